From an optimization exercise on the open Yosys and OpenROAD flow, aimed at small area, a short achievable clock period and few clock cycles; shortcuts taken in it are not production practice. The RTL was checked by simulation tests, not by an equivalence proof against the original design. Order is by start time. A run may have started before the one above it ended, and the first run may already hold edits. Not every run is shown, and edits may drop behaviour that the tests do not exercise. The clock port is modelled as an ideal driver; clocking choices that lean on that would not hold on a real chip. No activity file was given, so power comes from the tool's default toggle rates.

`flow/config.mk`:
```
export PLATFORM = sky130hd
export DESIGN_NAME = macci
export DESIGN_NICKNAME = macci
export VERILOG_FILES = /design/flow/design.v
export SDC_FILE = /design/flow/constraint.sdc
export NUM_CORES = 4
export LEC_CHECK = 0
export CAP_MARGIN = 20
export CORE_MARGIN = 2
export CORE_UTILIZATION = 40
export SLEW_MARGIN = 20
```
`flow/constraint.sdc`:
```
create_clock -name core_clock -period 11.0 [get_ports {clk}]
set_input_delay 2.2000 -clock core_clock [delete_from_list [all_inputs] [get_ports {clk}]]
set_output_delay 2.2000 -clock core_clock [all_outputs]
set_load 0.01 [all_outputs]
```
`flow/design.v`:
```
module macci(input  wire  clk,
             input  wire  clk_en,
             input  wire  reset,
             input  wire  [7:0]  n,
             input  wire  start,
             output reg   done,
             input  wire  [31:0] dataa,
             input  wire  [31:0] datab,
             output reg   [31:0] result);
  reg signed [31:0] acc;
  always @(posedge clk or posedge reset)
  begin
    if (reset) 
    begin
      acc <= 32'h0; 
      done <= 1'b0;
    end
    else begin
    done <= 1'b0;
    if (clk_en & start & (n == 8'd1))
        begin
            acc  <= acc + (dataa * datab);
            done <= 1'b1;
        end
    else if (clk_en & start & (n == 8'd2))
        begin
            result <= acc[31:0];
            acc <= 32'h0; 
            done <= 1'b1;
        end
    else if (clk_en & start & (n == 8'd3))
        begin
            acc  <= dataa * datab;
            done <= 1'b1;
        end
    end
end
endmodule
```
`flow/run.sh`:
```
#!/bin/bash
# synth_recipe.tcl (not shown) runs the flow's synth.tcl, then flattens the netlist and writes it again
# the make line also repeats each setting of config.mk as NAME=value (left out here)
make -C /OpenROAD-flow-scripts/flow DESIGN_CONFIG=/design/flow/config.mk WORK_HOME=/design/flow/orfs CLKGATE_MAP_FILE= SYNTH_SCRIPT=/design/flow/synth_recipe.tcl finish
```
==> metrics.md, run 1 <==
| Metric | Value |
|---|---|
| Outcome | `no timing/DRC/antenna violations` |
| Clock transition at the registers of the reported paths | `0.06 ns` |
| RSZ-0062 raised after global routing | `false` |
| Mapped Area | `19,700 um2` |
| Via-per-instance ratio | `5.03` |
| Slew Limit Fails | `0` |
| Count of final setup violators | `0` |
| Die Y | `226 um` |
| Synth Area in Compound Gates | `6.84%` |
| Final ANT Viol Nets | `0` |
| Largest net degree at the start of global routing | `34` |
| Tightest Hold Check Type | `reg -> reg` |
| Minimum clock period | `10.51 ns` |
| Share of the synthesized area in the top cell type | `41.6%` |
| Synth area leader | `fa_1` |
| Layout area overhead | `12.6%` |
| Post-CTS Setup Inserts | `0` |
| Clock Sinks | `65` |
| Worst skew pair latency | `0.33 ns` |
| Mux contribution to synthesized area | `0.204%` |
| Initial antenna violation count | `3` |
| CTS Buffer Depth | `2` |
| Critical-path maximum fanout | `12` |
| 1st-pass router iterations | `5` |
| Synthesized net count | `2,783` |
| Clk_skew | `0.00646 ns` |
| Proportion of layout cells with a drive suffix above 1 | `5.26%` |
| Library cells used by synthesis | `71` |
| Startpoint types | `input port` |
| Critical Path RT | `11.22 ns` |
| Routed WL | `55,400 um` |
| Slew HR | `24.8%` |
| CP Class | `in -> reg` |
| Slowest cell delay on critical path | `0.59 ns` |
| Global Route Usage Sum | `22.8%` |
| Post-Synth Adder-Cell Area | `51.6%` |
| Worst slew pin tran | `1.12 ns` |
| Number of synthesized flops with an enable pin | `32` |
| Via count | `14,600` |
| Port buffer count | `108` |
| Synthesis Warnings | `1` |
| GR Overflow Total | `0` |
| Post_cts resized | `0` |
| Top cells by area, synth | `fa_1 42%, ha_1 9.9%, and2_1 8.8%` |
| Largest family of logic cells by synthesized area | `adder cells` |
| Number of max-cap violations | `0` |
| Synth Area in XOR/XNOR | `5.16%` |
| Arrival time worst endpoint | `10.73 ns` |
| Htree depth | `3` |
| Final WS setup | `0.490 ns` |
| Prevailing post-synth register cell | `dfrtp_1` |
| Die X-Extent | `226 um` |
| Final hold violation count | `0` |
| Seq/Total Area, Yosys | `9.08%` |
| Pre-CTS WS | `0.110 ns` |
| Number of global-route vias before repair | `16,100` |
| I/O pin count | `109` |
| First-pass GRT wire length | `89,300 um` |
| RePlAce Congestion | `0.883` |
| Post-CTS Hold Buffers | `0` |
| Setup TNS | `0 ns` |
| CP most frequent cell | `fa_1` |
| Post-synthesis simple-gate area fraction | `17.4%` |
| Post-synthesis async set-or-reset flop share | `50.8%` |
| Slowest-stage cell, CP | `clkdlybuf4s50_1` |
| Post-synthesis register bit count | `65` |
| CTS tree | `done` |
| Core area | `48,700 um2` |
| Crit. End Element | `flop` |
| Fill cell count | `4,713` |
| Number of diodes | `0` |
| Final worst path period share | `95.5%` |
| DP HPWL | `47,400 um` |
| Row cnt | `81` |
| Initial Util | `40.3%` |
| Root buffer selected by CTS | `clkbuf_16` |
| Final-stage net count | `2,880` |
| Starting DRT DRC Count | `772` |
| Fmax | `95.1 MHz` |
| Synth Instances | `2,142` |
| Die Footprint | `51,000 um2` |
| Synthesized area per cell | `9.18 um2` |
| Routed len/inst | `19.1 um` |
| CTS Buf Count | `9` |
| # DRC | `0` |
-- cell usage after synthesis, types with 5 or more instances --
cell type,instances
nor2b_1,7
nand2_1,305
fa_1,409
nand2b_1,11
o211ai_1,5
o21a_1,5
inv_1,413
xnor2_1,84
and2_1,278
and3_1,5
edfxtp_1,32
a211oi_1,5
a21o_1,21
nand3_1,5
nand4_1,5
dfrtp_1,33
o21ai_1,6
a21oi_1,65
o21ai_0,41
clkbuf_1,91
nor2_1,36
o21bai_1,8
nor3_1,10
ha_1,156
a22oi_1,8
xor2_1,30
-- metal layers --
metal / up-vias / global-route usage [%] / share of wire [%] / routed length, um
met2: 359 / 41.4 / 52 / 29100
met4: 6 / 7.90 / 3.9 / 2180
met1: 7505 / 27.8 / 39 / 21700
met3: 119 / 2.89 / 4.4 / 2410
li1: 6643 / - / - / -
met5: - / 0 / 0.072 / 40
-- cells in the final DEF (no fill, tap or decap), drive strengths merged, types with 6 or more instances in the layout --
cell / Yosys / layout
nand2: 306 / 306
nor2: 37 / 37
a21oi: 67 / 67
nor2b: 8 / 8
inv: 413 / 413
xnor2: 85 / 85
o211ai: 6 / 6
o21bai: 8 / 8
a211oi: 7 / 7
o21ai: 49 / 49
nand2b: 11 / 11
buf: 5 / 74
clkdlybuf4s50: 0 / 108
nor3: 11 / 11
edfxtp: 32 / 32
xor2: 30 / 30
a22oi: 8 / 8
clkbuf: 91 / 10
fa: 409 / 409
a21o: 22 / 22
ha: 156 / 156
and2: 279 / 279
dfrtp: 33 / 33
-- kinds of logic after synthesis --
kind of cell | count (synthesis)
buffers and inverters | 509
AO/OA/AOI/OAI | 203
flip-flops | 65
XOR/XNOR | 115
AND/OR/NAND/NOR | 681
adder cells (fa/ha/maj) | 565
multiplexers | 4
-- registers in the layout, summed over array words and instances, names as in the netlist --
register and cells:
result 32, acc 32, done 1
-- worst max-delay path: cells and delay by family --
kind / cells / cell delay [ns]
simple gates: 8 / 1.13
fa+ha+maj: 10 / 4.64
compound gates: 6 / 1.39
buf+inv: 4 / 0.99
xor+xnor: 2 / 0.36
-- worst paths after layout --
| check | startpoint | to | slack, ns | cells past startpoint |
|---|---|---|---|---|
| setup / recovery | datab[2] | acc[31] | 0.49 | 30 |
| hold / removal | acc[8] | result[8] | 0.49 | 0 |
| setup reg to reg | acc[0] | acc[28] | 7.51 | 13 |
| hold reg to reg | acc[8] | result[8] | 0.49 | 0 |
| max in group asynchronous | reset | done | 8.34 | 3 |
| min in group asynchronous | reset | acc[6] | 2.33 | 3 |
-- final cells by class --
class	instances	area (um2)	area share, %
clock inverter	6	82.6	0.373
tap	664	831	3.75
clock buffer	10	229	1.03
sequential	65	1790	8.07
timing repair buffer	182	1690	7.62
multi-input combinational	1568	16000	72.2
inverter	413	1550	7.00
-- through the flow --
step	hold slack [ns]	cells	utilization [%]	area, um2
6_report	0.487	2908	45.4	22100
5_1_grt	0.501	2908	45.4	22100
4_1_cts	0.489	2908	45.4	22100
3_5_place_dp	0.476	2892	44.8	21800
3_3_place_gp	0.472	2892	44.8	21800
2_1_floorplan	0.448	2142	-	19700
Testbench counts, summed over its fixed seeds: cycles 4,883.
Power of run 1 is not shown: default switching activity piles up to over one toggle a cycle in this logic, so the estimate is an artifact.
==> run 2, diff against run 1 <==
==> flow/design.v (replaced) <==
module macci(input  wire  clk,
             input  wire  clk_en,
             input  wire  reset,
             input  wire  [7:0]  n,
             input  wire  start,
             output reg   done,
             input  wire  [31:0] dataa,
             input  wire  [31:0] datab,
             output wire  [31:0] result);
  wire go = start & clk_en;
  reg  [31:0] ar;
  reg  [31:0] br;
  reg         clr0, clr1, rdp;
  reg  [31:0] ps, pc;
  reg  [31:0] acc;
  wire pp0_0, pp0_1, pp0_2, pp0_3, pp0_4, pp0_5, pp0_6, pp0_7, pp0_8, pp0_9, pp0_10, pp0_11, pp0_12, pp0_13, pp0_14, pp0_15, pp0_16, pp0_17, pp0_18, pp0_19, pp0_20, pp0_21, pp0_22, pp0_23, pp0_24, pp0_25, pp0_26, pp0_27, pp0_28, pp0_29, pp0_30, pp0_31, pp1_0, pp1_1, pp1_2, pp1_3, pp1_4, pp1_5, pp1_6, pp1_7, pp1_8, pp1_9, pp1_10, pp1_11, pp1_12, pp1_13, pp1_14, pp1_15, pp1_16, pp1_17, pp1_18, pp1_19, pp1_20, pp1_21, pp1_22, pp1_23, pp1_24, pp1_25, pp1_26, pp1_27, pp1_28, pp1_29, pp2_0, pp2_1, pp2_2, pp2_3, pp2_4, pp2_5, pp2_6, pp2_7, pp2_8, pp2_9, pp2_10, pp2_11, pp2_12, pp2_13, pp2_14, pp2_15, pp2_16, pp2_17, pp2_18, pp2_19, pp2_20, pp2_21, pp2_22, pp2_23, pp2_24, pp2_25, pp2_26, pp2_27, pp3_0, pp3_1, pp3_2, pp3_3, pp3_4, pp3_5, pp3_6, pp3_7, pp3_8, pp3_9, pp3_10, pp3_11, pp3_12, pp3_13, pp3_14, pp3_15, pp3_16, pp3_17, pp3_18, pp3_19, pp3_20, pp3_21, pp3_22, pp3_23, pp3_24, pp3_25, pp4_0, pp4_1, pp4_2, pp4_3, pp4_4, pp4_5, pp4_6, pp4_7, pp4_8, pp4_9, pp4_10, pp4_11, pp4_12, pp4_13, pp4_14, pp4_15, pp4_16, pp4_17, pp4_18, pp4_19, pp4_20, pp4_21, pp4_22, pp4_23, pp5_0, pp5_1, pp5_2, pp5_3, pp5_4, pp5_5, pp5_6, pp5_7, pp5_8, pp5_9, pp5_10, pp5_11, pp5_12, pp5_13, pp5_14, pp5_15, pp5_16, pp5_17, pp5_18, pp5_19, pp5_20, pp5_21, pp6_0, pp6_1, pp6_2, pp6_3, pp6_4, pp6_5, pp6_6, pp6_7, pp6_8, pp6_9, pp6_10, pp6_11, pp6_12, pp6_13, pp6_14, pp6_15, pp6_16, pp6_17, pp6_18, pp6_19, pp7_0, pp7_1, pp7_2, pp7_3, pp7_4, pp7_5, pp7_6, pp7_7, pp7_8, pp7_9, pp7_10, pp7_11, pp7_12, pp7_13, pp7_14, pp7_15, pp7_16, pp7_17, pp8_0, pp8_1, pp8_2, pp8_3, pp8_4, pp8_5, pp8_6, pp8_7, pp8_8, pp8_9, pp8_10, pp8_11, pp8_12, pp8_13, pp8_14, pp8_15, pp9_0, pp9_1, pp9_2, pp9_3, pp9_4, pp9_5, pp9_6, pp9_7, pp9_8, pp9_9, pp9_10, pp9_11, pp9_12, pp9_13, pp10_0, pp10_1, pp10_2, pp10_3, pp10_4, pp10_5, pp10_6, pp10_7, pp10_8, pp10_9, pp10_10, pp10_11, pp11_0, pp11_1, pp11_2, pp11_3, pp11_4, pp11_5, pp11_6, pp11_7, pp11_8, pp11_9, pp12_0, pp12_1, pp12_2, pp12_3, pp12_4, pp12_5, pp12_6, pp12_7, pp13_0, pp13_1, pp13_2, pp13_3, pp13_4, pp13_5, pp14_0, pp14_1, pp14_2, pp14_3, pp15_0, pp15_1, hs0, hc0, hs1, hc1, fs2, fc2, hs3, hc3, fs4, fc4, hs5, hc5, fs6, fc6, fs7, fc7, hs8, hc8, fs9, fc9, fs10, fc10, hs11, hc11, fs12, fc12, fs13, fc13, fs14, fc14, hs15, hc15, fs16, fs17, fs18, hs19, hs20, hc20, hs21, hc21, fs22, fc22, hs23, hc23, fs24, fc24, hs25, hc25, fs26, fc26, fs27, fc27, hs28, hc28, fs29, fc29, fs30, fc30, hs31, hc31, fs32, fc32, fs33, fc33, fs34, fc34, hs35, hc35, fs36, fc36, fs37, fc37, fs38, fc38, hs39, hc39, fs40, fc40, fs41, fc41, fs42, fc42, fs43, fc43, fs44, fc44, fs45, fc45, fs46, fc46, fs47, fc47, fs48, fc48, fs49, fc49, fs50, fc50, fs51, fc51, fs52, fc52, fs53, fc53, fs54, fc54, fs55, fc55, fs56, fc56, fs57, fc57, fs58, fc58, fs59, fc59, fs60, fc60, fs61, fc61, fs62, fc62, fs63, fc63, fs64, fc64, fs65, fc65, fs66, fc66, fs67, fc67, fs68, fs69, fs70, fs71, hs72, hc72, hs73, hc73, fs74, fc74, hs75, hc75, fs76, fc76, hs77, hc77, fs78, fc78, fs79, fc79, hs80, hc80, fs81, fc81, fs82, fc82, hs83, hc83, fs84, fc84, fs85, fc85, fs86, fc86, fs87, fc87, fs88, fc88, fs89, fc89, fs90, fc90, fs91, fc91, fs92, fc92, fs93, fc93, fs94, fc94, fs95, fc95, fs96, fc96, fs97, fc97, fs98, fc98, fs99, fc99, fs100, fc100, fs101, fc101, fs102, fc102, fs103, fc103, fs104, fc104, fs105, fc105, fs106, fc106, fs107, fc107, fs108, fc108, fs109, fc109, fs110, fc110, fs111, fc111, fs112, fc112, fs113, fc113, fs114, fc114, fs115, fc115, fs116, fc116, fs117, fc117, fs118, fc118, fs119, fc119, fs120, fc120, fs121, fc121, fs122, fc122, fs123, fc123, fs124, fc124, fs125, fc125, fs126, fc126, fs127, fc127, fs128, fc128, fs129, fs130, fs131, hs132, hc132, hs133, hc133, fs134, fc134, hs135, hc135, fs136, fc136, hs137, hc137, fs138, fc138, fs139, fc139, fs140, fc140, fs141, fc141, fs142, fc142, fs143, fc143, fs144, fc144, fs145, fc145, fs146, fc146, fs147, fc147, fs148, fc148, fs149, fc149, fs150, fc150, fs151, fc151, fs152, fc152, fs153, fc153, fs154, fc154, fs155, fc155, fs156, fc156, fs157, fc157, fs158, fc158, fs159, fc159, fs160, fc160, fs161, fc161, fs162, fc162, fs163, fc163, fs164, fc164, fs165, fc165, fs166, fc166, fs167, fc167, fs168, fc168, fs169, fc169, fs170, fc170, fs171, fc171, fs172, fc172, fs173, fc173, fs174, fc174, fs175, fc175, fs176, fc176, fs177, fc177, fs178, fc178, fs179, fc179, fs180, fs181, hs182, hc182, hs183, hc183, fs184, fc184, fs185, fc185, fs186, fc186, fs187, fc187, fs188, fc188, fs189, fc189, fs190, fc190, fs191, fc191, fs192, fc192, fs193, fc193, fs194, fc194, fs195, fc195, fs196, fc196, fs197, fc197, fs198, fc198, fs199, fc199, fs200, fc200, fs201, fc201, fs202, fc202, fs203, fc203, fs204, fc204, fs205, fc205, fs206, fc206, fs207, fc207, fs208, fc208, fs209, hs210, hc210, hs211, hc211, fs212, fc212, fs213, fc213, fs214, fc214, fs215, fc215, fs216, fc216, fs217, fc217, fs218, fc218, fs219, fc219, fs220, fc220, fs221, fc221, fs222, fc222, fs223, fc223, fs224, fc224, fs225, fc225, fs226, fc226, fs227, fc227, fs228, fc228, fs229, fc229, fs230, fc230, fs231, fc231, fs232, fc232, fs233, fc233, fs234, fc234, fs235, fc235, fs236, fc236, fs237, fc237, fs238, fc238, fs239;
  wire neg0 = br[1];
  wire one0 = br[0] ^ 1'b0;
  wire two0 = (br[1] & ~br[0] & ~1'b0) | (~br[1] & br[0] & 1'b0);
  assign pp0_0 = ((one0 & ar[0]) | (two0 & 1'b0)) ^ neg0;
  assign pp0_1 = ((one0 & ar[1]) | (two0 & ar[0])) ^ neg0;
  assign pp0_2 = ((one0 & ar[2]) | (two0 & ar[1])) ^ neg0;
  assign pp0_3 = ((one0 & ar[3]) | (two0 & ar[2])) ^ neg0;
  assign pp0_4 = ((one0 & ar[4]) | (two0 & ar[3])) ^ neg0;
  assign pp0_5 = ((one0 & ar[5]) | (two0 & ar[4])) ^ neg0;
  assign pp0_6 = ((one0 & ar[6]) | (two0 & ar[5])) ^ neg0;
  assign pp0_7 = ((one0 & ar[7]) | (two0 & ar[6])) ^ neg0;
  assign pp0_8 = ((one0 & ar[8]) | (two0 & ar[7])) ^ neg0;
  assign pp0_9 = ((one0 & ar[9]) | (two0 & ar[8])) ^ neg0;
  assign pp0_10 = ((one0 & ar[10]) | (two0 & ar[9])) ^ neg0;
  assign pp0_11 = ((one0 & ar[11]) | (two0 & ar[10])) ^ neg0;
  assign pp0_12 = ((one0 & ar[12]) | (two0 & ar[11])) ^ neg0;
  assign pp0_13 = ((one0 & ar[13]) | (two0 & ar[12])) ^ neg0;
  assign pp0_14 = ((one0 & ar[14]) | (two0 & ar[13])) ^ neg0;
  assign pp0_15 = ((one0 & ar[15]) | (two0 & ar[14])) ^ neg0;
  assign pp0_16 = ((one0 & ar[16]) | (two0 & ar[15])) ^ neg0;
  assign pp0_17 = ((one0 & ar[17]) | (two0 & ar[16])) ^ neg0;
  assign pp0_18 = ((one0 & ar[18]) | (two0 & ar[17])) ^ neg0;
  assign pp0_19 = ((one0 & ar[19]) | (two0 & ar[18])) ^ neg0;
  assign pp0_20 = ((one0 & ar[20]) | (two0 & ar[19])) ^ neg0;
  assign pp0_21 = ((one0 & ar[21]) | (two0 & ar[20])) ^ neg0;
  assign pp0_22 = ((one0 & ar[22]) | (two0 & ar[21])) ^ neg0;
  assign pp0_23 = ((one0 & ar[23]) | (two0 & ar[22])) ^ neg0;
  assign pp0_24 = ((one0 & ar[24]) | (two0 & ar[23])) ^ neg0;
  assign pp0_25 = ((one0 & ar[25]) | (two0 & ar[24])) ^ neg0;
  assign pp0_26 = ((one0 & ar[26]) | (two0 & ar[25])) ^ neg0;
  assign pp0_27 = ((one0 & ar[27]) | (two0 & ar[26])) ^ neg0;
  assign pp0_28 = ((one0 & ar[28]) | (two0 & ar[27])) ^ neg0;
  assign pp0_29 = ((one0 & ar[29]) | (two0 & ar[28])) ^ neg0;
  assign pp0_30 = ((one0 & ar[30]) | (two0 & ar[29])) ^ neg0;
  assign pp0_31 = ((one0 & ar[31]) | (two0 & ar[30])) ^ neg0;
  wire neg1 = br[3];
  wire one1 = br[2] ^ br[1];
  wire two1 = (br[3] & ~br[2] & ~br[1]) | (~br[3] & br[2] & br[1]);
  assign pp1_0 = ((one1 & ar[0]) | (two1 & 1'b0)) ^ neg1;
  assign pp1_1 = ((one1 & ar[1]) | (two1 & ar[0])) ^ neg1;
  assign pp1_2 = ((one1 & ar[2]) | (two1 & ar[1])) ^ neg1;
  assign pp1_3 = ((one1 & ar[3]) | (two1 & ar[2])) ^ neg1;
  assign pp1_4 = ((one1 & ar[4]) | (two1 & ar[3])) ^ neg1;
  assign pp1_5 = ((one1 & ar[5]) | (two1 & ar[4])) ^ neg1;
  assign pp1_6 = ((one1 & ar[6]) | (two1 & ar[5])) ^ neg1;
  assign pp1_7 = ((one1 & ar[7]) | (two1 & ar[6])) ^ neg1;
  assign pp1_8 = ((one1 & ar[8]) | (two1 & ar[7])) ^ neg1;
  assign pp1_9 = ((one1 & ar[9]) | (two1 & ar[8])) ^ neg1;
  assign pp1_10 = ((one1 & ar[10]) | (two1 & ar[9])) ^ neg1;
  assign pp1_11 = ((one1 & ar[11]) | (two1 & ar[10])) ^ neg1;
  assign pp1_12 = ((one1 & ar[12]) | (two1 & ar[11])) ^ neg1;
  assign pp1_13 = ((one1 & ar[13]) | (two1 & ar[12])) ^ neg1;
  assign pp1_14 = ((one1 & ar[14]) | (two1 & ar[13])) ^ neg1;
  assign pp1_15 = ((one1 & ar[15]) | (two1 & ar[14])) ^ neg1;
  assign pp1_16 = ((one1 & ar[16]) | (two1 & ar[15])) ^ neg1;
  assign pp1_17 = ((one1 & ar[17]) | (two1 & ar[16])) ^ neg1;
  assign pp1_18 = ((one1 & ar[18]) | (two1 & ar[17])) ^ neg1;
  assign pp1_19 = ((one1 & ar[19]) | (two1 & ar[18])) ^ neg1;
  assign pp1_20 = ((one1 & ar[20]) | (two1 & ar[19])) ^ neg1;
  assign pp1_21 = ((one1 & ar[21]) | (two1 & ar[20])) ^ neg1;
  assign pp1_22 = ((one1 & ar[22]) | (two1 & ar[21])) ^ neg1;
  assign pp1_23 = ((one1 & ar[23]) | (two1 & ar[22])) ^ neg1;
  assign pp1_24 = ((one1 & ar[24]) | (two1 & ar[23])) ^ neg1;
  assign pp1_25 = ((one1 & ar[25]) | (two1 & ar[24])) ^ neg1;
  assign pp1_26 = ((one1 & ar[26]) | (two1 & ar[25])) ^ neg1;
  assign pp1_27 = ((one1 & ar[27]) | (two1 & ar[26])) ^ neg1;
  assign pp1_28 = ((one1 & ar[28]) | (two1 & ar[27])) ^ neg1;
  assign pp1_29 = ((one1 & ar[29]) | (two1 & ar[28])) ^ neg1;
  wire neg2 = br[5];
  wire one2 = br[4] ^ br[3];
  wire two2 = (br[5] & ~br[4] & ~br[3]) | (~br[5] & br[4] & br[3]);
  assign pp2_0 = ((one2 & ar[0]) | (two2 & 1'b0)) ^ neg2;
  assign pp2_1 = ((one2 & ar[1]) | (two2 & ar[0])) ^ neg2;
  assign pp2_2 = ((one2 & ar[2]) | (two2 & ar[1])) ^ neg2;
  assign pp2_3 = ((one2 & ar[3]) | (two2 & ar[2])) ^ neg2;
  assign pp2_4 = ((one2 & ar[4]) | (two2 & ar[3])) ^ neg2;
  assign pp2_5 = ((one2 & ar[5]) | (two2 & ar[4])) ^ neg2;
  assign pp2_6 = ((one2 & ar[6]) | (two2 & ar[5])) ^ neg2;
  assign pp2_7 = ((one2 & ar[7]) | (two2 & ar[6])) ^ neg2;
  assign pp2_8 = ((one2 & ar[8]) | (two2 & ar[7])) ^ neg2;
  assign pp2_9 = ((one2 & ar[9]) | (two2 & ar[8])) ^ neg2;
  assign pp2_10 = ((one2 & ar[10]) | (two2 & ar[9])) ^ neg2;
  assign pp2_11 = ((one2 & ar[11]) | (two2 & ar[10])) ^ neg2;
  assign pp2_12 = ((one2 & ar[12]) | (two2 & ar[11])) ^ neg2;
  assign pp2_13 = ((one2 & ar[13]) | (two2 & ar[12])) ^ neg2;
  assign pp2_14 = ((one2 & ar[14]) | (two2 & ar[13])) ^ neg2;
  assign pp2_15 = ((one2 & ar[15]) | (two2 & ar[14])) ^ neg2;
  assign pp2_16 = ((one2 & ar[16]) | (two2 & ar[15])) ^ neg2;
  assign pp2_17 = ((one2 & ar[17]) | (two2 & ar[16])) ^ neg2;
  assign pp2_18 = ((one2 & ar[18]) | (two2 & ar[17])) ^ neg2;
  assign pp2_19 = ((one2 & ar[19]) | (two2 & ar[18])) ^ neg2;
  assign pp2_20 = ((one2 & ar[20]) | (two2 & ar[19])) ^ neg2;
  assign pp2_21 = ((one2 & ar[21]) | (two2 & ar[20])) ^ neg2;
  assign pp2_22 = ((one2 & ar[22]) | (two2 & ar[21])) ^ neg2;
  assign pp2_23 = ((one2 & ar[23]) | (two2 & ar[22])) ^ neg2;
  assign pp2_24 = ((one2 & ar[24]) | (two2 & ar[23])) ^ neg2;
  assign pp2_25 = ((one2 & ar[25]) | (two2 & ar[24])) ^ neg2;
  assign pp2_26 = ((one2 & ar[26]) | (two2 & ar[25])) ^ neg2;
  assign pp2_27 = ((one2 & ar[27]) | (two2 & ar[26])) ^ neg2;
  wire neg3 = br[7];
  wire one3 = br[6] ^ br[5];
  wire two3 = (br[7] & ~br[6] & ~br[5]) | (~br[7] & br[6] & br[5]);
  assign pp3_0 = ((one3 & ar[0]) | (two3 & 1'b0)) ^ neg3;
  assign pp3_1 = ((one3 & ar[1]) | (two3 & ar[0])) ^ neg3;
  assign pp3_2 = ((one3 & ar[2]) | (two3 & ar[1])) ^ neg3;
  assign pp3_3 = ((one3 & ar[3]) | (two3 & ar[2])) ^ neg3;
  assign pp3_4 = ((one3 & ar[4]) | (two3 & ar[3])) ^ neg3;
  assign pp3_5 = ((one3 & ar[5]) | (two3 & ar[4])) ^ neg3;
  assign pp3_6 = ((one3 & ar[6]) | (two3 & ar[5])) ^ neg3;
  assign pp3_7 = ((one3 & ar[7]) | (two3 & ar[6])) ^ neg3;
  assign pp3_8 = ((one3 & ar[8]) | (two3 & ar[7])) ^ neg3;
  assign pp3_9 = ((one3 & ar[9]) | (two3 & ar[8])) ^ neg3;
  assign pp3_10 = ((one3 & ar[10]) | (two3 & ar[9])) ^ neg3;
  assign pp3_11 = ((one3 & ar[11]) | (two3 & ar[10])) ^ neg3;
  assign pp3_12 = ((one3 & ar[12]) | (two3 & ar[11])) ^ neg3;
  assign pp3_13 = ((one3 & ar[13]) | (two3 & ar[12])) ^ neg3;
  assign pp3_14 = ((one3 & ar[14]) | (two3 & ar[13])) ^ neg3;
  assign pp3_15 = ((one3 & ar[15]) | (two3 & ar[14])) ^ neg3;
  assign pp3_16 = ((one3 & ar[16]) | (two3 & ar[15])) ^ neg3;
  assign pp3_17 = ((one3 & ar[17]) | (two3 & ar[16])) ^ neg3;
  assign pp3_18 = ((one3 & ar[18]) | (two3 & ar[17])) ^ neg3;
  assign pp3_19 = ((one3 & ar[19]) | (two3 & ar[18])) ^ neg3;
  assign pp3_20 = ((one3 & ar[20]) | (two3 & ar[19])) ^ neg3;
  assign pp3_21 = ((one3 & ar[21]) | (two3 & ar[20])) ^ neg3;
  assign pp3_22 = ((one3 & ar[22]) | (two3 & ar[21])) ^ neg3;
  assign pp3_23 = ((one3 & ar[23]) | (two3 & ar[22])) ^ neg3;
  assign pp3_24 = ((one3 & ar[24]) | (two3 & ar[23])) ^ neg3;
  assign pp3_25 = ((one3 & ar[25]) | (two3 & ar[24])) ^ neg3;
  wire neg4 = br[9];
  wire one4 = br[8] ^ br[7];
  wire two4 = (br[9] & ~br[8] & ~br[7]) | (~br[9] & br[8] & br[7]);
  assign pp4_0 = ((one4 & ar[0]) | (two4 & 1'b0)) ^ neg4;
  assign pp4_1 = ((one4 & ar[1]) | (two4 & ar[0])) ^ neg4;
  assign pp4_2 = ((one4 & ar[2]) | (two4 & ar[1])) ^ neg4;
  assign pp4_3 = ((one4 & ar[3]) | (two4 & ar[2])) ^ neg4;
  assign pp4_4 = ((one4 & ar[4]) | (two4 & ar[3])) ^ neg4;
  assign pp4_5 = ((one4 & ar[5]) | (two4 & ar[4])) ^ neg4;
  assign pp4_6 = ((one4 & ar[6]) | (two4 & ar[5])) ^ neg4;
  assign pp4_7 = ((one4 & ar[7]) | (two4 & ar[6])) ^ neg4;
  assign pp4_8 = ((one4 & ar[8]) | (two4 & ar[7])) ^ neg4;
  assign pp4_9 = ((one4 & ar[9]) | (two4 & ar[8])) ^ neg4;
  assign pp4_10 = ((one4 & ar[10]) | (two4 & ar[9])) ^ neg4;
  assign pp4_11 = ((one4 & ar[11]) | (two4 & ar[10])) ^ neg4;
  assign pp4_12 = ((one4 & ar[12]) | (two4 & ar[11])) ^ neg4;
  assign pp4_13 = ((one4 & ar[13]) | (two4 & ar[12])) ^ neg4;
  assign pp4_14 = ((one4 & ar[14]) | (two4 & ar[13])) ^ neg4;
  assign pp4_15 = ((one4 & ar[15]) | (two4 & ar[14])) ^ neg4;
  assign pp4_16 = ((one4 & ar[16]) | (two4 & ar[15])) ^ neg4;
  assign pp4_17 = ((one4 & ar[17]) | (two4 & ar[16])) ^ neg4;
  assign pp4_18 = ((one4 & ar[18]) | (two4 & ar[17])) ^ neg4;
  assign pp4_19 = ((one4 & ar[19]) | (two4 & ar[18])) ^ neg4;
  assign pp4_20 = ((one4 & ar[20]) | (two4 & ar[19])) ^ neg4;
  assign pp4_21 = ((one4 & ar[21]) | (two4 & ar[20])) ^ neg4;
  assign pp4_22 = ((one4 & ar[22]) | (two4 & ar[21])) ^ neg4;
  assign pp4_23 = ((one4 & ar[23]) | (two4 & ar[22])) ^ neg4;
  wire neg5 = br[11];
  wire one5 = br[10] ^ br[9];
  wire two5 = (br[11] & ~br[10] & ~br[9]) | (~br[11] & br[10] & br[9]);
  assign pp5_0 = ((one5 & ar[0]) | (two5 & 1'b0)) ^ neg5;
  assign pp5_1 = ((one5 & ar[1]) | (two5 & ar[0])) ^ neg5;
  assign pp5_2 = ((one5 & ar[2]) | (two5 & ar[1])) ^ neg5;
  assign pp5_3 = ((one5 & ar[3]) | (two5 & ar[2])) ^ neg5;
  assign pp5_4 = ((one5 & ar[4]) | (two5 & ar[3])) ^ neg5;
  assign pp5_5 = ((one5 & ar[5]) | (two5 & ar[4])) ^ neg5;
  assign pp5_6 = ((one5 & ar[6]) | (two5 & ar[5])) ^ neg5;
  assign pp5_7 = ((one5 & ar[7]) | (two5 & ar[6])) ^ neg5;
  assign pp5_8 = ((one5 & ar[8]) | (two5 & ar[7])) ^ neg5;
  assign pp5_9 = ((one5 & ar[9]) | (two5 & ar[8])) ^ neg5;
  assign pp5_10 = ((one5 & ar[10]) | (two5 & ar[9])) ^ neg5;
  assign pp5_11 = ((one5 & ar[11]) | (two5 & ar[10])) ^ neg5;
  assign pp5_12 = ((one5 & ar[12]) | (two5 & ar[11])) ^ neg5;
  assign pp5_13 = ((one5 & ar[13]) | (two5 & ar[12])) ^ neg5;
  assign pp5_14 = ((one5 & ar[14]) | (two5 & ar[13])) ^ neg5;
  assign pp5_15 = ((one5 & ar[15]) | (two5 & ar[14])) ^ neg5;
  assign pp5_16 = ((one5 & ar[16]) | (two5 & ar[15])) ^ neg5;
  assign pp5_17 = ((one5 & ar[17]) | (two5 & ar[16])) ^ neg5;
  assign pp5_18 = ((one5 & ar[18]) | (two5 & ar[17])) ^ neg5;
  assign pp5_19 = ((one5 & ar[19]) | (two5 & ar[18])) ^ neg5;
  assign pp5_20 = ((one5 & ar[20]) | (two5 & ar[19])) ^ neg5;
  assign pp5_21 = ((one5 & ar[21]) | (two5 & ar[20])) ^ neg5;
  wire neg6 = br[13];
  wire one6 = br[12] ^ br[11];
  wire two6 = (br[13] & ~br[12] & ~br[11]) | (~br[13] & br[12] & br[11]);
  assign pp6_0 = ((one6 & ar[0]) | (two6 & 1'b0)) ^ neg6;
  assign pp6_1 = ((one6 & ar[1]) | (two6 & ar[0])) ^ neg6;
  assign pp6_2 = ((one6 & ar[2]) | (two6 & ar[1])) ^ neg6;
  assign pp6_3 = ((one6 & ar[3]) | (two6 & ar[2])) ^ neg6;
  assign pp6_4 = ((one6 & ar[4]) | (two6 & ar[3])) ^ neg6;
  assign pp6_5 = ((one6 & ar[5]) | (two6 & ar[4])) ^ neg6;
  assign pp6_6 = ((one6 & ar[6]) | (two6 & ar[5])) ^ neg6;
  assign pp6_7 = ((one6 & ar[7]) | (two6 & ar[6])) ^ neg6;
  assign pp6_8 = ((one6 & ar[8]) | (two6 & ar[7])) ^ neg6;
  assign pp6_9 = ((one6 & ar[9]) | (two6 & ar[8])) ^ neg6;
  assign pp6_10 = ((one6 & ar[10]) | (two6 & ar[9])) ^ neg6;
  assign pp6_11 = ((one6 & ar[11]) | (two6 & ar[10])) ^ neg6;
  assign pp6_12 = ((one6 & ar[12]) | (two6 & ar[11])) ^ neg6;
  assign pp6_13 = ((one6 & ar[13]) | (two6 & ar[12])) ^ neg6;
  assign pp6_14 = ((one6 & ar[14]) | (two6 & ar[13])) ^ neg6;
  assign pp6_15 = ((one6 & ar[15]) | (two6 & ar[14])) ^ neg6;
  assign pp6_16 = ((one6 & ar[16]) | (two6 & ar[15])) ^ neg6;
  assign pp6_17 = ((one6 & ar[17]) | (two6 & ar[16])) ^ neg6;
  assign pp6_18 = ((one6 & ar[18]) | (two6 & ar[17])) ^ neg6;
  assign pp6_19 = ((one6 & ar[19]) | (two6 & ar[18])) ^ neg6;
  wire neg7 = br[15];
  wire one7 = br[14] ^ br[13];
  wire two7 = (br[15] & ~br[14] & ~br[13]) | (~br[15] & br[14] & br[13]);
  assign pp7_0 = ((one7 & ar[0]) | (two7 & 1'b0)) ^ neg7;
  assign pp7_1 = ((one7 & ar[1]) | (two7 & ar[0])) ^ neg7;
  assign pp7_2 = ((one7 & ar[2]) | (two7 & ar[1])) ^ neg7;
  assign pp7_3 = ((one7 & ar[3]) | (two7 & ar[2])) ^ neg7;
  assign pp7_4 = ((one7 & ar[4]) | (two7 & ar[3])) ^ neg7;
  assign pp7_5 = ((one7 & ar[5]) | (two7 & ar[4])) ^ neg7;
  assign pp7_6 = ((one7 & ar[6]) | (two7 & ar[5])) ^ neg7;
  assign pp7_7 = ((one7 & ar[7]) | (two7 & ar[6])) ^ neg7;
  assign pp7_8 = ((one7 & ar[8]) | (two7 & ar[7])) ^ neg7;
  assign pp7_9 = ((one7 & ar[9]) | (two7 & ar[8])) ^ neg7;
  assign pp7_10 = ((one7 & ar[10]) | (two7 & ar[9])) ^ neg7;
  assign pp7_11 = ((one7 & ar[11]) | (two7 & ar[10])) ^ neg7;
  assign pp7_12 = ((one7 & ar[12]) | (two7 & ar[11])) ^ neg7;
  assign pp7_13 = ((one7 & ar[13]) | (two7 & ar[12])) ^ neg7;
  assign pp7_14 = ((one7 & ar[14]) | (two7 & ar[13])) ^ neg7;
  assign pp7_15 = ((one7 & ar[15]) | (two7 & ar[14])) ^ neg7;
  assign pp7_16 = ((one7 & ar[16]) | (two7 & ar[15])) ^ neg7;
  assign pp7_17 = ((one7 & ar[17]) | (two7 & ar[16])) ^ neg7;
  wire neg8 = br[17];
  wire one8 = br[16] ^ br[15];
  wire two8 = (br[17] & ~br[16] & ~br[15]) | (~br[17] & br[16] & br[15]);
  assign pp8_0 = ((one8 & ar[0]) | (two8 & 1'b0)) ^ neg8;
  assign pp8_1 = ((one8 & ar[1]) | (two8 & ar[0])) ^ neg8;
  assign pp8_2 = ((one8 & ar[2]) | (two8 & ar[1])) ^ neg8;
  assign pp8_3 = ((one8 & ar[3]) | (two8 & ar[2])) ^ neg8;
  assign pp8_4 = ((one8 & ar[4]) | (two8 & ar[3])) ^ neg8;
  assign pp8_5 = ((one8 & ar[5]) | (two8 & ar[4])) ^ neg8;
  assign pp8_6 = ((one8 & ar[6]) | (two8 & ar[5])) ^ neg8;
  assign pp8_7 = ((one8 & ar[7]) | (two8 & ar[6])) ^ neg8;
  assign pp8_8 = ((one8 & ar[8]) | (two8 & ar[7])) ^ neg8;
  assign pp8_9 = ((one8 & ar[9]) | (two8 & ar[8])) ^ neg8;
  assign pp8_10 = ((one8 & ar[10]) | (two8 & ar[9])) ^ neg8;
  assign pp8_11 = ((one8 & ar[11]) | (two8 & ar[10])) ^ neg8;
  assign pp8_12 = ((one8 & ar[12]) | (two8 & ar[11])) ^ neg8;
  assign pp8_13 = ((one8 & ar[13]) | (two8 & ar[12])) ^ neg8;
  assign pp8_14 = ((one8 & ar[14]) | (two8 & ar[13])) ^ neg8;
  assign pp8_15 = ((one8 & ar[15]) | (two8 & ar[14])) ^ neg8;
  wire neg9 = br[19];
  wire one9 = br[18] ^ br[17];
  wire two9 = (br[19] & ~br[18] & ~br[17]) | (~br[19] & br[18] & br[17]);
  assign pp9_0 = ((one9 & ar[0]) | (two9 & 1'b0)) ^ neg9;
  assign pp9_1 = ((one9 & ar[1]) | (two9 & ar[0])) ^ neg9;
  assign pp9_2 = ((one9 & ar[2]) | (two9 & ar[1])) ^ neg9;
  assign pp9_3 = ((one9 & ar[3]) | (two9 & ar[2])) ^ neg9;
  assign pp9_4 = ((one9 & ar[4]) | (two9 & ar[3])) ^ neg9;
  assign pp9_5 = ((one9 & ar[5]) | (two9 & ar[4])) ^ neg9;
  assign pp9_6 = ((one9 & ar[6]) | (two9 & ar[5])) ^ neg9;
  assign pp9_7 = ((one9 & ar[7]) | (two9 & ar[6])) ^ neg9;
  assign pp9_8 = ((one9 & ar[8]) | (two9 & ar[7])) ^ neg9;
  assign pp9_9 = ((one9 & ar[9]) | (two9 & ar[8])) ^ neg9;
  assign pp9_10 = ((one9 & ar[10]) | (two9 & ar[9])) ^ neg9;
  assign pp9_11 = ((one9 & ar[11]) | (two9 & ar[10])) ^ neg9;
  assign pp9_12 = ((one9 & ar[12]) | (two9 & ar[11])) ^ neg9;
  assign pp9_13 = ((one9 & ar[13]) | (two9 & ar[12])) ^ neg9;
  wire neg10 = br[21];
  wire one10 = br[20] ^ br[19];
  wire two10 = (br[21] & ~br[20] & ~br[19]) | (~br[21] & br[20] & br[19]);
  assign pp10_0 = ((one10 & ar[0]) | (two10 & 1'b0)) ^ neg10;
  assign pp10_1 = ((one10 & ar[1]) | (two10 & ar[0])) ^ neg10;
  assign pp10_2 = ((one10 & ar[2]) | (two10 & ar[1])) ^ neg10;
  assign pp10_3 = ((one10 & ar[3]) | (two10 & ar[2])) ^ neg10;
  assign pp10_4 = ((one10 & ar[4]) | (two10 & ar[3])) ^ neg10;
  assign pp10_5 = ((one10 & ar[5]) | (two10 & ar[4])) ^ neg10;
  assign pp10_6 = ((one10 & ar[6]) | (two10 & ar[5])) ^ neg10;
  assign pp10_7 = ((one10 & ar[7]) | (two10 & ar[6])) ^ neg10;
  assign pp10_8 = ((one10 & ar[8]) | (two10 & ar[7])) ^ neg10;
  assign pp10_9 = ((one10 & ar[9]) | (two10 & ar[8])) ^ neg10;
  assign pp10_10 = ((one10 & ar[10]) | (two10 & ar[9])) ^ neg10;
  assign pp10_11 = ((one10 & ar[11]) | (two10 & ar[10])) ^ neg10;
  wire neg11 = br[23];
  wire one11 = br[22] ^ br[21];
  wire two11 = (br[23] & ~br[22] & ~br[21]) | (~br[23] & br[22] & br[21]);
  assign pp11_0 = ((one11 & ar[0]) | (two11 & 1'b0)) ^ neg11;
  assign pp11_1 = ((one11 & ar[1]) | (two11 & ar[0])) ^ neg11;
  assign pp11_2 = ((one11 & ar[2]) | (two11 & ar[1])) ^ neg11;
  assign pp11_3 = ((one11 & ar[3]) | (two11 & ar[2])) ^ neg11;
  assign pp11_4 = ((one11 & ar[4]) | (two11 & ar[3])) ^ neg11;
  assign pp11_5 = ((one11 & ar[5]) | (two11 & ar[4])) ^ neg11;
  assign pp11_6 = ((one11 & ar[6]) | (two11 & ar[5])) ^ neg11;
  assign pp11_7 = ((one11 & ar[7]) | (two11 & ar[6])) ^ neg11;
  assign pp11_8 = ((one11 & ar[8]) | (two11 & ar[7])) ^ neg11;
  assign pp11_9 = ((one11 & ar[9]) | (two11 & ar[8])) ^ neg11;
  wire neg12 = br[25];
  wire one12 = br[24] ^ br[23];
  wire two12 = (br[25] & ~br[24] & ~br[23]) | (~br[25] & br[24] & br[23]);
  assign pp12_0 = ((one12 & ar[0]) | (two12 & 1'b0)) ^ neg12;
  assign pp12_1 = ((one12 & ar[1]) | (two12 & ar[0])) ^ neg12;
  assign pp12_2 = ((one12 & ar[2]) | (two12 & ar[1])) ^ neg12;
  assign pp12_3 = ((one12 & ar[3]) | (two12 & ar[2])) ^ neg12;
  assign pp12_4 = ((one12 & ar[4]) | (two12 & ar[3])) ^ neg12;
  assign pp12_5 = ((one12 & ar[5]) | (two12 & ar[4])) ^ neg12;
  assign pp12_6 = ((one12 & ar[6]) | (two12 & ar[5])) ^ neg12;
  assign pp12_7 = ((one12 & ar[7]) | (two12 & ar[6])) ^ neg12;
  wire neg13 = br[27];
  wire one13 = br[26] ^ br[25];
  wire two13 = (br[27] & ~br[26] & ~br[25]) | (~br[27] & br[26] & br[25]);
  assign pp13_0 = ((one13 & ar[0]) | (two13 & 1'b0)) ^ neg13;
  assign pp13_1 = ((one13 & ar[1]) | (two13 & ar[0])) ^ neg13;
  assign pp13_2 = ((one13 & ar[2]) | (two13 & ar[1])) ^ neg13;
  assign pp13_3 = ((one13 & ar[3]) | (two13 & ar[2])) ^ neg13;
  assign pp13_4 = ((one13 & ar[4]) | (two13 & ar[3])) ^ neg13;
  assign pp13_5 = ((one13 & ar[5]) | (two13 & ar[4])) ^ neg13;
  wire neg14 = br[29];
  wire one14 = br[28] ^ br[27];
  wire two14 = (br[29] & ~br[28] & ~br[27]) | (~br[29] & br[28] & br[27]);
  assign pp14_0 = ((one14 & ar[0]) | (two14 & 1'b0)) ^ neg14;
  assign pp14_1 = ((one14 & ar[1]) | (two14 & ar[0])) ^ neg14;
  assign pp14_2 = ((one14 & ar[2]) | (two14 & ar[1])) ^ neg14;
  assign pp14_3 = ((one14 & ar[3]) | (two14 & ar[2])) ^ neg14;
  wire neg15 = br[31];
  wire one15 = br[30] ^ br[29];
  wire two15 = (br[31] & ~br[30] & ~br[29]) | (~br[31] & br[30] & br[29]);
  assign pp15_0 = ((one15 & ar[0]) | (two15 & 1'b0)) ^ neg15;
  assign pp15_1 = ((one15 & ar[1]) | (two15 & ar[0])) ^ neg15;
  assign hs0 = neg12 ^ pp0_24;
  assign hc0 = neg12 & pp0_24;
  assign hs1 = pp0_25 ^ pp1_23;
  assign hc1 = pp0_25 & pp1_23;
  assign fs2 = neg13 ^ pp0_26 ^ pp1_24;
  assign fc2 = (neg13 & pp0_26) | (neg13 & pp1_24) | (pp0_26 & pp1_24);
  assign hs3 = pp2_22 ^ pp3_20;
  assign hc3 = pp2_22 & pp3_20;
  assign fs4 = pp0_27 ^ pp1_25 ^ pp2_23;
  assign fc4 = (pp0_27 & pp1_25) | (pp0_27 & pp2_23) | (pp1_25 & pp2_23);
  assign hs5 = pp3_21 ^ pp4_19;
  assign hc5 = pp3_21 & pp4_19;
  assign fs6 = neg14 ^ pp0_28 ^ pp1_26;
  assign fc6 = (neg14 & pp0_28) | (neg14 & pp1_26) | (pp0_28 & pp1_26);
  assign fs7 = pp2_24 ^ pp3_22 ^ pp4_20;
  assign fc7 = (pp2_24 & pp3_22) | (pp2_24 & pp4_20) | (pp3_22 & pp4_20);
  assign hs8 = pp5_18 ^ pp6_16;
  assign hc8 = pp5_18 & pp6_16;
  assign fs9 = pp0_29 ^ pp1_27 ^ pp2_25;
  assign fc9 = (pp0_29 & pp1_27) | (pp0_29 & pp2_25) | (pp1_27 & pp2_25);
  assign fs10 = pp3_23 ^ pp4_21 ^ pp5_19;
  assign fc10 = (pp3_23 & pp4_21) | (pp3_23 & pp5_19) | (pp4_21 & pp5_19);
  assign hs11 = pp6_17 ^ pp7_15;
  assign hc11 = pp6_17 & pp7_15;
  assign fs12 = neg15 ^ pp0_30 ^ pp1_28;
  assign fc12 = (neg15 & pp0_30) | (neg15 & pp1_28) | (pp0_30 & pp1_28);
  assign fs13 = pp2_26 ^ pp3_24 ^ pp4_22;
  assign fc13 = (pp2_26 & pp3_24) | (pp2_26 & pp4_22) | (pp3_24 & pp4_22);
  assign fs14 = pp5_20 ^ pp6_18 ^ pp7_16;
  assign fc14 = (pp5_20 & pp6_18) | (pp5_20 & pp7_16) | (pp6_18 & pp7_16);
  assign hs15 = pp8_14 ^ pp9_12;
  assign hc15 = pp8_14 & pp9_12;
  assign fs16 = pp0_31 ^ pp1_29 ^ pp2_27;
  assign fs17 = pp3_25 ^ pp4_23 ^ pp5_21;
  assign fs18 = pp6_19 ^ pp7_17 ^ pp8_15;
  assign hs19 = pp9_13 ^ pp10_11;
  assign hs20 = neg8 ^ pp0_16;
  assign hc20 = neg8 & pp0_16;
  assign hs21 = pp0_17 ^ pp1_15;
  assign hc21 = pp0_17 & pp1_15;
  assign fs22 = neg9 ^ pp0_18 ^ pp1_16;
  assign fc22 = (neg9 & pp0_18) | (neg9 & pp1_16) | (pp0_18 & pp1_16);
  assign hs23 = pp2_14 ^ pp3_12;
  assign hc23 = pp2_14 & pp3_12;
  assign fs24 = pp0_19 ^ pp1_17 ^ pp2_15;
  assign fc24 = (pp0_19 & pp1_17) | (pp0_19 & pp2_15) | (pp1_17 & pp2_15);
  assign hs25 = pp3_13 ^ pp4_11;
  assign hc25 = pp3_13 & pp4_11;
  assign fs26 = neg10 ^ pp0_20 ^ pp1_18;
  assign fc26 = (neg10 & pp0_20) | (neg10 & pp1_18) | (pp0_20 & pp1_18);
  assign fs27 = pp2_16 ^ pp3_14 ^ pp4_12;
  assign fc27 = (pp2_16 & pp3_14) | (pp2_16 & pp4_12) | (pp3_14 & pp4_12);
  assign hs28 = pp5_10 ^ pp6_8;
  assign hc28 = pp5_10 & pp6_8;
  assign fs29 = pp0_21 ^ pp1_19 ^ pp2_17;
  assign fc29 = (pp0_21 & pp1_19) | (pp0_21 & pp2_17) | (pp1_19 & pp2_17);
  assign fs30 = pp3_15 ^ pp4_13 ^ pp5_11;
  assign fc30 = (pp3_15 & pp4_13) | (pp3_15 & pp5_11) | (pp4_13 & pp5_11);
  assign hs31 = pp6_9 ^ pp7_7;
  assign hc31 = pp6_9 & pp7_7;
  assign fs32 = neg11 ^ pp0_22 ^ pp1_20;
  assign fc32 = (neg11 & pp0_22) | (neg11 & pp1_20) | (pp0_22 & pp1_20);
  assign fs33 = pp2_18 ^ pp3_16 ^ pp4_14;
  assign fc33 = (pp2_18 & pp3_16) | (pp2_18 & pp4_14) | (pp3_16 & pp4_14);
  assign fs34 = pp5_12 ^ pp6_10 ^ pp7_8;
  assign fc34 = (pp5_12 & pp6_10) | (pp5_12 & pp7_8) | (pp6_10 & pp7_8);
  assign hs35 = pp8_6 ^ pp9_4;
  assign hc35 = pp8_6 & pp9_4;
  assign fs36 = pp0_23 ^ pp1_21 ^ pp2_19;
  assign fc36 = (pp0_23 & pp1_21) | (pp0_23 & pp2_19) | (pp1_21 & pp2_19);
  assign fs37 = pp3_17 ^ pp4_15 ^ pp5_13;
  assign fc37 = (pp3_17 & pp4_15) | (pp3_17 & pp5_13) | (pp4_15 & pp5_13);
  assign fs38 = pp6_11 ^ pp7_9 ^ pp8_7;
  assign fc38 = (pp6_11 & pp7_9) | (pp6_11 & pp8_7) | (pp7_9 & pp8_7);
  assign hs39 = pp9_5 ^ pp10_3;
  assign hc39 = pp9_5 & pp10_3;
  assign fs40 = pp1_22 ^ pp2_20 ^ pp3_18;
  assign fc40 = (pp1_22 & pp2_20) | (pp1_22 & pp3_18) | (pp2_20 & pp3_18);
  assign fs41 = pp4_16 ^ pp5_14 ^ pp6_12;
  assign fc41 = (pp4_16 & pp5_14) | (pp4_16 & pp6_12) | (pp5_14 & pp6_12);
  assign fs42 = pp7_10 ^ pp8_8 ^ pp9_6;
  assign fc42 = (pp7_10 & pp8_8) | (pp7_10 & pp9_6) | (pp8_8 & pp9_6);
  assign fs43 = pp10_4 ^ pp11_2 ^ pp12_0;
  assign fc43 = (pp10_4 & pp11_2) | (pp10_4 & pp12_0) | (pp11_2 & pp12_0);
  assign fs44 = pp2_21 ^ pp3_19 ^ pp4_17;
  assign fc44 = (pp2_21 & pp3_19) | (pp2_21 & pp4_17) | (pp3_19 & pp4_17);
  assign fs45 = pp5_15 ^ pp6_13 ^ pp7_11;
  assign fc45 = (pp5_15 & pp6_13) | (pp5_15 & pp7_11) | (pp6_13 & pp7_11);
  assign fs46 = pp8_9 ^ pp9_7 ^ pp10_5;
  assign fc46 = (pp8_9 & pp9_7) | (pp8_9 & pp10_5) | (pp9_7 & pp10_5);
  assign fs47 = pp11_3 ^ pp12_1 ^ hc0;
  assign fc47 = (pp11_3 & pp12_1) | (pp11_3 & hc0) | (pp12_1 & hc0);
  assign fs48 = pp4_18 ^ pp5_16 ^ pp6_14;
  assign fc48 = (pp4_18 & pp5_16) | (pp4_18 & pp6_14) | (pp5_16 & pp6_14);
  assign fs49 = pp7_12 ^ pp8_10 ^ pp9_8;
  assign fc49 = (pp7_12 & pp8_10) | (pp7_12 & pp9_8) | (pp8_10 & pp9_8);
  assign fs50 = pp10_6 ^ pp11_4 ^ pp12_2;
  assign fc50 = (pp10_6 & pp11_4) | (pp10_6 & pp12_2) | (pp11_4 & pp12_2);
  assign fs51 = pp13_0 ^ hc1 ^ hs3;
  assign fc51 = (pp13_0 & hc1) | (pp13_0 & hs3) | (hc1 & hs3);
  assign fs52 = pp5_17 ^ pp6_15 ^ pp7_13;
  assign fc52 = (pp5_17 & pp6_15) | (pp5_17 & pp7_13) | (pp6_15 & pp7_13);
  assign fs53 = pp8_11 ^ pp9_9 ^ pp10_7;
  assign fc53 = (pp8_11 & pp9_9) | (pp8_11 & pp10_7) | (pp9_9 & pp10_7);
  assign fs54 = pp11_5 ^ pp12_3 ^ pp13_1;
  assign fc54 = (pp11_5 & pp12_3) | (pp11_5 & pp13_1) | (pp12_3 & pp13_1);
  assign fs55 = hc3 ^ hs5 ^ fc2;
  assign fc55 = (hc3 & hs5) | (hc3 & fc2) | (hs5 & fc2);
  assign fs56 = pp7_14 ^ pp8_12 ^ pp9_10;
  assign fc56 = (pp7_14 & pp8_12) | (pp7_14 & pp9_10) | (pp8_12 & pp9_10);
  assign fs57 = pp10_8 ^ pp11_6 ^ pp12_4;
  assign fc57 = (pp10_8 & pp11_6) | (pp10_8 & pp12_4) | (pp11_6 & pp12_4);
  assign fs58 = pp13_2 ^ pp14_0 ^ hc5;
  assign fc58 = (pp13_2 & pp14_0) | (pp13_2 & hc5) | (pp14_0 & hc5);
  assign fs59 = hs8 ^ fc4 ^ fs6;
  assign fc59 = (hs8 & fc4) | (hs8 & fs6) | (fc4 & fs6);
  assign fs60 = pp8_13 ^ pp9_11 ^ pp10_9;
  assign fc60 = (pp8_13 & pp9_11) | (pp8_13 & pp10_9) | (pp9_11 & pp10_9);
  assign fs61 = pp11_7 ^ pp12_5 ^ pp13_3;
  assign fc61 = (pp11_7 & pp12_5) | (pp11_7 & pp13_3) | (pp12_5 & pp13_3);
  assign fs62 = pp14_1 ^ hc8 ^ hs11;
  assign fc62 = (pp14_1 & hc8) | (pp14_1 & hs11) | (hc8 & hs11);
  assign fs63 = fc6 ^ fc7 ^ fs9;
  assign fc63 = (fc6 & fc7) | (fc6 & fs9) | (fc7 & fs9);
  assign fs64 = pp10_10 ^ pp11_8 ^ pp12_6;
  assign fc64 = (pp10_10 & pp11_8) | (pp10_10 & pp12_6) | (pp11_8 & pp12_6);
  assign fs65 = pp13_4 ^ pp14_2 ^ pp15_0;
  assign fc65 = (pp13_4 & pp14_2) | (pp13_4 & pp15_0) | (pp14_2 & pp15_0);
  assign fs66 = hc11 ^ hs15 ^ fc9;
  assign fc66 = (hc11 & hs15) | (hc11 & fc9) | (hs15 & fc9);
  assign fs67 = fc10 ^ fs12 ^ fs13;
  assign fc67 = (fc10 & fs12) | (fc10 & fs13) | (fs12 & fs13);
  assign fs68 = pp11_9 ^ pp12_7 ^ pp13_5;
  assign fs69 = pp14_3 ^ pp15_1 ^ hc15;
  assign fs70 = hs19 ^ fc12 ^ fc13;
  assign fs71 = fc14 ^ fs16 ^ fs17;
  assign hs72 = neg5 ^ pp0_10;
  assign hc72 = neg5 & pp0_10;
  assign hs73 = pp0_11 ^ pp1_9;
  assign hc73 = pp0_11 & pp1_9;
  assign fs74 = neg6 ^ pp0_12 ^ pp1_10;
  assign fc74 = (neg6 & pp0_12) | (neg6 & pp1_10) | (pp0_12 & pp1_10);
  assign hs75 = pp2_8 ^ pp3_6;
  assign hc75 = pp2_8 & pp3_6;
  assign fs76 = pp0_13 ^ pp1_11 ^ pp2_9;
  assign fc76 = (pp0_13 & pp1_11) | (pp0_13 & pp2_9) | (pp1_11 & pp2_9);
  assign hs77 = pp3_7 ^ pp4_5;
  assign hc77 = pp3_7 & pp4_5;
  assign fs78 = neg7 ^ pp0_14 ^ pp1_12;
  assign fc78 = (neg7 & pp0_14) | (neg7 & pp1_12) | (pp0_14 & pp1_12);
  assign fs79 = pp2_10 ^ pp3_8 ^ pp4_6;
  assign fc79 = (pp2_10 & pp3_8) | (pp2_10 & pp4_6) | (pp3_8 & pp4_6);
  assign hs80 = pp5_4 ^ pp6_2;
  assign hc80 = pp5_4 & pp6_2;
  assign fs81 = pp0_15 ^ pp1_13 ^ pp2_11;
  assign fc81 = (pp0_15 & pp1_13) | (pp0_15 & pp2_11) | (pp1_13 & pp2_11);
  assign fs82 = pp3_9 ^ pp4_7 ^ pp5_5;
  assign fc82 = (pp3_9 & pp4_7) | (pp3_9 & pp5_5) | (pp4_7 & pp5_5);
  assign hs83 = pp6_3 ^ pp7_1;
  assign hc83 = pp6_3 & pp7_1;
  assign fs84 = pp1_14 ^ pp2_12 ^ pp3_10;
  assign fc84 = (pp1_14 & pp2_12) | (pp1_14 & pp3_10) | (pp2_12 & pp3_10);
  assign fs85 = pp4_8 ^ pp5_6 ^ pp6_4;
  assign fc85 = (pp4_8 & pp5_6) | (pp4_8 & pp6_4) | (pp5_6 & pp6_4);
  assign fs86 = pp7_2 ^ pp8_0 ^ hs20;
  assign fc86 = (pp7_2 & pp8_0) | (pp7_2 & hs20) | (pp8_0 & hs20);
  assign fs87 = pp2_13 ^ pp3_11 ^ pp4_9;
  assign fc87 = (pp2_13 & pp3_11) | (pp2_13 & pp4_9) | (pp3_11 & pp4_9);
  assign fs88 = pp5_7 ^ pp6_5 ^ pp7_3;
  assign fc88 = (pp5_7 & pp6_5) | (pp5_7 & pp7_3) | (pp6_5 & pp7_3);
  assign fs89 = pp8_1 ^ hc20 ^ hs21;
  assign fc89 = (pp8_1 & hc20) | (pp8_1 & hs21) | (hc20 & hs21);
  assign fs90 = pp4_10 ^ pp5_8 ^ pp6_6;
  assign fc90 = (pp4_10 & pp5_8) | (pp4_10 & pp6_6) | (pp5_8 & pp6_6);
  assign fs91 = pp7_4 ^ pp8_2 ^ pp9_0;
  assign fc91 = (pp7_4 & pp8_2) | (pp7_4 & pp9_0) | (pp8_2 & pp9_0);
  assign fs92 = hc21 ^ hs23 ^ fs22;
  assign fc92 = (hc21 & hs23) | (hc21 & fs22) | (hs23 & fs22);
  assign fs93 = pp5_9 ^ pp6_7 ^ pp7_5;
  assign fc93 = (pp5_9 & pp6_7) | (pp5_9 & pp7_5) | (pp6_7 & pp7_5);
  assign fs94 = pp8_3 ^ pp9_1 ^ hc23;
  assign fc94 = (pp8_3 & pp9_1) | (pp8_3 & hc23) | (pp9_1 & hc23);
  assign fs95 = hs25 ^ fc22 ^ fs24;
  assign fc95 = (hs25 & fc22) | (hs25 & fs24) | (fc22 & fs24);
  assign fs96 = pp7_6 ^ pp8_4 ^ pp9_2;
  assign fc96 = (pp7_6 & pp8_4) | (pp7_6 & pp9_2) | (pp8_4 & pp9_2);
  assign fs97 = pp10_0 ^ hc25 ^ hs28;
  assign fc97 = (pp10_0 & hc25) | (pp10_0 & hs28) | (hc25 & hs28);
  assign fs98 = fc24 ^ fs26 ^ fs27;
  assign fc98 = (fc24 & fs26) | (fc24 & fs27) | (fs26 & fs27);
  assign fs99 = pp8_5 ^ pp9_3 ^ pp10_1;
  assign fc99 = (pp8_5 & pp9_3) | (pp8_5 & pp10_1) | (pp9_3 & pp10_1);
  assign fs100 = hc28 ^ hs31 ^ fc26;
  assign fc100 = (hc28 & hs31) | (hc28 & fc26) | (hs31 & fc26);
  assign fs101 = fc27 ^ fs29 ^ fs30;
  assign fc101 = (fc27 & fs29) | (fc27 & fs30) | (fs29 & fs30);
  assign fs102 = pp10_2 ^ pp11_0 ^ hc31;
  assign fc102 = (pp10_2 & pp11_0) | (pp10_2 & hc31) | (pp11_0 & hc31);
  assign fs103 = hs35 ^ fc29 ^ fc30;
  assign fc103 = (hs35 & fc29) | (hs35 & fc30) | (fc29 & fc30);
  assign fs104 = fs32 ^ fs33 ^ fs34;
  assign fc104 = (fs32 & fs33) | (fs32 & fs34) | (fs33 & fs34);
  assign fs105 = pp11_1 ^ hc35 ^ hs39;
  assign fc105 = (pp11_1 & hc35) | (pp11_1 & hs39) | (hc35 & hs39);
  assign fs106 = fc32 ^ fc33 ^ fc34;
  assign fc106 = (fc32 & fc33) | (fc32 & fc34) | (fc33 & fc34);
  assign fs107 = fs36 ^ fs37 ^ fs38;
  assign fc107 = (fs36 & fs37) | (fs36 & fs38) | (fs37 & fs38);
  assign fs108 = hc39 ^ hs0 ^ fc36;
  assign fc108 = (hc39 & hs0) | (hc39 & fc36) | (hs0 & fc36);
  assign fs109 = fc37 ^ fc38 ^ fs40;
  assign fc109 = (fc37 & fc38) | (fc37 & fs40) | (fc38 & fs40);
  assign fs110 = fs41 ^ fs42 ^ fs43;
  assign fc110 = (fs41 & fs42) | (fs41 & fs43) | (fs42 & fs43);
  assign fs111 = hs1 ^ fc40 ^ fc41;
  assign fc111 = (hs1 & fc40) | (hs1 & fc41) | (fc40 & fc41);
  assign fs112 = fc42 ^ fc43 ^ fs44;
  assign fc112 = (fc42 & fc43) | (fc42 & fs44) | (fc43 & fs44);
  assign fs113 = fs45 ^ fs46 ^ fs47;
  assign fc113 = (fs45 & fs46) | (fs45 & fs47) | (fs46 & fs47);
  assign fs114 = fc44 ^ fc45 ^ fc46;
  assign fc114 = (fc44 & fc45) | (fc44 & fc46) | (fc45 & fc46);
  assign fs115 = fs48 ^ fs49 ^ fs50;
  assign fc115 = (fs48 & fs49) | (fs48 & fs50) | (fs49 & fs50);
  assign fs116 = fs2 ^ fc47 ^ fs51;
  assign fc116 = (fs2 & fc47) | (fs2 & fs51) | (fc47 & fs51);
  assign fs117 = fc48 ^ fc49 ^ fc50;
  assign fc117 = (fc48 & fc49) | (fc48 & fc50) | (fc49 & fc50);
  assign fs118 = fs52 ^ fs53 ^ fs54;
  assign fc118 = (fs52 & fs53) | (fs52 & fs54) | (fs53 & fs54);
  assign fs119 = fs4 ^ fc51 ^ fs55;
  assign fc119 = (fs4 & fc51) | (fs4 & fs55) | (fc51 & fs55);
  assign fs120 = fc52 ^ fc53 ^ fc54;
  assign fc120 = (fc52 & fc53) | (fc52 & fc54) | (fc53 & fc54);
  assign fs121 = fs56 ^ fs57 ^ fs7;
  assign fc121 = (fs56 & fs57) | (fs56 & fs7) | (fs57 & fs7);
  assign fs122 = fs58 ^ fc55 ^ fs59;
  assign fc122 = (fs58 & fc55) | (fs58 & fs59) | (fc55 & fs59);
  assign fs123 = fc56 ^ fc57 ^ fs60;
  assign fc123 = (fc56 & fc57) | (fc56 & fs60) | (fc57 & fs60);
  assign fs124 = fs61 ^ fs10 ^ fc58;
  assign fc124 = (fs61 & fs10) | (fs61 & fc58) | (fs10 & fc58);
  assign fs125 = fs62 ^ fc59 ^ fs63;
  assign fc125 = (fs62 & fc59) | (fs62 & fs63) | (fc59 & fs63);
  assign fs126 = fc60 ^ fc61 ^ fs64;
  assign fc126 = (fc60 & fc61) | (fc60 & fs64) | (fc61 & fs64);
  assign fs127 = fs65 ^ fs14 ^ fc62;
  assign fc127 = (fs65 & fs14) | (fs65 & fc62) | (fs14 & fc62);
  assign fs128 = fc63 ^ fs66 ^ fs67;
  assign fc128 = (fc63 & fs66) | (fc63 & fs67) | (fs66 & fs67);
  assign fs129 = fc64 ^ fc65 ^ fs68;
  assign fs130 = fs18 ^ fs69 ^ fc66;
  assign fs131 = fc67 ^ fs70 ^ fs71;
  assign hs132 = neg3 ^ pp0_6;
  assign hc132 = neg3 & pp0_6;
  assign hs133 = pp0_7 ^ pp1_5;
  assign hc133 = pp0_7 & pp1_5;
  assign fs134 = neg4 ^ pp0_8 ^ pp1_6;
  assign fc134 = (neg4 & pp0_8) | (neg4 & pp1_6) | (pp0_8 & pp1_6);
  assign hs135 = pp2_4 ^ pp3_2;
  assign hc135 = pp2_4 & pp3_2;
  assign fs136 = pp0_9 ^ pp1_7 ^ pp2_5;
  assign fc136 = (pp0_9 & pp1_7) | (pp0_9 & pp2_5) | (pp1_7 & pp2_5);
  assign hs137 = pp3_3 ^ pp4_1;
  assign hc137 = pp3_3 & pp4_1;
  assign fs138 = pp1_8 ^ pp2_6 ^ pp3_4;
  assign fc138 = (pp1_8 & pp2_6) | (pp1_8 & pp3_4) | (pp2_6 & pp3_4);
  assign fs139 = pp4_2 ^ pp5_0 ^ hs72;
  assign fc139 = (pp4_2 & pp5_0) | (pp4_2 & hs72) | (pp5_0 & hs72);
  assign fs140 = pp2_7 ^ pp3_5 ^ pp4_3;
  assign fc140 = (pp2_7 & pp3_5) | (pp2_7 & pp4_3) | (pp3_5 & pp4_3);
  assign fs141 = pp5_1 ^ hc72 ^ hs73;
  assign fc141 = (pp5_1 & hc72) | (pp5_1 & hs73) | (hc72 & hs73);
  assign fs142 = pp4_4 ^ pp5_2 ^ pp6_0;
  assign fc142 = (pp4_4 & pp5_2) | (pp4_4 & pp6_0) | (pp5_2 & pp6_0);
  assign fs143 = hc73 ^ hs75 ^ fs74;
  assign fc143 = (hc73 & hs75) | (hc73 & fs74) | (hs75 & fs74);
  assign fs144 = pp5_3 ^ pp6_1 ^ hc75;
  assign fc144 = (pp5_3 & pp6_1) | (pp5_3 & hc75) | (pp6_1 & hc75);
  assign fs145 = hs77 ^ fc74 ^ fs76;
  assign fc145 = (hs77 & fc74) | (hs77 & fs76) | (fc74 & fs76);
  assign fs146 = pp7_0 ^ hc77 ^ hs80;
  assign fc146 = (pp7_0 & hc77) | (pp7_0 & hs80) | (hc77 & hs80);
  assign fs147 = fc76 ^ fs78 ^ fs79;
  assign fc147 = (fc76 & fs78) | (fc76 & fs79) | (fs78 & fs79);
  assign fs148 = hc80 ^ hs83 ^ fc78;
  assign fc148 = (hc80 & hs83) | (hc80 & fc78) | (hs83 & fc78);
  assign fs149 = fc79 ^ fs81 ^ fs82;
  assign fc149 = (fc79 & fs81) | (fc79 & fs82) | (fs81 & fs82);
  assign fs150 = hc83 ^ fc81 ^ fc82;
  assign fc150 = (hc83 & fc81) | (hc83 & fc82) | (fc81 & fc82);
  assign fs151 = fs84 ^ fs85 ^ fs86;
  assign fc151 = (fs84 & fs85) | (fs84 & fs86) | (fs85 & fs86);
  assign fs152 = fc84 ^ fc85 ^ fs87;
  assign fc152 = (fc84 & fc85) | (fc84 & fs87) | (fc85 & fs87);
  assign fs153 = fs88 ^ fc86 ^ fs89;
  assign fc153 = (fs88 & fc86) | (fs88 & fs89) | (fc86 & fs89);
  assign fs154 = fc87 ^ fc88 ^ fs90;
  assign fc154 = (fc87 & fc88) | (fc87 & fs90) | (fc88 & fs90);
  assign fs155 = fs91 ^ fc89 ^ fs92;
  assign fc155 = (fs91 & fc89) | (fs91 & fs92) | (fc89 & fs92);
  assign fs156 = fc90 ^ fc91 ^ fs93;
  assign fc156 = (fc90 & fc91) | (fc90 & fs93) | (fc91 & fs93);
  assign fs157 = fs94 ^ fc92 ^ fs95;
  assign fc157 = (fs94 & fc92) | (fs94 & fs95) | (fc92 & fs95);
  assign fs158 = fc93 ^ fs96 ^ fc94;
  assign fc158 = (fc93 & fs96) | (fc93 & fc94) | (fs96 & fc94);
  assign fs159 = fs97 ^ fc95 ^ fs98;
  assign fc159 = (fs97 & fc95) | (fs97 & fs98) | (fc95 & fs98);
  assign fs160 = fc96 ^ fs99 ^ fc97;
  assign fc160 = (fc96 & fs99) | (fc96 & fc97) | (fs99 & fc97);
  assign fs161 = fc98 ^ fs100 ^ fs101;
  assign fc161 = (fc98 & fs100) | (fc98 & fs101) | (fs100 & fs101);
  assign fs162 = fc99 ^ fs102 ^ fc100;
  assign fc162 = (fc99 & fs102) | (fc99 & fc100) | (fs102 & fc100);
  assign fs163 = fc101 ^ fs103 ^ fs104;
  assign fc163 = (fc101 & fs103) | (fc101 & fs104) | (fs103 & fs104);
  assign fs164 = fc102 ^ fc103 ^ fs105;
  assign fc164 = (fc102 & fc103) | (fc102 & fs105) | (fc103 & fs105);
  assign fs165 = fc104 ^ fs106 ^ fs107;
  assign fc165 = (fc104 & fs106) | (fc104 & fs107) | (fs106 & fs107);
  assign fs166 = fc105 ^ fc106 ^ fc107;
  assign fc166 = (fc105 & fc106) | (fc105 & fc107) | (fc106 & fc107);
  assign fs167 = fs108 ^ fs109 ^ fs110;
  assign fc167 = (fs108 & fs109) | (fs108 & fs110) | (fs109 & fs110);
  assign fs168 = fc108 ^ fc109 ^ fc110;
  assign fc168 = (fc108 & fc109) | (fc108 & fc110) | (fc109 & fc110);
  assign fs169 = fs111 ^ fs112 ^ fs113;
  assign fc169 = (fs111 & fs112) | (fs111 & fs113) | (fs112 & fs113);
  assign fs170 = fc111 ^ fc112 ^ fs114;
  assign fc170 = (fc111 & fc112) | (fc111 & fs114) | (fc112 & fs114);
  assign fs171 = fs115 ^ fc113 ^ fs116;
  assign fc171 = (fs115 & fc113) | (fs115 & fs116) | (fc113 & fs116);
  assign fs172 = fc114 ^ fc115 ^ fs117;
  assign fc172 = (fc114 & fc115) | (fc114 & fs117) | (fc115 & fs117);
  assign fs173 = fs118 ^ fc116 ^ fs119;
  assign fc173 = (fs118 & fc116) | (fs118 & fs119) | (fc116 & fs119);
  assign fs174 = fc117 ^ fc118 ^ fs120;
  assign fc174 = (fc117 & fc118) | (fc117 & fs120) | (fc118 & fs120);
  assign fs175 = fs121 ^ fc119 ^ fs122;
  assign fc175 = (fs121 & fc119) | (fs121 & fs122) | (fc119 & fs122);
  assign fs176 = fc120 ^ fc121 ^ fs123;
  assign fc176 = (fc120 & fc121) | (fc120 & fs123) | (fc121 & fs123);
  assign fs177 = fs124 ^ fc122 ^ fs125;
  assign fc177 = (fs124 & fc122) | (fs124 & fs125) | (fc122 & fs125);
  assign fs178 = fc123 ^ fs126 ^ fc124;
  assign fc178 = (fc123 & fs126) | (fc123 & fc124) | (fs126 & fc124);
  assign fs179 = fs127 ^ fc125 ^ fs128;
  assign fc179 = (fs127 & fc125) | (fs127 & fs128) | (fc125 & fs128);
  assign fs180 = fc126 ^ fs129 ^ fc127;
  assign fs181 = fs130 ^ fc128 ^ fs131;
  assign hs182 = neg2 ^ pp0_4;
  assign hc182 = neg2 & pp0_4;
  assign hs183 = pp0_5 ^ pp1_3;
  assign hc183 = pp0_5 & pp1_3;
  assign fs184 = pp1_4 ^ pp2_2 ^ pp3_0;
  assign fc184 = (pp1_4 & pp2_2) | (pp1_4 & pp3_0) | (pp2_2 & pp3_0);
  assign fs185 = pp2_3 ^ pp3_1 ^ hc132;
  assign fc185 = (pp2_3 & pp3_1) | (pp2_3 & hc132) | (pp3_1 & hc132);
  assign fs186 = pp4_0 ^ hc133 ^ hs135;
  assign fc186 = (pp4_0 & hc133) | (pp4_0 & hs135) | (hc133 & hs135);
  assign fs187 = hc135 ^ hs137 ^ fc134;
  assign fc187 = (hc135 & hs137) | (hc135 & fc134) | (hs137 & fc134);
  assign fs188 = hc137 ^ fc136 ^ fs138;
  assign fc188 = (hc137 & fc136) | (hc137 & fs138) | (fc136 & fs138);
  assign fs189 = fc138 ^ fs140 ^ fc139;
  assign fc189 = (fc138 & fs140) | (fc138 & fc139) | (fs140 & fc139);
  assign fs190 = fc140 ^ fs142 ^ fc141;
  assign fc190 = (fc140 & fs142) | (fc140 & fc141) | (fs142 & fc141);
  assign fs191 = fc142 ^ fs144 ^ fc143;
  assign fc191 = (fc142 & fs144) | (fc142 & fc143) | (fs144 & fc143);
  assign fs192 = fc144 ^ fs146 ^ fc145;
  assign fc192 = (fc144 & fs146) | (fc144 & fc145) | (fs146 & fc145);
  assign fs193 = fc146 ^ fc147 ^ fs148;
  assign fc193 = (fc146 & fc147) | (fc146 & fs148) | (fc147 & fs148);
  assign fs194 = fc148 ^ fc149 ^ fs150;
  assign fc194 = (fc148 & fc149) | (fc148 & fs150) | (fc149 & fs150);
  assign fs195 = fc150 ^ fs152 ^ fc151;
  assign fc195 = (fc150 & fs152) | (fc150 & fc151) | (fs152 & fc151);
  assign fs196 = fc152 ^ fs154 ^ fc153;
  assign fc196 = (fc152 & fs154) | (fc152 & fc153) | (fs154 & fc153);
  assign fs197 = fc154 ^ fs156 ^ fc155;
  assign fc197 = (fc154 & fs156) | (fc154 & fc155) | (fs156 & fc155);
  assign fs198 = fc156 ^ fs158 ^ fc157;
  assign fc198 = (fc156 & fs158) | (fc156 & fc157) | (fs158 & fc157);
  assign fs199 = fc158 ^ fs160 ^ fc159;
  assign fc199 = (fc158 & fs160) | (fc158 & fc159) | (fs160 & fc159);
  assign fs200 = fc160 ^ fs162 ^ fc161;
  assign fc200 = (fc160 & fs162) | (fc160 & fc161) | (fs162 & fc161);
  assign fs201 = fc162 ^ fs164 ^ fc163;
  assign fc201 = (fc162 & fs164) | (fc162 & fc163) | (fs164 & fc163);
  assign fs202 = fc164 ^ fc165 ^ fs166;
  assign fc202 = (fc164 & fc165) | (fc164 & fs166) | (fc165 & fs166);
  assign fs203 = fc166 ^ fc167 ^ fs168;
  assign fc203 = (fc166 & fc167) | (fc166 & fs168) | (fc167 & fs168);
  assign fs204 = fc168 ^ fs170 ^ fc169;
  assign fc204 = (fc168 & fs170) | (fc168 & fc169) | (fs170 & fc169);
  assign fs205 = fc170 ^ fs172 ^ fc171;
  assign fc205 = (fc170 & fs172) | (fc170 & fc171) | (fs172 & fc171);
  assign fs206 = fc172 ^ fs174 ^ fc173;
  assign fc206 = (fc172 & fs174) | (fc172 & fc173) | (fs174 & fc173);
  assign fs207 = fc174 ^ fs176 ^ fc175;
  assign fc207 = (fc174 & fs176) | (fc174 & fc175) | (fs176 & fc175);
  assign fs208 = fc176 ^ fs178 ^ fc177;
  assign fc208 = (fc176 & fs178) | (fc176 & fc177) | (fs178 & fc177);
  assign fs209 = fc178 ^ fs180 ^ fc179;
  assign hs210 = neg1 ^ pp0_2;
  assign hc210 = neg1 & pp0_2;
  assign hs211 = pp0_3 ^ pp1_1;
  assign hc211 = pp0_3 & pp1_1;
  assign fs212 = pp1_2 ^ pp2_0 ^ hs182;
  assign fc212 = (pp1_2 & pp2_0) | (pp1_2 & hs182) | (pp2_0 & hs182);
  assign fs213 = pp2_1 ^ hc182 ^ hs183;
  assign fc213 = (pp2_1 & hc182) | (pp2_1 & hs183) | (hc182 & hs183);
  assign fs214 = hc183 ^ hs132 ^ fs184;
  assign fc214 = (hc183 & hs132) | (hc183 & fs184) | (hs132 & fs184);
  assign fs215 = hs133 ^ fc184 ^ fs185;
  assign fc215 = (hs133 & fc184) | (hs133 & fs185) | (fc184 & fs185);
  assign fs216 = fs134 ^ fc185 ^ fs186;
  assign fc216 = (fs134 & fc185) | (fs134 & fs186) | (fc185 & fs186);
  assign fs217 = fs136 ^ fc186 ^ fs187;
  assign fc217 = (fs136 & fc186) | (fs136 & fs187) | (fc186 & fs187);
  assign fs218 = fc187 ^ fs139 ^ fs188;
  assign fc218 = (fc187 & fs139) | (fc187 & fs188) | (fs139 & fs188);
  assign fs219 = fs141 ^ fc188 ^ fs189;
  assign fc219 = (fs141 & fc188) | (fs141 & fs189) | (fc188 & fs189);
  assign fs220 = fs143 ^ fc189 ^ fs190;
  assign fc220 = (fs143 & fc189) | (fs143 & fs190) | (fc189 & fs190);
  assign fs221 = fs145 ^ fc190 ^ fs191;
  assign fc221 = (fs145 & fc190) | (fs145 & fs191) | (fc190 & fs191);
  assign fs222 = fs147 ^ fc191 ^ fs192;
  assign fc222 = (fs147 & fc191) | (fs147 & fs192) | (fc191 & fs192);
  assign fs223 = fs149 ^ fc192 ^ fs193;
  assign fc223 = (fs149 & fc192) | (fs149 & fs193) | (fc192 & fs193);
  assign fs224 = fc193 ^ fs151 ^ fs194;
  assign fc224 = (fc193 & fs151) | (fc193 & fs194) | (fs151 & fs194);
  assign fs225 = fc194 ^ fs153 ^ fs195;
  assign fc225 = (fc194 & fs153) | (fc194 & fs195) | (fs153 & fs195);
  assign fs226 = fs155 ^ fc195 ^ fs196;
  assign fc226 = (fs155 & fc195) | (fs155 & fs196) | (fc195 & fs196);
  assign fs227 = fs157 ^ fc196 ^ fs197;
  assign fc227 = (fs157 & fc196) | (fs157 & fs197) | (fc196 & fs197);
  assign fs228 = fs159 ^ fc197 ^ fs198;
  assign fc228 = (fs159 & fc197) | (fs159 & fs198) | (fc197 & fs198);
  assign fs229 = fs161 ^ fc198 ^ fs199;
  assign fc229 = (fs161 & fc198) | (fs161 & fs199) | (fc198 & fs199);
  assign fs230 = fs163 ^ fc199 ^ fs200;
  assign fc230 = (fs163 & fc199) | (fs163 & fs200) | (fc199 & fs200);
  assign fs231 = fs165 ^ fc200 ^ fs201;
  assign fc231 = (fs165 & fc200) | (fs165 & fs201) | (fc200 & fs201);
  assign fs232 = fs167 ^ fc201 ^ fs202;
  assign fc232 = (fs167 & fc201) | (fs167 & fs202) | (fc201 & fs202);
  assign fs233 = fs169 ^ fc202 ^ fs203;
  assign fc233 = (fs169 & fc202) | (fs169 & fs203) | (fc202 & fs203);
  assign fs234 = fc203 ^ fs171 ^ fs204;
  assign fc234 = (fc203 & fs171) | (fc203 & fs204) | (fs171 & fs204);
  assign fs235 = fs173 ^ fc204 ^ fs205;
  assign fc235 = (fs173 & fc204) | (fs173 & fs205) | (fc204 & fs205);
  assign fs236 = fs175 ^ fc205 ^ fs206;
  assign fc236 = (fs175 & fc205) | (fs175 & fs206) | (fc205 & fs206);
  assign fs237 = fs177 ^ fc206 ^ fs207;
  assign fc237 = (fs177 & fc206) | (fs177 & fs207) | (fc206 & fs207);
  assign fs238 = fs179 ^ fc207 ^ fs208;
  assign fc238 = (fs179 & fc207) | (fs179 & fs208) | (fc207 & fs208);
  assign fs239 = fs181 ^ fc208 ^ fs209;
  wire [31:0] s_nx = {fc238, fc237, fc236, fc235, fc234, fc233, fc232, fc231, fc230, fc229, fc228, fc227, fc226, fc225, fc224, fc223, fc222, fc221, fc220, fc219, fc218, fc217, fc216, fc215, fc214, fc213, fc212, hc211, hc210, hs210, pp0_1, neg0};
  wire [31:0] c_nx = {fs239, fs238, fs237, fs236, fs235, fs234, fs233, fs232, fs231, fs230, fs229, fs228, fs227, fs226, fs225, fs224, fs223, fs222, fs221, fs220, fs219, fs218, fs217, fs216, fs215, fs214, fs213, fs212, hs211, pp1_0, 1'b0, pp0_0};
  always @(posedge clk)
    br <= datab;
  always @(posedge clk or posedge reset)
  begin
    if (reset) begin
      ar   <= 32'h0;
      clr0 <= 1'b0;
      clr1 <= 1'b0;
      rdp  <= 1'b0;
      done <= 1'b0;
      ps   <= 32'h0;
      pc   <= 32'h0;
      acc  <= 32'h0;
    end else begin
      ar   <= (go & n[0]) ? dataa : 32'h0;
      clr0 <= go & n[1];
      clr1 <= clr0;
      rdp  <= go & n[1] & ~n[0];
      done <= (go & ~(n[1] & ~n[0])) | rdp;
      ps   <= s_nx;
      pc   <= c_nx;
      acc  <= (clr1 ? 32'h0 : acc) + ps + pc;
    end
  end
  assign result = acc;
endmodule
==> metrics.md, run 2 <==
| Metric | Value |
|---|---|
| Synthesized net count | `3,076` |
| CP Class | `reg -> reg` |
| Worst skew pair latency | `0.49 ns` |
| Final ANT Viol Nets | `0` |
| Row cnt | `84` |
| 1st-pass router iterations | `5` |
| Setup TNS | `0 ns` |
| Post-synthesis async set-or-reset flop share | `80.4%` |
| Initial antenna violation count | `0` |
| Final-stage net count | `2,952` |
| Largest net degree at the start of global routing | `84` |
| Most frequent cells in the layout | `311 x a21oi_1, 259 x nor2_1, 230 x inv_1` |
| CTS Buffer Depth | `2` |
| CTS Buf Count | `17` |
| Synth area leader | `fa_1` |
| Hold_ws | `0.349 ns` |
| Clk_skew | `0.0117 ns` |
| Pre-CTS WS | `5.44 ns` |
| Register-to-register setup slack | `5.42 ns` |
| Final WS setup | `5.42 ns` |
| Via-per-instance ratio | `6.00` |
| Htree depth | `4` |
| GR Overflow Total | `0` |
| Number of synthesized flops with an enable pin | `0` |
| Synth Instances | `2,713` |
| Final hold violation count | `0` |
| Top cells by area, synth | `fa_1 21%, dfrtp_1 15%, a21oi_1 7.3%` |
| Max rail drop VDD | `0.136 mV` |
| Share of the synthesized area in the top cell type | `21.2%` |
| Critical-path maximum fanout | `76` |
| Starting DRT DRC Count | `2,272` |
| Worst path cell trace | `buf_4, and2_1, a211oi_1, o22ai_1, fa_1, fa_1, fa_1, inv_1, fa_1, inv_1, fa_1, xnor2_1, xnor2_1, xnor2_1, xnor2_1, xnor2_1, xnor2_1, xnor2_1` |
| CP most frequent cell | `xnor2_1` |
| # DRC | `0` |
| Global Route Usage Sum | `25.1%` |
| Number of global-route vias before repair | `18,700` |
| Startpoint types | `flop` |
| Port buffer count | `102` |
| Library cells used by synthesis | `60` |
| Slowest cell delay on critical path | `0.74 ns` |
| I/O pin count | `109` |
| Routed len/inst | `20.9 um` |
| Initial Util | `40.5%` |
| Layout area overhead | `8.84%` |
| Slew HR | `26.3%` |
| Final worst path period share | `50.7%` |
| Clock transition at the registers of the reported paths | `0.07 ns` |
| Die Y | `235 um` |
| Slew Limit Fails | `0` |
| Critical Path RT | `11.38 ns` |
| Lkg Pwr | `9.27 nW` |
| CTS tree | `done` |
| DP HPWL | `49,100 um` |
| Count of final setup violators | `0` |
| Slowest-stage cell, CP | `and2_1` |
| Mapped Area | `21,400 um2` |
| Proportion of layout cells with a drive suffix above 1 | `4.46%` |
| Post-CTS Hold Buffers | `0` |
| Number of max-cap violations | `0` |
| Worst slew pin tran | `1.10 ns` |
| Core area | `52,800 um2` |
| Most frequent cell after synthesis | `a21oi_1` |
| Prevailing post-synth register cell | `dfrtp_1` |
| Synthesis Warnings | `1` |
| Commonest non-fill, non-tap cell in the layout | `a21oi_1` |
| Commonest cells in the netlist | `311 x a21oi_1, 260 x nor2_1, 237 x clkbuf_1, 231 x inv_1, 227 x fa_1` |
| First-pass GRT wire length | `109,000 um` |
| Outcome | `no timing/DRC/antenna violations` |
| Die Footprint | `55,300 um2` |
| Minimum clock period | `5.58 ns` |
| Synthesized area per cell | `7.89 um2` |
| Post-synthesis register bit count | `163` |
| Routed WL | `68,800 um` |
| Root buffer selected by CTS | `clkbuf_16` |
| Crit. End Element | `flop` |
| RSZ-0062 raised after global routing | `false` |
| Via count | `19,800` |
| Power Dens Cells | `243 nW/um2` |
| RePlAce Congestion | `0.899` |
| Post-CTS Setup Inserts | `0` |
| Post_cts resized | `0` |
| Clock Sinks | `163` |
| Fmax | `179 MHz` |
| Tightest Hold Check Type | `reg -> reg` |
| Arrival time worst endpoint | `5.96 ns` |
| Seq/Total Area, Yosys | `18.3%` |
| Die X-Extent | `235 um` |
[run 2: cell count changes after synthesis, moves of 103 or more]
cell / delta
inv_1: -182
fa_1: -182
and2_1: -223
clkbuf_1: +146
nor2_1: +224
a21oi_1: +246
o21ai_0: +103
[run 2: worst max-delay path: cells and delay by family (launching register included)]
kind                       cells  cell delay [ns]
adders and majority gates      5             2.01
DFF                            1             0.31
xor gates and xnor gates       7             1.24
AOI/OAI and AO/OA              2             0.36
buffers and inverters          3             0.73
and+or+nand+nor                1             0.74
[run 2: power breakdown]
group          leakage (nW)  switching (mW)  internal (mW)
clock network         0.325           0.262          0.422
logic                  7.07            2.27           1.74
registers              1.87           0.119          0.856
total                  9.27            2.65           3.02
[run 2: final timing paths]
check,start,endpoint,cells after the start
setup / recovery,br[5],pc[31],18
hold / removal,clr0,clr1,0
setup reg to reg,br[5],pc[31],18
hold reg to reg,clr0,clr1,0
max in group asynchronous,reset,pc[15],3
min in group asynchronous,reset,acc[26],2
[run 2: layout make-up]
| type | count | area, um2 |
|---|---|---|
| repair buffers | 162 | 1490 |
| well taps | 688 | 861 |
| clock buffers | 21 | 470 |
| inverters | 239 | 902 |
| clock inverters | 11 | 198 |
| fillers | 5221 | 29500 |
| flip-flops and latches | 163 | 3940 |
| multi-input cells | 2006 | 15400 |
| diodes | 1 | 2.50 |
[run 2: layer usage]
layer / global-route usage, % / share of wire [%] / vias up
met5: 0 / 0 / -
met4: 11.3 / 3.9 / 0
met3: 4.12 / 8.2 / 132
met2: 38.6 / 45 / 934
met1: 34.9 / 43 / 9618
li1: - / - / 9067
[run 2: kinds of logic (layout without fill, tap and decap cells)]
group / after synthesis / in the layout / share of synthesized area (%)
muxes: 1 / 1 / 0.0526
AOI/OAI and AO/OA: 921 / 921 / 27.2
DFF: 163 / 163 / 18.3
buffers and inverters: 544 / 433 / 9.62
adders and majority gates: 314 / 314 / 26.0
and+or+nand+nor: 635 / 635 / 13.2
other: 0 / 1 / 0
xor gates and xnor gates: 135 / 135 / 5.53
[run 2: metrics by stage]
| stage | power [mW] | utilization (%) | area [um2] | instances |
|---|---|---|---|---|
| after global placement | 4.93 | 42.8 | 22600 | 3257 |
| after detailed placement | 5.01 | 42.8 | 22600 | 3257 |
| after CTS | 5.73 | 44.1 | 23300 | 3289 |
| final | 5.67 | 44.1 | 23300 | 3291 |
| after global routing | 6.26 | 44.1 | 23300 | 3290 |
| after floorplan | 3.83 | - | 21400 | 2713 |
Testbench counts for the RTL of run 2, summed over its fixed seeds: cycles 5,395.
==> run 3, diff against run 2 <==
==> flow/design.v (replaced) <==
module macci(input  wire  clk,
             input  wire  clk_en,
             input  wire  reset,
             input  wire  [7:0]  n,
             input  wire  start,
             output reg   done,
             input  wire  [31:0] dataa,
             input  wire  [31:0] datab,
             output wire  [31:0] result);
  wire        go = start & clk_en;
  reg  [31:0] ar;
  reg  [31:0] br;                  
  wire [15:0] neg, one, two;        
  reg         clr0, clr1, rdp;
  reg  [31:0] ps, pc;
  reg  [31:0] acc;
  wire pp0_0, pp0_1, pp0_2, pp0_3, pp0_4, pp0_5, pp0_6, pp0_7, pp0_8, pp0_9, pp0_10, pp0_11, pp0_12, pp0_13, pp0_14, pp0_15, pp0_16, pp0_17, pp0_18, pp0_19, pp0_20, pp0_21, pp0_22, pp0_23, pp0_24, pp0_25, pp0_26, pp0_27, pp0_28, pp0_29, pp0_30, pp0_31, pp1_0, pp1_1, pp1_2, pp1_3, pp1_4, pp1_5, pp1_6, pp1_7, pp1_8, pp1_9, pp1_10, pp1_11, pp1_12, pp1_13, pp1_14, pp1_15, pp1_16, pp1_17, pp1_18, pp1_19, pp1_20, pp1_21, pp1_22, pp1_23, pp1_24, pp1_25, pp1_26, pp1_27, pp1_28, pp1_29, pp2_0, pp2_1, pp2_2, pp2_3, pp2_4, pp2_5, pp2_6, pp2_7, pp2_8, pp2_9, pp2_10, pp2_11, pp2_12, pp2_13, pp2_14, pp2_15, pp2_16, pp2_17, pp2_18, pp2_19, pp2_20, pp2_21, pp2_22, pp2_23, pp2_24, pp2_25, pp2_26, pp2_27, pp3_0, pp3_1, pp3_2, pp3_3, pp3_4, pp3_5, pp3_6, pp3_7, pp3_8, pp3_9, pp3_10, pp3_11, pp3_12, pp3_13, pp3_14, pp3_15, pp3_16, pp3_17, pp3_18, pp3_19, pp3_20, pp3_21, pp3_22, pp3_23, pp3_24, pp3_25, pp4_0, pp4_1, pp4_2, pp4_3, pp4_4, pp4_5, pp4_6, pp4_7, pp4_8, pp4_9, pp4_10, pp4_11, pp4_12, pp4_13, pp4_14, pp4_15, pp4_16, pp4_17, pp4_18, pp4_19, pp4_20, pp4_21, pp4_22, pp4_23, pp5_0, pp5_1, pp5_2, pp5_3, pp5_4, pp5_5, pp5_6, pp5_7, pp5_8, pp5_9, pp5_10, pp5_11, pp5_12, pp5_13, pp5_14, pp5_15, pp5_16, pp5_17, pp5_18, pp5_19, pp5_20, pp5_21, pp6_0, pp6_1, pp6_2, pp6_3, pp6_4, pp6_5, pp6_6, pp6_7, pp6_8, pp6_9, pp6_10, pp6_11, pp6_12, pp6_13, pp6_14, pp6_15, pp6_16, pp6_17, pp6_18, pp6_19, pp7_0, pp7_1, pp7_2, pp7_3, pp7_4, pp7_5, pp7_6, pp7_7, pp7_8, pp7_9, pp7_10, pp7_11, pp7_12, pp7_13, pp7_14, pp7_15, pp7_16, pp7_17, pp8_0, pp8_1, pp8_2, pp8_3, pp8_4, pp8_5, pp8_6, pp8_7, pp8_8, pp8_9, pp8_10, pp8_11, pp8_12, pp8_13, pp8_14, pp8_15, pp9_0, pp9_1, pp9_2, pp9_3, pp9_4, pp9_5, pp9_6, pp9_7, pp9_8, pp9_9, pp9_10, pp9_11, pp9_12, pp9_13, pp10_0, pp10_1, pp10_2, pp10_3, pp10_4, pp10_5, pp10_6, pp10_7, pp10_8, pp10_9, pp10_10, pp10_11, pp11_0, pp11_1, pp11_2, pp11_3, pp11_4, pp11_5, pp11_6, pp11_7, pp11_8, pp11_9, pp12_0, pp12_1, pp12_2, pp12_3, pp12_4, pp12_5, pp12_6, pp12_7, pp13_0, pp13_1, pp13_2, pp13_3, pp13_4, pp13_5, pp14_0, pp14_1, pp14_2, pp14_3, pp15_0, pp15_1, t0s, t0c, t1s, t1c, t2s, t2c, t3s, t3c, t4s, t4c, t5s, t5c, t6s, t6c, t7s, t7c, t8s, t8c, t9s, t9c, t10s, t10c, t11s, t11c, t12s, t12c, t13s, t13c, t14s, t14c, t15s, t15c, t16s, t17s, t18s, t19s, t20s, t20c, t21s, t21c, t22s, t22c, t23s, t23c, t24s, t24c, t25s, t25c, t26s, t26c, t27s, t27c, t28s, t28c, t29s, t29c, t30s, t30c, t31s, t31c, t32s, t32c, t33s, t33c, t34s, t34c, t35s, t35c, t36s, t36c, t37s, t37c, t38s, t38c, t39s, t39c, t40s, t40c, t41s, t41c, t42s, t42c, t43s, t43c, t44s, t44c, t45s, t45c, t46s, t46c, t47s, t47c, t48s, t48c, t49s, t49c, t50s, t50c, t51s, t51c, t52s, t52c, t53s, t53c, t54s, t54c, t55s, t55c, t56s, t56c, t57s, t57c, t58s, t58c, t59s, t59c, t60s, t60c, t61s, t61c, t62s, t62c, t63s, t63c, t64s, t64c, t65s, t65c, t66s, t66c, t67s, t67c, t68s, t69s, t70s, t71s, t72s, t72c, t73s, t73c, t74s, t74c, t75s, t75c, t76s, t76c, t77s, t77c, t78s, t78c, t79s, t79c, t80s, t80c, t81s, t81c, t82s, t82c, t83s, t83c, t84s, t84c, t85s, t85c, t86s, t86c, t87s, t87c, t88s, t88c, t89s, t89c, t90s, t90c, t91s, t91c, t92s, t92c, t93s, t93c, t94s, t94c, t95s, t95c, t96s, t96c, t97s, t97c, t98s, t98c, t99s, t99c, t100s, t100c, t101s, t101c, t102s, t102c, t103s, t103c, t104s, t104c, t105s, t105c, t106s, t106c, t107s, t107c, t108s, t108c, t109s, t109c, t110s, t110c, t111s, t111c, t112s, t112c, t113s, t113c, t114s, t114c, t115s, t115c, t116s, t116c, t117s, t117c, t118s, t118c, t119s, t119c, t120s, t120c, t121s, t121c, t122s, t122c, t123s, t123c, t124s, t124c, t125s, t125c, t126s, t126c, t127s, t127c, t128s, t128c, t129s, t130s, t131s, t132s, t132c, t133s, t133c, t134s, t134c, t135s, t135c, t136s, t136c, t137s, t137c, t138s, t138c, t139s, t139c, t140s, t140c, t141s, t141c, t142s, t142c, t143s, t143c, t144s, t144c, t145s, t145c, t146s, t146c, t147s, t147c, t148s, t148c, t149s, t149c, t150s, t150c, t151s, t151c, t152s, t152c, t153s, t153c, t154s, t154c, t155s, t155c, t156s, t156c, t157s, t157c, t158s, t158c, t159s, t159c, t160s, t160c, t161s, t161c, t162s, t162c, t163s, t163c, t164s, t164c, t165s, t165c, t166s, t166c, t167s, t167c, t168s, t168c, t169s, t169c, t170s, t170c, t171s, t171c, t172s, t172c, t173s, t173c, t174s, t174c, t175s, t175c, t176s, t176c, t177s, t177c, t178s, t178c, t179s, t179c, t180s, t181s, t182s, t182c, t183s, t183c, t184s, t184c, t185s, t185c, t186s, t186c, t187s, t187c, t188s, t188c, t189s, t189c, t190s, t190c, t191s, t191c, t192s, t192c, t193s, t193c, t194s, t194c, t195s, t195c, t196s, t196c, t197s, t197c, t198s, t198c, t199s, t199c, t200s, t200c, t201s, t201c, t202s, t202c, t203s, t203c, t204s, t204c, t205s, t205c, t206s, t206c, t207s, t207c, t208s, t208c, t209s, t210s, t210c, t211s, t211c, t212s, t212c, t213s, t213c, t214s, t214c, t215s, t215c, t216s, t216c, t217s, t217c, t218s, t218c, t219s, t219c, t220s, t220c, t221s, t221c, t222s, t222c, t223s, t223c, t224s, t224c, t225s, t225c, t226s, t226c, t227s, t227c, t228s, t228c, t229s, t229c, t230s, t230c, t231s, t231c, t232s, t232c, t233s, t233c, t234s, t234c, t235s, t235c, t236s, t236c, t237s, t237c, t238s, t238c, t239s;
  wire [31:0] s_nx, c_nx;
  always @(posedge clk)
    br <= datab;
  assign neg[0] = br[1];
  assign one[0] = br[0] ^ 1'b0;
  assign two[0] = (br[1] & ~br[0] & ~1'b0) | (~br[1] & br[0] & 1'b0);
  assign neg[1] = br[3];
  assign one[1] = br[2] ^ br[1];
  assign two[1] = (br[3] & ~br[2] & ~br[1]) | (~br[3] & br[2] & br[1]);
  assign neg[2] = br[5];
  assign one[2] = br[4] ^ br[3];
  assign two[2] = (br[5] & ~br[4] & ~br[3]) | (~br[5] & br[4] & br[3]);
  assign neg[3] = br[7];
  assign one[3] = br[6] ^ br[5];
  assign two[3] = (br[7] & ~br[6] & ~br[5]) | (~br[7] & br[6] & br[5]);
  assign neg[4] = br[9];
  assign one[4] = br[8] ^ br[7];
  assign two[4] = (br[9] & ~br[8] & ~br[7]) | (~br[9] & br[8] & br[7]);
  assign neg[5] = br[11];
  assign one[5] = br[10] ^ br[9];
  assign two[5] = (br[11] & ~br[10] & ~br[9]) | (~br[11] & br[10] & br[9]);
  assign neg[6] = br[13];
  assign one[6] = br[12] ^ br[11];
  assign two[6] = (br[13] & ~br[12] & ~br[11]) | (~br[13] & br[12] & br[11]);
  assign neg[7] = br[15];
  assign one[7] = br[14] ^ br[13];
  assign two[7] = (br[15] & ~br[14] & ~br[13]) | (~br[15] & br[14] & br[13]);
  assign neg[8] = br[17];
  assign one[8] = br[16] ^ br[15];
  assign two[8] = (br[17] & ~br[16] & ~br[15]) | (~br[17] & br[16] & br[15]);
  assign neg[9] = br[19];
  assign one[9] = br[18] ^ br[17];
  assign two[9] = (br[19] & ~br[18] & ~br[17]) | (~br[19] & br[18] & br[17]);
  assign neg[10] = br[21];
  assign one[10] = br[20] ^ br[19];
  assign two[10] = (br[21] & ~br[20] & ~br[19]) | (~br[21] & br[20] & br[19]);
  assign neg[11] = br[23];
  assign one[11] = br[22] ^ br[21];
  assign two[11] = (br[23] & ~br[22] & ~br[21]) | (~br[23] & br[22] & br[21]);
  assign neg[12] = br[25];
  assign one[12] = br[24] ^ br[23];
  assign two[12] = (br[25] & ~br[24] & ~br[23]) | (~br[25] & br[24] & br[23]);
  assign neg[13] = br[27];
  assign one[13] = br[26] ^ br[25];
  assign two[13] = (br[27] & ~br[26] & ~br[25]) | (~br[27] & br[26] & br[25]);
  assign neg[14] = br[29];
  assign one[14] = br[28] ^ br[27];
  assign two[14] = (br[29] & ~br[28] & ~br[27]) | (~br[29] & br[28] & br[27]);
  assign neg[15] = br[31];
  assign one[15] = br[30] ^ br[29];
  assign two[15] = (br[31] & ~br[30] & ~br[29]) | (~br[31] & br[30] & br[29]);
  assign pp0_0 = ((one[0] & ar[0]) | (two[0] & 1'b0)) ^ neg[0];
  assign pp0_1 = ((one[0] & ar[1]) | (two[0] & ar[0])) ^ neg[0];
  assign pp0_2 = ((one[0] & ar[2]) | (two[0] & ar[1])) ^ neg[0];
  assign pp0_3 = ((one[0] & ar[3]) | (two[0] & ar[2])) ^ neg[0];
  assign pp0_4 = ((one[0] & ar[4]) | (two[0] & ar[3])) ^ neg[0];
  assign pp0_5 = ((one[0] & ar[5]) | (two[0] & ar[4])) ^ neg[0];
  assign pp0_6 = ((one[0] & ar[6]) | (two[0] & ar[5])) ^ neg[0];
  assign pp0_7 = ((one[0] & ar[7]) | (two[0] & ar[6])) ^ neg[0];
  assign pp0_8 = ((one[0] & ar[8]) | (two[0] & ar[7])) ^ neg[0];
  assign pp0_9 = ((one[0] & ar[9]) | (two[0] & ar[8])) ^ neg[0];
  assign pp0_10 = ((one[0] & ar[10]) | (two[0] & ar[9])) ^ neg[0];
  assign pp0_11 = ((one[0] & ar[11]) | (two[0] & ar[10])) ^ neg[0];
  assign pp0_12 = ((one[0] & ar[12]) | (two[0] & ar[11])) ^ neg[0];
  assign pp0_13 = ((one[0] & ar[13]) | (two[0] & ar[12])) ^ neg[0];
  assign pp0_14 = ((one[0] & ar[14]) | (two[0] & ar[13])) ^ neg[0];
  assign pp0_15 = ((one[0] & ar[15]) | (two[0] & ar[14])) ^ neg[0];
  assign pp0_16 = ((one[0] & ar[16]) | (two[0] & ar[15])) ^ neg[0];
  assign pp0_17 = ((one[0] & ar[17]) | (two[0] & ar[16])) ^ neg[0];
  assign pp0_18 = ((one[0] & ar[18]) | (two[0] & ar[17])) ^ neg[0];
  assign pp0_19 = ((one[0] & ar[19]) | (two[0] & ar[18])) ^ neg[0];
  assign pp0_20 = ((one[0] & ar[20]) | (two[0] & ar[19])) ^ neg[0];
  assign pp0_21 = ((one[0] & ar[21]) | (two[0] & ar[20])) ^ neg[0];
  assign pp0_22 = ((one[0] & ar[22]) | (two[0] & ar[21])) ^ neg[0];
  assign pp0_23 = ((one[0] & ar[23]) | (two[0] & ar[22])) ^ neg[0];
  assign pp0_24 = ((one[0] & ar[24]) | (two[0] & ar[23])) ^ neg[0];
  assign pp0_25 = ((one[0] & ar[25]) | (two[0] & ar[24])) ^ neg[0];
  assign pp0_26 = ((one[0] & ar[26]) | (two[0] & ar[25])) ^ neg[0];
  assign pp0_27 = ((one[0] & ar[27]) | (two[0] & ar[26])) ^ neg[0];
  assign pp0_28 = ((one[0] & ar[28]) | (two[0] & ar[27])) ^ neg[0];
  assign pp0_29 = ((one[0] & ar[29]) | (two[0] & ar[28])) ^ neg[0];
  assign pp0_30 = ((one[0] & ar[30]) | (two[0] & ar[29])) ^ neg[0];
  assign pp0_31 = ((one[0] & ar[31]) | (two[0] & ar[30])) ^ neg[0];
  assign pp1_0 = ((one[1] & ar[0]) | (two[1] & 1'b0)) ^ neg[1];
  assign pp1_1 = ((one[1] & ar[1]) | (two[1] & ar[0])) ^ neg[1];
  assign pp1_2 = ((one[1] & ar[2]) | (two[1] & ar[1])) ^ neg[1];
  assign pp1_3 = ((one[1] & ar[3]) | (two[1] & ar[2])) ^ neg[1];
  assign pp1_4 = ((one[1] & ar[4]) | (two[1] & ar[3])) ^ neg[1];
  assign pp1_5 = ((one[1] & ar[5]) | (two[1] & ar[4])) ^ neg[1];
  assign pp1_6 = ((one[1] & ar[6]) | (two[1] & ar[5])) ^ neg[1];
  assign pp1_7 = ((one[1] & ar[7]) | (two[1] & ar[6])) ^ neg[1];
  assign pp1_8 = ((one[1] & ar[8]) | (two[1] & ar[7])) ^ neg[1];
  assign pp1_9 = ((one[1] & ar[9]) | (two[1] & ar[8])) ^ neg[1];
  assign pp1_10 = ((one[1] & ar[10]) | (two[1] & ar[9])) ^ neg[1];
  assign pp1_11 = ((one[1] & ar[11]) | (two[1] & ar[10])) ^ neg[1];
  assign pp1_12 = ((one[1] & ar[12]) | (two[1] & ar[11])) ^ neg[1];
  assign pp1_13 = ((one[1] & ar[13]) | (two[1] & ar[12])) ^ neg[1];
  assign pp1_14 = ((one[1] & ar[14]) | (two[1] & ar[13])) ^ neg[1];
  assign pp1_15 = ((one[1] & ar[15]) | (two[1] & ar[14])) ^ neg[1];
  assign pp1_16 = ((one[1] & ar[16]) | (two[1] & ar[15])) ^ neg[1];
  assign pp1_17 = ((one[1] & ar[17]) | (two[1] & ar[16])) ^ neg[1];
  assign pp1_18 = ((one[1] & ar[18]) | (two[1] & ar[17])) ^ neg[1];
  assign pp1_19 = ((one[1] & ar[19]) | (two[1] & ar[18])) ^ neg[1];
  assign pp1_20 = ((one[1] & ar[20]) | (two[1] & ar[19])) ^ neg[1];
  assign pp1_21 = ((one[1] & ar[21]) | (two[1] & ar[20])) ^ neg[1];
  assign pp1_22 = ((one[1] & ar[22]) | (two[1] & ar[21])) ^ neg[1];
  assign pp1_23 = ((one[1] & ar[23]) | (two[1] & ar[22])) ^ neg[1];
  assign pp1_24 = ((one[1] & ar[24]) | (two[1] & ar[23])) ^ neg[1];
  assign pp1_25 = ((one[1] & ar[25]) | (two[1] & ar[24])) ^ neg[1];
  assign pp1_26 = ((one[1] & ar[26]) | (two[1] & ar[25])) ^ neg[1];
  assign pp1_27 = ((one[1] & ar[27]) | (two[1] & ar[26])) ^ neg[1];
  assign pp1_28 = ((one[1] & ar[28]) | (two[1] & ar[27])) ^ neg[1];
  assign pp1_29 = ((one[1] & ar[29]) | (two[1] & ar[28])) ^ neg[1];
  assign pp2_0 = ((one[2] & ar[0]) | (two[2] & 1'b0)) ^ neg[2];
  assign pp2_1 = ((one[2] & ar[1]) | (two[2] & ar[0])) ^ neg[2];
  assign pp2_2 = ((one[2] & ar[2]) | (two[2] & ar[1])) ^ neg[2];
  assign pp2_3 = ((one[2] & ar[3]) | (two[2] & ar[2])) ^ neg[2];
  assign pp2_4 = ((one[2] & ar[4]) | (two[2] & ar[3])) ^ neg[2];
  assign pp2_5 = ((one[2] & ar[5]) | (two[2] & ar[4])) ^ neg[2];
  assign pp2_6 = ((one[2] & ar[6]) | (two[2] & ar[5])) ^ neg[2];
  assign pp2_7 = ((one[2] & ar[7]) | (two[2] & ar[6])) ^ neg[2];
  assign pp2_8 = ((one[2] & ar[8]) | (two[2] & ar[7])) ^ neg[2];
  assign pp2_9 = ((one[2] & ar[9]) | (two[2] & ar[8])) ^ neg[2];
  assign pp2_10 = ((one[2] & ar[10]) | (two[2] & ar[9])) ^ neg[2];
  assign pp2_11 = ((one[2] & ar[11]) | (two[2] & ar[10])) ^ neg[2];
  assign pp2_12 = ((one[2] & ar[12]) | (two[2] & ar[11])) ^ neg[2];
  assign pp2_13 = ((one[2] & ar[13]) | (two[2] & ar[12])) ^ neg[2];
  assign pp2_14 = ((one[2] & ar[14]) | (two[2] & ar[13])) ^ neg[2];
  assign pp2_15 = ((one[2] & ar[15]) | (two[2] & ar[14])) ^ neg[2];
  assign pp2_16 = ((one[2] & ar[16]) | (two[2] & ar[15])) ^ neg[2];
  assign pp2_17 = ((one[2] & ar[17]) | (two[2] & ar[16])) ^ neg[2];
  assign pp2_18 = ((one[2] & ar[18]) | (two[2] & ar[17])) ^ neg[2];
  assign pp2_19 = ((one[2] & ar[19]) | (two[2] & ar[18])) ^ neg[2];
  assign pp2_20 = ((one[2] & ar[20]) | (two[2] & ar[19])) ^ neg[2];
  assign pp2_21 = ((one[2] & ar[21]) | (two[2] & ar[20])) ^ neg[2];
  assign pp2_22 = ((one[2] & ar[22]) | (two[2] & ar[21])) ^ neg[2];
  assign pp2_23 = ((one[2] & ar[23]) | (two[2] & ar[22])) ^ neg[2];
  assign pp2_24 = ((one[2] & ar[24]) | (two[2] & ar[23])) ^ neg[2];
  assign pp2_25 = ((one[2] & ar[25]) | (two[2] & ar[24])) ^ neg[2];
  assign pp2_26 = ((one[2] & ar[26]) | (two[2] & ar[25])) ^ neg[2];
  assign pp2_27 = ((one[2] & ar[27]) | (two[2] & ar[26])) ^ neg[2];
  assign pp3_0 = ((one[3] & ar[0]) | (two[3] & 1'b0)) ^ neg[3];
  assign pp3_1 = ((one[3] & ar[1]) | (two[3] & ar[0])) ^ neg[3];
  assign pp3_2 = ((one[3] & ar[2]) | (two[3] & ar[1])) ^ neg[3];
  assign pp3_3 = ((one[3] & ar[3]) | (two[3] & ar[2])) ^ neg[3];
  assign pp3_4 = ((one[3] & ar[4]) | (two[3] & ar[3])) ^ neg[3];
  assign pp3_5 = ((one[3] & ar[5]) | (two[3] & ar[4])) ^ neg[3];
  assign pp3_6 = ((one[3] & ar[6]) | (two[3] & ar[5])) ^ neg[3];
  assign pp3_7 = ((one[3] & ar[7]) | (two[3] & ar[6])) ^ neg[3];
  assign pp3_8 = ((one[3] & ar[8]) | (two[3] & ar[7])) ^ neg[3];
  assign pp3_9 = ((one[3] & ar[9]) | (two[3] & ar[8])) ^ neg[3];
  assign pp3_10 = ((one[3] & ar[10]) | (two[3] & ar[9])) ^ neg[3];
  assign pp3_11 = ((one[3] & ar[11]) | (two[3] & ar[10])) ^ neg[3];
  assign pp3_12 = ((one[3] & ar[12]) | (two[3] & ar[11])) ^ neg[3];
  assign pp3_13 = ((one[3] & ar[13]) | (two[3] & ar[12])) ^ neg[3];
  assign pp3_14 = ((one[3] & ar[14]) | (two[3] & ar[13])) ^ neg[3];
  assign pp3_15 = ((one[3] & ar[15]) | (two[3] & ar[14])) ^ neg[3];
  assign pp3_16 = ((one[3] & ar[16]) | (two[3] & ar[15])) ^ neg[3];
  assign pp3_17 = ((one[3] & ar[17]) | (two[3] & ar[16])) ^ neg[3];
  assign pp3_18 = ((one[3] & ar[18]) | (two[3] & ar[17])) ^ neg[3];
  assign pp3_19 = ((one[3] & ar[19]) | (two[3] & ar[18])) ^ neg[3];
  assign pp3_20 = ((one[3] & ar[20]) | (two[3] & ar[19])) ^ neg[3];
  assign pp3_21 = ((one[3] & ar[21]) | (two[3] & ar[20])) ^ neg[3];
  assign pp3_22 = ((one[3] & ar[22]) | (two[3] & ar[21])) ^ neg[3];
  assign pp3_23 = ((one[3] & ar[23]) | (two[3] & ar[22])) ^ neg[3];
  assign pp3_24 = ((one[3] & ar[24]) | (two[3] & ar[23])) ^ neg[3];
  assign pp3_25 = ((one[3] & ar[25]) | (two[3] & ar[24])) ^ neg[3];
  assign pp4_0 = ((one[4] & ar[0]) | (two[4] & 1'b0)) ^ neg[4];
  assign pp4_1 = ((one[4] & ar[1]) | (two[4] & ar[0])) ^ neg[4];
  assign pp4_2 = ((one[4] & ar[2]) | (two[4] & ar[1])) ^ neg[4];
  assign pp4_3 = ((one[4] & ar[3]) | (two[4] & ar[2])) ^ neg[4];
  assign pp4_4 = ((one[4] & ar[4]) | (two[4] & ar[3])) ^ neg[4];
  assign pp4_5 = ((one[4] & ar[5]) | (two[4] & ar[4])) ^ neg[4];
  assign pp4_6 = ((one[4] & ar[6]) | (two[4] & ar[5])) ^ neg[4];
  assign pp4_7 = ((one[4] & ar[7]) | (two[4] & ar[6])) ^ neg[4];
  assign pp4_8 = ((one[4] & ar[8]) | (two[4] & ar[7])) ^ neg[4];
  assign pp4_9 = ((one[4] & ar[9]) | (two[4] & ar[8])) ^ neg[4];
  assign pp4_10 = ((one[4] & ar[10]) | (two[4] & ar[9])) ^ neg[4];
  assign pp4_11 = ((one[4] & ar[11]) | (two[4] & ar[10])) ^ neg[4];
  assign pp4_12 = ((one[4] & ar[12]) | (two[4] & ar[11])) ^ neg[4];
  assign pp4_13 = ((one[4] & ar[13]) | (two[4] & ar[12])) ^ neg[4];
  assign pp4_14 = ((one[4] & ar[14]) | (two[4] & ar[13])) ^ neg[4];
  assign pp4_15 = ((one[4] & ar[15]) | (two[4] & ar[14])) ^ neg[4];
  assign pp4_16 = ((one[4] & ar[16]) | (two[4] & ar[15])) ^ neg[4];
  assign pp4_17 = ((one[4] & ar[17]) | (two[4] & ar[16])) ^ neg[4];
  assign pp4_18 = ((one[4] & ar[18]) | (two[4] & ar[17])) ^ neg[4];
  assign pp4_19 = ((one[4] & ar[19]) | (two[4] & ar[18])) ^ neg[4];
  assign pp4_20 = ((one[4] & ar[20]) | (two[4] & ar[19])) ^ neg[4];
  assign pp4_21 = ((one[4] & ar[21]) | (two[4] & ar[20])) ^ neg[4];
  assign pp4_22 = ((one[4] & ar[22]) | (two[4] & ar[21])) ^ neg[4];
  assign pp4_23 = ((one[4] & ar[23]) | (two[4] & ar[22])) ^ neg[4];
  assign pp5_0 = ((one[5] & ar[0]) | (two[5] & 1'b0)) ^ neg[5];
  assign pp5_1 = ((one[5] & ar[1]) | (two[5] & ar[0])) ^ neg[5];
  assign pp5_2 = ((one[5] & ar[2]) | (two[5] & ar[1])) ^ neg[5];
  assign pp5_3 = ((one[5] & ar[3]) | (two[5] & ar[2])) ^ neg[5];
  assign pp5_4 = ((one[5] & ar[4]) | (two[5] & ar[3])) ^ neg[5];
  assign pp5_5 = ((one[5] & ar[5]) | (two[5] & ar[4])) ^ neg[5];
  assign pp5_6 = ((one[5] & ar[6]) | (two[5] & ar[5])) ^ neg[5];
  assign pp5_7 = ((one[5] & ar[7]) | (two[5] & ar[6])) ^ neg[5];
  assign pp5_8 = ((one[5] & ar[8]) | (two[5] & ar[7])) ^ neg[5];
  assign pp5_9 = ((one[5] & ar[9]) | (two[5] & ar[8])) ^ neg[5];
  assign pp5_10 = ((one[5] & ar[10]) | (two[5] & ar[9])) ^ neg[5];
  assign pp5_11 = ((one[5] & ar[11]) | (two[5] & ar[10])) ^ neg[5];
  assign pp5_12 = ((one[5] & ar[12]) | (two[5] & ar[11])) ^ neg[5];
  assign pp5_13 = ((one[5] & ar[13]) | (two[5] & ar[12])) ^ neg[5];
  assign pp5_14 = ((one[5] & ar[14]) | (two[5] & ar[13])) ^ neg[5];
  assign pp5_15 = ((one[5] & ar[15]) | (two[5] & ar[14])) ^ neg[5];
  assign pp5_16 = ((one[5] & ar[16]) | (two[5] & ar[15])) ^ neg[5];
  assign pp5_17 = ((one[5] & ar[17]) | (two[5] & ar[16])) ^ neg[5];
  assign pp5_18 = ((one[5] & ar[18]) | (two[5] & ar[17])) ^ neg[5];
  assign pp5_19 = ((one[5] & ar[19]) | (two[5] & ar[18])) ^ neg[5];
  assign pp5_20 = ((one[5] & ar[20]) | (two[5] & ar[19])) ^ neg[5];
  assign pp5_21 = ((one[5] & ar[21]) | (two[5] & ar[20])) ^ neg[5];
  assign pp6_0 = ((one[6] & ar[0]) | (two[6] & 1'b0)) ^ neg[6];
  assign pp6_1 = ((one[6] & ar[1]) | (two[6] & ar[0])) ^ neg[6];
  assign pp6_2 = ((one[6] & ar[2]) | (two[6] & ar[1])) ^ neg[6];
  assign pp6_3 = ((one[6] & ar[3]) | (two[6] & ar[2])) ^ neg[6];
  assign pp6_4 = ((one[6] & ar[4]) | (two[6] & ar[3])) ^ neg[6];
  assign pp6_5 = ((one[6] & ar[5]) | (two[6] & ar[4])) ^ neg[6];
  assign pp6_6 = ((one[6] & ar[6]) | (two[6] & ar[5])) ^ neg[6];
  assign pp6_7 = ((one[6] & ar[7]) | (two[6] & ar[6])) ^ neg[6];
  assign pp6_8 = ((one[6] & ar[8]) | (two[6] & ar[7])) ^ neg[6];
  assign pp6_9 = ((one[6] & ar[9]) | (two[6] & ar[8])) ^ neg[6];
  assign pp6_10 = ((one[6] & ar[10]) | (two[6] & ar[9])) ^ neg[6];
  assign pp6_11 = ((one[6] & ar[11]) | (two[6] & ar[10])) ^ neg[6];
  assign pp6_12 = ((one[6] & ar[12]) | (two[6] & ar[11])) ^ neg[6];
  assign pp6_13 = ((one[6] & ar[13]) | (two[6] & ar[12])) ^ neg[6];
  assign pp6_14 = ((one[6] & ar[14]) | (two[6] & ar[13])) ^ neg[6];
  assign pp6_15 = ((one[6] & ar[15]) | (two[6] & ar[14])) ^ neg[6];
  assign pp6_16 = ((one[6] & ar[16]) | (two[6] & ar[15])) ^ neg[6];
  assign pp6_17 = ((one[6] & ar[17]) | (two[6] & ar[16])) ^ neg[6];
  assign pp6_18 = ((one[6] & ar[18]) | (two[6] & ar[17])) ^ neg[6];
  assign pp6_19 = ((one[6] & ar[19]) | (two[6] & ar[18])) ^ neg[6];
  assign pp7_0 = ((one[7] & ar[0]) | (two[7] & 1'b0)) ^ neg[7];
  assign pp7_1 = ((one[7] & ar[1]) | (two[7] & ar[0])) ^ neg[7];
  assign pp7_2 = ((one[7] & ar[2]) | (two[7] & ar[1])) ^ neg[7];
  assign pp7_3 = ((one[7] & ar[3]) | (two[7] & ar[2])) ^ neg[7];
  assign pp7_4 = ((one[7] & ar[4]) | (two[7] & ar[3])) ^ neg[7];
  assign pp7_5 = ((one[7] & ar[5]) | (two[7] & ar[4])) ^ neg[7];
  assign pp7_6 = ((one[7] & ar[6]) | (two[7] & ar[5])) ^ neg[7];
  assign pp7_7 = ((one[7] & ar[7]) | (two[7] & ar[6])) ^ neg[7];
  assign pp7_8 = ((one[7] & ar[8]) | (two[7] & ar[7])) ^ neg[7];
  assign pp7_9 = ((one[7] & ar[9]) | (two[7] & ar[8])) ^ neg[7];
  assign pp7_10 = ((one[7] & ar[10]) | (two[7] & ar[9])) ^ neg[7];
  assign pp7_11 = ((one[7] & ar[11]) | (two[7] & ar[10])) ^ neg[7];
  assign pp7_12 = ((one[7] & ar[12]) | (two[7] & ar[11])) ^ neg[7];
  assign pp7_13 = ((one[7] & ar[13]) | (two[7] & ar[12])) ^ neg[7];
  assign pp7_14 = ((one[7] & ar[14]) | (two[7] & ar[13])) ^ neg[7];
  assign pp7_15 = ((one[7] & ar[15]) | (two[7] & ar[14])) ^ neg[7];
  assign pp7_16 = ((one[7] & ar[16]) | (two[7] & ar[15])) ^ neg[7];
  assign pp7_17 = ((one[7] & ar[17]) | (two[7] & ar[16])) ^ neg[7];
  assign pp8_0 = ((one[8] & ar[0]) | (two[8] & 1'b0)) ^ neg[8];
  assign pp8_1 = ((one[8] & ar[1]) | (two[8] & ar[0])) ^ neg[8];
  assign pp8_2 = ((one[8] & ar[2]) | (two[8] & ar[1])) ^ neg[8];
  assign pp8_3 = ((one[8] & ar[3]) | (two[8] & ar[2])) ^ neg[8];
  assign pp8_4 = ((one[8] & ar[4]) | (two[8] & ar[3])) ^ neg[8];
  assign pp8_5 = ((one[8] & ar[5]) | (two[8] & ar[4])) ^ neg[8];
  assign pp8_6 = ((one[8] & ar[6]) | (two[8] & ar[5])) ^ neg[8];
  assign pp8_7 = ((one[8] & ar[7]) | (two[8] & ar[6])) ^ neg[8];
  assign pp8_8 = ((one[8] & ar[8]) | (two[8] & ar[7])) ^ neg[8];
  assign pp8_9 = ((one[8] & ar[9]) | (two[8] & ar[8])) ^ neg[8];
  assign pp8_10 = ((one[8] & ar[10]) | (two[8] & ar[9])) ^ neg[8];
  assign pp8_11 = ((one[8] & ar[11]) | (two[8] & ar[10])) ^ neg[8];
  assign pp8_12 = ((one[8] & ar[12]) | (two[8] & ar[11])) ^ neg[8];
  assign pp8_13 = ((one[8] & ar[13]) | (two[8] & ar[12])) ^ neg[8];
  assign pp8_14 = ((one[8] & ar[14]) | (two[8] & ar[13])) ^ neg[8];
  assign pp8_15 = ((one[8] & ar[15]) | (two[8] & ar[14])) ^ neg[8];
  assign pp9_0 = ((one[9] & ar[0]) | (two[9] & 1'b0)) ^ neg[9];
  assign pp9_1 = ((one[9] & ar[1]) | (two[9] & ar[0])) ^ neg[9];
  assign pp9_2 = ((one[9] & ar[2]) | (two[9] & ar[1])) ^ neg[9];
  assign pp9_3 = ((one[9] & ar[3]) | (two[9] & ar[2])) ^ neg[9];
  assign pp9_4 = ((one[9] & ar[4]) | (two[9] & ar[3])) ^ neg[9];
  assign pp9_5 = ((one[9] & ar[5]) | (two[9] & ar[4])) ^ neg[9];
  assign pp9_6 = ((one[9] & ar[6]) | (two[9] & ar[5])) ^ neg[9];
  assign pp9_7 = ((one[9] & ar[7]) | (two[9] & ar[6])) ^ neg[9];
  assign pp9_8 = ((one[9] & ar[8]) | (two[9] & ar[7])) ^ neg[9];
  assign pp9_9 = ((one[9] & ar[9]) | (two[9] & ar[8])) ^ neg[9];
  assign pp9_10 = ((one[9] & ar[10]) | (two[9] & ar[9])) ^ neg[9];
  assign pp9_11 = ((one[9] & ar[11]) | (two[9] & ar[10])) ^ neg[9];
  assign pp9_12 = ((one[9] & ar[12]) | (two[9] & ar[11])) ^ neg[9];
  assign pp9_13 = ((one[9] & ar[13]) | (two[9] & ar[12])) ^ neg[9];
  assign pp10_0 = ((one[10] & ar[0]) | (two[10] & 1'b0)) ^ neg[10];
  assign pp10_1 = ((one[10] & ar[1]) | (two[10] & ar[0])) ^ neg[10];
  assign pp10_2 = ((one[10] & ar[2]) | (two[10] & ar[1])) ^ neg[10];
  assign pp10_3 = ((one[10] & ar[3]) | (two[10] & ar[2])) ^ neg[10];
  assign pp10_4 = ((one[10] & ar[4]) | (two[10] & ar[3])) ^ neg[10];
  assign pp10_5 = ((one[10] & ar[5]) | (two[10] & ar[4])) ^ neg[10];
  assign pp10_6 = ((one[10] & ar[6]) | (two[10] & ar[5])) ^ neg[10];
  assign pp10_7 = ((one[10] & ar[7]) | (two[10] & ar[6])) ^ neg[10];
  assign pp10_8 = ((one[10] & ar[8]) | (two[10] & ar[7])) ^ neg[10];
  assign pp10_9 = ((one[10] & ar[9]) | (two[10] & ar[8])) ^ neg[10];
  assign pp10_10 = ((one[10] & ar[10]) | (two[10] & ar[9])) ^ neg[10];
  assign pp10_11 = ((one[10] & ar[11]) | (two[10] & ar[10])) ^ neg[10];
  assign pp11_0 = ((one[11] & ar[0]) | (two[11] & 1'b0)) ^ neg[11];
  assign pp11_1 = ((one[11] & ar[1]) | (two[11] & ar[0])) ^ neg[11];
  assign pp11_2 = ((one[11] & ar[2]) | (two[11] & ar[1])) ^ neg[11];
  assign pp11_3 = ((one[11] & ar[3]) | (two[11] & ar[2])) ^ neg[11];
  assign pp11_4 = ((one[11] & ar[4]) | (two[11] & ar[3])) ^ neg[11];
  assign pp11_5 = ((one[11] & ar[5]) | (two[11] & ar[4])) ^ neg[11];
  assign pp11_6 = ((one[11] & ar[6]) | (two[11] & ar[5])) ^ neg[11];
  assign pp11_7 = ((one[11] & ar[7]) | (two[11] & ar[6])) ^ neg[11];
  assign pp11_8 = ((one[11] & ar[8]) | (two[11] & ar[7])) ^ neg[11];
  assign pp11_9 = ((one[11] & ar[9]) | (two[11] & ar[8])) ^ neg[11];
  assign pp12_0 = ((one[12] & ar[0]) | (two[12] & 1'b0)) ^ neg[12];
  assign pp12_1 = ((one[12] & ar[1]) | (two[12] & ar[0])) ^ neg[12];
  assign pp12_2 = ((one[12] & ar[2]) | (two[12] & ar[1])) ^ neg[12];
  assign pp12_3 = ((one[12] & ar[3]) | (two[12] & ar[2])) ^ neg[12];
  assign pp12_4 = ((one[12] & ar[4]) | (two[12] & ar[3])) ^ neg[12];
  assign pp12_5 = ((one[12] & ar[5]) | (two[12] & ar[4])) ^ neg[12];
  assign pp12_6 = ((one[12] & ar[6]) | (two[12] & ar[5])) ^ neg[12];
  assign pp12_7 = ((one[12] & ar[7]) | (two[12] & ar[6])) ^ neg[12];
  assign pp13_0 = ((one[13] & ar[0]) | (two[13] & 1'b0)) ^ neg[13];
  assign pp13_1 = ((one[13] & ar[1]) | (two[13] & ar[0])) ^ neg[13];
  assign pp13_2 = ((one[13] & ar[2]) | (two[13] & ar[1])) ^ neg[13];
  assign pp13_3 = ((one[13] & ar[3]) | (two[13] & ar[2])) ^ neg[13];
  assign pp13_4 = ((one[13] & ar[4]) | (two[13] & ar[3])) ^ neg[13];
  assign pp13_5 = ((one[13] & ar[5]) | (two[13] & ar[4])) ^ neg[13];
  assign pp14_0 = ((one[14] & ar[0]) | (two[14] & 1'b0)) ^ neg[14];
  assign pp14_1 = ((one[14] & ar[1]) | (two[14] & ar[0])) ^ neg[14];
  assign pp14_2 = ((one[14] & ar[2]) | (two[14] & ar[1])) ^ neg[14];
  assign pp14_3 = ((one[14] & ar[3]) | (two[14] & ar[2])) ^ neg[14];
  assign pp15_0 = ((one[15] & ar[0]) | (two[15] & 1'b0)) ^ neg[15];
  assign pp15_1 = ((one[15] & ar[1]) | (two[15] & ar[0])) ^ neg[15];
  assign t0s = neg[12] ^ pp0_24;
  assign t0c = neg[12] & pp0_24;
  assign t1s = pp0_25 ^ pp1_23;
  assign t1c = pp0_25 & pp1_23;
  assign t2s = neg[13] ^ pp0_26 ^ pp1_24;
  assign t2c = (neg[13] & pp0_26) | (neg[13] & pp1_24) | (pp0_26 & pp1_24);
  assign t3s = pp2_22 ^ pp3_20;
  assign t3c = pp2_22 & pp3_20;
  assign t4s = pp0_27 ^ pp1_25 ^ pp2_23;
  assign t4c = (pp0_27 & pp1_25) | (pp0_27 & pp2_23) | (pp1_25 & pp2_23);
  assign t5s = pp3_21 ^ pp4_19;
  assign t5c = pp3_21 & pp4_19;
  assign t6s = neg[14] ^ pp0_28 ^ pp1_26;
  assign t6c = (neg[14] & pp0_28) | (neg[14] & pp1_26) | (pp0_28 & pp1_26);
  assign t7s = pp2_24 ^ pp3_22 ^ pp4_20;
  assign t7c = (pp2_24 & pp3_22) | (pp2_24 & pp4_20) | (pp3_22 & pp4_20);
  assign t8s = pp5_18 ^ pp6_16;
  assign t8c = pp5_18 & pp6_16;
  assign t9s = pp0_29 ^ pp1_27 ^ pp2_25;
  assign t9c = (pp0_29 & pp1_27) | (pp0_29 & pp2_25) | (pp1_27 & pp2_25);
  assign t10s = pp3_23 ^ pp4_21 ^ pp5_19;
  assign t10c = (pp3_23 & pp4_21) | (pp3_23 & pp5_19) | (pp4_21 & pp5_19);
  assign t11s = pp6_17 ^ pp7_15;
  assign t11c = pp6_17 & pp7_15;
  assign t12s = neg[15] ^ pp0_30 ^ pp1_28;
  assign t12c = (neg[15] & pp0_30) | (neg[15] & pp1_28) | (pp0_30 & pp1_28);
  assign t13s = pp2_26 ^ pp3_24 ^ pp4_22;
  assign t13c = (pp2_26 & pp3_24) | (pp2_26 & pp4_22) | (pp3_24 & pp4_22);
  assign t14s = pp5_20 ^ pp6_18 ^ pp7_16;
  assign t14c = (pp5_20 & pp6_18) | (pp5_20 & pp7_16) | (pp6_18 & pp7_16);
  assign t15s = pp8_14 ^ pp9_12;
  assign t15c = pp8_14 & pp9_12;
  assign t16s = pp0_31 ^ pp1_29 ^ pp2_27;
  assign t17s = pp3_25 ^ pp4_23 ^ pp5_21;
  assign t18s = pp6_19 ^ pp7_17 ^ pp8_15;
  assign t19s = pp9_13 ^ pp10_11;
  assign t20s = neg[8] ^ pp0_16;
  assign t20c = neg[8] & pp0_16;
  assign t21s = pp0_17 ^ pp1_15;
  assign t21c = pp0_17 & pp1_15;
  assign t22s = neg[9] ^ pp0_18 ^ pp1_16;
  assign t22c = (neg[9] & pp0_18) | (neg[9] & pp1_16) | (pp0_18 & pp1_16);
  assign t23s = pp2_14 ^ pp3_12;
  assign t23c = pp2_14 & pp3_12;
  assign t24s = pp0_19 ^ pp1_17 ^ pp2_15;
  assign t24c = (pp0_19 & pp1_17) | (pp0_19 & pp2_15) | (pp1_17 & pp2_15);
  assign t25s = pp3_13 ^ pp4_11;
  assign t25c = pp3_13 & pp4_11;
  assign t26s = neg[10] ^ pp0_20 ^ pp1_18;
  assign t26c = (neg[10] & pp0_20) | (neg[10] & pp1_18) | (pp0_20 & pp1_18);
  assign t27s = pp2_16 ^ pp3_14 ^ pp4_12;
  assign t27c = (pp2_16 & pp3_14) | (pp2_16 & pp4_12) | (pp3_14 & pp4_12);
  assign t28s = pp5_10 ^ pp6_8;
  assign t28c = pp5_10 & pp6_8;
  assign t29s = pp0_21 ^ pp1_19 ^ pp2_17;
  assign t29c = (pp0_21 & pp1_19) | (pp0_21 & pp2_17) | (pp1_19 & pp2_17);
  assign t30s = pp3_15 ^ pp4_13 ^ pp5_11;
  assign t30c = (pp3_15 & pp4_13) | (pp3_15 & pp5_11) | (pp4_13 & pp5_11);
  assign t31s = pp6_9 ^ pp7_7;
  assign t31c = pp6_9 & pp7_7;
  assign t32s = neg[11] ^ pp0_22 ^ pp1_20;
  assign t32c = (neg[11] & pp0_22) | (neg[11] & pp1_20) | (pp0_22 & pp1_20);
  assign t33s = pp2_18 ^ pp3_16 ^ pp4_14;
  assign t33c = (pp2_18 & pp3_16) | (pp2_18 & pp4_14) | (pp3_16 & pp4_14);
  assign t34s = pp5_12 ^ pp6_10 ^ pp7_8;
  assign t34c = (pp5_12 & pp6_10) | (pp5_12 & pp7_8) | (pp6_10 & pp7_8);
  assign t35s = pp8_6 ^ pp9_4;
  assign t35c = pp8_6 & pp9_4;
  assign t36s = pp0_23 ^ pp1_21 ^ pp2_19;
  assign t36c = (pp0_23 & pp1_21) | (pp0_23 & pp2_19) | (pp1_21 & pp2_19);
  assign t37s = pp3_17 ^ pp4_15 ^ pp5_13;
  assign t37c = (pp3_17 & pp4_15) | (pp3_17 & pp5_13) | (pp4_15 & pp5_13);
  assign t38s = pp6_11 ^ pp7_9 ^ pp8_7;
  assign t38c = (pp6_11 & pp7_9) | (pp6_11 & pp8_7) | (pp7_9 & pp8_7);
  assign t39s = pp9_5 ^ pp10_3;
  assign t39c = pp9_5 & pp10_3;
  assign t40s = pp1_22 ^ pp2_20 ^ pp3_18;
  assign t40c = (pp1_22 & pp2_20) | (pp1_22 & pp3_18) | (pp2_20 & pp3_18);
  assign t41s = pp4_16 ^ pp5_14 ^ pp6_12;
  assign t41c = (pp4_16 & pp5_14) | (pp4_16 & pp6_12) | (pp5_14 & pp6_12);
  assign t42s = pp7_10 ^ pp8_8 ^ pp9_6;
  assign t42c = (pp7_10 & pp8_8) | (pp7_10 & pp9_6) | (pp8_8 & pp9_6);
  assign t43s = pp10_4 ^ pp11_2 ^ pp12_0;
  assign t43c = (pp10_4 & pp11_2) | (pp10_4 & pp12_0) | (pp11_2 & pp12_0);
  assign t44s = pp2_21 ^ pp3_19 ^ pp4_17;
  assign t44c = (pp2_21 & pp3_19) | (pp2_21 & pp4_17) | (pp3_19 & pp4_17);
  assign t45s = pp5_15 ^ pp6_13 ^ pp7_11;
  assign t45c = (pp5_15 & pp6_13) | (pp5_15 & pp7_11) | (pp6_13 & pp7_11);
  assign t46s = pp8_9 ^ pp9_7 ^ pp10_5;
  assign t46c = (pp8_9 & pp9_7) | (pp8_9 & pp10_5) | (pp9_7 & pp10_5);
  assign t47s = pp11_3 ^ pp12_1 ^ t0c;
  assign t47c = (pp11_3 & pp12_1) | (pp11_3 & t0c) | (pp12_1 & t0c);
  assign t48s = pp4_18 ^ pp5_16 ^ pp6_14;
  assign t48c = (pp4_18 & pp5_16) | (pp4_18 & pp6_14) | (pp5_16 & pp6_14);
  assign t49s = pp7_12 ^ pp8_10 ^ pp9_8;
  assign t49c = (pp7_12 & pp8_10) | (pp7_12 & pp9_8) | (pp8_10 & pp9_8);
  assign t50s = pp10_6 ^ pp11_4 ^ pp12_2;
  assign t50c = (pp10_6 & pp11_4) | (pp10_6 & pp12_2) | (pp11_4 & pp12_2);
  assign t51s = pp13_0 ^ t1c ^ t3s;
  assign t51c = (pp13_0 & t1c) | (pp13_0 & t3s) | (t1c & t3s);
  assign t52s = pp5_17 ^ pp6_15 ^ pp7_13;
  assign t52c = (pp5_17 & pp6_15) | (pp5_17 & pp7_13) | (pp6_15 & pp7_13);
  assign t53s = pp8_11 ^ pp9_9 ^ pp10_7;
  assign t53c = (pp8_11 & pp9_9) | (pp8_11 & pp10_7) | (pp9_9 & pp10_7);
  assign t54s = pp11_5 ^ pp12_3 ^ pp13_1;
  assign t54c = (pp11_5 & pp12_3) | (pp11_5 & pp13_1) | (pp12_3 & pp13_1);
  assign t55s = t3c ^ t5s ^ t2c;
  assign t55c = (t3c & t5s) | (t3c & t2c) | (t5s & t2c);
  assign t56s = pp7_14 ^ pp8_12 ^ pp9_10;
  assign t56c = (pp7_14 & pp8_12) | (pp7_14 & pp9_10) | (pp8_12 & pp9_10);
  assign t57s = pp10_8 ^ pp11_6 ^ pp12_4;
  assign t57c = (pp10_8 & pp11_6) | (pp10_8 & pp12_4) | (pp11_6 & pp12_4);
  assign t58s = pp13_2 ^ pp14_0 ^ t5c;
  assign t58c = (pp13_2 & pp14_0) | (pp13_2 & t5c) | (pp14_0 & t5c);
  assign t59s = t8s ^ t4c ^ t6s;
  assign t59c = (t8s & t4c) | (t8s & t6s) | (t4c & t6s);
  assign t60s = pp8_13 ^ pp9_11 ^ pp10_9;
  assign t60c = (pp8_13 & pp9_11) | (pp8_13 & pp10_9) | (pp9_11 & pp10_9);
  assign t61s = pp11_7 ^ pp12_5 ^ pp13_3;
  assign t61c = (pp11_7 & pp12_5) | (pp11_7 & pp13_3) | (pp12_5 & pp13_3);
  assign t62s = pp14_1 ^ t8c ^ t11s;
  assign t62c = (pp14_1 & t8c) | (pp14_1 & t11s) | (t8c & t11s);
  assign t63s = t6c ^ t7c ^ t9s;
  assign t63c = (t6c & t7c) | (t6c & t9s) | (t7c & t9s);
  assign t64s = pp10_10 ^ pp11_8 ^ pp12_6;
  assign t64c = (pp10_10 & pp11_8) | (pp10_10 & pp12_6) | (pp11_8 & pp12_6);
  assign t65s = pp13_4 ^ pp14_2 ^ pp15_0;
  assign t65c = (pp13_4 & pp14_2) | (pp13_4 & pp15_0) | (pp14_2 & pp15_0);
  assign t66s = t11c ^ t15s ^ t9c;
  assign t66c = (t11c & t15s) | (t11c & t9c) | (t15s & t9c);
  assign t67s = t10c ^ t12s ^ t13s;
  assign t67c = (t10c & t12s) | (t10c & t13s) | (t12s & t13s);
  assign t68s = pp11_9 ^ pp12_7 ^ pp13_5;
  assign t69s = pp14_3 ^ pp15_1 ^ t15c;
  assign t70s = t19s ^ t12c ^ t13c;
  assign t71s = t14c ^ t16s ^ t17s;
  assign t72s = neg[5] ^ pp0_10;
  assign t72c = neg[5] & pp0_10;
  assign t73s = pp0_11 ^ pp1_9;
  assign t73c = pp0_11 & pp1_9;
  assign t74s = neg[6] ^ pp0_12 ^ pp1_10;
  assign t74c = (neg[6] & pp0_12) | (neg[6] & pp1_10) | (pp0_12 & pp1_10);
  assign t75s = pp2_8 ^ pp3_6;
  assign t75c = pp2_8 & pp3_6;
  assign t76s = pp0_13 ^ pp1_11 ^ pp2_9;
  assign t76c = (pp0_13 & pp1_11) | (pp0_13 & pp2_9) | (pp1_11 & pp2_9);
  assign t77s = pp3_7 ^ pp4_5;
  assign t77c = pp3_7 & pp4_5;
  assign t78s = neg[7] ^ pp0_14 ^ pp1_12;
  assign t78c = (neg[7] & pp0_14) | (neg[7] & pp1_12) | (pp0_14 & pp1_12);
  assign t79s = pp2_10 ^ pp3_8 ^ pp4_6;
  assign t79c = (pp2_10 & pp3_8) | (pp2_10 & pp4_6) | (pp3_8 & pp4_6);
  assign t80s = pp5_4 ^ pp6_2;
  assign t80c = pp5_4 & pp6_2;
  assign t81s = pp0_15 ^ pp1_13 ^ pp2_11;
  assign t81c = (pp0_15 & pp1_13) | (pp0_15 & pp2_11) | (pp1_13 & pp2_11);
  assign t82s = pp3_9 ^ pp4_7 ^ pp5_5;
  assign t82c = (pp3_9 & pp4_7) | (pp3_9 & pp5_5) | (pp4_7 & pp5_5);
  assign t83s = pp6_3 ^ pp7_1;
  assign t83c = pp6_3 & pp7_1;
  assign t84s = pp1_14 ^ pp2_12 ^ pp3_10;
  assign t84c = (pp1_14 & pp2_12) | (pp1_14 & pp3_10) | (pp2_12 & pp3_10);
  assign t85s = pp4_8 ^ pp5_6 ^ pp6_4;
  assign t85c = (pp4_8 & pp5_6) | (pp4_8 & pp6_4) | (pp5_6 & pp6_4);
  assign t86s = pp7_2 ^ pp8_0 ^ t20s;
  assign t86c = (pp7_2 & pp8_0) | (pp7_2 & t20s) | (pp8_0 & t20s);
  assign t87s = pp2_13 ^ pp3_11 ^ pp4_9;
  assign t87c = (pp2_13 & pp3_11) | (pp2_13 & pp4_9) | (pp3_11 & pp4_9);
  assign t88s = pp5_7 ^ pp6_5 ^ pp7_3;
  assign t88c = (pp5_7 & pp6_5) | (pp5_7 & pp7_3) | (pp6_5 & pp7_3);
  assign t89s = pp8_1 ^ t20c ^ t21s;
  assign t89c = (pp8_1 & t20c) | (pp8_1 & t21s) | (t20c & t21s);
  assign t90s = pp4_10 ^ pp5_8 ^ pp6_6;
  assign t90c = (pp4_10 & pp5_8) | (pp4_10 & pp6_6) | (pp5_8 & pp6_6);
  assign t91s = pp7_4 ^ pp8_2 ^ pp9_0;
  assign t91c = (pp7_4 & pp8_2) | (pp7_4 & pp9_0) | (pp8_2 & pp9_0);
  assign t92s = t21c ^ t23s ^ t22s;
  assign t92c = (t21c & t23s) | (t21c & t22s) | (t23s & t22s);
  assign t93s = pp5_9 ^ pp6_7 ^ pp7_5;
  assign t93c = (pp5_9 & pp6_7) | (pp5_9 & pp7_5) | (pp6_7 & pp7_5);
  assign t94s = pp8_3 ^ pp9_1 ^ t23c;
  assign t94c = (pp8_3 & pp9_1) | (pp8_3 & t23c) | (pp9_1 & t23c);
  assign t95s = t25s ^ t22c ^ t24s;
  assign t95c = (t25s & t22c) | (t25s & t24s) | (t22c & t24s);
  assign t96s = pp7_6 ^ pp8_4 ^ pp9_2;
  assign t96c = (pp7_6 & pp8_4) | (pp7_6 & pp9_2) | (pp8_4 & pp9_2);
  assign t97s = pp10_0 ^ t25c ^ t28s;
  assign t97c = (pp10_0 & t25c) | (pp10_0 & t28s) | (t25c & t28s);
  assign t98s = t24c ^ t26s ^ t27s;
  assign t98c = (t24c & t26s) | (t24c & t27s) | (t26s & t27s);
  assign t99s = pp8_5 ^ pp9_3 ^ pp10_1;
  assign t99c = (pp8_5 & pp9_3) | (pp8_5 & pp10_1) | (pp9_3 & pp10_1);
  assign t100s = t28c ^ t31s ^ t26c;
  assign t100c = (t28c & t31s) | (t28c & t26c) | (t31s & t26c);
  assign t101s = t27c ^ t29s ^ t30s;
  assign t101c = (t27c & t29s) | (t27c & t30s) | (t29s & t30s);
  assign t102s = pp10_2 ^ pp11_0 ^ t31c;
  assign t102c = (pp10_2 & pp11_0) | (pp10_2 & t31c) | (pp11_0 & t31c);
  assign t103s = t35s ^ t29c ^ t30c;
  assign t103c = (t35s & t29c) | (t35s & t30c) | (t29c & t30c);
  assign t104s = t32s ^ t33s ^ t34s;
  assign t104c = (t32s & t33s) | (t32s & t34s) | (t33s & t34s);
  assign t105s = pp11_1 ^ t35c ^ t39s;
  assign t105c = (pp11_1 & t35c) | (pp11_1 & t39s) | (t35c & t39s);
  assign t106s = t32c ^ t33c ^ t34c;
  assign t106c = (t32c & t33c) | (t32c & t34c) | (t33c & t34c);
  assign t107s = t36s ^ t37s ^ t38s;
  assign t107c = (t36s & t37s) | (t36s & t38s) | (t37s & t38s);
  assign t108s = t39c ^ t0s ^ t36c;
  assign t108c = (t39c & t0s) | (t39c & t36c) | (t0s & t36c);
  assign t109s = t37c ^ t38c ^ t40s;
  assign t109c = (t37c & t38c) | (t37c & t40s) | (t38c & t40s);
  assign t110s = t41s ^ t42s ^ t43s;
  assign t110c = (t41s & t42s) | (t41s & t43s) | (t42s & t43s);
  assign t111s = t1s ^ t40c ^ t41c;
  assign t111c = (t1s & t40c) | (t1s & t41c) | (t40c & t41c);
  assign t112s = t42c ^ t43c ^ t44s;
  assign t112c = (t42c & t43c) | (t42c & t44s) | (t43c & t44s);
  assign t113s = t45s ^ t46s ^ t47s;
  assign t113c = (t45s & t46s) | (t45s & t47s) | (t46s & t47s);
  assign t114s = t44c ^ t45c ^ t46c;
  assign t114c = (t44c & t45c) | (t44c & t46c) | (t45c & t46c);
  assign t115s = t48s ^ t49s ^ t50s;
  assign t115c = (t48s & t49s) | (t48s & t50s) | (t49s & t50s);
  assign t116s = t2s ^ t47c ^ t51s;
  assign t116c = (t2s & t47c) | (t2s & t51s) | (t47c & t51s);
  assign t117s = t48c ^ t49c ^ t50c;
  assign t117c = (t48c & t49c) | (t48c & t50c) | (t49c & t50c);
  assign t118s = t52s ^ t53s ^ t54s;
  assign t118c = (t52s & t53s) | (t52s & t54s) | (t53s & t54s);
  assign t119s = t4s ^ t51c ^ t55s;
  assign t119c = (t4s & t51c) | (t4s & t55s) | (t51c & t55s);
  assign t120s = t52c ^ t53c ^ t54c;
  assign t120c = (t52c & t53c) | (t52c & t54c) | (t53c & t54c);
  assign t121s = t56s ^ t57s ^ t7s;
  assign t121c = (t56s & t57s) | (t56s & t7s) | (t57s & t7s);
  assign t122s = t58s ^ t55c ^ t59s;
  assign t122c = (t58s & t55c) | (t58s & t59s) | (t55c & t59s);
  assign t123s = t56c ^ t57c ^ t60s;
  assign t123c = (t56c & t57c) | (t56c & t60s) | (t57c & t60s);
  assign t124s = t61s ^ t10s ^ t58c;
  assign t124c = (t61s & t10s) | (t61s & t58c) | (t10s & t58c);
  assign t125s = t62s ^ t59c ^ t63s;
  assign t125c = (t62s & t59c) | (t62s & t63s) | (t59c & t63s);
  assign t126s = t60c ^ t61c ^ t64s;
  assign t126c = (t60c & t61c) | (t60c & t64s) | (t61c & t64s);
  assign t127s = t65s ^ t14s ^ t62c;
  assign t127c = (t65s & t14s) | (t65s & t62c) | (t14s & t62c);
  assign t128s = t63c ^ t66s ^ t67s;
  assign t128c = (t63c & t66s) | (t63c & t67s) | (t66s & t67s);
  assign t129s = t64c ^ t65c ^ t68s;
  assign t130s = t18s ^ t69s ^ t66c;
  assign t131s = t67c ^ t70s ^ t71s;
  assign t132s = neg[3] ^ pp0_6;
  assign t132c = neg[3] & pp0_6;
  assign t133s = pp0_7 ^ pp1_5;
  assign t133c = pp0_7 & pp1_5;
  assign t134s = neg[4] ^ pp0_8 ^ pp1_6;
  assign t134c = (neg[4] & pp0_8) | (neg[4] & pp1_6) | (pp0_8 & pp1_6);
  assign t135s = pp2_4 ^ pp3_2;
  assign t135c = pp2_4 & pp3_2;
  assign t136s = pp0_9 ^ pp1_7 ^ pp2_5;
  assign t136c = (pp0_9 & pp1_7) | (pp0_9 & pp2_5) | (pp1_7 & pp2_5);
  assign t137s = pp3_3 ^ pp4_1;
  assign t137c = pp3_3 & pp4_1;
  assign t138s = pp1_8 ^ pp2_6 ^ pp3_4;
  assign t138c = (pp1_8 & pp2_6) | (pp1_8 & pp3_4) | (pp2_6 & pp3_4);
  assign t139s = pp4_2 ^ pp5_0 ^ t72s;
  assign t139c = (pp4_2 & pp5_0) | (pp4_2 & t72s) | (pp5_0 & t72s);
  assign t140s = pp2_7 ^ pp3_5 ^ pp4_3;
  assign t140c = (pp2_7 & pp3_5) | (pp2_7 & pp4_3) | (pp3_5 & pp4_3);
  assign t141s = pp5_1 ^ t72c ^ t73s;
  assign t141c = (pp5_1 & t72c) | (pp5_1 & t73s) | (t72c & t73s);
  assign t142s = pp4_4 ^ pp5_2 ^ pp6_0;
  assign t142c = (pp4_4 & pp5_2) | (pp4_4 & pp6_0) | (pp5_2 & pp6_0);
  assign t143s = t73c ^ t75s ^ t74s;
  assign t143c = (t73c & t75s) | (t73c & t74s) | (t75s & t74s);
  assign t144s = pp5_3 ^ pp6_1 ^ t75c;
  assign t144c = (pp5_3 & pp6_1) | (pp5_3 & t75c) | (pp6_1 & t75c);
  assign t145s = t77s ^ t74c ^ t76s;
  assign t145c = (t77s & t74c) | (t77s & t76s) | (t74c & t76s);
  assign t146s = pp7_0 ^ t77c ^ t80s;
  assign t146c = (pp7_0 & t77c) | (pp7_0 & t80s) | (t77c & t80s);
  assign t147s = t76c ^ t78s ^ t79s;
  assign t147c = (t76c & t78s) | (t76c & t79s) | (t78s & t79s);
  assign t148s = t80c ^ t83s ^ t78c;
  assign t148c = (t80c & t83s) | (t80c & t78c) | (t83s & t78c);
  assign t149s = t79c ^ t81s ^ t82s;
  assign t149c = (t79c & t81s) | (t79c & t82s) | (t81s & t82s);
  assign t150s = t83c ^ t81c ^ t82c;
  assign t150c = (t83c & t81c) | (t83c & t82c) | (t81c & t82c);
  assign t151s = t84s ^ t85s ^ t86s;
  assign t151c = (t84s & t85s) | (t84s & t86s) | (t85s & t86s);
  assign t152s = t84c ^ t85c ^ t87s;
  assign t152c = (t84c & t85c) | (t84c & t87s) | (t85c & t87s);
  assign t153s = t88s ^ t86c ^ t89s;
  assign t153c = (t88s & t86c) | (t88s & t89s) | (t86c & t89s);
  assign t154s = t87c ^ t88c ^ t90s;
  assign t154c = (t87c & t88c) | (t87c & t90s) | (t88c & t90s);
  assign t155s = t91s ^ t89c ^ t92s;
  assign t155c = (t91s & t89c) | (t91s & t92s) | (t89c & t92s);
  assign t156s = t90c ^ t91c ^ t93s;
  assign t156c = (t90c & t91c) | (t90c & t93s) | (t91c & t93s);
  assign t157s = t94s ^ t92c ^ t95s;
  assign t157c = (t94s & t92c) | (t94s & t95s) | (t92c & t95s);
  assign t158s = t93c ^ t96s ^ t94c;
  assign t158c = (t93c & t96s) | (t93c & t94c) | (t96s & t94c);
  assign t159s = t97s ^ t95c ^ t98s;
  assign t159c = (t97s & t95c) | (t97s & t98s) | (t95c & t98s);
  assign t160s = t96c ^ t99s ^ t97c;
  assign t160c = (t96c & t99s) | (t96c & t97c) | (t99s & t97c);
  assign t161s = t98c ^ t100s ^ t101s;
  assign t161c = (t98c & t100s) | (t98c & t101s) | (t100s & t101s);
  assign t162s = t99c ^ t102s ^ t100c;
  assign t162c = (t99c & t102s) | (t99c & t100c) | (t102s & t100c);
  assign t163s = t101c ^ t103s ^ t104s;
  assign t163c = (t101c & t103s) | (t101c & t104s) | (t103s & t104s);
  assign t164s = t102c ^ t103c ^ t105s;
  assign t164c = (t102c & t103c) | (t102c & t105s) | (t103c & t105s);
  assign t165s = t104c ^ t106s ^ t107s;
  assign t165c = (t104c & t106s) | (t104c & t107s) | (t106s & t107s);
  assign t166s = t105c ^ t106c ^ t107c;
  assign t166c = (t105c & t106c) | (t105c & t107c) | (t106c & t107c);
  assign t167s = t108s ^ t109s ^ t110s;
  assign t167c = (t108s & t109s) | (t108s & t110s) | (t109s & t110s);
  assign t168s = t108c ^ t109c ^ t110c;
  assign t168c = (t108c & t109c) | (t108c & t110c) | (t109c & t110c);
  assign t169s = t111s ^ t112s ^ t113s;
  assign t169c = (t111s & t112s) | (t111s & t113s) | (t112s & t113s);
  assign t170s = t111c ^ t112c ^ t114s;
  assign t170c = (t111c & t112c) | (t111c & t114s) | (t112c & t114s);
  assign t171s = t115s ^ t113c ^ t116s;
  assign t171c = (t115s & t113c) | (t115s & t116s) | (t113c & t116s);
  assign t172s = t114c ^ t115c ^ t117s;
  assign t172c = (t114c & t115c) | (t114c & t117s) | (t115c & t117s);
  assign t173s = t118s ^ t116c ^ t119s;
  assign t173c = (t118s & t116c) | (t118s & t119s) | (t116c & t119s);
  assign t174s = t117c ^ t118c ^ t120s;
  assign t174c = (t117c & t118c) | (t117c & t120s) | (t118c & t120s);
  assign t175s = t121s ^ t119c ^ t122s;
  assign t175c = (t121s & t119c) | (t121s & t122s) | (t119c & t122s);
  assign t176s = t120c ^ t121c ^ t123s;
  assign t176c = (t120c & t121c) | (t120c & t123s) | (t121c & t123s);
  assign t177s = t124s ^ t122c ^ t125s;
  assign t177c = (t124s & t122c) | (t124s & t125s) | (t122c & t125s);
  assign t178s = t123c ^ t126s ^ t124c;
  assign t178c = (t123c & t126s) | (t123c & t124c) | (t126s & t124c);
  assign t179s = t127s ^ t125c ^ t128s;
  assign t179c = (t127s & t125c) | (t127s & t128s) | (t125c & t128s);
  assign t180s = t126c ^ t129s ^ t127c;
  assign t181s = t130s ^ t128c ^ t131s;
  assign t182s = neg[2] ^ pp0_4;
  assign t182c = neg[2] & pp0_4;
  assign t183s = pp0_5 ^ pp1_3;
  assign t183c = pp0_5 & pp1_3;
  assign t184s = pp1_4 ^ pp2_2 ^ pp3_0;
  assign t184c = (pp1_4 & pp2_2) | (pp1_4 & pp3_0) | (pp2_2 & pp3_0);
  assign t185s = pp2_3 ^ pp3_1 ^ t132c;
  assign t185c = (pp2_3 & pp3_1) | (pp2_3 & t132c) | (pp3_1 & t132c);
  assign t186s = pp4_0 ^ t133c ^ t135s;
  assign t186c = (pp4_0 & t133c) | (pp4_0 & t135s) | (t133c & t135s);
  assign t187s = t135c ^ t137s ^ t134c;
  assign t187c = (t135c & t137s) | (t135c & t134c) | (t137s & t134c);
  assign t188s = t137c ^ t136c ^ t138s;
  assign t188c = (t137c & t136c) | (t137c & t138s) | (t136c & t138s);
  assign t189s = t138c ^ t140s ^ t139c;
  assign t189c = (t138c & t140s) | (t138c & t139c) | (t140s & t139c);
  assign t190s = t140c ^ t142s ^ t141c;
  assign t190c = (t140c & t142s) | (t140c & t141c) | (t142s & t141c);
  assign t191s = t142c ^ t144s ^ t143c;
  assign t191c = (t142c & t144s) | (t142c & t143c) | (t144s & t143c);
  assign t192s = t144c ^ t146s ^ t145c;
  assign t192c = (t144c & t146s) | (t144c & t145c) | (t146s & t145c);
  assign t193s = t146c ^ t147c ^ t148s;
  assign t193c = (t146c & t147c) | (t146c & t148s) | (t147c & t148s);
  assign t194s = t148c ^ t149c ^ t150s;
  assign t194c = (t148c & t149c) | (t148c & t150s) | (t149c & t150s);
  assign t195s = t150c ^ t152s ^ t151c;
  assign t195c = (t150c & t152s) | (t150c & t151c) | (t152s & t151c);
  assign t196s = t152c ^ t154s ^ t153c;
  assign t196c = (t152c & t154s) | (t152c & t153c) | (t154s & t153c);
  assign t197s = t154c ^ t156s ^ t155c;
  assign t197c = (t154c & t156s) | (t154c & t155c) | (t156s & t155c);
  assign t198s = t156c ^ t158s ^ t157c;
  assign t198c = (t156c & t158s) | (t156c & t157c) | (t158s & t157c);
  assign t199s = t158c ^ t160s ^ t159c;
  assign t199c = (t158c & t160s) | (t158c & t159c) | (t160s & t159c);
  assign t200s = t160c ^ t162s ^ t161c;
  assign t200c = (t160c & t162s) | (t160c & t161c) | (t162s & t161c);
  assign t201s = t162c ^ t164s ^ t163c;
  assign t201c = (t162c & t164s) | (t162c & t163c) | (t164s & t163c);
  assign t202s = t164c ^ t165c ^ t166s;
  assign t202c = (t164c & t165c) | (t164c & t166s) | (t165c & t166s);
  assign t203s = t166c ^ t167c ^ t168s;
  assign t203c = (t166c & t167c) | (t166c & t168s) | (t167c & t168s);
  assign t204s = t168c ^ t170s ^ t169c;
  assign t204c = (t168c & t170s) | (t168c & t169c) | (t170s & t169c);
  assign t205s = t170c ^ t172s ^ t171c;
  assign t205c = (t170c & t172s) | (t170c & t171c) | (t172s & t171c);
  assign t206s = t172c ^ t174s ^ t173c;
  assign t206c = (t172c & t174s) | (t172c & t173c) | (t174s & t173c);
  assign t207s = t174c ^ t176s ^ t175c;
  assign t207c = (t174c & t176s) | (t174c & t175c) | (t176s & t175c);
  assign t208s = t176c ^ t178s ^ t177c;
  assign t208c = (t176c & t178s) | (t176c & t177c) | (t178s & t177c);
  assign t209s = t178c ^ t180s ^ t179c;
  assign t210s = neg[1] ^ pp0_2;
  assign t210c = neg[1] & pp0_2;
  assign t211s = pp0_3 ^ pp1_1;
  assign t211c = pp0_3 & pp1_1;
  assign t212s = pp1_2 ^ pp2_0 ^ t182s;
  assign t212c = (pp1_2 & pp2_0) | (pp1_2 & t182s) | (pp2_0 & t182s);
  assign t213s = pp2_1 ^ t182c ^ t183s;
  assign t213c = (pp2_1 & t182c) | (pp2_1 & t183s) | (t182c & t183s);
  assign t214s = t183c ^ t132s ^ t184s;
  assign t214c = (t183c & t132s) | (t183c & t184s) | (t132s & t184s);
  assign t215s = t133s ^ t184c ^ t185s;
  assign t215c = (t133s & t184c) | (t133s & t185s) | (t184c & t185s);
  assign t216s = t134s ^ t185c ^ t186s;
  assign t216c = (t134s & t185c) | (t134s & t186s) | (t185c & t186s);
  assign t217s = t136s ^ t186c ^ t187s;
  assign t217c = (t136s & t186c) | (t136s & t187s) | (t186c & t187s);
  assign t218s = t187c ^ t139s ^ t188s;
  assign t218c = (t187c & t139s) | (t187c & t188s) | (t139s & t188s);
  assign t219s = t141s ^ t188c ^ t189s;
  assign t219c = (t141s & t188c) | (t141s & t189s) | (t188c & t189s);
  assign t220s = t143s ^ t189c ^ t190s;
  assign t220c = (t143s & t189c) | (t143s & t190s) | (t189c & t190s);
  assign t221s = t145s ^ t190c ^ t191s;
  assign t221c = (t145s & t190c) | (t145s & t191s) | (t190c & t191s);
  assign t222s = t147s ^ t191c ^ t192s;
  assign t222c = (t147s & t191c) | (t147s & t192s) | (t191c & t192s);
  assign t223s = t149s ^ t192c ^ t193s;
  assign t223c = (t149s & t192c) | (t149s & t193s) | (t192c & t193s);
  assign t224s = t193c ^ t151s ^ t194s;
  assign t224c = (t193c & t151s) | (t193c & t194s) | (t151s & t194s);
  assign t225s = t194c ^ t153s ^ t195s;
  assign t225c = (t194c & t153s) | (t194c & t195s) | (t153s & t195s);
  assign t226s = t155s ^ t195c ^ t196s;
  assign t226c = (t155s & t195c) | (t155s & t196s) | (t195c & t196s);
  assign t227s = t157s ^ t196c ^ t197s;
  assign t227c = (t157s & t196c) | (t157s & t197s) | (t196c & t197s);
  assign t228s = t159s ^ t197c ^ t198s;
  assign t228c = (t159s & t197c) | (t159s & t198s) | (t197c & t198s);
  assign t229s = t161s ^ t198c ^ t199s;
  assign t229c = (t161s & t198c) | (t161s & t199s) | (t198c & t199s);
  assign t230s = t163s ^ t199c ^ t200s;
  assign t230c = (t163s & t199c) | (t163s & t200s) | (t199c & t200s);
  assign t231s = t165s ^ t200c ^ t201s;
  assign t231c = (t165s & t200c) | (t165s & t201s) | (t200c & t201s);
  assign t232s = t167s ^ t201c ^ t202s;
  assign t232c = (t167s & t201c) | (t167s & t202s) | (t201c & t202s);
  assign t233s = t169s ^ t202c ^ t203s;
  assign t233c = (t169s & t202c) | (t169s & t203s) | (t202c & t203s);
  assign t234s = t203c ^ t171s ^ t204s;
  assign t234c = (t203c & t171s) | (t203c & t204s) | (t171s & t204s);
  assign t235s = t173s ^ t204c ^ t205s;
  assign t235c = (t173s & t204c) | (t173s & t205s) | (t204c & t205s);
  assign t236s = t175s ^ t205c ^ t206s;
  assign t236c = (t175s & t205c) | (t175s & t206s) | (t205c & t206s);
  assign t237s = t177s ^ t206c ^ t207s;
  assign t237c = (t177s & t206c) | (t177s & t207s) | (t206c & t207s);
  assign t238s = t179s ^ t207c ^ t208s;
  assign t238c = (t179s & t207c) | (t179s & t208s) | (t207c & t208s);
  assign t239s = t181s ^ t208c ^ t209s;
  assign s_nx = {t238c, t237c, t236c, t235c, t234c, t233c, t232c, t231c, t230c, t229c, t228c, t227c, t226c, t225c, t224c, t223c, t222c, t221c, t220c, t219c, t218c, t217c, t216c, t215c, t214c, t213c, t212c, t211c, t210c, t210s, pp0_1, neg[0]};
  assign c_nx = {t239s, t238s, t237s, t236s, t235s, t234s, t233s, t232s, t231s, t230s, t229s, t228s, t227s, t226s, t225s, t224s, t223s, t222s, t221s, t220s, t219s, t218s, t217s, t216s, t215s, t214s, t213s, t212s, t211s, pp1_0, 1'b0, pp0_0};
  always @(posedge clk)
    ar <= (go & n[0]) ? dataa : 32'h0;
  always @(posedge clk or posedge reset)
  begin
    if (reset) begin
      clr0 <= 1'b0;
      clr1 <= 1'b0;
      rdp  <= 1'b0;
      done <= 1'b0;
      ps   <= 32'h0;
      pc   <= 32'h0;
      acc  <= 32'h0;
    end else begin
      clr0 <= go & n[1];
      clr1 <= clr0;
      rdp  <= go & n[1] & ~n[0];
      done <= (go & ~(n[1] & ~n[0])) | rdp;
      ps   <= s_nx;
      pc   <= c_nx;
      acc  <= (clr1 ? 32'h0 : acc) + ps + pc;
    end
  end
  assign result = acc;
endmodule
==> flow/flow/run.sh (new file) <==
#!/bin/bash
# The standard layout (standard.sh: the standard flow's synthesis and ORFS's steps, same
# constraints), with two changes to how it is made:
#  - the timing repair steps aim for MARGIN ns of setup slack beyond the
#    constraints instead of 0, so they size the logic for a shorter period;
#  - the port buffers are sky130_fd_sc_hd__buf_1 (every port still gets one).
# make's whole output goes to flow_make.log; each ORFS step keeps its own log
# under orfs/logs/.
set -euo pipefail
cd "$(dirname "$0")/.."
MARGIN=7.2
bash standard.sh "SETUP_SLACK_MARGIN=$MARGIN" \
  "BUFFER_PORTS_ARGS=-buffer_cell sky130_fd_sc_hd__buf_1" finish > flow_make.log 2>&1
==> flow/standard.sh (new file) <==
#!/bin/bash
# synth_recipe.tcl (not shown) runs the flow's synth.tcl, then flattens the netlist and writes it again
# the make line also repeats each setting of config.mk as NAME=value (left out here)
make -C /OpenROAD-flow-scripts/flow DESIGN_CONFIG=/design/flow/config.mk WORK_HOME=/design/flow/orfs CLKGATE_MAP_FILE= SYNTH_SCRIPT=/design/flow/synth_recipe.tcl "${@:-finish}"
--- a/flow/config.mk
+++ b/flow/config.mk
@@ -5,7 +5,8 @@
 export SDC_FILE = /design/flow/constraint.sdc
 export NUM_CORES = 4
 export LEC_CHECK = 0
+export ABC_AREA = 1
 export CAP_MARGIN = 20
 export CORE_MARGIN = 2
-export CORE_UTILIZATION = 40
+export CORE_UTILIZATION = 65
 export SLEW_MARGIN = 20
removed: flow/run.sh
==> metrics.md, run 3 <==
| Metric | Value |
|---|---|
| Die Y | `168 um` |
| Number of max-cap violations | `0` |
| Max rail drop VDD | `0.203 mV` |
| Htree depth | `4` |
| Dpl cells | `2,323` |
| Critical-path maximum fanout | `16` |
| Reg2reg end | `pc[31]` |
| RSZ-0062 raised after global routing | `true` |
| CTS Buf Count | `17` |
| Slowest cell delay on critical path | `0.47 ns` |
| Crit. End Element | `flop` |
| Synthesized net count | `2,347` |
| Reg2reg start | `br[9]` |
| CP Class | `reg -> reg` |
| Seq/Total Area, Yosys | `21.6%` |
| Hold_ws | `0.363 ns` |
| GR Overflow Total | `0` |
| Lkg Pwr | `10.0 nW` |
| Post-synthesis async set-or-reset flop share | `60.7%` |
| I/O pin count | `109` |
| Most frequent cells in the layout | `314 x inv_1, 267 x xor2_1, 188 x o22ai_1` |
| CP bufs+invs | `8` |
| Startpoint types | `flop` |
| Number of synthesized flops with an enable pin | `0` |
| Clock Sinks | `163` |
| Final worst path period share | `44.7%` |
| Die Footprint | `28,100 um2` |
| Outcome | `no timing/DRC/antenna violations` |
| Commonest cells in the netlist | `365 x inv_1, 283 x xor2_1, 241 x o22ai_1, 227 x fa_1, 202 x nand2_1` |
| Minimum clock period | `4.91 ns` |
| Worst R2R Path Depth | `26` |
| Hold endpoint | `clr1` |
| Routed WL | `63,400 um` |
| DP HPWL | `34,900 um` |
| Routed len/inst | `25.5 um` |
| Critical Path RT | `11.36 ns` |
| Initial antenna violation count | `0` |
| Largest net degree at the start of global routing | `55` |
| CTS tree | `done` |
| Fmax | `204 MHz` |
| Layout area overhead | `20.8%` |
| # DRC | `0` |
| Port buffer count | `102` |
| Synth Instances | `1,984` |
| Prevailing post-synth register cell | `dfrtp_1` |
| Proportion of layout cells with a drive suffix above 1 | `22.0%` |
| 1st-pass router iterations | `12` |
| Final-stage net count | `2,497` |
| Top cells by area, synth | `fa_1 26%, xor2_1 14%, dfrtp_1 14%` |
| Share of the synthesized area in the top cell type | `26.1%` |
| Tightest Hold Check Type | `reg -> reg` |
| Post-synthesis register bit count | `163` |
| CTS Buffer Depth | `2` |
| Row cnt | `59` |
| Final std cells w/o fill | `2,482` |
| Count of final setup violators | `0` |
| Starting DRT DRC Count | `2,873` |
| Core area | `26,200 um2` |
| Top delay family on crit path | `adder cells` |
| WHS Path Cells | `0` |
| Root buffer selected by CTS | `clkbuf_16` |
| Final ANT Viol Nets | `0` |
| Final instance area | `21,100 um2` |
| Clock transition at the registers of the reported paths | `0.08 ns` |
| First-pass GRT wire length | `87,000 um` |
| Number of diodes | `0` |
| Arrival time worst endpoint | `5.27 ns` |
| CP most frequent cell | `nand2_1` |
| Synthesized area per cell | `8.79 um2` |
| Worst slew pin tran | `0.816 ns` |
| Hold path start | `clr0` |
| Via count | `16,400` |
| Worst skew pair latency | `0.46 ns` |
| Placed cell areas | `18,000 um2` |
| Slew Limit Fails | `0` |
| Synth area leader | `fa_1` |
| Most frequent cell after synthesis | `inv_1` |
| Global Route Usage Sum | `40.7%` |
| Commonest non-fill, non-tap cell in the layout | `inv_1` |
| Power Dens Cells | `275 nW/um2` |
| Setup TNS | `0 ns` |
| Number of global-route vias before repair | `16,100` |
| Initial Util | `66.5%` |
| Die X-Extent | `168 um` |
| Final hold violation count | `0` |
| Mapped Area | `17,400 um2` |
| Register-to-register setup slack | `6.09 ns` |
| Slowest-stage cell, CP | `fa_1` |
| Clk_skew | `0.0184 ns` |
| Library cells used by synthesis | `49` |
| RePlAce Congestion | `0.934` |
| Slew HR | `45.5%` |
| Synthesis Warnings | `1` |
| Via-per-instance ratio | `6.62` |
[run 3: metal layers]
| metal | routed length [um] | track usage (%) |
|---|---|---|
| met3 | 8810 | 10.5 |
| met5 | 0 | 0 |
| met1 | 21000 | 49.5 |
| met2 | 26700 | 63.6 |
| met4 | 6910 | 28.7 |
[run 3: report_power, final]
group	internal (mW)	total (mW)	switching [mW]
clock	0.324	0.630	0.306
combinational	1.58	4.20	2.62
sequential	0.846	0.957	0.112
total	2.75	5.79	3.04
[run 3: cells by family after synthesis]
logic type      Yosys count  share of synthesized area [%]
fa+ha+maj               287                           30.4
simple gates            403                           9.85
buf+inv                 499                           11.3
compound gates          337                           12.1
xor+xnor                295                           14.8
flops                   163                           21.6
[run 3: layout make-up]
cell class / instances / area, um2
flip-flops and latches: 163 / 3810
well taps: 335 / 419
inverters: 391 / 1630
multi-input cells: 1331 / 13000
repair buffers: 224 / 1600
repair inverters: 6 / 43.8
fillers: 1521 / 5140
clock inverters: 14 / 159
clock buffers: 18 / 429
[run 3: worst max path at each step]
stage                from     end  slack [ns]  depth (start not counted)
finish              br[9]  pc[31]        6.09                         26
global route        br[9]  pc[31]        5.95                         26
CTS                 br[3]  pc[31]        6.66                         26
detailed placement  br[3]  pc[31]        5.35                         26
global placement    br[3]  pc[31]        5.41                         26
floorplan           br[5]  pc[28]        7.02                         17
[run 3: repair_timing]
action	CTS	global route
pin swaps	83	66
gates resized for setup	214	123
setup endpoints to repair	43	40
hold buffers	0	0
gates cloned	15	3
buffers inserted	72	36
[run 3: per-stage QoR]
stage	utilization, %	power [mW]	setup WS, ns
detailed placement	68.8	4.78	5.35
finish	80.4	5.79	6.09
CTS	77.1	5.53	6.66
floorplan	-	3.69	7.02
global placement	68.8	4.67	5.41
global route	80.4	6.30	5.95
Testbench counts for the RTL of run 3, summed over its fixed seeds: cycles 5,395.
==> run 4, diff against run 3 <==
==> flow/design.v (replaced) <==
module macci(input  wire  clk,
             input  wire  clk_en,
             input  wire  reset,
             input  wire  [7:0]  n,
             input  wire  start,
             output reg   done,
             input  wire  [31:0] dataa,
             input  wire  [31:0] datab,
             output wire  [31:0] result);
  wire        go = start & clk_en;
  reg  [31:0] ar;
  reg  [31:0] br;                  
  wire [15:0] neg, one, two;        
  reg         clr0, clr1, rdp;
  reg  [31:0] ps, pc;
  reg  [31:0] acc;
  reg  [15:0] dq;                  
  wire [31:0] accg = clr1 ? 32'h0 : acc;
  wire [31:0] s2, c2;
  wire pp0_0, pp0_1, pp0_2, pp0_3, pp0_4, pp0_5, pp0_6, pp0_7, pp0_8, pp0_9, pp0_10, pp0_11, pp0_12, pp0_13, pp0_14, pp0_15, pp0_16, pp0_17, pp0_18, pp0_19, pp0_20, pp0_21, pp0_22, pp0_23, pp0_24, pp0_25, pp0_26, pp0_27, pp0_28, pp0_29, pp0_30, pp0_31, pp1_0, pp1_1, pp1_2, pp1_3, pp1_4, pp1_5, pp1_6, pp1_7, pp1_8, pp1_9, pp1_10, pp1_11, pp1_12, pp1_13, pp1_14, pp1_15, pp1_16, pp1_17, pp1_18, pp1_19, pp1_20, pp1_21, pp1_22, pp1_23, pp1_24, pp1_25, pp1_26, pp1_27, pp1_28, pp1_29, pp2_0, pp2_1, pp2_2, pp2_3, pp2_4, pp2_5, pp2_6, pp2_7, pp2_8, pp2_9, pp2_10, pp2_11, pp2_12, pp2_13, pp2_14, pp2_15, pp2_16, pp2_17, pp2_18, pp2_19, pp2_20, pp2_21, pp2_22, pp2_23, pp2_24, pp2_25, pp2_26, pp2_27, pp3_0, pp3_1, pp3_2, pp3_3, pp3_4, pp3_5, pp3_6, pp3_7, pp3_8, pp3_9, pp3_10, pp3_11, pp3_12, pp3_13, pp3_14, pp3_15, pp3_16, pp3_17, pp3_18, pp3_19, pp3_20, pp3_21, pp3_22, pp3_23, pp3_24, pp3_25, pp4_0, pp4_1, pp4_2, pp4_3, pp4_4, pp4_5, pp4_6, pp4_7, pp4_8, pp4_9, pp4_10, pp4_11, pp4_12, pp4_13, pp4_14, pp4_15, pp4_16, pp4_17, pp4_18, pp4_19, pp4_20, pp4_21, pp4_22, pp4_23, pp5_0, pp5_1, pp5_2, pp5_3, pp5_4, pp5_5, pp5_6, pp5_7, pp5_8, pp5_9, pp5_10, pp5_11, pp5_12, pp5_13, pp5_14, pp5_15, pp5_16, pp5_17, pp5_18, pp5_19, pp5_20, pp5_21, pp6_0, pp6_1, pp6_2, pp6_3, pp6_4, pp6_5, pp6_6, pp6_7, pp6_8, pp6_9, pp6_10, pp6_11, pp6_12, pp6_13, pp6_14, pp6_15, pp6_16, pp6_17, pp6_18, pp6_19, pp7_0, pp7_1, pp7_2, pp7_3, pp7_4, pp7_5, pp7_6, pp7_7, pp7_8, pp7_9, pp7_10, pp7_11, pp7_12, pp7_13, pp7_14, pp7_15, pp7_16, pp7_17, pp8_0, pp8_1, pp8_2, pp8_3, pp8_4, pp8_5, pp8_6, pp8_7, pp8_8, pp8_9, pp8_10, pp8_11, pp8_12, pp8_13, pp8_14, pp8_15, pp9_0, pp9_1, pp9_2, pp9_3, pp9_4, pp9_5, pp9_6, pp9_7, pp9_8, pp9_9, pp9_10, pp9_11, pp9_12, pp9_13, pp10_0, pp10_1, pp10_2, pp10_3, pp10_4, pp10_5, pp10_6, pp10_7, pp10_8, pp10_9, pp10_10, pp10_11, pp11_0, pp11_1, pp11_2, pp11_3, pp11_4, pp11_5, pp11_6, pp11_7, pp11_8, pp11_9, pp12_0, pp12_1, pp12_2, pp12_3, pp12_4, pp12_5, pp12_6, pp12_7, pp13_0, pp13_1, pp13_2, pp13_3, pp13_4, pp13_5, pp14_0, pp14_1, pp14_2, pp14_3, pp15_0, pp15_1, t0s, t0c, t1s, t1c, t2s, t2c, t3s, t3c, t4s, t4c, t5s, t5c, t6s, t6c, t7s, t7c, t8s, t8c, t9s, t9c, t10s, t10c, t11s, t11c, t12s, t12c, t13s, t13c, t14s, t14c, t15s, t15c, t16s, t16c, t17s, t17c, t18s, t18c, t19s, t19c, t20s, t20c, t21s, t21c, t22s, t22c, t23s, t23c, t24s, t24c, t25s, t25c, t26s, t26c, t27s, t27c, t28s, t28c, t29s, t29c, t30s, t30c, t31s, t31c, t32s, t32c, t33s, t33c, t34s, t34c, t35s, t35c, t36s, t36c, t37s, t37c, t38s, t38c, t39s, t39c, t40s, t40c, t41s, t41c, t42s, t42c, t43s, t43c, t44s, t44c, t45s, t45c, t46s, t46c, t47s, t47c, t48s, t49s, t50s, t51s, t52s, t52c, t53s, t53c, t54s, t54c, t55s, t55c, t56s, t56c, t57s, t57c, t58s, t58c, t59s, t59c, t60s, t60c, t61s, t61c, t62s, t62c, t63s, t63c, t64s, t64c, t65s, t65c, t66s, t66c, t67s, t67c, t68s, t68c, t69s, t69c, t70s, t70c, t71s, t71c, t72s, t72c, t73s, t73c, t74s, t74c, t75s, t75c, t76s, t76c, t77s, t77c, t78s, t78c, t79s, t79c, t80s, t80c, t81s, t81c, t82s, t82c, t83s, t83c, t84s, t84c, t85s, t85c, t86s, t86c, t87s, t87c, t88s, t88c, t89s, t89c, t90s, t90c, t91s, t91c, t92s, t92c, t93s, t93c, t94s, t94c, t95s, t95c, t96s, t96c, t97s, t97c, t98s, t98c, t99s, t99c, t100s, t100c, t101s, t101c, t102s, t102c, t103s, t103c, t104s, t104c, t105s, t105c, t106s, t106c, t107s, t107c, t108s, t108c, t109s, t110s, t111s, t112s, t112c, t113s, t113c, t114s, t114c, t115s, t115c, t116s, t116c, t117s, t117c, t118s, t118c, t119s, t119c, t120s, t120c, t121s, t121c, t122s, t122c, t123s, t123c, t124s, t124c, t125s, t125c, t126s, t126c, t127s, t127c, t128s, t128c, t129s, t129c, t130s, t130c, t131s, t131c, t132s, t132c, t133s, t133c, t134s, t134c, t135s, t135c, t136s, t136c, t137s, t137c, t138s, t138c, t139s, t139c, t140s, t140c, t141s, t141c, t142s, t142c, t143s, t143c, t144s, t144c, t145s, t145c, t146s, t146c, t147s, t147c, t148s, t148c, t149s, t149c, t150s, t150c, t151s, t151c, t152s, t152c, t153s, t153c, t154s, t154c, t155s, t155c, t156s, t156c, t157s, t157c, t158s, t158c, t159s, t159c, t160s, t161s, t162s, t162c, t163s, t163c, t164s, t164c, t165s, t165c, t166s, t166c, t167s, t167c, t168s, t168c, t169s, t169c, t170s, t170c, t171s, t171c, t172s, t172c, t173s, t173c, t174s, t174c, t175s, t175c, t176s, t176c, t177s, t177c, t178s, t178c, t179s, t179c, t180s, t180c, t181s, t181c, t182s, t182c, t183s, t183c, t184s, t184c, t185s, t185c, t186s, t186c, t187s, t187c, t188s, t188c, t189s, t190s, t190c, t191s, t191c, t192s, t192c, t193s, t193c, t194s, t194c, t195s, t195c, t196s, t196c, t197s, t197c, t198s, t198c, t199s, t199c, t200s, t200c, t201s, t201c, t202s, t202c, t203s, t203c, t204s, t204c, t205s, t205c, t206s, t206c, t207s, t207c, t208s, t208c, t209s, t209c, t210s, t210c, t211s, t211c, t212s, t212c, t213s, t213c, t214s, t214c, t215s, t215c, t216s, t216c, t217s, t217c, t218s, t218c, t219s, t220s, t220c, t221s, t222s, t222c, t223s, t223c, t224s, t224c, t225s, t225c, t226s, t226c, t227s, t227c, t228s, t228c, t229s, t229c, t230s, t231s, t232s, t232c, t233s, t233c, t234s, t234c, t235s, t235c, t236s, t236c, t237s, t237c, t238s, t238c, t239s, t240s, t240c, t241s, t241c, t242s, t242c, t243s, t243c, t244s, t244c, t245s, t245c, t246s, t246c, t247s, t247c, t248s, t248c, t249s, t249c, t250s, t250c, t251s, t251c, t252s, t252c, t253s, t253c, t254s, t254c, t255s, t255c, t256s, t256c, t257s, t257c, t258s, t258c, t259s, t259c, t260s, t260c, t261s, t261c, t262s, t262c, t263s, t263c, t264s, t264c, t265s, t265c, t266s, t266c, t267s, t267c, t268s, t268c, t269s, t269c, t270s, t270c, t271s;
  wire [31:0] s_nx, c_nx;
  always @(posedge clk)
    br <= datab;
  assign neg[0] = br[1];
  assign one[0] = br[0] ^ 1'b0;
  assign two[0] = (br[1] & ~br[0] & ~1'b0) | (~br[1] & br[0] & 1'b0);
  assign neg[1] = br[3];
  assign one[1] = br[2] ^ br[1];
  assign two[1] = (br[3] & ~br[2] & ~br[1]) | (~br[3] & br[2] & br[1]);
  assign neg[2] = br[5];
  assign one[2] = br[4] ^ br[3];
  assign two[2] = (br[5] & ~br[4] & ~br[3]) | (~br[5] & br[4] & br[3]);
  assign neg[3] = br[7];
  assign one[3] = br[6] ^ br[5];
  assign two[3] = (br[7] & ~br[6] & ~br[5]) | (~br[7] & br[6] & br[5]);
  assign neg[4] = br[9];
  assign one[4] = br[8] ^ br[7];
  assign two[4] = (br[9] & ~br[8] & ~br[7]) | (~br[9] & br[8] & br[7]);
  assign neg[5] = br[11];
  assign one[5] = br[10] ^ br[9];
  assign two[5] = (br[11] & ~br[10] & ~br[9]) | (~br[11] & br[10] & br[9]);
  assign neg[6] = br[13];
  assign one[6] = br[12] ^ br[11];
  assign two[6] = (br[13] & ~br[12] & ~br[11]) | (~br[13] & br[12] & br[11]);
  assign neg[7] = br[15];
  assign one[7] = br[14] ^ br[13];
  assign two[7] = (br[15] & ~br[14] & ~br[13]) | (~br[15] & br[14] & br[13]);
  assign neg[8] = br[17];
  assign one[8] = br[16] ^ br[15];
  assign two[8] = (br[17] & ~br[16] & ~br[15]) | (~br[17] & br[16] & br[15]);
  assign neg[9] = br[19];
  assign one[9] = br[18] ^ br[17];
  assign two[9] = (br[19] & ~br[18] & ~br[17]) | (~br[19] & br[18] & br[17]);
  assign neg[10] = br[21];
  assign one[10] = br[20] ^ br[19];
  assign two[10] = (br[21] & ~br[20] & ~br[19]) | (~br[21] & br[20] & br[19]);
  assign neg[11] = br[23];
  assign one[11] = br[22] ^ br[21];
  assign two[11] = (br[23] & ~br[22] & ~br[21]) | (~br[23] & br[22] & br[21]);
  assign neg[12] = br[25];
  assign one[12] = br[24] ^ br[23];
  assign two[12] = (br[25] & ~br[24] & ~br[23]) | (~br[25] & br[24] & br[23]);
  assign neg[13] = br[27];
  assign one[13] = br[26] ^ br[25];
  assign two[13] = (br[27] & ~br[26] & ~br[25]) | (~br[27] & br[26] & br[25]);
  assign neg[14] = br[29];
  assign one[14] = br[28] ^ br[27];
  assign two[14] = (br[29] & ~br[28] & ~br[27]) | (~br[29] & br[28] & br[27]);
  assign neg[15] = br[31];
  assign one[15] = br[30] ^ br[29];
  assign two[15] = (br[31] & ~br[30] & ~br[29]) | (~br[31] & br[30] & br[29]);
  assign pp0_0 = ((one[0] & ar[0]) | (two[0] & 1'b0)) ^ neg[0];
  assign pp0_1 = ((one[0] & ar[1]) | (two[0] & ar[0])) ^ neg[0];
  assign pp0_2 = ((one[0] & ar[2]) | (two[0] & ar[1])) ^ neg[0];
  assign pp0_3 = ((one[0] & ar[3]) | (two[0] & ar[2])) ^ neg[0];
  assign pp0_4 = ((one[0] & ar[4]) | (two[0] & ar[3])) ^ neg[0];
  assign pp0_5 = ((one[0] & ar[5]) | (two[0] & ar[4])) ^ neg[0];
  assign pp0_6 = ((one[0] & ar[6]) | (two[0] & ar[5])) ^ neg[0];
  assign pp0_7 = ((one[0] & ar[7]) | (two[0] & ar[6])) ^ neg[0];
  assign pp0_8 = ((one[0] & ar[8]) | (two[0] & ar[7])) ^ neg[0];
  assign pp0_9 = ((one[0] & ar[9]) | (two[0] & ar[8])) ^ neg[0];
  assign pp0_10 = ((one[0] & ar[10]) | (two[0] & ar[9])) ^ neg[0];
  assign pp0_11 = ((one[0] & ar[11]) | (two[0] & ar[10])) ^ neg[0];
  assign pp0_12 = ((one[0] & ar[12]) | (two[0] & ar[11])) ^ neg[0];
  assign pp0_13 = ((one[0] & ar[13]) | (two[0] & ar[12])) ^ neg[0];
  assign pp0_14 = ((one[0] & ar[14]) | (two[0] & ar[13])) ^ neg[0];
  assign pp0_15 = ((one[0] & ar[15]) | (two[0] & ar[14])) ^ neg[0];
  assign pp0_16 = ((one[0] & ar[16]) | (two[0] & ar[15])) ^ neg[0];
  assign pp0_17 = ((one[0] & ar[17]) | (two[0] & ar[16])) ^ neg[0];
  assign pp0_18 = ((one[0] & ar[18]) | (two[0] & ar[17])) ^ neg[0];
  assign pp0_19 = ((one[0] & ar[19]) | (two[0] & ar[18])) ^ neg[0];
  assign pp0_20 = ((one[0] & ar[20]) | (two[0] & ar[19])) ^ neg[0];
  assign pp0_21 = ((one[0] & ar[21]) | (two[0] & ar[20])) ^ neg[0];
  assign pp0_22 = ((one[0] & ar[22]) | (two[0] & ar[21])) ^ neg[0];
  assign pp0_23 = ((one[0] & ar[23]) | (two[0] & ar[22])) ^ neg[0];
  assign pp0_24 = ((one[0] & ar[24]) | (two[0] & ar[23])) ^ neg[0];
  assign pp0_25 = ((one[0] & ar[25]) | (two[0] & ar[24])) ^ neg[0];
  assign pp0_26 = ((one[0] & ar[26]) | (two[0] & ar[25])) ^ neg[0];
  assign pp0_27 = ((one[0] & ar[27]) | (two[0] & ar[26])) ^ neg[0];
  assign pp0_28 = ((one[0] & ar[28]) | (two[0] & ar[27])) ^ neg[0];
  assign pp0_29 = ((one[0] & ar[29]) | (two[0] & ar[28])) ^ neg[0];
  assign pp0_30 = ((one[0] & ar[30]) | (two[0] & ar[29])) ^ neg[0];
  assign pp0_31 = ((one[0] & ar[31]) | (two[0] & ar[30])) ^ neg[0];
  assign pp1_0 = ((one[1] & ar[0]) | (two[1] & 1'b0)) ^ neg[1];
  assign pp1_1 = ((one[1] & ar[1]) | (two[1] & ar[0])) ^ neg[1];
  assign pp1_2 = ((one[1] & ar[2]) | (two[1] & ar[1])) ^ neg[1];
  assign pp1_3 = ((one[1] & ar[3]) | (two[1] & ar[2])) ^ neg[1];
  assign pp1_4 = ((one[1] & ar[4]) | (two[1] & ar[3])) ^ neg[1];
  assign pp1_5 = ((one[1] & ar[5]) | (two[1] & ar[4])) ^ neg[1];
  assign pp1_6 = ((one[1] & ar[6]) | (two[1] & ar[5])) ^ neg[1];
  assign pp1_7 = ((one[1] & ar[7]) | (two[1] & ar[6])) ^ neg[1];
  assign pp1_8 = ((one[1] & ar[8]) | (two[1] & ar[7])) ^ neg[1];
  assign pp1_9 = ((one[1] & ar[9]) | (two[1] & ar[8])) ^ neg[1];
  assign pp1_10 = ((one[1] & ar[10]) | (two[1] & ar[9])) ^ neg[1];
  assign pp1_11 = ((one[1] & ar[11]) | (two[1] & ar[10])) ^ neg[1];
  assign pp1_12 = ((one[1] & ar[12]) | (two[1] & ar[11])) ^ neg[1];
  assign pp1_13 = ((one[1] & ar[13]) | (two[1] & ar[12])) ^ neg[1];
  assign pp1_14 = ((one[1] & ar[14]) | (two[1] & ar[13])) ^ neg[1];
  assign pp1_15 = ((one[1] & ar[15]) | (two[1] & ar[14])) ^ neg[1];
  assign pp1_16 = ((one[1] & ar[16]) | (two[1] & ar[15])) ^ neg[1];
  assign pp1_17 = ((one[1] & ar[17]) | (two[1] & ar[16])) ^ neg[1];
  assign pp1_18 = ((one[1] & ar[18]) | (two[1] & ar[17])) ^ neg[1];
  assign pp1_19 = ((one[1] & ar[19]) | (two[1] & ar[18])) ^ neg[1];
  assign pp1_20 = ((one[1] & ar[20]) | (two[1] & ar[19])) ^ neg[1];
  assign pp1_21 = ((one[1] & ar[21]) | (two[1] & ar[20])) ^ neg[1];
  assign pp1_22 = ((one[1] & ar[22]) | (two[1] & ar[21])) ^ neg[1];
  assign pp1_23 = ((one[1] & ar[23]) | (two[1] & ar[22])) ^ neg[1];
  assign pp1_24 = ((one[1] & ar[24]) | (two[1] & ar[23])) ^ neg[1];
  assign pp1_25 = ((one[1] & ar[25]) | (two[1] & ar[24])) ^ neg[1];
  assign pp1_26 = ((one[1] & ar[26]) | (two[1] & ar[25])) ^ neg[1];
  assign pp1_27 = ((one[1] & ar[27]) | (two[1] & ar[26])) ^ neg[1];
  assign pp1_28 = ((one[1] & ar[28]) | (two[1] & ar[27])) ^ neg[1];
  assign pp1_29 = ((one[1] & ar[29]) | (two[1] & ar[28])) ^ neg[1];
  assign pp2_0 = ((one[2] & ar[0]) | (two[2] & 1'b0)) ^ neg[2];
  assign pp2_1 = ((one[2] & ar[1]) | (two[2] & ar[0])) ^ neg[2];
  assign pp2_2 = ((one[2] & ar[2]) | (two[2] & ar[1])) ^ neg[2];
  assign pp2_3 = ((one[2] & ar[3]) | (two[2] & ar[2])) ^ neg[2];
  assign pp2_4 = ((one[2] & ar[4]) | (two[2] & ar[3])) ^ neg[2];
  assign pp2_5 = ((one[2] & ar[5]) | (two[2] & ar[4])) ^ neg[2];
  assign pp2_6 = ((one[2] & ar[6]) | (two[2] & ar[5])) ^ neg[2];
  assign pp2_7 = ((one[2] & ar[7]) | (two[2] & ar[6])) ^ neg[2];
  assign pp2_8 = ((one[2] & ar[8]) | (two[2] & ar[7])) ^ neg[2];
  assign pp2_9 = ((one[2] & ar[9]) | (two[2] & ar[8])) ^ neg[2];
  assign pp2_10 = ((one[2] & ar[10]) | (two[2] & ar[9])) ^ neg[2];
  assign pp2_11 = ((one[2] & ar[11]) | (two[2] & ar[10])) ^ neg[2];
  assign pp2_12 = ((one[2] & ar[12]) | (two[2] & ar[11])) ^ neg[2];
  assign pp2_13 = ((one[2] & ar[13]) | (two[2] & ar[12])) ^ neg[2];
  assign pp2_14 = ((one[2] & ar[14]) | (two[2] & ar[13])) ^ neg[2];
  assign pp2_15 = ((one[2] & ar[15]) | (two[2] & ar[14])) ^ neg[2];
  assign pp2_16 = ((one[2] & ar[16]) | (two[2] & ar[15])) ^ neg[2];
  assign pp2_17 = ((one[2] & ar[17]) | (two[2] & ar[16])) ^ neg[2];
  assign pp2_18 = ((one[2] & ar[18]) | (two[2] & ar[17])) ^ neg[2];
  assign pp2_19 = ((one[2] & ar[19]) | (two[2] & ar[18])) ^ neg[2];
  assign pp2_20 = ((one[2] & ar[20]) | (two[2] & ar[19])) ^ neg[2];
  assign pp2_21 = ((one[2] & ar[21]) | (two[2] & ar[20])) ^ neg[2];
  assign pp2_22 = ((one[2] & ar[22]) | (two[2] & ar[21])) ^ neg[2];
  assign pp2_23 = ((one[2] & ar[23]) | (two[2] & ar[22])) ^ neg[2];
  assign pp2_24 = ((one[2] & ar[24]) | (two[2] & ar[23])) ^ neg[2];
  assign pp2_25 = ((one[2] & ar[25]) | (two[2] & ar[24])) ^ neg[2];
  assign pp2_26 = ((one[2] & ar[26]) | (two[2] & ar[25])) ^ neg[2];
  assign pp2_27 = ((one[2] & ar[27]) | (two[2] & ar[26])) ^ neg[2];
  assign pp3_0 = ((one[3] & ar[0]) | (two[3] & 1'b0)) ^ neg[3];
  assign pp3_1 = ((one[3] & ar[1]) | (two[3] & ar[0])) ^ neg[3];
  assign pp3_2 = ((one[3] & ar[2]) | (two[3] & ar[1])) ^ neg[3];
  assign pp3_3 = ((one[3] & ar[3]) | (two[3] & ar[2])) ^ neg[3];
  assign pp3_4 = ((one[3] & ar[4]) | (two[3] & ar[3])) ^ neg[3];
  assign pp3_5 = ((one[3] & ar[5]) | (two[3] & ar[4])) ^ neg[3];
  assign pp3_6 = ((one[3] & ar[6]) | (two[3] & ar[5])) ^ neg[3];
  assign pp3_7 = ((one[3] & ar[7]) | (two[3] & ar[6])) ^ neg[3];
  assign pp3_8 = ((one[3] & ar[8]) | (two[3] & ar[7])) ^ neg[3];
  assign pp3_9 = ((one[3] & ar[9]) | (two[3] & ar[8])) ^ neg[3];
  assign pp3_10 = ((one[3] & ar[10]) | (two[3] & ar[9])) ^ neg[3];
  assign pp3_11 = ((one[3] & ar[11]) | (two[3] & ar[10])) ^ neg[3];
  assign pp3_12 = ((one[3] & ar[12]) | (two[3] & ar[11])) ^ neg[3];
  assign pp3_13 = ((one[3] & ar[13]) | (two[3] & ar[12])) ^ neg[3];
  assign pp3_14 = ((one[3] & ar[14]) | (two[3] & ar[13])) ^ neg[3];
  assign pp3_15 = ((one[3] & ar[15]) | (two[3] & ar[14])) ^ neg[3];
  assign pp3_16 = ((one[3] & ar[16]) | (two[3] & ar[15])) ^ neg[3];
  assign pp3_17 = ((one[3] & ar[17]) | (two[3] & ar[16])) ^ neg[3];
  assign pp3_18 = ((one[3] & ar[18]) | (two[3] & ar[17])) ^ neg[3];
  assign pp3_19 = ((one[3] & ar[19]) | (two[3] & ar[18])) ^ neg[3];
  assign pp3_20 = ((one[3] & ar[20]) | (two[3] & ar[19])) ^ neg[3];
  assign pp3_21 = ((one[3] & ar[21]) | (two[3] & ar[20])) ^ neg[3];
  assign pp3_22 = ((one[3] & ar[22]) | (two[3] & ar[21])) ^ neg[3];
  assign pp3_23 = ((one[3] & ar[23]) | (two[3] & ar[22])) ^ neg[3];
  assign pp3_24 = ((one[3] & ar[24]) | (two[3] & ar[23])) ^ neg[3];
  assign pp3_25 = ((one[3] & ar[25]) | (two[3] & ar[24])) ^ neg[3];
  assign pp4_0 = ((one[4] & ar[0]) | (two[4] & 1'b0)) ^ neg[4];
  assign pp4_1 = ((one[4] & ar[1]) | (two[4] & ar[0])) ^ neg[4];
  assign pp4_2 = ((one[4] & ar[2]) | (two[4] & ar[1])) ^ neg[4];
  assign pp4_3 = ((one[4] & ar[3]) | (two[4] & ar[2])) ^ neg[4];
  assign pp4_4 = ((one[4] & ar[4]) | (two[4] & ar[3])) ^ neg[4];
  assign pp4_5 = ((one[4] & ar[5]) | (two[4] & ar[4])) ^ neg[4];
  assign pp4_6 = ((one[4] & ar[6]) | (two[4] & ar[5])) ^ neg[4];
  assign pp4_7 = ((one[4] & ar[7]) | (two[4] & ar[6])) ^ neg[4];
  assign pp4_8 = ((one[4] & ar[8]) | (two[4] & ar[7])) ^ neg[4];
  assign pp4_9 = ((one[4] & ar[9]) | (two[4] & ar[8])) ^ neg[4];
  assign pp4_10 = ((one[4] & ar[10]) | (two[4] & ar[9])) ^ neg[4];
  assign pp4_11 = ((one[4] & ar[11]) | (two[4] & ar[10])) ^ neg[4];
  assign pp4_12 = ((one[4] & ar[12]) | (two[4] & ar[11])) ^ neg[4];
  assign pp4_13 = ((one[4] & ar[13]) | (two[4] & ar[12])) ^ neg[4];
  assign pp4_14 = ((one[4] & ar[14]) | (two[4] & ar[13])) ^ neg[4];
  assign pp4_15 = ((one[4] & ar[15]) | (two[4] & ar[14])) ^ neg[4];
  assign pp4_16 = ((one[4] & ar[16]) | (two[4] & ar[15])) ^ neg[4];
  assign pp4_17 = ((one[4] & ar[17]) | (two[4] & ar[16])) ^ neg[4];
  assign pp4_18 = ((one[4] & ar[18]) | (two[4] & ar[17])) ^ neg[4];
  assign pp4_19 = ((one[4] & ar[19]) | (two[4] & ar[18])) ^ neg[4];
  assign pp4_20 = ((one[4] & ar[20]) | (two[4] & ar[19])) ^ neg[4];
  assign pp4_21 = ((one[4] & ar[21]) | (two[4] & ar[20])) ^ neg[4];
  assign pp4_22 = ((one[4] & ar[22]) | (two[4] & ar[21])) ^ neg[4];
  assign pp4_23 = ((one[4] & ar[23]) | (two[4] & ar[22])) ^ neg[4];
  assign pp5_0 = ((one[5] & ar[0]) | (two[5] & 1'b0)) ^ neg[5];
  assign pp5_1 = ((one[5] & ar[1]) | (two[5] & ar[0])) ^ neg[5];
  assign pp5_2 = ((one[5] & ar[2]) | (two[5] & ar[1])) ^ neg[5];
  assign pp5_3 = ((one[5] & ar[3]) | (two[5] & ar[2])) ^ neg[5];
  assign pp5_4 = ((one[5] & ar[4]) | (two[5] & ar[3])) ^ neg[5];
  assign pp5_5 = ((one[5] & ar[5]) | (two[5] & ar[4])) ^ neg[5];
  assign pp5_6 = ((one[5] & ar[6]) | (two[5] & ar[5])) ^ neg[5];
  assign pp5_7 = ((one[5] & ar[7]) | (two[5] & ar[6])) ^ neg[5];
  assign pp5_8 = ((one[5] & ar[8]) | (two[5] & ar[7])) ^ neg[5];
  assign pp5_9 = ((one[5] & ar[9]) | (two[5] & ar[8])) ^ neg[5];
  assign pp5_10 = ((one[5] & ar[10]) | (two[5] & ar[9])) ^ neg[5];
  assign pp5_11 = ((one[5] & ar[11]) | (two[5] & ar[10])) ^ neg[5];
  assign pp5_12 = ((one[5] & ar[12]) | (two[5] & ar[11])) ^ neg[5];
  assign pp5_13 = ((one[5] & ar[13]) | (two[5] & ar[12])) ^ neg[5];
  assign pp5_14 = ((one[5] & ar[14]) | (two[5] & ar[13])) ^ neg[5];
  assign pp5_15 = ((one[5] & ar[15]) | (two[5] & ar[14])) ^ neg[5];
  assign pp5_16 = ((one[5] & ar[16]) | (two[5] & ar[15])) ^ neg[5];
  assign pp5_17 = ((one[5] & ar[17]) | (two[5] & ar[16])) ^ neg[5];
  assign pp5_18 = ((one[5] & ar[18]) | (two[5] & ar[17])) ^ neg[5];
  assign pp5_19 = ((one[5] & ar[19]) | (two[5] & ar[18])) ^ neg[5];
  assign pp5_20 = ((one[5] & ar[20]) | (two[5] & ar[19])) ^ neg[5];
  assign pp5_21 = ((one[5] & ar[21]) | (two[5] & ar[20])) ^ neg[5];
  assign pp6_0 = ((one[6] & ar[0]) | (two[6] & 1'b0)) ^ neg[6];
  assign pp6_1 = ((one[6] & ar[1]) | (two[6] & ar[0])) ^ neg[6];
  assign pp6_2 = ((one[6] & ar[2]) | (two[6] & ar[1])) ^ neg[6];
  assign pp6_3 = ((one[6] & ar[3]) | (two[6] & ar[2])) ^ neg[6];
  assign pp6_4 = ((one[6] & ar[4]) | (two[6] & ar[3])) ^ neg[6];
  assign pp6_5 = ((one[6] & ar[5]) | (two[6] & ar[4])) ^ neg[6];
  assign pp6_6 = ((one[6] & ar[6]) | (two[6] & ar[5])) ^ neg[6];
  assign pp6_7 = ((one[6] & ar[7]) | (two[6] & ar[6])) ^ neg[6];
  assign pp6_8 = ((one[6] & ar[8]) | (two[6] & ar[7])) ^ neg[6];
  assign pp6_9 = ((one[6] & ar[9]) | (two[6] & ar[8])) ^ neg[6];
  assign pp6_10 = ((one[6] & ar[10]) | (two[6] & ar[9])) ^ neg[6];
  assign pp6_11 = ((one[6] & ar[11]) | (two[6] & ar[10])) ^ neg[6];
  assign pp6_12 = ((one[6] & ar[12]) | (two[6] & ar[11])) ^ neg[6];
  assign pp6_13 = ((one[6] & ar[13]) | (two[6] & ar[12])) ^ neg[6];
  assign pp6_14 = ((one[6] & ar[14]) | (two[6] & ar[13])) ^ neg[6];
  assign pp6_15 = ((one[6] & ar[15]) | (two[6] & ar[14])) ^ neg[6];
  assign pp6_16 = ((one[6] & ar[16]) | (two[6] & ar[15])) ^ neg[6];
  assign pp6_17 = ((one[6] & ar[17]) | (two[6] & ar[16])) ^ neg[6];
  assign pp6_18 = ((one[6] & ar[18]) | (two[6] & ar[17])) ^ neg[6];
  assign pp6_19 = ((one[6] & ar[19]) | (two[6] & ar[18])) ^ neg[6];
  assign pp7_0 = ((one[7] & ar[0]) | (two[7] & 1'b0)) ^ neg[7];
  assign pp7_1 = ((one[7] & ar[1]) | (two[7] & ar[0])) ^ neg[7];
  assign pp7_2 = ((one[7] & ar[2]) | (two[7] & ar[1])) ^ neg[7];
  assign pp7_3 = ((one[7] & ar[3]) | (two[7] & ar[2])) ^ neg[7];
  assign pp7_4 = ((one[7] & ar[4]) | (two[7] & ar[3])) ^ neg[7];
  assign pp7_5 = ((one[7] & ar[5]) | (two[7] & ar[4])) ^ neg[7];
  assign pp7_6 = ((one[7] & ar[6]) | (two[7] & ar[5])) ^ neg[7];
  assign pp7_7 = ((one[7] & ar[7]) | (two[7] & ar[6])) ^ neg[7];
  assign pp7_8 = ((one[7] & ar[8]) | (two[7] & ar[7])) ^ neg[7];
  assign pp7_9 = ((one[7] & ar[9]) | (two[7] & ar[8])) ^ neg[7];
  assign pp7_10 = ((one[7] & ar[10]) | (two[7] & ar[9])) ^ neg[7];
  assign pp7_11 = ((one[7] & ar[11]) | (two[7] & ar[10])) ^ neg[7];
  assign pp7_12 = ((one[7] & ar[12]) | (two[7] & ar[11])) ^ neg[7];
  assign pp7_13 = ((one[7] & ar[13]) | (two[7] & ar[12])) ^ neg[7];
  assign pp7_14 = ((one[7] & ar[14]) | (two[7] & ar[13])) ^ neg[7];
  assign pp7_15 = ((one[7] & ar[15]) | (two[7] & ar[14])) ^ neg[7];
  assign pp7_16 = ((one[7] & ar[16]) | (two[7] & ar[15])) ^ neg[7];
  assign pp7_17 = ((one[7] & ar[17]) | (two[7] & ar[16])) ^ neg[7];
  assign pp8_0 = ((one[8] & ar[0]) | (two[8] & 1'b0)) ^ neg[8];
  assign pp8_1 = ((one[8] & ar[1]) | (two[8] & ar[0])) ^ neg[8];
  assign pp8_2 = ((one[8] & ar[2]) | (two[8] & ar[1])) ^ neg[8];
  assign pp8_3 = ((one[8] & ar[3]) | (two[8] & ar[2])) ^ neg[8];
  assign pp8_4 = ((one[8] & ar[4]) | (two[8] & ar[3])) ^ neg[8];
  assign pp8_5 = ((one[8] & ar[5]) | (two[8] & ar[4])) ^ neg[8];
  assign pp8_6 = ((one[8] & ar[6]) | (two[8] & ar[5])) ^ neg[8];
  assign pp8_7 = ((one[8] & ar[7]) | (two[8] & ar[6])) ^ neg[8];
  assign pp8_8 = ((one[8] & ar[8]) | (two[8] & ar[7])) ^ neg[8];
  assign pp8_9 = ((one[8] & ar[9]) | (two[8] & ar[8])) ^ neg[8];
  assign pp8_10 = ((one[8] & ar[10]) | (two[8] & ar[9])) ^ neg[8];
  assign pp8_11 = ((one[8] & ar[11]) | (two[8] & ar[10])) ^ neg[8];
  assign pp8_12 = ((one[8] & ar[12]) | (two[8] & ar[11])) ^ neg[8];
  assign pp8_13 = ((one[8] & ar[13]) | (two[8] & ar[12])) ^ neg[8];
  assign pp8_14 = ((one[8] & ar[14]) | (two[8] & ar[13])) ^ neg[8];
  assign pp8_15 = ((one[8] & ar[15]) | (two[8] & ar[14])) ^ neg[8];
  assign pp9_0 = ((one[9] & ar[0]) | (two[9] & 1'b0)) ^ neg[9];
  assign pp9_1 = ((one[9] & ar[1]) | (two[9] & ar[0])) ^ neg[9];
  assign pp9_2 = ((one[9] & ar[2]) | (two[9] & ar[1])) ^ neg[9];
  assign pp9_3 = ((one[9] & ar[3]) | (two[9] & ar[2])) ^ neg[9];
  assign pp9_4 = ((one[9] & ar[4]) | (two[9] & ar[3])) ^ neg[9];
  assign pp9_5 = ((one[9] & ar[5]) | (two[9] & ar[4])) ^ neg[9];
  assign pp9_6 = ((one[9] & ar[6]) | (two[9] & ar[5])) ^ neg[9];
  assign pp9_7 = ((one[9] & ar[7]) | (two[9] & ar[6])) ^ neg[9];
  assign pp9_8 = ((one[9] & ar[8]) | (two[9] & ar[7])) ^ neg[9];
  assign pp9_9 = ((one[9] & ar[9]) | (two[9] & ar[8])) ^ neg[9];
  assign pp9_10 = ((one[9] & ar[10]) | (two[9] & ar[9])) ^ neg[9];
  assign pp9_11 = ((one[9] & ar[11]) | (two[9] & ar[10])) ^ neg[9];
  assign pp9_12 = ((one[9] & ar[12]) | (two[9] & ar[11])) ^ neg[9];
  assign pp9_13 = ((one[9] & ar[13]) | (two[9] & ar[12])) ^ neg[9];
  assign pp10_0 = ((one[10] & ar[0]) | (two[10] & 1'b0)) ^ neg[10];
  assign pp10_1 = ((one[10] & ar[1]) | (two[10] & ar[0])) ^ neg[10];
  assign pp10_2 = ((one[10] & ar[2]) | (two[10] & ar[1])) ^ neg[10];
  assign pp10_3 = ((one[10] & ar[3]) | (two[10] & ar[2])) ^ neg[10];
  assign pp10_4 = ((one[10] & ar[4]) | (two[10] & ar[3])) ^ neg[10];
  assign pp10_5 = ((one[10] & ar[5]) | (two[10] & ar[4])) ^ neg[10];
  assign pp10_6 = ((one[10] & ar[6]) | (two[10] & ar[5])) ^ neg[10];
  assign pp10_7 = ((one[10] & ar[7]) | (two[10] & ar[6])) ^ neg[10];
  assign pp10_8 = ((one[10] & ar[8]) | (two[10] & ar[7])) ^ neg[10];
  assign pp10_9 = ((one[10] & ar[9]) | (two[10] & ar[8])) ^ neg[10];
  assign pp10_10 = ((one[10] & ar[10]) | (two[10] & ar[9])) ^ neg[10];
  assign pp10_11 = ((one[10] & ar[11]) | (two[10] & ar[10])) ^ neg[10];
  assign pp11_0 = ((one[11] & ar[0]) | (two[11] & 1'b0)) ^ neg[11];
  assign pp11_1 = ((one[11] & ar[1]) | (two[11] & ar[0])) ^ neg[11];
  assign pp11_2 = ((one[11] & ar[2]) | (two[11] & ar[1])) ^ neg[11];
  assign pp11_3 = ((one[11] & ar[3]) | (two[11] & ar[2])) ^ neg[11];
  assign pp11_4 = ((one[11] & ar[4]) | (two[11] & ar[3])) ^ neg[11];
  assign pp11_5 = ((one[11] & ar[5]) | (two[11] & ar[4])) ^ neg[11];
  assign pp11_6 = ((one[11] & ar[6]) | (two[11] & ar[5])) ^ neg[11];
  assign pp11_7 = ((one[11] & ar[7]) | (two[11] & ar[6])) ^ neg[11];
  assign pp11_8 = ((one[11] & ar[8]) | (two[11] & ar[7])) ^ neg[11];
  assign pp11_9 = ((one[11] & ar[9]) | (two[11] & ar[8])) ^ neg[11];
  assign pp12_0 = ((one[12] & ar[0]) | (two[12] & 1'b0)) ^ neg[12];
  assign pp12_1 = ((one[12] & ar[1]) | (two[12] & ar[0])) ^ neg[12];
  assign pp12_2 = ((one[12] & ar[2]) | (two[12] & ar[1])) ^ neg[12];
  assign pp12_3 = ((one[12] & ar[3]) | (two[12] & ar[2])) ^ neg[12];
  assign pp12_4 = ((one[12] & ar[4]) | (two[12] & ar[3])) ^ neg[12];
  assign pp12_5 = ((one[12] & ar[5]) | (two[12] & ar[4])) ^ neg[12];
  assign pp12_6 = ((one[12] & ar[6]) | (two[12] & ar[5])) ^ neg[12];
  assign pp12_7 = ((one[12] & ar[7]) | (two[12] & ar[6])) ^ neg[12];
  assign pp13_0 = ((one[13] & ar[0]) | (two[13] & 1'b0)) ^ neg[13];
  assign pp13_1 = ((one[13] & ar[1]) | (two[13] & ar[0])) ^ neg[13];
  assign pp13_2 = ((one[13] & ar[2]) | (two[13] & ar[1])) ^ neg[13];
  assign pp13_3 = ((one[13] & ar[3]) | (two[13] & ar[2])) ^ neg[13];
  assign pp13_4 = ((one[13] & ar[4]) | (two[13] & ar[3])) ^ neg[13];
  assign pp13_5 = ((one[13] & ar[5]) | (two[13] & ar[4])) ^ neg[13];
  assign pp14_0 = ((one[14] & ar[0]) | (two[14] & 1'b0)) ^ neg[14];
  assign pp14_1 = ((one[14] & ar[1]) | (two[14] & ar[0])) ^ neg[14];
  assign pp14_2 = ((one[14] & ar[2]) | (two[14] & ar[1])) ^ neg[14];
  assign pp14_3 = ((one[14] & ar[3]) | (two[14] & ar[2])) ^ neg[14];
  assign pp15_0 = ((one[15] & ar[0]) | (two[15] & 1'b0)) ^ neg[15];
  assign pp15_1 = ((one[15] & ar[1]) | (two[15] & ar[0])) ^ neg[15];
  assign t0s = neg[8] ^ pp0_16;
  assign t0c = neg[8] & pp0_16;
  assign t1s = pp0_17 ^ pp1_15;
  assign t1c = pp0_17 & pp1_15;
  assign t2s = neg[9] ^ pp0_18 ^ pp1_16;
  assign t2c = (neg[9] & pp0_18) | (neg[9] & pp1_16) | (pp0_18 & pp1_16);
  assign t3s = pp2_14 ^ pp3_12;
  assign t3c = pp2_14 & pp3_12;
  assign t4s = pp0_19 ^ pp1_17 ^ pp2_15;
  assign t4c = (pp0_19 & pp1_17) | (pp0_19 & pp2_15) | (pp1_17 & pp2_15);
  assign t5s = pp3_13 ^ pp4_11;
  assign t5c = pp3_13 & pp4_11;
  assign t6s = neg[10] ^ pp0_20 ^ pp1_18;
  assign t6c = (neg[10] & pp0_20) | (neg[10] & pp1_18) | (pp0_20 & pp1_18);
  assign t7s = pp2_16 ^ pp3_14 ^ pp4_12;
  assign t7c = (pp2_16 & pp3_14) | (pp2_16 & pp4_12) | (pp3_14 & pp4_12);
  assign t8s = pp5_10 ^ pp6_8;
  assign t8c = pp5_10 & pp6_8;
  assign t9s = pp0_21 ^ pp1_19 ^ pp2_17;
  assign t9c = (pp0_21 & pp1_19) | (pp0_21 & pp2_17) | (pp1_19 & pp2_17);
  assign t10s = pp3_15 ^ pp4_13 ^ pp5_11;
  assign t10c = (pp3_15 & pp4_13) | (pp3_15 & pp5_11) | (pp4_13 & pp5_11);
  assign t11s = pp6_9 ^ pp7_7;
  assign t11c = pp6_9 & pp7_7;
  assign t12s = neg[11] ^ pp0_22 ^ pp1_20;
  assign t12c = (neg[11] & pp0_22) | (neg[11] & pp1_20) | (pp0_22 & pp1_20);
  assign t13s = pp2_18 ^ pp3_16 ^ pp4_14;
  assign t13c = (pp2_18 & pp3_16) | (pp2_18 & pp4_14) | (pp3_16 & pp4_14);
  assign t14s = pp5_12 ^ pp6_10 ^ pp7_8;
  assign t14c = (pp5_12 & pp6_10) | (pp5_12 & pp7_8) | (pp6_10 & pp7_8);
  assign t15s = pp8_6 ^ pp9_4;
  assign t15c = pp8_6 & pp9_4;
  assign t16s = pp0_23 ^ pp1_21 ^ pp2_19;
  assign t16c = (pp0_23 & pp1_21) | (pp0_23 & pp2_19) | (pp1_21 & pp2_19);
  assign t17s = pp3_17 ^ pp4_15 ^ pp5_13;
  assign t17c = (pp3_17 & pp4_15) | (pp3_17 & pp5_13) | (pp4_15 & pp5_13);
  assign t18s = pp6_11 ^ pp7_9 ^ pp8_7;
  assign t18c = (pp6_11 & pp7_9) | (pp6_11 & pp8_7) | (pp7_9 & pp8_7);
  assign t19s = pp9_5 ^ pp10_3;
  assign t19c = pp9_5 & pp10_3;
  assign t20s = pp0_24 ^ pp1_22 ^ pp2_20;
  assign t20c = (pp0_24 & pp1_22) | (pp0_24 & pp2_20) | (pp1_22 & pp2_20);
  assign t21s = pp3_18 ^ pp4_16 ^ pp5_14;
  assign t21c = (pp3_18 & pp4_16) | (pp3_18 & pp5_14) | (pp4_16 & pp5_14);
  assign t22s = pp6_12 ^ pp7_10 ^ pp8_8;
  assign t22c = (pp6_12 & pp7_10) | (pp6_12 & pp8_8) | (pp7_10 & pp8_8);
  assign t23s = pp9_6 ^ pp10_4 ^ pp11_2;
  assign t23c = (pp9_6 & pp10_4) | (pp9_6 & pp11_2) | (pp10_4 & pp11_2);
  assign t24s = pp0_25 ^ pp1_23 ^ pp2_21;
  assign t24c = (pp0_25 & pp1_23) | (pp0_25 & pp2_21) | (pp1_23 & pp2_21);
  assign t25s = pp3_19 ^ pp4_17 ^ pp5_15;
  assign t25c = (pp3_19 & pp4_17) | (pp3_19 & pp5_15) | (pp4_17 & pp5_15);
  assign t26s = pp6_13 ^ pp7_11 ^ pp8_9;
  assign t26c = (pp6_13 & pp7_11) | (pp6_13 & pp8_9) | (pp7_11 & pp8_9);
  assign t27s = pp9_7 ^ pp10_5 ^ pp11_3;
  assign t27c = (pp9_7 & pp10_5) | (pp9_7 & pp11_3) | (pp10_5 & pp11_3);
  assign t28s = pp0_26 ^ pp1_24 ^ pp2_22;
  assign t28c = (pp0_26 & pp1_24) | (pp0_26 & pp2_22) | (pp1_24 & pp2_22);
  assign t29s = pp3_20 ^ pp4_18 ^ pp5_16;
  assign t29c = (pp3_20 & pp4_18) | (pp3_20 & pp5_16) | (pp4_18 & pp5_16);
  assign t30s = pp6_14 ^ pp7_12 ^ pp8_10;
  assign t30c = (pp6_14 & pp7_12) | (pp6_14 & pp8_10) | (pp7_12 & pp8_10);
  assign t31s = pp9_8 ^ pp10_6 ^ pp11_4;
  assign t31c = (pp9_8 & pp10_6) | (pp9_8 & pp11_4) | (pp10_6 & pp11_4);
  assign t32s = pp0_27 ^ pp1_25 ^ pp2_23;
  assign t32c = (pp0_27 & pp1_25) | (pp0_27 & pp2_23) | (pp1_25 & pp2_23);
  assign t33s = pp3_21 ^ pp4_19 ^ pp5_17;
  assign t33c = (pp3_21 & pp4_19) | (pp3_21 & pp5_17) | (pp4_19 & pp5_17);
  assign t34s = pp6_15 ^ pp7_13 ^ pp8_11;
  assign t34c = (pp6_15 & pp7_13) | (pp6_15 & pp8_11) | (pp7_13 & pp8_11);
  assign t35s = pp9_9 ^ pp10_7 ^ pp11_5;
  assign t35c = (pp9_9 & pp10_7) | (pp9_9 & pp11_5) | (pp10_7 & pp11_5);
  assign t36s = pp0_28 ^ pp1_26 ^ pp2_24;
  assign t36c = (pp0_28 & pp1_26) | (pp0_28 & pp2_24) | (pp1_26 & pp2_24);
  assign t37s = pp3_22 ^ pp4_20 ^ pp5_18;
  assign t37c = (pp3_22 & pp4_20) | (pp3_22 & pp5_18) | (pp4_20 & pp5_18);
  assign t38s = pp6_16 ^ pp7_14 ^ pp8_12;
  assign t38c = (pp6_16 & pp7_14) | (pp6_16 & pp8_12) | (pp7_14 & pp8_12);
  assign t39s = pp9_10 ^ pp10_8 ^ pp11_6;
  assign t39c = (pp9_10 & pp10_8) | (pp9_10 & pp11_6) | (pp10_8 & pp11_6);
  assign t40s = pp0_29 ^ pp1_27 ^ pp2_25;
  assign t40c = (pp0_29 & pp1_27) | (pp0_29 & pp2_25) | (pp1_27 & pp2_25);
  assign t41s = pp3_23 ^ pp4_21 ^ pp5_19;
  assign t41c = (pp3_23 & pp4_21) | (pp3_23 & pp5_19) | (pp4_21 & pp5_19);
  assign t42s = pp6_17 ^ pp7_15 ^ pp8_13;
  assign t42c = (pp6_17 & pp7_15) | (pp6_17 & pp8_13) | (pp7_15 & pp8_13);
  assign t43s = pp9_11 ^ pp10_9 ^ pp11_7;
  assign t43c = (pp9_11 & pp10_9) | (pp9_11 & pp11_7) | (pp10_9 & pp11_7);
  assign t44s = pp0_30 ^ pp1_28 ^ pp2_26;
  assign t44c = (pp0_30 & pp1_28) | (pp0_30 & pp2_26) | (pp1_28 & pp2_26);
  assign t45s = pp3_24 ^ pp4_22 ^ pp5_20;
  assign t45c = (pp3_24 & pp4_22) | (pp3_24 & pp5_20) | (pp4_22 & pp5_20);
  assign t46s = pp6_18 ^ pp7_16 ^ pp8_14;
  assign t46c = (pp6_18 & pp7_16) | (pp6_18 & pp8_14) | (pp7_16 & pp8_14);
  assign t47s = pp9_12 ^ pp10_10 ^ pp11_8;
  assign t47c = (pp9_12 & pp10_10) | (pp9_12 & pp11_8) | (pp10_10 & pp11_8);
  assign t48s = pp0_31 ^ pp1_29 ^ pp2_27;
  assign t49s = pp3_25 ^ pp4_23 ^ pp5_21;
  assign t50s = pp6_19 ^ pp7_17 ^ pp8_15;
  assign t51s = pp9_13 ^ pp10_11 ^ pp11_9;
  assign t52s = neg[5] ^ pp0_10;
  assign t52c = neg[5] & pp0_10;
  assign t53s = pp0_11 ^ pp1_9;
  assign t53c = pp0_11 & pp1_9;
  assign t54s = neg[6] ^ pp0_12 ^ pp1_10;
  assign t54c = (neg[6] & pp0_12) | (neg[6] & pp1_10) | (pp0_12 & pp1_10);
  assign t55s = pp2_8 ^ pp3_6;
  assign t55c = pp2_8 & pp3_6;
  assign t56s = pp0_13 ^ pp1_11 ^ pp2_9;
  assign t56c = (pp0_13 & pp1_11) | (pp0_13 & pp2_9) | (pp1_11 & pp2_9);
  assign t57s = pp3_7 ^ pp4_5;
  assign t57c = pp3_7 & pp4_5;
  assign t58s = neg[7] ^ pp0_14 ^ pp1_12;
  assign t58c = (neg[7] & pp0_14) | (neg[7] & pp1_12) | (pp0_14 & pp1_12);
  assign t59s = pp2_10 ^ pp3_8 ^ pp4_6;
  assign t59c = (pp2_10 & pp3_8) | (pp2_10 & pp4_6) | (pp3_8 & pp4_6);
  assign t60s = pp5_4 ^ pp6_2;
  assign t60c = pp5_4 & pp6_2;
  assign t61s = pp0_15 ^ pp1_13 ^ pp2_11;
  assign t61c = (pp0_15 & pp1_13) | (pp0_15 & pp2_11) | (pp1_13 & pp2_11);
  assign t62s = pp3_9 ^ pp4_7 ^ pp5_5;
  assign t62c = (pp3_9 & pp4_7) | (pp3_9 & pp5_5) | (pp4_7 & pp5_5);
  assign t63s = pp6_3 ^ pp7_1;
  assign t63c = pp6_3 & pp7_1;
  assign t64s = pp1_14 ^ pp2_12 ^ pp3_10;
  assign t64c = (pp1_14 & pp2_12) | (pp1_14 & pp3_10) | (pp2_12 & pp3_10);
  assign t65s = pp4_8 ^ pp5_6 ^ pp6_4;
  assign t65c = (pp4_8 & pp5_6) | (pp4_8 & pp6_4) | (pp5_6 & pp6_4);
  assign t66s = pp7_2 ^ pp8_0 ^ t0s;
  assign t66c = (pp7_2 & pp8_0) | (pp7_2 & t0s) | (pp8_0 & t0s);
  assign t67s = pp2_13 ^ pp3_11 ^ pp4_9;
  assign t67c = (pp2_13 & pp3_11) | (pp2_13 & pp4_9) | (pp3_11 & pp4_9);
  assign t68s = pp5_7 ^ pp6_5 ^ pp7_3;
  assign t68c = (pp5_7 & pp6_5) | (pp5_7 & pp7_3) | (pp6_5 & pp7_3);
  assign t69s = pp8_1 ^ t0c ^ t1s;
  assign t69c = (pp8_1 & t0c) | (pp8_1 & t1s) | (t0c & t1s);
  assign t70s = pp4_10 ^ pp5_8 ^ pp6_6;
  assign t70c = (pp4_10 & pp5_8) | (pp4_10 & pp6_6) | (pp5_8 & pp6_6);
  assign t71s = pp7_4 ^ pp8_2 ^ pp9_0;
  assign t71c = (pp7_4 & pp8_2) | (pp7_4 & pp9_0) | (pp8_2 & pp9_0);
  assign t72s = t1c ^ t3s ^ t2s;
  assign t72c = (t1c & t3s) | (t1c & t2s) | (t3s & t2s);
  assign t73s = pp5_9 ^ pp6_7 ^ pp7_5;
  assign t73c = (pp5_9 & pp6_7) | (pp5_9 & pp7_5) | (pp6_7 & pp7_5);
  assign t74s = pp8_3 ^ pp9_1 ^ t3c;
  assign t74c = (pp8_3 & pp9_1) | (pp8_3 & t3c) | (pp9_1 & t3c);
  assign t75s = t5s ^ t2c ^ t4s;
  assign t75c = (t5s & t2c) | (t5s & t4s) | (t2c & t4s);
  assign t76s = pp7_6 ^ pp8_4 ^ pp9_2;
  assign t76c = (pp7_6 & pp8_4) | (pp7_6 & pp9_2) | (pp8_4 & pp9_2);
  assign t77s = pp10_0 ^ t5c ^ t8s;
  assign t77c = (pp10_0 & t5c) | (pp10_0 & t8s) | (t5c & t8s);
  assign t78s = t4c ^ t6s ^ t7s;
  assign t78c = (t4c & t6s) | (t4c & t7s) | (t6s & t7s);
  assign t79s = pp8_5 ^ pp9_3 ^ pp10_1;
  assign t79c = (pp8_5 & pp9_3) | (pp8_5 & pp10_1) | (pp9_3 & pp10_1);
  assign t80s = t8c ^ t11s ^ t6c;
  assign t80c = (t8c & t11s) | (t8c & t6c) | (t11s & t6c);
  assign t81s = t7c ^ t9s ^ t10s;
  assign t81c = (t7c & t9s) | (t7c & t10s) | (t9s & t10s);
  assign t82s = pp10_2 ^ pp11_0 ^ t11c;
  assign t82c = (pp10_2 & pp11_0) | (pp10_2 & t11c) | (pp11_0 & t11c);
  assign t83s = t15s ^ t9c ^ t10c;
  assign t83c = (t15s & t9c) | (t15s & t10c) | (t9c & t10c);
  assign t84s = t12s ^ t13s ^ t14s;
  assign t84c = (t12s & t13s) | (t12s & t14s) | (t13s & t14s);
  assign t85s = pp11_1 ^ t15c ^ t19s;
  assign t85c = (pp11_1 & t15c) | (pp11_1 & t19s) | (t15c & t19s);
  assign t86s = t12c ^ t13c ^ t14c;
  assign t86c = (t12c & t13c) | (t12c & t14c) | (t13c & t14c);
  assign t87s = t16s ^ t17s ^ t18s;
  assign t87c = (t16s & t17s) | (t16s & t18s) | (t17s & t18s);
  assign t88s = pp12_0 ^ t19c ^ t16c;
  assign t88c = (pp12_0 & t19c) | (pp12_0 & t16c) | (t19c & t16c);
  assign t89s = t17c ^ t18c ^ t20s;
  assign t89c = (t17c & t18c) | (t17c & t20s) | (t18c & t20s);
  assign t90s = t21s ^ t22s ^ t23s;
  assign t90c = (t21s & t22s) | (t21s & t23s) | (t22s & t23s);
  assign t91s = pp12_1 ^ t20c ^ t21c;
  assign t91c = (pp12_1 & t20c) | (pp12_1 & t21c) | (t20c & t21c);
  assign t92s = t22c ^ t23c ^ t24s;
  assign t92c = (t22c & t23c) | (t22c & t24s) | (t23c & t24s);
  assign t93s = t25s ^ t26s ^ t27s;
  assign t93c = (t25s & t26s) | (t25s & t27s) | (t26s & t27s);
  assign t94s = pp12_2 ^ t24c ^ t25c;
  assign t94c = (pp12_2 & t24c) | (pp12_2 & t25c) | (t24c & t25c);
  assign t95s = t26c ^ t27c ^ t28s;
  assign t95c = (t26c & t27c) | (t26c & t28s) | (t27c & t28s);
  assign t96s = t29s ^ t30s ^ t31s;
  assign t96c = (t29s & t30s) | (t29s & t31s) | (t30s & t31s);
  assign t97s = pp12_3 ^ t28c ^ t29c;
  assign t97c = (pp12_3 & t28c) | (pp12_3 & t29c) | (t28c & t29c);
  assign t98s = t30c ^ t31c ^ t32s;
  assign t98c = (t30c & t31c) | (t30c & t32s) | (t31c & t32s);
  assign t99s = t33s ^ t34s ^ t35s;
  assign t99c = (t33s & t34s) | (t33s & t35s) | (t34s & t35s);
  assign t100s = pp12_4 ^ t32c ^ t33c;
  assign t100c = (pp12_4 & t32c) | (pp12_4 & t33c) | (t32c & t33c);
  assign t101s = t34c ^ t35c ^ t36s;
  assign t101c = (t34c & t35c) | (t34c & t36s) | (t35c & t36s);
  assign t102s = t37s ^ t38s ^ t39s;
  assign t102c = (t37s & t38s) | (t37s & t39s) | (t38s & t39s);
  assign t103s = pp12_5 ^ t36c ^ t37c;
  assign t103c = (pp12_5 & t36c) | (pp12_5 & t37c) | (t36c & t37c);
  assign t104s = t38c ^ t39c ^ t40s;
  assign t104c = (t38c & t39c) | (t38c & t40s) | (t39c & t40s);
  assign t105s = t41s ^ t42s ^ t43s;
  assign t105c = (t41s & t42s) | (t41s & t43s) | (t42s & t43s);
  assign t106s = pp12_6 ^ t40c ^ t41c;
  assign t106c = (pp12_6 & t40c) | (pp12_6 & t41c) | (t40c & t41c);
  assign t107s = t42c ^ t43c ^ t44s;
  assign t107c = (t42c & t43c) | (t42c & t44s) | (t43c & t44s);
  assign t108s = t45s ^ t46s ^ t47s;
  assign t108c = (t45s & t46s) | (t45s & t47s) | (t46s & t47s);
  assign t109s = pp12_7 ^ t44c ^ t45c;
  assign t110s = t46c ^ t47c ^ t48s;
  assign t111s = t49s ^ t50s ^ t51s;
  assign t112s = neg[3] ^ pp0_6;
  assign t112c = neg[3] & pp0_6;
  assign t113s = pp0_7 ^ pp1_5;
  assign t113c = pp0_7 & pp1_5;
  assign t114s = neg[4] ^ pp0_8 ^ pp1_6;
  assign t114c = (neg[4] & pp0_8) | (neg[4] & pp1_6) | (pp0_8 & pp1_6);
  assign t115s = pp2_4 ^ pp3_2;
  assign t115c = pp2_4 & pp3_2;
  assign t116s = pp0_9 ^ pp1_7 ^ pp2_5;
  assign t116c = (pp0_9 & pp1_7) | (pp0_9 & pp2_5) | (pp1_7 & pp2_5);
  assign t117s = pp3_3 ^ pp4_1;
  assign t117c = pp3_3 & pp4_1;
  assign t118s = pp1_8 ^ pp2_6 ^ pp3_4;
  assign t118c = (pp1_8 & pp2_6) | (pp1_8 & pp3_4) | (pp2_6 & pp3_4);
  assign t119s = pp4_2 ^ pp5_0 ^ t52s;
  assign t119c = (pp4_2 & pp5_0) | (pp4_2 & t52s) | (pp5_0 & t52s);
  assign t120s = pp2_7 ^ pp3_5 ^ pp4_3;
  assign t120c = (pp2_7 & pp3_5) | (pp2_7 & pp4_3) | (pp3_5 & pp4_3);
  assign t121s = pp5_1 ^ t52c ^ t53s;
  assign t121c = (pp5_1 & t52c) | (pp5_1 & t53s) | (t52c & t53s);
  assign t122s = pp4_4 ^ pp5_2 ^ pp6_0;
  assign t122c = (pp4_4 & pp5_2) | (pp4_4 & pp6_0) | (pp5_2 & pp6_0);
  assign t123s = t53c ^ t55s ^ t54s;
  assign t123c = (t53c & t55s) | (t53c & t54s) | (t55s & t54s);
  assign t124s = pp5_3 ^ pp6_1 ^ t55c;
  assign t124c = (pp5_3 & pp6_1) | (pp5_3 & t55c) | (pp6_1 & t55c);
  assign t125s = t57s ^ t54c ^ t56s;
  assign t125c = (t57s & t54c) | (t57s & t56s) | (t54c & t56s);
  assign t126s = pp7_0 ^ t57c ^ t60s;
  assign t126c = (pp7_0 & t57c) | (pp7_0 & t60s) | (t57c & t60s);
  assign t127s = t56c ^ t58s ^ t59s;
  assign t127c = (t56c & t58s) | (t56c & t59s) | (t58s & t59s);
  assign t128s = t60c ^ t63s ^ t58c;
  assign t128c = (t60c & t63s) | (t60c & t58c) | (t63s & t58c);
  assign t129s = t59c ^ t61s ^ t62s;
  assign t129c = (t59c & t61s) | (t59c & t62s) | (t61s & t62s);
  assign t130s = t63c ^ t61c ^ t62c;
  assign t130c = (t63c & t61c) | (t63c & t62c) | (t61c & t62c);
  assign t131s = t64s ^ t65s ^ t66s;
  assign t131c = (t64s & t65s) | (t64s & t66s) | (t65s & t66s);
  assign t132s = t64c ^ t65c ^ t67s;
  assign t132c = (t64c & t65c) | (t64c & t67s) | (t65c & t67s);
  assign t133s = t68s ^ t66c ^ t69s;
  assign t133c = (t68s & t66c) | (t68s & t69s) | (t66c & t69s);
  assign t134s = t67c ^ t68c ^ t70s;
  assign t134c = (t67c & t68c) | (t67c & t70s) | (t68c & t70s);
  assign t135s = t71s ^ t69c ^ t72s;
  assign t135c = (t71s & t69c) | (t71s & t72s) | (t69c & t72s);
  assign t136s = t70c ^ t71c ^ t73s;
  assign t136c = (t70c & t71c) | (t70c & t73s) | (t71c & t73s);
  assign t137s = t74s ^ t72c ^ t75s;
  assign t137c = (t74s & t72c) | (t74s & t75s) | (t72c & t75s);
  assign t138s = t73c ^ t76s ^ t74c;
  assign t138c = (t73c & t76s) | (t73c & t74c) | (t76s & t74c);
  assign t139s = t77s ^ t75c ^ t78s;
  assign t139c = (t77s & t75c) | (t77s & t78s) | (t75c & t78s);
  assign t140s = t76c ^ t79s ^ t77c;
  assign t140c = (t76c & t79s) | (t76c & t77c) | (t79s & t77c);
  assign t141s = t78c ^ t80s ^ t81s;
  assign t141c = (t78c & t80s) | (t78c & t81s) | (t80s & t81s);
  assign t142s = t79c ^ t82s ^ t80c;
  assign t142c = (t79c & t82s) | (t79c & t80c) | (t82s & t80c);
  assign t143s = t81c ^ t83s ^ t84s;
  assign t143c = (t81c & t83s) | (t81c & t84s) | (t83s & t84s);
  assign t144s = t82c ^ t83c ^ t85s;
  assign t144c = (t82c & t83c) | (t82c & t85s) | (t83c & t85s);
  assign t145s = t84c ^ t86s ^ t87s;
  assign t145c = (t84c & t86s) | (t84c & t87s) | (t86s & t87s);
  assign t146s = t85c ^ t86c ^ t87c;
  assign t146c = (t85c & t86c) | (t85c & t87c) | (t86c & t87c);
  assign t147s = t88s ^ t89s ^ t90s;
  assign t147c = (t88s & t89s) | (t88s & t90s) | (t89s & t90s);
  assign t148s = t88c ^ t89c ^ t90c;
  assign t148c = (t88c & t89c) | (t88c & t90c) | (t89c & t90c);
  assign t149s = t91s ^ t92s ^ t93s;
  assign t149c = (t91s & t92s) | (t91s & t93s) | (t92s & t93s);
  assign t150s = t91c ^ t92c ^ t93c;
  assign t150c = (t91c & t92c) | (t91c & t93c) | (t92c & t93c);
  assign t151s = t94s ^ t95s ^ t96s;
  assign t151c = (t94s & t95s) | (t94s & t96s) | (t95s & t96s);
  assign t152s = t94c ^ t95c ^ t96c;
  assign t152c = (t94c & t95c) | (t94c & t96c) | (t95c & t96c);
  assign t153s = t97s ^ t98s ^ t99s;
  assign t153c = (t97s & t98s) | (t97s & t99s) | (t98s & t99s);
  assign t154s = t97c ^ t98c ^ t99c;
  assign t154c = (t97c & t98c) | (t97c & t99c) | (t98c & t99c);
  assign t155s = t100s ^ t101s ^ t102s;
  assign t155c = (t100s & t101s) | (t100s & t102s) | (t101s & t102s);
  assign t156s = t100c ^ t101c ^ t102c;
  assign t156c = (t100c & t101c) | (t100c & t102c) | (t101c & t102c);
  assign t157s = t103s ^ t104s ^ t105s;
  assign t157c = (t103s & t104s) | (t103s & t105s) | (t104s & t105s);
  assign t158s = t103c ^ t104c ^ t105c;
  assign t158c = (t103c & t104c) | (t103c & t105c) | (t104c & t105c);
  assign t159s = t106s ^ t107s ^ t108s;
  assign t159c = (t106s & t107s) | (t106s & t108s) | (t107s & t108s);
  assign t160s = t106c ^ t107c ^ t108c;
  assign t161s = t109s ^ t110s ^ t111s;
  assign t162s = neg[2] ^ pp0_4;
  assign t162c = neg[2] & pp0_4;
  assign t163s = pp0_5 ^ pp1_3;
  assign t163c = pp0_5 & pp1_3;
  assign t164s = pp1_4 ^ pp2_2 ^ pp3_0;
  assign t164c = (pp1_4 & pp2_2) | (pp1_4 & pp3_0) | (pp2_2 & pp3_0);
  assign t165s = pp2_3 ^ pp3_1 ^ t112c;
  assign t165c = (pp2_3 & pp3_1) | (pp2_3 & t112c) | (pp3_1 & t112c);
  assign t166s = pp4_0 ^ t113c ^ t115s;
  assign t166c = (pp4_0 & t113c) | (pp4_0 & t115s) | (t113c & t115s);
  assign t167s = t115c ^ t117s ^ t114c;
  assign t167c = (t115c & t117s) | (t115c & t114c) | (t117s & t114c);
  assign t168s = t117c ^ t116c ^ t118s;
  assign t168c = (t117c & t116c) | (t117c & t118s) | (t116c & t118s);
  assign t169s = t118c ^ t120s ^ t119c;
  assign t169c = (t118c & t120s) | (t118c & t119c) | (t120s & t119c);
  assign t170s = t120c ^ t122s ^ t121c;
  assign t170c = (t120c & t122s) | (t120c & t121c) | (t122s & t121c);
  assign t171s = t122c ^ t124s ^ t123c;
  assign t171c = (t122c & t124s) | (t122c & t123c) | (t124s & t123c);
  assign t172s = t124c ^ t126s ^ t125c;
  assign t172c = (t124c & t126s) | (t124c & t125c) | (t126s & t125c);
  assign t173s = t126c ^ t127c ^ t128s;
  assign t173c = (t126c & t127c) | (t126c & t128s) | (t127c & t128s);
  assign t174s = t128c ^ t129c ^ t130s;
  assign t174c = (t128c & t129c) | (t128c & t130s) | (t129c & t130s);
  assign t175s = t130c ^ t132s ^ t131c;
  assign t175c = (t130c & t132s) | (t130c & t131c) | (t132s & t131c);
  assign t176s = t132c ^ t134s ^ t133c;
  assign t176c = (t132c & t134s) | (t132c & t133c) | (t134s & t133c);
  assign t177s = t134c ^ t136s ^ t135c;
  assign t177c = (t134c & t136s) | (t134c & t135c) | (t136s & t135c);
  assign t178s = t136c ^ t138s ^ t137c;
  assign t178c = (t136c & t138s) | (t136c & t137c) | (t138s & t137c);
  assign t179s = t138c ^ t140s ^ t139c;
  assign t179c = (t138c & t140s) | (t138c & t139c) | (t140s & t139c);
  assign t180s = t140c ^ t142s ^ t141c;
  assign t180c = (t140c & t142s) | (t140c & t141c) | (t142s & t141c);
  assign t181s = t142c ^ t144s ^ t143c;
  assign t181c = (t142c & t144s) | (t142c & t143c) | (t144s & t143c);
  assign t182s = t144c ^ t145c ^ t146s;
  assign t182c = (t144c & t145c) | (t144c & t146s) | (t145c & t146s);
  assign t183s = t146c ^ t147c ^ t148s;
  assign t183c = (t146c & t147c) | (t146c & t148s) | (t147c & t148s);
  assign t184s = t148c ^ t149c ^ t150s;
  assign t184c = (t148c & t149c) | (t148c & t150s) | (t149c & t150s);
  assign t185s = t150c ^ t151c ^ t152s;
  assign t185c = (t150c & t151c) | (t150c & t152s) | (t151c & t152s);
  assign t186s = t152c ^ t153c ^ t154s;
  assign t186c = (t152c & t153c) | (t152c & t154s) | (t153c & t154s);
  assign t187s = t154c ^ t155c ^ t156s;
  assign t187c = (t154c & t155c) | (t154c & t156s) | (t155c & t156s);
  assign t188s = t156c ^ t157c ^ t158s;
  assign t188c = (t156c & t157c) | (t156c & t158s) | (t157c & t158s);
  assign t189s = t158c ^ t159c ^ t160s;
  assign t190s = neg[1] ^ pp0_2;
  assign t190c = neg[1] & pp0_2;
  assign t191s = pp0_3 ^ pp1_1;
  assign t191c = pp0_3 & pp1_1;
  assign t192s = pp1_2 ^ pp2_0 ^ t162s;
  assign t192c = (pp1_2 & pp2_0) | (pp1_2 & t162s) | (pp2_0 & t162s);
  assign t193s = pp2_1 ^ t162c ^ t163s;
  assign t193c = (pp2_1 & t162c) | (pp2_1 & t163s) | (t162c & t163s);
  assign t194s = t163c ^ t112s ^ t164s;
  assign t194c = (t163c & t112s) | (t163c & t164s) | (t112s & t164s);
  assign t195s = t113s ^ t164c ^ t165s;
  assign t195c = (t113s & t164c) | (t113s & t165s) | (t164c & t165s);
  assign t196s = t114s ^ t165c ^ t166s;
  assign t196c = (t114s & t165c) | (t114s & t166s) | (t165c & t166s);
  assign t197s = t116s ^ t166c ^ t167s;
  assign t197c = (t116s & t166c) | (t116s & t167s) | (t166c & t167s);
  assign t198s = t167c ^ t119s ^ t168s;
  assign t198c = (t167c & t119s) | (t167c & t168s) | (t119s & t168s);
  assign t199s = t121s ^ t168c ^ t169s;
  assign t199c = (t121s & t168c) | (t121s & t169s) | (t168c & t169s);
  assign t200s = t123s ^ t169c ^ t170s;
  assign t200c = (t123s & t169c) | (t123s & t170s) | (t169c & t170s);
  assign t201s = t125s ^ t170c ^ t171s;
  assign t201c = (t125s & t170c) | (t125s & t171s) | (t170c & t171s);
  assign t202s = t127s ^ t171c ^ t172s;
  assign t202c = (t127s & t171c) | (t127s & t172s) | (t171c & t172s);
  assign t203s = t129s ^ t172c ^ t173s;
  assign t203c = (t129s & t172c) | (t129s & t173s) | (t172c & t173s);
  assign t204s = t173c ^ t131s ^ t174s;
  assign t204c = (t173c & t131s) | (t173c & t174s) | (t131s & t174s);
  assign t205s = t174c ^ t133s ^ t175s;
  assign t205c = (t174c & t133s) | (t174c & t175s) | (t133s & t175s);
  assign t206s = t135s ^ t175c ^ t176s;
  assign t206c = (t135s & t175c) | (t135s & t176s) | (t175c & t176s);
  assign t207s = t137s ^ t176c ^ t177s;
  assign t207c = (t137s & t176c) | (t137s & t177s) | (t176c & t177s);
  assign t208s = t139s ^ t177c ^ t178s;
  assign t208c = (t139s & t177c) | (t139s & t178s) | (t177c & t178s);
  assign t209s = t141s ^ t178c ^ t179s;
  assign t209c = (t141s & t178c) | (t141s & t179s) | (t178c & t179s);
  assign t210s = t143s ^ t179c ^ t180s;
  assign t210c = (t143s & t179c) | (t143s & t180s) | (t179c & t180s);
  assign t211s = t145s ^ t180c ^ t181s;
  assign t211c = (t145s & t180c) | (t145s & t181s) | (t180c & t181s);
  assign t212s = t147s ^ t181c ^ t182s;
  assign t212c = (t147s & t181c) | (t147s & t182s) | (t181c & t182s);
  assign t213s = t149s ^ t182c ^ t183s;
  assign t213c = (t149s & t182c) | (t149s & t183s) | (t182c & t183s);
  assign t214s = t151s ^ t183c ^ t184s;
  assign t214c = (t151s & t183c) | (t151s & t184s) | (t183c & t184s);
  assign t215s = t153s ^ t184c ^ t185s;
  assign t215c = (t153s & t184c) | (t153s & t185s) | (t184c & t185s);
  assign t216s = t155s ^ t185c ^ t186s;
  assign t216c = (t155s & t185c) | (t155s & t186s) | (t185c & t186s);
  assign t217s = t157s ^ t186c ^ t187s;
  assign t217c = (t157s & t186c) | (t157s & t187s) | (t186c & t187s);
  assign t218s = t159s ^ t187c ^ t188s;
  assign t218c = (t159s & t187c) | (t159s & t188s) | (t187c & t188s);
  assign t219s = t161s ^ t188c ^ t189s;
  assign t220s = ps[30] ^ pc[30];
  assign t220c = ps[30] & pc[30];
  assign t221s = ps[31] ^ pc[31];
  assign t222s = ps[26] ^ pc[26];
  assign t222c = ps[26] & pc[26];
  assign t223s = ps[27] ^ pc[27];
  assign t223c = ps[27] & pc[27];
  assign t224s = ps[28] ^ pc[28] ^ dq[4];
  assign t224c = (ps[28] & pc[28]) | (ps[28] & dq[4]) | (pc[28] & dq[4]);
  assign t225s = dq[5] ^ dq[6];
  assign t225c = dq[5] & dq[6];
  assign t226s = ps[29] ^ pc[29] ^ dq[7];
  assign t226c = (ps[29] & pc[29]) | (ps[29] & dq[7]) | (pc[29] & dq[7]);
  assign t227s = dq[8] ^ accg[29];
  assign t227c = dq[8] & accg[29];
  assign t228s = dq[9] ^ dq[10] ^ dq[11];
  assign t228c = (dq[9] & dq[10]) | (dq[9] & dq[11]) | (dq[10] & dq[11]);
  assign t229s = dq[12] ^ accg[30] ^ t220s;
  assign t229c = (dq[12] & accg[30]) | (dq[12] & t220s) | (accg[30] & t220s);
  assign t230s = dq[13] ^ dq[14] ^ dq[15];
  assign t231s = accg[31] ^ t220c ^ t221s;
  assign t232s = ps[24] ^ pc[24];
  assign t232c = ps[24] & pc[24];
  assign t233s = ps[25] ^ pc[25];
  assign t233c = ps[25] & pc[25];
  assign t234s = dq[1] ^ dq[2] ^ accg[26];
  assign t234c = (dq[1] & dq[2]) | (dq[1] & accg[26]) | (dq[2] & accg[26]);
  assign t235s = dq[3] ^ accg[27] ^ t222c;
  assign t235c = (dq[3] & accg[27]) | (dq[3] & t222c) | (accg[27] & t222c);
  assign t236s = accg[28] ^ t223c ^ t225s;
  assign t236c = (accg[28] & t223c) | (accg[28] & t225s) | (t223c & t225s);
  assign t237s = t225c ^ t224c ^ t226s;
  assign t237c = (t225c & t224c) | (t225c & t226s) | (t224c & t226s);
  assign t238s = t227c ^ t226c ^ t228s;
  assign t238c = (t227c & t226c) | (t227c & t228s) | (t226c & t228s);
  assign t239s = t228c ^ t230s ^ t229c;
  assign t240s = ps[0] ^ pc[0];
  assign t240c = ps[0] & pc[0];
  assign t241s = ps[1] ^ pc[1] ^ accg[1];
  assign t241c = (ps[1] & pc[1]) | (ps[1] & accg[1]) | (pc[1] & accg[1]);
  assign t242s = ps[2] ^ pc[2] ^ accg[2];
  assign t242c = (ps[2] & pc[2]) | (ps[2] & accg[2]) | (pc[2] & accg[2]);
  assign t243s = ps[3] ^ pc[3] ^ accg[3];
  assign t243c = (ps[3] & pc[3]) | (ps[3] & accg[3]) | (pc[3] & accg[3]);
  assign t244s = ps[4] ^ pc[4] ^ accg[4];
  assign t244c = (ps[4] & pc[4]) | (ps[4] & accg[4]) | (pc[4] & accg[4]);
  assign t245s = ps[5] ^ pc[5] ^ accg[5];
  assign t245c = (ps[5] & pc[5]) | (ps[5] & accg[5]) | (pc[5] & accg[5]);
  assign t246s = ps[6] ^ pc[6] ^ accg[6];
  assign t246c = (ps[6] & pc[6]) | (ps[6] & accg[6]) | (pc[6] & accg[6]);
  assign t247s = ps[7] ^ pc[7] ^ accg[7];
  assign t247c = (ps[7] & pc[7]) | (ps[7] & accg[7]) | (pc[7] & accg[7]);
  assign t248s = ps[8] ^ pc[8] ^ accg[8];
  assign t248c = (ps[8] & pc[8]) | (ps[8] & accg[8]) | (pc[8] & accg[8]);
  assign t249s = ps[9] ^ pc[9] ^ accg[9];
  assign t249c = (ps[9] & pc[9]) | (ps[9] & accg[9]) | (pc[9] & accg[9]);
  assign t250s = ps[10] ^ pc[10] ^ accg[10];
  assign t250c = (ps[10] & pc[10]) | (ps[10] & accg[10]) | (pc[10] & accg[10]);
  assign t251s = ps[11] ^ pc[11] ^ accg[11];
  assign t251c = (ps[11] & pc[11]) | (ps[11] & accg[11]) | (pc[11] & accg[11]);
  assign t252s = ps[12] ^ pc[12] ^ accg[12];
  assign t252c = (ps[12] & pc[12]) | (ps[12] & accg[12]) | (pc[12] & accg[12]);
  assign t253s = ps[13] ^ pc[13] ^ accg[13];
  assign t253c = (ps[13] & pc[13]) | (ps[13] & accg[13]) | (pc[13] & accg[13]);
  assign t254s = ps[14] ^ pc[14] ^ accg[14];
  assign t254c = (ps[14] & pc[14]) | (ps[14] & accg[14]) | (pc[14] & accg[14]);
  assign t255s = ps[15] ^ pc[15] ^ accg[15];
  assign t255c = (ps[15] & pc[15]) | (ps[15] & accg[15]) | (pc[15] & accg[15]);
  assign t256s = ps[16] ^ pc[16] ^ accg[16];
  assign t256c = (ps[16] & pc[16]) | (ps[16] & accg[16]) | (pc[16] & accg[16]);
  assign t257s = ps[17] ^ pc[17] ^ accg[17];
  assign t257c = (ps[17] & pc[17]) | (ps[17] & accg[17]) | (pc[17] & accg[17]);
  assign t258s = ps[18] ^ pc[18] ^ accg[18];
  assign t258c = (ps[18] & pc[18]) | (ps[18] & accg[18]) | (pc[18] & accg[18]);
  assign t259s = ps[19] ^ pc[19] ^ accg[19];
  assign t259c = (ps[19] & pc[19]) | (ps[19] & accg[19]) | (pc[19] & accg[19]);
  assign t260s = ps[20] ^ pc[20] ^ accg[20];
  assign t260c = (ps[20] & pc[20]) | (ps[20] & accg[20]) | (pc[20] & accg[20]);
  assign t261s = ps[21] ^ pc[21] ^ accg[21];
  assign t261c = (ps[21] & pc[21]) | (ps[21] & accg[21]) | (pc[21] & accg[21]);
  assign t262s = ps[22] ^ pc[22] ^ accg[22];
  assign t262c = (ps[22] & pc[22]) | (ps[22] & accg[22]) | (pc[22] & accg[22]);
  assign t263s = ps[23] ^ pc[23] ^ accg[23];
  assign t263c = (ps[23] & pc[23]) | (ps[23] & accg[23]) | (pc[23] & accg[23]);
  assign t264s = dq[0] ^ accg[24] ^ t232s;
  assign t264c = (dq[0] & accg[24]) | (dq[0] & t232s) | (accg[24] & t232s);
  assign t265s = accg[25] ^ t232c ^ t233s;
  assign t265c = (accg[25] & t232c) | (accg[25] & t233s) | (t232c & t233s);
  assign t266s = t233c ^ t222s ^ t234s;
  assign t266c = (t233c & t222s) | (t233c & t234s) | (t222s & t234s);
  assign t267s = t223s ^ t234c ^ t235s;
  assign t267c = (t223s & t234c) | (t223s & t235s) | (t234c & t235s);
  assign t268s = t224s ^ t235c ^ t236s;
  assign t268c = (t224s & t235c) | (t224s & t236s) | (t235c & t236s);
  assign t269s = t227s ^ t236c ^ t237s;
  assign t269c = (t227s & t236c) | (t227s & t237s) | (t236c & t237s);
  assign t270s = t229s ^ t237c ^ t238s;
  assign t270c = (t229s & t237c) | (t229s & t238s) | (t237c & t238s);
  assign t271s = t231s ^ t238c ^ t239s;
  assign s_nx = {t218c, t217c, t216c, t215c, t214c, t213c, t212c, t211c, t210c, t209c, t208c, t207c, t206c, t205c, t204c, t203c, t202c, t201c, t200c, t199c, t198c, t197c, t196c, t195c, t194c, t193c, t192c, t191c, t190c, t190s, pp0_1, neg[0]};
  assign c_nx = {t219s, t218s, t217s, t216s, t215s, t214s, t213s, t212s, t211s, t210s, t209s, t208s, t207s, t206s, t205s, t204s, t203s, t202s, t201s, t200s, t199s, t198s, t197s, t196s, t195s, t194s, t193s, t192s, t191s, pp1_0, 1'b0, pp0_0};
  assign s2 = {t270c, t269c, t268c, t267c, t266c, t265c, t264c, t263c, t262c, t261c, t260c, t259c, t258c, t257c, t256c, t255c, t254c, t253c, t252c, t251c, t250c, t249c, t248c, t247c, t246c, t245c, t244c, t243c, t242c, t241c, t240c, t240s};
  assign c2 = {t271s, t270s, t269s, t268s, t267s, t266s, t265s, t264s, t263s, t262s, t261s, t260s, t259s, t258s, t257s, t256s, t255s, t254s, t253s, t252s, t251s, t250s, t249s, t248s, t247s, t246s, t245s, t244s, t243s, t242s, t241s, accg[0]};
  always @(posedge clk)
    ar <= (go & n[0]) ? dataa : 32'h0;
  always @(posedge clk or posedge reset)
  begin
    if (reset) begin
      clr0 <= 1'b0;
      clr1 <= 1'b0;
      rdp  <= 1'b0;
      done <= 1'b0;
      ps   <= 32'h0;
      pc   <= 32'h0;
      dq   <= 16'h0;
      acc  <= 32'h0;
    end else begin
      clr0 <= go & n[1];
      clr1 <= clr0;
      rdp  <= go & n[1] & ~n[0];
      done <= (go & ~(n[1] & ~n[0])) | rdp;
      ps   <= s_nx;
      pc   <= c_nx;
      dq   <= {pp13_5, pp14_3, pp15_1, pp13_4, pp14_2, pp15_0, neg[15], pp13_3, pp14_1, pp13_2, pp14_0, neg[14], pp13_1, pp13_0, neg[13], neg[12]};
      acc  <= s2 + c2;
    end
  end
  assign result = acc;
endmodule
==> flow/flow/run.sh (replaced) <==
#!/bin/bash
# The standard layout (standard.sh: the standard flow's synthesis and ORFS's steps, same
# constraints), with three changes to how it is made:
#  - after the standard synthesis, flow/polarity.py removes the inverters that
#    synthesis leaves around full adders (same function, same flip-flops) and
#    the netlist is read in again;
#  - the timing repair steps aim for MARGIN ns of setup slack beyond the
#    constraints instead of 0, so they size the logic for a shorter period;
#  - the port buffers are sky130_fd_sc_hd__buf_1 (every port still gets one).
# Logs: log_synth.log, log_polarity.log and log_layout.log here, and each
# ORFS step's own log under orfs/logs/.
set -euo pipefail
cd "$(dirname "$0")/.."
MARGIN=7.2
R=orfs/results/$FLOW_PLATFORM/macci/base
bash standard.sh synth > log_synth.log 2>&1
python3 flow/polarity.py $R/1_2_yosys.v $R/1_2_yosys.pol.v > log_polarity.log 2>&1
cp $R/1_2_yosys.v $R/1_2_yosys.std.v
mv $R/1_2_yosys.pol.v $R/1_2_yosys.v
rm -f $R/1_synth.odb $R/1_synth.sdc
bash standard.sh "SETUP_SLACK_MARGIN=$MARGIN" \
  "BUFFER_PORTS_ARGS=-buffer_cell sky130_fd_sc_hd__buf_1" finish > log_layout.log 2>&1
==> flow/flow/polarity.py (new file) <==
#!/usr/bin/env python3
"""Inverter clean-up for a mapped sky130 netlist (Yosys write_verilog output).

Full adders are self-dual: FA(~a,~b,~c) = (~sum, ~cout).  Synthesis leaves
many inverters on full-adder pins; this script removes every inverter that
does not drive a port, then picks for each full adder whether to build it on
inverted signals, and for each xor2/xnor2 its output polarity (swapping
xor2 <-> xnor2), so that as few signals as possible need an inverter, and
adds one inv_1 per signal that still needs its complement.
The function of the netlist is unchanged; flip-flops are not touched.

usage: polarity.py IN.v OUT.v
"""
import random
import re
import sys

OUTPINS = {"X", "Y", "Q", "Q_N", "SUM", "COUT", "HI", "LO"}
LIB = "sky130_fd_sc_hd__"

def main(inp, outp):
    src = open(inp).read()
    inst_re = re.compile(r"(?:\(\*[^)]*\*\)\s*)?(" + LIB + r"\w+)\s+(\\\S+\s|[\w$]+)\s*\((.*?)\);", re.S)
    insts = list(inst_re.finditer(src))
    header = src[: insts[0].start()]
    footer = src[insts[-1].end():]
    ports = set()
    m = re.search(r"module\s+\w+\s*\((.*?)\);", src, re.S)
    portnames = [p.strip() for p in m.group(1).split(",")]
    # every bit of an output port is a net whose driver must stay
    outs = set()
    for pm in re.finditer(r"output\s+(\[(\d+):(\d+)\]\s*)?(\w+)\s*;", header):
        if pm.group(1):
            hi, lo = int(pm.group(2)), int(pm.group(3))
            for i in range(min(hi, lo), max(hi, lo) + 1):
                outs.add(f"{pm.group(4)}[{i}]")
        else:
            outs.add(pm.group(4))
    cells = []
    for im in insts:
        typ, name, body = im.group(1), im.group(2).strip(), im.group(3)
        pins = [(p, n.strip()) for p, n in re.findall(r"\.(\w+)\(([^()]*)\)", body)]
        cells.append([typ, name, pins])
    kind = lambda t: t[len(LIB):].rsplit("_", 1)[0]
    driver = {}
    for ci, (typ, name, pins) in enumerate(cells):
        for p, n in pins:
            if p in OUTPINS:
                driver[n] = ci
    removable = set()
    for ci, (typ, name, pins) in enumerate(cells):
        if kind(typ) in ("inv", "clkinv"):
            y = dict(pins)["Y"]
            if y not in outs:
                removable.add(ci)

    def resolve(n):
        b = 0
        while n in driver and driver[n] in removable:
            n = dict(cells[driver[n]][2])["A"]
            b ^= 1
        return n, b

    FA = {ci for ci, c in enumerate(cells) if kind(c[0]) == "fa"}
    XO = {ci for ci, c in enumerate(cells) if kind(c[0]) in ("xor2", "xnor2")}
    # consumers: (cell, pin, root, b); xor inputs never need an inverter
    cons = []
    for ci, (typ, name, pins) in enumerate(cells):
        if ci in removable:
            continue
        for p, n in pins:
            if p in OUTPINS:
                continue
            r, b = resolve(n)
            cons.append((ci, p, r, b))
    var = {ci: 0 for ci in FA | XO}
    rootcons = {}
    for k, (ci, p, r, b) in enumerate(cons):
        rootcons.setdefault(r, []).append(k)
    incons = {}
    for k, (ci, p, r, b) in enumerate(cons):
        incons.setdefault(ci, []).append(k)
    drives = {}
    for n, ci in driver.items():
        drives.setdefault(ci, []).append(n)

    def phase(r):
        ci = driver.get(r)
        return var.get(ci, 0) if ci is not None else 0

    def needs(k):
        ci, p, r, b = cons[k]
        if ci in XO:
            return 0
        return b ^ (var[ci] if ci in FA else 0) ^ phase(r)

    cnt = {r: sum(needs(k) for k in ks) for r, ks in rootcons.items()}
    cost = sum(1 for v in cnt.values() if v)
    start = cost

    def affected(ci):
        ks = set()
        for n in drives.get(ci, []):
            ks.update(rootcons.get(n, []))
        if ci in FA:
            ks.update(incons.get(ci, []))
        return ks

    def flip(ci):
        nonlocal cost
        ks = affected(ci)
        roots = {cons[k][2] for k in ks}
        before = sum(1 for r in roots if cnt[r])
        for k in ks:
            cnt[cons[k][2]] -= needs(k)
        var[ci] ^= 1
        for k in ks:
            cnt[cons[k][2]] += needs(k)
        after = sum(1 for r in roots if cnt[r])
        cost += after - before
        return after - before

    rng = random.Random(1)
    order = sorted(var)
    improved = True
    while improved:
        improved = False
        rng.shuffle(order)
        for ci in order:
            d = flip(ci)
            if d < 0:
                improved = True
            elif d > 0 or rng.random() < 0.5:
                flip(ci)
    sys.stderr.write(f"inverters: {len(removable)} removed, {cost} added "
                     f"(greedy start {start}); flipped {sum(var[c] for c in FA)} of {len(FA)} full adders\n")

    # rebuild
    invnet = {}
    body = []
    def lit(r, want_inv):
        if not want_inv:
            return r
        if r not in invnet:
            invnet[r] = f"_pol{len(invnet)}_"
        return invnet[r]
    def fmt(n):
        return n + " " if n.startswith("\\") else n
    newdecl = []
    for ci, (typ, name, pins) in enumerate(cells):
        if ci in removable:
            continue
        conn = []
        if ci in XO:
            ins = [(p, n) for p, n in pins if p not in OUTPINS]
            outn = [n for p, n in pins if p in OUTPINS][0]
            x = 1 if kind(typ) == "xnor2" else 0
            for p, n in ins:
                r, b = resolve(n)
                x ^= b ^ phase(r)
                conn.append((p, r))
            x ^= var[ci]
            size = typ.rsplit("_", 1)[1]
            typ = f"{LIB}{'xnor2' if x else 'xor2'}_{size}"
            conn.append(("Y" if x else "X", outn))
        else:
            for p, n in pins:
                if p in OUTPINS:
                    conn.append((p, n))
                else:
                    r, b = resolve(n)
                    inv = b ^ (var[ci] if ci in FA else 0) ^ phase(r)
                    conn.append((p, lit(r, inv)))
        body.append(f"  {typ} {fmt(name)} (\n" + ",\n".join(f"    .{p}({fmt(n)})" for p, n in conn) + "\n  );\n")
    for r, y in invnet.items():
        body.append(f"  {LIB}inv_1 {y}inst (\n    .A({fmt(r)}),\n    .Y({y})\n  );\n")
    decl = "".join(f"  wire {y};\n" for y in invnet.values())
    open(outp, "w").write(header + decl + "".join(body) + footer)

if __name__ == "__main__":
    main(sys.argv[1], sys.argv[2])
--- a/flow/config.mk
+++ b/flow/config.mk
@@ -9,4 +9,5 @@
 export CAP_MARGIN = 20
 export CORE_MARGIN = 2
 export CORE_UTILIZATION = 65
+export CTS_BUF_LIST = sky130_fd_sc_hd__clkbuf_4 sky130_fd_sc_hd__clkbuf_8
 export SLEW_MARGIN = 20
==> metrics.md, run 4 <==
| Metric | Value |
|---|---|
| Outcome | `no timing/DRC/antenna violations` |
| Proportion of layout cells with a drive suffix above 1 | `16.9%` |
| Routed WL | `53,700 um` |
| Hold endpoint | `clr1` |
| Number of global-route vias before repair | `15,300` |
| Clk_skew | `0.0210 ns` |
| Mapped Area | `17,400 um2` |
| Global Route Usage Sum | `38.7%` |
| Worst slew pin tran | `0.933 ns` |
| Fmax | `236 MHz` |
| WHS Path Cells | `0` |
| GR Overflow Total | `0` |
| Slew Limit Fails | `0` |
| Reg2reg start | `br[7]` |
| Clock Sinks | `179` |
| Commonest non-fill, non-tap cell in the layout | `xor2_1` |
| CP bufs+invs | `7` |
| Lkg Pwr | `9.13 nW` |
| Top delay family on crit path | `adder cells` |
| Synthesized net count | `2,239` |
| Worst R2R Path Depth | `16` |
| Final std cells w/o fill | `2,364` |
| Row cnt | `59` |
| Reg2reg end | `pc[27]` |
| Number of max-cap violations | `0` |
| Via-per-instance ratio | `6.30` |
| Die Y | `167 um` |
| Most frequent cells in the layout | `228 x xor2_1, 217 x o22ai_1, 206 x inv_1` |
| CP most frequent cell | `fa_2` |
| Tightest Hold Check Type | `reg -> reg` |
| Worst skew pair latency | `0.51 ns` |
| Final worst path period share | `38.6%` |
| Dpl cells | `2,222` |
| Worst path cell trace | `buf_12, clkinvlp_4, nand3_2, nand2_4, clkinvlp_4, buf_4, buf_6, buf_6, o22ai_2, xnor2_1, fa_2, fa_2, fa_2, fa_2, fa_2, inv_1` |
| First-pass GRT wire length | `82,800 um` |
| Die X-Extent | `167 um` |
| Routed len/inst | `22.7 um` |
| Root buffer selected by CTS | `clkbuf_8` |
| Hold path start | `clr0` |
| Register-to-register setup slack | `6.76 ns` |
| Final hold violation count | `0` |
| Synthesized area per cell | `9.26 um2` |
| Power Dens Cells | `282 nW/um2` |
| RePlAce Congestion | `0.948` |
| Critical Path RT | `11.41 ns` |
| Slew HR | `37.7%` |
| I/O pin count | `109` |
| CP Class | `reg -> reg` |
| Layout area overhead | `15.7%` |
| Largest net degree at the start of global routing | `65` |
| Placed cell areas | `17,900 um2` |
| Count of final setup violators | `0` |
| Die Footprint | `28,000 um2` |
| CTS Buffer Depth | `2` |
| Core area | `26,100 um2` |
| Starting DRT DRC Count | `1,685` |
| 1st-pass router iterations | `19` |
| Initial Util | `66.4%` |
| Htree depth | `4` |
| Crit. End Element | `flop` |
| Slowest cell delay on critical path | `0.55 ns` |
| Synthesis Warnings | `1` |
| Slowest-stage cell, CP | `fa_2` |
| Final-stage net count | `2,379` |
| Critical-path maximum fanout | `6` |
| Setup TNS | `0 ns` |
| Fill cell count | `1,783` |
| Final ANT Viol Nets | `0` |
| CTS tree | `done` |
| Post-CTS Hold Buffers | `0` |
| # DRC | `0` |
| RSZ-0062 raised after global routing | `true` |
| Final core occ | `76.9%` |
| Startpoint types | `flop` |
| Total power | `5.67 mW` |
| Via count | `14,900` |
| CTS Buf Count | `17` |
| Synth Instances | `1,875` |
| Arrival time worst endpoint | `4.66 ns` |
| Clock transition at the registers of the reported paths | `0.11 ns` |
| Minimum clock period | `4.24 ns` |
| Port buffer count | `102` |
| Max rail drop VDD | `0.220 mV` |
| DP HPWL | `34,300 um` |
| Final instance area | `20,100 um2` |
| Initial antenna violation count | `0` |
## run 4: cell count changes in the layout (fill, tap and decap cells not counted), sizes merged, moves of 6 or more
cell	previous run	this run
a21oi	32	40
clkinv	14	8
inv	377	225
dfrtp	99	115
xnor2	12	73
xor2	283	230
nand2	226	243
buf	221	207
clkinvlp	18	30
## run 4: cell type report
type | count | area, um2 | share of cell area [%]
Antenna cell | 1 | 2.50 | 0.0125
Clock buffer | 19 | 249 | 1.24
Clock inverter | 13 | 103 | 0.511
Inverter | 239 | 1020 | 5.09
Multi-Input combinational cell | 1352 | 12400 | 61.9
Sequential cell | 179 | 4200 | 20.9
Tap cell | 335 | 419 | 2.09
Timing Repair Buffer | 215 | 1570 | 7.82
Timing Repair inverter | 11 | 80.1 | 0.399
## run 4: worst max-delay path by stage
stage / startpoint / end / slack [ns] / cells after the start
detailed placement: br[7] / pc[31] / 5.71 / 23
global route: br[7] / pc[31] / 6.62 / 24
floorplan: br[9] / pc[31] / 7.14 / 24
global placement: br[1] / pc[31] / 5.85 / 23
CTS: br[7] / pc[31] / 6.81 / 23
finish: br[7] / pc[27] / 6.76 / 16
## run 4: routing by layer
layer | vias up | GRT usage [%] | part of all wire [%] | routed length [um]
li1 | 6343 | - | - | -
met1 | 7121 | 49.0 | 37 | 19900
met2 | 1112 | 60.1 | 44 | 23700
met3 | 319 | 9.74 | 11 | 6030
met4 | 0 | 24.0 | 7.8 | 4160
met5 | - | 0 | 0 | 0
## run 4: repair_timing
item                                    in CTS  in global routing
pin swaps                                   80                 33
setup buffers                               63                 22
cloned                                      20                  4
gates resized for setup                    188                 35
endpoints found under the setup margin      44                 33
## run 4: power breakdown
part | switching (mW) | internal, mW | leakage [nW] | total, mW
logic | 2.53 | 1.68 | 7.05 | 4.20
clock network | 0.283 | 0.166 | 0.185 | 0.449
registers | 0.107 | 0.913 | 1.89 | 1.02
total | 2.92 | 2.75 | 9.13 | 5.67
## run 4: stage by stage
stage                     worst slack (ns)  hold slack [ns]
after floorplan                       7.14            0.329
after global placement                5.85            0.334
after detailed placement              5.71            0.345
after CTS                             6.81            0.361
after global routing                  6.62            0.366
final                                 6.76            0.365
Testbench counts for the RTL of run 4, summed over its fixed seeds: cycles 5,395.
==> run 5, diff against run 4 <==
--- a/flow/design.v
+++ b/flow/design.v
@@ -9,8 +9,7 @@
              output wire  [31:0] result);
   wire        go = start & clk_en;
   reg  [31:0] ar;
-  reg  [31:0] br;                  
-  wire [15:0] neg, one, two;        
+  reg  [15:0] neg, one, two;      
   reg         clr0, clr1, rdp;
   reg  [31:0] ps, pc;
   reg  [31:0] acc;
@@ -20,55 +19,56 @@
   wire pp0_0, pp0_1, pp0_2, pp0_3, pp0_4, pp0_5, pp0_6, pp0_7, pp0_8, pp0_9, pp0_10, pp0_11, pp0_12, pp0_13, pp0_14, pp0_15, pp0_16, pp0_17, pp0_18, pp0_19, pp0_20, pp0_21, pp0_22, pp0_23, pp0_24, pp0_25, pp0_26, pp0_27, pp0_28, pp0_29, pp0_30, pp0_31, pp1_0, pp1_1, pp1_2, pp1_3, pp1_4, pp1_5, pp1_6, pp1_7, pp1_8, pp1_9, pp1_10, pp1_11, pp1_12, pp1_13, pp1_14, pp1_15, pp1_16, pp1_17, pp1_18, pp1_19, pp1_20, pp1_21, pp1_22, pp1_23, pp1_24, pp1_25, pp1_26, pp1_27, pp1_28, pp1_29, pp2_0, pp2_1, pp2_2, pp2_3, pp2_4, pp2_5, pp2_6, pp2_7, pp2_8, pp2_9, pp2_10, pp2_11, pp2_12, pp2_13, pp2_14, pp2_15, pp2_16, pp2_17, pp2_18, pp2_19, pp2_20, pp2_21, pp2_22, pp2_23, pp2_24, pp2_25, pp2_26, pp2_27, pp3_0, pp3_1, pp3_2, pp3_3, pp3_4, pp3_5, pp3_6, pp3_7, pp3_8, pp3_9, pp3_10, pp3_11, pp3_12, pp3_13, pp3_14, pp3_15, pp3_16, pp3_17, pp3_18, pp3_19, pp3_20, pp3_21, pp3_22, pp3_23, pp3_24, pp3_25, pp4_0, pp4_1, pp4_2, pp4_3, pp4_4, pp4_5, pp4_6, pp4_7, pp4_8, pp4_9, pp4_10, pp4_11, pp4_12, pp4_13, pp4_14, pp4_15, pp4_16, pp4_17, pp4_18, pp4_19, pp4_20, pp4_21, pp4_22, pp4_23, pp5_0, pp5_1, pp5_2, pp5_3, pp5_4, pp5_5, pp5_6, pp5_7, pp5_8, pp5_9, pp5_10, pp5_11, pp5_12, pp5_13, pp5_14, pp5_15, pp5_16, pp5_17, pp5_18, pp5_19, pp5_20, pp5_21, pp6_0, pp6_1, pp6_2, pp6_3, pp6_4, pp6_5, pp6_6, pp6_7, pp6_8, pp6_9, pp6_10, pp6_11, pp6_12, pp6_13, pp6_14, pp6_15, pp6_16, pp6_17, pp6_18, pp6_19, pp7_0, pp7_1, pp7_2, pp7_3, pp7_4, pp7_5, pp7_6, pp7_7, pp7_8, pp7_9, pp7_10, pp7_11, pp7_12, pp7_13, pp7_14, pp7_15, pp7_16, pp7_17, pp8_0, pp8_1, pp8_2, pp8_3, pp8_4, pp8_5, pp8_6, pp8_7, pp8_8, pp8_9, pp8_10, pp8_11, pp8_12, pp8_13, pp8_14, pp8_15, pp9_0, pp9_1, pp9_2, pp9_3, pp9_4, pp9_5, pp9_6, pp9_7, pp9_8, pp9_9, pp9_10, pp9_11, pp9_12, pp9_13, pp10_0, pp10_1, pp10_2, pp10_3, pp10_4, pp10_5, pp10_6, pp10_7, pp10_8, pp10_9, pp10_10, pp10_11, pp11_0, pp11_1, pp11_2, pp11_3, pp11_4, pp11_5, pp11_6, pp11_7, pp11_8, pp11_9, pp12_0, pp12_1, pp12_2, pp12_3, pp12_4, pp12_5, pp12_6, pp12_7, pp13_0, pp13_1, pp13_2, pp13_3, pp13_4, pp13_5, pp14_0, pp14_1, pp14_2, pp14_3, pp15_0, pp15_1, t0s, t0c, t1s, t1c, t2s, t2c, t3s, t3c, t4s, t4c, t5s, t5c, t6s, t6c, t7s, t7c, t8s, t8c, t9s, t9c, t10s, t10c, t11s, t11c, t12s, t12c, t13s, t13c, t14s, t14c, t15s, t15c, t16s, t16c, t17s, t17c, t18s, t18c, t19s, t19c, t20s, t20c, t21s, t21c, t22s, t22c, t23s, t23c, t24s, t24c, t25s, t25c, t26s, t26c, t27s, t27c, t28s, t28c, t29s, t29c, t30s, t30c, t31s, t31c, t32s, t32c, t33s, t33c, t34s, t34c, t35s, t35c, t36s, t36c, t37s, t37c, t38s, t38c, t39s, t39c, t40s, t40c, t41s, t41c, t42s, t42c, t43s, t43c, t44s, t44c, t45s, t45c, t46s, t46c, t47s, t47c, t48s, t49s, t50s, t51s, t52s, t52c, t53s, t53c, t54s, t54c, t55s, t55c, t56s, t56c, t57s, t57c, t58s, t58c, t59s, t59c, t60s, t60c, t61s, t61c, t62s, t62c, t63s, t63c, t64s, t64c, t65s, t65c, t66s, t66c, t67s, t67c, t68s, t68c, t69s, t69c, t70s, t70c, t71s, t71c, t72s, t72c, t73s, t73c, t74s, t74c, t75s, t75c, t76s, t76c, t77s, t77c, t78s, t78c, t79s, t79c, t80s, t80c, t81s, t81c, t82s, t82c, t83s, t83c, t84s, t84c, t85s, t85c, t86s, t86c, t87s, t87c, t88s, t88c, t89s, t89c, t90s, t90c, t91s, t91c, t92s, t92c, t93s, t93c, t94s, t94c, t95s, t95c, t96s, t96c, t97s, t97c, t98s, t98c, t99s, t99c, t100s, t100c, t101s, t101c, t102s, t102c, t103s, t103c, t104s, t104c, t105s, t105c, t106s, t106c, t107s, t107c, t108s, t108c, t109s, t110s, t111s, t112s, t112c, t113s, t113c, t114s, t114c, t115s, t115c, t116s, t116c, t117s, t117c, t118s, t118c, t119s, t119c, t120s, t120c, t121s, t121c, t122s, t122c, t123s, t123c, t124s, t124c, t125s, t125c, t126s, t126c, t127s, t127c, t128s, t128c, t129s, t129c, t130s, t130c, t131s, t131c, t132s, t132c, t133s, t133c, t134s, t134c, t135s, t135c, t136s, t136c, t137s, t137c, t138s, t138c, t139s, t139c, t140s, t140c, t141s, t141c, t142s, t142c, t143s, t143c, t144s, t144c, t145s, t145c, t146s, t146c, t147s, t147c, t148s, t148c, t149s, t149c, t150s, t150c, t151s, t151c, t152s, t152c, t153s, t153c, t154s, t154c, t155s, t155c, t156s, t156c, t157s, t157c, t158s, t158c, t159s, t159c, t160s, t161s, t162s, t162c, t163s, t163c, t164s, t164c, t165s, t165c, t166s, t166c, t167s, t167c, t168s, t168c, t169s, t169c, t170s, t170c, t171s, t171c, t172s, t172c, t173s, t173c, t174s, t174c, t175s, t175c, t176s, t176c, t177s, t177c, t178s, t178c, t179s, t179c, t180s, t180c, t181s, t181c, t182s, t182c, t183s, t183c, t184s, t184c, t185s, t185c, t186s, t186c, t187s, t187c, t188s, t188c, t189s, t190s, t190c, t191s, t191c, t192s, t192c, t193s, t193c, t194s, t194c, t195s, t195c, t196s, t196c, t197s, t197c, t198s, t198c, t199s, t199c, t200s, t200c, t201s, t201c, t202s, t202c, t203s, t203c, t204s, t204c, t205s, t205c, t206s, t206c, t207s, t207c, t208s, t208c, t209s, t209c, t210s, t210c, t211s, t211c, t212s, t212c, t213s, t213c, t214s, t214c, t215s, t215c, t216s, t216c, t217s, t217c, t218s, t218c, t219s, t220s, t220c, t221s, t222s, t222c, t223s, t223c, t224s, t224c, t225s, t225c, t226s, t226c, t227s, t227c, t228s, t228c, t229s, t229c, t230s, t231s, t232s, t232c, t233s, t233c, t234s, t234c, t235s, t235c, t236s, t236c, t237s, t237c, t238s, t238c, t239s, t240s, t240c, t241s, t241c, t242s, t242c, t243s, t243c, t244s, t244c, t245s, t245c, t246s, t246c, t247s, t247c, t248s, t248c, t249s, t249c, t250s, t250c, t251s, t251c, t252s, t252c, t253s, t253c, t254s, t254c, t255s, t255c, t256s, t256c, t257s, t257c, t258s, t258c, t259s, t259c, t260s, t260c, t261s, t261c, t262s, t262c, t263s, t263c, t264s, t264c, t265s, t265c, t266s, t266c, t267s, t267c, t268s, t268c, t269s, t269c, t270s, t270c, t271s;
   wire [31:0] s_nx, c_nx;
   always @(posedge clk)
-    br <= datab;
-  assign neg[0] = br[1];
-  assign one[0] = br[0] ^ 1'b0;
-  assign two[0] = (br[1] & ~br[0] & ~1'b0) | (~br[1] & br[0] & 1'b0);
-  assign neg[1] = br[3];
-  assign one[1] = br[2] ^ br[1];
-  assign two[1] = (br[3] & ~br[2] & ~br[1]) | (~br[3] & br[2] & br[1]);
-  assign neg[2] = br[5];
-  assign one[2] = br[4] ^ br[3];
-  assign two[2] = (br[5] & ~br[4] & ~br[3]) | (~br[5] & br[4] & br[3]);
-  assign neg[3] = br[7];
-  assign one[3] = br[6] ^ br[5];
-  assign two[3] = (br[7] & ~br[6] & ~br[5]) | (~br[7] & br[6] & br[5]);
-  assign neg[4] = br[9];
-  assign one[4] = br[8] ^ br[7];
-  assign two[4] = (br[9] & ~br[8] & ~br[7]) | (~br[9] & br[8] & br[7]);
-  assign neg[5] = br[11];
-  assign one[5] = br[10] ^ br[9];
-  assign two[5] = (br[11] & ~br[10] & ~br[9]) | (~br[11] & br[10] & br[9]);
-  assign neg[6] = br[13];
-  assign one[6] = br[12] ^ br[11];
-  assign two[6] = (br[13] & ~br[12] & ~br[11]) | (~br[13] & br[12] & br[11]);
-  assign neg[7] = br[15];
-  assign one[7] = br[14] ^ br[13];
-  assign two[7] = (br[15] & ~br[14] & ~br[13]) | (~br[15] & br[14] & br[13]);
-  assign neg[8] = br[17];
-  assign one[8] = br[16] ^ br[15];
-  assign two[8] = (br[17] & ~br[16] & ~br[15]) | (~br[17] & br[16] & br[15]);
-  assign neg[9] = br[19];
-  assign one[9] = br[18] ^ br[17];
-  assign two[9] = (br[19] & ~br[18] & ~br[17]) | (~br[19] & br[18] & br[17]);
-  assign neg[10] = br[21];
-  assign one[10] = br[20] ^ br[19];
-  assign two[10] = (br[21] & ~br[20] & ~br[19]) | (~br[21] & br[20] & br[19]);
-  assign neg[11] = br[23];
-  assign one[11] = br[22] ^ br[21];
-  assign two[11] = (br[23] & ~br[22] & ~br[21]) | (~br[23] & br[22] & br[21]);
-  assign neg[12] = br[25];
-  assign one[12] = br[24] ^ br[23];
-  assign two[12] = (br[25] & ~br[24] & ~br[23]) | (~br[25] & br[24] & br[23]);
-  assign neg[13] = br[27];
-  assign one[13] = br[26] ^ br[25];
-  assign two[13] = (br[27] & ~br[26] & ~br[25]) | (~br[27] & br[26] & br[25]);
-  assign neg[14] = br[29];
-  assign one[14] = br[28] ^ br[27];
-  assign two[14] = (br[29] & ~br[28] & ~br[27]) | (~br[29] & br[28] & br[27]);
-  assign neg[15] = br[31];
-  assign one[15] = br[30] ^ br[29];
-  assign two[15] = (br[31] & ~br[30] & ~br[29]) | (~br[31] & br[30] & br[29]);
+  begin
+    neg[0] <= datab[1];
+    one[0] <= datab[0] ^ 1'b0;
+    two[0] <= (datab[1] & ~datab[0] & ~1'b0) | (~datab[1] & datab[0] & 1'b0);
+    neg[1] <= datab[3];
+    one[1] <= datab[2] ^ datab[1];
+    two[1] <= (datab[3] & ~datab[2] & ~datab[1]) | (~datab[3] & datab[2] & datab[1]);
+    neg[2] <= datab[5];
+    one[2] <= datab[4] ^ datab[3];
+    two[2] <= (datab[5] & ~datab[4] & ~datab[3]) | (~datab[5] & datab[4] & datab[3]);
+    neg[3] <= datab[7];
+    one[3] <= datab[6] ^ datab[5];
+    two[3] <= (datab[7] & ~datab[6] & ~datab[5]) | (~datab[7] & datab[6] & datab[5]);
+    neg[4] <= datab[9];
+    one[4] <= datab[8] ^ datab[7];
+    two[4] <= (datab[9] & ~datab[8] & ~datab[7]) | (~datab[9] & datab[8] & datab[7]);
+    neg[5] <= datab[11];
+    one[5] <= datab[10] ^ datab[9];
+    two[5] <= (datab[11] & ~datab[10] & ~datab[9]) | (~datab[11] & datab[10] & datab[9]);
+    neg[6] <= datab[13];
+    one[6] <= datab[12] ^ datab[11];
+    two[6] <= (datab[13] & ~datab[12] & ~datab[11]) | (~datab[13] & datab[12] & datab[11]);
+    neg[7] <= datab[15];
+    one[7] <= datab[14] ^ datab[13];
+    two[7] <= (datab[15] & ~datab[14] & ~datab[13]) | (~datab[15] & datab[14] & datab[13]);
+    neg[8] <= datab[17];
+    one[8] <= datab[16] ^ datab[15];
+    two[8] <= (datab[17] & ~datab[16] & ~datab[15]) | (~datab[17] & datab[16] & datab[15]);
+    neg[9] <= datab[19];
+    one[9] <= datab[18] ^ datab[17];
+    two[9] <= (datab[19] & ~datab[18] & ~datab[17]) | (~datab[19] & datab[18] & datab[17]);
+    neg[10] <= datab[21];
+    one[10] <= datab[20] ^ datab[19];
+    two[10] <= (datab[21] & ~datab[20] & ~datab[19]) | (~datab[21] & datab[20] & datab[19]);
+    neg[11] <= datab[23];
+    one[11] <= datab[22] ^ datab[21];
+    two[11] <= (datab[23] & ~datab[22] & ~datab[21]) | (~datab[23] & datab[22] & datab[21]);
+    neg[12] <= datab[25];
+    one[12] <= datab[24] ^ datab[23];
+    two[12] <= (datab[25] & ~datab[24] & ~datab[23]) | (~datab[25] & datab[24] & datab[23]);
+    neg[13] <= datab[27];
+    one[13] <= datab[26] ^ datab[25];
+    two[13] <= (datab[27] & ~datab[26] & ~datab[25]) | (~datab[27] & datab[26] & datab[25]);
+    neg[14] <= datab[29];
+    one[14] <= datab[28] ^ datab[27];
+    two[14] <= (datab[29] & ~datab[28] & ~datab[27]) | (~datab[29] & datab[28] & datab[27]);
+    neg[15] <= datab[31];
+    one[15] <= datab[30] ^ datab[29];
+    two[15] <= (datab[31] & ~datab[30] & ~datab[29]) | (~datab[31] & datab[30] & datab[29]);
+  end
   assign pp0_0 = ((one[0] & ar[0]) | (two[0] & 1'b0)) ^ neg[0];
   assign pp0_1 = ((one[0] & ar[1]) | (two[0] & ar[0])) ^ neg[0];
   assign pp0_2 = ((one[0] & ar[2]) | (two[0] & ar[1])) ^ neg[0];
--- a/flow/flow/polarity.py
+++ b/flow/flow/polarity.py
@@ -11,6 +11,7 @@
 
 usage: polarity.py IN.v OUT.v
 """
+import math
 import random
 import re
 import sys
@@ -122,6 +123,14 @@
 
     rng = random.Random(1)
     order = sorted(var)
+    # simulated annealing over the flips, then a greedy pass
+    temp = 2.0
+    for it in range(300000):
+        ci = order[rng.randrange(len(order))]
+        d = flip(ci)
+        if d > 0 and rng.random() >= math.exp(-d / temp):
+            flip(ci)
+        temp = max(0.05, temp * 0.99997)
     improved = True
     while improved:
         improved = False
--- a/flow/config.mk
+++ b/flow/config.mk
@@ -9,5 +9,4 @@
 export CAP_MARGIN = 20
 export CORE_MARGIN = 2
 export CORE_UTILIZATION = 65
-export CTS_BUF_LIST = sky130_fd_sc_hd__clkbuf_4 sky130_fd_sc_hd__clkbuf_8
 export SLEW_MARGIN = 20
==> metrics.md, run 5 <==
| Metric | Value |
|---|---|
| Final std cells w/o fill | `2,376` |
| Clock Sinks | `195` |
| Via-per-instance ratio | `6.43` |
| Gate power share | `70.8%` |
| Synthesized area per cell | `9.50 um2` |
| I/O pin count | `109` |
| Critical-path maximum fanout | `9` |
| Number of diodes | `0` |
| Largest registers | `acc x32, ar x32, ps x32` |
| Sw Pwr | `3.15 mW` |
| 1st-pass router iterations | `15` |
| Initial Util | `65.6%` |
| Minimum clock period | `3.94 ns` |
| Clk_skew | `0.0179 ns` |
| RSZ-0062 raised after global routing | `true` |
| Critical Path RT | `11.36 ns` |
| Worst slew pin tran | `0.808 ns` |
| Final ANT Viol Nets | `0` |
| Most frequent cells in the layout | `233 x nand2_1, 225 x o22ai_1, 214 x fa_1` |
| Setup TNS | `0 ns` |
| Startpoint types | `flop` |
| Synth Instances | `1,840` |
| P_int | `3.00 mW` |
| Slew Limit Fails | `0` |
| Fill cell count | `1,764` |
| Top delay family on crit path | `adder cells` |
| Global Route Usage Sum | `40.0%` |
| Final core occ | `77.0%` |
| Tightest Hold Check Type | `reg -> reg` |
| Final worst path period share | `35.9%` |
| Clock transition at the registers of the reported paths | `0.09 ns` |
| Max rail drop VDD | `0.211 mV` |
| Mapped Area | `17,500 um2` |
| Post-CTS Hold Buffers | `0` |
| Row cnt | `60` |
| Outcome | `no timing/DRC/antenna violations` |
| DP HPWL | `35,400 um` |
| Slowest-stage cell, CP | `fa_1` |
| GR Overflow Total | `0` |
| Sequential power share | `17.9%` |
| Worst path cell trace | `clkinvlp_4, buf_4, o22ai_1, xnor2_1, fa_1, fa_1, fa_1, fa_1, fa_1` |
| Number of global-route vias before repair | `15,400` |
| Final hold violation count | `0` |
| Crit. End Element | `flop` |
| Number of cells on the critical path | `9` |
| Final-stage net count | `2,386` |
| Synthesized net count | `2,204` |
| Die X-Extent | `168 um` |
| Count of final setup violators | `0` |
| Arrival time worst endpoint | `4.31 ns` |
| Slew HR | `46.0%` |
| Initial antenna violation count | `1` |
| Dpl cells | `2,207` |
| CTS Buf Count | `17` |
| CP most frequent cell | `fa_1` |
| Worst R2R Path Depth | `9` |
| First-pass GRT wire length | `84,600 um` |
| CTS Buffer Depth | `2` |
| Via count | `15,300` |
| Lkg Pwr | `9.19 nW` |
| CP bufs+invs | `2` |
| Core area | `26,700 um2` |
| Switch share | `51.2%` |
| Root buffer selected by CTS | `clkbuf_16` |
| Synthesis Warnings | `1` |
| Power Dens Cells | `300 nW/um2` |
| Total power | `6.15 mW` |
| Die Footprint | `28,200 um2` |
| Hold_ws | `0.390 ns` |
| Fmax | `254 MHz` |
| CTS tree | `done` |
| RePlAce Congestion | `0.924` |
| Routed WL | `57,900 um` |
| Layout area overhead | `17.4%` |
| Routed len/inst | `24.4 um` |
| Slowest cell delay on critical path | `0.63 ns` |
| Commonest non-fill, non-tap cell in the layout | `nand2_1` |
| # DRC | `0` |
| Clock power frac | `11.3%` |
| Htree depth | `4` |
| CP Class | `reg -> reg` |
| Worst skew pair latency | `0.46 ns` |
| Largest net degree at the start of global routing | `82` |
| Proportion of layout cells with a drive suffix above 1 | `16.2%` |
| Starting DRT DRC Count | `2,245` |
| Die Y | `168 um` |
| WHS Path Cells | `0` |
| Port buffer count | `102` |
| Number of max-cap violations | `0` |
-- run 5: final timing paths --
path / startpoint / to / slack, ns
setup reg to reg: ar[15] / pc[22] / 7.06
max in group asynchronous: reset / dq[7] / 7.97
min in group asynchronous: reset / acc[1] / 1.86
hold reg to reg: neg[15] / dq[9] / 0.39
setup / recovery: ar[15] / pc[22] / 7.06
hold / removal: neg[15] / dq[9] / 0.39
-- run 5: worst reg2reg max path, delay by kind of cell (launching register included) --
kind,cells,cell delay [ns]
compound gates,1,0.19
xor+xnor,1,0.16
fa+ha+maj,5,2.72
buf+inv,2,0.40
flops,1,0.38
-- run 5: metal layers --
| metal | GRT usage (%) | share of wire, % |
|---|---|---|
| met1 | 48.5 | 35 |
| met2 | 63.9 | 45 |
| met3 | 11.9 | 12 |
| met4 | 23.5 | 7.9 |
| met5 | 0 | 0 |
-- run 5: area by class of cell --
class	instances	area (um2)	area share [%]
repair inverters	11	77.6	0.378
flip-flops and latches	195	4540	22.1
multi-input cells	1333	12100	58.7
clock buffers	17	425	2.07
repair buffers	254	1860	9.08
well taps	341	427	2.08
inverters	210	918	4.47
clock inverters	15	223	1.09
-- run 5: through the flow --
stage                     area, um2  setup WS [ns]
after floorplan               17500           7.33
after global placement        18100           6.71
after detailed placement      18100           6.68
after CTS                     19700           7.17
after global routing          20500           7.02
final                         20500           7.06
-- run 5: timing repair --
action	4_1_cts	5_1_grt
buffers inserted	71	52
setup endpoints to repair	25	33
resized for setup	84	72
gates cloned	14	0
hold endpoints to repair	0	0
pin swaps	2	32
-- run 5: power groups by stage --
stage	registers, mW	clock network, mW	logic (mW)
5_1_grt	1.12	0.722	4.81
2_1_floorplan	1.11	0	2.95
3_3_place_gp	1.11	0	4.08
3_5_place_dp	1.11	0	4.15
4_1_cts	1.10	0.697	4.21
6_report	1.10	0.694	4.36
Testbench counts for the RTL of run 5, summed over its fixed seeds: cycles 5,395.
--- run 6: outline of the changes from run 5 ---
flow/design.v: 901 -> 892 lines; modules unchanged: 0
  macci: edited, 901 -> 892 lines, shown in part
==> module macci, changes in run 6, first 16 of 871 lines <==
@@ -8,339 +8,340 @@
              input  wire  [31:0] datab,
              output wire  [31:0] result);
   wire        go = start & clk_en;
-  reg  [31:0] ar;
-  reg  [15:0] neg, one, two;      
+  reg  [31:0] arn;                 
+  reg  [15:0] neg, onen, twon;    
   reg         clr0, clr1, rdp;
   reg  [31:0] ps, pc;
   reg  [31:0] acc;
-  reg  [15:0] dq;                  
+  reg  [7:0] dq;                  
+  wire [7:0] dsum;
   wire [31:0] accg = clr1 ? 32'h0 : acc;
   wire [31:0] s2, c2;
==> flow/flow/run.sh (replaced) <==
#!/bin/bash
# The standard layout (standard.sh: the standard flow's synthesis and ORFS's steps, same
# constraints), with these changes to how it is made:
#  - after the standard synthesis, flow/polarity.py removes the inverters that
#    synthesis leaves around full adders (same function, same flip-flops) and
#    the netlist is read in again;
#  - the timing repair steps aim for MARGIN ns of setup slack beyond the
#    constraints instead of 0, so they size the logic for a shorter period;
#  - the port buffers are sky130_fd_sc_hd__buf_1 (every port still gets one);
#  - CTS adds no dummy loads;
#  - after CTS, flow/skew.tcl delays the clock of the internal registers
#    between the multiplier stage and the accumulator stage (ps, pc, dq) by a
#    few clock buffers, moving slack from the second stage to the first.  No
#    register that an input port feeds or that feeds an output port is moved.
# Logs: log_*.log here, and each ORFS step's own log under orfs/logs/.
set -euo pipefail
cd "$(dirname "$0")/.."
MARGIN=7.4
R=orfs/results/$FLOW_PLATFORM/macci/base
KNOBS=("SETUP_SLACK_MARGIN=$MARGIN"
       "BUFFER_PORTS_ARGS=-buffer_cell sky130_fd_sc_hd__buf_1"
       "CTS_ARGS=-sink_clustering_enable -repair_clock_nets -dont_use_dummy_load")
bash standard.sh synth > log_synth.log 2>&1
python3 flow/polarity.py $R/1_2_yosys.v $R/1_2_yosys.pol.v > log_polarity.log 2>&1
cp $R/1_2_yosys.v $R/1_2_yosys.std.v
mv $R/1_2_yosys.pol.v $R/1_2_yosys.v
rm -f $R/1_synth.odb $R/1_synth.sdc
bash standard.sh "${KNOBS[@]}" cts > log_cts.log 2>&1
cp $R/4_cts.odb $R/4_cts.noskew.odb
SKEW_IN=$R/4_cts.noskew.odb SKEW_OUT=$R/4_cts.odb \
  SKEW_BUFS="sky130_fd_sc_hd__clkbuf_1 sky130_fd_sc_hd__clkbuf_1 sky130_fd_sc_hd__clkbuf_2 sky130_fd_sc_hd__clkbuf_8" \
  SKEW_REGS='^(ps|pc|dq)[^a-z]' openroad -exit -no_init flow/skew.tcl > log_skew.log 2>&1
bash standard.sh "${KNOBS[@]}" finish > log_layout.log 2>&1
--- a/flow/flow/polarity.py
+++ b/flow/flow/polarity.py
@@ -1,12 +1,14 @@
 #!/usr/bin/env python3
 """Inverter clean-up for a mapped sky130 netlist (Yosys write_verilog output).
 
-Full adders are self-dual: FA(~a,~b,~c) = (~sum, ~cout).  Synthesis leaves
-many inverters on full-adder pins; this script removes every inverter that
-does not drive a port, then picks for each full adder whether to build it on
-inverted signals, and for each xor2/xnor2 its output polarity (swapping
-xor2 <-> xnor2), so that as few signals as possible need an inverter, and
-adds one inv_1 per signal that still needs its complement.
+Full adders are self-dual: FA(~a,~b,~c) = (~sum, ~cout); nand2 on
+complemented inputs is the complement of nor2, a21oi of o21ai, and so on.
+Synthesis leaves many inverters on full-adder pins; this script removes every
+inverter that does not drive a port, then picks for each such cell whether to
+build it (as itself or its dual) on complemented signals, and for each
+xor2/xnor2 its output polarity (swapping xor2 <-> xnor2), to minimise the
+area of the inverters still needed plus the area the swaps add, and adds one
+inv_1 per signal that still needs its complement.
 The function of the netlist is unchanged; flip-flops are not touched.
 
 usage: polarity.py IN.v OUT.v
@@ -18,6 +20,8 @@
 
 OUTPINS = {"X", "Y", "Q", "Q_N", "SUM", "COUT", "HI", "LO"}
 LIB = "sky130_fd_sc_hd__"
+ITERS = 1000000
+LIBTXT = open("/OpenROAD-flow-scripts/flow/platforms/sky130hd/lib/sky130_fd_sc_hd__tt_025C_1v80.lib").read()
 
 def main(inp, outp):
     src = open(inp).read()
@@ -62,7 +66,37 @@
             b ^= 1
         return n, b
 
-    FA = {ci for ci, c in enumerate(cells) if kind(c[0]) == "fa"}
+    # cells that can be rebuilt on complemented inputs, giving the complement:
+    # kind -> (dual kind, pins that are not complemented)
+    DUAL = {"fa": ("fa", ()), "maj3": ("maj3", ()), "buf": ("buf", ()),
+            "mux2": ("mux2", ("S",)),
+            "nand2": ("nor2", ()), "nor2": ("nand2", ()),
+            "nand3": ("nor3", ()), "nor3": ("nand3", ()),
+            "nand4": ("nor4", ()), "nor4": ("nand4", ()),
+            "and2": ("or2", ()), "or2": ("and2", ()),
+            "and3": ("or3", ()), "or3": ("and3", ()),
+            "a21oi": ("o21ai", ()), "o21ai": ("a21oi", ()),
+            "a22oi": ("o22ai", ()), "o22ai": ("a22oi", ()),
+            "a21o": ("o21a", ()), "o21a": ("a21o", ()),
+            "a22o": ("o22a", ()), "o22a": ("a22o", ()),
+            "a211oi": ("o211ai", ()), "o211ai": ("a211oi", ()),
+            "a31oi": ("o31ai", ()), "o31ai": ("a31oi", ()),
+            "a32oi": ("o32ai", ()), "o32ai": ("a32oi", ()),
+            "a221oi": ("o221ai", ()), "o221ai": ("a221oi", ())}
+    area = {m.group(1): float(m.group(2)) for m in re.finditer(
+        r'cell \("?' + LIB + r'(\w+)"?\)\s*\{.*?area\s*:\s*([0-9.]+)', LIBTXT, re.S)}
+    def dual_type(typ):
+        k = kind(typ)
+        if k not in DUAL:
+            return None
+        size = typ.rsplit("_", 1)[1]
+        d = f"{DUAL[k][0]}_{size}"
+        if d not in area:
+            return None
+        return LIB + d
+    FA = {ci for ci, c in enumerate(cells) if dual_type(c[0]) and kind(c[0]) not in ("buf",)}
+    darea = {ci: area[dual_type(cells[ci][0])[len(LIB):]] - area[cells[ci][0][len(LIB):]] for ci in FA}
+    fixedpins = {ci: DUAL[kind(cells[ci][0])][1] for ci in FA}
     XO = {ci for ci, c in enumerate(cells) if kind(c[0]) in ("xor2", "xnor2")}
     # consumers: (cell, pin, root, b); xor inputs never need an inverter
     cons = []
@@ -93,10 +127,11 @@
         ci, p, r, b = cons[k]
         if ci in XO:
             return 0
-        return b ^ (var[ci] if ci in FA else 0) ^ phase(r)
+        return b ^ (var[ci] if ci in FA and p not in fixedpins[ci] else 0) ^ phase(r)
 
     cnt = {r: sum(needs(k) for k in ks) for r, ks in rootcons.items()}
-    cost = sum(1 for v in cnt.values() if v)
+    INV = 3.7536
+    cost = INV * sum(1 for v in cnt.values() if v)
     start = cost
 
     def affected(ci):
@@ -104,7 +139,7 @@
         for n in drives.get(ci, []):
             ks.update(rootcons.get(n, []))
         if ci in FA:
-            ks.update(incons.get(ci, []))
+            ks.update(k for k in incons.get(ci, []) if cons[k][1] not in fixedpins[ci])
         return ks
 
     def flip(ci):
@@ -118,31 +153,37 @@
         for k in ks:
             cnt[cons[k][2]] += needs(k)
         after = sum(1 for r in roots if cnt[r])
-        cost += after - before
-        return after - before
+        d = INV * (after - before)
+        if ci in darea:
+            d += darea[ci] if var[ci] else -darea[ci]
+        cost += d
+        return d
 
     rng = random.Random(1)
     order = sorted(var)
     # simulated annealing over the flips, then a greedy pass
     temp = 2.0
-    for it in range(300000):
+    decay = (0.05 / 2.0) ** (1.0 / ITERS)
+    for it in range(ITERS):
         ci = order[rng.randrange(len(order))]
         d = flip(ci)
-        if d > 0 and rng.random() >= math.exp(-d / temp):
+        if d > 0 and rng.random() >= math.exp(-d / (INV * temp)):
             flip(ci)
-        temp = max(0.05, temp * 0.99997)
+        temp *= decay
     improved = True
     while improved:
         improved = False
         rng.shuffle(order)
         for ci in order:
             d = flip(ci)
-            if d < 0:
+            if d < -1e-9:
                 improved = True
-            elif d > 0 or rng.random() < 0.5:
+            elif d > 1e-9 or rng.random() < 0.5:
                 flip(ci)
-    sys.stderr.write(f"inverters: {len(removable)} removed, {cost} added "
-                     f"(greedy start {start}); flipped {sum(var[c] for c in FA)} of {len(FA)} full adders\n")
+    ninv = sum(1 for v in cnt.values() if v)
+    sys.stderr.write(f"inverters: {len(removable)} removed, {ninv} added; "
+                     f"{sum(var[c] for c in FA)} of {len(FA)} cells rebuilt on complemented inputs; "
+                     f"area change {cost - INV * len(removable) + 0.0:.1f} um2 (before: {start - INV * len(removable):.1f})\n")
 
     # rebuild
     invnet = {}
@@ -178,8 +219,10 @@
                     conn.append((p, n))
                 else:
                     r, b = resolve(n)
-                    inv = b ^ (var[ci] if ci in FA else 0) ^ phase(r)
+                    inv = b ^ (var[ci] if ci in FA and p not in fixedpins[ci] else 0) ^ phase(r)
                     conn.append((p, lit(r, inv)))
+            if ci in FA and var[ci]:
+                typ = dual_type(typ)
         body.append(f"  {typ} {fmt(name)} (\n" + ",\n".join(f"    .{p}({fmt(n)})" for p, n in conn) + "\n  );\n")
     for r, y in invnet.items():
         body.append(f"  {LIB}inv_1 {y}inst (\n    .A({fmt(r)}),\n    .Y({y})\n  );\n")
==> flow/flow/skew.tcl (new file) <==
# Delays the clock of the registers between stage 1 and stage 2 (ps, pc, dq):
# for each clock-tree leaf net that drives some of them, a short chain of
# clock buffers is put between that net and those registers' clock pins.
# This is skew between internal register stages only: every path it helps or
# hurts starts and ends at a register of the design.
# env: SKEW_IN, SKEW_OUT (odb), SKEW_BUFS (buffer masters, first to last),
#      SKEW_REGS (regexp of register instance names)
read_db $::env(SKEW_IN)
set db [ord::get_db]
set block [ord::get_db_block]
set bufs $::env(SKEW_BUFS)
set re $::env(SKEW_REGS)
array set groups {}
foreach inst [$block getInsts] {
  if {![regexp $re [$inst getName]]} { continue }
  set ck [$inst findITerm CLK]
  if {$ck == "NULL"} { continue }
  set net [$ck getNet]
  lappend groups([$net getName]) $ck
}
set k 0
foreach netname [lsort [array names groups]] {
  set sinks $groups($netname)
  set sx 0; set sy 0
  foreach ck $sinks {
    set b [[$ck getInst] getBBox]
    set sx [expr {$sx + ([$b xMin] + [$b xMax]) / 2}]
    set sy [expr {$sy + ([$b yMin] + [$b yMax]) / 2}]
  }
  set cx [expr {$sx / [llength $sinks]}]
  set cy [expr {$sy / [llength $sinks]}]
  set drv [$block findNet $netname]
  set i 0
  foreach m $bufs {
    set master [$db findMaster $m]
    set inst [odb::dbInst_create $block $master "skewbuf_${k}_$i"]
    $inst setLocation $cx $cy
    $inst setPlacementStatus PLACED
    set out [odb::dbNet_create $block "skewnet_${k}_$i"]
    $out setSigType CLOCK
    [$inst findITerm A] connect $drv
    [$inst findITerm X] connect $out
    set drv $out
    incr i
  }
  foreach ck $sinks {
    $ck disconnect
    $ck connect $drv
  }
  puts "skew: [llength $sinks] registers on $netname behind $i buffers"
  incr k
}
detailed_placement
check_placement -verbose
write_db $::env(SKEW_OUT)
==> metrics.md, run 6 <==
| Metric | Value |
|---|---|
| Outcome | `no timing/DRC/antenna violations` |
| Slew HR | `52.2%` |
| Multi-input gate area | `12,100 um2` |
| Pre-CTS WS | `6.61 ns` |
| Worst slew pin tran | `0.717 ns` |
| P_int | `2.96 mW` |
| Core area | `26,000 um2` |
| Die Footprint | `27,700 um2` |
| Via count | `14,100` |
| GR Overflow Total | `0` |
| Sequential power share | `18.8%` |
| Final core occ | `74.1%` |
| Proportion of layout cells with a drive suffix above 1 | `9.43%` |
| CTS tree | `done` |
| Row cnt | `59` |
| Sw Pwr | `2.95 mW` |
| CP Class | `reg -> reg` |
| # DRC | `0` |
| Switch share | `49.9%` |
| RePlAce Congestion | `0.948` |
| Global Route Usage Sum | `37.5%` |
| FF/Latch Area | `4340 um2` |
| Root buffer selected by CTS | `clkbuf_16` |
| Largest registers | `acc x32, arn x32, ps x32` |
| Number of global-route vias before repair | `15,200` |
| Synthesis Warnings | `1` |
| Setup TNS | `0 ns` |
| DP HPWL | `34,000 um` |
| Gate power share | `68.0%` |
| Largest net degree at the start of global routing | `78` |
| Clock power frac | `13.2%` |
| Fmax | `289 MHz` |
| Clk_skew | `0.514 ns` |
| Minimum clock period | `3.46 ns` |
| Final ANT Viol Nets | `0` |
| Crit. End Element | `flop` |
| Slew Limit Fails | `0` |
| Arrival time worst endpoint | `3.81 ns` |
| Critical Path RT | `11.34 ns` |
| Dpl cells | `2,158` |
| Starting DRT DRC Count | `1,520` |
| 1st-pass router iterations | `8` |
| Number of max-cap violations | `0` |
| Final-stage net count | `2,286` |
| Count of final setup violators | `0` |
| RSZ-0062 raised after global routing | `false` |
| Most frequent cells in the layout | `241 x o22ai_1, 223 x xor2_1, 222 x nand2_1` |
| Via-per-instance ratio | `6.27` |
| Synthesized net count | `2,191` |
| Worst skew pair latency | `0.92 ns` |
| I/O pin count | `109` |
| Layout area overhead | `12.2%` |
| Htree depth | `4` |
| CTS Buf Count | `17` |
| Startpoint types | `flop` |
| Routed len/inst | `22.1 um` |
| Port buffer count | `102` |
| Initial Util | `66.0%` |
| Commonest non-fill, non-tap cell in the layout | `o22ai_1` |
| Critical-path maximum fanout | `11` |
| Tightest Hold Check Type | `reg -> reg` |
| Lkg Pwr | `8.40 nW` |
| Final std cells w/o fill | `2,256` |
| Mapped Area | `17,200 um2` |
| Synth Instances | `1,827` |
| Routed WL | `49,900 um` |
| Final WS setup | `7.54 ns` |
| Synthesized area per cell | `9.39 um2` |
| Die X-Extent | `166 um` |
| First-pass GRT wire length | `80,500 um` |
| Power Dens Cells | `307 nW/um2` |
| Die Y | `166 um` |
| Max rail drop VDD | `0.334 mV` |
| Initial antenna violation count | `0` |
| Clock transition at the registers of the reported paths | `0.08 ns` |
| Hold_ws | `0.308 ns` |
| Fill cell count | `1,925` |
| Register-to-register setup slack | `7.54 ns` |
| Final hold violation count | `0` |
| Final worst path period share | `31.5%` |
| CTS Buffer Depth | `2` |
| Clock Sinks | `186` |
## run 6: repair_timing
item,4_1_cts,5_1_grt
setup endpoints to repair,46,7
pin swaps,18,3
gates resized for setup,130,7
cloned,8,0
setup buffers,18,2
hold buffers,0,0
## run 6: final cells by class
class | instances | area share, %
antenna | 1 | 0.0130
buffer | 52 | 1.77
clock buffer | 17 | 2.21
inverter | 113 | 2.36
multi-input combinational | 1396 | 62.8
sequential | 186 | 22.6
tap | 335 | 2.18
timing repair buffer | 155 | 6.05
timing repair inverter | 1 | 0.0390
## run 6: final timing paths
path / cells after the start / endpoint / startpoint
setup / recovery: 13 / acc[24] / clr1
hold / removal: 1 / ps[0] / neg[0]
setup reg to reg: 13 / acc[24] / clr1
hold reg to reg: 1 / ps[0] / neg[0]
max in group asynchronous: 3 / clr1 / reset
min in group asynchronous: 2 / acc[3] / reset
## run 6: layer usage
layer | vias to the layer above | global-route usage [%] | part of all wire (%)
li1 | 6201 | - | -
met1 | 6779 | 47.0 | 37
met2 | 896 | 59.5 | 46
met3 | 258 | 7.58 | 8.8
met4 | 0 | 25.0 | 7.8
met5 | - | 0 | 0
## run 6: critical path: stages (launching register included)
cell,delay (ns)
dfrtp_2,0.57
clkinvlp_4,0.14
buf_4,0.20
buf_12,0.14
nand2_1,0.05
inv_1,0.06
fa_1,0.43
ha_1,0.36
a21o_1,0.21
o21bai_1,0.16
a21oi_1,0.34
nand3_1,0.28
a21oi_1,0.26
xnor2_1,0.17
## run 6: stage by stage
stage / cell area (um2) / total power [mW]
6_report: 19200 / 5.91
5_1_grt: 19200 / 6.47
4_1_cts: 18900 / 5.63
3_5_place_dp: 17600 / 5.04
3_3_place_gp: 17600 / 4.95
2_1_floorplan: 17200 / 3.91
## run 6: power groups by stage
stage / Combinational [mW] / Sequential [mW] / Clock (mW)
floorplan: 2.83 / 1.08 / 0
detailed placement: 3.93 / 1.12 / 0
finish: 4.02 / 1.11 / 0.778
global placement: 3.85 / 1.11 / 0
global route: 4.52 / 1.13 / 0.824
CTS: 4.00 / 1.10 / 0.530
Testbench counts for the RTL of run 6, summed over its fixed seeds: cycles 5,395.
==> run 7, diff against run 6 <==
==> flow/flow/run.sh (replaced) <==
#!/bin/bash
# The standard layout (standard.sh: the standard flow's synthesis and ORFS's steps, same
# constraints), with these changes to how it is made:
#  - after the standard synthesis, flow/polarity.py removes the inverters that
#    synthesis leaves around full adders (same function, same flip-flops) and
#    the netlist is read in again;
#  - the timing repair steps aim for MARGIN ns of setup slack beyond the
#    constraints instead of 0, so they size the logic for a shorter period;
#  - the port buffers are sky130_fd_sc_hd__buf_1 (every port still gets one);
#  - CTS adds no dummy loads.
# Logs: log_*.log here, and each ORFS step's own log under orfs/logs/.
set -euo pipefail
cd "$(dirname "$0")/.."
MARGIN=7.2
R=orfs/results/$FLOW_PLATFORM/macci/base
KNOBS=("SETUP_SLACK_MARGIN=$MARGIN"
       "BUFFER_PORTS_ARGS=-buffer_cell sky130_fd_sc_hd__buf_1"
       "CTS_ARGS=-sink_clustering_enable -repair_clock_nets -dont_use_dummy_load")
bash standard.sh synth > log_synth.log 2>&1
python3 flow/polarity.py $R/1_2_yosys.v $R/1_2_yosys.pol.v > log_polarity.log 2>&1
cp $R/1_2_yosys.v $R/1_2_yosys.std.v
mv $R/1_2_yosys.pol.v $R/1_2_yosys.v
rm -f $R/1_synth.odb $R/1_synth.sdc
bash standard.sh "${KNOBS[@]}" finish > log_layout.log 2>&1
removed: flow/flow/skew.tcl
==> metrics.md, run 7 <==
| Metric | Value |
|---|---|
| Total power | `5.66 mW` |
| Proportion of layout cells with a drive suffix above 1 | `7.39%` |
| Htree depth | `4` |
| Number of global-route vias before repair | `14,300` |
| Arrival time worst endpoint | `4.11 ns` |
| Hold path start | `clr0` |
| Via count | `13,900` |
| Layout area overhead | `8.76%` |
| Register-to-register setup slack | `7.26 ns` |
| DP HPWL | `33,800 um` |
| Worst path cell trace | `buf_12, o22ai_1, xor2_1, fa_1, fa_1, fa_1, fa_1, fa_1` |
| Tightest Hold Check Type | `reg -> reg` |
| Root buffer selected by CTS | `clkbuf_16` |
| Largest net degree at the start of global routing | `64` |
| Fmax | `267 MHz` |
| Die Footprint | `27,700 um2` |
| Critical Path RT | `11.36 ns` |
| Slew Limit Fails | `0` |
| Slowest-stage cell, CP | `fa_1` |
| First-pass GRT wire length | `75,900 um` |
| Commonest non-fill, non-tap cell in the layout | `o22ai_1` |
| Synthesized area per cell | `9.39 um2` |
| WHS Path Cells | `0` |
| Starting DRT DRC Count | `1,394` |
| CTS tree | `done` |
| Routed WL | `48,300 um` |
| CP bufs+invs | `1` |
| Largest registers | `acc x32, arn x32, ps x32` |
| Number of diodes | `0` |
| Top delay family on crit path | `adder cells` |
| Number of max-cap violations | `0` |
| Core area | `26,000 um2` |
| Final hold violation count | `0` |
| Clk_skew | `0.0293 ns` |
| Final ANT Viol Nets | `0` |
| CTS Buf Count | `17` |
| Clock Sinks | `186` |
| Mapped Area | `17,200 um2` |
| CTS Buffer Depth | `2` |
| Final std cells w/o fill | `2,203` |
| Reg2reg start | `onen[0]` |
| Synthesis Warnings | `1` |
| Worst slew pin tran | `0.844 ns` |
| # DRC | `0` |
| Reg2reg end | `pc[19]` |
| Synth Instances | `1,827` |
| RSZ-0062 raised after global routing | `true` |
| 1st-pass router iterations | `5` |
| Max rail drop VDD | `0.345 mV` |
| Die Y | `166 um` |
| Clock transition at the registers of the reported paths | `0.08 ns` |
| Global Route Usage Sum | `35.2%` |
| Setup TNS | `0 ns` |
| Worst skew pair latency | `0.45 ns` |
| Hold endpoint | `clr1` |
| Most frequent cells in the layout | `242 x o22ai_1, 223 x xor2_1, 221 x nand2_1` |
| Crit. End Element | `flop` |
| Routed len/inst | `21.9 um` |
| Power Dens Cells | `303 nW/um2` |
| Row cnt | `59` |
| Port buffer count | `102` |
| I/O pin count | `109` |
| Final-stage net count | `2,234` |
| Critical-path maximum fanout | `33` |
| Lkg Pwr | `8.10 nW` |
| GR Overflow Total | `0` |
| Count of final setup violators | `0` |
| Startpoint types | `flop` |
| Outcome | `no timing/DRC/antenna violations` |
| RePlAce Congestion | `0.929` |
| Dpl cells | `2,160` |
| Initial antenna violation count | `0` |
| Fill cell count | `1,987` |
| Die X-Extent | `166 um` |
| Synthesized net count | `2,191` |
| Minimum clock period | `3.74 ns` |
| Initial Util | `66.0%` |
| CP most frequent cell | `fa_1` |
| Slowest cell delay on critical path | `0.54 ns` |
| Worst R2R Path Depth | `8` |
| CP Class | `reg -> reg` |
| Via-per-instance ratio | `6.32` |
| Final worst path period share | `34.0%` |
| Hold_ws | `0.351 ns` |
| Slew HR | `43.8%` |
[run 7: cell type report]
cell class | instances | area [um2] | share of cell area, %
inverters | 113 | 454 | 2.43
repair inverters | 1 | 7.51 | 0.0402
repair buffers | 155 | 1000 | 5.36
well taps | 335 | 419 | 2.25
multi-input cells | 1396 | 12000 | 64.5
flip-flops and latches | 186 | 4320 | 23.2
clock buffers | 17 | 425 | 2.28
[run 7: routing by layer]
layer,global-route usage (%),up-vias,wire length [um]
li1,-,6099,-
met1,44.6,6749,18200
met2,56.4,865,22300
met3,6.63,211,4440
met4,22.1,0,3400
met5,0,-,0
[run 7: worst register-to-register path, delay by kind of cell, from the launching register on]
family	cells	cell delay, ns
adder cells (fa/ha/maj)	5	2.59
XOR/XNOR	1	0.35
flip-flops	1	0.33
AO/OA/AOI/OAI	1	0.22
buffers and inverters	1	0.17
[run 7: worst max path at each step]
stage          depth (start not counted)     from  slack, ns      to
2_1_floorplan                          9   neg[0]       7.23  pc[19]
3_3_place_gp                          16   arn[7]       6.75  pc[31]
3_5_place_dp                          16   arn[7]       6.61  pc[31]
4_1_cts                               16  onen[6]       7.12  pc[31]
5_1_grt                               17  onen[3]       7.07  pc[31]
6_report                               8  onen[0]       7.26  pc[19]
[run 7: stage by stage]
step	worst slack, ns	utilization [%]	instance area [um2]
final	7.26	71.8	18700
after global routing	7.07	71.8	18700
after CTS	7.12	70.6	18400
after detailed placement	6.61	67.8	17600
after global placement	6.75	67.8	17600
after floorplan	7.23	-	17200
[run 7: repair_timing]
item,CTS,global route
hold buffers,0,0
setup endpoints to repair,25,27
resized for setup,57,53
cloned,2,2
buffers inserted,15,7
pin swaps,0,5
hold endpoints to repair,0,0
[run 7: report_power, final]
part / leakage [nW] / total (mW) / internal, mW / switching [mW]
Clock: 0.209 / 0.523 / 0.270 / 0.253
Combinational: 5.98 / 4.04 / 1.58 / 2.46
Sequential: 1.91 / 1.10 / 0.944 / 0.158
Total: 8.10 / 5.66 / 2.79 / 2.87
==> run 8, diff against run 7 <==
--- a/flow/flow/run.sh
+++ b/flow/flow/run.sh
@@ -7,11 +7,15 @@
 #  - the timing repair steps aim for MARGIN ns of setup slack beyond the
 #    constraints instead of 0, so they size the logic for a shorter period;
 #  - the port buffers are sky130_fd_sc_hd__buf_1 (every port still gets one);
-#  - CTS adds no dummy loads.
+#  - CTS adds no dummy loads;
+#  - after CTS, flow/skew.tcl delays the clock of the internal registers
+#    between the multiplier stage and the accumulator stage (ps, pc, dq) by a
+#    few clock buffers, moving slack from the second stage to the first.  No
+#    register that an input port feeds or that feeds an output port is moved.
 # Logs: log_*.log here, and each ORFS step's own log under orfs/logs/.
 set -euo pipefail
 cd "$(dirname "$0")/.."
-MARGIN=7.2
+MARGIN=7.3
 R=orfs/results/$FLOW_PLATFORM/macci/base
 KNOBS=("SETUP_SLACK_MARGIN=$MARGIN"
        "BUFFER_PORTS_ARGS=-buffer_cell sky130_fd_sc_hd__buf_1"
@@ -21,4 +25,9 @@
 cp $R/1_2_yosys.v $R/1_2_yosys.std.v
 mv $R/1_2_yosys.pol.v $R/1_2_yosys.v
 rm -f $R/1_synth.odb $R/1_synth.sdc
+bash standard.sh "${KNOBS[@]}" cts > log_cts.log 2>&1
+cp $R/4_cts.odb $R/4_cts.noskew.odb
+SKEW_IN=$R/4_cts.noskew.odb SKEW_OUT=$R/4_cts.odb \
+  SKEW_BUFS="sky130_fd_sc_hd__clkbuf_1 sky130_fd_sc_hd__clkbuf_1 sky130_fd_sc_hd__clkbuf_1 sky130_fd_sc_hd__clkbuf_2 sky130_fd_sc_hd__clkbuf_8" \
+  SKEW_REGS='^(ps|pc|dq)[^a-z]' openroad -exit -no_init flow/skew.tcl > log_skew.log 2>&1
 bash standard.sh "${KNOBS[@]}" finish > log_layout.log 2>&1
==> flow/flow/skew.tcl (new file) <==
# Delays the clock of the registers between stage 1 and stage 2 (ps, pc, dq):
# for each clock-tree leaf net that drives some of them, a short chain of
# clock buffers is put between that net and those registers' clock pins.
# This is skew between internal register stages only: every path it helps or
# hurts starts and ends at a register of the design.
# env: SKEW_IN, SKEW_OUT (odb), SKEW_BUFS (buffer masters, first to last),
#      SKEW_REGS (regexp of register instance names)
read_db $::env(SKEW_IN)
set db [ord::get_db]
set block [ord::get_db_block]
set bufs $::env(SKEW_BUFS)
set re $::env(SKEW_REGS)
array set groups {}
foreach inst [$block getInsts] {
  if {![regexp $re [$inst getName]]} { continue }
  set ck [$inst findITerm CLK]
  if {$ck == "NULL"} { continue }
  set net [$ck getNet]
  lappend groups([$net getName]) $ck
}
set k 0
foreach netname [lsort [array names groups]] {
  set sinks $groups($netname)
  set sx 0; set sy 0
  foreach ck $sinks {
    set b [[$ck getInst] getBBox]
    set sx [expr {$sx + ([$b xMin] + [$b xMax]) / 2}]
    set sy [expr {$sy + ([$b yMin] + [$b yMax]) / 2}]
  }
  set cx [expr {$sx / [llength $sinks]}]
  set cy [expr {$sy / [llength $sinks]}]
  set drv [$block findNet $netname]
  set i 0
  foreach m $bufs {
    set master [$db findMaster $m]
    set inst [odb::dbInst_create $block $master "skewbuf_${k}_$i"]
    $inst setLocation $cx $cy
    $inst setPlacementStatus PLACED
    set out [odb::dbNet_create $block "skewnet_${k}_$i"]
    $out setSigType CLOCK
    [$inst findITerm A] connect $drv
    [$inst findITerm X] connect $out
    set drv $out
    incr i
  }
  foreach ck $sinks {
    $ck disconnect
    $ck connect $drv
  }
  puts "skew: [llength $sinks] registers on $netname behind $i buffers"
  incr k
}
detailed_placement
check_placement -verbose
write_db $::env(SKEW_OUT)
==> metrics.md, run 8 <==
| Metric | Value |
|---|---|
| Die X-Extent | `166 um` |
| Count of final setup violators | `0` |
| Slew HR | `52.7%` |
| Slowest cell delay on critical path | `0.56 ns` |
| Post-CTS Hold Buffers | `0` |
| Clock Sinks | `186` |
| Port buffer count | `102` |
| Starting DRT DRC Count | `1,470` |
| Outcome | `no timing/DRC/antenna violations` |
| Slew Limit Fails | `0` |
| Dpl cells | `2,161` |
| Commonest non-fill, non-tap cell in the layout | `o22ai_1` |
| WHS Path Cells | `0` |
| Core area | `26,000 um2` |
| Worst skew pair latency | `1.02 ns` |
| Critical Path RT | `11.35 ns` |
| Row cnt | `59` |
| Worst slew pin tran | `0.708 ns` |
| DP HPWL | `34,100 um` |
| CP most frequent cell | `a21oi_1` |
| CP Class | `reg -> reg` |
| Number of max-cap violations | `0` |
| Synthesis Warnings | `1` |
| Largest registers | `acc x32, arn x32, ps x32` |
| Global Route Usage Sum | `36.8%` |
| Synthesized net count | `2,191` |
| Final std cells w/o fill | `2,260` |
| Minimum clock period | `3.50 ns` |
| Initial antenna violation count | `0` |
| Proportion of layout cells with a drive suffix above 1 | `7.43%` |
| WL met1 | `17,900 um` |
| First-pass GRT wire length | `78,700 um` |
| Layout area overhead | `10.3%` |
| Fill cell count | `1,953` |
| Largest net degree at the start of global routing | `58` |
| Die Footprint | `27,700 um2` |
| GR Overflow Total | `0` |
| Fmax | `286 MHz` |
| Synth Instances | `1,827` |
| RePlAce Congestion | `0.950` |
| Final WS setup | `7.50 ns` |
| Arrival time worst endpoint | `3.85 ns` |
| Number of diodes | `0` |
| Worst R2R Path Depth | `11` |
| I/O pin count | `109` |
| Pre-CTS WS | `6.64 ns` |
| # DRC | `0` |
| Number of cells on the critical path | `11` |
| CP bufs+invs | `2` |
| Htree depth | `4` |
| Crit. End Element | `flop` |
| 1st-pass router iterations | `6` |
| Final instance area | `18,900 um2` |
| Mapped Area | `17,200 um2` |
| Lkg Pwr | `8.25 nW` |
| Final-stage net count | `2,291` |
| CTS tree | `done` |
| Met3 routed WL | `4840 um` |
| Top delay family on crit path | `compound AO/OA/AOI/OAI gates` |
| Via count | `14,200` |
| Number of global-route vias before repair | `14,900` |
| Placed cell areas | `17,600 um2` |
| Clock transition at the registers of the reported paths | `0.07 ns` |
| Final worst path period share | `31.8%` |
| Routed WL | `49,400 um` |
| RSZ-0062 raised after global routing | `false` |
| Tightest Hold Check Type | `reg -> reg` |
| CTS Buf Count | `17` |
| Root buffer selected by CTS | `clkbuf_16` |
| CTS Buffer Depth | `2` |
| Worst path cell trace | `clkinvlp_4, nand2_1, inv_1, fa_1, ha_1, a21oi_1, o21ai_0, a21oi_1, nand3_1, a21oi_1, xnor2_1` |
| Initial Util | `66.0%` |
| Die Y | `166 um` |
| Critical-path maximum fanout | `13` |
| Met2 WL | `22,900 um` |
| Final ANT Viol Nets | `0` |
| Startpoint types | `flop` |
| Setup TNS | `0 ns` |
| Synthesized area per cell | `9.39 um2` |
| Final hold violation count | `0` |
| Slowest-stage cell, CP | `dfrtp_2` |
| Routed len/inst | `21.8 um` |
| Top sig layer | `met4` |
| Power Dens Cells | `313 nW/um2` |
| Most frequent cells in the layout | `243 x o22ai_1, 224 x xor2_1, 222 x nand2_1` |
| Clk_skew | `0.605 ns` |
| Max rail drop VDD | `0.390 mV` |
| Via-per-instance ratio | `6.28` |
run 8: power by group:
| group | switching [mW] | internal (mW) | total [mW] |
|---|---|---|---|
| sequential | 0.157 | 0.944 | 1.10 |
| combinational | 2.47 | 1.57 | 4.05 |
| clock | 0.338 | 0.444 | 0.782 |
run 8: through the flow:
stage	util, %	hold WS (ns)	power [mW]
floorplan	-	0.331	3.90
global placement	67.9	0.335	4.98
detailed placement	67.9	0.336	5.08
CTS	71.5	0.353	5.65
global route	72.8	0.157	6.51
finish	72.8	0.196	5.93
run 8: final cells by class:
class                   count  area [um2]  share of cell area [%]
well taps                 335         419                    2.21
flip-flops and latches    186        4310                    22.8
repair buffers            152         981                    5.18
clock buffers              17         425                    2.25
plain buffers              60         360                    1.90
multi-input cells        1396       12000                    63.2
repair inverters            1        7.51                  0.0397
inverters                 113         454                    2.40
run 8: timing repair:
action / 4_1_cts / 5_1_grt
setup endpoints to repair: 31 / 0
hold endpoints to repair: 0 / 0
gates resized for setup: 88 / 0
setup buffers: 18 / 0
run 8: path summary, 6_finish.rpt:
check,startpoint,end,slack [ns]
min in group asynchronous,reset,pc[31],1.42
max in group asynchronous,reset,ps[22],8.29
max,clr1,acc[24],7.50
min,neg[12],dq[0],0.20
min reg2reg,neg[12],dq[0],0.20
max reg2reg,clr1,acc[24],7.50
run 8: routing by layer:
metal,global-route usage [%],up-vias
li1,-,6214
met1,45.7,6776
met2,59.1,943
met3,7.53,257
met4,23.4,0
met5,0,-
==> run 9, diff against run 8 <==
--- a/flow/flow/run.sh
+++ b/flow/flow/run.sh
@@ -15,7 +15,7 @@
 # Logs: log_*.log here, and each ORFS step's own log under orfs/logs/.
 set -euo pipefail
 cd "$(dirname "$0")/.."
-MARGIN=7.3
+MARGIN=7.4
 R=orfs/results/$FLOW_PLATFORM/macci/base
 KNOBS=("SETUP_SLACK_MARGIN=$MARGIN"
        "BUFFER_PORTS_ARGS=-buffer_cell sky130_fd_sc_hd__buf_1"
@@ -28,6 +28,6 @@
 bash standard.sh "${KNOBS[@]}" cts > log_cts.log 2>&1
 cp $R/4_cts.odb $R/4_cts.noskew.odb
 SKEW_IN=$R/4_cts.noskew.odb SKEW_OUT=$R/4_cts.odb \
-  SKEW_BUFS="sky130_fd_sc_hd__clkbuf_1 sky130_fd_sc_hd__clkbuf_1 sky130_fd_sc_hd__clkbuf_1 sky130_fd_sc_hd__clkbuf_2 sky130_fd_sc_hd__clkbuf_8" \
+  SKEW_BUFS="sky130_fd_sc_hd__clkbuf_1 sky130_fd_sc_hd__clkbuf_1 sky130_fd_sc_hd__clkbuf_2 sky130_fd_sc_hd__clkbuf_8" \
   SKEW_REGS='^(ps|pc|dq)[^a-z]' openroad -exit -no_init flow/skew.tcl > log_skew.log 2>&1
 bash standard.sh "${KNOBS[@]}" finish > log_layout.log 2>&1
--- a/flow/config.mk
+++ b/flow/config.mk
@@ -8,5 +8,5 @@
 export ABC_AREA = 1
 export CAP_MARGIN = 20
 export CORE_MARGIN = 2
-export CORE_UTILIZATION = 65
+export CORE_UTILIZATION = 70
 export SLEW_MARGIN = 20
==> metrics.md, run 9 <==
| Metric | Value |
|---|---|
| Power Dens Cells | `306 nW/um2` |
| CP Class | `reg -> reg` |
| RePlAce Congestion | `0.987` |
| Synthesized area per cell | `9.39 um2` |
| # DRC | `0` |
| GR Overflow Total | `0` |
| Max rail drop VDD | `0.247 mV` |
| DP HPWL | `33,500 um` |
| CTS tree | `done` |
| Commonest non-fill, non-tap cell in the layout | `o22ai_1` |
| Proportion of layout cells with a drive suffix above 1 | `10.6%` |
| Clock transition at the registers of the reported paths | `0.06 ns` |
| Reg2reg end | `acc[29]` |
| Setup TNS | `0 ns` |
| Number of diodes | `0` |
| Switch share | `50.0%` |
| Lkg Pwr | `8.48 nW` |
| Sw Pwr | `2.97 mW` |
| Clock power frac | `12.4%` |
| Tightest Hold Check Type | `reg -> reg` |
| Routed len/inst | `23.4 um` |
| CTS Buffer Depth | `2` |
| Crit path capture | `acc[29]` |
| Final-stage net count | `2,295` |
| Outcome | `no timing/DRC/antenna violations` |
| Die Footprint | `25,800 um2` |
| Via count | `14,700` |
| Top delay family on crit path | `adder cells` |
| RSZ-0062 raised after global routing | `false` |
| Fmax | `292 MHz` |
| Synth Instances | `1,827` |
| Number of cells on the critical path | `9` |
| First-pass GRT wire length | `82,900 um` |
| Initial Util | `71.0%` |
| Number of global-route vias before repair | `15,500` |
| Worst path cell trace | `fa_1, fa_1, ha_1, a21oi_1, a21boi_0, o21ai_0, a21oi_1, nand2_1, xor2_1` |
| P_int | `2.97 mW` |
| Minimum clock period | `3.42 ns` |
| Synthesis Warnings | `1` |
| Largest net degree at the start of global routing | `76` |
| Fill cell count | `1,514` |
| Worst slew pin tran | `0.736 ns` |
| Final ANT Viol Nets | `0` |
| 1st-pass router iterations | `6` |
| Count of final setup violators | `0` |
| Most frequent cells in the layout | `232 x o22ai_1, 222 x xor2_1, 221 x nand2_1` |
| Dpl cells | `2,147` |
| Final worst path period share | `31.1%` |
| Synthesized net count | `2,191` |
| Starting DRT DRC Count | `1,864` |
| Htree depth | `4` |
| Final WS setup | `7.58 ns` |
| Die X-Extent | `161 um` |
| Reg2reg start | `ps[27]` |
| Pre-CTS WS | `6.53 ns` |
| Slew HR | `50.6%` |
| Slew Limit Fails | `0` |
| Root buffer selected by CTS | `clkbuf_16` |
| Core area | `24,200 um2` |
| Sequential power share | `18.7%` |
| Crit. End Element | `flop` |
| Worst R2R Path Depth | `9` |
| Setup crit start | `ps[27]` |
| Global Route Usage Sum | `42.6%` |
| Row cnt | `57` |
| Port buffer count | `102` |
| Final hold violation count | `0` |
| Slowest-stage cell, CP | `fa_1` |
| Via-per-instance ratio | `6.53` |
| Mapped Area | `17,200 um2` |
| Initial antenna violation count | `1` |
| Clock Sinks | `186` |
| Final std cells w/o fill | `2,253` |
| Critical-path maximum fanout | `5` |
| Register-to-register setup slack | `7.58 ns` |
| Startpoint types | `flop` |
| Critical Path RT | `11.31 ns` |
| Worst skew pair latency | `1.07 ns` |
| Layout area overhead | `13.2%` |
| Die Y | `161 um` |
| CTS Buf Count | `17` |
| Routed WL | `52,700 um` |
| Number of max-cap violations | `0` |
| I/O pin count | `109` |
| CP bufs+invs | `0` |
| Gate power share | `68.8%` |
| Arrival time worst endpoint | `3.73 ns` |
| Clk_skew | `0.650 ns` |
| Largest registers | `acc x32, arn x32, ps x32` |
| Slowest cell delay on critical path | `0.57 ns` |
run 9: per-layer routing:
| layer | track usage (%) | share of wire [%] |
|---|---|---|
| met5 | 0 | 0.025 |
| met4 | 31.9 | 9.3 |
| met3 | 11.0 | 11 |
| met2 | 67.0 | 45 |
| met1 | 50.6 | 34 |
run 9: worst register-to-register path, stage by stage (launching register included):
cell and delay [ns]:
dfrtp_1 0.41, fa_1 0.57, fa_1 0.47, ha_1 0.39
a21oi_1 0.21, a21boi_0 0.25, o21ai_0 0.14, a21oi_1 0.14
nand2_1 0.10, xor2_1 0.15
run 9: final cells by class:
| class | count | area [um2] | share of cell area, % |
|---|---|---|---|
| multi-input combinational | 1396 | 12100 | 62.3 |
| sequential | 186 | 4350 | 22.4 |
| timing repair buffer | 172 | 1390 | 7.13 |
| inverter | 113 | 454 | 2.34 |
| clock buffer | 17 | 425 | 2.19 |
| tap | 324 | 405 | 2.09 |
| buffer | 44 | 289 | 1.49 |
| timing repair inverter | 1 | 7.51 | 0.0386 |
run 9: stage by stage:
stage / area, um2 / util, % / hold WS, ns / power (mW)
2_1_floorplan: 17200 / - / 0.331 / 3.91
3_3_place_gp: 17600 / 72.8 / 0.337 / 4.93
3_5_place_dp: 17600 / 72.8 / 0.337 / 5.02
4_1_cts: 19100 / 79.1 / 0.352 / 5.63
5_1_grt: 19400 / 80.4 / 0.207 / 6.46
6_report: 19400 / 80.4 / 0.266 / 5.94
run 9: worst min path at each step:
stage                     startpoint  endpoint  slack, ns  depth (start not counted)
after floorplan                 clr0      clr1       0.33                          0
after global placement          clr0      clr1       0.34                          0
after detailed placement        clr0      clr1       0.34                          0
after CTS                       clr0      clr1       0.35                          0
after global routing          neg[0]     ps[0]       0.21                          1
final                        neg[12]     dq[0]       0.27                          0
run 9: what timing repair did:
| item | in CTS | in global routing |
|---|---|---|
| hold buffers | 0 | 0 |
| gates cloned | 10 | 0 |
| endpoints found under the setup margin | 43 | 1 |
| buffers inserted | 35 | 0 |
| resized for setup | 154 | 1 |
| pin swaps | 31 | 0 |
run 9: power by group through the flow:
stage / clock (mW) / combinational (mW) / sequential (mW)
detailed placement: 0 / 3.91 / 1.11
CTS: 0.514 / 4.01 / 1.10
global placement: 0 / 3.83 / 1.10
floorplan: 0 / 2.83 / 1.08
finish: 0.737 / 4.09 / 1.11
global route: 0.775 / 4.55 / 1.13
==> run 10, diff against run 9 <==
--- a/flow/design.v
+++ b/flow/design.v
@@ -864,11 +864,10 @@
   assign dsum = {t224c, t223c, t222c, t222s, pp13_1, neg[13], 1'b0, neg[12]} + {t225s, t224s, t223s, pp13_2, 1'b0, pp13_0, 1'b0, 1'b0};
   assign s2 = {t264c, t263c, t262c, t261c, t260c, t259c, t258c, t257c, t256c, t255c, t254c, t253c, t252c, t251c, t250c, t249c, t248c, t247c, t246c, t245c, t244c, t243c, t242c, t241c, t240c, t239c, t238c, t237c, t236c, t235c, t234c, t234s};
   assign c2 = {t265s, t264s, t263s, t262s, t261s, t260s, t259s, t258s, t257s, t256s, t255s, t254s, t253s, t252s, t251s, t250s, t249s, t248s, t247s, t246s, t245s, t244s, t243s, t242s, t241s, t240s, t239s, t238s, t237s, t236s, t235s, accg[0]};
-  always @(posedge clk)
-    arn <= (go & n[0]) ? ~dataa : 32'hffffffff;
   always @(posedge clk or posedge reset)
   begin
     if (reset) begin
+      arn  <= 32'hffffffff;
       clr0 <= 1'b0;
       clr1 <= 1'b0;
       rdp  <= 1'b0;
@@ -878,6 +877,7 @@
       dq   <= 8'h0;
       acc  <= 32'h0;
     end else begin
+      arn <= (go & n[0]) ? ~dataa : 32'hffffffff;
       clr0 <= go & n[1];
       clr1 <= clr0;
       rdp  <= go & n[1] & ~n[0];
--- a/flow/config.mk
+++ b/flow/config.mk
@@ -8,5 +8,5 @@
 export ABC_AREA = 1
 export CAP_MARGIN = 20
 export CORE_MARGIN = 2
-export CORE_UTILIZATION = 70
+export CORE_UTILIZATION = 65
 export SLEW_MARGIN = 20
==> metrics.md, run 10 <==
| Metric | Value |
|---|---|
| I/O pin count | `109` |
| Setup TNS | `0 ns` |
| Via-per-instance ratio | `6.29` |
| Worst slew pin tran | `0.823 ns` |
| RePlAce Congestion | `1.00` |
| CTS tree | `done` |
| Mapped Area | `17,200 um2` |
| Root buffer selected by CTS | `clkbuf_16` |
| Synthesized area per cell | `9.60 um2` |
| Synth Instances | `1,793` |
| Die Footprint | `27,800 um2` |
| Layout area overhead | `13.4%` |
| CTS Buf Count | `17` |
| Lkg Pwr | `8.41 nW` |
| Synthesized net count | `2,157` |
| Final core occ | `74.9%` |
| Row cnt | `59` |
| Fill cell count | `1,882` |
| Proportion of layout cells with a drive suffix above 1 | `13.2%` |
| Die X-Extent | `167 um` |
| Number of cells on the critical path | `8` |
| Clock Sinks | `186` |
| Arrival time worst endpoint | `3.76 ns` |
| Worst R2R Path Depth | `8` |
| Count of final setup violators | `0` |
| Htree depth | `4` |
| Final WS setup | `7.56 ns` |
| Outcome | `no timing/DRC/antenna violations` |
| Startpoint types | `flop` |
| Critical-path maximum fanout | `6` |
| Fmax | `291 MHz` |
| Clock transition at the registers of the reported paths | `0.08 ns` |
| Power Dens Cells | `298 nW/um2` |
| CP bufs+invs | `0` |
| Final-stage net count | `2,287` |
| Most frequent cells in the layout | `242 x o22ai_1, 223 x nand2_1, 221 x xor2_1` |
| Post-CTS Hold Buffers | `0` |
| Slowest-stage cell, CP | `fa_1` |
| Final ANT Viol Nets | `0` |
| Worst path cell trace | `fa_1, fa_1, ha_1, nand2_1, nor3_1, nand3_1, nand3_1, nand2_1` |
| Initial Util | `66.1%` |
| Core area | `26,100 um2` |
| Critical Path RT | `11.32 ns` |
| Via count | `14,200` |
| WHS Path Cells | `0` |
| GR Overflow Total | `0` |
| Number of global-route vias before repair | `15,100` |
| Commonest non-fill, non-tap cell in the layout | `o22ai_1` |
| Max rail drop VDD | `0.378 mV` |
| Number of max-cap violations | `0` |
| CP Class | `reg -> reg` |
| Number of diodes | `0` |
| Crit. End Element | `flop` |
| Top delay family on crit path | `adder cells` |
| RSZ-0062 raised after global routing | `false` |
| Largest net degree at the start of global routing | `69` |
| DP HPWL | `33,300 um` |
| Final hold violation count | `0` |
| Routed WL | `51,200 um` |
| Synthesis Warnings | `1` |
| Starting DRT DRC Count | `1,733` |
| Clk_skew | `0.474 ns` |
| Routed len/inst | `22.7 um` |
| Tightest Hold Check Type | `reg -> reg` |
| Initial antenna violation count | `1` |
| Final worst path period share | `31.3%` |
| Global Route Usage Sum | `38.3%` |
| Die Y | `167 um` |
| Worst skew pair latency | `0.89 ns` |
| 1st-pass router iterations | `8` |
| CTS Buffer Depth | `2` |
| Minimum clock period | `3.44 ns` |
| Pre-CTS WS | `6.61 ns` |
| First-pass GRT wire length | `81,100 um` |
| Port buffer count | `102` |
| Slowest cell delay on critical path | `0.53 ns` |
| # DRC | `0` |
| Slew HR | `45.1%` |
| Slew Limit Fails | `0` |
| Largest registers | `acc x32, arn x32, ps x32` |
[run 10: final cells by class]
type / count / area [um2] / share of cell area (%)
buffer: 44 / 289 / 1.48
multi-input combinational: 1369 / 12000 / 61.3
sequential: 186 / 4560 / 23.4
clock buffer: 17 / 425 / 2.18
timing repair buffer: 196 / 1430 / 7.30
timing repair inverter: 1 / 7.51 / 0.0385
inverter: 108 / 435 / 2.23
tap: 335 / 419 / 2.15
[run 10: layer usage]
metal | up-vias | GRT usage, % | routed length (um)
li1 | 6184 | - | -
met4 | 2 | 28.6 | 4290
met3 | 258 | 7.89 | 4790
met2 | 912 | 60.3 | 23300
met1 | 6838 | 46.9 | 18800
met5 | - | 0 | 13
[run 10: power breakdown]
part	switching [mW]	internal [mW]	total (mW)
Combinational	2.40	1.56	3.97
Sequential	0.163	0.950	1.11
Clock	0.317	0.414	0.731
Total	2.88	2.93	5.81
[run 10: metrics by stage]
step           total power, mW  hold WS [ns]  instance area (um2)  instances
2_1_floorplan             3.85         0.331                17400       1793
3_3_place_gp              4.86         0.425                17600       2120
3_5_place_dp              4.95         0.432                17600       2120
4_1_cts                   5.55         0.455                19200       2211
5_1_grt                   6.37         0.213                19500       2256
6_report                  5.81         0.233                19500       2256
[run 10: path summary, 6_finish.rpt]
check	from	end	slack, ns
worst max-delay path	dq[3]	acc[30]	7.56
worst min-delay path	neg[12]	dq[0]	0.23
worst max register to register	dq[3]	acc[30]	7.56
worst min register to register	neg[12]	dq[0]	0.23
max in group asynchronous	reset	acc[10]	8.11
min in group asynchronous	reset	dq[5]	1.31
[run 10: what timing repair did]
item | CTS | global route
gates cloned | 3 | 0
endpoints found under the setup margin | 44 | 5
buffers inserted | 71 | 1
gates resized for setup | 139 | 2
pin swaps | 50 | 0
Testbench counts for the RTL of run 10, summed over its fixed seeds: cycles 5,395.
==> run 11, diff against run 10 <==
--- a/flow/flow/run.sh
+++ b/flow/flow/run.sh
@@ -15,7 +15,7 @@
 # Logs: log_*.log here, and each ORFS step's own log under orfs/logs/.
 set -euo pipefail
 cd "$(dirname "$0")/.."
-MARGIN=7.4
+MARGIN=7.3
 R=orfs/results/$FLOW_PLATFORM/macci/base
 KNOBS=("SETUP_SLACK_MARGIN=$MARGIN"
        "BUFFER_PORTS_ARGS=-buffer_cell sky130_fd_sc_hd__buf_1"
==> metrics.md, run 11 <==
| Metric | Value |
|---|---|
| Via-per-instance ratio | `6.34` |
| Max rail drop VDD | `0.424 mV` |
| Worst skew pair latency | `0.84 ns` |
| Slew Limit Fails | `0` |
| Power Dens Cells | `300 nW/um2` |
| Die Footprint | `27,800 um2` |
| Number of diodes | `0` |
| RePlAce Congestion | `0.984` |
| Die Y | `167 um` |
| Critical Path RT | `11.71 ns` |
| Row cnt | `59` |
| Htree depth | `4` |
| Final worst path period share | `31.1%` |
| CTS Buffer Depth | `2` |
| Synthesis Warnings | `1` |
| # DRC | `0` |
| Final hold violation count | `0` |
| GR Overflow Total | `0` |
| Crit. End Element | `flop` |
| Lkg Pwr | `8.43 nW` |
| Gate power share | `68.6%` |
| Setup TNS | `0 ns` |
| Core area | `26,100 um2` |
| CP Class | `reg -> reg` |
| Worst slew pin tran | `0.955 ns` |
| Count of final setup violators | `0` |
| Sequential power share | `19.0%` |
| Total power | `5.84 mW` |
| Clock transition at the registers of the reported paths | `0.07 ns` |
| Root buffer selected by CTS | `clkbuf_16` |
| Minimum clock period | `3.42 ns` |
| Sw Pwr | `2.91 mW` |
| Outcome | `no timing/DRC/antenna violations` |
| Largest net degree at the start of global routing | `72` |
| Switch share | `49.9%` |
| Final WS setup | `7.58 ns` |
| Mapped Area | `17,200 um2` |
| Synthesized net count | `2,157` |
| WHS Path Cells | `0` |
| Clk_skew | `0.437 ns` |
| I/O pin count | `109` |
| Starting DRT DRC Count | `1,670` |
| Layout area overhead | `13.0%` |
| Clock Sinks | `186` |
| Number of global-route vias before repair | `14,900` |
| Most frequent cells in the layout | `242 x o22ai_1, 223 x nand2_1, 221 x xor2_1` |
| Routed len/inst | `22.6 um` |
| Final ANT Viol Nets | `0` |
| Via count | `14,300` |
| Die X-Extent | `167 um` |
| First-pass GRT wire length | `80,500 um` |
| RSZ-0062 raised after global routing | `false` |
| Final instance area | `19,400 um2` |
| Slew HR | `36.3%` |
| Number of max-cap violations | `0` |
| Register-to-register setup slack | `7.58 ns` |
| DP HPWL | `33,200 um` |
| Synthesized area per cell | `9.60 um2` |
| Initial Util | `66.1%` |
| Fmax | `293 MHz` |
| Hold endpoint | `dq[0]` |
| Commonest non-fill, non-tap cell in the layout | `o22ai_1` |
| Pre-CTS WS | `6.54 ns` |
| Hold path start | `neg[12]` |
| Placed cell areas | `17,600 um2` |
| Initial antenna violation count | `1` |
| Reg2reg start | `arn[18]` |
| Port buffer count | `102` |
| Routed WL | `51,100 um` |
| Synth Instances | `1,793` |
| Largest registers | `acc x32, arn x32, ps x32` |
| Final-stage net count | `2,290` |
| Worst R2R Path Depth | `8` |
| Startpoint types | `flop` |
| Reg2reg end | `pc[28]` |
| Tightest Hold Check Type | `reg -> reg` |
| Critical-path maximum fanout | `9` |
| CTS Buf Count | `17` |
| Proportion of layout cells with a drive suffix above 1 | `12.2%` |
| Global Route Usage Sum | `37.8%` |
| Final core occ | `74.6%` |
| CTS tree | `done` |
| Arrival time worst endpoint | `4.13 ns` |
| P_int | `2.93 mW` |
| 1st-pass router iterations | `6` |
| Clock power frac | `12.4%` |
## run 11: through the flow
stage | cells | hold slack [ns]
final | 2259 | 0.245
after global routing | 2259 | 0.201
after CTS | 2212 | 0.472
after detailed placement | 2121 | 0.443
after global placement | 2121 | 0.425
after floorplan | 1793 | 0.331
## run 11: layout make-up
| type | instances | area [um2] |
|---|---|---|
| buffer | 44 | 289 |
| clock buffer | 17 | 425 |
| fill | 1896 | 6610 |
| inverter | 108 | 435 |
| multi-input combinational | 1369 | 11900 |
| sequential | 186 | 4570 |
| tap | 335 | 419 |
| timing repair buffer | 199 | 1410 |
| timing repair inverter | 1 | 7.51 |
## run 11: repair_timing
item | in CTS | in global routing
cloned | 4 | 0
endpoints found under the setup margin | 33 | 41
gates resized for setup | 111 | 2
buffers inserted | 70 | 3
pin swaps | 36 | 0
hold buffers | 0 | 0
## run 11: power groups by stage
stage | logic, mW | clock network, mW | registers [mW]
after floorplan | 2.77 | 0 | 1.08
after global placement | 3.74 | 0 | 1.12
after detailed placement | 3.84 | 0 | 1.12
after CTS | 3.93 | 0.521 | 1.10
after global routing | 4.46 | 0.772 | 1.13
final | 4.01 | 0.727 | 1.11
## run 11: per-layer routing
layer | GRT usage (%) | wire (um)
met1 | 47.2 | 18800
met2 | 60.2 | 23100
met3 | 7.15 | 4990
met4 | 25.9 | 4160
met5 | 0 | 0
## run 11: worst max path at each step
stage / from / end / slack [ns] / cells after the start
4_1_cts: arn[13] / pc[28] / 7.26 / 8
5_1_grt: clr1 / acc[21] / 7.39 / 14
3_5_place_dp: onen[3] / pc[31] / 6.54 / 16
6_report: arn[18] / pc[28] / 7.58 / 8
2_1_floorplan: reset / acc[0] / 7.11 / 1
3_3_place_gp: neg[5] / pc[28] / 6.61 / 7
## run 11: critical path, stage by stage, from the launching register on
cell	delay [ns]
dfstp_4	0.66
buf_12	0.13
o22ai_1	0.10
xor2_1	0.19
fa_1	0.62
fa_1	0.48
fa_1	0.42
fa_1	0.62
fa_1	0.47
==> run 12, diff against run 11 <==
--- a/flow/flow/run.sh
+++ b/flow/flow/run.sh
@@ -15,7 +15,7 @@
 # Logs: log_*.log here, and each ORFS step's own log under orfs/logs/.
 set -euo pipefail
 cd "$(dirname "$0")/.."
-MARGIN=7.3
+MARGIN=7.5
 R=orfs/results/$FLOW_PLATFORM/macci/base
 KNOBS=("SETUP_SLACK_MARGIN=$MARGIN"
        "BUFFER_PORTS_ARGS=-buffer_cell sky130_fd_sc_hd__buf_1"
==> metrics.md, run 12 <==
| Metric | Value |
|---|---|
| 1st-pass router iterations | `9` |
| Worst R2R Path Depth | `8` |
| Final ANT Viol Nets | `0` |
| Worst slew pin tran | `0.728 ns` |
| Fmax | `293 MHz` |
| Minimum clock period | `3.42 ns` |
| I/O pin count | `109` |
| Tightest Hold Check Type | `reg -> reg` |
| Global Route Usage Sum | `39.8%` |
| Synthesis Warnings | `1` |
| Sequential power share | `18.8%` |
| Final instance area | `20,100 um2` |
| Placed cell areas | `17,700 um2` |
| Final hold violation count | `0` |
| Clock Sinks | `186` |
| Worst skew pair latency | `0.87 ns` |
| Register-to-register setup slack | `7.58 ns` |
| Synth Instances | `1,793` |
| Final std cells w/o fill | `2,281` |
| Starting DRT DRC Count | `1,633` |
| P_int | `2.98 mW` |
| Die Footprint | `27,800 um2` |
| Initial antenna violation count | `0` |
| Clock transition at the registers of the reported paths | `0.08 ns` |
| Startpoint types | `flop` |
| Clk_skew | `0.464 ns` |
| Largest net degree at the start of global routing | `73` |
| Setup TNS | `0 ns` |
| CTS Buffer Depth | `2` |
| Routed WL | `53,300 um` |
| Dpl cells | `2,122` |
| Synthesized area per cell | `9.60 um2` |
| Slew HR | `51.4%` |
| Switch share | `49.7%` |
| Proportion of layout cells with a drive suffix above 1 | `15.6%` |
| WHS Path Cells | `1` |
| Routed len/inst | `23.3 um` |
| Power Dens Cells | `295 nW/um2` |
| Gate power share | `68.8%` |
| Port buffer count | `102` |
| Critical-path maximum fanout | `5` |
| Most frequent cells in the layout | `233 x o22ai_1, 224 x nand2_1, 220 x xor2_1` |
| Max rail drop VDD | `0.359 mV` |
| Number of global-route vias before repair | `15,200` |
| Via count | `14,500` |
| Reg2reg end | `pc[28]` |
| DP HPWL | `33,300 um` |
| CTS tree | `done` |
| Mapped Area | `17,200 um2` |
| CTS Buf Count | `17` |
| Reg2reg start | `arn[24]` |
| Sw Pwr | `2.94 mW` |
| Final worst path period share | `31.1%` |
| Largest registers | `acc x32, arn x32, ps x32` |
| Total power | `5.91 mW` |
| Die X-Extent | `167 um` |
| Root buffer selected by CTS | `clkbuf_16` |
| First-pass GRT wire length | `84,300 um` |
| Number of max-cap violations | `0` |
| Core area | `26,100 um2` |
| Count of final setup violators | `0` |
| Via-per-instance ratio | `6.37` |
| Hold endpoint | `dq[2]` |
| Final WS setup | `7.58 ns` |
| Slew Limit Fails | `0` |
| # DRC | `0` |
| Hold_ws | `0.331 ns` |
| Arrival time worst endpoint | `4.08 ns` |
| Number of diodes | `0` |
| Initial Util | `66.1%` |
| Synthesized net count | `2,157` |
| Clock power frac | `12.4%` |
| Crit. End Element | `flop` |
| Final core occ | `77.0%` |
| Hold path start | `neg[13]` |
| RePlAce Congestion | `0.989` |
| Lkg Pwr | `8.66 nW` |
| Outcome | `no timing/DRC/antenna violations` |
| CP Class | `reg -> reg` |
| Htree depth | `4` |
| Pre-CTS WS | `6.59 ns` |
| Layout area overhead | `16.6%` |
| Final-stage net count | `2,312` |
| RSZ-0062 raised after global routing | `false` |
| Die Y | `167 um` |
| GR Overflow Total | `0` |
| Row cnt | `59` |
| Critical Path RT | `11.67 ns` |
| Commonest non-fill, non-tap cell in the layout | `o22ai_1` |
-- run 12: cell type report --
| class | instances | area (um2) |
|---|---|---|
| fill | 1731 | 5980 |
| tap | 335 | 419 |
| timing repair inverter | 1 | 7.51 |
| clock buffer | 17 | 425 |
| timing repair buffer | 221 | 1830 |
| inverter | 108 | 435 |
| sequential | 186 | 4560 |
| buffer | 44 | 289 |
| multi-input combinational | 1369 | 12100 |
-- run 12: worst max-delay path by stage --
stage | startpoint | depth (start not counted) | slack, ns | to
after floorplan | reset | 1 | 7.11 | acc[0]
after global placement | neg[5] | 7 | 6.61 | pc[28]
after detailed placement | neg[5] | 7 | 6.59 | pc[22]
after CTS | arn[16] | 16 | 7.29 | pc[31]
after global routing | clr1 | 11 | 7.50 | acc[24]
final | arn[24] | 8 | 7.58 | pc[28]
-- run 12: critical path, stage by stage (launching register included) --
cell and delay [ns]:
dfstp_2 0.61, buf_12 0.13, o22ai_1 0.07, xor2_1 0.18
fa_1 0.68, fa_1 0.49, fa_1 0.41, fa_1 0.58
fa_2 0.48
-- run 12: layer usage --
metal / track usage [%] / routed length, um
met1: 48.2 / 18800
met4: 29.6 / 4810
met3: 9.13 / 5630
met5: 0.522 / 0
met2: 62.6 / 24100
-- run 12: power by group through the flow --
stage / combinational, mW / clock (mW) / sequential (mW)
after detailed placement: 3.86 / 0 / 1.12
after floorplan: 2.78 / 0 / 1.08
after global placement: 3.76 / 0 / 1.11
final: 4.07 / 0.731 / 1.11
after CTS: 3.99 / 0.528 / 1.10
after global routing: 4.57 / 0.773 / 1.13
-- run 12: timing repair --
| action | in CTS | in global routing |
|---|---|---|
| pin swaps | 54 | 0 |
| setup endpoints to repair | 114 | 14 |
| endpoints found under the hold margin | 0 | 0 |
| resized for setup | 167 | 7 |
| cloned | 8 | 0 |
| hold buffers | 0 | 0 |
| buffers inserted | 89 | 1 |
==> run 13, diff against run 12 <==
--- a/flow/flow/run.sh
+++ b/flow/flow/run.sh
@@ -15,7 +15,7 @@
 # Logs: log_*.log here, and each ORFS step's own log under orfs/logs/.
 set -euo pipefail
 cd "$(dirname "$0")/.."
-MARGIN=7.5
+MARGIN=7.1
 R=orfs/results/$FLOW_PLATFORM/macci/base
 KNOBS=("SETUP_SLACK_MARGIN=$MARGIN"
        "BUFFER_PORTS_ARGS=-buffer_cell sky130_fd_sc_hd__buf_1"
==> metrics.md, run 13 <==
| Metric | Value |
|---|---|
| Outcome | `no timing/DRC/antenna violations` |
| RePlAce Congestion | `0.960` |
| Final-stage net count | `2,238` |
| Via-per-instance ratio | `6.24` |
| I/O pin count | `109` |
| Arrival time worst endpoint | `4.40 ns` |
| CTS tree | `done` |
| 1st-pass router iterations | `6` |
| Most frequent cells in the layout | `244 x o22ai_1, 226 x nand2_1, 223 x fa_1` |
| Number of max-cap violations | `0` |
| Setup crit start | `onen[8]` |
| Worst slew pin tran | `0.986 ns` |
| Core area | `26,100 um2` |
| Worst skew pair latency | `0.85 ns` |
| Final core occ | `71.6%` |
| Power Dens Cells | `306 nW/um2` |
| First-pass GRT wire length | `76,100 um` |
| Die Y | `167 um` |
| Htree depth | `4` |
| CTS Buf Count | `17` |
| Port buffer count | `102` |
| Max rail drop VDD | `0.386 mV` |
| Final hold violation count | `0` |
| Layout area overhead | `8.39%` |
| Commonest non-fill, non-tap cell in the layout | `o22ai_1` |
| Routed len/inst | `21.7 um` |
| Clock transition at the registers of the reported paths | `0.07 ns` |
| DP HPWL | `33,000 um` |
| CTS Buffer Depth | `2` |
| Mapped Area | `17,200 um2` |
| Global Route Usage Sum | `35.6%` |
| Slew HR | `34.3%` |
| Clk_skew | `0.443 ns` |
| Hold path start | `neg[0]` |
| Routed WL | `47,900 um` |
| Final ANT Viol Nets | `0` |
| Via count | `13,800` |
| Proportion of layout cells with a drive suffix above 1 | `7.59%` |
| Count of final setup violators | `0` |
| Largest registers | `acc x32, arn x32, ps x32` |
| Reg2reg start | `onen[8]` |
| Row cnt | `59` |
| Startpoint types | `flop` |
| Synth Instances | `1,793` |
| Initial Util | `66.1%` |
| Number of global-route vias before repair | `14,200` |
| GR Overflow Total | `0` |
| Die Footprint | `27,800 um2` |
| RSZ-0062 raised after global routing | `false` |
| Final worst path period share | `33.1%` |
| Lkg Pwr | `8.08 nW` |
| Starting DRT DRC Count | `1,528` |
| Fmax | `275 MHz` |
| Slew Limit Fails | `0` |
| Critical-path maximum fanout | `16` |
| Root buffer selected by CTS | `clkbuf_16` |
| Crit. End Element | `flop` |
| Initial antenna violation count | `0` |
| Synthesized area per cell | `9.60 um2` |
| Tightest Hold Check Type | `reg -> reg` |
| Synthesis Warnings | `1` |
| Largest net degree at the start of global routing | `75` |
| Setup TNS | `0 ns` |
| Synthesized net count | `2,157` |
| Die X-Extent | `167 um` |
| Number of diodes | `0` |
| Minimum clock period | `3.64 ns` |
| # DRC | `0` |
| Critical Path RT | `11.76 ns` |
| CP Class | `reg -> reg` |
| Clock Sinks | `186` |
run 13: worst max-delay path, stage by stage (launching register included):
cell	delay, ns
dfxtp_1	0.86
o22ai_1	0.18
xor2_1	0.20
fa_1	0.43
fa_1	0.51
fa_1	0.42
fa_1	0.42
xor2_1	0.17
nand3b_1	0.20
nand2_1	0.08
nand2_1	0.05
nand2_1	0.10
inv_1	0.05
nand2_1	0.06
nand2_1	0.06
nor2_1	0.10
inv_1	0.04
nand2_1	0.05
run 13: stage by stage:
stage	power, mW	hold WS, ns	area [um2]	instances	setup slack (ns)
global placement	4.83	0.426	17600	2122	6.63
global route	6.26	0.131	18700	2207	7.19
finish	5.71	0.185	18700	2207	7.36
floorplan	3.84	0.331	17200	1793	7.11
CTS	5.46	0.468	18300	2158	7.05
detailed placement	4.92	0.434	17600	2122	6.64
run 13: repair_timing:
| action | in CTS | in global routing |
|---|---|---|
| endpoints found under the setup margin | 25 | 7 |
| buffers inserted | 19 | 0 |
| resized for setup | 33 | 3 |
| hold endpoints to repair | 0 | 0 |
| hold buffers | 0 | 0 |
| gates cloned | 0 | 1 |
run 13: path summary, 6_finish.rpt:
path	to	depth (start not counted)	slack [ns]
hold / removal	ps[0]	1	0.18
hold reg to reg	ps[0]	1	0.18
max in group asynchronous	acc[20]	4	7.54
setup reg to reg	pc[31]	17	7.36
setup / recovery	pc[31]	17	7.36
min in group asynchronous	pc[30]	3	1.69
run 13: routing by layer:
layer	GRT usage [%]	wire, um
met3	6.49	4210
met5	0	0
met2	56.5	22000
met4	22.6	3330
met1	45.5	18400
run 13: area by class of cell:
class / instances / area, um2
repair inverters: 1 / 7.51
repair buffers: 143 / 737
multi-input cells: 1369 / 11800
plain buffers: 48 / 315
clock buffers: 17 / 425
inverters: 108 / 432
well taps: 335 / 419
fillers: 2015 / 7400
flip-flops and latches: 186 / 4510
run 13: power by group:
| group | total, mW | leakage, nW | switching [mW] | internal (mW) |
|---|---|---|---|---|
| registers | 1.11 | 1.99 | 0.162 | 0.950 |
| clock network | 0.741 | 0.374 | 0.315 | 0.427 |
| logic | 3.86 | 5.71 | 2.35 | 1.50 |
| total | 5.71 | 8.08 | 2.83 | 2.88 |
==> run 14, diff against run 13 <==
--- a/flow/flow/run.sh
+++ b/flow/flow/run.sh
@@ -15,7 +15,7 @@
 # Logs: log_*.log here, and each ORFS step's own log under orfs/logs/.
 set -euo pipefail
 cd "$(dirname "$0")/.."
-MARGIN=7.1
+MARGIN=7.3
 R=orfs/results/$FLOW_PLATFORM/macci/base
 KNOBS=("SETUP_SLACK_MARGIN=$MARGIN"
        "BUFFER_PORTS_ARGS=-buffer_cell sky130_fd_sc_hd__buf_1"
--- a/flow/config.mk
+++ b/flow/config.mk
@@ -8,5 +8,5 @@
 export ABC_AREA = 1
 export CAP_MARGIN = 20
 export CORE_MARGIN = 2
-export CORE_UTILIZATION = 65
+export CORE_UTILIZATION = 60
 export SLEW_MARGIN = 20
==> metrics.md, run 14 <==
| Metric | Value |
|---|---|
| Die Y | `173 um` |
| Layout area overhead | `11.2%` |
| Worst skew pair latency | `0.89 ns` |
| Via-per-instance ratio | `6.13` |
| Slowest cell delay on critical path | `0.52 ns` |
| 1st-pass router iterations | `6` |
| Synth Instances | `1,793` |
| Starting DRT DRC Count | `1,488` |
| First-pass GRT wire length | `80,100 um` |
| Synthesis Warnings | `1` |
| CP Class | `reg -> reg` |
| Final ANT Viol Nets | `0` |
| Hold path start | `neg[12]` |
| Final worst path period share | `31.9%` |
| Max rail drop VDD | `0.205 mV` |
| Outcome | `no timing/DRC/antenna violations` |
| Die X-Extent | `173 um` |
| Hold endpoint | `dq[0]` |
| Setup TNS | `0 ns` |
| Largest net degree at the start of global routing | `68` |
| Core area | `28,500 um2` |
| Fill cell count | `2,321` |
| I/O pin count | `109` |
| Lkg Pwr | `8.25 nW` |
| Register-to-register setup slack | `7.49 ns` |
| Synthesized net count | `2,157` |
| Fmax | `285 MHz` |
| Synthesized area per cell | `9.60 um2` |
| Final-stage net count | `2,266` |
| Worst slew pin tran | `0.829 ns` |
| CTS Buffer Depth | `2` |
| # DRC | `0` |
| WHS Path Cells | `0` |
| Number of max-cap violations | `0` |
| Setup crit start | `onen[1]` |
| Global Route Usage Sum | `35.1%` |
| Via count | `14,000` |
| Initial antenna violation count | `0` |
| GR Overflow Total | `0` |
| Clock Sinks | `186` |
| Commonest non-fill, non-tap cell in the layout | `o22ai_1` |
| Startpoint types | `flop` |
| RSZ-0062 raised after global routing | `false` |
| CTS tree | `done` |
| Slowest-stage cell, CP | `fa_1` |
| Worst R2R Path Depth | `17` |
| Clk_skew | `0.480 ns` |
| Largest registers | `acc x32, arn x32, ps x32` |
| Die Footprint | `30,100 um2` |
| Number of diodes | `0` |
| Minimum clock period | `3.51 ns` |
| Power Dens Cells | `301 nW/um2` |
| Slew Limit Fails | `0` |
| Clock transition at the registers of the reported paths | `0.07 ns` |
| Critical Path RT | `11.71 ns` |
| Number of global-route vias before repair | `14,600` |
| Arrival time worst endpoint | `4.23 ns` |
| Routed WL | `50,800 um` |
| Row cnt | `62` |
| Count of final setup violators | `0` |
| Critical-path maximum fanout | `30` |
| Final hold violation count | `0` |
| Tightest Hold Check Type | `reg -> reg` |
| Reg2reg end | `pc[31]` |
| Mapped Area | `17,200 um2` |
| Root buffer selected by CTS | `clkbuf_16` |
| Htree depth | `4` |
| RePlAce Congestion | `0.937` |
| Crit. End Element | `flop` |
| Routed len/inst | `22.3 um` |
| CTS Buf Count | `17` |
| Most frequent cells in the layout | `244 x o22ai_1, 226 x nand2_1, 221 x xor2_1` |
| Reg2reg start | `onen[1]` |
| Total power | `5.76 mW` |
| Proportion of layout cells with a drive suffix above 1 | `10.4%` |
| Worst path cell trace | `buf_6, o22ai_1, xor2_1, fa_1, fa_1, fa_1, fa_1, xor2_1, nand3b_1, nand2_1, nand2_1, nand2_1, nand3_1, nand2_1, nor2_1, inv_1, nand2_1` |
| Port buffer count | `102` |
| Initial Util | `60.5%` |
| CP most frequent cell | `nand2_1` |
| DP HPWL | `34,700 um` |
| Slew HR | `44.7%` |
[run 14: changes by cell type in the layout (fill, tap and decap cells not counted), moves of 2 or more]
cell / delta
dfstp_2: -5
buf_4: +20
buf_8: +5
clkbuf_1: -2
fa_1: -12
dfxtp_1: -8
xnor2_1: -4
dfxtp_4: +7
xnor2_2: +4
buf_6: +5
dfstp_4: +5
fa_2: +12
[run 14: cell type report]
cell class,instances,area (um2),share of cell area [%]
Timing Repair Buffer,175,1070,5.60
Tap cell,384,480,2.51
Clock buffer,17,425,2.22
Multi-Input combinational cell,1369,11900,62.0
Sequential cell,186,4560,23.8
Buffer,44,289,1.51
Timing Repair inverter,1,7.51,0.0392
Inverter,108,435,2.28
[run 14: metal layers]
layer / share of wire (%) / routed length (um) / up-vias / track usage [%]
li1: - / - / 6133 / -
met1: 38 / 19200 / 6799 / 43.4
met2: 46 / 23400 / 836 / 56.0
met3: 8.0 / 4080 / 226 / 6.07
met4: 8.1 / 4130 / 0 / 25.2
met5: 0 / 0 / - / 0
[run 14: worst max-delay path by stage]
stage / to / slack (ns) / cells after the start
after floorplan: acc[0] / 7.11 / 1
after global placement: pc[31] / 6.68 / 16
after detailed placement: pc[31] / 6.62 / 16
after CTS: pc[31] / 7.13 / 17
after global routing: pc[31] / 7.32 / 16
final: pc[31] / 7.49 / 17
[run 14: critical path: cells and delay by family (launching register included)]
family,cells,cell delay (ns)
flops,1,0.33
buf+inv,2,0.33
xor+xnor,2,0.39
simple gates,8,0.73
fa+ha+maj,4,1.84
compound gates,1,0.16
[run 14: where the power goes]
part           switching [mW]  total (mW)  internal [mW]  leakage [nW]
clock network           0.301       0.713          0.413         0.360
logic                    2.41        3.93           1.52          5.90
registers               0.169        1.12          0.950          1.99
total                    2.88        5.76           2.88          8.25
[run 14: per-stage QoR]
| stage | setup slack, ns | cells | hold WS (ns) | cell area [um2] | utilization, % |
|---|---|---|---|---|---|
| floorplan | 7.11 | 1793 | 0.331 | 17300 | - |
| global placement | 6.68 | 2170 | 0.443 | 17700 | 62.2 |
| detailed placement | 6.62 | 2170 | 0.446 | 17700 | 62.2 |
| CTS | 7.13 | 2239 | 0.480 | 18800 | 66.2 |
| global route | 7.32 | 2284 | 0.233 | 19100 | 67.2 |
| finish | 7.49 | 2284 | 0.296 | 19100 | 67.2 |
[run 14: repair_timing]
action                                  4_1_cts  5_1_grt
buffers inserted                             50        1
gates cloned                                  2        0
endpoints found under the setup margin       37        1
hold buffers                                  0        0
gates resized for setup                      88        0
pin swaps                                    23        0
==> run 15, diff against run 14 <==
--- a/flow/design.v
+++ b/flow/design.v
@@ -21,55 +21,44 @@
   wire [31:0] s_nx, c_nx;
   always @(posedge clk)
   begin
-    neg[0] <= datab[1];
     onen[0] <= ~(datab[0] ^ 1'b0);
     twon[0] <= ~((datab[1] & ~datab[0] & ~1'b0) | (~datab[1] & datab[0] & 1'b0));
-    neg[1] <= datab[3];
     onen[1] <= ~(datab[2] ^ datab[1]);
     twon[1] <= ~((datab[3] & ~datab[2] & ~datab[1]) | (~datab[3] & datab[2] & datab[1]));
-    neg[2] <= datab[5];
     onen[2] <= ~(datab[4] ^ datab[3]);
     twon[2] <= ~((datab[5] & ~datab[4] & ~datab[3]) | (~datab[5] & datab[4] & datab[3]));
-    neg[3] <= datab[7];
     onen[3] <= ~(datab[6] ^ datab[5]);
     twon[3] <= ~((datab[7] & ~datab[6] & ~datab[5]) | (~datab[7] & datab[6] & datab[5]));
-    neg[4] <= datab[9];
     onen[4] <= ~(datab[8] ^ datab[7]);
     twon[4] <= ~((datab[9] & ~datab[8] & ~datab[7]) | (~datab[9] & datab[8] & datab[7]));
-    neg[5] <= datab[11];
     onen[5] <= ~(datab[10] ^ datab[9]);
     twon[5] <= ~((datab[11] & ~datab[10] & ~datab[9]) | (~datab[11] & datab[10] & datab[9]));
-    neg[6] <= datab[13];
     onen[6] <= ~(datab[12] ^ datab[11]);
     twon[6] <= ~((datab[13] & ~datab[12] & ~datab[11]) | (~datab[13] & datab[12] & datab[11]));
-    neg[7] <= datab[15];
     onen[7] <= ~(datab[14] ^ datab[13]);
     twon[7] <= ~((datab[15] & ~datab[14] & ~datab[13]) | (~datab[15] & datab[14] & datab[13]));
-    neg[8] <= datab[17];
     onen[8] <= ~(datab[16] ^ datab[15]);
     twon[8] <= ~((datab[17] & ~datab[16] & ~datab[15]) | (~datab[17] & datab[16] & datab[15]));
-    neg[9] <= datab[19];
     onen[9] <= ~(datab[18] ^ datab[17]);
     twon[9] <= ~((datab[19] & ~datab[18] & ~datab[17]) | (~datab[19] & datab[18] & datab[17]));
-    neg[10] <= datab[21];
     onen[10] <= ~(datab[20] ^ datab[19]);
     twon[10] <= ~((datab[21] & ~datab[20] & ~datab[19]) | (~datab[21] & datab[20] & datab[19]));
-    neg[11] <= datab[23];
     onen[11] <= ~(datab[22] ^ datab[21]);
     twon[11] <= ~((datab[23] & ~datab[22] & ~datab[21]) | (~datab[23] & datab[22] & datab[21]));
-    neg[12] <= datab[25];
     onen[12] <= ~(datab[24] ^ datab[23]);
     twon[12] <= ~((datab[25] & ~datab[24] & ~datab[23]) | (~datab[25] & datab[24] & datab[23]));
-    neg[13] <= datab[27];
     onen[13] <= ~(datab[26] ^ datab[25]);
     twon[13] <= ~((datab[27] & ~datab[26] & ~datab[25]) | (~datab[27] & datab[26] & datab[25]));
-    neg[14] <= datab[29];
     onen[14] <= ~(datab[28] ^ datab[27]);
     twon[14] <= ~((datab[29] & ~datab[28] & ~datab[27]) | (~datab[29] & datab[28] & datab[27]));
-    neg[15] <= datab[31];
     onen[15] <= ~(datab[30] ^ datab[29]);
     twon[15] <= ~((datab[31] & ~datab[30] & ~datab[29]) | (~datab[31] & datab[30] & datab[29]));
   end
+  always @(posedge clk or posedge reset)
+    if (reset)
+      neg <= 16'h0;
+    else
+      neg <= {datab[31], datab[29], datab[27], datab[25], datab[23], datab[21], datab[19], datab[17], datab[15], datab[13], datab[11], datab[9], datab[7], datab[5], datab[3], datab[1]};
   assign pp0_0 = ~((onen[0] | arn[0]) & (twon[0] | 1'b1)) ^ neg[0];
   assign pp0_1 = ~((onen[0] | arn[1]) & (twon[0] | arn[0])) ^ neg[0];
   assign pp0_2 = ~((onen[0] | arn[2]) & (twon[0] | arn[1])) ^ neg[0];
--- a/flow/config.mk
+++ b/flow/config.mk
@@ -8,5 +8,5 @@
 export ABC_AREA = 1
 export CAP_MARGIN = 20
 export CORE_MARGIN = 2
-export CORE_UTILIZATION = 60
+export CORE_UTILIZATION = 65
 export SLEW_MARGIN = 20
==> metrics.md, run 15 <==
| Metric | Value |
|---|---|
| Critical Path RT | `11.31 ns` |
| Reg2reg end | `acc[22]` |
| Number of global-route vias before repair | `15,500` |
| Max rail drop VDD | `0.172 mV` |
| Slowest cell delay on critical path | `0.61 ns` |
| Synthesis Warnings | `1` |
| Hold endpoint | `pc[2]` |
| RSZ-0062 raised after global routing | `false` |
| Die Footprint | `28,300 um2` |
| Worst R2R Path Depth | `11` |
| Die X-Extent | `168 um` |
| Largest net degree at the start of global routing | `65` |
| Number of diodes | `0` |
| Final worst path period share | `32.2%` |
| Arrival time worst endpoint | `3.86 ns` |
| Tightest Hold Check Type | `reg -> reg` |
| Lkg Pwr | `8.54 nW` |
| Hold_ws | `0.325 ns` |
| Crit. End Element | `flop` |
| Clk_skew | `0.517 ns` |
| Proportion of layout cells with a drive suffix above 1 | `12.4%` |
| Worst path cell trace | `clkinvlp_4, nand2_1, inv_1, fa_1, ha_1, a21oi_1, a21boi_0, nand2_1, a21oi_1, nand2_1, xor2_1` |
| Critical-path maximum fanout | `12` |
| Largest registers | `acc x32, arn x32, ps x32` |
| Clock transition at the registers of the reported paths | `0.08 ns` |
| Die Y | `168 um` |
| FF/Latch Area | `4630 um2` |
| Layout area overhead | `12.0%` |
| Slew Limit Fails | `0` |
| Synthesized net count | `2,189` |
| Final-stage net count | `2,316` |
| Final core occ | `73.6%` |
| CTS Buffer Depth | `2` |
| Commonest non-fill, non-tap cell in the layout | `o22ai_1` |
| Placed cell areas | `17,900 um2` |
| Initial Util | `65.7%` |
| Root buffer selected by CTS | `clkbuf_16` |
| Port buffer count | `102` |
| Minimum clock period | `3.55 ns` |
| Hold path start | `neg[1]` |
| Setup TNS | `0 ns` |
| Final ANT Viol Nets | `0` |
| Reg2reg start | `clr1` |
| CTS Buf Count | `17` |
| # DRC | `0` |
| Fmax | `282 MHz` |
| Total power | `5.97 mW` |
| Final instance area | `19,700 um2` |
| I/O pin count | `109` |
| Post-CTS Hold Buffers | `0` |
| RePlAce Congestion | `0.938` |
| Worst skew pair latency | `0.92 ns` |
| Via count | `14,500` |
| Number of max-cap violations | `0` |
| Worst slew pin tran | `0.786 ns` |
| Initial antenna violation count | `1` |
| Routed WL | `51,900 um` |
| Mapped Area | `17,500 um2` |
| Count of final setup violators | `0` |
| Clock Sinks | `186` |
| Startpoint types | `flop` |
| First-pass GRT wire length | `81,900 um` |
| GR Overflow Total | `0` |
| WHS Path Cells | `2` |
| Fill cell count | `1,928` |
| Slew HR | `47.6%` |
| Power Dens Cells | `304 nW/um2` |
| Row cnt | `60` |
| CP bufs+invs | `2` |
| Synthesized area per cell | `9.61 um2` |
| Final hold violation count | `0` |
| Slowest-stage cell, CP | `dfrtp_2` |
| Outcome | `no timing/DRC/antenna violations` |
| Synth Instances | `1,825` |
| CP Class | `reg -> reg` |
| Multi-input gate area | `12,100 um2` |
| Core area | `26,700 um2` |
| CP most frequent cell | `nand2_1` |
| Register-to-register setup slack | `7.45 ns` |
| Top delay family on crit path | `compound AO/OA/AOI/OAI gates` |
| 1st-pass router iterations | `7` |
| DP HPWL | `34,900 um` |
| Most frequent cells in the layout | `243 x o22ai_1, 220 x xor2_1, 203 x fa_1` |
| Routed len/inst | `22.6 um` |
| Global Route Usage Sum | `38.1%` |
| CTS tree | `done` |
| Starting DRT DRC Count | `1,754` |
| Htree depth | `4` |
| Via-per-instance ratio | `6.33` |
[run 15: power by group]
part | internal, mW | switching (mW) | total, mW
sequential | 0.953 | 0.159 | 1.11
clock | 0.414 | 0.322 | 0.736
combinational | 1.60 | 2.52 | 4.12
total | 2.97 | 3.00 | 5.97
[run 15: per-layer routing]
metal / vias to the layer above / GRT usage (%) / part of all wire, %
met4: 2 / 28.4 / 8.2
met1: 6949 / 46.4 / 36
met3: 290 / 7.31 / 9.8
li1: 6286 / - / -
met2: 984 / 60.6 / 46
met5: - / 0 / 0.025
[run 15: how the worst max path moves through the flow]
stage	startpoint	to	slack, ns	cells after the start
after floorplan	reset	acc[0]	6.88	1
after global placement	neg[5]	pc[22]	6.64	7
after detailed placement	twon[2]	pc[31]	6.59	15
after CTS	onen[10]	pc[31]	7.14	15
after global routing	arn[18]	pc[31]	7.31	15
final	clr1	acc[22]	7.45	11
[run 15: per-stage QoR]
stage / setup slack (ns) / cells
3_5_place_dp: 6.59 / 2160
6_report: 7.45 / 2291
5_1_grt: 7.31 / 2291
3_3_place_gp: 6.64 / 2160
2_1_floorplan: 6.88 / 1825
4_1_cts: 7.14 / 2242
[run 15: timing repair]
| action | CTS | global route |
|---|---|---|
| hold endpoints to repair | 0 | 0 |
| pin swaps | 19 | 2 |
| resized for setup | 96 | 9 |
| gates cloned | 2 | 0 |
| buffers inserted | 63 | 5 |
| setup endpoints to repair | 44 | 1 |
[run 15: worst min-delay path, delay by kind of cell, from the launching register on]
kind | cells | cell delay (ns)
flops | 1 | 0.37
buf+inv | 1 | 0.21
xor+xnor | 1 | 0.09
[run 15: final cells by class]
cell class / count / area share (%)
Timing Repair Buffer: 193 / 6.71
Tap cell: 341 / 2.17
Inverter: 119 / 2.42
Clock buffer: 17 / 2.16
Timing Repair inverter: 1 / 0.0382
Multi-Input combinational cell: 1390 / 61.5
Buffer: 44 / 1.47
Sequential cell: 186 / 23.6
Testbench counts for the RTL of run 15, summed over its fixed seeds: cycles 5,395.
==> run 16, diff against run 15 <==
--- a/flow/flow/run.sh
+++ b/flow/flow/run.sh
@@ -15,7 +15,7 @@
 # Logs: log_*.log here, and each ORFS step's own log under orfs/logs/.
 set -euo pipefail
 cd "$(dirname "$0")/.."
-MARGIN=7.3
+MARGIN=7.4
 R=orfs/results/$FLOW_PLATFORM/macci/base
 KNOBS=("SETUP_SLACK_MARGIN=$MARGIN"
        "BUFFER_PORTS_ARGS=-buffer_cell sky130_fd_sc_hd__buf_1"
==> metrics.md, run 16 <==
| Metric | Value |
|---|---|
| Critical Path RT | `11.69 ns` |
| Minimum clock period | `3.46 ns` |
| Hold_ws | `0.299 ns` |
| First-pass GRT wire length | `84,600 um` |
| Synthesized net count | `2,189` |
| Switch share | `50.2%` |
| Largest registers | `acc x32, arn x32, ps x32` |
| Final worst path period share | `31.4%` |
| Setup TNS | `0 ns` |
| Largest net degree at the start of global routing | `70` |
| RSZ-0062 raised after global routing | `false` |
| Lkg Pwr | `8.80 nW` |
| Starting DRT DRC Count | `1,731` |
| 1st-pass router iterations | `6` |
| Routed WL | `54,100 um` |
| Slew HR | `43.7%` |
| Startpoint types | `flop` |
| Die Y | `168 um` |
| I/O pin count | `109` |
| Port buffer count | `102` |
| Most frequent cells in the layout | `239 x o22ai_1, 220 x xor2_1, 198 x nand2_1` |
| Max rail drop VDD | `0.175 mV` |
| Worst skew pair latency | `0.87 ns` |
| Synthesis Warnings | `1` |
| Final hold violation count | `0` |
| Clk_skew | `0.477 ns` |
| CTS tree | `done` |
| Htree depth | `4` |
| Final ANT Viol Nets | `0` |
| # DRC | `0` |
| Power Dens Cells | `300 nW/um2` |
| Commonest non-fill, non-tap cell in the layout | `o22ai_1` |
| Die Footprint | `28,300 um2` |
| Worst slew pin tran | `0.844 ns` |
| Initial antenna violation count | `0` |
| GR Overflow Total | `0` |
| Clock transition at the registers of the reported paths | `0.07 ns` |
| Sequential power share | `18.3%` |
| CP Class | `reg -> reg` |
| Clock Sinks | `186` |
| CTS Buffer Depth | `2` |
| Synth Instances | `1,825` |
| Arrival time worst endpoint | `4.15 ns` |
| Number of diodes | `0` |
| Slew Limit Fails | `0` |
| Mapped Area | `17,500 um2` |
| Row cnt | `60` |
| Critical-path maximum fanout | `16` |
| CTS Buf Count | `17` |
| Via count | `14,800` |
| Root buffer selected by CTS | `clkbuf_16` |
| Fmax | `289 MHz` |
| Initial Util | `65.7%` |
| RePlAce Congestion | `0.939` |
| Tightest Hold Check Type | `reg -> reg` |
| Routed len/inst | `23.3 um` |
| Layout area overhead | `15.3%` |
| Count of final setup violators | `0` |
| Gate power share | `69.3%` |
| Final-stage net count | `2,352` |
| Die X-Extent | `168 um` |
| Synthesized area per cell | `9.61 um2` |
| Number of global-route vias before repair | `15,800` |
| DP HPWL | `34,800 um` |
| Outcome | `no timing/DRC/antenna violations` |
| Number of max-cap violations | `0` |
| Proportion of layout cells with a drive suffix above 1 | `15.8%` |
| Fill cell count | `1,828` |
| Global Route Usage Sum | `39.7%` |
| P_int | `3.02 mW` |
| Core area | `26,700 um2` |
| Clock power frac | `12.4%` |
| Via-per-instance ratio | `6.37` |
| Crit. End Element | `flop` |
| Sw Pwr | `3.05 mW` |
| Total power | `6.07 mW` |
[run 16: routing by layer]
layer | part of all wire (%) | up-vias | GRT usage, %
li1 | - | 6356 | -
met1 | 35 | 7104 | 47.4
met2 | 46 | 1033 | 64.5
met3 | 10 | 328 | 8.04
met4 | 8.4 | 0 | 28.6
met5 | 0 | - | 0
[run 16: critical path, stage by stage (launching register included)]
cell	delay (ns)
dfstp_4	0.80
o22ai_1	0.15
xor2_1	0.19
fa_1	0.45
fa_2	0.45
fa_2	0.49
fa_2	0.66
fa_1	0.48
[run 16: repair_timing]
| action | 4_1_cts | 5_1_grt |
|---|---|---|
| hold buffers | 0 | 0 |
| setup endpoints to repair | 45 | 7 |
| resized for setup | 162 | 3 |
| cloned | 6 | 0 |
| endpoints found under the hold margin | 0 | 0 |
| pin swaps | 67 | 0 |
| buffers inserted | 95 | 1 |
[run 16: final cells by class]
| cell class | instances | area [um2] | area share (%) |
|---|---|---|---|
| Tap cell | 341 | 427 | 2.11 |
| Clock buffer | 17 | 425 | 2.10 |
| Inverter | 119 | 477 | 2.36 |
| Multi-Input combinational cell | 1390 | 12200 | 60.3 |
| Timing Repair Buffer | 225 | 1740 | 8.61 |
| Sequential cell | 186 | 4630 | 22.9 |
| Buffer | 48 | 315 | 1.56 |
| Timing Repair inverter | 1 | 7.51 | 0.0371 |
[run 16: worst paths after layout]
kind,end,from,slack [ns],depth (start not counted)
worst min-delay path,dq[0],neg[12],0.30,0
worst min register to register,dq[0],neg[12],0.30,0
max in group asynchronous,neg[7],reset,7.93,3
min in group asynchronous,dq[6],reset,1.38,2
worst max-delay path,pc[28],arn[3],7.54,7
worst max register to register,pc[28],arn[3],7.54,7
[run 16: power by group through the flow]
stage          Sequential, mW  Combinational [mW]  Clock (mW)
6_report                 1.11                4.21       0.751
5_1_grt                  1.13                4.67       0.796
4_1_cts                  1.11                4.13       0.527
3_5_place_dp             1.12                4.00           0
3_3_place_gp             1.12                3.94           0
2_1_floorplan            1.08                2.89           0
[run 16: through the flow]
step	cells	instance area, um2	worst slack (ns)	utilization (%)
finish	2327	20200	7.54	75.7
global route	2327	20200	7.43	75.7
CTS	2278	19900	7.30	74.4
detailed placement	2160	17900	6.60	67.1
global placement	2160	17900	6.65	67.1
floorplan	1825	17700	6.88	-

==> afterwards: timing with drivers on the ports <==
Ports are ideal in the flow. The routed layouts listed here were re-timed in OpenROAD. Step 1 sets driving cells, clkbuf_16 on the clock port and buf_2 on the other inputs (assumed; they add their load-dependent delay and slew). Step 2, shift: input delay + t, output delay - t, t = (earliest + latest rising clock arrival at the registers) / 2. This alone moves slack from input paths to output paths. Slacks: ideal ports / drivers / drivers and shift; pairs: ideal ports / drivers.
run | shift t [ns] | setup WS [ns] | latest minus earliest clock arrival (ns) | cell pins on the clock port's net
run 1 | 0.362 | 0.490 / 0.479 / 0.117 | 0.007 / 0.006 | 1
run 2 | 0.548 | 5.421 / 5.421 / 5.421 | 0.013 / 0.013 | 1
run 3 | 0.506 | 6.086 / 6.086 / 6.086 | 0.018 / 0.018 | 1
run 4 | 0.550 | 6.757 / 6.757 / 6.757 | 0.021 / 0.022 | 1
run 5 | 0.508 | 7.056 / 7.056 / 7.056 | 0.018 / 0.018 | 1
run 6 | 0.723 | 7.536 / 7.536 / 7.364 | 0.531 / 0.531 | 1
run 7 | 0.480 | 7.258 / 7.258 / 7.258 | 0.030 / 0.030 | 1
run 8 | 0.761 | 7.500 / 7.500 / 7.500 | 0.617 / 0.616 | 1
run 9 | 0.793 | 7.581 / 7.581 / 7.285 | 0.664 / 0.663 | 1
run 10 | 0.702 | 7.559 / 7.559 / 7.443 | 0.486 / 0.487 | 1
run 11 | 0.676 | 7.582 / 7.582 / 7.103 | 0.447 / 0.447 | 1
run 12 | 0.690 | 7.584 / 7.584 / 7.294 | 0.464 / 0.464 | 1
run 13 | 0.683 | 7.357 / 7.357 / 6.893 | 0.451 / 0.451 | 1
run 14 | 0.699 | 7.487 / 7.487 / 7.459 | 0.481 / 0.482 | 1
run 15 | 0.720 | 7.453 / 7.453 / 7.188 | 0.516 / 0.516 | 1
run 16 | 0.688 | 7.544 / 7.544 / 7.274 | 0.477 / 0.476 | 1
In 10 of these runs the clock reaches the registers at very different times; t lies between them, and the last value is a rough guide only. The setup slack of run 11, which loses most, moves by 0.000 ns with the drivers and by -0.479 ns with both steps. The worst setup slack also covers recovery checks on asynchronous resets.
